Background: an optimization exercise with open tools, aiming at small area and a short achievable clock period. Do not read the settings as production practice.
At most, simulation tests tie the RTL to the original design; equivalence was not proved.
Order is by start time. A run may have started before the one above it ended, and the first run may already hold edits.
The series may have gaps, and a smaller design here may also do less where the tests do not look.
For runs 2 to 4, only the layout was checked, not whether the RTL still works.

==> design.v <==
module sparc_alu_reg (
    input             clk,
    input      [31:0] valA_in,
    input      [31:0] valB_in,
    input      [1:0]  op_in,
    input      [2:0]  op2_in,
    input      [21:0] imm22_in,
    input      [5:0]  op3_in,
    input             i_in,
    input      [12:0] simm13_in,
    input      [31:0] pc_in,
    input             a_in,
    input      [3:0]  cond_in,
    input      [29:0] disp30_in,
    input      [3:0]  icc_in,
    input      [31:0] y_in,
    output reg [63:0] res_out,
    output reg [31:0] target_out,
    output reg        mux_sel_out,
    output reg [3:0]  icc_out,
    output reg [31:0] y_out,
    output reg        a_out,
    output reg        trap_out
);
    reg [31:0] r_valA, r_valB, r_pc, r_y;
    reg [1:0]  r_op;
    reg [2:0]  r_op2;
    reg [21:0] r_imm22;
    reg [5:0]  r_op3;
    reg        r_i, r_a;
    reg [12:0] r_simm13;
    reg [3:0]  r_cond, r_icc;
    reg [29:0] r_disp30;
    wire [63:0] w_res;
    wire [31:0] w_target, w_y;
    wire        w_mux_sel, w_a, w_trap;
    wire [3:0]  w_icc;
    always @(posedge clk) begin
        r_valA   <= valA_in;
        r_valB   <= valB_in;
        r_op     <= op_in;
        r_op2    <= op2_in;
        r_imm22  <= imm22_in;
        r_op3    <= op3_in;
        r_i      <= i_in;
        r_simm13 <= simm13_in;
        r_pc     <= pc_in;
        r_a      <= a_in;
        r_cond   <= cond_in;
        r_disp30 <= disp30_in;
        r_icc    <= icc_in;
        r_y      <= y_in;
        res_out     <= w_res;
        target_out  <= w_target;
        mux_sel_out <= w_mux_sel;
        icc_out     <= w_icc;
        y_out       <= w_y;
        a_out       <= w_a;
        trap_out    <= w_trap;
    end
    ALU alu (
        .ALU_valA_in(r_valA), .ALU_valB_in(r_valB), .ALU_op_in(r_op),
        .ALU_op2_in(r_op2), .ALU_imm22_in(r_imm22), .ALU_op3_in(r_op3),
        .ALU_i_in(r_i), .ALU_simm13_in(r_simm13), .ALU_res_out(w_res),
        .ALU_PC_in(r_pc), .ALU_a_in(r_a), .ALU_cond_in(r_cond),
        .ALU_rd_in(5'd0), .ALU_disp30_in(r_disp30),
        .ALU_target_address_out(w_target), .ALU_mux_sel_out(w_mux_sel),
        .clk(clk), .reset(1'b0), .ALU_icc_in(r_icc), .ALU_icc_out(w_icc),
        .ALU_Y_in(r_y), .ALU_Y_out(w_y), .ALU_a_out(w_a),
        .ALU_trap_out(w_trap)
    );
endmodule

module ALU
(
	input [31:0] ALU_valA_in,
	input [31:0] ALU_valB_in,
	input [1:0] ALU_op_in,
	input [2:0] ALU_op2_in,
	input [21:0] ALU_imm22_in,
	input [5:0] ALU_op3_in,
	input ALU_i_in,
	input [12:0] ALU_simm13_in,
	output logic [63:0] ALU_res_out,
	input [31:0] ALU_PC_in,
	input ALU_a_in,
	input [3:0] ALU_cond_in,
	input [4:0] ALU_rd_in,
	input [29:0] ALU_disp30_in,
	output logic [31:0] ALU_target_address_out,
	output logic ALU_mux_sel_out,
	input clk, 
	input reset,
	input [3:0] ALU_icc_in,
	output logic [3:0] ALU_icc_out,
	input [31:0] ALU_Y_in,
	output logic [31:0] ALU_Y_out,
	output logic ALU_a_out,
	output logic ALU_trap_out
);
logic [31:0] valB;
logic c, z, n, v;
always_comb begin
	ALU_mux_sel_out = 0;
	ALU_target_address_out = 0;
	ALU_icc_out = ALU_icc_in;
	ALU_Y_out = ALU_Y_in;
	ALU_a_out = ALU_a_in;
	ALU_trap_out = 0;
	c = 0;
	z = 0;
	n = 0;
	v = 0;
	if (ALU_i_in)
		valB = 32'(signed'(ALU_simm13_in));
	else
		valB = ALU_valB_in;
	ALU_res_out = ALU_valA_in + valB;
	if (ALU_op_in == 2'b01) begin  
		ALU_target_address_out = ALU_PC_in + (4*ALU_disp30_in);
		ALU_mux_sel_out = 1;
		ALU_res_out = ALU_PC_in;
		ALU_a_out = 0;
	end
	if (ALU_op_in == 2'b11) begin  
			ALU_res_out = ALU_valA_in + valB;
	end
	if (ALU_op_in == 2'b00) begin 
		if (ALU_op2_in == 3'b100)
			ALU_res_out = {ALU_imm22_in, 10'b0000000000};
		if (ALU_op2_in == 3'b010) begin  
			c = ALU_icc_in[0];
			v = ALU_icc_in[1];
			z = ALU_icc_in[2];
			n = ALU_icc_in[3];
			ALU_target_address_out = ALU_PC_in + (4*(32'(signed'(ALU_imm22_in))));
			if (ALU_cond_in == 4'b1000) begin
				ALU_mux_sel_out = 1;
			end
			if (ALU_cond_in == 4'b0000) begin
				ALU_mux_sel_out = 0;
			end
			if (ALU_cond_in == 4'b1001) begin
				if (~z)	begin
					ALU_mux_sel_out = 1;
					ALU_a_out = 0;
				end
			end
			if (ALU_cond_in == 4'b0001) begin
				if (z) begin	
					ALU_mux_sel_out = 1;
					ALU_a_out = 0;
				end
			end
			if (ALU_cond_in == 4'b1010) begin
				if (~(z || (n ^ v))) begin
					ALU_mux_sel_out = 1;
					ALU_a_out = 0;
				end
			end
			if (ALU_cond_in == 4'b0010) begin
				if (z || (n ^ v)) begin		
					ALU_mux_sel_out = 1;
					ALU_a_out = 0;
				end
			end
			if (ALU_cond_in == 4'b1011) begin
				if (~(n ^ v)) begin		
					ALU_mux_sel_out = 1;
					ALU_a_out = 0;
				end
			end
			if (ALU_cond_in == 4'b0011) begin
				if (n ^ v) begin		
					ALU_mux_sel_out = 1;
					ALU_a_out = 0;
				end
			end
			if (ALU_cond_in == 4'b1100) begin
				if (~(c || z)) begin		
					ALU_mux_sel_out = 1;
					ALU_a_out = 0;
				end
			end
			if (ALU_cond_in == 4'b0100) begin
				if (c || z) begin		
					ALU_mux_sel_out = 1;
					ALU_a_out = 0;
				end
			end
			if (ALU_cond_in == 4'b1101) begin
				if (~c) begin		
					ALU_mux_sel_out = 1;
					ALU_a_out = 0;
				end
			end
			if (ALU_cond_in == 4'b0101) begin
				if (c) begin		
					ALU_mux_sel_out = 1;
					ALU_a_out = 0;
				end
			end
			if (ALU_cond_in == 4'b1110) begin
				if (~n) begin		
					ALU_mux_sel_out = 1;
					ALU_a_out = 0;
				end
			end
			if (ALU_cond_in == 4'b0110) begin
				if (n) begin		
					ALU_mux_sel_out = 1;
					ALU_a_out = 0;
				end
			end
			if (ALU_cond_in == 4'b1111) begin
				if (~v)	begin
					ALU_mux_sel_out = 1;
					ALU_a_out = 0;
				end
			end
			if (ALU_cond_in == 4'b0111) begin
				if (v) begin		
					ALU_mux_sel_out = 1;
					ALU_a_out = 0;
				end
			end
		end
	end
	if (ALU_op_in == 2'b10) begin  
		if (ALU_op3_in == 6'b100101) 
			ALU_res_out = ALU_valA_in << valB[4:0];			
		if (ALU_op3_in == 6'b100110)
			ALU_res_out = ALU_valA_in >> valB[4:0];
		if (ALU_op3_in == 6'b100111)
			ALU_res_out = 32'(signed'(ALU_valA_in)) >>> valB[4:0];
		if (ALU_op3_in == 6'b000001)
			ALU_res_out = ALU_valA_in & valB;
		if (ALU_op3_in == 6'b010001) begin
			ALU_res_out = ALU_valA_in & valB;
			z = ALU_res_out?0:1;
			ALU_icc_out = ALU_icc_in;
			ALU_icc_out[2] = z;
		end
		if (ALU_op3_in == 6'b000101	)
			ALU_res_out = ALU_valA_in & (~valB);
		if (ALU_op3_in == 6'b010101) begin
			ALU_res_out = ALU_valA_in & (~valB);
			z = ALU_res_out?0:1;
			ALU_icc_out = ALU_icc_in;
			ALU_icc_out[2] = z;
		end
		if (ALU_op3_in == 6'b000010)
			ALU_res_out = ALU_valA_in | valB;
		if (ALU_op3_in == 6'b010010) begin
			ALU_res_out = ALU_valA_in | valB;
			z = ALU_res_out?0:1;
			ALU_icc_out = ALU_icc_in;
			ALU_icc_out[2] = z;
		end
		if (ALU_op3_in == 6'b000110)
			ALU_res_out = ALU_valA_in | (~valB);
		if (ALU_op3_in == 6'b010110) begin
			ALU_res_out = ALU_valA_in | (~valB);
			z = ALU_res_out?0:1;
			ALU_icc_out = ALU_icc_in;
			ALU_icc_out[2] = z;
		end
		if (ALU_op3_in == 6'b000011)
			ALU_res_out = ALU_valA_in ^ valB;
		if (ALU_op3_in == 6'b010011) begin
			ALU_res_out = ALU_valA_in ^ valB;
			z = ALU_res_out?0:1;
			ALU_icc_out = ALU_icc_in;
			ALU_icc_out[2] = z;
		end
		if (ALU_op3_in == 6'b000111)
			ALU_res_out = ALU_valA_in ^ (~valB);
		if (ALU_op3_in == 6'b010111) begin
			ALU_res_out = ALU_valA_in ^ (~valB);
			z = ALU_res_out?0:1;
			ALU_icc_out = ALU_icc_in;
			ALU_icc_out[2] = z;
		end
		if (ALU_op3_in == 6'b000000 || ALU_op3_in == 6'b111100 || ALU_op3_in == 6'b111101)
			ALU_res_out = ALU_valA_in + valB;
		if (ALU_op3_in == 6'b010000) begin
			ALU_res_out = ALU_valA_in + valB;
			c = ALU_res_out[32];
			z = ALU_res_out?0:1;
			n = ALU_res_out[31]?1:0;
			v = 0;
			if ((ALU_valA_in[31] == valB[31]) && (ALU_valA_in[31] != ALU_res_out[31]))
				v = 1;
			ALU_icc_out = {n,z,v,c};
		end
		if (ALU_op3_in == 6'b001000)
			ALU_res_out = ALU_valA_in + valB + ALU_icc_in[0];
		if (ALU_op3_in == 6'b011000) begin
			ALU_res_out = ALU_valA_in + valB + ALU_icc_in[0];
			c = ALU_res_out[32];
			z = ALU_res_out?0:1;
			n = ALU_res_out[31]?1:0;
			v = 0;
			if ((ALU_valA_in[31] == valB[31]) && (ALU_valA_in[31] != ALU_res_out[31]))
				v = 1;
			ALU_icc_out = {n,z,v,c};
		end
		if (ALU_op3_in == 6'b100000) begin
			ALU_res_out = ALU_valA_in + valB;
			c = ALU_res_out[32];
			z = ALU_res_out?0:1;
			n = ALU_res_out[31]?1:0;
			v = 0;
			if (ALU_valA_in[0] || ALU_valA_in[1] || valB[0] || valB[1])
				v = 1;
			if ((ALU_valA_in[31] == valB[31]) && (ALU_valA_in[31] != ALU_res_out[31]))
				v = 1;
			ALU_icc_out = {n,z,v,c};
		end
		if (ALU_op3_in == 6'b100010) begin
			ALU_res_out = ALU_valA_in + valB;
			c = ALU_res_out[32];
			z = ALU_res_out?0:1;
			n = ALU_res_out[31]?1:0;
			v = 0;
			ALU_icc_out = {n,z,v,c};
			if (ALU_valA_in[0] || ALU_valA_in[1] || valB[0] || valB[1]) begin
				v = 1;
				ALU_icc_out = ALU_icc_in;
			end
			if ((ALU_valA_in[31] == valB[31]) && (ALU_valA_in[31] != ALU_res_out[31])) begin
				v = 1;
				ALU_icc_out = ALU_icc_in;
			end
		end
		if (ALU_op3_in == 6'b100001) begin
			ALU_res_out = ALU_valA_in - valB;
			c = ALU_res_out[32];
			z = ALU_res_out?0:1;
			n = ALU_res_out[31]?1:0;
			v = 0;
			if (ALU_valA_in[0] || ALU_valA_in[1] || valB[0] || valB[1]) begin
				v = 1;
			end
			if ((ALU_valA_in[31] != valB[31]) && (ALU_valA_in[31] != ALU_res_out[31]))
				v = 1;
			ALU_icc_out = {n,z,v,c};
		end
		if (ALU_op3_in == 6'b100011) begin
			ALU_res_out = ALU_valA_in - valB;
			c = ALU_res_out[32];
			z = ALU_res_out?0:1;
			n = ALU_res_out[31]?1:0;
			v = 0;
			ALU_icc_out = {n,z,v,c};
			if (ALU_valA_in[0] || ALU_valA_in[1] || valB[0] || valB[1]) begin
				v = 1;
				ALU_icc_out = ALU_icc_in;
			end
			if ((ALU_valA_in[31] != valB[31]) && (ALU_valA_in[31] != ALU_res_out[31])) begin
				v = 1;
				ALU_icc_out = ALU_icc_in;
			end
		end
		if (ALU_op3_in == 6'b000100)
			ALU_res_out = ALU_valA_in - valB;
		if (ALU_op3_in == 6'b010100) begin
			ALU_res_out = ALU_valA_in - valB;
			c = ALU_res_out[32];
			z = ALU_res_out?0:1;
			n = ALU_res_out[31]?1:0;
			v = 0;
			if ((ALU_valA_in[31] != valB[31]) && (ALU_valA_in[31] != ALU_res_out[31]))
				v = 1;
			ALU_icc_out = {n,z,v,c};
		end
		if (ALU_op3_in == 6'b001100)
			ALU_res_out = ALU_valA_in - valB - ALU_icc_in[0];
		if (ALU_op3_in == 6'b011100) begin
			ALU_res_out = ALU_valA_in - valB - ALU_icc_in[0];
			c = ALU_res_out[32];
			z = ALU_res_out?0:1;
			n = ALU_res_out[31]?1:0;
			v = 0;
			if ((ALU_valA_in[31] != valB[31]) && (ALU_valA_in[31] != ALU_res_out[31]))
				v = 1;
			ALU_icc_out = {n,z,v,c};
		end
		if (ALU_op3_in == 6'b100100) begin
			logic [31:0] step2;
			step2 = {(ALU_icc_in[3] ^ ALU_icc_in[1]), (ALU_valA_in>>1)};
			if (ALU_Y_in[0])
				ALU_res_out = valB + step2;
			else
				ALU_res_out = 0 + step2;
			c = ALU_res_out[32];
			z = ALU_res_out?0:1;
			n = ALU_res_out[31]?1:0;
			v = 0;
			if ((ALU_valA_in[31] == valB[31]) && (ALU_valA_in[31] != ALU_res_out[31]))
				v = 1;
			ALU_icc_out = {n,z,v,c};
			ALU_Y_out = {ALU_valA_in[0], ALU_Y_in[31:1]};
		end
		if (ALU_op3_in == 6'b001010) 
			ALU_res_out = ALU_valA_in * valB;
		if (ALU_op3_in == 6'b001011) 
			ALU_res_out = 64'(signed'(ALU_valA_in * valB));
		if (ALU_op3_in == 6'b011010) begin 
			ALU_res_out = ALU_valA_in * valB;
			n = ALU_res_out[31]?1:0;
			z = (ALU_res_out[31:0] == 0)?1:0;
			v = 0;
			c = 0;
			ALU_icc_out = {n,z,v,c};
		end
		if (ALU_op3_in == 6'b011011) begin 
			ALU_res_out = 64'(signed'(ALU_valA_in * valB));
			n = ALU_res_out[31]?1:0;
			z = (ALU_res_out[31:0] == 0)?1:0;
			v = 0;
			c = 0;
			ALU_icc_out = {n,z,v,c};
		end
		if (ALU_op3_in == 6'b001110)  begin
			logic [31:0] quotient, remainder;
			logic [32:0] result;
			quotient = {ALU_Y_in,ALU_valA_in} / valB;
			remainder = {ALU_Y_in,ALU_valA_in} % valB;
			result = remainder + quotient;
			if ((result>(2**32)-1) && (remainder == valB-1)) 
				ALU_res_out = 32'hffffffff;
			else
				ALU_res_out = quotient;			
		end
		if (ALU_op3_in == 6'b011110)  begin
			logic [31:0] quotient, remainder;
			logic [32:0] result;
			quotient = {ALU_Y_in,ALU_valA_in} / valB;
			remainder = {ALU_Y_in,ALU_valA_in} % valB;
			result = remainder + quotient;
			if ((result>(2**32)-1) && (remainder == valB-1)) begin
				ALU_res_out = 32'hffffffff;
				v = 1;
			end
			else begin
				ALU_res_out = quotient;			
				v = 0;
			end
			n = ALU_res_out[31]?1:0;
			z = (ALU_res_out[31:0] == 0)?1:0;
			c = 0;
			ALU_icc_out = {n,z,v,c};
		end
		if (ALU_op3_in == 6'b001111) begin
			logic [31:0] quotient;
			logic [30:0] remainder;
			logic [31:0] result;
			quotient = {ALU_Y_in,ALU_valA_in} / valB;
			remainder = {ALU_Y_in,ALU_valA_in} % valB;
			result = remainder + quotient;
			if (result[31]) begin  
				if ((result < (-2**31)) && remainder == 0)
					ALU_res_out = 32'(signed'('h80000000));
				else 	
					ALU_res_out = quotient;			
			end
			else begin
				if ((result > (2**31)-1) && (remainder == valB[30:0]-1)) 
					ALU_res_out = 32'h7fffffff;
				else
					ALU_res_out = quotient;			
			end
		end
		if (ALU_op3_in == 6'b011111)  begin
			logic [31:0] quotient;
			logic [30:0] remainder;
			logic [31:0] result;
			quotient = {ALU_Y_in,ALU_valA_in} / valB;
			remainder = {ALU_Y_in,ALU_valA_in} % valB;
			result = remainder + quotient;
			if (result[31]) begin  
				if ((result < (-2**31)) && remainder == 0) begin
					v = 1;
					ALU_res_out = 32'(signed'('h80000000));
				end 
				else begin 	
					ALU_res_out = quotient;			
					v = 0;
				end
			end
			else begin
				if ((result > (2**31)-1) && (remainder == valB[30:0]-1)) begin
					ALU_res_out = 32'h7fffffff;
					v = 1;
				end
				else begin
					v = 0;
					ALU_res_out = quotient;			
				end
			end
			n = ALU_res_out[31]?1:0;
			z = (ALU_res_out[31:0] == 0)?1:0;
			c = 0;
			ALU_icc_out = {n,z,v,c};
		end
		if (ALU_op3_in == 6'b111000) begin
			ALU_target_address_out = ALU_valA_in + valB;
			ALU_res_out = ALU_PC_in;
			ALU_mux_sel_out = 1;
		end
		if (ALU_op3_in == 6'b101000)
			ALU_res_out = ALU_Y_in;
		if (ALU_op3_in == 6'b110000)
			ALU_res_out = {ALU_valA_in ^ valB, 32'h00000000} ;  
		if (ALU_op3_in == 6'b111010) begin
			c = ALU_icc_in[0];
			v = ALU_icc_in[1];
			z = ALU_icc_in[2];
			n = ALU_icc_in[3];
			ALU_res_out = 0;  
			if (ALU_cond_in == 4'b1000) begin
				ALU_trap_out = 1;
			end
			if (ALU_cond_in == 4'b1001) begin
				if (~z)
					ALU_trap_out = 1;
			end
			if (ALU_cond_in == 4'b0001) begin
				if (z)
					ALU_trap_out = 1;
			end
			if (ALU_cond_in == 4'b1010) begin
				if (~(z || (n ^ v)))
					ALU_trap_out = 1;
			end
			if (ALU_cond_in == 4'b0010) begin
				if ((z || (n ^ v)))
					ALU_trap_out = 1;
			end
			if (ALU_cond_in == 4'b1011) begin
				if (~(n ^ v))
					ALU_trap_out = 1;
			end
			if (ALU_cond_in == 4'b0011) begin
				if ((n ^ v))
					ALU_trap_out = 1;
			end
			if (ALU_cond_in == 4'b1100) begin
				if (~(c || z))
					ALU_trap_out = 1;
			end
			if (ALU_cond_in == 4'b0100) begin
				if (c || z)
					ALU_trap_out = 1;
			end
			if (ALU_cond_in == 4'b1101) begin
				if (~c)
					ALU_trap_out = 1;
			end
			if (ALU_cond_in == 4'b0101) begin
				if (c)
					ALU_trap_out = 1;
			end
			if (ALU_cond_in == 4'b1110) begin
				if (~n)
					ALU_trap_out = 1;
			end
			if (ALU_cond_in == 4'b0100) begin
				if (n)
					ALU_trap_out = 1;
			end
			if (ALU_cond_in == 4'b1111) begin
				if (~v)
					ALU_trap_out = 1;
			end
			if (ALU_cond_in == 4'b0111) begin
				if (v)
					ALU_trap_out = 1;
			end
		end
	end
end		
endmodule
==> run.sh <==
#!/bin/bash
# synth_recipe.tcl (not shown) runs the flow's synth.tcl, then flattens the netlist and writes it again
# the make line also repeats each setting of config.mk as NAME=value (left out here)
make -C /OpenROAD-flow-scripts/flow DESIGN_CONFIG=/design/flow/config.mk WORK_HOME=/design/flow/orfs CLKGATE_MAP_FILE= SYNTH_SCRIPT=/design/flow/synth_recipe.tcl finish
==> config.mk <==
export PLATFORM = sky130hd
export DESIGN_NAME = sparc_alu_reg
export DESIGN_NICKNAME = sparc_alu_reg
export VERILOG_FILES = /design/flow/design.v
export SDC_FILE = /design/flow/constraint.sdc
export NUM_CORES = 8
export LEC_CHECK = 0
export CAP_MARGIN = 20
export CORE_MARGIN = 2
export CORE_UTILIZATION = 40
export SLEW_MARGIN = 20
==> constraint.sdc <==
create_clock -name core_clock -period 400.0 [get_ports {clk}]
set_input_delay 80.0000 -clock core_clock [delete_from_list [all_inputs] [get_ports {clk}]]
set_output_delay 80.0000 -clock core_clock [all_outputs]
set_load 0.01 [all_outputs]
==> results.txt, run 1 <==
Min path:
- The terminating pin of the worst hold path is a_out.
- The instance count along the most critical hold path is 1.
- The worst hold path belongs to the class flip-flop to flip-flop.
- The worst hold path begins at r_a.

Floorplan:
- The number of core rows is 228.
- The effective utilization at floorplan is 40.1%.
- Measured along the y axis, the die boundary spans 626 um.
- For this design the top-level I/O count stands at 350.
- The die area is 0.392 mm^2.
- From left edge to right edge, the die measures 626 um.
- The region available for standard cell placement spans 0.385 mm^2.

Clock tree:
- Clock latency on the worst-skew pair, taken at its later pin, is 770 ps.
- The clock sink total is 349.
- The root buffer cell is sky130_fd_sc_hd__clkbuf_16.
- Once the clock tree was built, the setup fixing pass inserted 0 buffers.
- TritonCTS built the clock tree.
- No sink is reached through more buffers than the 3 on the longest clock path.
- The count of cells resized by post-cts repair is 0.
- The number of CTS-inserted buffers is 42.
- The clock-pin slew on the worst setup and hold paths is 70 ps.
- Hold repair after CTS inserted 0 buffers.
- The H-tree was split into 2 levels.

Global route:
- The initial antenna violation count is 101.
- The global-route wire length before repair is 1140 mm.
- The maximum number of pins on one net before global-route repair is 76.
- In the global route stage, overall resource usage came out at 39.8%.
- Global routing finished with a remaining overflow of 0.
- The via count of the first global-routing pass is 158000.

Synth:
- The synthesized area per cell is 7.32 um^2.
- The total nets after synthesis is 24300.
- In the synthesized netlist, the number of instances is 21100.
- The number of flip-flops and latches in the synthesized netlist is 349.
- The cell area that synthesis handed to floorplanning was 0.155 mm^2.
- The Yosys step of the flow raised 2 warnings.
- For this run, the register share of the synthesized area comes to 4.52%.
- The most used flip-flop cell after synthesis is sky130_fd_sc_hd__dfxtp_1.
- The number of different library cells in the post-synthesis netlist is 183.
- The synthesized design contains 0 enable-type register cells.
- The post-synthesis async set-or-reset flop share is 0%.

Placement:
- At the end of routability-driven placement, the weighted congestion stood at 1.11.
- The port buffer count is 349.
- The half-perimeter wire length of the detailed placement result is 658 mm.

Timing:
- The final number of max-transition violations is 0.
- The final number of setup-violating endpoints is 0.
- The count of endpoints failing hold in the final timing report is 0.
- The timing-limited maximum frequency is 0.00282 GHz.
- Setup repair after global routing left no endpoint under its margin.
- The post-route clock skew is 115 ps.
- The minimum clock period is 354660 ps.
- In this run the tightest slew margin relative to its limit is 2.01%.
- Adding up every negative setup slack in the final design gives 0 ps.
- The final cycle utilization of the critical path is 88.7%.

Worst setup path:
- The setup slack on the worst flop-to-flop path is 45340 ps.
- The worst reg2reg path endpoint is res_out[11].
- The startpoint identified for the worst register-to-register timing path is r_i.
- Counting cells, the worst reg-to-reg path comes to 1646.

Cells and area:
- The layout has 39800 filler cells.
- Compared with the post-synthesis result, the final layout area differs by 7.97%.
- The post-route netlist has 8.19% of its cells at a drive strength greater than 1.
- The most frequent standard cell in the layout excluding fill and tap cells is sky130_fd_sc_hd__nor2_1.
- The total number of nets in the final design is 24400.
- In the layout the commonest cells are 2259 x sky130_fd_sc_hd__nor2_1, 2100 x sky130_fd_sc_hd__ha_1, 2003 x sky130_fd_sc_hd__nand2_1, 1808 x sky130_fd_sc_hd__a21oi_1, 1583 x sky130_fd_sc_hd__inv_1.

Detailed routing:
- In the routed design, unresolved DRC markers number 0.
- The final antenna-violating net count is 0.
- The total wire length after detailed routing is 810 mm.
- The number of vias in the routed layout is 168000.
- The average via count per standard cell is 6.35.
- The number of violations reported at the end of detailed-routing iteration 0 is 19200.
- The first detailed-routing pass ran for 8 iterations.
- The average wire per standard cell is 30.6 um.

Flow run:
- Across the run, the number of max-cap violations was 0.

Run status:
- The flow ran to the end and the layout has no timing, DRC or antenna violations.
## metal layers
| metal | up-vias | global-route usage (%) | routed length, um |
|---|---|---|---|
| met5 | - | 0 | 399 |
| met4 | 46 | 28.7 | 70400 |
| li1 | 75700 | - | - |
| met3 | 2447 | 10.8 | 85700 |
| met1 | 80700 | 48.3 | 313000 |
| met2 | 9090 | 60.6 | 341000 |
## layout make-up
type | instances | area, um^2 | share of cell area (%)
clock inverters | 21 | 308 | 0.184
repair buffers | 922 | 7930 | 4.75
diodes | 55 | 138 | 0.0824
flip-flops and latches | 349 | 7030 | 4.21
inverters | 1658 | 6270 | 3.75
multi-input cells | 18200 | 138000 | 82.5
clock buffers | 54 | 1130 | 0.674
well taps | 5175 | 6470 | 3.88
## cell usage after synthesis (40+ instances only)
cell / instances / share of area (%)
sky130_fd_sc_hd__buf_1: 102 / 0.25
sky130_fd_sc_hd__a21o_1: 402 / 2.0
sky130_fd_sc_hd__or2_2: 253 / 1.0
sky130_fd_sc_hd__a211oi_1: 245 / 1.2
sky130_fd_sc_hd__fa_1: 903 / 12
sky130_fd_sc_hd__a31o_2: 46 / 0.26
sky130_fd_sc_hd__nand2b_1: 128 / 0.52
sky130_fd_sc_hd__and2_1: 156 / 0.63
sky130_fd_sc_hd__nor3_1: 835 / 2.7
sky130_fd_sc_hd__buf_4: 79 / 0.38
sky130_fd_sc_hd__inv_1: 1599 / 3.9
sky130_fd_sc_hd__buf_6: 68 / 0.49
sky130_fd_sc_hd__a21oi_1: 1818 / 5.9
sky130_fd_sc_hd__o221ai_1: 90 / 0.51
sky130_fd_sc_hd__nand4_1: 183 / 0.74
sky130_fd_sc_hd__dfxtp_1: 349 / 4.5
sky130_fd_sc_hd__nor3b_1: 40 / 0.19
sky130_fd_sc_hd__and4_1: 41 / 0.23
sky130_fd_sc_hd__xor2_1: 608 / 3.4
sky130_fd_sc_hd__or3_1: 188 / 0.76
sky130_fd_sc_hd__nor4_1: 143 / 0.58
sky130_fd_sc_hd__xnor2_1: 770 / 4.4
sky130_fd_sc_hd__o21ai_1: 82 / 0.27
sky130_fd_sc_hd__nand3_1: 353 / 1.1
sky130_fd_sc_hd__nor2b_1: 202 / 0.82
sky130_fd_sc_hd__mux2i_1: 252 / 1.6
sky130_fd_sc_hd__o2111ai_1: 43 / 0.24
sky130_fd_sc_hd__o21ai_0: 876 / 2.8
sky130_fd_sc_hd__nand2_1: 2005 / 4.9
sky130_fd_sc_hd__ha_1: 2100 / 17
sky130_fd_sc_hd__o21bai_1: 135 / 0.66
sky130_fd_sc_hd__a22oi_1: 99 / 0.48
sky130_fd_sc_hd__o22ai_1: 67 / 0.27
sky130_fd_sc_hd__a31oi_1: 162 / 0.66
sky130_fd_sc_hd__mux2_2: 345 / 2.5
sky130_fd_sc_hd__a21boi_0: 57 / 0.28
sky130_fd_sc_hd__o211ai_1: 191 / 0.93
sky130_fd_sc_hd__nor2_1: 2266 / 5.5
sky130_fd_sc_hd__o31ai_1: 283 / 1.4
sky130_fd_sc_hd__and3_1: 139 / 0.56
sky130_fd_sc_hd__a2111oi_0: 44 / 0.25
sky130_fd_sc_hd__or4_1: 56 / 0.27
sky130_fd_sc_hd__o21a_1: 690 / 3.3
sky130_fd_sc_hd__clkbuf_1: 600 / 1.5
sky130_fd_sc_hd__a221oi_1: 54 / 0.31
## state kept, by name, summed over array words and instances, names as in the netlist, 2 cells and up
signal      count
icc_out         4
r_cond          4
r_disp30       30
r_icc           4
r_imm22        22
r_op            2
r_op2           3
r_op3           6
r_pc           32
r_simm13       13
r_valA         32
r_valB         32
r_y            32
res_out        64
target_out     32
y_out          32
## cell families after synthesis
| family | count (synthesis) | synth area share (%) |
|---|---|---|
| buffers and inverters | 2555 | 6.89 |
| AND/OR/NAND/NOR | 7244 | 22.1 |
| XOR/XNOR | 1386 | 7.89 |
| adder cells (fa/ha/maj) | 3009 | 28.7 |
| flip-flops | 349 | 4.52 |
| AO/OA/AOI/OAI | 5966 | 25.5 |
| multiplexers | 621 | 4.35 |
## metrics by stage
stage / instance area, um^2 / hold WS [ps] / utilization [%] / instances / worst slack, ps
after floorplan: 155000 / 429 / - / 21100 / 76810
after global placement: 165000 / 490 / 42.9 / 26300 / 57220
after detailed placement: 165000 / 461 / 42.9 / 26300 / 52800
after CTS: 167000 / 493 / 43.3 / 26400 / 51690
after global routing: 167000 / 506 / 43.3 / 26400 / 16930
final: 167000 / 492 / 43.3 / 26500 / 45340
Power of run 1 is not shown: the default activity estimate is doubtful for this run.
==> inputs of run 2 (changes only) <==
==> design.v (replaced) <==
module sparc_alu_reg (
    input             clk,
    input      [31:0] valA_in,
    input      [31:0] valB_in,
    input      [1:0]  op_in,
    input      [2:0]  op2_in,
    input      [21:0] imm22_in,
    input      [5:0]  op3_in,
    input             i_in,
    input      [12:0] simm13_in,
    input      [31:0] pc_in,
    input             a_in,
    input      [3:0]  cond_in,
    input      [29:0] disp30_in,
    input      [3:0]  icc_in,
    input      [31:0] y_in,
    output reg [63:0] res_out,
    output reg [31:0] target_out,
    output reg        mux_sel_out,
    output reg [3:0]  icc_out,
    output reg [31:0] y_out,
    output reg        a_out,
    output reg        trap_out
);
    reg [31:0] r_valA, r_valB, r_pc, r_y;
    reg [1:0]  r_op;
    reg [2:0]  r_op2;
    reg [21:0] r_imm22;
    reg [5:0]  r_op3;
    reg        r_i, r_a;
    reg [12:0] r_simm13;
    reg [3:0]  r_cond, r_icc;
    reg [29:0] r_disp30;
    wire [63:0] w_res;
    wire [31:0] w_target, w_y;
    wire        w_mux_sel, w_a, w_trap;
    wire [3:0]  w_icc;
    always @(posedge clk) begin
        r_valA   <= valA_in;
        r_valB   <= valB_in;
        r_op     <= op_in;
        r_op2    <= op2_in;
        r_imm22  <= imm22_in;
        r_op3    <= op3_in;
        r_i      <= i_in;
        r_simm13 <= simm13_in;
        r_pc     <= pc_in;
        r_a      <= a_in;
        r_cond   <= cond_in;
        r_disp30 <= disp30_in;
        r_icc    <= icc_in;
        r_y      <= y_in;
        res_out     <= w_res;
        target_out  <= w_target;
        mux_sel_out <= w_mux_sel;
        icc_out     <= w_icc;
        y_out       <= w_y;
        a_out       <= w_a;
        trap_out    <= w_trap;
    end
    ALU alu (
        .ALU_valA_in(r_valA), .ALU_valB_in(r_valB), .ALU_op_in(r_op),
        .ALU_op2_in(r_op2), .ALU_imm22_in(r_imm22), .ALU_op3_in(r_op3),
        .ALU_i_in(r_i), .ALU_simm13_in(r_simm13), .ALU_res_out(w_res),
        .ALU_PC_in(r_pc), .ALU_a_in(r_a), .ALU_cond_in(r_cond),
        .ALU_rd_in(5'd0), .ALU_disp30_in(r_disp30),
        .ALU_target_address_out(w_target), .ALU_mux_sel_out(w_mux_sel),
        .clk(clk), .reset(1'b0), .ALU_icc_in(r_icc), .ALU_icc_out(w_icc),
        .ALU_Y_in(r_y), .ALU_Y_out(w_y), .ALU_a_out(w_a),
        .ALU_trap_out(w_trap)
    );
endmodule

module alu_fa (input a, input b, input c, output s, output co);
	assign s  = a ^ b ^ c;
	assign co = (a & b) | (a & c) | (b & c);
endmodule
module alu_rca #(parameter W = 32) (
	input  [W-1:0] a,
	input  [W-1:0] b,
	input          ci,
	output [W-1:0] s,
	output         co
);
	wire [W:0] c;
	assign c[0] = ci;
	genvar i;
	generate for (i = 0; i < W; i = i + 1) begin : g
		alu_fa fa (.a(a[i]), .b(b[i]), .c(c[i]), .s(s[i]), .co(c[i+1]));
	end endgenerate
	assign co = c[W];
endmodule
module alu_mul (
	input  [31:0] a,
	input  [31:0] b,
	output [63:0] p
);
	wire [31:0] ppn [0:31];
	genvar i, j;
	generate for (j = 0; j < 32; j = j + 1) begin : pp
		assign ppn[j] = ~(a & {32{b[j]}});
	end endgenerate
	wire [31:0] sn [0:31];
	wire [31:0] cn [0:31];
	wire [63:0] pn;
	assign pn[0] = ppn[0][0];
	assign sn[0] = {1'b1, ppn[0][31:1]};
	assign cn[0] = {32{1'b1}};
	generate for (j = 1; j < 32; j = j + 1) begin : row
		wire [31:0] s, c;
		for (i = 0; i < 32; i = i + 1) begin : col
			alu_fa fa (.a(ppn[j][i]), .b(sn[j-1][i]), .c(cn[j-1][i]), .s(s[i]), .co(c[i]));
		end
		assign pn[j] = s[0];
		assign sn[j] = {1'b1, s[31:1]};
		assign cn[j] = c;
	end endgenerate
	wire con;
	alu_rca #(32) fin (.a(sn[31]), .b(cn[31]), .ci(1'b1), .s(pn[63:32]), .co(con));
	assign p = ~pn;
endmodule
module alu_qsel (input [6:0] est, input [2:0] d, output pos, output s1, output s2);
	logic signed [6:0] tm1, t0, t1, t2;
	always_comb begin
		case (d)
			3'd0: begin tm1 = -7'sd13; t0 = -7'sd5; t1 = 7'sd4; t2 = 7'sd12; end
			3'd1: begin tm1 = -7'sd15; t0 = -7'sd5; t1 = 7'sd4; t2 = 7'sd14; end
			3'd2: begin tm1 = -7'sd16; t0 = -7'sd5; t1 = 7'sd4; t2 = 7'sd15; end
			3'd3: begin tm1 = -7'sd17; t0 = -7'sd5; t1 = 7'sd4; t2 = 7'sd17; end
			3'd4: begin tm1 = -7'sd19; t0 = -7'sd8; t1 = 7'sd6; t2 = 7'sd19; end
			3'd5: begin tm1 = -7'sd20; t0 = -7'sd8; t1 = 7'sd6; t2 = 7'sd20; end
			3'd6: begin tm1 = -7'sd21; t0 = -7'sd8; t1 = 7'sd6; t2 = 7'sd22; end
			default: begin tm1 = -7'sd23; t0 = -7'sd8; t1 = 7'sd6; t2 = 7'sd24; end
		endcase
	end
	wire signed [6:0] e = est;
	wire gm1 = e >= tm1;
	wire g0  = e >= t0;
	wire g1  = e >= t1;
	wire g2  = e >= t2;
	assign pos = g1;
	assign s2  = g2 | ~gm1;
	assign s1  = (g1 & ~g2) | (gm1 & ~g0);
endmodule
module alu_srt_step (
	input  [32:0] si,
	input  [32:0] ci,
	input  [1:0]  nb,     
	input  [31:0] dn,     
	output [32:0] so,
	output [32:0] co,
	output        pos,
	output        s1,
	output        s2
);
	wire [34:0] ys = {si, nb};
	wire [34:0] yc = {ci, 2'b00};
	wire [6:0] est = ys[34:28] + yc[34:28];
	alu_qsel q (.est(est), .d(dn[30:28]), .pos(pos), .s1(s1), .s2(s2));
	wire [32:0] d1 = {1'b0, dn};
	wire [32:0] d2 = {dn, 1'b0};
	wire [32:0] m = ((d1 & {33{s1}}) | (d2 & {33{s2}})) ^ {33{pos}};
	wire [31:0] mj;
	genvar i;
	generate for (i = 0; i < 33; i = i + 1) begin : b
		if (i < 32) begin : f
			alu_fa fa (.a(ys[i]), .b(yc[i]), .c(m[i]), .s(so[i]), .co(mj[i]));
		end else begin : l
			assign so[i] = ys[i] ^ yc[i] ^ m[i];
		end
	end endgenerate
	assign co = {mj, pos};
endmodule
module alu_div (
	input  [63:0] n,
	input  [31:0] d,
	output [31:0] q,
	output [31:0] r
);
	wire z16 = ~|d[31:16];
	wire [31:0] d_1 = z16 ? {d[15:0], 16'b0} : d;
	wire z8 = ~|d_1[31:24];
	wire [31:0] d_2 = z8 ? {d_1[23:0], 8'b0} : d_1;
	wire z4 = ~|d_2[31:28];
	wire [31:0] d_3 = z4 ? {d_2[27:0], 4'b0} : d_2;
	wire z2 = ~|d_3[31:30];
	wire [31:0] d_4 = z2 ? {d_3[29:0], 2'b0} : d_3;
	wire z1 = ~d_4[31];
	wire [31:0] dn = z1 ? {d_4[30:0], 1'b0} : d_4;
	wire [79:0] n_1 = z16 ? {n, 16'b0} : {16'b0, n};
	wire [87:0] n_2 = z8 ? {n_1, 8'b0} : {8'b0, n_1};
	wire [91:0] n_3 = z4 ? {n_2, 4'b0} : {4'b0, n_2};
	wire [93:0] n_4 = z2 ? {n_3, 2'b0} : {2'b0, n_3};
	wire [94:0] nn  = z1 ? {n_4, 1'b0} : {1'b0, n_4};
	wire [32:0] s [0:33];
	wire [32:0] c [0:33];
	wire [32:0] pos, s1, s2;
	assign s[33] = {4'b0, nn[94:66]};
	assign c[33] = 33'b0;
	genvar k;
	generate for (k = 32; k >= 0; k = k - 1) begin : st
		alu_srt_step step (.si(s[k+1]), .ci(c[k+1]), .nb(nn[2*k+1:2*k]), .dn(dn),
			.so(s[k]), .co(c[k]), .pos(pos[k]), .s1(s1[k]), .s2(s2[k]));
	end endgenerate
	wire [32:0] rem = s[0] + c[0];
	wire neg = rem[32];
	wire [31:0] qp, qn;
	generate for (k = 0; k < 16; k = k + 1) begin : qd
		assign qp[2*k+1:2*k] = {pos[k] & s2[k], pos[k] & s1[k]};
		assign qn[2*k+1:2*k] = {~pos[k] & s2[k], ~pos[k] & s1[k]};
	end endgenerate
	assign q = qp + ~qn + {31'b0, ~neg};
	wire [31:0] rc = rem[31:0] + (dn & {32{neg}});
	wire [31:0] r_1 = z1 ? {1'b0, rc[31:1]} : rc;
	wire [31:0] r_2 = z2 ? {2'b0, r_1[31:2]} : r_1;
	wire [31:0] r_3 = z4 ? {4'b0, r_2[31:4]} : r_2;
	wire [31:0] r_4 = z8 ? {8'b0, r_3[31:8]} : r_3;
	assign r = z16 ? {16'b0, r_4[31:16]} : r_4;
endmodule
module ALU
(
	input [31:0] ALU_valA_in,
	input [31:0] ALU_valB_in,
	input [1:0] ALU_op_in,
	input [2:0] ALU_op2_in,
	input [21:0] ALU_imm22_in,
	input [5:0] ALU_op3_in,
	input ALU_i_in,
	input [12:0] ALU_simm13_in,
	output logic [63:0] ALU_res_out,
	input [31:0] ALU_PC_in,
	input ALU_a_in,
	input [3:0] ALU_cond_in,
	input [4:0] ALU_rd_in,
	input [29:0] ALU_disp30_in,
	output logic [31:0] ALU_target_address_out,
	output logic ALU_mux_sel_out,
	input clk, 
	input reset,
	input [3:0] ALU_icc_in,
	output logic [3:0] ALU_icc_out,
	input [31:0] ALU_Y_in,
	output logic [31:0] ALU_Y_out,
	output logic ALU_a_out,
	output logic ALU_trap_out
);
	wire [31:0] A = ALU_valA_in;
	wire [31:0] B = ALU_i_in ? {{19{ALU_simm13_in[12]}}, ALU_simm13_in} : ALU_valB_in;
	wire [31:0] Y = ALU_Y_in;
	wire [5:0] op3 = ALU_op3_in;
	wire [3:0] cond = ALU_cond_in;
	wire [3:0] icc = ALU_icc_in;
	wire f3 = ALU_op_in == 2'b10;
	wire is_call = ALU_op_in == 2'b01;
	wire is_sethi = ALU_op_in == 2'b00 && ALU_op2_in == 3'b100;
	wire is_br = ALU_op_in == 2'b00 && ALU_op2_in == 3'b010;
	wire o_logic = f3 && op3[5] == 1'b0 && op3[3] == 1'b0 && op3[1:0] != 2'b00;
	wire o_logcc = o_logic && op3[4];
	wire o_sub   = f3 && (op3 == 6'b000100 || op3 == 6'b010100 || op3 == 6'b001100 || op3 == 6'b011100 ||
	                      op3 == 6'b100001 || op3 == 6'b100011);
	wire o_usec  = f3 && (op3 == 6'b001000 || op3 == 6'b011000 || op3 == 6'b001100 || op3 == 6'b011100);
	wire o_arcc  = f3 && (op3 == 6'b010000 || op3 == 6'b011000 || op3 == 6'b010100 || op3 == 6'b011100 ||
	                      op3 == 6'b100000 || op3 == 6'b100001 || op3 == 6'b100100);
	wire o_tag   = f3 && (op3 == 6'b100000 || op3 == 6'b100001);
	wire o_tagtv = f3 && (op3 == 6'b100010 || op3 == 6'b100011);
	wire o_mulscc = f3 && op3 == 6'b100100;
	wire o_shift = f3 && (op3 == 6'b100101 || op3 == 6'b100110 || op3 == 6'b100111);
	wire o_umul  = f3 && (op3 == 6'b001010 || op3 == 6'b011010);
	wire o_smul  = f3 && (op3 == 6'b001011 || op3 == 6'b011011);
	wire o_mulcc = f3 && (op3 == 6'b011010 || op3 == 6'b011011);
	wire o_udiv  = f3 && (op3 == 6'b001110 || op3 == 6'b011110);
	wire o_sdiv  = f3 && (op3 == 6'b001111 || op3 == 6'b011111);
	wire o_udivcc = f3 && op3 == 6'b011110;
	wire o_sdivcc = f3 && op3 == 6'b011111;
	wire o_jmpl  = f3 && op3 == 6'b111000;
	wire o_rdy   = f3 && op3 == 6'b101000;
	wire o_wry   = f3 && op3 == 6'b110000;
	wire o_trap  = f3 && op3 == 6'b111010;
	wire [31:0] ax = o_mulscc ? {1'b0, A[31:1]} : A;
	wire [31:0] bx = o_mulscc ? (B & {32{Y[0]}}) : B;
	wire cuse = o_usec & icc[0];
	wire [31:0] sum;
	wire cout;
	alu_rca #(32) add (.a(ax), .b(bx ^ {32{o_sub}}), .ci(cuse ^ o_sub), .s(sum), .co(cout));
	wire r32 = cout ^ o_sub;   
	wire [63:0] res_add = {{31{o_sub & r32}}, r32, sum};
	wire [31:0] bl = B ^ {32{op3[2]}};
	wire [31:0] lres = op3[1:0] == 2'b01 ? (A & bl) : op3[1:0] == 2'b10 ? (A | bl) : (A ^ bl);
	wire lhi = op3[2] & op3[1];   
	wire [63:0] res_log = {{32{lhi}}, lres};
	wire [4:0] sh = B[4:0];
	wire left = op3[1:0] == 2'b01;
	wire [4:0] ramt = left ? (~sh + 5'd1) : sh;
	wire [31:0] rt1 = ramt[0] ? {A[0], A[31:1]} : A;
	wire [31:0] rt2 = ramt[1] ? {rt1[1:0], rt1[31:2]} : rt1;
	wire [31:0] rt3 = ramt[2] ? {rt2[3:0], rt2[31:4]} : rt2;
	wire [31:0] rt4 = ramt[3] ? {rt3[7:0], rt3[31:8]} : rt3;
	wire [31:0] rot = ramt[4] ? {rt4[15:0], rt4[31:16]} : rt4;
	wire [31:0] ge;    
	genvar gi;
	generate for (gi = 0; gi < 32; gi = gi + 1) begin : thermo
		assign ge[gi] = gi >= sh;
	end endgenerate
	wire [31:0] ger;
	generate for (gi = 0; gi < 32; gi = gi + 1) begin : thermor
		assign ger[gi] = ge[31-gi];
	end endgenerate
	wire sgn = op3[0] & A[31];   
	wire [63:0] res_sh = left ? {rot & ~ge, rot & ge} :
	                     {{32{sgn}}, (rot & ger) | ({32{sgn}} & ~ger)};
	wire [63:0] prod;
	alu_mul mul (.a(A), .b(B), .p(prod));
	wire [31:0] dq, dr;
	alu_div div (.n({Y, A}), .d(B), .q(dq), .r(dr));
	wire [32:0] qr = {1'b0, dq} + {1'b0, dr};
	wire sat = qr[32] && dr == B - 32'd1;
	wire [31:0] udq = sat ? 32'hffffffff : dq;
	always_comb begin
		ALU_res_out = res_add;
		if (is_call || o_jmpl) ALU_res_out = {32'b0, ALU_PC_in};
		if (is_sethi) ALU_res_out = {32'b0, ALU_imm22_in, 10'b0};
		if (o_logic) ALU_res_out = res_log;
		if (o_shift) ALU_res_out = res_sh;
		if (o_umul) ALU_res_out = prod;
		if (o_smul) ALU_res_out = {{32{prod[31]}}, prod[31:0]};
		if (o_udiv) ALU_res_out = {32'b0, udq};
		if (o_sdiv) ALU_res_out = {32'b0, dq};
		if (o_rdy) ALU_res_out = {32'b0, Y};
		if (o_wry) ALU_res_out = {A ^ B, 32'b0};
		if (o_trap) ALU_res_out = 64'b0;
	end
	wire zadd = ~r32 & ~|sum;
	wire ovf = ~(A[31] ^ B[31] ^ o_sub) & (A[31] ^ sum[31]);
	wire tag = A[0] | A[1] | B[0] | B[1];
	always_comb begin
		ALU_icc_out = icc;
		if (o_logcc) ALU_icc_out[2] = ~lhi & ~|lres;
		if (o_arcc) ALU_icc_out = {sum[31], zadd, ovf | (o_tag & tag), r32};
		if (o_tagtv && !(tag || ovf)) ALU_icc_out = {sum[31], zadd, 1'b0, r32};
		if (o_mulcc) ALU_icc_out = {prod[31], ~|prod[31:0], 2'b00};
		if (o_udivcc) ALU_icc_out = {udq[31], ~|udq, sat, 1'b0};
		if (o_sdivcc) ALU_icc_out = {dq[31], ~|dq, 2'b00};
	end
	assign ALU_Y_out = o_mulscc ? {A[0], Y[31:1]} : Y;
	wire cn = icc[3], cz = icc[2], cv = icc[1], cc = icc[0];
	logic base;
	always_comb begin
		case (cond[2:0])
			3'd0: base = 1'b0;
			3'd1: base = cz;
			3'd2: base = cz | (cn ^ cv);
			3'd3: base = cn ^ cv;
			3'd4: base = cc | cz;
			3'd5: base = cc;
			3'd6: base = cn;
			default: base = cv;
		endcase
	end
	wire take = base ^ cond[3];
	wire ttake = cond == 4'b0100 ? (cc | cz | cn) : cond == 4'b0110 ? 1'b0 : take;
	wire [29:0] off = is_call ? ALU_disp30_in : {{8{ALU_imm22_in[21]}}, ALU_imm22_in};
	wire [29:0] pct;
	wire pcc;
	alu_rca #(30) tadd (.a(ALU_PC_in[31:2]), .b(off), .ci(1'b0), .s(pct), .co(pcc));
	assign ALU_target_address_out = o_jmpl ? sum : (is_call || is_br) ? {pct, ALU_PC_in[1:0]} : 32'b0;
	assign ALU_mux_sel_out = is_call | o_jmpl | (is_br & take);
	assign ALU_a_out = ALU_a_in & ~is_call & ~(is_br & take & (cond[2:0] != 3'b000));
	assign ALU_trap_out = o_trap & ttake;
endmodule
==> run 2 against run 1 <==
  * Utilization up 0.36 points
  * Count of clock-buffer cells in the layout down 12
  * Flip-flop and latch count unchanged
  * Global-route usage down 2.8 points
  * Synthesized cell count down 35%
  * Clock skew down 60 ps
  * Worst setup slack better by 200000 ps
  * Sequential share of layout area up 1.2 points
  * Routed wire length down 30%
==> results.txt, run 2 <==
Run status:
- Result of the run: complete, no violations (unchanged).

Worst setup path:
- In this design, the largest share of critical-path delay is due to compound AO/OA/AOI/OAI gates.
- The total stage count of the critical path is 637.
- The critical path's slowest cell is sky130_fd_sc_hd__and3_2.
- The maximum fanout encountered on the critical timing path is 55.
- The critical path buffer and inverter count is 89.
- The worst setup path is captured at a flip-flop.
- The worst reg2reg path endpoint was res_out[25] (was res_out[11]).
- Data arrives at the worst endpoint at 157140 ps.
- The largest single stage delay on the critical path is 970 ps.
- STA classifies the critical path startpoint as a flip-flop.
- The launch point of the worst path is r_i.
- The setup path with the least slack is of type flip-flop to flip-flop.
- The setup slack on the worst flop-to-flop path was 243410 ps (was 45340 ps).
- The most frequent cell on the critical path is sky130_fd_sc_hd__a21oi_1.
- The end point of the critical path is res_out[25].
- The start of the worst register-to-register path is r_i (unchanged).
- The number of cell instances on the worst register-to-register path is 637 (was 1646).
- The endpoint required time on the critical path is 400550 ps.

Cells and area:
- The number of flip-flops in the largest register was 64 (unchanged).
- The area growth from synthesis to layout is 8.96% (was 7.97%).
- The most frequent standard cell in the layout excluding fill and tap cells is sky130_fd_sc_hd__fa_1 (was sky130_fd_sc_hd__nor2_1).
- The post-route non-filler standard cell count was 17500 (was 26500).
- Top library cells by usage in the layout, fill and taps aside: 2011 x sky130_fd_sc_hd__fa_1, 1228 x sky130_fd_sc_hd__inv_1, 1171 x sky130_fd_sc_hd__xnor2_1, 1099 x sky130_fd_sc_hd__nand2_1, 1090 x sky130_fd_sc_hd__nor2_1 (was 2259 x sky130_fd_sc_hd__nor2_1, 2100 x sky130_fd_sc_hd__ha_1, 2003 x sky130_fd_sc_hd__nand2_1, 1808 x sky130_fd_sc_hd__a21oi_1, 1583 x sky130_fd_sc_hd__inv_1).
- The ratio of cells with drive above 1 in the final layout came to 6.81% (was 8.19%).
- The total number of nets in the final design is 16600 (was 24400).
- The register containing the most flip-flops in the final layout is res_out (unchanged).

Min path:
- The instance count along the most critical hold path came to 1 (unchanged).
- The terminating pin of the worst hold path is a_out (unchanged).
- The start point of the worst min-delay path was r_a (unchanged).
- The path class of the lowest-slack min-delay path is flip-flop to flip-flop (unchanged).

Placement:
- The routability congestion estimate from global placement came to 1.10 (was 1.11).
- The half-perimeter wire length of the detailed placement result is 461 mm (was 658 mm).
- The port buffer count was 349 (unchanged).
- The number of placed instances with taps included is 17400 (was 26300).

Synth:
- The number of cells produced by synthesis is 13700 (was 21100).
- The synthesized area per cell is 8.70 um^2 (was 7.32 um^2).
- The count of flip-flops with a built-in enable after synthesis was 0 (unchanged).
- The most repeated cell in the gate-level netlist after synthesis is sky130_fd_sc_hd__fa_1 (was sky130_fd_sc_hd__nor2_1).
- The number of different library cells in the post-synthesis netlist was 112 (was 183).
- The sequential area share after synthesis is 5.88% (was 4.52%).
- The total nets after synthesis is 16800 (was 24300).
- Cell types with the highest counts after synthesis: 2011 x sky130_fd_sc_hd__fa_1, 1233 x sky130_fd_sc_hd__inv_1, 1181 x sky130_fd_sc_hd__xnor2_1, 1114 x sky130_fd_sc_hd__nor2_1, 1108 x sky130_fd_sc_hd__nand2_1 (was 2266 x sky130_fd_sc_hd__nor2_1, 2100 x sky130_fd_sc_hd__ha_1, 2005 x sky130_fd_sc_hd__nand2_1, 1818 x sky130_fd_sc_hd__a21oi_1, 1599 x sky130_fd_sc_hd__inv_1).
- The most used flip-flop cell after synthesis is sky130_fd_sc_hd__dfxtp_1 (unchanged).
- The fraction of synthesized cell area taken by the top area cell type is 33.9% (was 17.0%).
- The warning count from the yosys run is 5 (was 2).
- The synthesized cell area is 0.119 mm^2 (was 0.155 mm^2).
- The cell type contributing the most total cell area after synthesis is sky130_fd_sc_hd__fa_1 (was sky130_fd_sc_hd__ha_1).
- The post-synthesis async set-or-reset flop share came to 0% (unchanged).
- The number of flip-flops and latches in the synthesized netlist came to 349 (unchanged).
- Leading cell types by total area after synthesis: sky130_fd_sc_hd__fa_1 34%, sky130_fd_sc_hd__ha_1 9.9%, sky130_fd_sc_hd__xnor2_1 8.7% (was sky130_fd_sc_hd__ha_1 17%, sky130_fd_sc_hd__fa_1 12%, sky130_fd_sc_hd__a21oi_1 5.9%).

Detailed routing:
- The final antenna-violating net count is 0 (unchanged).
- The post-detailed-route DRC marker count is 0 (unchanged).
- The number of violations reported at the end of detailed-routing iteration 0 is 15200 (was 19200).
- The iteration count of the initial detailed-routing pass was 9 (was 8).
- The total wire length after detailed routing is 568 mm (was 810 mm).
- The average via count per standard cell is 6.19 (was 6.35).
- The number of vias in the routed layout is 108000 (was 168000).
- The average wire per standard cell came to 32.4 um (was 30.6 um).

Timing:
- The final number of max-transition violations is 0 (unchanged).
- The minimum clock period is 156590 ps (was 354660 ps).
- The setup TNS is 0 ps (unchanged).
- The final number of setup-violating endpoints came to 0 (unchanged).
- For the pin with the worst max-slew slack, the measured transition is 1360 ps.
- The timing-limited maximum frequency is 0.00639 GHz (was 0.00282 GHz).
- Unrepaired setup endpoints after global routing: no (unchanged).
- The count of endpoints failing hold in the final timing report is 0 (unchanged).
- The final cycle utilization of the critical path is 39.1% (was 88.7%).
- The post-route clock skew is 55.2 ps (was 115 ps).
- The tightest slew margin relative to the limit came to 8.96% (was 2.01%).

Global route:
- The maximum number of pins on one net before global-route repair is 125 (was 76).
- The met3 layer usage reported by global route came to 14.6% (was 10.8%).
- The met1 routing resource usage after global routing is 52.8% (was 48.3%).
- The met2 global-route usage came to 49.0% (was 60.6%).
- The global-route wire length before repair is 800 mm (was 1140 mm).
- The overall track demand over capacity in global routing is 37.1% (was 39.8%).
- The global-route congestion overflow total was 0 (unchanged).
- The global routing's busiest layer was met1 (was met2).
- The initial antenna violation count came to 77 (was 101).
- The via count of the first global-routing pass is 104000 (was 158000).

Floorplan:
- The number of core rows is 200 (was 228).
- The effective utilization at floorplan is 40.1% (about the same).
- The top-level I/O count is 350 (unchanged).
- The vertical die dimension is 549 um (was 626 um).
- The die area is 0.302 mm^2 (was 0.392 mm^2).
- The x dimension of the die is 549 um (was 626 um).
- The area inside the core boundary was 0.296 mm^2 (was 0.385 mm^2).

Clock tree:
- The TritonCTS clock tree is done (unchanged).
- The root buffer cell is sky130_fd_sc_hd__clkbuf_16 (unchanged).
- The worst-case clock buffer depth is 3 (unchanged).
- The count of cells resized by post-cts repair is 0 (unchanged).
- The post-CTS setup buffer count was 0 (unchanged).
- The clock latency on the worst-skew pair is 660 ps (was 770 ps).
- The hold buffer count at cts was 0 (unchanged).
- The number of CTS-inserted buffers is 35 (was 42).
- The clock sink total was 349 (unchanged).
- The clock-pin slew on the worst setup and hold paths is 80 ps (was 70 ps).
- The H-tree depth reported by CTS is 2 (unchanged).

Flow run:
- The max-cap violation count was 0 (unchanged).
[run 2: changes by cell type after synthesis, sizes merged, moves of 653 or more]
cell	delta
a21oi	-1257
ha	-1164
nor2	-1163
fa	+1108
nand2	-902
o22ai	+760
nor3	-754
o21a	-653
[run 2: logic make-up after synthesis]
kind of cell | synth area share [%]
buf+inv | 7.60
fa+ha+maj | 43.7
xor+xnor | 10.9
compound gates | 16.3
mux | 4.23
flops | 5.88
simple gates | 11.4
[run 2: through the flow]
step	hold WS (ps)	cell area, um^2	worst slack, ps	util (%)
after detailed placement	452	128000	246390	43.2
after global placement	447	128000	247530	43.2
final	461	129000	243410	43.7
after global routing	472	129000	233140	43.7
after floorplan	425	119000	260830	-
after CTS	464	129000	245870	43.6
[run 2: metal layers]
layer / vias up / part of all wire, % / wire, um
li1: 45400 / - / -
met1: 54500 / 42 / 239000
met2: 7214 / 38 / 217000
met3: 1108 / 15 / 82800
met4: 48 / 5.2 / 29300
met5: - / 0.063 / 356
[run 2: cell type report]
class | instances | area (um^2)
diodes | 63 | 158
clock buffers | 42 | 932
clock inverters | 20 | 283
fillers | 29600 | 167000
inverters | 1265 | 4760
multi-input cells | 11000 | 104000
flip-flops and latches | 349 | 6990
well taps | 3939 | 4930
repair buffers | 866 | 7430
Power of run 2 is not shown: the default activity estimate is doubtful for this run.
==> inputs of run 3 (changes only) <==
--- a/design.v
+++ b/design.v
@@ -120,55 +120,97 @@
 	assign p = ~pn;
 endmodule
-module alu_qsel (input [6:0] est, input [2:0] d, output pos, output s1, output s2);
-	logic signed [6:0] tm1, t0, t1, t2;
-	always_comb begin
-		case (d)
-			3'd0: begin tm1 = -7'sd13; t0 = -7'sd5; t1 = 7'sd4; t2 = 7'sd12; end
-			3'd1: begin tm1 = -7'sd15; t0 = -7'sd5; t1 = 7'sd4; t2 = 7'sd14; end
-			3'd2: begin tm1 = -7'sd16; t0 = -7'sd5; t1 = 7'sd4; t2 = 7'sd15; end
-			3'd3: begin tm1 = -7'sd17; t0 = -7'sd5; t1 = 7'sd4; t2 = 7'sd17; end
-			3'd4: begin tm1 = -7'sd19; t0 = -7'sd8; t1 = 7'sd6; t2 = 7'sd19; end
-			3'd5: begin tm1 = -7'sd20; t0 = -7'sd8; t1 = 7'sd6; t2 = 7'sd20; end
-			3'd6: begin tm1 = -7'sd21; t0 = -7'sd8; t1 = 7'sd6; t2 = 7'sd22; end
-			default: begin tm1 = -7'sd23; t0 = -7'sd8; t1 = 7'sd6; t2 = 7'sd24; end
-		endcase
-	end
-	wire signed [6:0] e = est;
-	wire gm1 = e >= tm1;
-	wire g0  = e >= t0;
-	wire g1  = e >= t1;
-	wire g2  = e >= t2;
-	assign pos = g1;
-	assign s2  = g2 | ~gm1;
-	assign s1  = (g1 & ~g2) | (gm1 & ~g0);
+module alu_qsel (input [7:0] est, input [7:0] ds, output qp1, output qp2, output qn1, output qn2);
+	function automatic ge8(input [7:0] x, input [7:0] c);
+		logic r;
+		integer i;
+		begin
+			r = 1'b1;
+			for (i = 0; i < 8; i = i + 1)
+				if (c[i] ^ (i == 7)) r = (x[i] ^ (i == 7)) & r;
+				else r = (x[i] ^ (i == 7)) | r;
+			ge8 = r;
+		end
+	endfunction
+	wire gm1 = (ds[0] & ge8(est, 8'd230)) | (ds[1] & ge8(est, 8'd226)) | (ds[2] & ge8(est, 8'd224)) | (ds[3] & ge8(est, 8'd220)) | (ds[4] & ge8(est, 8'd216)) | (ds[5] & ge8(est, 8'd216)) | (ds[6] & ge8(est, 8'd212)) | (ds[7] & ge8(est, 8'd208));
+	wire g0 = (ds[0] & ge8(est, 8'd248)) | (ds[1] & ge8(est, 8'd244)) | (ds[2] & ge8(est, 8'd244)) | (ds[3] & ge8(est, 8'd244)) | (ds[4] & ge8(est, 8'd244)) | (ds[5] & ge8(est, 8'd244)) | (ds[6] & ge8(est, 8'd244)) | (ds[7] & ge8(est, 8'd240));
+	wire g1 = (ds[0] & ge8(est, 8'd8)) | (ds[1] & ge8(est, 8'd8)) | (ds[2] & ge8(est, 8'd8)) | (ds[3] & ge8(est, 8'd8)) | (ds[4] & ge8(est, 8'd12)) | (ds[5] & ge8(est, 8'd12)) | (ds[6] & ge8(est, 8'd12)) | (ds[7] & ge8(est, 8'd12));
+	wire g2 = (ds[0] & ge8(est, 8'd24)) | (ds[1] & ge8(est, 8'd28)) | (ds[2] & ge8(est, 8'd30)) | (ds[3] & ge8(est, 8'd32)) | (ds[4] & ge8(est, 8'd36)) | (ds[5] & ge8(est, 8'd40)) | (ds[6] & ge8(est, 8'd40)) | (ds[7] & ge8(est, 8'd44));
+	assign qp2 = g2;
+	assign qp1 = g1 & ~g2;
+	assign qn1 = gm1 & ~g0;
+	assign qn2 = ~gm1;
+endmodule
+module alu_add8 (input [7:0] a, input [7:0] b, output [7:0] s);
+	wire [7:0] p = a ^ b;
+	wire [7:0] P1, G1, P2, G2, P3, G3;
+	genvar i;
+	generate for (i = 0; i < 8; i = i + 1) begin : l
+		if (i % 2 == 1) begin : o1
+			assign P1[i] = p[i] & p[i-1];
+			assign G1[i] = p[i] ? a[i-1] : a[i];
+		end else begin : e1
+			assign P1[i] = p[i];
+			assign G1[i] = a[i];
+		end
+		if (i % 4 >= 2) begin : o2
+			assign P2[i] = P1[i] & P1[(i/4)*4+1];
+			assign G2[i] = P1[i] ? G1[(i/4)*4+1] : G1[i];
+		end else begin : e2
+			assign P2[i] = P1[i];
+			assign G2[i] = G1[i];
+		end
+		if (i >= 4) begin : o3
+			assign P3[i] = P2[i] & P2[3];
+			assign G3[i] = P2[i] ? G2[3] : G2[i];
+		end else begin : e3
+			assign P3[i] = P2[i];
+			assign G3[i] = G2[i];
+		end
+	end endgenerate
+	wire [7:0] c = {~P3[6:0] & G3[6:0], 1'b0};
+	assign s = p ^ c;
 endmodule
 module alu_srt_step (
-	input  [32:0] si,
-	input  [32:0] ci,
+	input  [7:0]  ti,
+	input  [24:0] si,
+	input  [24:0] ci,
+	input         ei,
 	input  [1:0]  nb,     
-	input  [31:0] dn,     
-	output [32:0] so,
-	output [32:0] co,
-	output        pos,
-	output        s1,
-	output        s2
+	input  [31:0] dn,
+	input  [31:0] dnb,    
+	input  [7:0]  ds,
+	output [7:0]  to,
+	output [24:0] so,
+	output [24:0] co,
+	output        eo,
+	output        qp1, qp2, qn1, qn2
 );
-	wire [34:0] ys = {si, nb};
-	wire [34:0] yc = {ci, 2'b00};
-	wire [6:0] est = ys[34:28] + yc[34:28];
-	alu_qsel q (.est(est), .d(dn[30:28]), .pos(pos), .s1(s1), .s2(s2));
-	wire [32:0] d1 = {1'b0, dn};
-	wire [32:0] d2 = {dn, 1'b0};
-	wire [32:0] m = ((d1 & {33{s1}}) | (d2 & {33{s2}})) ^ {33{pos}};
-	wire [31:0] mj;
+	alu_qsel q (.est(ti), .ds(ds), .qp1(qp1), .qp2(qp2), .qn1(qn1), .qn2(qn2));
+	wire [26:0] ys = {si, nb};
+	wire [26:0] yc = {ci, 2'b00};
+	wire [32:0] d1 = {1'b0, dn}, d1b = {1'b1, dnb};
+	wire [32:0] d2 = {dn, 1'b0}, d2b = {dnb, 1'b1};
+	wire [32:0] m = (d1b & {33{qp1}}) | (d1 & {33{qn1}}) | (d2b & {33{qp2}}) | (d2 & {33{qn2}});
+	wire [24:0] mj;
 	genvar i;
-	generate for (i = 0; i < 33; i = i + 1) begin : b
-		if (i < 32) begin : f
-			alu_fa fa (.a(ys[i]), .b(yc[i]), .c(m[i]), .s(so[i]), .co(mj[i]));
-		end else begin : l
-			assign so[i] = ys[i] ^ yc[i] ^ m[i];
-		end
+	generate for (i = 0; i < 25; i = i + 1) begin : b
+		alu_fa fa (.a(ys[i]), .b(yc[i]), .c(m[i]), .s(so[i]), .co(mj[i]));
+	end endgenerate
+	assign co = {mj[23:0], qp1 | qp2};
+	assign eo = mj[24];
+	wire [2:0] p = ys[26:25] + yc[26:25];
+	wire v1 = ei & p[2], v0 = ei ^ p[2];
+	wire [6:0] ic;
+	wire [5:0] ui;
+	assign ic[0] = v0;
+	assign ui[0] = ti[0] ^ v0;
+	assign ic[1] = (ti[0] & v0) | v1;
+	genvar j;
+	generate for (j = 1; j < 6; j = j + 1) begin : inc
+		assign ui[j] = ti[j] ^ ic[j];
+		assign ic[j+1] = ti[j] & ic[j];
 	end endgenerate
-	assign co = {mj, pos};
+	wire [7:0] u = {ui, p[1:0]};
+	alu_add8 ta (.a(u), .b(m[32:25]), .s(to));
 endmodule
 module alu_div (
@@ -188,4 +230,6 @@
 	wire z1 = ~d_4[31];
 	wire [31:0] dn = z1 ? {d_4[30:0], 1'b0} : d_4;
+	wire [31:0] dnb = ~dn;
+	wire [7:0] ds = 8'b1 << dn[30:28];
 	wire [79:0] n_1 = z16 ? {n, 16'b0} : {16'b0, n};
 	wire [87:0] n_2 = z8 ? {n_1, 8'b0} : {8'b0, n_1};
@@ -193,20 +237,25 @@
 	wire [93:0] n_4 = z2 ? {n_3, 2'b0} : {2'b0, n_3};
 	wire [94:0] nn  = z1 ? {n_4, 1'b0} : {1'b0, n_4};
-	wire [32:0] s [0:33];
-	wire [32:0] c [0:33];
-	wire [32:0] pos, s1, s2;
-	assign s[33] = {4'b0, nn[94:66]};
-	assign c[33] = 33'b0;
+	wire [7:0]  t [0:33];
+	wire [24:0] s [0:33];
+	wire [24:0] c [0:33];
+	wire [33:0] e;
+	wire [32:0] qp1, qp2, qn1, qn2;
+	assign t[33] = {4'b0, nn[94:91]};
+	assign s[33] = nn[90:66];
+	assign c[33] = 25'b0;
+	assign e[33] = 1'b0;
 	genvar k;
 	generate for (k = 32; k >= 0; k = k - 1) begin : st
-		alu_srt_step step (.si(s[k+1]), .ci(c[k+1]), .nb(nn[2*k+1:2*k]), .dn(dn),
-			.so(s[k]), .co(c[k]), .pos(pos[k]), .s1(s1[k]), .s2(s2[k]));
+		alu_srt_step step (.ti(t[k+1]), .si(s[k+1]), .ci(c[k+1]), .ei(e[k+1]), .nb(nn[2*k+1:2*k]),
+			.dn(dn), .dnb(dnb), .ds(ds), .to(t[k]), .so(s[k]), .co(c[k]), .eo(e[k]),
+			.qp1(qp1[k]), .qp2(qp2[k]), .qn1(qn1[k]), .qn2(qn2[k]));
 	end endgenerate
-	wire [32:0] rem = s[0] + c[0];
+	wire [32:0] rem = {t[0], s[0]} + {7'b0, e[0], c[0]};
 	wire neg = rem[32];
 	wire [31:0] qp, qn;
 	generate for (k = 0; k < 16; k = k + 1) begin : qd
-		assign qp[2*k+1:2*k] = {pos[k] & s2[k], pos[k] & s1[k]};
-		assign qn[2*k+1:2*k] = {~pos[k] & s2[k], ~pos[k] & s1[k]};
+		assign qp[2*k+1:2*k] = {qp2[k], qp1[k]};
+		assign qn[2*k+1:2*k] = {qn2[k], qn1[k]};
 	end endgenerate
 	assign q = qp + ~qn + {31'b0, ~neg};
--- a/config.mk
+++ b/config.mk
@@ -6,4 +6,5 @@
 export NUM_CORES = 8
 export LEC_CHECK = 0
+export ABC_AREA = 1
 export CAP_MARGIN = 20
 export CORE_MARGIN = 2
==> run 3 against run 2 <==
  * Utilization fell by 2.0 points
  * Die area increased by 15%
  * Worst setup slack gained 59000 ps
  * Synthesized cell count increased by 42%
  * Synthesized area grew 15%
  * Fmax up 60%
  * Critical path type unchanged
  * Global-route usage grew 3.4 points
  * Register-to-register slack improved by 59000 ps
  * Sequential share of layout area shrank 0.47 points
  * Count of clock-buffer cells in the layout is 11 higher
==> results.txt, run 3 <==
Run status:
- Result of the run: complete, no violations (unchanged).

Worst setup path:
- The launch point of the worst path is r_i (unchanged).
- The critical path's slowest cell is sky130_fd_sc_hd__dfxtp_1 (was sky130_fd_sc_hd__and3_2).
- The startpoint type of the worst setup path is a flip-flop (unchanged).
- The most frequent cell on the critical path is sky130_fd_sc_hd__nand2_1 (was sky130_fd_sc_hd__a21oi_1).
- The highest cell delay on the worst timing path is 1010 ps (was 970 ps).
- The endpoint required time on the critical path is 400430 ps (was 400550 ps).
- The maximum fanout encountered on the critical timing path is 76 (was 55).
- The setup slack on the worst flop-to-flop path is 302360 ps (was 243410 ps).
- The end point of the critical path was res_out[11] (was res_out[25]).
- The number of cell instances on the worst register-to-register path came to 654 (was 637).
- The arrival time at the worst endpoint is 98070 ps (was 157140 ps).
- The worst reg2reg path endpoint was res_out[11] (was res_out[25]).
- The total stage count of the critical path was 654 (was 637).
- The sort of element at the end of the critical path is a flip-flop (unchanged).
- The start of the worst register-to-register path was r_i (unchanged).
- The critical path buffer and inverter count was 74 (was 89).
- The critical path's top delay family is simple AND/OR/NAND/NOR gates (was compound AO/OA/AOI/OAI gates).
- The path type of the worst setup path is flip-flop to flip-flop (unchanged).

Placement:
- The port buffer count was 349 (unchanged).
- The placed instance area is 0.140 mm^2 (was 0.128 mm^2).
- The routability congestion estimate from global placement was 1.14 (was 1.10).
- The half-perimeter wire length of the detailed placement result is 573 mm (was 461 mm).

Timing:
- The minimum clock period is 97640 ps (was 156590 ps).
- The post-route clock skew is 57.6 ps (was 55.2 ps).
- The count of endpoints failing hold in the final timing report came to 0 (unchanged).
- The timing-limited maximum frequency is 0.0102 GHz (was 0.00639 GHz).
- The transition time at the pin with the least slew margin came to 1400 ps (was 1360 ps).
- The final cycle utilization of the critical path is 24.4% (was 39.1%).
- Unrepaired setup endpoints after global routing: no (unchanged).
- The setup TNS is 0 ps (unchanged).
- The final number of setup-violating endpoints was 0 (unchanged).
- The final number of max-transition violations is 0 (unchanged).
- The tightest slew margin relative to the limit was 6.47% (was 8.96%).

Synth:
- The sequential area share after synthesis is 5.11% (was 5.88%).
- The synthesized cell area is 0.137 mm^2 (was 0.119 mm^2).
- The post-synthesis async set-or-reset flop share is 0% (unchanged).
- The cell type contributing the most total cell area after synthesis was sky130_fd_sc_hd__fa_1 (unchanged).
- The count of flip-flops with a built-in enable after synthesis came to 0 (unchanged).
- The most repeated cell in the gate-level netlist after synthesis was sky130_fd_sc_hd__nand2_1 (was sky130_fd_sc_hd__fa_1).
- The number of flip-flops and latches in the synthesized netlist came to 349 (unchanged).
- The number of different library cells in the post-synthesis netlist is 107 (was 112).
- The total nets after synthesis is 22000 (was 16800).
- Cell types with the highest counts after synthesis: 4580 x sky130_fd_sc_hd__nand2_1, 1991 x sky130_fd_sc_hd__inv_1, 1824 x sky130_fd_sc_hd__fa_1, 1768 x sky130_fd_sc_hd__o21ai_0, 1566 x sky130_fd_sc_hd__nor2_1 (was 2011 x sky130_fd_sc_hd__fa_1, 1233 x sky130_fd_sc_hd__inv_1, 1181 x sky130_fd_sc_hd__xnor2_1, 1114 x sky130_fd_sc_hd__nor2_1, 1108 x sky130_fd_sc_hd__nand2_1).
- The fraction of synthesized cell area taken by the top area cell type is 26.7% (was 33.9%).
- The most used flip-flop cell after synthesis is sky130_fd_sc_hd__dfxtp_1 (unchanged).
- The warning count from the yosys run came to 5 (unchanged).
- Leading cell types by total area after synthesis: sky130_fd_sc_hd__fa_1 27%, sky130_fd_sc_hd__nand2_1 13%, sky130_fd_sc_hd__o21ai_0 6.5% (was sky130_fd_sc_hd__fa_1 34%, sky130_fd_sc_hd__ha_1 9.9%, sky130_fd_sc_hd__xnor2_1 8.7%).
- The number of cells produced by synthesis is 19400 (was 13700).
- The synthesized area per cell is 7.05 um^2 (was 8.70 um^2).

Global route:
- The met2 global-route usage came to 53.4% (was 49.0%).
- The met3 layer usage reported by global route was 17.3% (was 14.6%).
- The maximum number of pins on one net before global-route repair is 152 (was 125).
- The met1 routing resource usage after global routing is 56.0% (was 52.8%).
- The overall track demand over capacity in global routing was 40.5% (was 37.1%).
- The global-route wire length before repair came to 998 mm (was 800 mm).
- The global routing's busiest layer was met1 (unchanged).
- The initial antenna violation count is 100 (was 77).
- The global-route congestion overflow total is 0 (unchanged).
- The via count of the first global-routing pass was 128000 (was 104000).

Cells and area:
- The number of flip-flops in the largest register came to 64 (unchanged).
- The area of the multi-input gates was 0.112 mm^2 (was 0.104 mm^2).
- The number of fillers in the final layout was 36000 (was 29600).
- Top library cells by usage in the layout, fill and taps aside: 4579 x sky130_fd_sc_hd__nand2_1, 1973 x sky130_fd_sc_hd__inv_1, 1824 x sky130_fd_sc_hd__fa_1, 1753 x sky130_fd_sc_hd__o21ai_0, 1554 x sky130_fd_sc_hd__nor2_1 (was 2011 x sky130_fd_sc_hd__fa_1, 1228 x sky130_fd_sc_hd__inv_1, 1171 x sky130_fd_sc_hd__xnor2_1, 1099 x sky130_fd_sc_hd__nand2_1, 1090 x sky130_fd_sc_hd__nor2_1).
- The sequential standard cell area came to 0.00699 mm^2 (about the same).
- The ratio of cells with drive above 1 in the final layout came to 14.8% (was 6.81%).
- The most frequent standard cell in the layout excluding fill and tap cells is sky130_fd_sc_hd__nand2_1 (was sky130_fd_sc_hd__fa_1).
- The area growth from synthesis to layout is 3.65% (was 8.96%).
- The register containing the most flip-flops in the final layout is res_out (unchanged).
- The total number of nets in the final design is 21500 (was 16600).
- The post-route cell area came to 0.142 mm^2 (was 0.129 mm^2).

Clock tree:
- The clock latency on the worst-skew pair is 650 ps (was 660 ps).
- The post-CTS setup buffer count is 0 (unchanged).
- The root buffer cell is sky130_fd_sc_hd__clkbuf_16 (unchanged).
- The clock sink total is 349 (unchanged).
- The TritonCTS clock tree was done (unchanged).
- The number of CTS-inserted buffers is 37 (was 35).
- The worst-case clock buffer depth was 3 (unchanged).
- The H-tree depth reported by CTS is 2 (unchanged).
- The count of cells resized by post-cts repair is 0 (unchanged).
- The hold buffer count at cts is 0 (unchanged).
- The clock-pin slew on the worst setup and hold paths is 60 ps (was 80 ps).

Floorplan:
- The area inside the core boundary came to 0.340 mm^2 (was 0.296 mm^2).
- The top-level I/O count is 350 (unchanged).
- The vertical die dimension is 589 um (was 549 um).
- The die area is 0.347 mm^2 (was 0.302 mm^2).
- The number of core rows is 214 (was 200).
- The x dimension of the die is 589 um (was 549 um).
- The effective utilization at floorplan is 40.2% (was 40.1%).

Detailed routing:
- The iteration count of the initial detailed-routing pass came to 10 (was 9).
- The total wire length after detailed routing is 719 mm (was 568 mm).
- The number of vias in the routed layout is 140000 (was 108000).
- The post-detailed-route DRC marker count is 0 (unchanged).
- The average via count per standard cell is 5.95 (was 6.19).
- The number of violations reported at the end of detailed-routing iteration 0 came to 21600 (was 15200).
- The average wire per standard cell came to 30.5 um (was 32.4 um).
- The final antenna-violating net count is 0 (unchanged).

Min path:
- The path class of the lowest-slack min-delay path was flip-flop to flip-flop (unchanged).
- The start point of the worst min-delay path is r_a (unchanged).
- The instance count along the most critical hold path was 2 (was 1).
- The terminating pin of the worst hold path is a_out (unchanged).

Flow run:
- The max-cap violation count is 0 (unchanged).
[run 3: cell types whose count changed after synthesis, moves of 402 or more]
cell and change:
sky130_fd_sc_hd__o21ai_0 +1320, sky130_fd_sc_hd__nand3_1 +739, sky130_fd_sc_hd__ha_1 -402, sky130_fd_sc_hd__nand2_1 +3472, sky130_fd_sc_hd__xnor2_1 -1109, sky130_fd_sc_hd__inv_1 +758, sky130_fd_sc_hd__o22ai_1 -718, sky130_fd_sc_hd__nor2_1 +452
sky130_fd_sc_hd__nand2_2 +877
[run 3: final cells by class]
cell class | count | share of cell area (%)
well taps | 4536 | 4.00
inverters | 2354 | 6.46
repair buffers | 793 | 4.86
multi-input cells | 15400 | 78.7
clock inverters | 15 | 0.129
clock buffers | 53 | 0.759
diodes | 67 | 0.118
flip-flops and latches | 349 | 4.93
[run 3: routing by layer]
| metal | share of wire, % | wire length, um |
|---|---|---|
| met5 | 0.22 | 1600 |
| met4 | 5.4 | 38800 |
| met3 | 16 | 113000 |
| met2 | 38 | 271000 |
| met1 | 41 | 294000 |
[run 3: through the flow]
stage,std cells,util [%],setup slack [ps],hold WS (ps)
after floorplan,19400,-,319670,410
final,23500,41.7,302360,439
after detailed placement,23400,41.3,304720,428
after global routing,23500,41.7,293650,452
after global placement,23400,41.3,304890,440
after CTS,23500,41.7,304500,440
[run 3: cells by family after synthesis]
logic type | count (synthesis) | synth area share [%]
AND/OR/NAND/NOR | 8974 | 31.2
AO/OA/AOI/OAI | 3758 | 16.3
adder cells (fa/ha/maj) | 2360 | 31.6
buffers and inverters | 3670 | 13.8
XOR/XNOR | 284 | 1.99
flip-flops | 349 | 5.11
multiplexers | 6 | 0.0439
Power of run 3 is not shown: the default activity estimate is doubtful for this run.
## Run 4: large edit since run 3, in outline
design.v: 418 -> 1973 lines; modules unchanged: 3
  alu_fa: edited, 4 -> 4 lines
  alu_rca: edited, 15 -> 15 lines
  alu_rca0: new, 15 lines
  alu_mul: edited, 29 -> 1556 lines, shown in part
  alu_srt_step: edited, 43 -> 49 lines
  alu_div: edited, 53 -> 58 lines
  ALU: edited, 150 -> 152 lines
==> module alu_fa as of run 4 <==
module alu_fa (input A, input B, input CIN, output SUM, output COUT);
	assign SUM  = A ^ B ^ CIN;
	assign COUT = (A & B) | (A & CIN) | (B & CIN);
endmodule
==> module alu_rca as of run 4 <==
module alu_rca #(parameter W = 32) (
	input  [W-1:0] a,
	input  [W-1:0] b,
	input          ci,
	output [W-1:0] s,
	output         co
);
	wire [W:0] c;
	assign c[0] = ci;
	genvar i;
	generate for (i = 0; i < W; i = i + 1) begin : g
		alu_fa fa (.A(a[i]), .B(b[i]), .CIN(c[i]), .SUM(s[i]), .COUT(c[i+1]));
	end endgenerate
	assign co = c[W];
endmodule
==> module alu_rca0 as of run 4 <==
module alu_rca0 #(parameter W = 32) (
	input  [W-1:0] a,
	input  [W-1:0] b,
	output [W-1:0] s,
	output         co
);
	wire [W:0] c;
	assign s[0] = a[0] ^ b[0];
	assign c[1] = a[0] & b[0];
	genvar i;
	generate for (i = 1; i < W; i = i + 1) begin : g
		alu_fa fa (.A(a[i]), .B(b[i]), .CIN(c[i]), .SUM(s[i]), .COUT(c[i+1]));
	end endgenerate
	assign co = c[W];
endmodule
==> module alu_mul, changes in run 4, first 33 of 1575 lines <==
@@ -4,26 +4,1553 @@
 	output [63:0] p
 );
-	wire [31:0] ppn [0:31];
-	genvar i, j;
-	generate for (j = 0; j < 32; j = j + 1) begin : pp
-		assign ppn[j] = ~(a & {32{b[j]}});
-	end endgenerate
-	wire [31:0] sn [0:31];
-	wire [31:0] cn [0:31];
+	wire [33:0] a3;
+	wire [33:0] a3c;
+	assign a3[0] = a[0];
+	assign a3[1] = a[1] ^ a[0];
+	assign a3c[1] = a[1] & a[0];
+	alu_fa t2 (.A(a[2]), .B(a[1]), .CIN(a3c[1]), .SUM(a3[2]), .COUT(a3c[2]));
+	alu_fa t3 (.A(a[3]), .B(a[2]), .CIN(a3c[2]), .SUM(a3[3]), .COUT(a3c[3]));
+	alu_fa t4 (.A(a[4]), .B(a[3]), .CIN(a3c[3]), .SUM(a3[4]), .COUT(a3c[4]));
+	alu_fa t5 (.A(a[5]), .B(a[4]), .CIN(a3c[4]), .SUM(a3[5]), .COUT(a3c[5]));
+	alu_fa t6 (.A(a[6]), .B(a[5]), .CIN(a3c[5]), .SUM(a3[6]), .COUT(a3c[6]));
+	alu_fa t7 (.A(a[7]), .B(a[6]), .CIN(a3c[6]), .SUM(a3[7]), .COUT(a3c[7]));
+	alu_fa t8 (.A(a[8]), .B(a[7]), .CIN(a3c[7]), .SUM(a3[8]), .COUT(a3c[8]));
+	alu_fa t9 (.A(a[9]), .B(a[8]), .CIN(a3c[8]), .SUM(a3[9]), .COUT(a3c[9]));
+	alu_fa t10 (.A(a[10]), .B(a[9]), .CIN(a3c[9]), .SUM(a3[10]), .COUT(a3c[10]));
+	alu_fa t11 (.A(a[11]), .B(a[10]), .CIN(a3c[10]), .SUM(a3[11]), .COUT(a3c[11]));
+	alu_fa t12 (.A(a[12]), .B(a[11]), .CIN(a3c[11]), .SUM(a3[12]), .COUT(a3c[12]));
+	alu_fa t13 (.A(a[13]), .B(a[12]), .CIN(a3c[12]), .SUM(a3[13]), .COUT(a3c[13]));
+	alu_fa t14 (.A(a[14]), .B(a[13]), .CIN(a3c[13]), .SUM(a3[14]), .COUT(a3c[14]));
+	alu_fa t15 (.A(a[15]), .B(a[14]), .CIN(a3c[14]), .SUM(a3[15]), .COUT(a3c[15]));
+	alu_fa t16 (.A(a[16]), .B(a[15]), .CIN(a3c[15]), .SUM(a3[16]), .COUT(a3c[16]));
+	alu_fa t17 (.A(a[17]), .B(a[16]), .CIN(a3c[16]), .SUM(a3[17]), .COUT(a3c[17]));
+	alu_fa t18 (.A(a[18]), .B(a[17]), .CIN(a3c[17]), .SUM(a3[18]), .COUT(a3c[18]));
+	alu_fa t19 (.A(a[19]), .B(a[18]), .CIN(a3c[18]), .SUM(a3[19]), .COUT(a3c[19]));
==> module alu_srt_step, changes in run 4 <==
@@ -1,3 +1,3 @@
-module alu_srt_step (
+module alu_srt_step #(parameter FIRST = 0) (
 	input  [7:0]  ti,
 	input  [24:0] si,
@@ -5,5 +5,5 @@
 	input         ei,
 	input  [1:0]  nb,     
-	input  [31:0] dn,
+	input  [31:0] dn,     
 	input  [31:0] dnb,    
 	input  [7:0]  ds,
@@ -23,9 +23,15 @@
 	genvar i;
 	generate for (i = 0; i < 25; i = i + 1) begin : b
-		alu_fa fa (.a(ys[i]), .b(yc[i]), .c(m[i]), .s(so[i]), .co(mj[i]));
+		if (FIRST || i < 2) begin : h
+			assign so[i] = ys[i] ^ m[i];
+			assign mj[i] = ys[i] & m[i];
+		end else begin : f
+			alu_fa fa (.A(ys[i]), .B(yc[i]), .CIN(m[i]), .SUM(so[i]), .COUT(mj[i]));
+		end
 	end endgenerate
 	assign co = {mj[23:0], qp1 | qp2};
 	assign eo = mj[24];
-	wire [2:0] p = ys[26:25] + yc[26:25];
+	wire [2:0] p = {ys[26] & yc[26] | (ys[25] & yc[25] & (ys[26] ^ yc[26])),
+	                ys[26] ^ yc[26] ^ (ys[25] & yc[25]), ys[25] ^ yc[25]};
 	wire v1 = ei & p[2], v0 = ei ^ p[2];
 	wire [6:0] ic;
==> module alu_div as of run 4 <==
module alu_div (
	input  [63:0] n,
	input  [31:0] d,
	output [31:0] q,
	output [31:0] r
);
	wire z16 = ~|d[31:16];
	wire [15:0] h16 = z16 ? d[15:0] : d[31:16];
	wire z8 = ~|h16[15:8];
	wire [7:0] h8 = z8 ? h16[7:0] : h16[15:8];
	wire z4 = ~|h8[7:4];
	wire [3:0] h4 = z4 ? h8[3:0] : h8[7:4];
	wire z2 = ~|h4[3:2];
	wire [1:0] h2 = z2 ? h4[1:0] : h4[3:2];
	wire z1 = ~h2[1];
	wire [31:0] d_1 = z16 ? {d[15:0], 16'b0} : d;
	wire [31:0] d_2 = z8 ? {d_1[23:0], 8'b0} : d_1;
	wire [31:0] d_3 = z4 ? {d_2[27:0], 4'b0} : d_2;
	wire [31:0] d_4 = z2 ? {d_3[29:0], 2'b0} : d_3;
	wire [31:0] dn  = z1 ? {d_4[30:0], 1'b0} : d_4;
	wire [31:0] dnb = ~dn;
	wire [7:0] ds = 8'b1 << dn[30:28];
	wire [79:0] n_1 = z16 ? {n, 16'b0} : {16'b0, n};
	wire [87:0] n_2 = z8 ? {n_1, 8'b0} : {8'b0, n_1};
	wire [91:0] n_3 = z4 ? {n_2, 4'b0} : {4'b0, n_2};
	wire [93:0] n_4 = z2 ? {n_3, 2'b0} : {2'b0, n_3};
	wire [94:0] nn  = z1 ? {n_4, 1'b0} : {1'b0, n_4};
	wire [7:0]  t [0:33];
	wire [24:0] s [0:33];
	wire [24:0] c [0:33];
	wire [33:0] e;
	wire [32:0] qp1, qp2, qn1, qn2;
	assign t[33] = {4'b0, nn[94:91]};
	assign s[33] = nn[90:66];
	assign c[33] = 25'b0;
	assign e[33] = 1'b0;
	genvar k;
	generate for (k = 32; k >= 0; k = k - 1) begin : st
		alu_srt_step #(.FIRST(k == 32)) step (.ti(t[k+1]), .si(s[k+1]), .ci(c[k+1]), .ei(e[k+1]),
			.nb(nn[2*k+1:2*k]), .dn(dn), .dnb(dnb), .ds(ds), .to(t[k]), .so(s[k]), .co(c[k]),
			.eo(e[k]), .qp1(qp1[k]), .qp2(qp2[k]), .qn1(qn1[k]), .qn2(qn2[k]));
	end endgenerate
	wire [32:0] rem = {t[0], s[0]} + {7'b0, e[0], c[0]};
	wire neg = rem[32];
	wire [31:0] remd = {t[0][6:0], s[0]} + {6'b0, e[0], c[0]} + dn;
	wire [31:0] rc = neg ? remd : rem[31:0];
	wire [31:0] qp, qn;
	generate for (k = 0; k < 16; k = k + 1) begin : qd
		assign qp[2*k+1:2*k] = {qp2[k], qp1[k]};
		assign qn[2*k+1:2*k] = {qn2[k], qn1[k]};
	end endgenerate
	assign q = qp + ~qn + {31'b0, ~neg};
	wire [31:0] r_1 = z1 ? {1'b0, rc[31:1]} : rc;
	wire [31:0] r_2 = z2 ? {2'b0, r_1[31:2]} : r_1;
	wire [31:0] r_3 = z4 ? {4'b0, r_2[31:4]} : r_2;
	wire [31:0] r_4 = z8 ? {8'b0, r_3[31:8]} : r_3;
	assign r = z16 ? {16'b0, r_4[31:16]} : r_4;
endmodule
==> module ALU, changes in run 4 <==
@@ -63,8 +63,10 @@
 	wire [31:0] sum;
 	wire cout;
-	alu_rca #(32) add (.a(ax), .b(bx ^ {32{o_sub}}), .ci(cuse ^ o_sub), .s(sum), .co(cout));
+	wire binv = o_sub | (o_logic & op3[2]);   
+	wire [31:0] bi = bx ^ {32{binv}};
+	alu_rca #(32) add (.a(ax), .b(bi), .ci(cuse ^ o_sub), .s(sum), .co(cout));
 	wire r32 = cout ^ o_sub;   
 	wire [63:0] res_add = {{31{o_sub & r32}}, r32, sum};
-	wire [31:0] bl = B ^ {32{op3[2]}};
+	wire [31:0] bl = bi;
 	wire [31:0] lres = op3[1:0] == 2'b01 ? (A & bl) : op3[1:0] == 2'b10 ? (A | bl) : (A ^ bl);
 	wire lhi = op3[2] & op3[1];   
@@ -143,5 +145,5 @@
 	wire [29:0] pct;
 	wire pcc;
-	alu_rca #(30) tadd (.a(ALU_PC_in[31:2]), .b(off), .ci(1'b0), .s(pct), .co(pcc));
+	alu_rca0 #(30) tadd (.a(ALU_PC_in[31:2]), .b(off), .s(pct), .co(pcc));
 	assign ALU_target_address_out = o_jmpl ? sum : (is_call || is_br) ? {pct, ALU_PC_in[1:0]} : 32'b0;
 	assign ALU_mux_sel_out = is_call | o_jmpl | (is_br & take);
==> run 4 against run 3 <==
  * Global-route usage grew 2.3 points
  * Fmax grew 1.4%
  * Flip-flop and latch count is the same
  * Worst setup slack gained 1400 ps
  * Largest cell class unchanged
  * Highest routed layer unchanged
==> results.txt, run 4 <==
Detailed routing:
- The number of vias in the routed layout came to 143000 (was 140000).
- The total wire length after detailed routing is 737 mm (was 719 mm).
- The final antenna-violating net count is 0 (unchanged).
- The average wire per standard cell is 31.8 um (was 30.5 um).
- The post-detailed-route DRC marker count came to 0 (unchanged).
- The number of violations reported at the end of detailed-routing iteration 0 was 23400 (was 21600).
- The iteration count of the initial detailed-routing pass is 10 (unchanged).
- The average via count per standard cell is 6.18 (was 5.95).

Synth:
- The synthesized area per cell was 6.81 um^2 (was 7.05 um^2).
- The post-synthesis async set-or-reset flop share is 0% (unchanged).
- The total nets after synthesis is 21400 (was 22000).
- The warning count from the yosys run is 4 (was 5).
- The most used flip-flop cell after synthesis was sky130_fd_sc_hd__dfxtp_1 (unchanged).
- The sequential area share after synthesis is 5.32% (was 5.11%).
- The number of cells produced by synthesis is 19300 (was 19400).
- Cell types with the highest counts after synthesis: 4600 x sky130_fd_sc_hd__nand2_1, 2176 x sky130_fd_sc_hd__inv_1, 1781 x sky130_fd_sc_hd__o21ai_0, 1397 x sky130_fd_sc_hd__fa_1, 931 x sky130_fd_sc_hd__nor2_1 (was 4580 x sky130_fd_sc_hd__nand2_1, 1991 x sky130_fd_sc_hd__inv_1, 1824 x sky130_fd_sc_hd__fa_1, 1768 x sky130_fd_sc_hd__o21ai_0, 1566 x sky130_fd_sc_hd__nor2_1).
- The cell type contributing the most total cell area after synthesis is sky130_fd_sc_hd__fa_1 (unchanged).
- The number of different library cells in the post-synthesis netlist is 103 (was 107).
- Leading cell types by total area after synthesis: sky130_fd_sc_hd__fa_1 21%, sky130_fd_sc_hd__nand2_1 13%, sky130_fd_sc_hd__o21ai_0 6.8% (was sky130_fd_sc_hd__fa_1 27%, sky130_fd_sc_hd__nand2_1 13%, sky130_fd_sc_hd__o21ai_0 6.5%).
- The most repeated cell in the gate-level netlist after synthesis is sky130_fd_sc_hd__nand2_1 (unchanged).
- The fraction of synthesized cell area taken by the top area cell type is 21.3% (was 26.7%).
- The number of flip-flops and latches in the synthesized netlist is 349 (unchanged).
- The synthesized cell area came to 0.131 mm^2 (was 0.137 mm^2).
- The count of flip-flops with a built-in enable after synthesis was 0 (unchanged).

Timing:
- The minimum clock period is 96280 ps (was 97640 ps).
- The setup TNS is 0 ps (unchanged).
- The tightest slew margin relative to the limit is 6.49% (was 6.47%).
- The timing-limited maximum frequency is 0.0104 GHz (was 0.0102 GHz).
- The final number of setup-violating endpoints was 0 (unchanged).
- The post-route clock skew is 69.1 ps (was 57.6 ps).
- The final number of max-transition violations came to 0 (unchanged).
- The count of endpoints failing hold in the final timing report is 0 (unchanged).
- Unrepaired setup endpoints after global routing: no (unchanged).
- The transition time at the pin with the least slew margin is 1400 ps (about the same).
- The final cycle utilization of the critical path was 24.1% (was 24.4%).
- The worst hold slack was 464 ps (was 439 ps).

Global route:
- The via count of the first global-routing pass is 129000 (was 128000).
- The global-route congestion overflow total was 0 (unchanged).
- The initial antenna violation count is 107 (was 100).
- The overall track demand over capacity in global routing came to 42.8% (was 40.5%).
- The maximum number of pins on one net before global-route repair is 106 (was 152).
- The global-route wire length before repair is 1010 mm (was 998 mm).

Floorplan:
- The effective utilization at floorplan is 40.1% (was 40.2%).
- The x dimension of the die was 577 um (was 589 um).
- The top-level I/O count is 350 (unchanged).
- The die area is 0.333 mm^2 (was 0.347 mm^2).
- The area inside the core boundary came to 0.327 mm^2 (was 0.340 mm^2).
- The vertical die dimension is 577 um (was 589 um).
- The number of core rows was 210 (was 214).

Clock tree:
- The root buffer cell is sky130_fd_sc_hd__clkbuf_16 (unchanged).
- The worst-case clock buffer depth is 3 (unchanged).
- The post-CTS setup buffer count is 0 (unchanged).
- The count of cells resized by post-cts repair was 0 (unchanged).
- The H-tree depth reported by CTS is 2 (unchanged).
- The TritonCTS clock tree was done (unchanged).
- The hold buffer count at cts is 0 (unchanged).
- The clock sink total is 349 (unchanged).
- The number of CTS-inserted buffers was 40 (was 37).
- The clock-pin slew on the worst setup and hold paths is 60 ps (about the same).
- The clock latency on the worst-skew pair is 660 ps (was 650 ps).

Cells and area:
- The ratio of cells with drive above 1 in the final layout is 14.9% (was 14.8%).
- The register containing the most flip-flops in the final layout is res_out (unchanged).
- The sequential standard cell area is 0.00699 mm^2 (about the same).
- The number of flip-flops in the largest register is 64 (unchanged).
- Top library cells by usage in the layout, fill and taps aside: 4597 x sky130_fd_sc_hd__nand2_1, 2159 x sky130_fd_sc_hd__inv_1, 1749 x sky130_fd_sc_hd__o21ai_0, 1397 x sky130_fd_sc_hd__fa_1, 908 x sky130_fd_sc_hd__nor2_1 (was 4579 x sky130_fd_sc_hd__nand2_1, 1973 x sky130_fd_sc_hd__inv_1, 1824 x sky130_fd_sc_hd__fa_1, 1753 x sky130_fd_sc_hd__o21ai_0, 1554 x sky130_fd_sc_hd__nor2_1).
- The post-route cell area came to 0.136 mm^2 (was 0.142 mm^2).
- The most frequent standard cell in the layout excluding fill and tap cells is sky130_fd_sc_hd__nand2_1 (unchanged).
- The total number of nets in the final design was 20800 (was 21500).
- The area growth from synthesis to layout is 3.65% (about the same).
- The number of fillers in the final layout is 34800 (was 36000).
- The area of the multi-input gates was 0.105 mm^2 (was 0.112 mm^2).

Worst setup path:
- The worst reg2reg path endpoint is res_out[10] (was res_out[11]).
- The endpoint required time on the critical path was 400460 ps (was 400430 ps).
- The startpoint type of the worst setup path is a flip-flop (unchanged).
- The arrival time at the worst endpoint is 96730 ps (was 98070 ps).
- The start of the worst register-to-register path is r_i (unchanged).
- The path type of the worst setup path is flip-flop to flip-flop (unchanged).
- The total stage count of the critical path is 652 (was 654).
- The critical path buffer and inverter count is 75 (was 74).
- The most frequent cell on the critical path was sky130_fd_sc_hd__nand2_1 (unchanged).
- The maximum fanout encountered on the critical timing path came to 89 (was 76).
- The launch point of the worst path is r_i (unchanged).
- The number of cell instances on the worst register-to-register path is 652 (was 654).
- The highest cell delay on the worst timing path was 840 ps (was 1010 ps).
- The setup slack on the worst flop-to-flop path came to 303720 ps (was 302360 ps).
- The sort of element at the end of the critical path is a flip-flop (unchanged).
- The end point of the critical path is res_out[10] (was res_out[11]).
- The critical path's slowest cell is sky130_fd_sc_hd__buf_4 (was sky130_fd_sc_hd__dfxtp_1).
- The critical path's top delay family is simple AND/OR/NAND/NOR gates (unchanged).

Run status:
- Result of the run: complete, no violations (unchanged).

Placement:
- The half-perimeter wire length of the detailed placement result is 565 mm (was 573 mm).
- The port buffer count was 349 (unchanged).
- The placed instance area was 0.134 mm^2 (was 0.140 mm^2).
- The routability congestion estimate from global placement was 1.19 (was 1.14).

Min path:
- The start point of the worst min-delay path is r_y[23] (was r_a).
- The instance count along the most critical hold path came to 2 (unchanged).
- The path class of the lowest-slack min-delay path is flip-flop to flip-flop (unchanged).
- The terminating pin of the worst hold path is y_out[23] (was a_out).

Flow run:
- The max-cap violation count was 0 (unchanged).
## run 4: kinds of logic after synthesis
kind of cell	after synthesis	share of synthesized area [%]
simple gates	8388	30.9
compound gates	4412	20.4
buf+inv	3923	15.0
fa+ha+maj	1909	26.2
flops	349	5.32
xor+xnor	283	2.13
mux	7	0.0534
## run 4: metrics by stage
stage / std cells / util, % / worst slack [ps]
final: 23200 / 41.6 / 303720
after global routing: 23100 / 41.6 / 294640
after CTS: 23100 / 41.5 / 305930
after detailed placement: 23000 / 41.1 / 306180
after global placement: 23000 / 41.1 / 306740
after floorplan: 19300 / - / 319670
## run 4: area by class of cell
cell class | instances | share of cell area, %
repair buffers | 796 | 5.08
diodes | 63 | 0.116
flip-flops and latches | 349 | 5.14
inverters | 2536 | 7.22
clock inverters | 18 | 0.153
well taps | 4346 | 4.00
clock buffers | 55 | 0.851
multi-input cells | 15000 | 77.4
## run 4: per-layer routing
layer,vias up,share of wire (%),GRT usage (%)
met2,11000,37,55.7
met5,-,0.21,1.42
met4,94,7.0,24.0
met3,2369,16,20.0
li1,61700,-,-
met1,68000,39,56.8
Power of run 4 is not shown: the default activity estimate is doubtful for this run.
==> inputs of run 5 (changes only) <==
==> design.v (replaced) <==
module sparc_alu_reg (
    input             clk,
    input      [31:0] valA_in,
    input      [31:0] valB_in,
    input      [1:0]  op_in,
    input      [2:0]  op2_in,
    input      [21:0] imm22_in,
    input      [5:0]  op3_in,
    input             i_in,
    input      [12:0] simm13_in,
    input      [31:0] pc_in,
    input             a_in,
    input      [3:0]  cond_in,
    input      [29:0] disp30_in,
    input      [3:0]  icc_in,
    input      [31:0] y_in,
    output reg [63:0] res_out,
    output reg [31:0] target_out,
    output reg        mux_sel_out,
    output reg [3:0]  icc_out,
    output reg [31:0] y_out,
    output reg        a_out,
    output reg        trap_out
);
    reg [31:0] r_valA, r_valB, r_pc, r_y;
    reg [1:0]  r_op;
    reg [2:0]  r_op2;
    reg [21:0] r_imm22;
    reg [5:0]  r_op3;
    reg        r_i, r_a;
    reg [12:0] r_simm13;
    reg [3:0]  r_cond, r_icc;
    reg [29:0] r_disp30;
    wire [63:0] w_res;
    wire [31:0] w_target, w_y;
    wire        w_mux_sel, w_a, w_trap;
    wire [3:0]  w_icc;
    always @(posedge clk) begin
        r_valA   <= valA_in;
        r_valB   <= valB_in;
        r_op     <= op_in;
        r_op2    <= op2_in;
        r_imm22  <= imm22_in;
        r_op3    <= op3_in;
        r_i      <= i_in;
        r_simm13 <= simm13_in;
        r_pc     <= pc_in;
        r_a      <= a_in;
        r_cond   <= cond_in;
        r_disp30 <= disp30_in;
        r_icc    <= icc_in;
        r_y      <= y_in;
        res_out     <= w_res;
        target_out  <= w_target;
        mux_sel_out <= w_mux_sel;
        icc_out     <= w_icc;
        y_out       <= w_y;
        a_out       <= w_a;
        trap_out    <= w_trap;
    end
    ALU alu (
        .ALU_valA_in(r_valA), .ALU_valB_in(r_valB), .ALU_op_in(r_op),
        .ALU_op2_in(r_op2), .ALU_imm22_in(r_imm22), .ALU_op3_in(r_op3),
        .ALU_i_in(r_i), .ALU_simm13_in(r_simm13), .ALU_res_out(w_res),
        .ALU_PC_in(r_pc), .ALU_a_in(r_a), .ALU_cond_in(r_cond),
        .ALU_rd_in(5'd0), .ALU_disp30_in(r_disp30),
        .ALU_target_address_out(w_target), .ALU_mux_sel_out(w_mux_sel),
        .clk(clk), .reset(1'b0), .ALU_icc_in(r_icc), .ALU_icc_out(w_icc),
        .ALU_Y_in(r_y), .ALU_Y_out(w_y), .ALU_a_out(w_a),
        .ALU_trap_out(w_trap)
    );
endmodule

module alu_fa (input A, input B, input CIN, output SUM, output COUT);
	assign SUM  = A ^ B ^ CIN;
	assign COUT = (A & B) | (A & CIN) | (B & CIN);
endmodule
module alu_rca #(parameter W = 32) (
	input  [W-1:0] a,
	input  [W-1:0] b,
	input          ci,
	output [W-1:0] s,
	output         co
);
	wire [W:0] c;
	assign c[0] = ci;
	genvar i;
	generate for (i = 0; i < W; i = i + 1) begin : g
		alu_fa fa (.A(a[i]), .B(b[i]), .CIN(c[i]), .SUM(s[i]), .COUT(c[i+1]));
	end endgenerate
	assign co = c[W];
endmodule
module alu_rca0 #(parameter W = 32) (
	input  [W-1:0] a,
	input  [W-1:0] b,
	output [W-1:0] s,
	output         co
);
	wire [W:0] c;
	assign s[0] = a[0] ^ b[0];
	assign c[1] = a[0] & b[0];
	genvar i;
	generate for (i = 1; i < W; i = i + 1) begin : g
		alu_fa fa (.A(a[i]), .B(b[i]), .CIN(c[i]), .SUM(s[i]), .COUT(c[i+1]));
	end endgenerate
	assign co = c[W];
endmodule
module alu_add_sk #(parameter W = 32) (
	input  [W-1:0] a,
	input  [W-1:0] b,
	input          ci,
	output [W-1:0] s,
	output         co
);
	localparam L = W > 32 ? 6 : W > 16 ? 5 : W > 8 ? 4 : W > 4 ? 3 : W > 2 ? 2 : 1;
	wire [W-1:0] g [0:L];
	wire [W-1:0] p [0:L];
	assign g[0] = a & b;
	assign p[0] = a ^ b;
	genvar l, i;
	generate for (l = 0; l < L; l = l + 1) begin : lv
		for (i = 0; i < W; i = i + 1) begin : nd
			if ((i >> l) % 2 == 1) begin : c
				assign g[l+1][i] = g[l][i] | (p[l][i] & g[l][((i >> l) << l) - 1]);
				assign p[l+1][i] = p[l][i] & p[l][((i >> l) << l) - 1];
			end else begin : n
				assign g[l+1][i] = g[l][i];
				assign p[l+1][i] = p[l][i];
			end
		end
	end endgenerate
	wire [W:0] c;
	assign c[0] = ci;
	generate for (i = 0; i < W; i = i + 1) begin : cc
		assign c[i+1] = g[L][i] | (p[L][i] & ci);
	end endgenerate
	assign s = p[0] ^ c[W-1:0];
	assign co = c[W];
endmodule
module alu_carry #(parameter W = 32) (
	input  [W-1:0] a,
	input  [W-1:0] b,
	output         co
);
	function automatic [1:0] gp(input integer lo, input integer n, input [W-1:0] x, input [W-1:0] y);
		reg [1:0] h, l;
		begin
			if (n == 1) gp = {x[lo] & y[lo], x[lo] | y[lo]};
			else begin
				l = gp(lo, n / 2, x, y);
				h = gp(lo + n / 2, n - n / 2, x, y);
				gp = {h[1] | (h[0] & l[1]), h[0] & l[0]};
			end
		end
	endfunction
	wire [1:0] r = gp(0, W, a, b);
	assign co = r[1];
endmodule
module alu_qsel (input [6:0] est, input [7:0] ds, output qp1, output qp2, output qn1, output qn2);
	function automatic ge7(input [6:0] x, input [6:0] c);
		logic r;
		integer i;
		begin
			r = 1'b1;
			for (i = 0; i < 7; i = i + 1)
				if (c[i] ^ (i == 6)) r = (x[i] ^ (i == 6)) & r;
				else r = (x[i] ^ (i == 6)) | r;
			ge7 = r;
		end
	endfunction
	wire gm1 = (ds[0] & ge7(est, 7'd115)) | (ds[1] & ge7(est, 7'd113)) | (ds[2] & ge7(est, 7'd112)) | (ds[3] & ge7(est, 7'd111)) | (ds[4] & ge7(est, 7'd109)) | (ds[5] & ge7(est, 7'd108)) | (ds[6] & ge7(est, 7'd107)) | (ds[7] & ge7(est, 7'd105));
	wire g0 = (ds[0] & ge7(est, 7'd123)) | (ds[1] & ge7(est, 7'd123)) | (ds[2] & ge7(est, 7'd123)) | (ds[3] & ge7(est, 7'd123)) | (ds[4] & ge7(est, 7'd120)) | (ds[5] & ge7(est, 7'd120)) | (ds[6] & ge7(est, 7'd120)) | (ds[7] & ge7(est, 7'd120));
	wire g1 = (ds[0] & ge7(est, 7'd4)) | (ds[1] & ge7(est, 7'd4)) | (ds[2] & ge7(est, 7'd4)) | (ds[3] & ge7(est, 7'd4)) | (ds[4] & ge7(est, 7'd6)) | (ds[5] & ge7(est, 7'd6)) | (ds[6] & ge7(est, 7'd6)) | (ds[7] & ge7(est, 7'd6));
	wire g2 = (ds[0] & ge7(est, 7'd12)) | (ds[1] & ge7(est, 7'd14)) | (ds[2] & ge7(est, 7'd15)) | (ds[3] & ge7(est, 7'd17)) | (ds[4] & ge7(est, 7'd19)) | (ds[5] & ge7(est, 7'd20)) | (ds[6] & ge7(est, 7'd22)) | (ds[7] & ge7(est, 7'd24));
	assign qp2 = g2;
	assign qp1 = g1 & ~g2;
	assign qn1 = gm1 & ~g0;
	assign qn2 = ~gm1;
endmodule
module alu_qsel2 (input [6:0] est, input [27:0] thr, output qp1, output qp2, output qn1, output qn2);
	function automatic ge(input [6:0] x, input [6:0] y);
		reg [6:0] a, b, g, p;
		reg [6:0] G, P;
		integer i;
		begin
			a = x ^ 7'h40;
			b = ~(y ^ 7'h40);
			g = a & b;
			p = a | b;
			G[0] = g[0] | p[0];
			for (i = 1; i < 7; i = i + 1) G[i] = g[i] | (p[i] & G[i-1]);
			ge = G[6];
		end
	endfunction
	wire gm1 = ge(est, thr[6:0]);
	wire g0  = ge(est, thr[13:7]);
	wire g1  = ge(est, thr[20:14]);
	wire g2  = ge(est, thr[27:21]);
	assign qp2 = g2;
	assign qp1 = g1 & ~g2;
	assign qn1 = gm1 & ~g0;
	assign qn2 = ~gm1;
endmodule
module alu_add7 (input [6:0] a, input [6:0] b, input ci, output [6:0] s, output co);
	wire [6:0] p = a ^ b;
	wire [6:0] P1, G1, P2, G2, P3, G3;
	genvar i;
	generate for (i = 0; i < 7; i = i + 1) begin : l
		if (i % 2 == 1) begin : o1
			assign P1[i] = p[i] & p[i-1];
			assign G1[i] = p[i] ? a[i-1] : a[i];
		end else begin : e1
			assign P1[i] = p[i];
			assign G1[i] = a[i];
		end
		if (i % 4 >= 2) begin : o2
			assign P2[i] = P1[i] & P1[(i/4)*4+1];
			assign G2[i] = P1[i] ? G1[(i/4)*4+1] : G1[i];
		end else begin : e2
			assign P2[i] = P1[i];
			assign G2[i] = G1[i];
		end
		if (i >= 4) begin : o3
			assign P3[i] = P2[i] & P2[3];
			assign G3[i] = P2[i] ? G2[3] : G2[i];
		end else begin : e3
			assign P3[i] = P2[i];
			assign G3[i] = G2[i];
		end
	end endgenerate
	wire [6:0] c = {(P3[5:0] & {6{ci}}) | (~P3[5:0] & G3[5:0]), ci};
	assign s = p ^ c;
	assign co = P3[6] ? ci : G3[6];
endmodule
module alu_sm (input qp1, input qp2, input qn1, input qn2, output pos, output m1, output m2);
	assign pos = qp1 | qp2;
	assign m1 = qp1 | qn1;
	assign m2 = qp2 | qn2;
endmodule
module alu_srt_win (
	input  [6:0] ti,      
	input  [1:0] ys2,     
	input  [1:0] yc2,     
	input  [7:0] ds,      
	input  [6:0] dt,      
	input        cl,      
	input        mul,     
	input  [3:0] bs,      
	output [6:0] to,      
	output       hc,      
	output       ac,      
	output       qp1, qp2, qn1, qn2
);
	wire sp1, sp2, sn1, sn2;
	alu_qsel q (.est(ti), .ds(ds), .qp1(sp1), .qp2(sp2), .qn1(sn1), .qn2(sn2));
	assign qp1 = mul ? bs[3] : sp1;
	assign qp2 = mul ? bs[2] : sp2;
	assign qn1 = mul ? bs[1] : sn1;
	assign qn2 = mul ? bs[0] : sn2;
	wire [6:0] d1 = {1'b0, dt[6:1]};
	wire [6:0] d2 = dt;
	wire [6:0] m = (~d1 & {7{qp1}}) | (d1 & {7{qn1}}) | (~d2 & {7{qp2}}) | (d2 & {7{qn2}});
	wire [2:0] p = {ys2[1] & yc2[1] | (ys2[0] & yc2[0] & (ys2[1] ^ yc2[1])),
	                ys2[1] ^ yc2[1] ^ (ys2[0] & yc2[0]), ys2[0] ^ yc2[0]};
	wire [5:0] ic;
	wire [4:0] ui;
	assign ic[0] = p[2];
	genvar j;
	generate for (j = 0; j < 5; j = j + 1) begin : inc
		assign ui[j] = ti[j] ^ ic[j];
		assign ic[j+1] = ti[j] & ic[j];
	end endgenerate
	assign hc = ic[5];
	alu_add7 ta (.a({ui, p[1:0]}), .b(m), .ci(cl), .s(to), .co(ac));
endmodule
module alu_srt_step #(parameter FIRST = 0) (
	input  [6:0]  ti,
	input  [25:0] si,
	input  [25:0] ci,
	input  [1:0]  nb,     
	input  [31:0] dn,     
	input  [7:0]  ds,
	input         mul,
	input  [3:0]  bs,
	output [6:0]  to,
	output [25:0] so,
	output [25:0] co,
	output        hc, ac,
	output        qp1, qp2, qn1, qn2
);
	wire [27:0] ys = {si, nb};
	wire [27:0] yc = {ci, 2'b00};
	wire [25:0] mj;
	alu_srt_win win (.ti(ti), .ys2(ys[27:26]), .yc2(yc[27:26]), .ds(ds), .dt(dn[31:25]),
		.cl(mj[25]), .mul(mul), .bs(bs), .to(to), .hc(hc), .ac(ac),
		.qp1(qp1), .qp2(qp2), .qn1(qn1), .qn2(qn2));
	wire lpos, lm1, lm2;
	alu_sm sm (.qp1(qp1), .qp2(qp2), .qn1(qn1), .qn2(qn2), .pos(lpos), .m1(lm1), .m2(lm2));
	wire [25:0] d1 = dn[25:0];
	wire [25:0] d2 = {dn[24:0], 1'b0};
	wire [25:0] m;
	assign m[25] = (~d1[25] & qp1) | (d1[25] & qn1) | (~d2[25] & qp2) | (d2[25] & qn2);
	assign m[24:0] = ((d1[24:0] & {25{lm1}}) | (d2[24:0] & {25{lm2}})) ^ {25{lpos}};
	genvar i;
	generate for (i = 0; i < 26; i = i + 1) begin : b
		if (FIRST || i < 2) begin : h
			assign so[i] = ys[i] ^ m[i];
			assign mj[i] = ys[i] & m[i];
		end else if (i == 25) begin : t
			assign so[i] = ys[i] ^ yc[i] ^ m[i];
			assign mj[i] = (ys[i] & yc[i]) | (m[i] & (ys[i] | yc[i]));
		end else begin : f
			alu_fa fa (.A(ys[i]), .B(yc[i]), .CIN(m[i]), .SUM(so[i]), .COUT(mj[i]));
		end
	end endgenerate
	assign co = {mj[24:0], lpos};
endmodule
module alu_div_norm (
	input  [31:0] d,
	output [31:0] dn,
	output [4:0]  lz,
	output [7:0]  ds
);
	wire z16 = ~|d[31:16];
	wire [15:0] h16 = z16 ? d[15:0] : d[31:16];
	wire z8 = ~|h16[15:8];
	wire [7:0] h8 = z8 ? h16[7:0] : h16[15:8];
	wire z4 = ~|h8[7:4];
	wire [3:0] h4 = z4 ? h8[3:0] : h8[7:4];
	wire z2 = ~|h4[3:2];
	wire [1:0] h2 = z2 ? h4[1:0] : h4[3:2];
	wire z1 = ~h2[1];
	assign lz = {z16, z8, z4, z2, z1};
	wire [31:0] d_1 = z16 ? {d[15:0], 16'b0} : d;
	wire [31:0] d_2 = z8 ? {d_1[23:0], 8'b0} : d_1;
	wire [31:0] d_3 = z4 ? {d_2[27:0], 4'b0} : d_2;
	wire [31:0] d_4 = z2 ? {d_3[29:0], 2'b0} : d_3;
	assign dn = z1 ? {d_4[30:0], 1'b0} : d_4;
	assign ds = 8'b1 << dn[30:28];
endmodule
module alu_div_fin (
	input  [6:0]  t,
	input  [25:0] s,
	input  [25:0] c,
	input  [31:0] d,      
	input  [31:0] dn,     
	input  [4:0]  lz,
	input  [31:0] qp,
	input  [31:0] qn,
	output [31:0] q,
	output        sat,
	output [32:0] pl,
	output        plc
);
	wire [32:0] rem;
	alu_add_sk #(33) ar (.a({t, s}), .b({7'b0, c}), .ci(1'b0), .s(rem), .co(plc));
	assign pl = rem;
	wire neg = rem[32];
	wire qc;
	alu_add_sk #(32) aq (.a(qp), .b(~qn), .ci(~neg), .s(q), .co(qc));
	wire [32:0] ge, low;
	wire [31:0] dz;
	genvar i;
	generate for (i = 0; i < 33; i = i + 1) begin : st
		assign ge[i] = i >= lz;
		if (i == 0) begin : z
			assign low[i] = 1'b1;
			assign dz[i] = 1'b1;
		end else begin : nz
			assign low[i] = low[i-1] & ~dn[i-1];
			if (i < 32) begin : dd
				assign dz[i] = dz[i-1] & ~d[i-1];
			end
		end
	end endgenerate
	wire [32:0] k1 = {1'b0, dn} ^ (ge & low);    
	wire [32:0] k2 = ge;                          
	wire [31:0] dm1 = d ^ dz;                     
	wire [32:0] ea = {t, s}, eb = {7'b0, c};
	wire [32:0] ex = ea ^ eb;
	wire [32:0] x1 = ex ^ k1, x2 = ex ^ k2;
	wire [32:0] m1 = (ea & eb) | (ex & ~k1);
	wire [32:0] m2 = (ea & eb) | (ex & ~k2);
	wire eq1 = ~|(x1 ^ {m1[31:0], 1'b0});
	wire eq2 = ~|(x2 ^ {m2[31:0], 1'b0});
	wire qd;
	alu_carry #(32) qdc (.a(q), .b(dm1), .co(qd));
	assign sat = (eq1 | eq2) & qd;
endmodule
module alu_muldiv (
	input  [63:0] n,      
	input  [31:0] d,      
	input  [31:0] a,      
	input  [31:0] b,      
	input         mul,    
	output [31:0] q,
	output        sat,
	output [63:0] p
);
	wire [31:0] dn;
	wire [4:0] lz;
	wire [7:0] ds;
	alu_div_norm norm (.d(d), .dn(dn), .lz(lz), .ds(ds));
	wire [31:0] x = mul ? a : dn;
	wire [63:0] nm = n & {64{~mul}};
	wire [79:0] n_1 = lz[4] ? {nm, 16'b0} : {16'b0, nm};
	wire [87:0] n_2 = lz[3] ? {n_1, 8'b0} : {8'b0, n_1};
	wire [91:0] n_3 = lz[2] ? {n_2, 4'b0} : {4'b0, n_2};
	wire [93:0] n_4 = lz[1] ? {n_3, 2'b0} : {2'b0, n_3};
	wire [94:0] nn  = lz[0] ? {n_4, 1'b0} : {1'b0, n_4};
	wire [34:0] bx = {2'b0, b, 1'b0};
	wire [3:0] bsel [0:32];
	genvar k;
	generate for (k = 0; k < 33; k = k + 1) begin : bd
		if (k <= 16) begin : d
			wire b2 = bx[2*k+2], b1 = bx[2*k+1], b0 = bx[2*k];
			assign bsel[k] = {b2 & (b1 ^ b0), b2 & ~b1 & ~b0, ~b2 & (b1 ^ b0), ~b2 & b1 & b0};
		end else begin : z
			assign bsel[k] = 4'b0;
		end
	end endgenerate
	wire [6:0]  t [0:33];
	wire [25:0] s [0:33];
	wire [25:0] c [0:33];
	wire [32:0] qp1, qp2, qn1, qn2, hc, ac;
	assign t[33] = {4'b0, nn[94:92]};
	assign s[33] = nn[91:66];
	assign c[33] = 26'b0;
	generate for (k = 32; k >= 0; k = k - 1) begin : st
		alu_srt_step #(.FIRST(k == 32)) step (.ti(t[k+1]), .si(s[k+1]), .ci(c[k+1]),
			.nb(nn[2*k+1:2*k]), .dn(x), .ds(ds), .mul(mul), .bs(bsel[k]), .to(t[k]), .so(s[k]),
			.co(c[k]), .hc(hc[k]), .ac(ac[k]), .qp1(qp1[k]), .qp2(qp2[k]), .qn1(qn1[k]), .qn2(qn2[k]));
	end endgenerate
	wire [31:0] qp, qn;
	generate for (k = 0; k < 16; k = k + 1) begin : qd
		assign qp[2*k+1:2*k] = {qp2[k], qp1[k]};
		assign qn[2*k+1:2*k] = {qn2[k], qn1[k]};
	end endgenerate
	wire [32:0] pl;
	wire plc;
	alu_div_fin fin (.t(t[0]), .s(s[0]), .c(c[0]), .d(d), .dn(dn), .lz(lz), .qp(qp), .qn(qn),
		.q(q), .sat(sat), .pl(pl), .plc(plc));
	wire [30:0] v1, v2, v3;
	generate for (k = 0; k < 16; k = k + 1) begin : hi
		assign v1[2*k] = t[k+1][5];
		assign v2[2*k] = hc[k] ^ ac[k];
		assign v3[2*k] = ~(qp1[k] | qp2[k]);
		if (k < 15) begin : u
			assign v1[2*k+1] = t[k+1][6];
			assign v2[2*k+1] = hc[k] & ac[k];
			assign v3[2*k+1] = 1'b1;
		end
	end endgenerate
	wire [30:0] hs = v1 ^ v2 ^ v3;
	wire [30:0] hk = (v1 & v2) | (v1 & v3) | (v2 & v3);
	wire [30:0] ph;
	wire phc;
	alu_add_sk #(31) ah (.a(hs), .b({hk[29:0], 1'b1}), .ci(plc), .s(ph), .co(phc));
	assign p = {ph, pl};
endmodule
module ALU
(
	input [31:0] ALU_valA_in,
	input [31:0] ALU_valB_in,
	input [1:0] ALU_op_in,
	input [2:0] ALU_op2_in,
	input [21:0] ALU_imm22_in,
	input [5:0] ALU_op3_in,
	input ALU_i_in,
	input [12:0] ALU_simm13_in,
	output logic [63:0] ALU_res_out,
	input [31:0] ALU_PC_in,
	input ALU_a_in,
	input [3:0] ALU_cond_in,
	input [4:0] ALU_rd_in,
	input [29:0] ALU_disp30_in,
	output logic [31:0] ALU_target_address_out,
	output logic ALU_mux_sel_out,
	input clk, 
	input reset,
	input [3:0] ALU_icc_in,
	output logic [3:0] ALU_icc_out,
	input [31:0] ALU_Y_in,
	output logic [31:0] ALU_Y_out,
	output logic ALU_a_out,
	output logic ALU_trap_out
);
	wire [31:0] A = ALU_valA_in;
	wire [31:0] B = ALU_i_in ? {{19{ALU_simm13_in[12]}}, ALU_simm13_in} : ALU_valB_in;
	wire [31:0] Y = ALU_Y_in;
	wire [5:0] op3 = ALU_op3_in;
	wire [3:0] cond = ALU_cond_in;
	wire [3:0] icc = ALU_icc_in;
	wire f3 = ALU_op_in == 2'b10;
	wire is_call = ALU_op_in == 2'b01;
	wire is_sethi = ALU_op_in == 2'b00 && ALU_op2_in == 3'b100;
	wire is_br = ALU_op_in == 2'b00 && ALU_op2_in == 3'b010;
	wire o_logic = f3 && op3[5] == 1'b0 && op3[3] == 1'b0 && op3[1:0] != 2'b00;
	wire o_logcc = o_logic && op3[4];
	wire o_sub   = f3 && (op3 == 6'b000100 || op3 == 6'b010100 || op3 == 6'b001100 || op3 == 6'b011100 ||
	                      op3 == 6'b100001 || op3 == 6'b100011);
	wire o_usec  = f3 && (op3 == 6'b001000 || op3 == 6'b011000 || op3 == 6'b001100 || op3 == 6'b011100);
	wire o_arcc  = f3 && (op3 == 6'b010000 || op3 == 6'b011000 || op3 == 6'b010100 || op3 == 6'b011100 ||
	                      op3 == 6'b100000 || op3 == 6'b100001 || op3 == 6'b100100);
	wire o_tag   = f3 && (op3 == 6'b100000 || op3 == 6'b100001);
	wire o_tagtv = f3 && (op3 == 6'b100010 || op3 == 6'b100011);
	wire o_mulscc = f3 && op3 == 6'b100100;
	wire o_shift = f3 && (op3 == 6'b100101 || op3 == 6'b100110 || op3 == 6'b100111);
	wire o_umul  = f3 && (op3 == 6'b001010 || op3 == 6'b011010);
	wire o_smul  = f3 && (op3 == 6'b001011 || op3 == 6'b011011);
	wire o_mulcc = f3 && (op3 == 6'b011010 || op3 == 6'b011011);
	wire o_udiv  = f3 && (op3 == 6'b001110 || op3 == 6'b011110);
	wire o_sdiv  = f3 && (op3 == 6'b001111 || op3 == 6'b011111);
	wire o_udivcc = f3 && op3 == 6'b011110;
	wire o_sdivcc = f3 && op3 == 6'b011111;
	wire o_jmpl  = f3 && op3 == 6'b111000;
	wire o_rdy   = f3 && op3 == 6'b101000;
	wire o_wry   = f3 && op3 == 6'b110000;
	wire o_trap  = f3 && op3 == 6'b111010;
	wire [31:0] ax = o_mulscc ? {1'b0, A[31:1]} : A;
	wire [31:0] bx = o_mulscc ? (B & {32{Y[0]}}) : B;
	wire cuse = o_usec & icc[0];
	wire [31:0] sum;
	wire cout;
	wire binv = o_sub | (o_logic & op3[2]);   
	wire [31:0] bi = bx ^ {32{binv}};
	alu_rca #(32) add (.a(ax), .b(bi), .ci(cuse ^ o_sub), .s(sum), .co(cout));
	wire r32 = cout ^ o_sub;   
	wire [63:0] res_add = {{31{o_sub & r32}}, r32, sum};
	wire [31:0] bl = bi;
	wire [31:0] lres = op3[1:0] == 2'b01 ? (A & bl) : op3[1:0] == 2'b10 ? (A | bl) : (A ^ bl);
	wire lhi = op3[2] & op3[1];   
	wire [63:0] res_log = {{32{lhi}}, lres};
	wire [4:0] sh = B[4:0];
	wire left = op3[1:0] == 2'b01;
	wire [4:0] ramt = left ? (~sh + 5'd1) : sh;
	wire [31:0] rt1 = ramt[0] ? {A[0], A[31:1]} : A;
	wire [31:0] rt2 = ramt[1] ? {rt1[1:0], rt1[31:2]} : rt1;
	wire [31:0] rt3 = ramt[2] ? {rt2[3:0], rt2[31:4]} : rt2;
	wire [31:0] rt4 = ramt[3] ? {rt3[7:0], rt3[31:8]} : rt3;
	wire [31:0] rot = ramt[4] ? {rt4[15:0], rt4[31:16]} : rt4;
	wire [31:0] ge;    
	genvar gi;
	generate for (gi = 0; gi < 32; gi = gi + 1) begin : thermo
		assign ge[gi] = gi >= sh;
	end endgenerate
	wire [31:0] ger;
	generate for (gi = 0; gi < 32; gi = gi + 1) begin : thermor
		assign ger[gi] = ge[31-gi];
	end endgenerate
	wire sgn = op3[0] & A[31];   
	wire [63:0] res_sh = left ? {rot & ~ge, rot & ge} :
	                     {{32{sgn}}, (rot & ger) | ({32{sgn}} & ~ger)};
	wire [63:0] prod;
	wire [31:0] dq;
	wire sat;    
	alu_muldiv md (.n({Y, A}), .d(B), .a(A), .b(B), .mul(o_umul | o_smul), .q(dq), .sat(sat),
		.p(prod));
	wire [31:0] udq = sat ? 32'hffffffff : dq;
	always_comb begin
		ALU_res_out = res_add;
		if (is_call || o_jmpl) ALU_res_out = {32'b0, ALU_PC_in};
		if (is_sethi) ALU_res_out = {32'b0, ALU_imm22_in, 10'b0};
		if (o_logic) ALU_res_out = res_log;
		if (o_shift) ALU_res_out = res_sh;
		if (o_umul) ALU_res_out = prod;
		if (o_smul) ALU_res_out = {{32{prod[31]}}, prod[31:0]};
		if (o_udiv) ALU_res_out = {32'b0, udq};
		if (o_sdiv) ALU_res_out = {32'b0, dq};
		if (o_rdy) ALU_res_out = {32'b0, Y};
		if (o_wry) ALU_res_out = {A ^ B, 32'b0};
		if (o_trap) ALU_res_out = 64'b0;
	end
	wire zadd = ~r32 & ~|sum;
	wire ovf = ~(A[31] ^ B[31] ^ o_sub) & (A[31] ^ sum[31]);
	wire tag = A[0] | A[1] | B[0] | B[1];
	always_comb begin
		ALU_icc_out = icc;
		if (o_logcc) ALU_icc_out[2] = ~lhi & ~|lres;
		if (o_arcc) ALU_icc_out = {sum[31], zadd, ovf | (o_tag & tag), r32};
		if (o_tagtv && !(tag || ovf)) ALU_icc_out = {sum[31], zadd, 1'b0, r32};
		if (o_mulcc) ALU_icc_out = {prod[31], ~|prod[31:0], 2'b00};
		if (o_udivcc) ALU_icc_out = {udq[31], ~|udq, sat, 1'b0};
		if (o_sdivcc) ALU_icc_out = {dq[31], ~|dq, 2'b00};
	end
	assign ALU_Y_out = o_mulscc ? {A[0], Y[31:1]} : Y;
	wire cn = icc[3], cz = icc[2], cv = icc[1], cc = icc[0];
	logic base;
	always_comb begin
		case (cond[2:0])
			3'd0: base = 1'b0;
			3'd1: base = cz;
			3'd2: base = cz | (cn ^ cv);
			3'd3: base = cn ^ cv;
			3'd4: base = cc | cz;
			3'd5: base = cc;
			3'd6: base = cn;
			default: base = cv;
		endcase
	end
	wire take = base ^ cond[3];
	wire ttake = cond == 4'b0100 ? (cc | cz | cn) : cond == 4'b0110 ? 1'b0 : take;
	wire [29:0] off = is_call ? ALU_disp30_in : {{8{ALU_imm22_in[21]}}, ALU_imm22_in};
	wire [29:0] pct;
	wire pcc;
	alu_rca0 #(30) tadd (.a(ALU_PC_in[31:2]), .b(off), .s(pct), .co(pcc));
	assign ALU_target_address_out = o_jmpl ? sum : (is_call || is_br) ? {pct, ALU_PC_in[1:0]} : 32'b0;
	assign ALU_mux_sel_out = is_call | o_jmpl | (is_br & take);
	assign ALU_a_out = ALU_a_in & ~is_call & ~(is_br & take & (cond[2:0] != 3'b000));
	assign ALU_trap_out = o_trap & ttake;
endmodule
--- a/config.mk
+++ b/config.mk
@@ -9,4 +9,4 @@
 export CAP_MARGIN = 20
 export CORE_MARGIN = 2
-export CORE_UTILIZATION = 40
+export CORE_UTILIZATION = 55
 export SLEW_MARGIN = 20
==> run 5 against run 4 <==
  * Still clean
  * Synthesized area decreased by 18%
  * Clock skew fell by 16 ps
  * Hold slack worse by 6.5 ps
  * Die area down 40%
  * Fmax is 0.61% lower
  * Utilization rose by 17 points
  * Global-route usage rose by 9.9 points
  * Sequential share of layout area rose by 0.99 points
  * Register-to-register slack got worse by 590 ps
  * Worst setup slack lost 590 ps
  * Final cell count fell by 21%
  * Highest routed layer unchanged
==> results.txt, run 5 <==
Timing:
- The transition time at the pin with the least slew margin is 1330 ps (was 1400 ps).
- The tightest slew margin relative to the limit is 10.9% (was 6.49%).
- The final number of max-transition violations was 0 (unchanged).
- The final number of setup-violating endpoints is 0 (unchanged).
- The minimum clock period is 96870 ps (was 96280 ps).
- The setup TNS is 0 ps (unchanged).
- Unrepaired setup endpoints after global routing: no (unchanged).
- The post-route clock skew is 53.5 ps (was 69.1 ps).
- The count of endpoints failing hold in the final timing report is 0 (unchanged).
- The timing-limited maximum frequency is 0.0103 GHz (was 0.0104 GHz).
- The final cycle utilization of the critical path was 24.2% (was 24.1%).

Cells and area:
- The number of flip-flops in the largest register is 64 (unchanged).
- The total number of nets in the final design is 17400 (was 20800).
- Top library cells by usage in the layout, fill and taps aside: 3997 x sky130_fd_sc_hd__nand2_1, 1691 x sky130_fd_sc_hd__inv_1, 998 x sky130_fd_sc_hd__o21ai_0, 933 x sky130_fd_sc_hd__fa_1, 841 x sky130_fd_sc_hd__nand2_2 (was 4597 x sky130_fd_sc_hd__nand2_1, 2159 x sky130_fd_sc_hd__inv_1, 1749 x sky130_fd_sc_hd__o21ai_0, 1397 x sky130_fd_sc_hd__fa_1, 908 x sky130_fd_sc_hd__nor2_1).
- The ratio of cells with drive above 1 in the final layout is 15.9% (was 14.9%).
- The post-route non-filler standard cell count is 18400 (was 23200).
- The register containing the most flip-flops in the final layout is res_out (unchanged).
- The most frequent standard cell in the layout excluding fill and tap cells is sky130_fd_sc_hd__nand2_1 (unchanged).
- The number of fillers in the final layout is 18200 (was 34800).
- The sequential standard cell area was 0.00699 mm^2 (about the same).
- The area growth from synthesis to layout is 5.43% (was 3.65%).
- The fraction of the core area covered by cells at the end of the flow is 58.4% (was 41.6%).
- The area of the multi-input gates is 0.0888 mm^2 (was 0.105 mm^2).

Worst setup path:
- The most frequent cell on the critical path is sky130_fd_sc_hd__nand2_1 (unchanged).
- The start of the worst register-to-register path is r_i (unchanged).
- The worst reg2reg path endpoint is res_out[4] (was res_out[10]).
- The endpoint required time on the critical path came to 400410 ps (was 400460 ps).
- The critical path's slowest cell is sky130_fd_sc_hd__o21ai_0 (was sky130_fd_sc_hd__buf_4).
- The critical path buffer and inverter count is 76 (was 75).
- The arrival time at the worst endpoint came to 97280 ps (was 96730 ps).
- The launch point of the worst path was r_i (unchanged).
- The end point of the critical path was res_out[4] (was res_out[10]).
- The path type of the worst setup path is flip-flop to flip-flop (unchanged).
- The critical path's top delay family is simple AND/OR/NAND/NOR gates (unchanged).
- The highest cell delay on the worst timing path was 860 ps (was 840 ps).
- The startpoint type of the worst setup path was a flip-flop (unchanged).
- The setup slack on the worst flop-to-flop path is 303130 ps (was 303720 ps).
- The total stage count of the critical path is 627 (was 652).
- The number of cell instances on the worst register-to-register path was 627 (was 652).
- The sort of element at the end of the critical path is a flip-flop (unchanged).
- The maximum fanout encountered on the critical timing path is 70 (was 89).

Synth:
- The number of flip-flops and latches in the synthesized netlist came to 349 (unchanged).
- The fraction of synthesized cell area taken by the top area cell type is 17.3% (was 21.3%).
- The synthesized area per cell came to 6.85 um^2 (was 6.81 um^2).
- The number of different library cells in the post-synthesis netlist is 109 (was 103).
- Cell types with the highest counts after synthesis: 3998 x sky130_fd_sc_hd__nand2_1, 1699 x sky130_fd_sc_hd__inv_1, 1008 x sky130_fd_sc_hd__o21ai_0, 933 x sky130_fd_sc_hd__fa_1, 843 x sky130_fd_sc_hd__nand2_2 (was 4600 x sky130_fd_sc_hd__nand2_1, 2176 x sky130_fd_sc_hd__inv_1, 1781 x sky130_fd_sc_hd__o21ai_0, 1397 x sky130_fd_sc_hd__fa_1, 931 x sky130_fd_sc_hd__nor2_1).
- The cell type contributing the most total cell area after synthesis is sky130_fd_sc_hd__fa_1 (unchanged).
- The count of flip-flops with a built-in enable after synthesis is 0 (unchanged).
- The sequential area share after synthesis was 6.46% (was 5.32%).
- The number of cells produced by synthesis came to 15800 (was 19300).
- The synthesized cell area is 0.108 mm^2 (was 0.131 mm^2).
- The most used flip-flop cell after synthesis is sky130_fd_sc_hd__dfxtp_1 (unchanged).
- The most repeated cell in the gate-level netlist after synthesis is sky130_fd_sc_hd__nand2_1 (unchanged).
- The warning count from the yosys run is 8 (was 4).
- Leading cell types by total area after synthesis: sky130_fd_sc_hd__fa_1 17%, sky130_fd_sc_hd__nand2_1 14%, sky130_fd_sc_hd__xor2_1 6.5% (was sky130_fd_sc_hd__fa_1 21%, sky130_fd_sc_hd__nand2_1 13%, sky130_fd_sc_hd__o21ai_0 6.8%).
- The post-synthesis async set-or-reset flop share came to 0% (unchanged).
- The total nets after synthesis is 17500 (was 21400).

Floorplan:
- The number of core rows is 162 (was 210).
- The die area is 0.200 mm^2 (was 0.333 mm^2).
- The top-level I/O count is 350 (unchanged).
- The x dimension of the die was 447 um (was 577 um).
- The vertical die dimension is 447 um (was 577 um).
- The effective utilization at floorplan was 55.4% (was 40.1%).
- The area inside the core boundary is 0.195 mm^2 (was 0.327 mm^2).

Clock tree:
- The count of cells resized by post-cts repair is 0 (unchanged).
- The hold buffer count at cts is 0 (unchanged).
- The worst-case clock buffer depth was 3 (unchanged).
- The root buffer cell is sky130_fd_sc_hd__clkbuf_16 (unchanged).
- The clock sink total is 349 (unchanged).
- The number of CTS-inserted buffers was 36 (was 40).
- The TritonCTS clock tree is done (unchanged).
- The clock-pin slew on the worst setup and hold paths is 60 ps (about the same).
- The post-CTS setup buffer count is 0 (unchanged).
- The clock latency on the worst-skew pair is 610 ps (was 660 ps).
- The H-tree depth reported by CTS is 2 (unchanged).

Detailed routing:
- The total wire length after detailed routing came to 544 mm (was 737 mm).
- The iteration count of the initial detailed-routing pass is 13 (was 10).
- The average wire per standard cell came to 29.6 um (was 31.8 um).
- The number of vias in the routed layout is 120000 (was 143000).
- The final antenna-violating net count is 0 (unchanged).
- The post-detailed-route DRC marker count is 0 (unchanged).
- The average via count per standard cell was 6.54 (was 6.18).
- The number of violations reported at the end of detailed-routing iteration 0 is 19100 (was 23400).

Global route:
- The overall track demand over capacity in global routing is 52.6% (was 42.8%).
- The global-route wire length before repair is 771 mm (was 1010 mm).
- The initial antenna violation count is 58 (was 107).
- The via count of the first global-routing pass came to 112000 (was 129000).
- The maximum number of pins on one net before global-route repair is 128 (was 106).
- The global-route congestion overflow total is 0 (unchanged).

Min path:
- The start point of the worst min-delay path was r_a (was r_y[23]).
- The instance count along the most critical hold path is 2 (unchanged).
- The terminating pin of the worst hold path is a_out (was y_out[23]).
- The path class of the lowest-slack min-delay path is flip-flop to flip-flop (unchanged).

Placement:
- The routability congestion estimate from global placement came to 1.16 (was 1.19).
- The half-perimeter wire length of the detailed placement result is 431 mm (was 565 mm).
- The number of placed instances with taps included is 18300 (was 23000).
- The port buffer count is 349 (unchanged).

Flow run:
- The max-cap violation count is 0 (unchanged).

Run status:
- Result of the run: complete, no violations (unchanged).
run 5: changes by cell type after synthesis, moves of 98 or more:
cell | previous run | this run
sky130_fd_sc_hd__nor2_1 | 931 | 634
sky130_fd_sc_hd__clkbuf_1 | 813 | 461
sky130_fd_sc_hd__o221ai_1 | 354 | 17
sky130_fd_sc_hd__a21oi_1 | 852 | 284
sky130_fd_sc_hd__o22ai_1 | 273 | 797
sky130_fd_sc_hd__xor2_1 | 177 | 807
sky130_fd_sc_hd__nand2_1 | 4600 | 3998
sky130_fd_sc_hd__a211oi_1 | 184 | 9
sky130_fd_sc_hd__fa_1 | 1397 | 933
sky130_fd_sc_hd__o211ai_1 | 278 | 92
sky130_fd_sc_hd__o21ai_0 | 1781 | 1008
sky130_fd_sc_hd__a221oi_1 | 108 | 10
sky130_fd_sc_hd__inv_1 | 2176 | 1699
sky130_fd_sc_hd__clkbuf_8 | 283 | 159
run 5: metrics by stage:
stage	hold slack [ps]	instance area, um^2	setup WS [ps]
after floorplan	410	108000	319670
after global placement	431	113000	308600
after detailed placement	459	113000	307310
after CTS	463	114000	307020
after global routing	507	114000	297030
final	458	114000	303130
run 5: final cells by class:
cell class | count | area share (%)
sequential | 349 | 6.13
antenna | 62 | 0.136
tap | 2624 | 2.88
clock buffer | 46 | 0.876
clock inverter | 17 | 0.192
inverter | 1932 | 6.67
multi-input combinational | 12700 | 77.9
timing repair buffer | 673 | 5.23
run 5: kinds of logic (layout without fill, tap and decap cells):
| family | Yosys count | after routing | synth area share, % |
|---|---|---|---|
| compound gates | 2781 | 2781 | 15.6 |
| fa+ha+maj | 1474 | 1474 | 23.5 |
| buf+inv | 2752 | 2668 | 11.9 |
| mux | 23 | 23 | 0.213 |
| simple gates | 7434 | 7434 | 34.3 |
| other cells | 0 | 62 | 0 |
| xor+xnor | 977 | 977 | 8.02 |
| flops | 349 | 349 | 6.46 |
run 5: routing by layer:
layer	up-vias	wire, um	global-route usage [%]
met5	-	467	0
met4	44	53300	40.7
met3	2883	88100	22.4
met2	10600	209000	71.7
met1	55900	193000	64.8
li1	50900	-	-
Power of run 5 is not shown: the default activity estimate is doubtful for this run.
==> inputs of run 6 (changes only) <==
--- a/design.v
+++ b/design.v
@@ -138,4 +138,36 @@
 	assign co = c[W];
 endmodule
+module alu_add_mx #(parameter W = 32) (
+	input  [W-1:0] a,
+	input  [W-1:0] b,
+	input          ci,
+	output [W-1:0] s,
+	output         co
+);
+	localparam L = W > 32 ? 6 : W > 16 ? 5 : W > 8 ? 4 : W > 4 ? 3 : W > 2 ? 2 : 1;
+	wire [W-1:0] g [0:L];
+	wire [W-1:0] p [0:L];
+	assign g[0] = a;
+	assign p[0] = a ^ b;
+	genvar l, i;
+	generate for (l = 0; l < L; l = l + 1) begin : lv
+		for (i = 0; i < W; i = i + 1) begin : nd
+			if ((i >> l) % 2 == 1) begin : c
+				assign g[l+1][i] = p[l][i] ? g[l][((i >> l) << l) - 1] : g[l][i];
+				assign p[l+1][i] = p[l][i] & p[l][((i >> l) << l) - 1];
+			end else begin : n
+				assign g[l+1][i] = g[l][i];
+				assign p[l+1][i] = p[l][i];
+			end
+		end
+	end endgenerate
+	wire [W:0] c;
+	assign c[0] = ci;
+	generate for (i = 0; i < W; i = i + 1) begin : cc
+		assign c[i+1] = p[L][i] ? ci : g[L][i];
+	end endgenerate
+	assign s = p[0] ^ c[W-1:0];
+	assign co = c[W];
+endmodule
 module alu_carry #(parameter W = 32) (
 	input  [W-1:0] a,
@@ -354,9 +386,9 @@
 );
 	wire [32:0] rem;
-	alu_add_sk #(33) ar (.a({t, s}), .b({7'b0, c}), .ci(1'b0), .s(rem), .co(plc));
+	alu_add_mx #(33) ar (.a({t, s}), .b({7'b0, c}), .ci(1'b0), .s(rem), .co(plc));
 	assign pl = rem;
 	wire neg = rem[32];
 	wire qc;
-	alu_add_sk #(32) aq (.a(qp), .b(~qn), .ci(~neg), .s(q), .co(qc));
+	alu_add_mx #(32) aq (.a(qp), .b(~qn), .ci(~neg), .s(q), .co(qc));
 	wire [32:0] ge, low;
 	wire [31:0] dz;
@@ -456,5 +488,5 @@
 	wire [30:0] ph;
 	wire phc;
-	alu_add_sk #(31) ah (.a(hs), .b({hk[29:0], 1'b1}), .ci(plc), .s(ph), .co(phc));
+	alu_add_mx #(31) ah (.a(hs), .b({hk[29:0], 1'b1}), .ci(plc), .s(ph), .co(phc));
 	assign p = {ph, pl};
 endmodule
==> run 6 against run 5 <==
  * Die area is 1.6% higher
  * Synthesized cell count is 4.3% higher
  * Cell area is 1.4% higher
  * Utilization is 0.31 points lower
  * Final cell count is 3.7% higher
  * Non-clock buffer count is 20 lower
  * Register-to-register slack better by 9600 ps
  * Routed wire length is 5.1% lower
  * Hold slack worse by 27 ps
  * Sequential share of layout area is 0.086 points lower
  * Clock skew is 23 ps lower
  * Worst setup slack better by 9600 ps
  * Highest routed layer unchanged
==> results.txt, run 6 <==
Worst setup path:
- The path type of the worst setup path was flip-flop to flip-flop (unchanged).
- The worst reg2reg path endpoint is res_out[10] (was res_out[4]).
- The critical path's slowest cell is sky130_fd_sc_hd__a21oi_1 (was sky130_fd_sc_hd__o21ai_0).
- The setup slack on the worst flop-to-flop path came to 312760 ps (was 303130 ps).
- The most frequent cell on the critical path is sky130_fd_sc_hd__nand2_1 (unchanged).
- The startpoint type of the worst setup path is a flip-flop (unchanged).
- The critical path buffer and inverter count is 65 (was 76).
- The maximum fanout encountered on the critical timing path is 75 (was 70).
- The critical path's top delay family is simple AND/OR/NAND/NOR gates (unchanged).
- The endpoint required time on the critical path is 400460 ps (was 400410 ps).
- The end point of the critical path is res_out[10] (was res_out[4]).
- The number of cell instances on the worst register-to-register path is 540 (was 627).
- The highest cell delay on the worst timing path was 1110 ps (was 860 ps).
- The start of the worst register-to-register path is r_i (unchanged).
- The sort of element at the end of the critical path is a flip-flop (unchanged).
- The arrival time at the worst endpoint came to 87700 ps (was 97280 ps).
- The total stage count of the critical path is 540 (was 627).
- The launch point of the worst path is r_i (unchanged).

Detailed routing:
- The amount of wire on met2 after detailed routing was 202 mm (was 209 mm).
- The number of violations reported at the end of detailed-routing iteration 0 is 16600 (was 19100).
- The total wire length after detailed routing is 516 mm (was 544 mm).
- The top layer reached by signal wires is met5 (unchanged).
- The average wire per standard cell was 27.1 um (was 29.6 um).
- The wire length on met1 is 196 mm (was 193 mm).
- The met3 routed wirelength is 77.2 mm (was 88.1 mm).
- The number of vias in the routed layout is 118000 (was 120000).
- The average via count per standard cell was 6.18 (was 6.54).
- The final antenna-violating net count is 0 (unchanged).
- The iteration count of the initial detailed-routing pass came to 10 (was 13).
- The post-detailed-route DRC marker count is 0 (unchanged).

Placement:
- The number of placed instances with taps included was 19000 (was 18300).
- The port buffer count is 349 (unchanged).
- The placed instance area is 0.114 mm^2 (was 0.113 mm^2).
- The half-perimeter wire length of the detailed placement result is 416 mm (was 431 mm).
- The routability congestion estimate from global placement is 1.14 (was 1.16).

Synth:
- The compound-cell area share of the yosys netlist is 15.4% (was 15.6%).
- The synthesized cell area is 0.110 mm^2 (was 0.108 mm^2).
- The sequential area share after synthesis is 6.36% (was 6.46%).
- The most repeated cell in the gate-level netlist after synthesis is sky130_fd_sc_hd__nand2_1 (unchanged).
- The xor/xnor cell area share of the yosys netlist came to 7.89% (was 8.02%).
- The total nets after synthesis is 18100 (was 17500).
- The fraction of synthesized cell area taken by the top area cell type is 16.9% (was 17.3%).
- The multiplexer share of the synthesized area is 0.230% (was 0.213%).
- Leading cell types by total area after synthesis: sky130_fd_sc_hd__fa_1 17%, sky130_fd_sc_hd__nand2_1 14%, sky130_fd_sc_hd__inv_1 6.4% (was sky130_fd_sc_hd__fa_1 17%, sky130_fd_sc_hd__nand2_1 14%, sky130_fd_sc_hd__xor2_1 6.5%).
- The post-synthesis async set-or-reset flop share came to 0% (unchanged).
- The number of flip-flops and latches in the synthesized netlist was 349 (unchanged).
- The synthesized-area fraction occupied by and/or/nand/nor cells is 35.3% (was 34.3%).
- The number of different library cells in the post-synthesis netlist was 114 (was 109).
- The cell type contributing the most total cell area after synthesis is sky130_fd_sc_hd__fa_1 (unchanged).
- The count of flip-flops with a built-in enable after synthesis came to 0 (unchanged).
- The synthesized area per cell is 6.67 um^2 (was 6.85 um^2).
- The largest family of logic cells by synthesized area is simple AND/OR/NAND/NOR gates (unchanged).
- The warning count from the yosys run is 8 (unchanged).
- The number of cells produced by synthesis is 16500 (was 15800).
- Cell types with the highest counts after synthesis: 4155 x sky130_fd_sc_hd__nand2_1, 1879 x sky130_fd_sc_hd__inv_1, 1028 x sky130_fd_sc_hd__o21ai_0, 927 x sky130_fd_sc_hd__fa_1, 883 x sky130_fd_sc_hd__nand3_1 (was 3998 x sky130_fd_sc_hd__nand2_1, 1699 x sky130_fd_sc_hd__inv_1, 1008 x sky130_fd_sc_hd__o21ai_0, 933 x sky130_fd_sc_hd__fa_1, 843 x sky130_fd_sc_hd__nand2_2).
- The fraction of the mapped netlist area in adder cells is 22.4% (was 23.5%).
- The most used flip-flop cell after synthesis is sky130_fd_sc_hd__dfxtp_1 (unchanged).

Floorplan:
- The x dimension of the die is 451 um (was 447 um).
- The top-level I/O count is 350 (unchanged).
- The die area is 0.203 mm^2 (was 0.200 mm^2).
- The area inside the core boundary is 0.199 mm^2 (was 0.195 mm^2).
- The effective utilization at floorplan came to 55.2% (was 55.4%).
- The number of core rows is 164 (was 162).
- The vertical die dimension is 451 um (was 447 um).

Cells and area:
- The area growth from synthesis to layout is 5.25% (was 5.43%).
- The register containing the most flip-flops in the final layout is res_out (unchanged).
- The most frequent standard cell in the layout excluding fill and tap cells was sky130_fd_sc_hd__nand2_1 (unchanged).
- Top library cells by usage in the layout, fill and taps aside: 4154 x sky130_fd_sc_hd__nand2_1, 1870 x sky130_fd_sc_hd__inv_1, 1022 x sky130_fd_sc_hd__o21ai_0, 927 x sky130_fd_sc_hd__fa_1, 883 x sky130_fd_sc_hd__nand3_1 (was 3997 x sky130_fd_sc_hd__nand2_1, 1691 x sky130_fd_sc_hd__inv_1, 998 x sky130_fd_sc_hd__o21ai_0, 933 x sky130_fd_sc_hd__fa_1, 841 x sky130_fd_sc_hd__nand2_2).
- The post-route non-filler standard cell count is 19100 (was 18400).
- The total number of nets in the final design was 18000 (was 17400).
- The fraction of the core area covered by cells at the end of the flow is 58.1% (was 58.4%).
- The number of flip-flops in the largest register is 64 (unchanged).
- The ratio of cells with drive above 1 in the final layout is 15.2% (was 15.9%).
- The post-route cell area was 0.116 mm^2 (was 0.114 mm^2).

Min path:
- The terminating pin of the worst hold path is a_out (unchanged).
- The start point of the worst min-delay path is r_a (unchanged).
- The instance count along the most critical hold path is 2 (unchanged).
- The path class of the lowest-slack min-delay path is flip-flop to flip-flop (unchanged).

Clock tree:
- The hold buffer count at cts is 0 (unchanged).
- The clock sink total is 349 (unchanged).
- The post-CTS setup buffer count came to 0 (unchanged).
- The TritonCTS clock tree is done (unchanged).
- The H-tree depth reported by CTS is 2 (unchanged).
- The root buffer cell is sky130_fd_sc_hd__clkbuf_16 (unchanged).
- The count of cells resized by post-cts repair is 0 (unchanged).
- The worst-case clock buffer depth is 3 (unchanged).
- The clock-pin slew on the worst setup and hold paths is 70 ps (was 60 ps).
- The clock latency on the worst-skew pair was 610 ps (about the same).
- The number of CTS-inserted buffers came to 36 (unchanged).

Global route:
- The initial antenna violation count is 46 (was 58).
- The global-route congestion overflow total is 0 (unchanged).
- The global-route wire length before repair is 738 mm (was 771 mm).
- The maximum number of pins on one net before global-route repair is 88 (was 128).
- The overall track demand over capacity in global routing is 49.1% (was 52.6%).
- The via count of the first global-routing pass is 107000 (was 112000).

Timing:
- The final cycle utilization of the critical path came to 21.8% (was 24.2%).
- The minimum clock period is 87240 ps (was 96870 ps).
- The count of endpoints failing hold in the final timing report is 0 (unchanged).
- The setup TNS is 0 ps (unchanged).
- Unrepaired setup endpoints after global routing: no (unchanged).
- The final number of setup-violating endpoints is 0 (unchanged).
- The final number of max-transition violations is 0 (unchanged).
- The tightest slew margin relative to the limit is 13.6% (was 10.9%).
- The timing-limited maximum frequency is 0.0115 GHz (was 0.0103 GHz).
- The transition time at the pin with the least slew margin is 1300 ps (was 1330 ps).
- The post-route clock skew is 30.5 ps (was 53.5 ps).

Flow run:
- The max-cap violation count was 0 (unchanged).

Run status:
- Result of the run: complete, no violations (unchanged).
[run 6: how the worst max path moves through the flow]
stage	endpoint	slack, ps
floorplan	a_out	319670
global placement	res_out[10]	316230
[run 6: area by class of cell]
class / count / area [um^2]
clock inverters: 17 / 267
flip-flops and latches: 349 / 6990
well taps: 2656 / 3320
multi-input cells: 13200 / 89600
inverters: 2155 / 8460
fillers: 19600 / 83400
diodes: 46 / 115
repair buffers: 653 / 5850
clock buffers: 47 / 993
[run 6: through the flow]
| stage | worst slack [ps] | hold WS (ps) |
|---|---|---|
| floorplan | 319670 | 410 |
| global placement | 316230 | 417 |
| detailed placement | 315430 | 421 |
| CTS | 315110 | 429 |
| global route | 306280 | 444 |
| finish | 312760 | 430 |
[run 6: kinds of logic after synthesis]
kind of cell / count (synthesis)
AND/OR/NAND/NOR: 7914
buffers and inverters: 2969
AO/OA/AOI/OAI: 2832
adder cells (fa/ha/maj): 1407
XOR/XNOR: 974
flip-flops: 349
multiplexers: 25
[run 6: layer usage]
metal,track usage (%),up-vias
li1,-,52900
met1,64.2,54800
met2,67.4,8465
met3,17.8,1781
met4,31.8,28
met5,0,-
Power of run 6 is not shown: the default activity estimate is doubtful for this run.
==> inputs of run 7 (changes only) <==
--- a/config.mk
+++ b/config.mk
@@ -7,6 +7,6 @@
 export LEC_CHECK = 0
 export ABC_AREA = 1
-export CAP_MARGIN = 20
+export CAP_MARGIN = 50
 export CORE_MARGIN = 2
 export CORE_UTILIZATION = 55
-export SLEW_MARGIN = 20
+export SLEW_MARGIN = 50
==> run 7 against run 6 <==
  * First-iteration DRC count increased by 7.5%
  * Cell area is 0.40% higher
  * Count of clock-buffer cells in the layout stayed put
  * Largest cell class unchanged
  * Highest routed layer unchanged
==> results.txt, run 7 <==
Synth:
- The number of flip-flops and latches in the synthesized netlist came to 349 (unchanged).
- Cell types with the highest counts after synthesis: 4155 x sky130_fd_sc_hd__nand2_1, 1879 x sky130_fd_sc_hd__inv_1, 1028 x sky130_fd_sc_hd__o21ai_0, 927 x sky130_fd_sc_hd__fa_1, 883 x sky130_fd_sc_hd__nand3_1 (unchanged).
- The most repeated cell in the gate-level netlist after synthesis was sky130_fd_sc_hd__nand2_1 (unchanged).
- The compound-cell area share of the yosys netlist is 15.4% (unchanged).
- Leading cell types by total area after synthesis: sky130_fd_sc_hd__fa_1 17%, sky130_fd_sc_hd__nand2_1 14%, sky130_fd_sc_hd__inv_1 6.4% (unchanged).
- The cell type contributing the most total cell area after synthesis is sky130_fd_sc_hd__fa_1 (unchanged).
- The fraction of the mapped netlist area in adder cells is 22.4% (unchanged).
- The most used flip-flop cell after synthesis is sky130_fd_sc_hd__dfxtp_1 (unchanged).
- The sequential area share after synthesis was 6.36% (unchanged).
- The total nets after synthesis was 18100 (unchanged).
- The post-synthesis async set-or-reset flop share was 0% (unchanged).
- The number of different library cells in the post-synthesis netlist was 114 (unchanged).
- The xor/xnor cell area share of the yosys netlist was 7.89% (unchanged).
- The warning count from the yosys run is 8 (unchanged).
- The synthesized area per cell came to 6.67 um^2 (unchanged).
- The fraction of synthesized cell area taken by the top area cell type is 16.9% (unchanged).
- The number of cells produced by synthesis is 16500 (unchanged).
- The synthesized cell area is 0.110 mm^2 (unchanged).
- The largest family of logic cells by synthesized area is simple AND/OR/NAND/NOR gates (unchanged).
- The multiplexer share of the synthesized area is 0.230% (unchanged).
- The count of flip-flops with a built-in enable after synthesis is 0 (unchanged).
- The synthesized-area fraction occupied by and/or/nand/nor cells is 35.3% (unchanged).

Cells and area:
- The number of fillers in the final layout was 19700 (was 19600).
- The area of the multi-input gates is 0.0899 mm^2 (was 0.0896 mm^2).
- The number of flip-flops in the largest register is 64 (unchanged).
- The total number of nets in the final design was 18000 (about the same).
- The ratio of cells with drive above 1 in the final layout is 15.8% (was 15.2%).
- The post-route non-filler standard cell count is 19100 (about the same).
- The area growth from synthesis to layout came to 5.66% (was 5.25%).
- The sequential standard cell area is 0.00699 mm^2 (unchanged).
- The register containing the most flip-flops in the final layout is res_out (unchanged).
- The fraction of the core area covered by cells at the end of the flow is 58.3% (was 58.1%).
- Top library cells by usage in the layout, fill and taps aside: 4151 x sky130_fd_sc_hd__nand2_1, 1844 x sky130_fd_sc_hd__inv_1, 986 x sky130_fd_sc_hd__o21ai_0, 927 x sky130_fd_sc_hd__fa_1, 884 x sky130_fd_sc_hd__nand2_2 (was 4154 x sky130_fd_sc_hd__nand2_1, 1870 x sky130_fd_sc_hd__inv_1, 1022 x sky130_fd_sc_hd__o21ai_0, 927 x sky130_fd_sc_hd__fa_1, 883 x sky130_fd_sc_hd__nand3_1).
- The most frequent standard cell in the layout excluding fill and tap cells was sky130_fd_sc_hd__nand2_1 (unchanged).

Min path:
- The instance count along the most critical hold path was 2 (unchanged).
- The start point of the worst min-delay path is r_a (unchanged).
- The path class of the lowest-slack min-delay path is flip-flop to flip-flop (unchanged).
- The terminating pin of the worst hold path is a_out (unchanged).

Timing:
- The setup TNS came to 0 ps (unchanged).
- The count of endpoints failing hold in the final timing report was 0 (unchanged).
- The final number of max-transition violations was 0 (unchanged).
- The final cycle utilization of the critical path is 21.3% (was 21.8%).
- The minimum clock period is 85260 ps (was 87240 ps).
- The smallest setup slack after layout is 314740 ps (was 312760 ps).
- The transition time at the pin with the least slew margin is 924 ps (was 1300 ps).
- The timing-limited maximum frequency was 0.0117 GHz (was 0.0115 GHz).
- The final number of setup-violating endpoints is 0 (unchanged).
- Unrepaired setup endpoints after global routing: no (unchanged).
- The tightest slew margin relative to the limit is 37.8% (was 13.6%).
- The post-route clock skew is 20.4 ps (was 30.5 ps).

Detailed routing:
- The iteration count of the initial detailed-routing pass was 9 (was 10).
- The average via count per standard cell is 6.18 (about the same).
- The number of vias in the routed layout is 118000 (about the same).
- The average wire per standard cell is 27.1 um (about the same).
- The number of violations reported at the end of detailed-routing iteration 0 came to 17800 (was 16600).
- The post-detailed-route DRC marker count was 0 (unchanged).
- The total wire length after detailed routing came to 517 mm (was 516 mm).
- The final antenna-violating net count is 0 (unchanged).

Global route:
- The global-route wire length before repair is 739 mm (was 738 mm).
- The maximum number of pins on one net before global-route repair was 88 (unchanged).
- The via count of the first global-routing pass is 107000 (about the same).
- The initial antenna violation count is 49 (was 46).
- The global-route congestion overflow total is 0 (unchanged).
- The overall track demand over capacity in global routing is 49.2% (was 49.1%).

Placement:
- The half-perimeter wire length of the detailed placement result came to 416 mm (about the same).
- The routability congestion estimate from global placement is 1.14 (unchanged).
- The number of placed instances with taps included came to 19000 (about the same).
- The minimum setup slack after placement is 317390 ps (was 315430 ps).
- The port buffer count is 349 (unchanged).

Floorplan:
- The number of core rows was 164 (unchanged).
- The x dimension of the die is 451 um (unchanged).
- The die area is 0.203 mm^2 (unchanged).
- The vertical die dimension is 451 um (unchanged).
- The top-level I/O count was 350 (unchanged).
- The area inside the core boundary is 0.199 mm^2 (unchanged).
- The effective utilization at floorplan is 55.2% (unchanged).

Worst setup path:
- The arrival time at the worst endpoint is 85750 ps (was 87700 ps).
- The critical path buffer and inverter count came to 67 (was 65).
- The startpoint type of the worst setup path is a flip-flop (unchanged).
- The start of the worst register-to-register path is r_i (unchanged).
- The number of cell instances on the worst register-to-register path is 580 (was 540).
- The launch point of the worst path is r_i (unchanged).
- The worst reg2reg path endpoint is icc_out[2] (was res_out[10]).
- The setup slack on the worst flop-to-flop path is 314740 ps (was 312760 ps).
- The critical path's slowest cell is sky130_fd_sc_hd__nor4_1 (was sky130_fd_sc_hd__a21oi_1).
- The maximum fanout encountered on the critical timing path was 75 (unchanged).
- The total stage count of the critical path was 580 (was 540).
- The most frequent cell on the critical path is sky130_fd_sc_hd__nand2_1 (unchanged).
- The end point of the critical path is icc_out[2] (was res_out[10]).
- The path type of the worst setup path was flip-flop to flip-flop (unchanged).
- The sort of element at the end of the critical path is a flip-flop (unchanged).
- The endpoint required time on the critical path is 400480 ps (was 400460 ps).
- The highest cell delay on the worst timing path is 790 ps (was 1110 ps).
- The critical path's top delay family is simple AND/OR/NAND/NOR gates (unchanged).

Clock tree:
- The H-tree depth reported by CTS is 2 (unchanged).
- The worst-case clock buffer depth is 3 (unchanged).
- The hold buffer count at cts is 0 (unchanged).
- The number of CTS-inserted buffers came to 36 (unchanged).
- The root buffer cell is sky130_fd_sc_hd__clkbuf_16 (unchanged).
- The post-CTS setup buffer count is 0 (unchanged).
- The clock sink total is 349 (unchanged).
- The TritonCTS clock tree is done (unchanged).
- The clock latency on the worst-skew pair is 630 ps (was 610 ps).
- The count of cells resized by post-cts repair is 0 (unchanged).
- The clock-pin slew on the worst setup and hold paths came to 70 ps (about the same).

Flow run:
- The max-cap violation count is 0 (unchanged).

Run status:
- Result of the run: complete, no violations (unchanged).
## run 7: changes by cell type in the layout (fill, tap and decap cells not counted), sizes merged
cell      before  now
buf          304  315
clkinv        54   55
diode         46   57
clkbuf        47   48
clkinvlp       4    1
## run 7: cell type report
| cell class | instances | area share [%] |
|---|---|---|
| multi-input combinational | 13200 | 77.4 |
| inverter | 2155 | 7.30 |
| sequential | 349 | 6.02 |
| timing repair buffer | 665 | 5.20 |
| tap | 2656 | 2.86 |
| clock buffer | 47 | 0.863 |
| clock inverter | 15 | 0.222 |
| antenna | 57 | 0.123 |
## run 7: worst max path at each step
stage             slack, ps          end  start
floorplan            319670        a_out  a_out
global placement     316230  res_out[10]    r_i
## run 7: logic make-up after synthesis
group / after synthesis
multiplexers: 25
flip-flops: 349
buffers and inverters: 2969
AND/OR/NAND/NOR: 7914
XOR/XNOR: 974
adder cells (fa/ha/maj): 1407
AO/OA/AOI/OAI: 2832
## run 7: per-stage QoR
step                hold WS, ps  instance area [um^2]
finish                      429                116000
global route                444                116000
CTS                         430                116000
detailed placement          421                115000
global placement            417                114000
floorplan                   410                110000
## run 7: per-layer routing
layer	vias up	track usage (%)	wire, um
met5	-	0	378
met4	52	31.0	40800
met3	1745	17.7	76600
met2	8429	67.7	202000
met1	54800	64.6	197000
li1	52900	-	-
Power of run 7 is not shown: the default activity estimate is doubtful for this run.
==> inputs of run 8 (changes only) <==
--- a/config.mk
+++ b/config.mk
@@ -9,4 +9,5 @@
 export CAP_MARGIN = 50
 export CORE_MARGIN = 2
-export CORE_UTILIZATION = 55
+export CORE_UTILIZATION = 60
+export PLACE_DENSITY = 0.7
 export SLEW_MARGIN = 50
==> run 8 against run 7 <==
  * Count of clock-buffer cells in the layout rose by 1
  * Synthesized area did not move
  * Non-clock buffer count rose by 1
  * Clock skew rose by 15 ps
  * Die area fell by 8.3%
  * Cell area fell by 0.49%
  * Flip-flop and latch count did not move
  * Sequential share of layout area barely moved
  * Global-route usage rose by 3.2 points
  * Register-to-register slack improved by 90 ps
  * Utilization rose by 5.0 points
  * Critical endpoint is now res_out[18]
==> results.txt, run 8 <==
Clock tree:
- The hold buffer count at cts is 0 (unchanged).
- The worst-case clock buffer depth is 3 (unchanged).
- The H-tree depth reported by CTS came to 2 (unchanged).
- The root buffer cell is sky130_fd_sc_hd__clkbuf_16 (unchanged).
- The count of cells resized by post-cts repair is 0 (unchanged).
- The number of CTS-inserted buffers is 34 (was 36).
- The clock-pin slew on the worst setup and hold paths was 80 ps (was 70 ps).
- The TritonCTS clock tree is done (unchanged).
- The post-CTS setup buffer count was 0 (unchanged).
- The clock latency on the worst-skew pair is 630 ps (about the same).
- The clock sink total is 349 (unchanged).

Floorplan:
- The top-level I/O count is 350 (unchanged).
- The die area is 0.187 mm^2 (was 0.203 mm^2).
- The effective utilization at floorplan is 60.2% (was 55.2%).
- The number of core rows was 157 (was 164).
- The vertical die dimension came to 432 um (was 451 um).
- The area inside the core boundary is 0.182 mm^2 (was 0.199 mm^2).
- The x dimension of the die is 432 um (was 451 um).

Worst setup path:
- The path type of the worst setup path is flip-flop to flip-flop (unchanged).
- The most frequent cell on the critical path is sky130_fd_sc_hd__nand2_1 (unchanged).
- The worst reg2reg path endpoint is res_out[18] (was icc_out[2]).
- The critical path buffer and inverter count is 71 (was 67).
- The highest cell delay on the worst timing path was 610 ps (was 790 ps).
- The critical path's top delay family was simple AND/OR/NAND/NOR gates (unchanged).
- The sort of element at the end of the critical path is a flip-flop (unchanged).
- The maximum fanout encountered on the critical timing path is 71 (was 75).
- The launch point of the worst path is r_i (unchanged).
- The end point of the critical path is res_out[18] (was icc_out[2]).
- The startpoint type of the worst setup path is a flip-flop (unchanged).
- The total stage count of the critical path is 583 (was 580).
- The number of cell instances on the worst register-to-register path came to 583 (was 580).
- The endpoint required time on the critical path is 400520 ps (was 400480 ps).
- The start of the worst register-to-register path is r_i (unchanged).
- The setup slack on the worst flop-to-flop path was 314830 ps (was 314740 ps).
- The arrival time at the worst endpoint is 85690 ps (was 85750 ps).
- The critical path's slowest cell is sky130_fd_sc_hd__buf_4 (was sky130_fd_sc_hd__nor4_1).

Synth:
- The warning count from the yosys run is 8 (unchanged).
- The cell type contributing the most total cell area after synthesis is sky130_fd_sc_hd__fa_1 (unchanged).
- The most used flip-flop cell after synthesis is sky130_fd_sc_hd__dfxtp_1 (unchanged).
- Cell types with the highest counts after synthesis: 4155 x sky130_fd_sc_hd__nand2_1, 1879 x sky130_fd_sc_hd__inv_1, 1028 x sky130_fd_sc_hd__o21ai_0, 927 x sky130_fd_sc_hd__fa_1, 883 x sky130_fd_sc_hd__nand3_1 (unchanged).
- The synthesized area per cell came to 6.67 um^2 (unchanged).
- The post-synthesis async set-or-reset flop share is 0% (unchanged).
- Leading cell types by total area after synthesis: sky130_fd_sc_hd__fa_1 17%, sky130_fd_sc_hd__nand2_1 14%, sky130_fd_sc_hd__inv_1 6.4% (unchanged).
- The number of cells produced by synthesis is 16500 (unchanged).
- The count of flip-flops with a built-in enable after synthesis was 0 (unchanged).
- The total nets after synthesis came to 18100 (unchanged).
- The sequential area share after synthesis was 6.36% (unchanged).
- The synthesized cell area is 0.110 mm^2 (unchanged).
- The number of different library cells in the post-synthesis netlist is 114 (unchanged).
- The most repeated cell in the gate-level netlist after synthesis is sky130_fd_sc_hd__nand2_1 (unchanged).
- The number of flip-flops and latches in the synthesized netlist is 349 (unchanged).
- The fraction of synthesized cell area taken by the top area cell type was 16.9% (unchanged).

Global route:
- The overall track demand over capacity in global routing is 52.4% (was 49.2%).
- The global-route congestion overflow total came to 0 (unchanged).
- The initial antenna violation count is 37 (was 49).
- The maximum number of pins on one net before global-route repair is 106 (was 88).
- The via count of the first global-routing pass is 106000 (was 107000).
- The global-route wire length before repair is 722 mm (was 739 mm).

Timing:
- The setup TNS is 0 ps (unchanged).
- The minimum clock period is 85170 ps (was 85260 ps).
- The transition time at the pin with the least slew margin was 856 ps (was 924 ps).
- The post-route clock skew is 35.4 ps (was 20.4 ps).
- The final cycle utilization of the critical path is 21.3% (about the same).
- The timing-limited maximum frequency is 0.0117 GHz (about the same).
- Unrepaired setup endpoints after global routing: no (unchanged).
- The tightest slew margin relative to the limit was 42.3% (was 37.8%).
- The final number of setup-violating endpoints was 0 (unchanged).
- The final number of max-transition violations came to 0 (unchanged).
- The worst hold slack is 457 ps (was 429 ps).
- The count of endpoints failing hold in the final timing report is 0 (unchanged).

Cells and area:
- The ratio of cells with drive above 1 in the final layout was 15.6% (was 15.8%).
- The most frequent standard cell in the layout excluding fill and tap cells is sky130_fd_sc_hd__nand2_1 (unchanged).
- The total number of nets in the final design is 18000 (about the same).
- Top library cells by usage in the layout, fill and taps aside: 4150 x sky130_fd_sc_hd__nand2_1, 1846 x sky130_fd_sc_hd__inv_1, 973 x sky130_fd_sc_hd__o21ai_0, 927 x sky130_fd_sc_hd__fa_1, 886 x sky130_fd_sc_hd__nand2_2 (was 4151 x sky130_fd_sc_hd__nand2_1, 1844 x sky130_fd_sc_hd__inv_1, 986 x sky130_fd_sc_hd__o21ai_0, 927 x sky130_fd_sc_hd__fa_1, 884 x sky130_fd_sc_hd__nand2_2).
- The area growth from synthesis to layout was 5.15% (was 5.66%).
- The number of flip-flops in the largest register is 64 (unchanged).
- The register containing the most flip-flops in the final layout is res_out (unchanged).

Detailed routing:
- The total wire length after detailed routing is 506 mm (was 517 mm).
- The average via count per standard cell is 6.31 (was 6.18).
- The number of vias in the routed layout is 119000 (was 118000).
- The average wire per standard cell was 26.9 um (was 27.1 um).
- The iteration count of the initial detailed-routing pass is 10 (was 9).
- The number of violations reported at the end of detailed-routing iteration 0 is 17200 (was 17800).
- The post-detailed-route DRC marker count was 0 (unchanged).
- The final antenna-violating net count is 0 (unchanged).

Flow run:
- The max-cap violation count was 0 (unchanged).

Min path:
- The path class of the lowest-slack min-delay path is flip-flop to flip-flop (unchanged).
- The start point of the worst min-delay path was r_a (unchanged).
- The instance count along the most critical hold path is 2 (unchanged).
- The terminating pin of the worst hold path is a_out (unchanged).

Placement:
- The half-perimeter wire length of the detailed placement result is 400 mm (was 416 mm).
- The port buffer count is 349 (unchanged).
- The routability congestion estimate from global placement was 1.16 (was 1.14).

Run status:
- Result of the run: complete, no violations (unchanged).
-- run 8: cell count changes in the layout (fill, tap and decap cells not counted), sizes merged --
cell    change
clkinv      +7
inv         -5
buf         +2
bufinv      -5
diode      -20
-- run 8: metal layers --
layer	wire, um	GRT usage, %
met1	184000	67.6
met2	194000	71.0
met3	83800	21.1
met4	43300	35.6
met5	396	0.234
-- run 8: worst max-delay path by stage --
stage	depth (start not counted)	end	startpoint
2_1_floorplan	0	a_out	a_out
3_3_place_gp	542	res_out[18]	r_i
-- run 8: cell type report --
class                      instances  area, um^2
sequential                       349        6990
antenna                           37        92.6
multi-input combinational      13200       89800
clock buffer                      48         985
fill                           17100       67000
timing repair buffer             666        6070
clock inverter                    12         133
tap                             2385        2980
inverter                        2155        8470
-- run 8: cells by family (layout without fill, tap and decap cells) --
logic type | Yosys count | in the layout | share of synthesized area [%]
simple gates | 7914 | 7914 | 35.3
buf+inv | 2969 | 2881 | 12.5
compound gates | 2832 | 2832 | 15.4
fa+ha+maj | 1407 | 1407 | 22.4
xor+xnor | 974 | 974 | 7.89
flops | 349 | 349 | 6.36
mux | 25 | 25 | 0.230
other cells | 0 | 37 | 0
-- run 8: through the flow --
stage	cell area, um^2	cells	utilization, %	setup WS, ps
after floorplan	110000	16500	-	319670
after global placement	114000	18700	62.4	317440
after detailed placement	114000	18700	62.6	317790
after CTS	115000	18800	63.2	317650
after global routing	115000	18800	63.3	308470
final	116000	18800	63.3	314830
Power of run 8 is not shown: the default activity estimate is doubtful for this run.
==> inputs of run 9 (changes only) <==
--- a/design.v
+++ b/design.v
@@ -589,22 +589,21 @@
 	alu_muldiv md (.n({Y, A}), .d(B), .a(A), .b(B), .mul(o_umul | o_smul), .q(dq), .sat(sat),
 		.p(prod));
-	wire [31:0] udq = sat ? 32'hffffffff : dq;
-	always_comb begin
-		ALU_res_out = res_add;
-		if (is_call || o_jmpl) ALU_res_out = {32'b0, ALU_PC_in};
-		if (is_sethi) ALU_res_out = {32'b0, ALU_imm22_in, 10'b0};
-		if (o_logic) ALU_res_out = res_log;
-		if (o_shift) ALU_res_out = res_sh;
-		if (o_umul) ALU_res_out = prod;
-		if (o_smul) ALU_res_out = {{32{prod[31]}}, prod[31:0]};
-		if (o_udiv) ALU_res_out = {32'b0, udq};
-		if (o_sdiv) ALU_res_out = {32'b0, dq};
-		if (o_rdy) ALU_res_out = {32'b0, Y};
-		if (o_wry) ALU_res_out = {A ^ B, 32'b0};
-		if (o_trap) ALU_res_out = 64'b0;
-	end
+	wire s_pc   = is_call | o_jmpl;
+	wire s_div  = o_udiv | o_sdiv;
+	wire s_mul  = o_umul | o_smul;
+	wire s_none = s_pc | is_sethi | o_logic | o_shift | s_mul | s_div | o_rdy | o_wry | o_trap;
+	wire s_add  = ~s_none;
+	wire [31:0] dres = dq | {32{sat & o_udiv}};
+	assign ALU_res_out[31:0] = ({32{s_add}} & sum) | ({32{s_pc}} & ALU_PC_in) |
+		({32{is_sethi}} & {ALU_imm22_in, 10'b0}) | ({32{o_logic}} & lres) |
+		({32{o_shift}} & res_sh[31:0]) | ({32{s_mul}} & prod[31:0]) | ({32{s_div}} & dres) |
+		({32{o_rdy}} & Y);
+	assign ALU_res_out[63:32] = ({32{s_add}} & {{31{o_sub & r32}}, r32}) | ({32{o_logic & lhi}}) |
+		({32{o_shift}} & res_sh[63:32]) | ({32{o_umul}} & prod[63:32]) |
+		({32{o_smul & prod[31]}}) | ({32{o_wry}} & (A ^ B));
 	wire zadd = ~r32 & ~|sum;
 	wire ovf = ~(A[31] ^ B[31] ^ o_sub) & (A[31] ^ sum[31]);
 	wire tag = A[0] | A[1] | B[0] | B[1];
+	wire zdq = ~|dq;
 	always_comb begin
 		ALU_icc_out = icc;
@@ -613,6 +612,6 @@
 		if (o_tagtv && !(tag || ovf)) ALU_icc_out = {sum[31], zadd, 1'b0, r32};
 		if (o_mulcc) ALU_icc_out = {prod[31], ~|prod[31:0], 2'b00};
-		if (o_udivcc) ALU_icc_out = {udq[31], ~|udq, sat, 1'b0};
-		if (o_sdivcc) ALU_icc_out = {dq[31], ~|dq, 2'b00};
+		if (o_udivcc) ALU_icc_out = {dq[31] | sat, zdq & ~sat, sat, 1'b0};
+		if (o_sdivcc) ALU_icc_out = {dq[31], zdq, 2'b00};
 	end
 	assign ALU_Y_out = o_mulscc ? {A[0], Y[31:1]} : Y;
--- a/config.mk
+++ b/config.mk
@@ -9,5 +9,4 @@
 export CAP_MARGIN = 50
 export CORE_MARGIN = 2
-export CORE_UTILIZATION = 60
-export PLACE_DENSITY = 0.7
+export CORE_UTILIZATION = 55
 export SLEW_MARGIN = 50
==> run 9 against run 8 <==
  * Still clean on timing, DRC and antenna
  * Sequential share of layout area rose by 0.11 points
  * Synthesized cell count decreased by 3.7%
  * First-iteration DRC count grew 5.1%
  * Via count shrank 0.31%
  * Critical path depth is 19 lower
  * Worst setup slack worse by 760 ps
  * Hold slack better by 2.1 ps
==> results.txt, run 9 <==
Floorplan:
- The die area was 0.198 mm^2 (was 0.187 mm^2).
- The effective utilization at floorplan is 55.4% (was 60.2%).
- The vertical die dimension is 445 um (was 432 um).
- The top-level I/O count is 350 (unchanged).
- The number of core rows came to 161 (was 157).
- The x dimension of the die is 445 um (was 432 um).
- The area inside the core boundary is 0.193 mm^2 (was 0.182 mm^2).

Timing:
- The count of endpoints failing hold in the final timing report came to 0 (unchanged).
- Unrepaired setup endpoints after global routing: no (unchanged).
- The timing-limited maximum frequency came to 0.0116 GHz (was 0.0117 GHz).
- The final cycle utilization of the critical path came to 21.5% (was 21.3%).
- The setup TNS is 0 ps (unchanged).
- The worst hold slack is 459 ps (was 457 ps).
- The final number of setup-violating endpoints is 0 (unchanged).
- The tightest slew margin relative to the limit is 35.5% (was 42.3%).
- The transition time at the pin with the least slew margin was 964 ps (was 856 ps).
- The post-route clock skew came to 26.3 ps (was 35.4 ps).
- The minimum clock period is 85930 ps (was 85170 ps).
- The final number of max-transition violations is 0 (unchanged).

Run status:
- Result of the run: complete, no violations (unchanged).

Global route:
- The overall track demand over capacity in global routing is 51.4% (was 52.4%).
- The via count of the first global-routing pass came to 111000 (was 106000).
- The initial antenna violation count is 55 (was 37).
- The met2 global-route usage was 71.5% (was 71.0%).
- The global routing's busiest layer is met2 (unchanged).
- The met3 layer usage reported by global route is 20.9% (was 21.1%).
- The global-route congestion overflow total is 0 (unchanged).
- The global-route wire length before repair is 751 mm (was 722 mm).
- The met1 routing resource usage after global routing was 62.9% (was 67.6%).
- The maximum number of pins on one net before global-route repair is 114 (was 106).

Flow run:
- The max-cap violation count is 0 (unchanged).

Worst setup path:
- The highest cell delay on the worst timing path is 660 ps (was 610 ps).
- The start of the worst register-to-register path is r_i (unchanged).
- The most frequent cell on the critical path is sky130_fd_sc_hd__nand2_1 (unchanged).
- The launch point of the worst path is r_i (unchanged).
- The path type of the worst setup path is flip-flop to flip-flop (unchanged).
- The endpoint required time on the critical path is 400520 ps (about the same).
- The critical path's top delay family was simple AND/OR/NAND/NOR gates (unchanged).
- The startpoint type of the worst setup path is a flip-flop (unchanged).
- The setup slack on the worst flop-to-flop path is 314070 ps (was 314830 ps).
- The critical path buffer and inverter count is 65 (was 71).
- The critical path's slowest cell is sky130_fd_sc_hd__fa_1 (was sky130_fd_sc_hd__buf_4).
- The arrival time at the worst endpoint is 86450 ps (was 85690 ps).
- The number of cell instances on the worst register-to-register path is 564 (was 583).
- The sort of element at the end of the critical path is a flip-flop (unchanged).
- The end point of the critical path is res_out[20] (was res_out[18]).
- The maximum fanout encountered on the critical timing path came to 53 (was 71).
- The total stage count of the critical path was 564 (was 583).
- The worst reg2reg path endpoint was res_out[20] (was res_out[18]).

Synth:
- The number of cells produced by synthesis was 15900 (was 16500).
- The number of flip-flops and latches in the synthesized netlist came to 349 (unchanged).
- The synthesized area per cell is 6.73 um^2 (was 6.67 um^2).
- The most used flip-flop cell after synthesis is sky130_fd_sc_hd__dfxtp_1 (unchanged).
- The cell type contributing the most total cell area after synthesis is sky130_fd_sc_hd__fa_1 (unchanged).
- The most repeated cell in the gate-level netlist after synthesis was sky130_fd_sc_hd__nand2_1 (unchanged).
- The total nets after synthesis came to 17500 (was 18100).
- The count of flip-flops with a built-in enable after synthesis is 0 (unchanged).
- The warning count from the yosys run is 8 (unchanged).
- Leading cell types by total area after synthesis: sky130_fd_sc_hd__fa_1 17%, sky130_fd_sc_hd__nand2_1 14%, sky130_fd_sc_hd__dfxtp_1 6.5% (was sky130_fd_sc_hd__fa_1 17%, sky130_fd_sc_hd__nand2_1 14%, sky130_fd_sc_hd__inv_1 6.4%).
- The post-synthesis async set-or-reset flop share is 0% (unchanged).
- The fraction of synthesized cell area taken by the top area cell type is 17.4% (was 16.9%).
- The synthesized cell area came to 0.107 mm^2 (was 0.110 mm^2).
- The number of different library cells in the post-synthesis netlist is 111 (was 114).
- The sequential area share after synthesis is 6.54% (was 6.36%).
- Cell types with the highest counts after synthesis: 4075 x sky130_fd_sc_hd__nand2_1, 1709 x sky130_fd_sc_hd__inv_1, 938 x sky130_fd_sc_hd__o21ai_0, 927 x sky130_fd_sc_hd__fa_1, 883 x sky130_fd_sc_hd__nor2_1 (was 4155 x sky130_fd_sc_hd__nand2_1, 1879 x sky130_fd_sc_hd__inv_1, 1028 x sky130_fd_sc_hd__o21ai_0, 927 x sky130_fd_sc_hd__fa_1, 883 x sky130_fd_sc_hd__nand3_1).

Clock tree:
- The clock sink total is 349 (unchanged).
- The H-tree depth reported by CTS is 2 (unchanged).
- The count of cells resized by post-cts repair came to 0 (unchanged).
- The clock latency on the worst-skew pair is 590 ps (was 630 ps).
- The root buffer cell was sky130_fd_sc_hd__clkbuf_16 (unchanged).
- The worst-case clock buffer depth is 3 (unchanged).
- The post-CTS setup buffer count is 0 (unchanged).
- The hold buffer count at cts came to 0 (unchanged).
- The number of CTS-inserted buffers is 36 (was 34).
- The clock-pin slew on the worst setup and hold paths is 70 ps (was 80 ps).
- The TritonCTS clock tree is done (unchanged).

Detailed routing:
- The number of vias in the routed layout is 118000 (was 119000).
- The average wire per standard cell is 28.6 um (was 26.9 um).
- The final antenna-violating net count was 0 (unchanged).
- The iteration count of the initial detailed-routing pass is 14 (was 10).
- The total wire length after detailed routing is 525 mm (was 506 mm).
- The number of violations reported at the end of detailed-routing iteration 0 is 18100 (was 17200).
- The post-detailed-route DRC marker count was 0 (unchanged).
- The average via count per standard cell was 6.45 (was 6.31).

Min path:
- The start point of the worst min-delay path is r_y[6] (was r_a).
- The instance count along the most critical hold path is 2 (unchanged).
- The path class of the lowest-slack min-delay path is flip-flop to flip-flop (unchanged).
- The terminating pin of the worst hold path is y_out[5] (was a_out).

Cells and area:
- Top library cells by usage in the layout, fill and taps aside: 4068 x sky130_fd_sc_hd__nand2_1, 1674 x sky130_fd_sc_hd__inv_1, 927 x sky130_fd_sc_hd__fa_1, 890 x sky130_fd_sc_hd__o21ai_0, 863 x sky130_fd_sc_hd__nor2_1 (was 4150 x sky130_fd_sc_hd__nand2_1, 1846 x sky130_fd_sc_hd__inv_1, 973 x sky130_fd_sc_hd__o21ai_0, 927 x sky130_fd_sc_hd__fa_1, 886 x sky130_fd_sc_hd__nand2_2).
- The number of fillers in the final layout is 18500 (was 17100).
- The most frequent standard cell in the layout excluding fill and tap cells is sky130_fd_sc_hd__nand2_1 (unchanged).
- The fraction of the core area covered by cells at the end of the flow is 58.8% (was 63.3%).
- The area growth from synthesis to layout is 6.16% (was 5.15%).
- The total number of nets in the final design is 17400 (was 18000).
- The ratio of cells with drive above 1 in the final layout is 15.9% (was 15.6%).
- The register containing the most flip-flops in the final layout is res_out (unchanged).
- The number of flip-flops in the largest register is 64 (unchanged).

Placement:
- The routability congestion estimate from global placement was 1.16 (about the same).
- The port buffer count was 349 (unchanged).
- The half-perimeter wire length of the detailed placement result is 417 mm (was 400 mm).
run 9: layout make-up:
class	count	area [um^2]	share of cell area, %
antenna	25	62.6	0.0552
clock buffer	42	953	0.841
clock inverter	21	265	0.234
inverter	1985	7780	6.86
multi-input combinational	12700	88100	77.7
sequential	349	6990	6.16
tap	2526	3160	2.79
timing repair buffer	656	6090	5.37
run 9: metal layers:
layer  routed length (um)  up-vias
li1                     -    51000
met1               185000    55200
met5                  378        -
met3                84000     2567
met4                51000       56
met2               205000     9378
run 9: worst max path at each step:
| stage | from | end | slack [ps] | depth (start not counted) |
|---|---|---|---|---|
| floorplan | a_out | a_out | 319670 | 0 |
| global placement | r_i | res_out[20] | 317220 | 507 |
run 9: cells by family (layout without fill, tap and decap cells):
group | Yosys count | count (layout) | share of synthesized area, %
AOI/OAI and AO/OA | 2649 | 2649 | 15.1
xor gates and xnor gates | 964 | 964 | 8.02
adders and majority gates | 1408 | 1408 | 23.0
buffers and inverters | 2764 | 2704 | 11.9
DFF | 349 | 349 | 6.54
muxes | 21 | 21 | 0.197
other | 0 | 25 | 0
and+or+nand+nor | 7702 | 7702 | 35.2
run 9: stage by stage:
step           cells  instance area [um^2]  worst slack (ps)
2_1_floorplan  15900                107000            319670
3_3_place_gp   18200                111000            317220
3_5_place_dp   18300                112000            316840
4_1_cts        18300                113000            316590
5_1_grt        18300                113000            307460
6_report       18300                113000            314070
Power of run 9 is not shown: the default activity estimate is doubtful for this run.
==> inputs of run 10 (changes only) <==
--- a/design.v
+++ b/design.v
@@ -340,5 +340,6 @@
 			assign mj[i] = ys[i] & m[i];
 		end else if (i == 25) begin : t
-			assign so[i] = ys[i] ^ yc[i] ^ m[i];
+			wire ms = ((d1[i] & lm1) | (d2[i] & lm2)) ^ lpos;
+			assign so[i] = ys[i] ^ yc[i] ^ ms;
 			assign mj[i] = (ys[i] & yc[i]) | (m[i] & (ys[i] | yc[i]));
 		end else begin : f
==> run 10 against run 9 <==
  * Synthesized area rose by 4.3%
  * Worst setup slack improved by 4200 ps
  * Die area rose by 4.2%
  * Fmax rose by 5.2%
  * Global-route usage fell by 3.9 points
  * Final cell count rose by 5.5%
  * Critical path type is now flip-flop to output pin
  * Highest routed layer unchanged
==> results.txt, run 10 <==
Synth:
- The fraction of synthesized cell area taken by the top area cell type is 16.1% (was 17.4%).
- The sequential area share after synthesis is 6.27% (was 6.54%).
- The cell type contributing the most total cell area after synthesis was sky130_fd_sc_hd__fa_1 (unchanged).
- The most repeated cell in the gate-level netlist after synthesis is sky130_fd_sc_hd__nand2_1 (unchanged).
- The synthesized cell area is 0.111 mm^2 (was 0.107 mm^2).
- The number of flip-flops and latches in the synthesized netlist is 349 (unchanged).
- Leading cell types by total area after synthesis: sky130_fd_sc_hd__fa_1 16%, sky130_fd_sc_hd__nand2_1 14%, sky130_fd_sc_hd__inv_1 6.4% (was sky130_fd_sc_hd__fa_1 17%, sky130_fd_sc_hd__nand2_1 14%, sky130_fd_sc_hd__dfxtp_1 6.5%).
- The most used flip-flop cell after synthesis was sky130_fd_sc_hd__dfxtp_1 (unchanged).
- The number of cells produced by synthesis is 16700 (was 15900).
- The total nets after synthesis is 18400 (was 17500).
- The warning count from the yosys run is 8 (unchanged).
- Cell types with the highest counts after synthesis: 4263 x sky130_fd_sc_hd__nand2_1, 1891 x sky130_fd_sc_hd__inv_1, 1057 x sky130_fd_sc_hd__nand3_1, 936 x sky130_fd_sc_hd__nand2_2, 927 x sky130_fd_sc_hd__nor2_1 (was 4075 x sky130_fd_sc_hd__nand2_1, 1709 x sky130_fd_sc_hd__inv_1, 938 x sky130_fd_sc_hd__o21ai_0, 927 x sky130_fd_sc_hd__fa_1, 883 x sky130_fd_sc_hd__nor2_1).
- The count of flip-flops with a built-in enable after synthesis was 0 (unchanged).
- The synthesized area per cell is 6.66 um^2 (was 6.73 um^2).
- The post-synthesis async set-or-reset flop share is 0% (unchanged).
- The number of different library cells in the post-synthesis netlist is 116 (was 111).

Floorplan:
- The area inside the core boundary is 0.202 mm^2 (was 0.193 mm^2).
- The effective utilization at floorplan was 55.2% (was 55.4%).
- The top-level I/O count was 350 (unchanged).
- The die area is 0.206 mm^2 (was 0.198 mm^2).
- The vertical die dimension came to 454 um (was 445 um).
- The x dimension of the die is 454 um (was 445 um).
- The number of core rows is 165 (was 161).

Placement:
- The half-perimeter wire length of the detailed placement result is 405 mm (was 417 mm).
- The minimum setup slack after placement is 319020 ps (was 316840 ps).
- The routability congestion estimate from global placement was 1.10 (was 1.16).
- The port buffer count is 349 (unchanged).

Worst setup path:
- The endpoint required time on the critical path is 320000 ps (was 400520 ps).
- The start of the worst register-to-register path is r_i (unchanged).
- The path type of the worst setup path is flip-flop to output pin (was flip-flop to flip-flop).
- The startpoint type of the worst setup path is a flip-flop (unchanged).
- The highest cell delay on the worst timing path was 610 ps (was 660 ps).
- The critical path buffer and inverter count is 1 (was 65).
- The critical path's slowest cell is sky130_fd_sc_hd__clkdlybuf4s50_1 (was sky130_fd_sc_hd__fa_1).
- The end point of the critical path was icc_out[2] (was res_out[20]).
- The setup slack on the worst flop-to-flop path is 318640 ps (was 314070 ps).
- The total stage count of the critical path was 1 (was 564).
- The number of cell instances on the worst register-to-register path is 437 (was 564).
- The sort of element at the end of the critical path was an output pin (was flip-flop).
- The maximum fanout encountered on the critical timing path is 1 (was 53).
- The arrival time at the worst endpoint is 1720 ps (was 86450 ps).
- The launch point of the worst path is icc_out[2] (was r_i).
- The worst reg2reg path endpoint was res_out[21] (was res_out[20]).
- Traced cell by cell, the critical path runs through clkdlybuf4s50_1.
- The critical path's top delay family is buffers and inverters (was simple AND/OR/NAND/NOR gates).

Cells and area:
- The most frequent standard cell in the layout excluding fill and tap cells is sky130_fd_sc_hd__nand2_1 (unchanged).
- The number of fillers in the final layout is 20200 (was 18500).
- The number of flip-flops in the largest register is 64 (unchanged).
- The area growth from synthesis to layout is 5.38% (was 6.16%).
- The total number of nets in the final design is 18300 (was 17400).
- Top library cells by usage in the layout, fill and taps aside: 4261 x sky130_fd_sc_hd__nand2_1, 1865 x sky130_fd_sc_hd__inv_1, 1057 x sky130_fd_sc_hd__nand3_1, 937 x sky130_fd_sc_hd__nand2_2, 914 x sky130_fd_sc_hd__nor2_1 (was 4068 x sky130_fd_sc_hd__nand2_1, 1674 x sky130_fd_sc_hd__inv_1, 927 x sky130_fd_sc_hd__fa_1, 890 x sky130_fd_sc_hd__o21ai_0, 863 x sky130_fd_sc_hd__nor2_1).
- The ratio of cells with drive above 1 in the final layout came to 15.7% (was 15.9%).
- The register containing the most flip-flops in the final layout is res_out (unchanged).

Timing:
- The final number of setup-violating endpoints is 0 (unchanged).
- The count of endpoints failing hold in the final timing report is 0 (unchanged).
- The tightest slew margin relative to the limit came to 39.6% (was 35.5%).
- Unrepaired setup endpoints after global routing: no (unchanged).
- The post-route clock skew is 50.4 ps (was 26.3 ps).
- The smallest setup slack after layout is 318280 ps (was 314070 ps).
- The final number of max-transition violations is 0 (unchanged).
- The timing-limited maximum frequency was 0.0122 GHz (was 0.0116 GHz).
- The final cycle utilization of the critical path is 20.4% (was 21.5%).
- The transition time at the pin with the least slew margin came to 897 ps (was 964 ps).
- The minimum clock period is 81720 ps (was 85930 ps).
- The setup TNS was 0 ps (unchanged).

Clock tree:
- The H-tree depth reported by CTS is 1 (was 2).
- The root buffer cell is sky130_fd_sc_hd__clkbuf_16 (unchanged).
- The clock latency on the worst-skew pair came to 680 ps (was 590 ps).
- The clock sink total was 349 (unchanged).
- The hold buffer count at cts came to 0 (unchanged).
- The clock-pin slew on the worst setup and hold paths was 80 ps (was 70 ps).
- The TritonCTS clock tree is done (unchanged).
- The worst-case clock buffer depth is 3 (unchanged).
- The number of CTS-inserted buffers is 31 (was 36).
- The post-CTS setup buffer count is 0 (unchanged).
- The count of cells resized by post-cts repair is 0 (unchanged).

Flow run:
- The max-cap violation count came to 0 (unchanged).

Global route:
- The global-route wire length before repair is 726 mm (was 751 mm).
- The overall track demand over capacity in global routing is 47.5% (was 51.4%).
- The via count of the first global-routing pass is 107000 (was 111000).
- The global-route congestion overflow total is 0 (unchanged).
- The initial antenna violation count is 41 (was 55).
- The maximum number of pins on one net before global-route repair is 131 (was 114).

Detailed routing:
- The post-detailed-route DRC marker count is 0 (unchanged).
- The average via count per standard cell is 6.07 (was 6.45).
- The number of violations reported at the end of detailed-routing iteration 0 is 16000 (was 18100).
- The number of vias in the routed layout is 117000 (was 118000).
- The average wire per standard cell is 26.1 um (was 28.6 um).
- The total wire length after detailed routing is 505 mm (was 525 mm).
- The final antenna-violating net count was 0 (unchanged).
- The iteration count of the initial detailed-routing pass is 10 (was 14).

Run status:
- Result of the run: complete, no violations (unchanged).

Min path:
- The path class of the lowest-slack min-delay path is flip-flop to flip-flop (unchanged).
[run 10: metal layers]
layer / GRT usage, % / wire length, um / share of wire, % / vias to the layer above
met4: 31.3 / 41100 / 8.1 / 21
met3: 15.8 / 71400 / 14 / 1629
li1: - / - / - / 53600
met2: 66.6 / 199000 / 39 / 7669
met1: 61.7 / 193000 / 38 / 54500
met5: 0 / 149 / 0.030 / -
[run 10: area by class of cell]
cell class / count / area (um^2) / area share [%]
Antenna cell: 34 / 85.1 / 0.0725
Clock buffer: 40 / 830 / 0.707
Clock inverter: 17 / 225 / 0.192
Inverter: 2173 / 8450 / 7.20
Multi-Input combinational cell: 13400 / 91200 / 77.8
Sequential cell: 349 / 6990 / 5.96
Tap cell: 2672 / 3340 / 2.85
Timing Repair Buffer: 686 / 6170 / 5.26
[run 10: per-stage QoR]
stage               hold WS [ps]  cells  instance area [um^2]  util (%)
global route                 457  19300                117000      58.1
finish                       437  19400                117000      58.2
global placement             413  19200                116000      57.3
CTS                          439  19300                117000      58.1
detailed placement           429  19300                116000      57.6
floorplan                    410  16700                111000         -
[run 10: how the worst min path moves through the flow]
stage | end | depth (start not counted) | start | slack (ps)
after floorplan | a_out | 2 | r_a | 410
after global placement | a_out | 2 | r_a | 410
after detailed placement | a_out | 2 | r_a | 430
after CTS | a_out | 2 | r_a | 440
after global routing | a_out | 2 | r_a | 460
final | a_out | 2 | r_a | 440
[run 10: cells by family (layout without fill, tap and decap cells)]
logic type	count (synthesis)	after routing	share of synthesized area, %
flops	349	349	6.27
other cells	0	34	0
fa+ha+maj	1440	1440	22.2
xor+xnor	1003	1003	7.95
compound gates	2639	2639	14.5
simple gates	8277	8277	36.3
buf+inv	2984	2916	12.5
mux	25	25	0.225
Power of run 10 is not shown: default switching activity piles up to over one toggle a cycle in this logic, so the estimate is an artifact.
==> inputs of run 11 (changes only) <==
--- a/config.mk
+++ b/config.mk
@@ -7,6 +7,6 @@
 export LEC_CHECK = 0
 export ABC_AREA = 1
-export CAP_MARGIN = 50
+export CAP_MARGIN = 70
 export CORE_MARGIN = 2
 export CORE_UTILIZATION = 55
-export SLEW_MARGIN = 50
+export SLEW_MARGIN = 70
==> run 11 against run 10 <==
  * Still clean
  * Register-to-register slack gained 2000 ps
  * Global-route usage grew 0.19 points
  * Cell area grew 2.3%
  * Worst setup slack gained 32 ps
  * Die area is the same
  * Routed wire length grew 0.40%
  * Synthesized area is the same
  * Largest cell class unchanged
==> results.txt, run 11 <==
Timing:
- The count of endpoints failing hold in the final timing report is 0 (unchanged).
- The final number of setup-violating endpoints was 0 (unchanged).
- The transition time at the pin with the least slew margin was 585 ps (was 897 ps).
- The final number of max-transition violations is 0 (unchanged).
- The minimum clock period came to 81690 ps (was 81720 ps).
- The setup TNS is 0 ps (unchanged).
- The final cycle utilization of the critical path is 20.4% (about the same).
- The smallest setup slack after layout came to 318310 ps (was 318280 ps).
- The timing-limited maximum frequency is 0.0122 GHz (about the same).
- The post-route clock skew is 59.3 ps (was 50.4 ps).
- The tightest slew margin relative to the limit is 60.9% (was 39.6%).
- Unrepaired setup endpoints after global routing: no (unchanged).

Detailed routing:
- The number of vias in the routed layout is 118000 (was 117000).
- The number of violations reported at the end of detailed-routing iteration 0 came to 15600 (was 16000).
- The total wire length after detailed routing came to 507 mm (was 505 mm).
- The average wire per standard cell is 26.1 um (about the same).
- The post-detailed-route DRC marker count is 0 (unchanged).
- The average via count per standard cell was 6.08 (was 6.07).
- The iteration count of the initial detailed-routing pass was 8 (was 10).
- The final antenna-violating net count is 0 (unchanged).

Synth:
- The number of cells produced by synthesis is 16700 (unchanged).
- The total nets after synthesis is 18400 (unchanged).
- The number of flip-flops and latches in the synthesized netlist is 349 (unchanged).
- The synthesized area per cell is 6.66 um^2 (unchanged).
- The number of different library cells in the post-synthesis netlist is 116 (unchanged).
- Leading cell types by total area after synthesis: sky130_fd_sc_hd__fa_1 16%, sky130_fd_sc_hd__nand2_1 14%, sky130_fd_sc_hd__inv_1 6.4% (unchanged).
- The cell type contributing the most total cell area after synthesis is sky130_fd_sc_hd__fa_1 (unchanged).
- Cell types with the highest counts after synthesis: 4263 x sky130_fd_sc_hd__nand2_1, 1891 x sky130_fd_sc_hd__inv_1, 1057 x sky130_fd_sc_hd__nand3_1, 936 x sky130_fd_sc_hd__nand2_2, 927 x sky130_fd_sc_hd__nor2_1 (unchanged).
- The warning count from the yosys run is 8 (unchanged).
- The synthesized cell area is 0.111 mm^2 (unchanged).
- The post-synthesis async set-or-reset flop share is 0% (unchanged).
- The count of flip-flops with a built-in enable after synthesis is 0 (unchanged).
- The most used flip-flop cell after synthesis is sky130_fd_sc_hd__dfxtp_1 (unchanged).
- The sequential area share after synthesis is 6.27% (unchanged).
- The most repeated cell in the gate-level netlist after synthesis is sky130_fd_sc_hd__nand2_1 (unchanged).
- The fraction of synthesized cell area taken by the top area cell type came to 16.1% (unchanged).

Floorplan:
- The area inside the core boundary is 0.202 mm^2 (unchanged).
- The effective utilization at floorplan was 55.2% (unchanged).
- The vertical die dimension is 454 um (unchanged).
- The x dimension of the die is 454 um (unchanged).
- The die area came to 0.206 mm^2 (unchanged).
- The number of core rows is 165 (unchanged).
- The top-level I/O count is 350 (unchanged).

Clock tree:
- The clock-pin slew on the worst setup and hold paths is 80 ps (about the same).
- The clock sink total is 349 (unchanged).
- The TritonCTS clock tree was done (unchanged).
- The root buffer cell is sky130_fd_sc_hd__clkbuf_16 (unchanged).
- The worst-case clock buffer depth is 3 (unchanged).
- The number of CTS-inserted buffers is 31 (unchanged).
- The post-CTS setup buffer count is 0 (unchanged).
- The count of cells resized by post-cts repair was 0 (unchanged).
- The clock latency on the worst-skew pair is 690 ps (was 680 ps).
- The hold buffer count at cts is 0 (unchanged).
- The H-tree depth reported by CTS is 1 (unchanged).

Worst setup path:
- The critical path's slowest cell was sky130_fd_sc_hd__clkdlybuf4s50_1 (unchanged).
- Crit path cell chain: clkdlybuf4s50_1 (unchanged).
- The critical path buffer and inverter count is 1 (unchanged).
- The path type of the worst setup path is flip-flop to output pin (unchanged).
- The critical path's top delay family is buffers and inverters (unchanged).
- The maximum fanout encountered on the critical timing path is 1 (unchanged).
- The sort of element at the end of the critical path is an output pin (unchanged).
- The startpoint type of the worst setup path is a flip-flop (unchanged).
- The endpoint required time on the critical path was 320000 ps (about the same).
- The arrival time at the worst endpoint is 1690 ps (was 1720 ps).
- The highest cell delay on the worst timing path was 590 ps (was 610 ps).

Placement:
- The port buffer count is 349 (unchanged).
- The routability congestion estimate from global placement is 1.10 (unchanged).
- The half-perimeter wire length of the detailed placement result came to 410 mm (was 405 mm).
- The minimum setup slack after placement is 319020 ps (unchanged).
- The placed instance area came to 0.118 mm^2 (was 0.116 mm^2).

Min path:
- The path class of the lowest-slack min-delay path is flip-flop to flip-flop (unchanged).

Cells and area:
- The number of flip-flops in the largest register came to 64 (unchanged).
- The area growth from synthesis to layout is 7.77% (was 5.38%).
- The post-route cell area is 0.120 mm^2 (was 0.117 mm^2).
- The most frequent standard cell in the layout excluding fill and tap cells is sky130_fd_sc_hd__nand2_1 (unchanged).
- Top library cells by usage in the layout, fill and taps aside: 4259 x sky130_fd_sc_hd__nand2_1, 1820 x sky130_fd_sc_hd__inv_1, 1054 x sky130_fd_sc_hd__nand3_1, 938 x sky130_fd_sc_hd__nand2_2, 894 x sky130_fd_sc_hd__nor2_1 (was 4261 x sky130_fd_sc_hd__nand2_1, 1865 x sky130_fd_sc_hd__inv_1, 1057 x sky130_fd_sc_hd__nand3_1, 937 x sky130_fd_sc_hd__nand2_2, 914 x sky130_fd_sc_hd__nor2_1).
- The ratio of cells with drive above 1 in the final layout is 17.5% (was 15.7%).
- The register containing the most flip-flops in the final layout is res_out (unchanged).
- The total number of nets in the final design is 18400 (was 18300).

Run status:
- Result of the run: complete, no violations (unchanged).

Global route:
- The via count of the first global-routing pass was 107000 (about the same).
- The global-route wire length before repair is 730 mm (was 726 mm).
- The overall track demand over capacity in global routing is 47.7% (was 47.5%).
- The maximum number of pins on one net before global-route repair was 92 (was 131).
- The initial antenna violation count came to 30 (was 41).
- The global-route congestion overflow total is 0 (unchanged).

Flow run:
- The max-cap violation count is 0 (unchanged).
==> run 11: layer usage <==
metal  track usage (%)  wire [um]
met1              62.1     193000
met2              66.9     199000
met3              15.4      71800
met4              31.6      42700
met5                 0        171
==> run 11: stage by stage <==
stage	instances	utilization, %	hold slack, ps
after floorplan	16700	-	410
after global placement	19200	57.3	413
after detailed placement	19300	58.7	428
after CTS	19400	59.2	446
after global routing	19400	59.5	465
final	19400	59.5	444
==> run 11: layout make-up <==
| cell class | count | area, um^2 |
|---|---|---|
| inverters | 2173 | 8520 |
| flip-flops and latches | 349 | 7010 |
| clock inverters | 14 | 164 |
| clock buffers | 44 | 885 |
| multi-input cells | 13400 | 92500 |
| diodes | 21 | 52.6 |
| repair buffers | 762 | 7510 |
| fillers | 19900 | 81700 |
| well taps | 2672 | 3340 |
==> run 11: worst min-delay path, stage by stage, from the launching register on <==
cell	delay [ps]
sky130_fd_sc_hd__dfxtp_1	300
sky130_fd_sc_hd__nand2_1	60
sky130_fd_sc_hd__nor2_1	40
==> run 11: worst paths after layout <==
check | start | to | slack [ps] | cells after the start
worst max register to register | r_i | res_out[21] | 320610 | 456
worst min register to register | r_a | a_out | 440 | 2
worst max-delay path | icc_out[2] | icc_out[2] | 318310 | 1
worst min-delay path | r_a | a_out | 440 | 2
==> run 11: cell families after synthesis <==
kind of cell               Yosys count  share of synthesized area, %
muxes                               25                         0.225
adders and majority gates         1440                          22.2
buffers and inverters             2984                          12.5
xor gates and xnor gates          1003                          7.95
and+or+nand+nor                   8277                          36.3
DFF                                349                          6.27
AOI/OAI and AO/OA                 2639                          14.5
Power of run 11 is left out for the same reason.
==> inputs of run 12 (changes only) <==
--- a/config.mk
+++ b/config.mk
@@ -7,6 +7,6 @@
 export LEC_CHECK = 0
 export ABC_AREA = 1
-export CAP_MARGIN = 70
+export CAP_MARGIN = 50
 export CORE_MARGIN = 2
-export CORE_UTILIZATION = 55
-export SLEW_MARGIN = 70
+export CORE_UTILIZATION = 60
+export SLEW_MARGIN = 50
==> run 12 against run 11 <==
  * Cell area fell by 2.5%
  * Final cell count fell by 1.3%
  * Count of clock-buffer cells in the layout fell by 9
  * Die area fell by 8.3%
  * Sequential share of layout area rose by 0.13 points
  * Fmax rose by 0.15%
  * Critical endpoint is now res_out[7]
  * Hold slack got worse by 10 ps
  * Still clean
  * Clock skew fell by 26 ps
  * Flip-flop and latch count did not move
  * Synthesized cell count did not move
  * Via count rose by 1.2%
  * Global-route usage rose by 3.0 points
==> results.txt, run 12 <==
Run status:
- Result of the run: complete, no violations (unchanged).

Synth:
- The synthesized-area fraction occupied by and/or/nand/nor cells is 36.3% (unchanged).
- The cell type contributing the most total cell area after synthesis is sky130_fd_sc_hd__fa_1 (unchanged).
- The largest family of logic cells by synthesized area is simple AND/OR/NAND/NOR gates (unchanged).
- The synthesized cell area is 0.111 mm^2 (unchanged).
- The number of cells produced by synthesis came to 16700 (unchanged).
- The multiplexer share of the synthesized area was 0.225% (unchanged).
- The count of flip-flops with a built-in enable after synthesis is 0 (unchanged).
- Leading cell types by total area after synthesis: sky130_fd_sc_hd__fa_1 16%, sky130_fd_sc_hd__nand2_1 14%, sky130_fd_sc_hd__inv_1 6.4% (unchanged).
- The number of flip-flops and latches in the synthesized netlist was 349 (unchanged).
- The compound-cell area share of the yosys netlist is 14.5% (unchanged).
- The fraction of synthesized cell area taken by the top area cell type came to 16.1% (unchanged).
- The fraction of the mapped netlist area in adder cells was 22.2% (unchanged).
- The sequential area share after synthesis was 6.27% (unchanged).
- The most repeated cell in the gate-level netlist after synthesis is sky130_fd_sc_hd__nand2_1 (unchanged).
- The xor/xnor cell area share of the yosys netlist is 7.95% (unchanged).
- Cell types with the highest counts after synthesis: 4263 x sky130_fd_sc_hd__nand2_1, 1891 x sky130_fd_sc_hd__inv_1, 1057 x sky130_fd_sc_hd__nand3_1, 936 x sky130_fd_sc_hd__nand2_2, 927 x sky130_fd_sc_hd__nor2_1 (unchanged).
- The synthesized area per cell is 6.66 um^2 (unchanged).
- The most used flip-flop cell after synthesis is sky130_fd_sc_hd__dfxtp_1 (unchanged).
- The number of different library cells in the post-synthesis netlist came to 116 (unchanged).
- The warning count from the yosys run came to 8 (unchanged).
- The total nets after synthesis is 18400 (unchanged).
- The post-synthesis async set-or-reset flop share was 0% (unchanged).

Worst setup path:
- The worst reg2reg path endpoint is res_out[15] (was res_out[21]).
- The startpoint type of the worst setup path is a flip-flop (unchanged).
- The arrival time at the worst endpoint is 1560 ps (was 1690 ps).
- The critical path's top delay family is buffers and inverters (unchanged).
- The setup slack on the worst flop-to-flop path is 319030 ps (was 320610 ps).
- The start of the worst register-to-register path is r_i (unchanged).
- The sort of element at the end of the critical path is an output pin (unchanged).
- The maximum fanout encountered on the critical timing path is 1 (unchanged).
- The number of cell instances on the worst register-to-register path is 440 (was 456).
- Crit path cell chain: clkdlybuf4s50_1 (unchanged).
- The path type of the worst setup path was flip-flop to output pin (unchanged).
- The endpoint required time on the critical path came to 320000 ps (about the same).
- The critical path buffer and inverter count is 1 (unchanged).
- The highest cell delay on the worst timing path is 550 ps (was 590 ps).
- The critical path's slowest cell is sky130_fd_sc_hd__clkdlybuf4s50_1 (unchanged).

Detailed routing:
- The iteration count of the initial detailed-routing pass is 10 (was 8).
- The average wire per standard cell came to 25.9 um (was 26.1 um).
- The post-detailed-route DRC marker count is 0 (unchanged).
- The final antenna-violating net count is 0 (unchanged).
- The number of violations reported at the end of detailed-routing iteration 0 was 17700 (was 15600).
- The number of vias in the routed layout is 120000 (was 118000).
- The average via count per standard cell is 6.24 (was 6.08).
- The total wire length after detailed routing was 497 mm (was 507 mm).

Placement:
- The routability congestion estimate from global placement came to 1.14 (was 1.10).
- The half-perimeter wire length of the detailed placement result is 394 mm (was 410 mm).
- The port buffer count is 349 (unchanged).

Cells and area:
- The number of flip-flops in the largest register is 64 (unchanged).
- Top library cells by usage in the layout, fill and taps aside: 4262 x sky130_fd_sc_hd__nand2_1, 1861 x sky130_fd_sc_hd__inv_1, 1057 x sky130_fd_sc_hd__nand3_1, 936 x sky130_fd_sc_hd__nand2_2, 913 x sky130_fd_sc_hd__nor2_1 (was 4259 x sky130_fd_sc_hd__nand2_1, 1820 x sky130_fd_sc_hd__inv_1, 1054 x sky130_fd_sc_hd__nand3_1, 938 x sky130_fd_sc_hd__nand2_2, 894 x sky130_fd_sc_hd__nor2_1).
- The area growth from synthesis to layout is 5.09% (was 7.77%).
- The fraction of the core area covered by cells at the end of the flow is 63.3% (was 59.5%).
- The number of fillers in the final layout is 17600 (was 19900).
- The register containing the most flip-flops in the final layout is res_out (unchanged).
- The sequential standard cell area is 0.00699 mm^2 (was 0.00701 mm^2).
- The most frequent standard cell in the layout excluding fill and tap cells is sky130_fd_sc_hd__nand2_1 (unchanged).
- The area of the multi-input gates is 0.0911 mm^2 (was 0.0925 mm^2).
- The total number of nets in the final design was 18300 (was 18400).
- The ratio of cells with drive above 1 in the final layout was 15.7% (was 17.5%).

Flow run:
- The max-cap violation count is 0 (unchanged).

Global route:
- The global-route congestion overflow total is 0 (unchanged).
- The global-route wire length before repair is 723 mm (was 730 mm).
- The via count of the first global-routing pass is 109000 (was 107000).
- The initial antenna violation count is 37 (was 30).
- The maximum number of pins on one net before global-route repair came to 79 (was 92).
- The overall track demand over capacity in global routing is 50.7% (was 47.7%).

Timing:
- The tightest slew margin relative to the limit came to 38.9% (was 60.9%).
- The final number of setup-violating endpoints is 0 (unchanged).
- The timing-limited maximum frequency came to 0.0123 GHz (was 0.0122 GHz).
- The final cycle utilization of the critical path is 20.4% (about the same).
- The setup TNS is 0 ps (unchanged).
- The count of endpoints failing hold in the final timing report is 0 (unchanged).
- Unrepaired setup endpoints after global routing: no (unchanged).
- The post-route clock skew is 33.2 ps (was 59.3 ps).
- The final number of max-transition violations is 0 (unchanged).
- The minimum clock period was 81560 ps (was 81690 ps).
- The transition time at the pin with the least slew margin is 914 ps (was 585 ps).

Clock tree:
- The count of cells resized by post-cts repair came to 0 (unchanged).
- The post-CTS setup buffer count came to 0 (unchanged).
- The hold buffer count at cts is 0 (unchanged).
- The clock sink total is 349 (unchanged).
- The clock latency on the worst-skew pair is 660 ps (was 690 ps).
- The H-tree depth reported by CTS came to 1 (unchanged).
- The worst-case clock buffer depth was 3 (unchanged).
- The number of CTS-inserted buffers was 30 (was 31).
- The TritonCTS clock tree is done (unchanged).
- The clock-pin slew on the worst setup and hold paths is 70 ps (was 80 ps).
- The root buffer cell is sky130_fd_sc_hd__clkbuf_16 (unchanged).

Floorplan:
- The die area is 0.189 mm^2 (was 0.206 mm^2).
- The vertical die dimension is 435 um (was 454 um).
- The area inside the core boundary is 0.185 mm^2 (was 0.202 mm^2).
- The number of core rows was 158 (was 165).
- The top-level I/O count is 350 (unchanged).
- The x dimension of the die is 435 um (was 454 um).
- The effective utilization at floorplan came to 60.2% (was 55.2%).

Min path:
- The instance count along the most critical hold path is 2 (unchanged).
- The start point of the worst min-delay path was r_a (unchanged).
- The path class of the lowest-slack min-delay path is flip-flop to flip-flop (unchanged).
- The terminating pin of the worst hold path was a_out (unchanged).
run 12: cell counts after synthesis:
No cell type changed its count.
run 12: worst max-delay path by stage:
| stage | startpoint | to | slack [ps] | cells after the start |
|---|---|---|---|---|
| after CTS | y_out[17] | y_out[17] | 318430 | 1 |
| after global placement | res_out[10] | res_out[10] | 319110 | 1 |
| after floorplan | a_out | a_out | 319670 | 0 |
| after detailed placement | res_out[5] | res_out[5] | 319110 | 1 |
| final | res_out[7] | res_out[7] | 318440 | 1 |
| after global routing | r_i | res_out[13] | 314180 | 457 |
run 12: routing by layer:
layer,routed length [um],vias up,global-route usage [%],share of wire (%)
met5,234,-,0,0.047
met4,42400,24,34.4,8.5
met2,192000,9005,69.6,39
li1,-,53600,-,-
met3,80500,1940,19.3,16
met1,182000,54900,65.3,37
run 12: cell families after synthesis:
kind of cell / count (synthesis)
and+or+nand+nor: 8277
AOI/OAI and AO/OA: 2639
muxes: 25
xor gates and xnor gates: 1003
adders and majority gates: 1440
buffers and inverters: 2984
DFF: 349
run 12: area by class of cell:
cell class / instances / share of cell area [%]
clock inverters: 19 / 0.251
well taps: 2480 / 2.65
clock buffers: 35 / 0.675
inverters: 2173 / 7.22
flip-flops and latches: 349 / 5.98
repair buffers: 680 / 5.23
diodes: 46 / 0.0984
multi-input cells: 13400 / 77.9
run 12: worst min-delay path, stage by stage (launching register included):
cell and delay [ps]:
sky130_fd_sc_hd__dfxtp_1 300, sky130_fd_sc_hd__nand2_1 50, sky130_fd_sc_hd__nor2_1 40
run 12: through the flow:
step | setup slack, ps | hold WS, ps | cell area, um^2 | instances
after floorplan | 319670 | 410 | 111000 | 16700
after global placement | 319110 | 417 | 115000 | 19000
after detailed placement | 319110 | 425 | 116000 | 19100
after CTS | 318430 | 434 | 117000 | 19100
after global routing | 314180 | 468 | 117000 | 19100
final | 318440 | 434 | 117000 | 19200
Power of run 12 is left out for the same reason.
==> inputs of run 13 (changes only) <==
==> flow/run.sh (new file) <==
#!/bin/bash
# Own flow: the standard layout (standard.sh: the standard synthesis and every ORFS step
# unchanged), except that the port buffers that ORFS's buffer_ports inserts during placement
# are the library's smallest buffer, sky130_fd_sc_hd__buf_1 (ORFS's BUFFER_PORTS_ARGS), instead
# of the cell the resizer picks by default. Every input and output port still gets a buffer.
set -euo pipefail
bash standard.sh "BUFFER_PORTS_ARGS=-buffer_cell sky130_fd_sc_hd__buf_1" finish > layout.log 2>&1
==> standard.sh (new file) <==
#!/bin/bash
# synth_recipe.tcl (not shown) runs the flow's synth.tcl, then flattens the netlist and writes it again
# the make line also repeats each setting of config.mk as NAME=value (left out here)
make -C /OpenROAD-flow-scripts/flow DESIGN_CONFIG=/design/flow/config.mk WORK_HOME=/design/flow/orfs CLKGATE_MAP_FILE= SYNTH_SCRIPT=/design/flow/synth_recipe.tcl "${@:-finish}"
--- a/config.mk
+++ b/config.mk
@@ -9,4 +9,4 @@
 export CAP_MARGIN = 50
 export CORE_MARGIN = 2
-export CORE_UTILIZATION = 60
+export CORE_UTILIZATION = 55
 export SLEW_MARGIN = 50
removed: run.sh
==> run 13 against run 12 <==
  * Critical endpoint is now res_out[11]
  * Sequential share of layout area up 0.082 points
  * Fmax up 0.47%
  * Synthesized cell count is the same
  * Utilization decreased by 6.1 points
==> results.txt, run 13 <==
Clock tree:
- The clock-pin slew on the worst setup and hold paths came to 60 ps (was 70 ps).
- The worst-case clock buffer depth was 3 (unchanged).
- The number of CTS-inserted buffers is 35 (was 30).
- The H-tree depth reported by CTS is 2 (was 1).
- The hold buffer count at cts came to 0 (unchanged).
- The count of cells resized by post-cts repair was 0 (unchanged).
- The clock latency on the worst-skew pair was 630 ps (was 660 ps).
- The root buffer cell is sky130_fd_sc_hd__clkbuf_16 (unchanged).
- The TritonCTS clock tree is done (unchanged).
- The post-CTS setup buffer count is 0 (unchanged).
- The clock sink total was 349 (unchanged).

Floorplan:
- The top-level I/O count is 350 (unchanged).
- The effective utilization at floorplan came to 55.2% (was 60.2%).
- The number of core rows came to 165 (was 158).
- The area inside the core boundary came to 0.202 mm^2 (was 0.185 mm^2).
- The vertical die dimension was 454 um (was 435 um).
- The x dimension of the die came to 454 um (was 435 um).
- The die area is 0.206 mm^2 (was 0.189 mm^2).

Timing:
- The timing-limited maximum frequency is 0.0123 GHz (about the same).
- The post-route clock skew was 61.5 ps (was 33.2 ps).
- The tightest slew margin relative to the limit is 43.7% (was 38.9%).
- The count of endpoints failing hold in the final timing report is 0 (unchanged).
- The transition time at the pin with the least slew margin is 836 ps (was 914 ps).
- Unrepaired setup endpoints after global routing: no (unchanged).
- The final number of max-transition violations is 0 (unchanged).
- The final number of setup-violating endpoints is 0 (unchanged).
- The minimum clock period came to 81180 ps (was 81560 ps).
- The setup TNS came to 0 ps (unchanged).
- The final cycle utilization of the critical path is 20.3% (was 20.4%).

Cells and area:
- The register containing the most flip-flops in the final layout is res_out (unchanged).
- The area growth from synthesis to layout came to 3.64% (was 5.09%).
- The ratio of cells with drive above 1 in the final layout is 15.8% (was 15.7%).
- The most frequent standard cell in the layout excluding fill and tap cells is sky130_fd_sc_hd__nand2_1 (unchanged).
- The sequential standard cell area is 0.00699 mm^2 (about the same).
- Top library cells by usage in the layout, fill and taps aside: 4261 x sky130_fd_sc_hd__nand2_1, 1865 x sky130_fd_sc_hd__inv_1, 1057 x sky130_fd_sc_hd__nand3_1, 937 x sky130_fd_sc_hd__nand2_2, 919 x sky130_fd_sc_hd__nor2_1 (was 4262 x sky130_fd_sc_hd__nand2_1, 1861 x sky130_fd_sc_hd__inv_1, 1057 x sky130_fd_sc_hd__nand3_1, 936 x sky130_fd_sc_hd__nand2_2, 913 x sky130_fd_sc_hd__nor2_1).
- The total number of nets in the final design is 18300 (about the same).
- The number of flip-flops in the largest register is 64 (unchanged).
- The number of fillers in the final layout came to 20300 (was 17600).
- The area of the multi-input gates is 0.0912 mm^2 (was 0.0911 mm^2).

Global route:
- The via count of the first global-routing pass is 107000 (was 109000).
- The global-route wire length before repair is 742 mm (was 723 mm).
- The overall track demand over capacity in global routing was 48.9% (was 50.7%).
- The initial antenna violation count is 50 (was 37).
- The global-route congestion overflow total is 0 (unchanged).
- The maximum number of pins on one net before global-route repair came to 108 (was 79).

Detailed routing:
- The total wire length after detailed routing is 519 mm (was 497 mm).
- The number of vias in the routed layout is 118000 (was 120000).
- The post-detailed-route DRC marker count is 0 (unchanged).
- The average wire per standard cell is 26.8 um (was 25.9 um).
- The final antenna-violating net count is 0 (unchanged).
- The number of violations reported at the end of detailed-routing iteration 0 was 16800 (was 17700).
- The iteration count of the initial detailed-routing pass is 7 (was 10).
- The average via count per standard cell is 6.11 (was 6.24).

Worst setup path:
- The maximum fanout encountered on the critical timing path is 1 (unchanged).
- The critical path's top delay family is flip-flops (was buffers and inverters).
- The sort of element at the end of the critical path was an output pin (unchanged).
- The critical path's slowest cell is sky130_fd_sc_hd__dfxtp_1 (was sky130_fd_sc_hd__clkdlybuf4s50_1).
- The start of the worst register-to-register path is r_i (unchanged).
- The setup slack on the worst flop-to-flop path is 319570 ps (was 319030 ps).
- Crit path cell chain: buf_1 (was clkdlybuf4s50_1).
- The worst reg2reg path endpoint is res_out[60] (was res_out[15]).
- The path type of the worst setup path is flip-flop to output pin (unchanged).
- The arrival time at the worst endpoint is 1180 ps (was 1560 ps).
- The highest cell delay on the worst timing path is 400 ps (was 550 ps).
- The number of cell instances on the worst register-to-register path was 430 (was 440).
- The startpoint type of the worst setup path is a flip-flop (unchanged).
- The critical path buffer and inverter count was 1 (unchanged).
- The endpoint required time on the critical path came to 320000 ps (about the same).

Synth:
- The most used flip-flop cell after synthesis is sky130_fd_sc_hd__dfxtp_1 (unchanged).
- The post-synthesis async set-or-reset flop share is 0% (unchanged).
- The synthesized cell area was 0.111 mm^2 (unchanged).
- Cell types with the highest counts after synthesis: 4263 x sky130_fd_sc_hd__nand2_1, 1891 x sky130_fd_sc_hd__inv_1, 1057 x sky130_fd_sc_hd__nand3_1, 936 x sky130_fd_sc_hd__nand2_2, 927 x sky130_fd_sc_hd__nor2_1 (unchanged).
- Leading cell types by total area after synthesis: sky130_fd_sc_hd__fa_1 16%, sky130_fd_sc_hd__nand2_1 14%, sky130_fd_sc_hd__inv_1 6.4% (unchanged).
- The most repeated cell in the gate-level netlist after synthesis was sky130_fd_sc_hd__nand2_1 (unchanged).
- The cell type contributing the most total cell area after synthesis was sky130_fd_sc_hd__fa_1 (unchanged).
- The number of flip-flops and latches in the synthesized netlist is 349 (unchanged).
- The synthesized area per cell is 6.66 um^2 (unchanged).
- The total nets after synthesis is 18400 (unchanged).
- The warning count from the yosys run is 8 (unchanged).
- The number of different library cells in the post-synthesis netlist is 116 (unchanged).
- The number of cells produced by synthesis is 16700 (unchanged).
- The fraction of synthesized cell area taken by the top area cell type is 16.1% (unchanged).
- The count of flip-flops with a built-in enable after synthesis was 0 (unchanged).
- The sequential area share after synthesis is 6.27% (unchanged).

Placement:
- The routability congestion estimate from global placement is 1.17 (was 1.14).
- The port buffer count is 349 (unchanged).
- The half-perimeter wire length of the detailed placement result is 418 mm (was 394 mm).

Run status:
- Result of the run: complete, no violations (unchanged).

Min path:
- The instance count along the most critical hold path is 2 (unchanged).
- The terminating pin of the worst hold path is a_out (unchanged).
- The path class of the lowest-slack min-delay path is flip-flop to flip-flop (unchanged).
- The start point of the worst min-delay path is r_a (unchanged).

Flow run:
- The max-cap violation count is 0 (unchanged).
==> run 13: changes by cell type in the layout (fill, tap and decap cells not counted), moves of 12 or more <==
cell                              before  now
sky130_fd_sc_hd__o21ai_0             829  816
sky130_fd_sc_hd__buf_4               303  291
sky130_fd_sc_hd__buf_1                 0  349
sky130_fd_sc_hd__diode_2              46   24
sky130_fd_sc_hd__clkdlybuf4s50_1     349    0
sky130_fd_sc_hd__buf_6                14   30
==> run 13: worst max path at each step <==
stage                              to  cells past startpoint        start
after floorplan                 a_out                      0        a_out
after global placement    res_out[30]                    435          r_i
after detailed placement   icc_out[3]                      1   icc_out[3]
after CTS                  icc_out[3]                      1   icc_out[3]
after global routing      res_out[30]                    436          r_i
final                     res_out[11]                      1  res_out[11]
==> run 13: metrics by stage <==
step	worst slack (ps)	hold slack (ps)	instance area [um^2]	utilization (%)	instances
after detailed placement	319410	421	114000	56.4	19300
after global placement	318410	423	113000	56.2	19200
after CTS	318790	431	115000	57.1	19300
after global routing	314420	447	115000	57.2	19300
after floorplan	319670	410	111000	-	16700
final	318820	428	115000	57.2	19400
==> run 13: final cells by class <==
| type | count | area share (%) |
|---|---|---|
| clock buffer | 44 | 0.858 |
| clock inverter | 18 | 0.224 |
| antenna | 24 | 0.0520 |
| multi-input combinational | 13400 | 79.1 |
| tap | 2672 | 2.90 |
| sequential | 349 | 6.06 |
| inverter | 2173 | 7.32 |
| timing repair buffer | 687 | 3.54 |
==> run 13: routing by layer <==
metal | part of all wire [%] | vias to the layer above | track usage (%)
li1 | - | 53600 | -
met1 | 38 | 54900 | 62.9
met2 | 39 | 8023 | 67.9
met3 | 15 | 1644 | 19.0
met4 | 7.7 | 62 | 30.7
met5 | 0.075 | - | 0
==> run 13: kinds of logic (layout without fill, tap and decap cells) <==
family | after synthesis | after routing | synth area share, %
simple gates | 8277 | 8277 | 36.3
buf+inv | 2984 | 2922 | 12.5
compound gates | 2639 | 2639 | 14.5
fa+ha+maj | 1440 | 1440 | 22.2
xor+xnor | 1003 | 1003 | 7.95
flops | 349 | 349 | 6.27
mux | 25 | 25 | 0.225
other cells | 0 | 24 | 0
==> run 13: worst min-delay path, stage by stage, from the launching register on <==
cell                      delay, ps
sky130_fd_sc_hd__dfxtp_1        300
sky130_fd_sc_hd__nand2_1         50
sky130_fd_sc_hd__nor2_1          40
Power of run 13 is left out for the same reason.
==> inputs of run 14 (changes only) <==
==> run.sh (new file) <==
#!/bin/bash
# synth_recipe.tcl (not shown) runs the flow's synth.tcl, then flattens the netlist and writes it again
# the make line also repeats each setting of config.mk as NAME=value (left out here)
make -C /OpenROAD-flow-scripts/flow DESIGN_CONFIG=/design/flow/config.mk WORK_HOME=/design/flow/orfs CLKGATE_MAP_FILE= SYNTH_SCRIPT=/design/flow/synth_recipe.tcl finish
--- a/config.mk
+++ b/config.mk
@@ -7,6 +7,6 @@
 export LEC_CHECK = 0
 export ABC_AREA = 1
-export CAP_MARGIN = 50
+export CAP_MARGIN = 60
 export CORE_MARGIN = 2
-export CORE_UTILIZATION = 55
-export SLEW_MARGIN = 50
+export CORE_UTILIZATION = 60
+export SLEW_MARGIN = 60
removed: flow/run.sh
removed: standard.sh
==> run 14 against run 13 <==
  * First-iteration DRC count grew 4.0%
  * Register-to-register slack better by 430 ps
  * Utilization increased by 6.5 points
  * Via count increased by 0.94%
  * Synthesized area stayed put
  * Cell area up 2.0%
  * Fmax down 0.45%
==> results.txt, run 14 <==
Run status:
- Result of the run: complete, no violations (unchanged).

Synth:
- The number of cells produced by synthesis is 16700 (unchanged).
- The cell type contributing the most total cell area after synthesis is sky130_fd_sc_hd__fa_1 (unchanged).
- The synthesized area per cell is 6.66 um^2 (unchanged).
- The synthesized-area fraction occupied by and/or/nand/nor cells came to 36.3% (unchanged).
- The post-synthesis async set-or-reset flop share is 0% (unchanged).
- The count of flip-flops with a built-in enable after synthesis was 0 (unchanged).
- The total nets after synthesis is 18400 (unchanged).
- The fraction of synthesized cell area taken by the top area cell type came to 16.1% (unchanged).
- Cell types with the highest counts after synthesis: 4263 x sky130_fd_sc_hd__nand2_1, 1891 x sky130_fd_sc_hd__inv_1, 1057 x sky130_fd_sc_hd__nand3_1, 936 x sky130_fd_sc_hd__nand2_2, 927 x sky130_fd_sc_hd__nor2_1 (unchanged).
- The sequential area share after synthesis was 6.27% (unchanged).
- The compound-cell area share of the yosys netlist is 14.5% (unchanged).
- The xor/xnor cell area share of the yosys netlist was 7.95% (unchanged).
- Leading cell types by total area after synthesis: sky130_fd_sc_hd__fa_1 16%, sky130_fd_sc_hd__nand2_1 14%, sky130_fd_sc_hd__inv_1 6.4% (unchanged).
- The synthesized cell area is 0.111 mm^2 (unchanged).
- The fraction of the mapped netlist area in adder cells was 22.2% (unchanged).
- The most repeated cell in the gate-level netlist after synthesis is sky130_fd_sc_hd__nand2_1 (unchanged).
- The warning count from the yosys run is 8 (unchanged).
- The number of flip-flops and latches in the synthesized netlist is 349 (unchanged).
- The number of different library cells in the post-synthesis netlist is 116 (unchanged).
- The most used flip-flop cell after synthesis is sky130_fd_sc_hd__dfxtp_1 (unchanged).
- The largest family of logic cells by synthesized area is simple AND/OR/NAND/NOR gates (unchanged).
- The multiplexer share of the synthesized area is 0.225% (unchanged).

Detailed routing:
- The number of violations reported at the end of detailed-routing iteration 0 is 17400 (was 16800).
- The post-detailed-route DRC marker count is 0 (unchanged).
- The iteration count of the initial detailed-routing pass is 7 (unchanged).
- The final antenna-violating net count came to 0 (unchanged).
- The average wire per standard cell is 25.9 um (was 26.8 um).
- The number of vias in the routed layout is 119000 (was 118000).
- The average via count per standard cell was 6.22 (was 6.11).
- The total wire length after detailed routing is 496 mm (was 519 mm).

Clock tree:
- The TritonCTS clock tree is done (unchanged).
- The clock sink total came to 349 (unchanged).
- The root buffer cell is sky130_fd_sc_hd__clkbuf_16 (unchanged).
- The post-CTS setup buffer count came to 0 (unchanged).
- The clock latency on the worst-skew pair is 650 ps (was 630 ps).
- The clock-pin slew on the worst setup and hold paths is 70 ps (was 60 ps).
- The H-tree depth reported by CTS is 1 (was 2).
- The worst-case clock buffer depth is 3 (unchanged).
- The count of cells resized by post-cts repair is 0 (unchanged).
- The number of CTS-inserted buffers was 30 (was 35).
- The hold buffer count at cts is 0 (unchanged).

Placement:
- The routability congestion estimate from global placement is 1.14 (was 1.17).
- The port buffer count is 349 (unchanged).
- The half-perimeter wire length of the detailed placement result is 396 mm (was 418 mm).
- The placed instance area is 0.116 mm^2 (was 0.114 mm^2).

Timing:
- Unrepaired setup endpoints after global routing: no (unchanged).
- The setup TNS is 0 ps (unchanged).
- The tightest slew margin relative to the limit is 53.0% (was 43.7%).
- The final cycle utilization of the critical path is 20.4% (was 20.3%).
- The post-route clock skew is 27.3 ps (was 61.5 ps).
- The minimum clock period is 81550 ps (was 81180 ps).
- The count of endpoints failing hold in the final timing report was 0 (unchanged).
- The final number of max-transition violations came to 0 (unchanged).
- The transition time at the pin with the least slew margin is 703 ps (was 836 ps).
- The final number of setup-violating endpoints is 0 (unchanged).
- The timing-limited maximum frequency was 0.0123 GHz (about the same).

Worst setup path:
- The sort of element at the end of the critical path is an output pin (unchanged).
- The maximum fanout encountered on the critical timing path is 1 (unchanged).
- The critical path's slowest cell is sky130_fd_sc_hd__clkdlybuf4s50_1 (was sky130_fd_sc_hd__dfxtp_1).
- The critical path's top delay family is buffers and inverters (was flip-flops).
- The endpoint required time on the critical path is 320000 ps (about the same).
- Crit path cell chain: clkdlybuf4s50_1 (was buf_1).
- The critical path buffer and inverter count came to 1 (unchanged).
- The startpoint type of the worst setup path was a flip-flop (unchanged).
- The arrival time at the worst endpoint is 1550 ps (was 1180 ps).
- The highest cell delay on the worst timing path is 570 ps (was 400 ps).
- The path type of the worst setup path was flip-flop to output pin (unchanged).

Cells and area:
- Top library cells by usage in the layout, fill and taps aside: 4258 x sky130_fd_sc_hd__nand2_1, 1848 x sky130_fd_sc_hd__inv_1, 1057 x sky130_fd_sc_hd__nand3_1, 940 x sky130_fd_sc_hd__nand2_2, 909 x sky130_fd_sc_hd__nor2_1 (was 4261 x sky130_fd_sc_hd__nand2_1, 1865 x sky130_fd_sc_hd__inv_1, 1057 x sky130_fd_sc_hd__nand3_1, 937 x sky130_fd_sc_hd__nand2_2, 919 x sky130_fd_sc_hd__nor2_1).
- The ratio of cells with drive above 1 in the final layout is 16.2% (was 15.8%).
- The area growth from synthesis to layout came to 5.74% (was 3.64%).
- The register containing the most flip-flops in the final layout is res_out (unchanged).
- The number of flip-flops in the largest register was 64 (unchanged).
- The post-route cell area came to 0.118 mm^2 (was 0.115 mm^2).
- The number of fillers in the final layout came to 17600 (was 20300).
- The most frequent standard cell in the layout excluding fill and tap cells is sky130_fd_sc_hd__nand2_1 (unchanged).
- The total number of nets in the final design is 18300 (about the same).

Floorplan:
- The x dimension of the die is 435 um (was 454 um).
- The die area is 0.189 mm^2 (was 0.206 mm^2).
- The top-level I/O count came to 350 (unchanged).
- The vertical die dimension is 435 um (was 454 um).
- The number of core rows is 158 (was 165).
- The area inside the core boundary came to 0.185 mm^2 (was 0.202 mm^2).
- The effective utilization at floorplan came to 60.2% (was 55.2%).

Global route:
- The initial antenna violation count is 32 (was 50).
- The overall track demand over capacity in global routing is 50.6% (was 48.9%).
- The maximum number of pins on one net before global-route repair is 79 (was 108).
- The via count of the first global-routing pass is 109000 (was 107000).
- The global-route congestion overflow total is 0 (unchanged).
- The global-route wire length before repair came to 721 mm (was 742 mm).

Flow run:
- The max-cap violation count is 0 (unchanged).

Min path:
- The path class of the lowest-slack min-delay path was flip-flop to flip-flop (unchanged).
[run 14: cell counts after synthesis]
No cell type changed its count.
[run 14: logic make-up (layout without fill, tap and decap cells)]
| kind of cell | after synthesis | after routing |
|---|---|---|
| AO/OA/AOI/OAI | 2639 | 2639 |
| XOR/XNOR | 1003 | 1003 |
| adder cells (fa/ha/maj) | 1440 | 1440 |
| buffers and inverters | 2984 | 2929 |
| flip-flops | 349 | 349 |
| multiplexers | 25 | 25 |
| other | 0 | 43 |
| AND/OR/NAND/NOR | 8277 | 8277 |
[run 14: per-layer routing]
metal / global-route usage, % / vias up / routed length (um)
met5: 0 / - / 115
met2: 69.1 / 8861 / 190000
met1: 64.8 / 54800 / 183000
li1: - / 53700 / -
met4: 36.2 / 18 / 45000
met3: 19.2 / 2079 / 77900
[run 14: per-stage QoR]
stage / std cells / hold slack (ps) / utilization, % / setup slack [ps]
floorplan: 16700 / 410 / - / 319670
global placement: 19000 / 417 / 62.4 / 319110
detailed placement: 19100 / 423 / 62.9 / 319110
CTS: 19100 / 434 / 63.5 / 318410
global route: 19100 / 482 / 63.6 / 315350
finish: 19200 / 433 / 63.7 / 318450
[run 14: final cells by class]
cell class	instances	area [um^2]	area share, %
repair buffers	702	6490	5.52
well taps	2480	3100	2.64
inverters	2173	8460	7.19
multi-input cells	13400	91500	77.7
diodes	43	108	0.0914
clock inverters	18	278	0.236
clock buffers	36	823	0.699
flip-flops and latches	349	7000	5.94
[run 14: final timing paths]
path	depth (start not counted)	slack, ps	endpoint	from
setup / recovery	1	318450	y_out[18]	y_out[18]
setup reg to reg	447	320000	res_out[24]	r_i
hold reg to reg	2	430	a_out	r_a
hold / removal	2	430	a_out	r_a
[run 14: worst reg2reg max path: cells and delay by family, from the launching register on]
family / cells / cell delay, ps
and+or+nand+nor: 232 / 31290
AOI/OAI and AO/OA: 36 / 7170
adders and majority gates: 103 / 29210
xor gates and xnor gates: 17 / 3230
buffers and inverters: 59 / 8740
DFF: 1 / 310
Power of run 14 is left out for the same reason.
==> inputs of run 15 (changes only) <==
==> flow/run.sh (new file) <==
#!/bin/bash
# Own flow: the standard layout (standard.sh: the standard synthesis and every ORFS step
# unchanged), except that the port buffers that ORFS's buffer_ports inserts during placement
# are the library's smallest buffer, sky130_fd_sc_hd__buf_1 (ORFS's BUFFER_PORTS_ARGS), instead
# of the cell the resizer picks by default. Every input and output port still gets a buffer.
set -euo pipefail
bash standard.sh "BUFFER_PORTS_ARGS=-buffer_cell sky130_fd_sc_hd__buf_1" finish > layout.log 2>&1
==> standard.sh (new file) <==
#!/bin/bash
# synth_recipe.tcl (not shown) runs the flow's synth.tcl, then flattens the netlist and writes it again
# the make line also repeats each setting of config.mk as NAME=value (left out here)
make -C /OpenROAD-flow-scripts/flow DESIGN_CONFIG=/design/flow/config.mk WORK_HOME=/design/flow/orfs CLKGATE_MAP_FILE= SYNTH_SCRIPT=/design/flow/synth_recipe.tcl "${@:-finish}"
--- a/config.mk
+++ b/config.mk
@@ -7,6 +7,6 @@
 export LEC_CHECK = 0
 export ABC_AREA = 1
-export CAP_MARGIN = 60
+export CAP_MARGIN = 50
 export CORE_MARGIN = 2
 export CORE_UTILIZATION = 60
-export SLEW_MARGIN = 60
+export SLEW_MARGIN = 50
removed: run.sh
==> run 15 against run 14 <==
  * Still clean
  * Utilization shrank 1.6 points
  * Critical path depth grew 431
  * Worst setup slack gained 210 ps
  * Non-clock buffer count shrank 20
  * Fmax grew 0.26%
  * Global-route usage shrank 0.99 points
  * First-iteration DRC count shrank 5.6%
  * Routed wire length shrank 1.8%
  * Hold slack lost 10 ps
  * Sequential share of layout area grew 0.15 points
  * Critical endpoint is now res_out[30]
  * Highest routed layer unchanged
==> results.txt, run 15 <==
Run status:
- Result of the run: complete, no violations (unchanged).

Worst setup path:
- The highest cell delay on the worst timing path is 710 ps (was 570 ps).
- The cell that appears most often on the critical path is sky130_fd_sc_hd__nand2_1.
- The worst reg2reg path endpoint is res_out[30] (was res_out[24]).
- The start of the worst register-to-register path is r_i (unchanged).
- The setup slack on the worst flop-to-flop path is 318660 ps (was 320000 ps).
- The arrival time at the worst endpoint came to 81910 ps (was 1550 ps).
- The maximum fanout encountered on the critical timing path came to 62 (was 1).
- The path type of the worst setup path is flip-flop to flip-flop (was flip-flop to output pin).
- The number of cell instances on the worst register-to-register path is 432 (was 447).
- The end point of the critical path is res_out[30] (was y_out[18]).
- The sort of element at the end of the critical path is a flip-flop (was output pin).
- The critical path's slowest cell is sky130_fd_sc_hd__fa_1 (was sky130_fd_sc_hd__clkdlybuf4s50_1).
- The launch point of the worst path is r_i (was y_out[18]).
- The endpoint required time on the critical path was 400570 ps (was 320000 ps).
- The startpoint type of the worst setup path is a flip-flop (unchanged).

Timing:
- The final number of max-transition violations is 0 (unchanged).
- The minimum clock period is 81340 ps (was 81550 ps).
- The smallest setup slack after layout is 318660 ps (was 318450 ps).
- The final cycle utilization of the critical path is 20.3% (was 20.4%).
- The timing-limited maximum frequency came to 0.0123 GHz (about the same).
- The count of endpoints failing hold in the final timing report is 0 (unchanged).
- The post-route clock skew is 49.7 ps (was 27.3 ps).
- The tightest slew margin relative to the limit was 42.6% (was 53.0%).
- The transition time at the pin with the least slew margin is 861 ps (was 703 ps).
- The setup TNS is 0 ps (unchanged).
- Unrepaired setup endpoints after global routing: no (unchanged).
- The final number of setup-violating endpoints came to 0 (unchanged).

Cells and area:
- The sequential standard cell area is 0.00699 mm^2 (was 0.00700 mm^2).
- The number of fillers in the final layout is 18000 (was 17600).
- The area growth from synthesis to layout was 3.10% (was 5.74%).
- Top library cells by usage in the layout, fill and taps aside: 4262 x sky130_fd_sc_hd__nand2_1, 1858 x sky130_fd_sc_hd__inv_1, 1057 x sky130_fd_sc_hd__nand3_1, 936 x sky130_fd_sc_hd__nand2_2, 915 x sky130_fd_sc_hd__nor2_1 (was 4258 x sky130_fd_sc_hd__nand2_1, 1848 x sky130_fd_sc_hd__inv_1, 1057 x sky130_fd_sc_hd__nand3_1, 940 x sky130_fd_sc_hd__nand2_2, 909 x sky130_fd_sc_hd__nor2_1).
- The number of flip-flops in the largest register is 64 (unchanged).
- The register containing the most flip-flops in the final layout is res_out (unchanged).
- The post-route non-filler standard cell count is 19200 (about the same).
- The area of the multi-input gates is 0.0912 mm^2 (was 0.0915 mm^2).
- The most frequent standard cell in the layout excluding fill and tap cells is sky130_fd_sc_hd__nand2_1 (unchanged).
- The total number of nets in the final design came to 18300 (about the same).
- The ratio of cells with drive above 1 in the final layout is 15.7% (was 16.2%).

Clock tree:
- The worst-case clock buffer depth is 3 (unchanged).
- The clock sink total is 349 (unchanged).
- The clock latency on the worst-skew pair is 660 ps (was 650 ps).
- The H-tree depth reported by CTS is 1 (unchanged).
- The clock-pin slew on the worst setup and hold paths is 70 ps (about the same).
- The count of cells resized by post-cts repair is 0 (unchanged).
- The hold buffer count at cts is 0 (unchanged).
- The number of CTS-inserted buffers is 29 (was 30).
- The root buffer cell was sky130_fd_sc_hd__clkbuf_16 (unchanged).
- The post-CTS setup buffer count is 0 (unchanged).
- The TritonCTS clock tree is done (unchanged).

Synth:
- The post-synthesis async set-or-reset flop share is 0% (unchanged).
- The synthesized-area fraction occupied by and/or/nand/nor cells was 36.3% (unchanged).
- The most used flip-flop cell after synthesis is sky130_fd_sc_hd__dfxtp_1 (unchanged).
- The compound-cell area share of the yosys netlist is 14.5% (unchanged).
- The most repeated cell in the gate-level netlist after synthesis is sky130_fd_sc_hd__nand2_1 (unchanged).
- The fraction of the mapped netlist area in adder cells is 22.2% (unchanged).
- The largest family of logic cells by synthesized area was simple AND/OR/NAND/NOR gates (unchanged).
- Cell types with the highest counts after synthesis: 4263 x sky130_fd_sc_hd__nand2_1, 1891 x sky130_fd_sc_hd__inv_1, 1057 x sky130_fd_sc_hd__nand3_1, 936 x sky130_fd_sc_hd__nand2_2, 927 x sky130_fd_sc_hd__nor2_1 (unchanged).
- The total nets after synthesis is 18400 (unchanged).
- The fraction of synthesized cell area taken by the top area cell type is 16.1% (unchanged).
- The synthesized cell area is 0.111 mm^2 (unchanged).
- The synthesized area per cell is 6.66 um^2 (unchanged).
- The xor/xnor cell area share of the yosys netlist came to 7.95% (unchanged).
- The multiplexer share of the synthesized area came to 0.225% (unchanged).
- The cell type contributing the most total cell area after synthesis is sky130_fd_sc_hd__fa_1 (unchanged).
- The warning count from the yosys run is 8 (unchanged).
- The count of flip-flops with a built-in enable after synthesis was 0 (unchanged).
- The number of flip-flops and latches in the synthesized netlist is 349 (unchanged).
- The number of cells produced by synthesis was 16700 (unchanged).
- The sequential area share after synthesis was 6.27% (unchanged).
- Leading cell types by total area after synthesis: sky130_fd_sc_hd__fa_1 16%, sky130_fd_sc_hd__nand2_1 14%, sky130_fd_sc_hd__inv_1 6.4% (unchanged).
- The number of different library cells in the post-synthesis netlist is 116 (unchanged).

Floorplan:
- The top-level I/O count is 350 (unchanged).
- The effective utilization at floorplan is 60.2% (unchanged).
- The die area is 0.189 mm^2 (unchanged).
- The x dimension of the die is 435 um (unchanged).
- The area inside the core boundary is 0.185 mm^2 (unchanged).
- The number of core rows came to 158 (unchanged).
- The vertical die dimension was 435 um (unchanged).

Detailed routing:
- The average wire per standard cell was 25.4 um (was 25.9 um).
- The final antenna-violating net count came to 0 (unchanged).
- The post-detailed-route DRC marker count is 0 (unchanged).
- The total wire length after detailed routing was 487 mm (was 496 mm).
- The average via count per standard cell came to 6.18 (was 6.22).
- The number of violations reported at the end of detailed-routing iteration 0 came to 16400 (was 17400).
- The iteration count of the initial detailed-routing pass is 10 (was 7).
- The number of vias in the routed layout is 118000 (was 119000).

Min path:
- The instance count along the most critical hold path is 2 (unchanged).
- The path class of the lowest-slack min-delay path is flip-flop to flip-flop (unchanged).

Placement:
- The half-perimeter wire length of the detailed placement result is 389 mm (was 396 mm).
- The number of placed instances with taps included is 19100 (about the same).
- The port buffer count is 349 (unchanged).
- The minimum setup slack after placement is 319500 ps (was 319110 ps).
- The routability congestion estimate from global placement was 1.14 (about the same).

Global route:
- The global routing's busiest layer is met2 (unchanged).
- The initial antenna violation count is 39 (was 32).
- The global-route wire length before repair is 706 mm (was 721 mm).
- The overall track demand over capacity in global routing is 49.6% (was 50.6%).
- The met2 global-route usage is 68.5% (was 69.1%).
- The global-route congestion overflow total is 0 (unchanged).
- The met1 routing resource usage after global routing is 63.9% (was 64.8%).
- The met3 layer usage reported by global route came to 17.5% (was 19.2%).
- The maximum number of pins on one net before global-route repair is 83 (was 79).
- The via count of the first global-routing pass is 107000 (was 109000).

Flow run:
- The max-cap violation count came to 0 (unchanged).
run 15: final cells by class:
type,instances,area share [%]
antenna,39,0.0850
clock buffer,40,0.729
clock inverter,14,0.140
inverter,2173,7.35
multi-input combinational,13400,79.4
sequential,349,6.09
tap,2480,2.70
timing repair buffer,682,3.50
run 15: worst min-delay path by stage:
| stage | to | start | slack, ps |
|---|---|---|---|
| 2_1_floorplan | a_out | r_a | 410 |
| 3_3_place_gp | a_out | r_a | 420 |
| 6_report | a_out | r_a | 420 |
| 3_5_place_dp | a_out | r_a | 420 |
| 5_1_grt | a_out | r_a | 440 |
| 4_1_cts | a_out | r_a | 430 |
run 15: through the flow:
stage               utilization [%]  hold WS, ps  instance area (um^2)
floorplan                         -          410                111000
global placement               61.2          417                113000
detailed placement             61.4          417                113000
CTS                            61.9          426                114000
global route                   62.1          444                115000
finish                         62.1          423                115000
run 15: logic make-up (layout without fill, tap and decap cells):
group | after synthesis | after routing
compound gates | 2639 | 2639
xor+xnor | 1003 | 1003
fa+ha+maj | 1440 | 1440
buf+inv | 2984 | 2909
flops | 349 | 349
mux | 25 | 25
other cells | 0 | 39
simple gates | 8277 | 8277
run 15: per-layer routing:
layer  routed length, um  part of all wire [%]
met1              182000                    37
met2              189000                    39
met3               72700                    15
met4               43500                   8.9
met5                 157                 0.032
run 15: worst max-delay path, delay by kind of cell (launching register included):
kind	cells	cell delay, ps
flops	1	310
simple gates	229	31330
fa+ha+maj	100	29250
xor+xnor	16	3170
buf+inv	58	10620
compound gates	29	5920
Power of run 15 is left out for the same reason.
==> inputs of run 16 (changes only) <==
--- a/config.mk
+++ b/config.mk
@@ -7,6 +7,6 @@
 export LEC_CHECK = 0
 export ABC_AREA = 1
-export CAP_MARGIN = 50
+export CAP_MARGIN = 60
 export CORE_MARGIN = 2
-export CORE_UTILIZATION = 60
-export SLEW_MARGIN = 50
+export CORE_UTILIZATION = 55
+export SLEW_MARGIN = 60
==> run 16 against run 15 <==
  * Still clean
  * First-iteration DRC count up 5.8%
  * Cell area up 1.1%
  * Synthesized area unchanged
  * Routed wire length up 6.9%
  * Fmax up 0.17%
  * Via count up 0.58%
  * Synthesized cell count unchanged
==> results.txt, run 16 <==
Global route:
- The global-route congestion overflow total came to 0 (unchanged).
- The maximum number of pins on one net before global-route repair is 108 (was 83).
- The initial antenna violation count is 43 (was 39).
- The global-route wire length before repair is 742 mm (was 706 mm).
- The via count of the first global-routing pass is 107000 (about the same).
- The overall track demand over capacity in global routing is 48.9% (was 49.6%).

Cells and area:
- Top library cells by usage in the layout, fill and taps aside: 4259 x sky130_fd_sc_hd__nand2_1, 1849 x sky130_fd_sc_hd__inv_1, 1055 x sky130_fd_sc_hd__nand3_1, 939 x sky130_fd_sc_hd__nand2_2, 909 x sky130_fd_sc_hd__nor2_1 (was 4262 x sky130_fd_sc_hd__nand2_1, 1858 x sky130_fd_sc_hd__inv_1, 1057 x sky130_fd_sc_hd__nand3_1, 936 x sky130_fd_sc_hd__nand2_2, 915 x sky130_fd_sc_hd__nor2_1).
- The total number of nets in the final design is 18300 (about the same).
- The fraction of the core area covered by cells at the end of the flow is 57.5% (was 62.1%).
- The area of the multi-input gates is 0.0916 mm^2 (was 0.0912 mm^2).
- The number of fillers in the final layout came to 20200 (was 18000).
- The area growth from synthesis to layout is 4.24% (was 3.10%).
- The most frequent standard cell in the layout excluding fill and tap cells is sky130_fd_sc_hd__nand2_1 (unchanged).
- The register containing the most flip-flops in the final layout is res_out (unchanged).
- The ratio of cells with drive above 1 in the final layout came to 16.4% (was 15.7%).
- The sequential standard cell area was 0.00700 mm^2 (was 0.00699 mm^2).
- The number of flip-flops in the largest register is 64 (unchanged).

Detailed routing:
- The number of violations reported at the end of detailed-routing iteration 0 is 17400 (was 16400).
- The post-detailed-route DRC marker count was 0 (unchanged).
- The final antenna-violating net count is 0 (unchanged).
- The average wire per standard cell is 26.9 um (was 25.4 um).
- The iteration count of the initial detailed-routing pass came to 7 (was 10).
- The total wire length after detailed routing was 521 mm (was 487 mm).
- The average via count per standard cell came to 6.14 (was 6.18).
- The number of vias in the routed layout came to 119000 (was 118000).

Clock tree:
- The clock sink total is 349 (unchanged).
- The clock latency on the worst-skew pair is 630 ps (was 660 ps).
- The worst-case clock buffer depth is 3 (unchanged).
- The post-CTS setup buffer count is 0 (unchanged).
- The TritonCTS clock tree was done (unchanged).
- The count of cells resized by post-cts repair is 0 (unchanged).
- The number of CTS-inserted buffers came to 35 (was 29).
- The hold buffer count at cts is 0 (unchanged).
- The root buffer cell is sky130_fd_sc_hd__clkbuf_16 (unchanged).
- The H-tree depth reported by CTS was 2 (was 1).
- The clock-pin slew on the worst setup and hold paths is 70 ps (about the same).

Worst setup path:
- The setup slack on the worst flop-to-flop path is 320550 ps (was 318660 ps).
- The critical path goes through buf_1.
- The startpoint type of the worst setup path is a flip-flop (unchanged).
- The critical path's top delay family was flip-flops (was simple AND/OR/NAND/NOR gates).
- The start of the worst register-to-register path is r_i (unchanged).
- The maximum fanout encountered on the critical timing path is 1 (was 62).
- The sort of element at the end of the critical path is an output pin (was flip-flop).
- The critical path buffer and inverter count is 1 (was 58).
- The critical path's slowest cell is sky130_fd_sc_hd__dfxtp_1 (was sky130_fd_sc_hd__fa_1).
- The worst reg2reg path endpoint is res_out[24] (was res_out[30]).
- The arrival time at the worst endpoint is 1200 ps (was 81910 ps).
- The endpoint required time on the critical path came to 320000 ps (was 400570 ps).
- The path type of the worst setup path is flip-flop to output pin (was flip-flop to flip-flop).
- The number of cell instances on the worst register-to-register path is 435 (was 432).
- The highest cell delay on the worst timing path was 430 ps (was 710 ps).

Flow run:
- The max-cap violation count was 0 (unchanged).

Timing:
- The final number of setup-violating endpoints is 0 (unchanged).
- The setup TNS is 0 ps (unchanged).
- Unrepaired setup endpoints after global routing: no (unchanged).
- The minimum clock period is 81200 ps (was 81340 ps).
- The worst hold slack was 428 ps (was 423 ps).
- The count of endpoints failing hold in the final timing report is 0 (unchanged).
- The final cycle utilization of the critical path is 20.3% (about the same).
- The timing-limited maximum frequency is 0.0123 GHz (about the same).
- The transition time at the pin with the least slew margin is 712 ps (was 861 ps).
- The tightest slew margin relative to the limit is 52.6% (was 42.6%).
- The final number of max-transition violations is 0 (unchanged).
- The post-route clock skew is 56.8 ps (was 49.7 ps).

Synth:
- Leading cell types by total area after synthesis: sky130_fd_sc_hd__fa_1 16%, sky130_fd_sc_hd__nand2_1 14%, sky130_fd_sc_hd__inv_1 6.4% (unchanged).
- The most repeated cell in the gate-level netlist after synthesis is sky130_fd_sc_hd__nand2_1 (unchanged).
- The cell type contributing the most total cell area after synthesis is sky130_fd_sc_hd__fa_1 (unchanged).
- The warning count from the yosys run is 8 (unchanged).
- The count of flip-flops with a built-in enable after synthesis is 0 (unchanged).
- The number of flip-flops and latches in the synthesized netlist was 349 (unchanged).
- The post-synthesis async set-or-reset flop share came to 0% (unchanged).
- The most used flip-flop cell after synthesis is sky130_fd_sc_hd__dfxtp_1 (unchanged).
- The synthesized cell area is 0.111 mm^2 (unchanged).
- The number of cells produced by synthesis came to 16700 (unchanged).
- The total nets after synthesis is 18400 (unchanged).
- The synthesized area per cell is 6.66 um^2 (unchanged).
- The sequential area share after synthesis is 6.27% (unchanged).
- Cell types with the highest counts after synthesis: 4263 x sky130_fd_sc_hd__nand2_1, 1891 x sky130_fd_sc_hd__inv_1, 1057 x sky130_fd_sc_hd__nand3_1, 936 x sky130_fd_sc_hd__nand2_2, 927 x sky130_fd_sc_hd__nor2_1 (unchanged).
- The fraction of synthesized cell area taken by the top area cell type is 16.1% (unchanged).
- The number of different library cells in the post-synthesis netlist is 116 (unchanged).

Floorplan:
- The vertical die dimension is 454 um (was 435 um).
- The effective utilization at floorplan is 55.2% (was 60.2%).
- The area inside the core boundary is 0.202 mm^2 (was 0.185 mm^2).
- The number of core rows is 165 (was 158).
- The die area is 0.206 mm^2 (was 0.189 mm^2).
- The x dimension of the die is 454 um (was 435 um).
- The top-level I/O count is 350 (unchanged).

Placement:
- The half-perimeter wire length of the detailed placement result is 420 mm (was 389 mm).
- The routability congestion estimate from global placement is 1.17 (was 1.14).
- The port buffer count is 349 (unchanged).

Min path:
- The path class of the lowest-slack min-delay path was flip-flop to flip-flop (unchanged).
- The terminating pin of the worst hold path is a_out (unchanged).
- The start point of the worst min-delay path is r_a (unchanged).
- The instance count along the most critical hold path is 2 (unchanged).

Run status:
- Result of the run: complete, no violations (unchanged).
==> run 16: cells by family (layout without fill, tap and decap cells) <==
kind of cell | count (synthesis) | in the layout | synth area share [%]
AND/OR/NAND/NOR | 8277 | 8277 | 36.3
buffers and inverters | 2984 | 2953 | 12.5
AO/OA/AOI/OAI | 2639 | 2639 | 14.5
adder cells (fa/ha/maj) | 1440 | 1440 | 22.2
XOR/XNOR | 1003 | 1003 | 7.95
flip-flops | 349 | 349 | 6.27
multiplexers | 25 | 25 | 0.225
other | 0 | 38 | 0
==> run 16: worst max-delay path by stage <==
| stage | startpoint | to | cells after the start |
|---|---|---|---|
| final | icc_out[3] | icc_out[3] | 1 |
| after detailed placement | icc_out[3] | icc_out[3] | 1 |
| after floorplan | a_out | a_out | 0 |
| after CTS | icc_out[3] | icc_out[3] | 1 |
| after global routing | r_i | res_out[21] | 449 |
| after global placement | r_i | res_out[30] | 435 |
==> run 16: metal layers <==
metal | up-vias | GRT usage, % | routed length [um] | part of all wire (%)
li1 | 53700 | - | - | -
met3 | 1594 | 17.3 | 77000 | 15
met5 | - | 0 | 292 | 0.056
met1 | 55500 | 64.2 | 200000 | 38
met2 | 8201 | 68.4 | 206000 | 40
met4 | 42 | 29.3 | 37900 | 7.3
==> run 16: layout make-up <==
| type | instances | area share (%) |
|---|---|---|
| antenna | 38 | 0.0819 |
| clock buffer | 44 | 0.818 |
| clock inverter | 18 | 0.196 |
| inverter | 2173 | 7.28 |
| multi-input combinational | 13400 | 78.9 |
| sequential | 349 | 6.03 |
| tap | 2672 | 2.88 |
| timing repair buffer | 718 | 3.82 |
==> run 16: through the flow <==
stage	area (um^2)	worst slack, ps	instances
6_report	116000	318800	19400
4_1_cts	116000	318790	19400
3_5_place_dp	115000	319410	19300
2_1_floorplan	111000	319670	16700
5_1_grt	116000	315490	19400
3_3_place_gp	113000	318410	19200
==> run 16: worst min-delay path: stages, from the launching register on <==
cell	delay (ps)
sky130_fd_sc_hd__dfxtp_1	300
sky130_fd_sc_hd__nand2_1	50
sky130_fd_sc_hd__nor2_1	40
Power of run 16 is left out for the same reason.
==> inputs of run 17 (changes only) <==
--- a/design.v
+++ b/design.v
@@ -392,5 +392,5 @@
 	wire qc;
 	alu_add_mx #(32) aq (.a(qp), .b(~qn), .ci(~neg), .s(q), .co(qc));
-	wire [32:0] ge, low;
+	wire [32:0] ge;
 	wire [31:0] dz;
 	genvar i;
@@ -398,23 +398,12 @@
 		assign ge[i] = i >= lz;
 		if (i == 0) begin : z
-			assign low[i] = 1'b1;
 			assign dz[i] = 1'b1;
-		end else begin : nz
-			assign low[i] = low[i-1] & ~dn[i-1];
-			if (i < 32) begin : dd
-				assign dz[i] = dz[i-1] & ~d[i-1];
-			end
+		end else if (i < 32) begin : nz
+			assign dz[i] = dz[i-1] & ~d[i-1];
 		end
 	end endgenerate
-	wire [32:0] k1 = {1'b0, dn} ^ (ge & low);    
-	wire [32:0] k2 = ge;                          
 	wire [31:0] dm1 = d ^ dz;                     
-	wire [32:0] ea = {t, s}, eb = {7'b0, c};
-	wire [32:0] ex = ea ^ eb;
-	wire [32:0] x1 = ex ^ k1, x2 = ex ^ k2;
-	wire [32:0] m1 = (ea & eb) | (ex & ~k1);
-	wire [32:0] m2 = (ea & eb) | (ex & ~k2);
-	wire eq1 = ~|(x1 ^ {m1[31:0], 1'b0});
-	wire eq2 = ~|(x2 ^ {m2[31:0], 1'b0});
+	wire eq2 = rem == ge;
+	wire eq1 = (d == 32'd2 && rem == 33'h040000000) || (d == 32'd3 && rem == 33'h080000000);
 	wire qd;
 	alu_carry #(32) qdc (.a(q), .b(dm1), .co(qd));
--- a/config.mk
+++ b/config.mk
@@ -7,6 +7,6 @@
 export LEC_CHECK = 0
 export ABC_AREA = 1
-export CAP_MARGIN = 60
+export CAP_MARGIN = 50
 export CORE_MARGIN = 2
 export CORE_UTILIZATION = 55
-export SLEW_MARGIN = 60
+export SLEW_MARGIN = 50
==> run 17 against run 16 <==
  * Non-clock buffer count shrank 37
  * Critical path type unchanged
  * Clock skew increased by 16 ps
  * Global-route usage fell by 2.4 points
  * Synthesized cell count decreased by 1.3%
  * Fmax barely moved
  * Synthesized area is 2.0% lower
==> results.txt, run 17 <==
Detailed routing:
- The iteration count of the initial detailed-routing pass came to 7 (unchanged).
- The post-detailed-route DRC marker count is 0 (unchanged).
- The final antenna-violating net count is 0 (unchanged).
- The total wire length after detailed routing is 485 mm (was 521 mm).
- The number of violations reported at the end of detailed-routing iteration 0 is 14700 (was 17400).
- The average wire per standard cell is 25.4 um (was 26.9 um).
- The number of vias in the routed layout came to 114000 (was 119000).
- The average via count per standard cell is 5.99 (was 6.14).

Worst setup path:
- The arrival time at the worst endpoint is 1250 ps (was 1200 ps).
- The critical path's slowest cell is sky130_fd_sc_hd__dfxtp_1 (unchanged).
- The path type of the worst setup path is flip-flop to output pin (unchanged).
- The endpoint required time on the critical path is 320000 ps (about the same).
- The maximum fanout encountered on the critical timing path is 1 (unchanged).
- The sort of element at the end of the critical path was an output pin (unchanged).
- The highest cell delay on the worst timing path is 390 ps (was 430 ps).
- The critical path buffer and inverter count is 1 (unchanged).
- Crit path cell chain: buf_1 (unchanged).
- The startpoint type of the worst setup path is a flip-flop (unchanged).
- The critical path's top delay family was flip-flops (unchanged).

Synth:
- The number of cells produced by synthesis is 16500 (was 16700).
- The total nets after synthesis is 18100 (was 18400).
- The warning count from the yosys run is 8 (unchanged).
- The number of flip-flops and latches in the synthesized netlist came to 349 (unchanged).
- The sequential area share after synthesis came to 6.40% (was 6.27%).
- The number of different library cells in the post-synthesis netlist is 106 (was 116).
- The most repeated cell in the gate-level netlist after synthesis is sky130_fd_sc_hd__nand2_1 (unchanged).
- The synthesized area per cell is 6.62 um^2 (was 6.66 um^2).
- The most used flip-flop cell after synthesis is sky130_fd_sc_hd__dfxtp_1 (unchanged).
- Cell types with the highest counts after synthesis: 4237 x sky130_fd_sc_hd__nand2_1, 1899 x sky130_fd_sc_hd__inv_1, 1017 x sky130_fd_sc_hd__nand3_1, 906 x sky130_fd_sc_hd__o21ai_0, 903 x sky130_fd_sc_hd__nor2_1 (was 4263 x sky130_fd_sc_hd__nand2_1, 1891 x sky130_fd_sc_hd__inv_1, 1057 x sky130_fd_sc_hd__nand3_1, 936 x sky130_fd_sc_hd__nand2_2, 927 x sky130_fd_sc_hd__nor2_1).
- The post-synthesis async set-or-reset flop share is 0% (unchanged).
- Leading cell types by total area after synthesis: sky130_fd_sc_hd__fa_1 15%, sky130_fd_sc_hd__nand2_1 15%, sky130_fd_sc_hd__inv_1 6.5% (was sky130_fd_sc_hd__fa_1 16%, sky130_fd_sc_hd__nand2_1 14%, sky130_fd_sc_hd__inv_1 6.4%).
- The synthesized cell area was 0.109 mm^2 (was 0.111 mm^2).
- The count of flip-flops with a built-in enable after synthesis was 0 (unchanged).
- The fraction of synthesized cell area taken by the top area cell type came to 15.5% (was 16.1%).
- The cell type contributing the most total cell area after synthesis is sky130_fd_sc_hd__fa_1 (unchanged).

Timing:
- The final cycle utilization of the critical path is 20.3% (about the same).
- The tightest slew margin relative to the limit is 41.4% (was 52.6%).
- The timing-limited maximum frequency came to 0.0123 GHz (about the same).
- The post-route clock skew is 72.9 ps (was 56.8 ps).
- The worst hold slack is 470 ps (was 428 ps).
- The count of endpoints failing hold in the final timing report came to 0 (unchanged).
- The final number of max-transition violations is 0 (unchanged).
- The minimum clock period is 81250 ps (was 81200 ps).
- The setup TNS was 0 ps (unchanged).
- The final number of setup-violating endpoints was 0 (unchanged).
- Unrepaired setup endpoints after global routing: no (unchanged).
- The transition time at the pin with the least slew margin is 872 ps (was 712 ps).

Global route:
- The global-route congestion overflow total came to 0 (unchanged).
- The initial antenna violation count is 36 (was 43).
- The overall track demand over capacity in global routing came to 46.5% (was 48.9%).
- The via count of the first global-routing pass was 105000 (was 107000).
- The global-route wire length before repair came to 705 mm (was 742 mm).
- The maximum number of pins on one net before global-route repair came to 107 (was 108).

Clock tree:
- The clock sink total was 349 (unchanged).
- The root buffer cell is sky130_fd_sc_hd__clkbuf_16 (unchanged).
- The H-tree depth reported by CTS is 1 (was 2).
- The TritonCTS clock tree was done (unchanged).
- The clock latency on the worst-skew pair was 690 ps (was 630 ps).
- The count of cells resized by post-cts repair is 0 (unchanged).
- The clock-pin slew on the worst setup and hold paths is 70 ps (about the same).
- The number of CTS-inserted buffers is 30 (was 35).
- The post-CTS setup buffer count is 0 (unchanged).
- The hold buffer count at cts came to 0 (unchanged).
- The worst-case clock buffer depth is 3 (unchanged).

Cells and area:
- Top library cells by usage in the layout, fill and taps aside: 4234 x sky130_fd_sc_hd__nand2_1, 1875 x sky130_fd_sc_hd__inv_1, 1017 x sky130_fd_sc_hd__nand3_1, 902 x sky130_fd_sc_hd__nand2_2, 892 x sky130_fd_sc_hd__nor2_1 (was 4259 x sky130_fd_sc_hd__nand2_1, 1849 x sky130_fd_sc_hd__inv_1, 1055 x sky130_fd_sc_hd__nand3_1, 939 x sky130_fd_sc_hd__nand2_2, 909 x sky130_fd_sc_hd__nor2_1).
- The most frequent standard cell in the layout excluding fill and tap cells is sky130_fd_sc_hd__nand2_1 (unchanged).
- The total number of nets in the final design came to 18000 (was 18300).
- The area growth from synthesis to layout is 3.25% (was 4.24%).
- The register containing the most flip-flops in the final layout is res_out (unchanged).
- The fraction of the core area covered by cells at the end of the flow came to 57.1% (was 57.5%).
- The number of flip-flops in the largest register is 64 (unchanged).
- The number of fillers in the final layout is 20100 (was 20200).
- The ratio of cells with drive above 1 in the final layout is 16.1% (was 16.4%).

Floorplan:
- The die area came to 0.202 mm^2 (was 0.206 mm^2).
- The vertical die dimension was 449 um (was 454 um).
- The number of core rows is 163 (was 165).
- The top-level I/O count is 350 (unchanged).
- The x dimension of the die is 449 um (was 454 um).
- The area inside the core boundary is 0.197 mm^2 (was 0.202 mm^2).
- The effective utilization at floorplan is 55.3% (was 55.2%).

Run status:
- Result of the run: complete, no violations (unchanged).

Placement:
- The half-perimeter wire length of the detailed placement result is 391 mm (was 420 mm).
- The port buffer count was 349 (unchanged).
- The routability congestion estimate from global placement is 1.11 (was 1.17).

Flow run:
- The max-cap violation count is 0 (unchanged).

Min path:
- The path class of the lowest-slack min-delay path is flip-flop to flip-flop (unchanged).
run 17: final cells by class:
cell class | instances | area [um^2] | share of cell area [%]
well taps | 2640 | 3300 | 2.93
inverters | 2216 | 8670 | 7.70
clock buffers | 39 | 835 | 0.741
clock inverters | 16 | 253 | 0.224
repair buffers | 681 | 3890 | 3.45
diodes | 21 | 52.6 | 0.0466
multi-input cells | 13100 | 88700 | 78.7
flip-flops and latches | 349 | 6990 | 6.20
run 17: per-layer routing:
| metal | vias to the layer above | global-route usage, % | share of wire, % |
|---|---|---|---|
| li1 | 52800 | - | - |
| met1 | 53000 | 60.6 | 39 |
| met2 | 7063 | 66.3 | 40 |
| met3 | 1586 | 13.7 | 13 |
| met4 | 36 | 30.5 | 8.3 |
| met5 | - | 0 | 0.049 |
run 17: worst paths after layout:
kind / start / endpoint / slack [ps] / cells past startpoint
setup / recovery: res_out[60] / res_out[60] / 318750 / 1
hold / removal: r_a / a_out / 470 / 2
setup reg to reg: r_i / res_out[16] / 319100 / 454
hold reg to reg: r_a / a_out / 470 / 2
run 17: stage by stage:
stage / cell area, um^2 / worst slack (ps) / instances
after global placement: 111000 / 319450 / 19000
after detailed placement: 111000 / 319460 / 19000
final: 113000 / 318750 / 19100
after floorplan: 109000 / 319670 / 16500
after global routing: 113000 / 314580 / 19100
after CTS: 112000 / 318750 / 19100
run 17: cell families (layout without fill, tap and decap cells):
group | after synthesis | after routing | share of synthesized area (%)
compound gates | 2621 | 2621 | 14.7
xor+xnor | 962 | 962 | 7.82
other cells | 0 | 21 | 0
buf+inv | 3012 | 2952 | 12.8
mux | 23 | 23 | 0.214
flops | 349 | 349 | 6.40
fa+ha+maj | 1349 | 1349 | 21.3
simple gates | 8179 | 8179 | 36.8
Power of run 17 is left out for the same reason.
==> inputs of run 18 (changes only) <==
--- a/design.v
+++ b/design.v
@@ -556,26 +556,16 @@
 	wire [4:0] sh = B[4:0];
 	wire left = op3[1:0] == 2'b01;
-	wire [4:0] ramt = left ? (~sh + 5'd1) : sh;
-	wire [31:0] rt1 = ramt[0] ? {A[0], A[31:1]} : A;
-	wire [31:0] rt2 = ramt[1] ? {rt1[1:0], rt1[31:2]} : rt1;
-	wire [31:0] rt3 = ramt[2] ? {rt2[3:0], rt2[31:4]} : rt2;
-	wire [31:0] rt4 = ramt[3] ? {rt3[7:0], rt3[31:8]} : rt3;
-	wire [31:0] rot = ramt[4] ? {rt4[15:0], rt4[31:16]} : rt4;
-	wire [31:0] ge;    
+	wire [31:0] shm = 32'b1 << (left ? sh : ~sh);
+	wire [31:0] ger;   
 	genvar gi;
 	generate for (gi = 0; gi < 32; gi = gi + 1) begin : thermo
-		assign ge[gi] = gi >= sh;
+		assign ger[gi] = gi + sh > 31;
 	end endgenerate
-	wire [31:0] ger;
-	generate for (gi = 0; gi < 32; gi = gi + 1) begin : thermor
-		assign ger[gi] = ge[31-gi];
-	end endgenerate
-	wire sgn = op3[0] & A[31];   
-	wire [63:0] res_sh = left ? {rot & ~ge, rot & ge} :
-	                     {{32{sgn}}, (rot & ger) | ({32{sgn}} & ~ger)};
+	wire sgn = op3[1] & op3[0] & A[31];   
 	wire [63:0] prod;
 	wire [31:0] dq;
 	wire sat;    
-	alu_muldiv md (.n({Y, A}), .d(B), .a(A), .b(B), .mul(o_umul | o_smul), .q(dq), .sat(sat),
+	alu_muldiv md (.n({Y, A}), .d(B), .a(A), .b(o_shift ? shm : B), .mul(o_umul | o_smul | o_shift),
+		.q(dq), .sat(sat),
 		.p(prod));
 	wire s_pc   = is_call | o_jmpl;
@@ -587,8 +577,10 @@
 	assign ALU_res_out[31:0] = ({32{s_add}} & sum) | ({32{s_pc}} & ALU_PC_in) |
 		({32{is_sethi}} & {ALU_imm22_in, 10'b0}) | ({32{o_logic}} & lres) |
-		({32{o_shift}} & res_sh[31:0]) | ({32{s_mul}} & prod[31:0]) | ({32{s_div}} & dres) |
+		({32{o_shift & left}} & prod[31:0]) |
+		({32{o_shift & ~left}} & (prod[62:31] | ({32{sgn}} & ger))) |
+		({32{s_mul}} & prod[31:0]) | ({32{s_div}} & dres) |
 		({32{o_rdy}} & Y);
 	assign ALU_res_out[63:32] = ({32{s_add}} & {{31{o_sub & r32}}, r32}) | ({32{o_logic & lhi}}) |
-		({32{o_shift}} & res_sh[63:32]) | ({32{o_umul}} & prod[63:32]) |
+		({32{o_shift & left}} & prod[63:32]) | ({32{o_shift & sgn}}) | ({32{o_umul}} & prod[63:32]) |
 		({32{o_smul & prod[31]}}) | ({32{o_wry}} & (A ^ B));
 	wire zadd = ~r32 & ~|sum;
==> run 18 against run 17 <==
  * Via count fell by 1.0%
  * Sequential share of layout area increased by 0.15 points
  * Critical endpoint is now res_out[29]
  * Die area is 2.4% lower
  * Highest routed layer unchanged
  * Count of clock-buffer cells in the layout increased by 11
  * Synthesized cell count fell by 4.5%
  * Clock skew fell by 50 ps
  * Largest cell class unchanged
  * Hold slack got worse by 19 ps
  * Critical path depth is 415 higher
  * Cell area is 2.4% lower
==> results.txt, run 18 <==
Synth:
- The post-synthesis async set-or-reset flop share is 0% (unchanged).
- The most repeated cell in the gate-level netlist after synthesis is sky130_fd_sc_hd__nand2_1 (unchanged).
- The warning count from the yosys run came to 8 (unchanged).
- The sequential area share after synthesis was 6.56% (was 6.40%).
- The synthesized cell area is 0.106 mm^2 (was 0.109 mm^2).
- The number of flip-flops and latches in the synthesized netlist is 349 (unchanged).
- Leading cell types by total area after synthesis: sky130_fd_sc_hd__fa_1 16%, sky130_fd_sc_hd__nand2_1 13%, sky130_fd_sc_hd__xor2_1 6.6% (was sky130_fd_sc_hd__fa_1 15%, sky130_fd_sc_hd__nand2_1 15%, sky130_fd_sc_hd__inv_1 6.5%).
- The most used flip-flop cell after synthesis is sky130_fd_sc_hd__dfxtp_1 (unchanged).
- The count of flip-flops with a built-in enable after synthesis is 0 (unchanged).
- The synthesized area per cell is 6.76 um^2 (was 6.62 um^2).
- The cell type contributing the most total cell area after synthesis is sky130_fd_sc_hd__fa_1 (unchanged).
- The fraction of synthesized cell area taken by the top area cell type is 15.9% (was 15.5%).
- The number of different library cells in the post-synthesis netlist came to 119 (was 106).
- The total nets after synthesis is 17300 (was 18100).
- The number of cells produced by synthesis was 15800 (was 16500).
- Cell types with the highest counts after synthesis: 3811 x sky130_fd_sc_hd__nand2_1, 1780 x sky130_fd_sc_hd__inv_1, 1033 x sky130_fd_sc_hd__nand2_2, 974 x sky130_fd_sc_hd__nand3_1, 888 x sky130_fd_sc_hd__nor2_1 (was 4237 x sky130_fd_sc_hd__nand2_1, 1899 x sky130_fd_sc_hd__inv_1, 1017 x sky130_fd_sc_hd__nand3_1, 906 x sky130_fd_sc_hd__o21ai_0, 903 x sky130_fd_sc_hd__nor2_1).

Cells and area:
- The ratio of cells with drive above 1 in the final layout is 17.3% (was 16.1%).
- Top library cells by usage in the layout, fill and taps aside: 3806 x sky130_fd_sc_hd__nand2_1, 1753 x sky130_fd_sc_hd__inv_1, 1034 x sky130_fd_sc_hd__nand2_2, 972 x sky130_fd_sc_hd__nand3_1, 875 x sky130_fd_sc_hd__nor2_1 (was 4234 x sky130_fd_sc_hd__nand2_1, 1875 x sky130_fd_sc_hd__inv_1, 1017 x sky130_fd_sc_hd__nand3_1, 902 x sky130_fd_sc_hd__nand2_2, 892 x sky130_fd_sc_hd__nor2_1).
- The register containing the most flip-flops in the final layout is res_out (unchanged).
- The sequential standard cell area was 0.00699 mm^2 (about the same).
- The number of fillers in the final layout came to 18700 (was 20100).
- The number of flip-flops in the largest register is 64 (unchanged).
- The area growth from synthesis to layout came to 3.34% (was 3.25%).
- The area of the multi-input gates is 0.0869 mm^2 (was 0.0887 mm^2).
- The most frequent standard cell in the layout excluding fill and tap cells is sky130_fd_sc_hd__nand2_1 (unchanged).
- The total number of nets in the final design is 17200 (was 18000).

Worst setup path:
- The sort of element at the end of the critical path is a flip-flop (was output pin).
- The setup slack on the worst flop-to-flop path is 317800 ps (was 319100 ps).
- The path type of the worst setup path is flip-flop to flip-flop (was flip-flop to output pin).
- The endpoint required time on the critical path came to 400490 ps (was 320000 ps).
- The maximum fanout encountered on the critical timing path is 43 (was 1).
- The launch point of the worst path is r_i (was res_out[60]).
- The critical path's slowest cell is sky130_fd_sc_hd__dfxtp_2 (was sky130_fd_sc_hd__dfxtp_1).
- The start of the worst register-to-register path is r_i (unchanged).
- The end point of the critical path is res_out[29] (was res_out[60]).
- The startpoint type of the worst setup path is a flip-flop (unchanged).
- The worst reg2reg path endpoint is res_out[29] (was res_out[16]).
- The highest cell delay on the worst timing path came to 650 ps (was 390 ps).
- The number of cell instances on the worst register-to-register path was 416 (was 454).
- The most frequent cell on the critical path is sky130_fd_sc_hd__nand2_1.
- The arrival time at the worst endpoint is 82690 ps (was 1250 ps).

Global route:
- The initial antenna violation count is 32 (was 36).
- The overall track demand over capacity in global routing is 46.9% (was 46.5%).
- The global-route congestion overflow total was 0 (unchanged).
- The maximum number of pins on one net before global-route repair was 125 (was 107).
- The via count of the first global-routing pass came to 107000 (was 105000).
- The global-route wire length before repair is 697 mm (was 705 mm).

Detailed routing:
- The iteration count of the initial detailed-routing pass is 9 (was 7).
- The total wire length after detailed routing is 478 mm (was 485 mm).
- The average wire per standard cell is 26.2 um (was 25.4 um).
- The number of vias in the routed layout is 113000 (was 114000).
- The average via count per standard cell came to 6.21 (was 5.99).
- The final antenna-violating net count came to 0 (unchanged).
- The number of violations reported at the end of detailed-routing iteration 0 came to 14500 (was 14700).
- The post-detailed-route DRC marker count is 0 (unchanged).

Clock tree:
- The hold buffer count at cts was 0 (unchanged).
- The clock sink total came to 349 (unchanged).
- The clock latency on the worst-skew pair is 570 ps (was 690 ps).
- The count of cells resized by post-cts repair was 0 (unchanged).
- The clock-pin slew on the worst setup and hold paths came to 70 ps (about the same).
- The worst-case clock buffer depth is 3 (unchanged).
- The root buffer cell is sky130_fd_sc_hd__clkbuf_16 (unchanged).
- The TritonCTS clock tree is done (unchanged).
- The post-CTS setup buffer count was 0 (unchanged).
- The number of CTS-inserted buffers is 35 (was 30).
- The H-tree depth reported by CTS came to 2 (was 1).

Timing:
- The transition time at the pin with the least slew margin is 842 ps (was 872 ps).
- The setup TNS is 0 ps (unchanged).
- The tightest slew margin relative to the limit is 43.8% (was 41.4%).
- The final number of max-transition violations came to 0 (unchanged).
- The minimum clock period is 82200 ps (was 81250 ps).
- Unrepaired setup endpoints after global routing: no (unchanged).
- The post-route clock skew is 23.2 ps (was 72.9 ps).
- The count of endpoints failing hold in the final timing report was 0 (unchanged).
- The timing-limited maximum frequency was 0.0122 GHz (was 0.0123 GHz).
- The final cycle utilization of the critical path came to 20.6% (was 20.3%).
- The final number of setup-violating endpoints is 0 (unchanged).

Floorplan:
- The die area is 0.197 mm^2 (was 0.202 mm^2).
- The number of core rows is 161 (was 163).
- The vertical die dimension is 444 um (was 449 um).
- The area inside the core boundary was 0.192 mm^2 (was 0.197 mm^2).
- The effective utilization at floorplan was 55.3% (about the same).
- The top-level I/O count is 350 (unchanged).
- The x dimension of the die was 444 um (was 449 um).

Placement:
- The port buffer count is 349 (unchanged).
- The routability congestion estimate from global placement came to 1.08 (was 1.11).
- The half-perimeter wire length of the detailed placement result is 381 mm (was 391 mm).

Flow run:
- The max-cap violation count is 0 (unchanged).

Min path:
- The path class of the lowest-slack min-delay path is flip-flop to flip-flop (unchanged).

Run status:
- Result of the run: complete, no violations (unchanged).
[run 18: changes by cell type after synthesis, sizes merged, moves of 36 or more]
cell,delta
nand3,-47
o22ai,+36
nand2,-336
o21ai,-202
inv,-129
xnor2,+48
[run 18: kinds of logic after synthesis]
group,after synthesis,share of synthesized area (%)
and+or+nand+nor,7768,36.1
AOI/OAI and AO/OA,2438,14.5
buffers and inverters,2827,12.5
xor gates and xnor gates,1017,8.46
adders and majority gates,1343,21.7
muxes,12,0.118
DFF,349,6.56
[run 18: cell type report]
cell class	instances	area share (%)
Antenna cell	24	0.0546
Timing Repair Buffer	631	3.34
Clock inverter	12	0.133
Tap cell	2526	2.87
Sequential cell	349	6.36
Multi-Input combinational cell	12600	79.0
Clock buffer	50	0.911
Inverter	2064	7.33
[run 18: stage by stage]
step / hold WS [ps] / instances / worst slack, ps / utilization [%] / instance area, um^2
after floorplan: 410 / 15800 / 319670 / - / 106000
after global placement: 423 / 18100 / 318580 / 56.0 / 108000
after detailed placement: 441 / 18100 / 319230 / 56.4 / 109000
after CTS: 449 / 18200 / 318820 / 57.0 / 110000
after global routing: 471 / 18200 / 313130 / 57.1 / 110000
final: 451 / 18200 / 317800 / 57.2 / 110000
[run 18: how the worst min path moves through the flow]
stage | start | end | slack [ps] | cells past startpoint
after floorplan | r_a | a_out | 410 | 2
after global placement | r_a | a_out | 420 | 2
after detailed placement | r_a | a_out | 440 | 2
after CTS | r_a | a_out | 450 | 2
after global routing | r_a | a_out | 470 | 2
final | r_a | a_out | 450 | 2
[run 18: worst max-delay path, delay by kind of cell (launching register included)]
family	cells	cell delay [ps]
DFF	1	650
and+or+nand+nor	196	27580
AOI/OAI and AO/OA	34	7640
adders and majority gates	107	31490
xor gates and xnor gates	20	4840
buffers and inverters	59	9480
[run 18: routing by layer]
| layer | GRT usage, % | vias up | part of all wire (%) |
|---|---|---|---|
| li1 | - | 50500 | - |
| met1 | 59.0 | 53200 | 37 |
| met2 | 68.9 | 7674 | 41 |
| met3 | 14.7 | 1883 | 14 |
| met4 | 31.3 | 30 | 8.1 |
| met5 | 0 | - | 0.046 |
Power of run 18 is left out for the same reason.
==> inputs of run 19 (changes only) <==
--- a/config.mk
+++ b/config.mk
@@ -7,6 +7,6 @@
 export LEC_CHECK = 0
 export ABC_AREA = 1
-export CAP_MARGIN = 50
+export CAP_MARGIN = 60
 export CORE_MARGIN = 2
 export CORE_UTILIZATION = 55
-export SLEW_MARGIN = 50
+export SLEW_MARGIN = 60
==> run 19 against run 18 <==
  * Still clean
  * Die area did not move
  * Via count grew 0.69%
  * Utilization is 0.49 points higher
  * Final cell count is 0.19% higher
  * Worst setup slack improved by 1000 ps
  * First-iteration DRC count rose by 5.3%
  * Critical endpoint is now res_out[3]
==> results.txt, run 19 <==
Timing:
- The minimum clock period is 81190 ps (was 82200 ps).
- The timing-limited maximum frequency is 0.0123 GHz (was 0.0122 GHz).
- The final number of max-transition violations is 0 (unchanged).
- The setup TNS was 0 ps (unchanged).
- The final number of setup-violating endpoints is 0 (unchanged).
- The final cycle utilization of the critical path is 20.3% (was 20.6%).
- The tightest slew margin relative to the limit is 54.3% (was 43.8%).
- Unrepaired setup endpoints after global routing: no (unchanged).
- The post-route clock skew is 30.0 ps (was 23.2 ps).
- The transition time at the pin with the least slew margin is 679 ps (was 842 ps).
- The count of endpoints failing hold in the final timing report is 0 (unchanged).

Synth:
- The post-synthesis async set-or-reset flop share is 0% (unchanged).
- The most used flip-flop cell after synthesis is sky130_fd_sc_hd__dfxtp_1 (unchanged).
- The xor/xnor cell area share of the yosys netlist is 8.46% (unchanged).
- The sequential area share after synthesis is 6.56% (unchanged).
- The warning count from the yosys run was 8 (unchanged).
- The number of cells produced by synthesis is 15800 (unchanged).
- The number of flip-flops and latches in the synthesized netlist came to 349 (unchanged).
- The multiplexer share of the synthesized area is 0.118% (unchanged).
- The synthesized area per cell is 6.76 um^2 (unchanged).
- The largest family of logic cells by synthesized area is simple AND/OR/NAND/NOR gates (unchanged).
- Cell types with the highest counts after synthesis: 3811 x sky130_fd_sc_hd__nand2_1, 1780 x sky130_fd_sc_hd__inv_1, 1033 x sky130_fd_sc_hd__nand2_2, 974 x sky130_fd_sc_hd__nand3_1, 888 x sky130_fd_sc_hd__nor2_1 (unchanged).
- The synthesized cell area is 0.106 mm^2 (unchanged).
- The cell type contributing the most total cell area after synthesis is sky130_fd_sc_hd__fa_1 (unchanged).
- The number of different library cells in the post-synthesis netlist is 119 (unchanged).
- Leading cell types by total area after synthesis: sky130_fd_sc_hd__fa_1 16%, sky130_fd_sc_hd__nand2_1 13%, sky130_fd_sc_hd__xor2_1 6.6% (unchanged).
- The compound-cell area share of the yosys netlist was 14.5% (unchanged).
- The fraction of synthesized cell area taken by the top area cell type is 15.9% (unchanged).
- The total nets after synthesis came to 17300 (unchanged).
- The fraction of the mapped netlist area in adder cells is 21.7% (unchanged).
- The synthesized-area fraction occupied by and/or/nand/nor cells is 36.1% (unchanged).
- The most repeated cell in the gate-level netlist after synthesis is sky130_fd_sc_hd__nand2_1 (unchanged).
- The count of flip-flops with a built-in enable after synthesis is 0 (unchanged).

Worst setup path:
- The launch point of the worst path is res_out[3] (was r_i).
- The highest cell delay on the worst timing path was 430 ps (was 650 ps).
- The critical path's slowest cell is sky130_fd_sc_hd__dfxtp_1 (was sky130_fd_sc_hd__dfxtp_2).
- The endpoint required time on the critical path is 320000 ps (was 400490 ps).
- The startpoint type of the worst setup path is a flip-flop (unchanged).
- The arrival time at the worst endpoint is 1190 ps (was 82690 ps).
- The critical path's top delay family is flip-flops (was adder cells).
- The start of the worst register-to-register path is r_i (unchanged).
- The signal on the critical path passes through buf_1.
- The maximum fanout encountered on the critical timing path came to 1 (was 43).
- The critical path buffer and inverter count was 1 (was 59).
- The sort of element at the end of the critical path is an output pin (was flip-flop).
- The path type of the worst setup path is flip-flop to output pin (was flip-flop to flip-flop).

Placement:
- The port buffer count came to 349 (unchanged).
- The routability congestion estimate from global placement came to 1.08 (unchanged).
- The half-perimeter wire length of the detailed placement result is 382 mm (was 381 mm).

Detailed routing:
- The number of vias in the routed layout is 114000 (was 113000).
- The average wire per standard cell was 26.2 um (about the same).
- The post-detailed-route DRC marker count came to 0 (unchanged).
- The iteration count of the initial detailed-routing pass is 7 (was 9).
- The total wire length after detailed routing is 479 mm (was 478 mm).
- The final antenna-violating net count came to 0 (unchanged).
- The number of violations reported at the end of detailed-routing iteration 0 is 15300 (was 14500).
- The average via count per standard cell came to 6.24 (was 6.21).

Clock tree:
- The hold buffer count at cts is 0 (unchanged).
- The number of CTS-inserted buffers was 35 (unchanged).
- The TritonCTS clock tree is done (unchanged).
- The H-tree depth reported by CTS is 2 (unchanged).
- The clock-pin slew on the worst setup and hold paths is 70 ps (about the same).
- The clock latency on the worst-skew pair came to 580 ps (was 570 ps).
- The clock sink total was 349 (unchanged).
- The root buffer cell is sky130_fd_sc_hd__clkbuf_16 (unchanged).
- The count of cells resized by post-cts repair is 0 (unchanged).
- The post-CTS setup buffer count is 0 (unchanged).
- The worst-case clock buffer depth is 3 (unchanged).

Global route:
- The initial antenna violation count is 39 (was 32).
- The global-route congestion overflow total is 0 (unchanged).
- The via count of the first global-routing pass is 107000 (about the same).
- The maximum number of pins on one net before global-route repair is 87 (was 125).
- The global-route wire length before repair came to 696 mm (was 697 mm).
- The overall track demand over capacity in global routing is 46.9% (about the same).

Floorplan:
- The area inside the core boundary was 0.192 mm^2 (unchanged).
- The vertical die dimension is 444 um (unchanged).
- The number of core rows is 161 (unchanged).
- The top-level I/O count came to 350 (unchanged).
- The effective utilization at floorplan was 55.3% (unchanged).
- The die area is 0.197 mm^2 (unchanged).
- The x dimension of the die is 444 um (unchanged).

Flow run:
- The max-cap violation count is 0 (unchanged).

Cells and area:
- The number of fillers in the final layout is 18600 (was 18700).
- The register containing the most flip-flops in the final layout was res_out (unchanged).
- Top library cells by usage in the layout, fill and taps aside: 3804 x sky130_fd_sc_hd__nand2_1, 1748 x sky130_fd_sc_hd__inv_1, 1035 x sky130_fd_sc_hd__nand2_2, 972 x sky130_fd_sc_hd__nand3_1, 872 x sky130_fd_sc_hd__nor2_1 (was 3806 x sky130_fd_sc_hd__nand2_1, 1753 x sky130_fd_sc_hd__inv_1, 1034 x sky130_fd_sc_hd__nand2_2, 972 x sky130_fd_sc_hd__nand3_1, 875 x sky130_fd_sc_hd__nor2_1).
- The area growth from synthesis to layout is 4.22% (was 3.34%).
- The sequential standard cell area is 0.00699 mm^2 (about the same).
- The number of flip-flops in the largest register is 64 (unchanged).
- The ratio of cells with drive above 1 in the final layout is 17.7% (was 17.3%).
- The most frequent standard cell in the layout excluding fill and tap cells is sky130_fd_sc_hd__nand2_1 (unchanged).
- The total number of nets in the final design was 17200 (about the same).
- The area of the multi-input gates is 0.0873 mm^2 (was 0.0869 mm^2).

Run status:
- Result of the run: complete, no violations (unchanged).

Min path:
- The start point of the worst min-delay path is r_a (unchanged).
- The path class of the lowest-slack min-delay path is flip-flop to flip-flop (unchanged).
run 19: stage by stage:
step,std cells,hold WS [ps],area [um^2],util [%],worst slack (ps)
after floorplan,15800,410,106000,-,319670
after global placement,18100,423,108000,56.0,318580
after detailed placement,18200,441,109000,56.8,319430
after CTS,18200,454,110000,57.4,318820
after global routing,18200,475,111000,57.6,314540
final,18300,451,111000,57.7,318810
run 19: logic make-up (layout without fill, tap and decap cells):
family | after synthesis | count (layout)
multiplexers | 12 | 12
XOR/XNOR | 1017 | 1017
flip-flops | 349 | 349
other | 0 | 41
AO/OA/AOI/OAI | 2438 | 2438
AND/OR/NAND/NOR | 7768 | 7768
adder cells (fa/ha/maj) | 1343 | 1343
buffers and inverters | 2827 | 2775
run 19: routing by layer:
metal	vias up	global-route usage, %	wire, um	part of all wire (%)
met3	1962	14.4	64500	13
met5	-	0	198	0.041
met4	28	32.4	40300	8.4
met2	7883	68.6	196000	41
met1	53600	58.9	178000	37
li1	50600	-	-	-
run 19: cell type report:
cell class | count | area share [%]
timing repair buffer | 647 | 3.61
antenna | 41 | 0.0925
multi-input combinational | 12600 | 78.7
clock inverter | 17 | 0.271
clock buffer | 47 | 0.875
inverter | 2064 | 7.28
sequential | 349 | 6.31
tap | 2526 | 2.85
run 19: worst reg2reg max path: cells and delay by family (launching register included):
| family | cells | cell delay, ps |
|---|---|---|
| AO/OA/AOI/OAI | 30 | 6110 |
| XOR/XNOR | 19 | 4110 |
| adder cells (fa/ha/maj) | 105 | 30750 |
| buffers and inverters | 63 | 10170 |
| flip-flops | 1 | 660 |
| AND/OR/NAND/NOR | 214 | 28700 |
run 19: final timing paths:
check | slack, ps | depth (start not counted) | end
worst max-delay path | 318810 | 1 | res_out[3]
worst min-delay path | 450 | 2 | a_out
worst max register to register | 319320 | 431 | res_out[19]
worst min register to register | 450 | 2 | a_out
Power of run 19 is left out for the same reason.
==> inputs of run 20 (changes only) <==
--- a/design.v
+++ b/design.v
@@ -583,5 +583,5 @@
 	assign ALU_res_out[63:32] = ({32{s_add}} & {{31{o_sub & r32}}, r32}) | ({32{o_logic & lhi}}) |
 		({32{o_shift & left}} & prod[63:32]) | ({32{o_shift & sgn}}) | ({32{o_umul}} & prod[63:32]) |
-		({32{o_smul & prod[31]}}) | ({32{o_wry}} & (A ^ B));
+		({32{o_smul & prod[31]}}) | ({32{o_wry}} & lres);
 	wire zadd = ~r32 & ~|sum;
 	wire ovf = ~(A[31] ^ B[31] ^ o_sub) & (A[31] ^ sum[31]);
==> run 20 against run 19 <==
  * Still clean
  * Routed wire length rose by 2.6%
  * Register-to-register slack got worse by 240 ps
  * Non-clock buffer count fell by 9
  * Critical path depth did not move
  * Clock skew rose by 16 ps
  * Flip-flop and latch count did not move
  * Via count rose by 0.46%
  * Fmax fell by 0.19%
  * Die area rose by 0.50%
  * Utilization rose by 0.29 points
  * Global-route usage rose by 0.92 points
==> results.txt, run 20 <==
Run status:
- Result of the run: complete, no violations (unchanged).

Flow run:
- The max-cap violation count is 0 (unchanged).

Clock tree:
- The worst-case clock buffer depth is 3 (unchanged).
- The number of CTS-inserted buffers is 37 (was 35).
- The clock-pin slew on the worst setup and hold paths is 60 ps (was 70 ps).
- The count of cells resized by post-cts repair was 0 (unchanged).
- The hold buffer count at cts came to 0 (unchanged).
- The H-tree depth reported by CTS came to 2 (unchanged).
- The TritonCTS clock tree is done (unchanged).
- The post-CTS setup buffer count was 0 (unchanged).
- The clock sink total came to 349 (unchanged).
- The clock latency on the worst-skew pair is 610 ps (was 580 ps).
- The root buffer cell is sky130_fd_sc_hd__clkbuf_16 (unchanged).

Timing:
- The final number of setup-violating endpoints was 0 (unchanged).
- The tightest slew margin relative to the limit is 53.4% (was 54.3%).
- The minimum clock period was 81350 ps (was 81190 ps).
- Unrepaired setup endpoints after global routing: no (unchanged).
- The count of endpoints failing hold in the final timing report is 0 (unchanged).
- The setup TNS is 0 ps (unchanged).
- The transition time at the pin with the least slew margin is 698 ps (was 679 ps).
- The post-route clock skew is 46.4 ps (was 30.0 ps).
- The timing-limited maximum frequency is 0.0123 GHz (about the same).
- The final number of max-transition violations came to 0 (unchanged).
- The final cycle utilization of the critical path is 20.3% (about the same).

Floorplan:
- The die area came to 0.198 mm^2 (was 0.197 mm^2).
- The x dimension of the die is 445 um (was 444 um).
- The area inside the core boundary is 0.193 mm^2 (was 0.192 mm^2).
- The effective utilization at floorplan was 55.4% (was 55.3%).
- The top-level I/O count came to 350 (unchanged).
- The vertical die dimension is 445 um (was 444 um).
- The number of core rows came to 161 (unchanged).

Worst setup path:
- The critical path's slowest cell is sky130_fd_sc_hd__dfxtp_1 (unchanged).
- The worst reg2reg path endpoint is icc_out[3] (was res_out[19]).
- The sort of element at the end of the critical path was an output pin (unchanged).
- The highest cell delay on the worst timing path is 570 ps (was 430 ps).
- The endpoint required time on the critical path is 320000 ps (about the same).
- Crit path cell chain: buf_1 (unchanged).
- The critical path's top delay family is flip-flops (unchanged).
- The arrival time at the worst endpoint is 1350 ps (was 1190 ps).
- The start of the worst register-to-register path is r_i (unchanged).
- The maximum fanout encountered on the critical timing path is 1 (unchanged).
- The setup slack on the worst flop-to-flop path is 319080 ps (was 319320 ps).
- The path type of the worst setup path is flip-flop to output pin (unchanged).
- The number of cell instances on the worst register-to-register path was 419 (was 431).
- The startpoint type of the worst setup path is a flip-flop (unchanged).
- The critical path buffer and inverter count was 1 (unchanged).

Min path:
- The instance count along the most critical hold path is 2 (unchanged).
- The path class of the lowest-slack min-delay path is flip-flop to flip-flop (unchanged).
- The terminating pin of the worst hold path is y_out[7] (was a_out).
- The start point of the worst min-delay path was r_y[7] (was r_a).

Global route:
- The via count of the first global-routing pass is 108000 (was 107000).
- The global-route wire length before repair came to 707 mm (was 696 mm).
- The global routing's busiest layer is met2 (unchanged).
- The overall track demand over capacity in global routing is 47.8% (was 46.9%).
- The maximum number of pins on one net before global-route repair is 86 (was 87).
- The global-route congestion overflow total was 0 (unchanged).
- The met2 global-route usage is 69.2% (was 68.6%).
- The met3 layer usage reported by global route was 17.2% (was 14.4%).
- The met1 routing resource usage after global routing is 59.0% (was 58.9%).
- The initial antenna violation count was 40 (was 39).

Cells and area:
- The area growth from synthesis to layout was 4.55% (was 4.22%).
- Top library cells by usage in the layout, fill and taps aside: 3767 x sky130_fd_sc_hd__nand2_1, 1753 x sky130_fd_sc_hd__inv_1, 1087 x sky130_fd_sc_hd__nand3_1, 885 x sky130_fd_sc_hd__nand2_2, 841 x sky130_fd_sc_hd__fa_1 (was 3804 x sky130_fd_sc_hd__nand2_1, 1748 x sky130_fd_sc_hd__inv_1, 1035 x sky130_fd_sc_hd__nand2_2, 972 x sky130_fd_sc_hd__nand3_1, 872 x sky130_fd_sc_hd__nor2_1).
- The number of flip-flops in the largest register was 64 (unchanged).
- The ratio of cells with drive above 1 in the final layout is 17.8% (was 17.7%).
- The register containing the most flip-flops in the final layout was res_out (unchanged).
- The post-route non-filler standard cell count is 18300 (about the same).
- The total number of nets in the final design is 17200 (about the same).
- The most frequent standard cell in the layout excluding fill and tap cells is sky130_fd_sc_hd__nand2_1 (unchanged).

Placement:
- The port buffer count is 349 (unchanged).
- The routability congestion estimate from global placement is 1.12 (was 1.08).
- The half-perimeter wire length of the detailed placement result is 395 mm (was 382 mm).
- The number of placed instances with taps included is 18200 (about the same).

Synth:
- The compound-cell area share of the yosys netlist is 14.1% (was 14.5%).
- The number of flip-flops and latches in the synthesized netlist is 349 (unchanged).
- The post-synthesis async set-or-reset flop share was 0% (unchanged).
- The count of flip-flops with a built-in enable after synthesis was 0 (unchanged).
- The warning count from the yosys run came to 8 (unchanged).
- The synthesized area per cell is 6.79 um^2 (was 6.76 um^2).
- The multiplexer share of the synthesized area is 0.140% (was 0.118%).
- The cell type contributing the most total cell area after synthesis was sky130_fd_sc_hd__fa_1 (unchanged).
- Cell types with the highest counts after synthesis: 3777 x sky130_fd_sc_hd__nand2_1, 1787 x sky130_fd_sc_hd__inv_1, 1109 x sky130_fd_sc_hd__nand3_1, 878 x sky130_fd_sc_hd__nand2_2, 842 x sky130_fd_sc_hd__fa_1 (was 3811 x sky130_fd_sc_hd__nand2_1, 1780 x sky130_fd_sc_hd__inv_1, 1033 x sky130_fd_sc_hd__nand2_2, 974 x sky130_fd_sc_hd__nand3_1, 888 x sky130_fd_sc_hd__nor2_1).
- The largest family of logic cells by synthesized area is simple AND/OR/NAND/NOR gates (unchanged).
- The number of cells produced by synthesis is 15800 (about the same).
- The total nets after synthesis was 17300 (about the same).
- The most repeated cell in the gate-level netlist after synthesis was sky130_fd_sc_hd__nand2_1 (unchanged).
- The number of different library cells in the post-synthesis netlist is 120 (was 119).
- The fraction of the mapped netlist area in adder cells was 21.6% (was 21.7%).
- The most used flip-flop cell after synthesis is sky130_fd_sc_hd__dfxtp_1 (unchanged).
- Leading cell types by total area after synthesis: sky130_fd_sc_hd__fa_1 16%, sky130_fd_sc_hd__nand2_1 13%, sky130_fd_sc_hd__xor2_1 6.6% (unchanged).
- The xor/xnor cell area share of the yosys netlist came to 8.22% (was 8.46%).
- The synthesized-area fraction occupied by and/or/nand/nor cells is 36.8% (was 36.1%).
- The synthesized cell area came to 0.107 mm^2 (was 0.106 mm^2).
- The sequential area share after synthesis is 6.53% (was 6.56%).
- The fraction of synthesized cell area taken by the top area cell type is 15.8% (was 15.9%).

Detailed routing:
- The average via count per standard cell is 6.28 (was 6.24).
- The number of violations reported at the end of detailed-routing iteration 0 is 15400 (was 15300).
- The iteration count of the initial detailed-routing pass is 8 (was 7).
- The post-detailed-route DRC marker count is 0 (unchanged).
- The total wire length after detailed routing came to 491 mm (was 479 mm).
- The number of vias in the routed layout is 115000 (was 114000).
- The average wire per standard cell is 26.9 um (was 26.2 um).
- The final antenna-violating net count is 0 (unchanged).
==> run 20: cell count changes in the layout (fill, tap and decap cells not counted), moves of 52 or more <==
cell,before,now
sky130_fd_sc_hd__nand3_1,972,1087
sky130_fd_sc_hd__nand2_2,1035,885
sky130_fd_sc_hd__nand4_1,129,182
sky130_fd_sc_hd__o22ai_1,819,764
sky130_fd_sc_hd__nor2_1,872,820
sky130_fd_sc_hd__o21ai_0,670,611
==> run 20: how the worst max path moves through the flow <==
stage	start	to	slack (ps)	cells after the start
after global placement	r_i	res_out[25]	315950	404
final	icc_out[1]	icc_out[1]	318650	1
after floorplan	a_out	a_out	319670	0
after detailed placement	icc_out[1]	icc_out[1]	319270	1
after global routing	r_i	res_out[18]	314700	421
after CTS	icc_out[1]	icc_out[1]	318660	1
==> run 20: worst min-delay path, stage by stage (launching register included) <==
cell and delay, ps:
sky130_fd_sc_hd__dfxtp_1 320, sky130_fd_sc_hd__nand2_1 50, sky130_fd_sc_hd__o21ai_0 60
==> run 20: kinds of logic after synthesis <==
logic type / after synthesis
flip-flops: 349
XOR/XNOR: 988
multiplexers: 15
buffers and inverters: 2857
AO/OA/AOI/OAI: 2359
AND/OR/NAND/NOR: 7842
adder cells (fa/ha/maj): 1342
==> run 20: metal layers <==
metal | wire, um | vias to the layer above
li1 | - | 50800
met1 | 179000 | 53800
met2 | 199000 | 8001
met3 | 70500 | 1989
met4 | 42500 | 46
met5 | 320 | -
==> run 20: area by class of cell <==
class	count	area, um^2
multi-input cells	12500	88000
fillers	18500	81100
flip-flops and latches	349	6990
clock buffers	48	1020
diodes	27	67.6
well taps	2526	3160
clock inverters	19	240
repair buffers	638	3960
inverters	2102	8380
==> run 20: per-stage QoR <==
step / area (um^2) / util, % / hold slack [ps] / worst slack, ps
floorplan: 107000 / - / 410 / 319670
global placement: 108000 / 56.1 / 450 / 315950
detailed placement: 110000 / 57.1 / 451 / 319270
CTS: 111000 / 57.7 / 472 / 318660
global route: 112000 / 57.9 / 504 / 314700
finish: 112000 / 58.0 / 465 / 318650
Power of run 20 is left out for the same reason.
==> inputs of run 21 (changes only) <==
--- a/config.mk
+++ b/config.mk
@@ -7,6 +7,6 @@
 export LEC_CHECK = 0
 export ABC_AREA = 1
-export CAP_MARGIN = 60
+export CAP_MARGIN = 70
 export CORE_MARGIN = 2
 export CORE_UTILIZATION = 55
-export SLEW_MARGIN = 60
+export SLEW_MARGIN = 70
==> run 21 against run 20 <==
  * Count of clock-buffer cells in the layout down 4
  * Sequential share of layout area down 0.12 points
  * Cell area up 2.0%
  * Critical path type unchanged
  * Highest routed layer unchanged
==> results.txt, run 21 <==
Placement:
- The half-perimeter wire length of the detailed placement result is 399 mm (was 395 mm).
- The routability congestion estimate from global placement is 1.12 (unchanged).
- The number of placed instances with taps included is 18200 (about the same).
- The minimum setup slack after placement is 319280 ps (was 319270 ps).
- The port buffer count is 349 (unchanged).
- The placed instance area is 0.112 mm^2 (was 0.110 mm^2).

Worst setup path:
- The number of cell instances on the worst register-to-register path came to 415 (was 419).
- The critical path's slowest cell is sky130_fd_sc_hd__dfxtp_1 (unchanged).
- The endpoint required time on the critical path is 320000 ps (about the same).
- The critical path buffer and inverter count is 1 (unchanged).
- The highest cell delay on the worst timing path is 610 ps (was 570 ps).
- The worst reg2reg path endpoint is icc_out[3] (unchanged).
- The start of the worst register-to-register path is r_i (unchanged).
- The arrival time at the worst endpoint is 1390 ps (was 1350 ps).
- The critical path's top delay family is flip-flops (unchanged).
- The setup slack on the worst flop-to-flop path was 320690 ps (was 319080 ps).
- The startpoint type of the worst setup path is a flip-flop (unchanged).
- The maximum fanout encountered on the critical timing path is 2 (was 1).
- Crit path cell chain: buf_1 (unchanged).
- The sort of element at the end of the critical path is an output pin (unchanged).
- The path type of the worst setup path is flip-flop to output pin (unchanged).

Global route:
- The initial antenna violation count is 38 (was 40).
- The via count of the first global-routing pass is 109000 (was 108000).
- The maximum number of pins on one net before global-route repair is 85 (was 86).
- The overall track demand over capacity in global routing is 48.0% (was 47.8%).
- The global-route wire length before repair is 710 mm (was 707 mm).
- The global-route congestion overflow total is 0 (unchanged).

Synth:
- The compound-cell area share of the yosys netlist is 14.1% (unchanged).
- The most repeated cell in the gate-level netlist after synthesis is sky130_fd_sc_hd__nand2_1 (unchanged).
- The xor/xnor cell area share of the yosys netlist is 8.22% (unchanged).
- The most used flip-flop cell after synthesis is sky130_fd_sc_hd__dfxtp_1 (unchanged).
- The count of flip-flops with a built-in enable after synthesis is 0 (unchanged).
- The synthesized-area fraction occupied by and/or/nand/nor cells is 36.8% (unchanged).
- The number of cells produced by synthesis is 15800 (unchanged).
- The sequential area share after synthesis is 6.53% (unchanged).
- The number of flip-flops and latches in the synthesized netlist was 349 (unchanged).
- The number of different library cells in the post-synthesis netlist is 120 (unchanged).
- The cell type contributing the most total cell area after synthesis is sky130_fd_sc_hd__fa_1 (unchanged).
- The fraction of the mapped netlist area in adder cells is 21.6% (unchanged).
- The total nets after synthesis is 17300 (unchanged).
- The largest family of logic cells by synthesized area is simple AND/OR/NAND/NOR gates (unchanged).
- The synthesized cell area is 0.107 mm^2 (unchanged).
- Cell types with the highest counts after synthesis: 3777 x sky130_fd_sc_hd__nand2_1, 1787 x sky130_fd_sc_hd__inv_1, 1109 x sky130_fd_sc_hd__nand3_1, 878 x sky130_fd_sc_hd__nand2_2, 842 x sky130_fd_sc_hd__fa_1 (unchanged).
- The warning count from the yosys run is 8 (unchanged).
- The post-synthesis async set-or-reset flop share came to 0% (unchanged).
- The multiplexer share of the synthesized area is 0.140% (unchanged).
- The synthesized area per cell is 6.79 um^2 (unchanged).
- Leading cell types by total area after synthesis: sky130_fd_sc_hd__fa_1 16%, sky130_fd_sc_hd__nand2_1 13%, sky130_fd_sc_hd__xor2_1 6.6% (unchanged).
- The fraction of synthesized cell area taken by the top area cell type is 15.8% (unchanged).

Detailed routing:
- The amount of wire on met2 after detailed routing is 200 mm (was 199 mm).
- The average wire per standard cell is 26.9 um (about the same).
- The iteration count of the initial detailed-routing pass is 9 (was 8).
- The total wire length after detailed routing was 492 mm (was 491 mm).
- The post-detailed-route DRC marker count is 0 (unchanged).
- The met3 routed wirelength is 70.7 mm (was 70.5 mm).
- The number of violations reported at the end of detailed-routing iteration 0 came to 15100 (was 15400).
- The final antenna-violating net count is 0 (unchanged).
- The average via count per standard cell is 6.26 (was 6.28).
- The top layer reached by signal wires was met5 (unchanged).
- The number of vias in the routed layout is 115000 (about the same).
- The wire length on met1 came to 179 mm (about the same).

Timing:
- The tightest slew margin relative to the limit is 65.1% (was 53.4%).
- The minimum clock period is 81390 ps (was 81350 ps).
- Unrepaired setup endpoints after global routing: no (unchanged).
- The final number of max-transition violations was 0 (unchanged).
- The transition time at the pin with the least slew margin is 524 ps (was 698 ps).
- The setup TNS was 0 ps (unchanged).
- The count of endpoints failing hold in the final timing report is 0 (unchanged).
- The final cycle utilization of the critical path came to 20.3% (about the same).
- The post-route clock skew is 29.9 ps (was 46.4 ps).
- The timing-limited maximum frequency is 0.0123 GHz (about the same).
- The smallest setup slack after layout is 318610 ps (was 318650 ps).
- The final number of setup-violating endpoints is 0 (unchanged).

Clock tree:
- The TritonCTS clock tree is done (unchanged).
- The clock-pin slew on the worst setup and hold paths is 60 ps (about the same).
- The post-CTS setup buffer count is 0 (unchanged).
- The root buffer cell is sky130_fd_sc_hd__clkbuf_16 (unchanged).
- The count of cells resized by post-cts repair is 0 (unchanged).
- The clock latency on the worst-skew pair was 570 ps (was 610 ps).
- The worst-case clock buffer depth was 3 (unchanged).
- The number of CTS-inserted buffers was 35 (was 37).
- The H-tree depth reported by CTS is 2 (unchanged).
- The clock sink total was 349 (unchanged).
- The hold buffer count at cts is 0 (unchanged).

Min path:
- The start point of the worst min-delay path is r_y[8] (was r_y[7]).
- The terminating pin of the worst hold path is y_out[8] (was y_out[7]).
- The instance count along the most critical hold path is 2 (unchanged).
- The path class of the lowest-slack min-delay path is flip-flop to flip-flop (unchanged).

Cells and area:
- The ratio of cells with drive above 1 in the final layout is 18.8% (was 17.8%).
- The number of flip-flops in the largest register is 64 (unchanged).
- The post-route cell area was 0.114 mm^2 (was 0.112 mm^2).
- The number of fillers in the final layout is 18200 (was 18500).
- The most frequent standard cell in the layout excluding fill and tap cells is sky130_fd_sc_hd__nand2_1 (unchanged).
- The area growth from synthesis to layout is 6.65% (was 4.55%).
- Top library cells by usage in the layout, fill and taps aside: 3764 x sky130_fd_sc_hd__nand2_1, 1747 x sky130_fd_sc_hd__inv_1, 1087 x sky130_fd_sc_hd__nand3_1, 881 x sky130_fd_sc_hd__nand2_2, 842 x sky130_fd_sc_hd__fa_1 (was 3767 x sky130_fd_sc_hd__nand2_1, 1753 x sky130_fd_sc_hd__inv_1, 1087 x sky130_fd_sc_hd__nand3_1, 885 x sky130_fd_sc_hd__nand2_2, 841 x sky130_fd_sc_hd__fa_1).
- The post-route non-filler standard cell count is 18300 (about the same).
- The register containing the most flip-flops in the final layout is res_out (unchanged).
- The total number of nets in the final design is 17300 (was 17200).

Floorplan:
- The effective utilization at floorplan is 55.4% (unchanged).
- The top-level I/O count is 350 (unchanged).
- The number of core rows is 161 (unchanged).
- The area inside the core boundary is 0.193 mm^2 (unchanged).
- The die area came to 0.198 mm^2 (unchanged).
- The vertical die dimension is 445 um (unchanged).
- The x dimension of the die was 445 um (unchanged).

Flow run:
- The max-cap violation count is 0 (unchanged).

Run status:
- Result of the run: complete, no violations (unchanged).
==> run 21: tightest hold or removal path, delay by kind of cell (launching register included) <==
kind	cells	cell delay, ps
DFF	1	320
AOI/OAI and AO/OA	1	60
and+or+nand+nor	1	50
==> run 21: stage by stage <==
step / utilization, % / hold WS [ps]
5_1_grt: 59.1 / 504
3_3_place_gp: 56.1 / 450
6_report: 59.1 / 467
4_1_cts: 58.7 / 476
3_5_place_dp: 58.1 / 447
2_1_floorplan: - / 410
==> run 21: how the worst max path moves through the flow <==
stage	start	end	slack, ps	depth (start not counted)
after global placement	r_i	res_out[25]	315950	404
final	icc_out[1]	icc_out[1]	318610	1
after global routing	r_i	icc_out[3]	316270	436
after CTS	icc_out[1]	icc_out[1]	318670	1
after detailed placement	icc_out[1]	icc_out[1]	319280	1
after floorplan	a_out	a_out	319670	0
==> run 21: routing by layer <==
layer,vias to the layer above,global-route usage [%]
li1,50900,-
met1,53800,58.9
met2,8024,69.5
met3,2023,17.3
met4,26,33.9
met5,-,0.488
==> run 21: logic make-up (layout without fill, tap and decap cells) <==
kind of cell             Yosys count  count (layout)
AO/OA/AOI/OAI                   2359            2359
XOR/XNOR                         988             988
adder cells (fa/ha/maj)         1342            1342
buffers and inverters           2857            2879
flip-flops                       349             349
multiplexers                      15              15
other                              0              28
AND/OR/NAND/NOR                 7842            7842
==> run 21: layout make-up <==
type	instances	area, um^2	area share [%]
Antenna cell	28	70.1	0.0614
Clock buffer	44	970	0.850
Clock inverter	16	198	0.173
Inverter	2102	8440	7.40
Multi-Input combinational cell	12500	89200	78.2
Sequential cell	349	7000	6.13
Tap cell	2526	3160	2.77
Timing Repair Buffer	717	5080	4.45
Power of run 21 is left out for the same reason.
==> inputs of run 22 (changes only) <==
--- a/design.v
+++ b/design.v
@@ -301,5 +301,5 @@
 	generate for (j = 0; j < 5; j = j + 1) begin : inc
 		assign ui[j] = ti[j] ^ ic[j];
-		assign ic[j+1] = ti[j] & ic[j];
+		assign ic[j+1] = p[2] & (&ti[j:0]);
 	end endgenerate
 	assign hc = ic[5];
@@ -583,5 +583,5 @@
 	assign ALU_res_out[63:32] = ({32{s_add}} & {{31{o_sub & r32}}, r32}) | ({32{o_logic & lhi}}) |
 		({32{o_shift & left}} & prod[63:32]) | ({32{o_shift & sgn}}) | ({32{o_umul}} & prod[63:32]) |
-		({32{o_smul & prod[31]}}) | ({32{o_wry}} & lres);
+		({32{o_smul & prod[31]}}) | ({32{o_wry}} & (A ^ B));
 	wire zadd = ~r32 & ~|sum;
 	wire ovf = ~(A[31] ^ B[31] ^ o_sub) & (A[31] ^ sum[31]);
--- a/config.mk
+++ b/config.mk
@@ -7,6 +7,6 @@
 export LEC_CHECK = 0
 export ABC_AREA = 1
-export CAP_MARGIN = 70
+export CAP_MARGIN = 60
 export CORE_MARGIN = 2
 export CORE_UTILIZATION = 55
-export SLEW_MARGIN = 70
+export SLEW_MARGIN = 60
==> run 22 against run 21 <==
  * Register-to-register slack got worse by 450 ps
  * Synthesized area fell by 0.32%
  * Routed wire length increased by 0.70%
  * Cell area is 2.3% lower
  * Largest cell class unchanged
  * Critical path depth unchanged
  * Final cell count is 0.54% higher
  * Synthesized cell count rose by 0.81%
  * Clock skew is 0.72 ps higher
  * Die area shrank 0.31%
  * Via count up 1.3%
  * Still clean on timing, DRC and antenna
==> results.txt, run 22 <==
Detailed routing:
- The post-detailed-route DRC marker count is 0 (unchanged).
- The iteration count of the initial detailed-routing pass is 10 (was 9).
- The final antenna-violating net count is 0 (unchanged).
- The amount of wire on met2 after detailed routing is 202 mm (was 200 mm).
- The wire length on met1 is 179 mm (about the same).
- The number of violations reported at the end of detailed-routing iteration 0 is 15900 (was 15100).
- The total wire length after detailed routing is 496 mm (was 492 mm).
- The top layer reached by signal wires is met5 (unchanged).
- The number of vias in the routed layout is 116000 (was 115000).
- The met3 routed wirelength is 72.9 mm (was 70.7 mm).
- The average wire per standard cell is 26.9 um (about the same).
- The average via count per standard cell is 6.31 (was 6.26).

Clock tree:
- The worst-case clock buffer depth was 3 (unchanged).
- The H-tree depth reported by CTS came to 1 (was 2).
- The number of CTS-inserted buffers is 29 (was 35).
- The clock-pin slew on the worst setup and hold paths is 70 ps (was 60 ps).
- The post-CTS setup buffer count was 0 (unchanged).
- The root buffer cell is sky130_fd_sc_hd__clkbuf_16 (unchanged).
- The clock sink total is 349 (unchanged).
- The TritonCTS clock tree is done (unchanged).
- The clock latency on the worst-skew pair is 590 ps (was 570 ps).
- The hold buffer count at cts is 0 (unchanged).
- The count of cells resized by post-cts repair is 0 (unchanged).

Worst setup path:
- The worst reg2reg path endpoint is res_out[29] (was icc_out[3]).
- The critical path buffer and inverter count came to 1 (unchanged).
- The path type of the worst setup path is flip-flop to output pin (unchanged).
- The total stage count of the critical path is 1 (unchanged).
- The endpoint required time on the critical path is 320000 ps (about the same).
- Crit path cell chain: buf_1 (unchanged).
- The startpoint type of the worst setup path is a flip-flop (unchanged).
- The end point of the critical path is res_out[24] (was icc_out[1]).
- The highest cell delay on the worst timing path is 340 ps (was 610 ps).
- The launch point of the worst path is res_out[24] (was icc_out[1]).
- The start of the worst register-to-register path was r_i (unchanged).
- The sort of element at the end of the critical path was an output pin (unchanged).
- The arrival time at the worst endpoint came to 1120 ps (was 1390 ps).
- The critical path's top delay family is flip-flops (unchanged).
- The setup slack on the worst flop-to-flop path was 320240 ps (was 320690 ps).
- The number of cell instances on the worst register-to-register path is 460 (was 415).
- The maximum fanout encountered on the critical timing path was 1 (was 2).
- The critical path's slowest cell was sky130_fd_sc_hd__dfxtp_1 (unchanged).

Cells and area:
- The most frequent standard cell in the layout excluding fill and tap cells is sky130_fd_sc_hd__nand2_1 (unchanged).
- The number of flip-flops in the largest register is 64 (unchanged).
- The total number of nets in the final design is 17300 (about the same).
- The post-route cell area is 0.111 mm^2 (was 0.114 mm^2).
- Top library cells by usage in the layout, fill and taps aside: 3840 x sky130_fd_sc_hd__nand2_1, 1730 x sky130_fd_sc_hd__inv_1, 1095 x sky130_fd_sc_hd__nand3_1, 975 x sky130_fd_sc_hd__nand2_2, 912 x sky130_fd_sc_hd__nor2_1 (was 3764 x sky130_fd_sc_hd__nand2_1, 1747 x sky130_fd_sc_hd__inv_1, 1087 x sky130_fd_sc_hd__nand3_1, 881 x sky130_fd_sc_hd__nand2_2, 842 x sky130_fd_sc_hd__fa_1).
- The ratio of cells with drive above 1 in the final layout is 17.7% (was 18.8%).
- The register containing the most flip-flops in the final layout was res_out (unchanged).
- The area growth from synthesis to layout is 4.48% (was 6.65%).

Timing:
- The transition time at the pin with the least slew margin was 693 ps (was 524 ps).
- The post-route clock skew is 30.6 ps (was 29.9 ps).
- The count of endpoints failing hold in the final timing report is 0 (unchanged).
- The setup TNS came to 0 ps (unchanged).
- The final number of max-transition violations is 0 (unchanged).
- Unrepaired setup endpoints after global routing: no (unchanged).
- The tightest slew margin relative to the limit was 53.8% (was 65.1%).
- The timing-limited maximum frequency came to 0.0123 GHz (about the same).
- The minimum clock period came to 81120 ps (was 81390 ps).
- The final cycle utilization of the critical path is 20.3% (about the same).
- The final number of setup-violating endpoints is 0 (unchanged).

Global route:
- The overall track demand over capacity in global routing is 48.5% (was 48.0%).
- The via count of the first global-routing pass is 108000 (was 109000).
- The maximum number of pins on one net before global-route repair came to 95 (was 85).
- The global-route congestion overflow total came to 0 (unchanged).
- The initial antenna violation count is 42 (was 38).
- The global-route wire length before repair is 717 mm (was 710 mm).

Placement:
- The half-perimeter wire length of the detailed placement result came to 393 mm (was 399 mm).
- The port buffer count is 349 (unchanged).
- The placed instance area was 0.110 mm^2 (was 0.112 mm^2).
- The routability congestion estimate from global placement was 1.09 (was 1.12).

Floorplan:
- The area inside the core boundary was 0.193 mm^2 (about the same).
- The effective utilization at floorplan is 55.4% (about the same).
- The top-level I/O count is 350 (unchanged).
- The vertical die dimension is 444 um (was 445 um).
- The number of core rows came to 161 (unchanged).
- The x dimension of the die was 444 um (was 445 um).
- The die area is 0.197 mm^2 (was 0.198 mm^2).

Synth:
- The warning count from the yosys run is 8 (unchanged).
- Cell types with the highest counts after synthesis: 3848 x sky130_fd_sc_hd__nand2_1, 1767 x sky130_fd_sc_hd__inv_1, 1096 x sky130_fd_sc_hd__nand3_1, 968 x sky130_fd_sc_hd__nand2_2, 930 x sky130_fd_sc_hd__nor2_1 (was 3777 x sky130_fd_sc_hd__nand2_1, 1787 x sky130_fd_sc_hd__inv_1, 1109 x sky130_fd_sc_hd__nand3_1, 878 x sky130_fd_sc_hd__nand2_2, 842 x sky130_fd_sc_hd__fa_1).
- The fraction of synthesized cell area taken by the top area cell type came to 15.8% (about the same).
- The number of different library cells in the post-synthesis netlist is 115 (was 120).
- The cell type contributing the most total cell area after synthesis is sky130_fd_sc_hd__fa_1 (unchanged).
- Leading cell types by total area after synthesis: sky130_fd_sc_hd__fa_1 16%, sky130_fd_sc_hd__nand2_1 14%, sky130_fd_sc_hd__xor2_1 7.0% (was sky130_fd_sc_hd__fa_1 16%, sky130_fd_sc_hd__nand2_1 13%, sky130_fd_sc_hd__xor2_1 6.6%).
- The synthesized cell area was 0.107 mm^2 (about the same).
- The number of cells produced by synthesis was 15900 (was 15800).
- The synthesized area per cell is 6.72 um^2 (was 6.79 um^2).
- The most repeated cell in the gate-level netlist after synthesis was sky130_fd_sc_hd__nand2_1 (unchanged).
- The number of flip-flops and latches in the synthesized netlist is 349 (unchanged).
- The most used flip-flop cell after synthesis was sky130_fd_sc_hd__dfxtp_1 (unchanged).
- The total nets after synthesis is 17300 (about the same).
- The count of flip-flops with a built-in enable after synthesis came to 0 (unchanged).
- The sequential area share after synthesis is 6.55% (was 6.53%).
- The post-synthesis async set-or-reset flop share is 0% (unchanged).

Run status:
- Result of the run: complete, no violations (unchanged).

Min path:
- The path class of the lowest-slack min-delay path is flip-flop to flip-flop (unchanged).

Flow run:
- The max-cap violation count is 0 (unchanged).
-- run 22: cell count changes after synthesis, sizes merged, moves of 44 or more --
| cell | change |
|---|---|
| nand2 | +165 |
| xor2 | +59 |
| ha | -112 |
| nor2 | +69 |
| nand4 | -48 |
| o22ai | +58 |
| a22o | -44 |
-- run 22: kinds of logic after synthesis --
| logic type | Yosys count | share of synthesized area (%) |
|---|---|---|
| and+or+nand+nor | 7947 | 37.1 |
| AOI/OAI and AO/OA | 2461 | 14.6 |
| DFF | 349 | 6.55 |
| adders and majority gates | 1230 | 20.4 |
| muxes | 17 | 0.168 |
| xor gates and xnor gates | 1035 | 8.64 |
| buffers and inverters | 2840 | 12.6 |
-- run 22: layer usage --
metal / track usage, % / vias to the layer above
li1: - / 51200
met1: 60.2 / 54400
met2: 70.2 / 8541
met3: 16.8 / 2058
met4: 33.9 / 30
met5: 0 / -
-- run 22: cell type report --
type / count / area [um^2]
Multi-Input combinational cell: 12700 / 87600
Fill cell: 18700 / 81200
Inverter: 2080 / 8230
Sequential cell: 349 / 6990
Timing Repair Buffer: 680 / 4350
Tap cell: 2526 / 3160
Clock buffer: 39 / 813
Antenna cell: 50 / 125
Clock inverter: 13 / 120
-- run 22: stage by stage --
step                      cells  hold WS, ps  utilization, %  setup slack (ps)
final                     18400          443            57.8            318880
after global routing      18400          470            57.8            315610
after CTS                 18400          445            57.5            318870
after detailed placement  18300          432            57.0            319490
after global placement    18300          433            56.1            319490
after floorplan           15900          410               -            319670
-- run 22: worst reg2reg max path, delay by kind of cell (launching register included) --
family,cells,cell delay (ps)
AND/OR/NAND/NOR,273,33370
flip-flops,1,310
buffers and inverters,60,10540
adder cells (fa/ha/maj),64,21860
AO/OA/AOI/OAI,38,8270
XOR/XNOR,25,5390
-- run 22: worst min path at each step --
| stage | from | end | slack, ps | cells past startpoint |
|---|---|---|---|---|
| 6_report | r_a | a_out | 440 | 2 |
| 5_1_grt | r_a | a_out | 470 | 2 |
| 4_1_cts | r_a | a_out | 440 | 2 |
| 3_5_place_dp | r_a | a_out | 430 | 2 |
| 3_3_place_gp | r_a | a_out | 430 | 2 |
| 2_1_floorplan | r_a | a_out | 410 | 2 |
Power of run 22 is left out for the same reason.
==> inputs of run 23 (changes only) <==
--- a/design.v
+++ b/design.v
@@ -332,6 +332,7 @@
 	wire [25:0] d2 = {dn[24:0], 1'b0};
 	wire [25:0] m;
-	assign m[25] = (~d1[25] & qp1) | (d1[25] & qn1) | (~d2[25] & qp2) | (d2[25] & qn2);
-	assign m[24:0] = ((d1[24:0] & {25{lm1}}) | (d2[24:0] & {25{lm2}})) ^ {25{lpos}};
+	assign m[25:23] = (~d1[25:23] & {3{qp1}}) | (d1[25:23] & {3{qn1}}) | (~d2[25:23] & {3{qp2}}) |
+		(d2[25:23] & {3{qn2}});
+	assign m[22:0] = ((d1[22:0] & {23{lm1}}) | (d2[22:0] & {23{lm2}})) ^ {23{lpos}};
 	genvar i;
 	generate for (i = 0; i < 26; i = i + 1) begin : b
==> run 23 against run 22 <==
  * Still clean on timing, DRC and antenna
  * Hold slack improved by 30 ps
  * Non-clock buffer count shrank 7
  * Synthesized area increased by 1.6%
  * Critical path type unchanged
  * Critical endpoint is now res_out[54]
  * Largest cell class unchanged
  * Highest routed layer unchanged
==> results.txt, run 23 <==
Placement:
- The number of placed instances with taps included is 18700 (was 18300).
- The port buffer count is 349 (unchanged).
- The routability congestion estimate from global placement was 1.10 (was 1.09).
- The half-perimeter wire length of the detailed placement result is 399 mm (was 393 mm).

Clock tree:
- The post-CTS setup buffer count is 0 (unchanged).
- The clock sink total was 349 (unchanged).
- The root buffer cell is sky130_fd_sc_hd__clkbuf_16 (unchanged).
- The count of cells resized by post-cts repair is 0 (unchanged).
- The clock-pin slew on the worst setup and hold paths is 60 ps (was 70 ps).
- The hold buffer count at cts is 0 (unchanged).
- The H-tree depth reported by CTS is 1 (unchanged).
- The number of CTS-inserted buffers is 31 (was 29).
- The worst-case clock buffer depth is 3 (unchanged).
- The clock latency on the worst-skew pair is 590 ps (about the same).
- The TritonCTS clock tree is done (unchanged).

Detailed routing:
- The total wire length after detailed routing is 497 mm (was 496 mm).
- The number of violations reported at the end of detailed-routing iteration 0 is 15800 (was 15900).
- The average via count per standard cell is 6.22 (was 6.31).
- The post-detailed-route DRC marker count came to 0 (unchanged).
- The number of vias in the routed layout is 117000 (was 116000).
- The final antenna-violating net count is 0 (unchanged).
- The iteration count of the initial detailed-routing pass came to 10 (unchanged).
- The average wire per standard cell is 26.5 um (was 26.9 um).

Timing:
- Unrepaired setup endpoints after global routing: no (unchanged).
- The transition time at the pin with the least slew margin is 704 ps (was 693 ps).
- The setup TNS is 0 ps (unchanged).
- The minimum clock period is 81080 ps (was 81120 ps).
- The timing-limited maximum frequency is 0.0123 GHz (about the same).
- The final cycle utilization of the critical path is 20.3% (about the same).
- The tightest slew margin relative to the limit is 53.0% (was 53.8%).
- The final number of setup-violating endpoints is 0 (unchanged).
- The post-route clock skew is 30.0 ps (was 30.6 ps).
- The final number of max-transition violations came to 0 (unchanged).
- The count of endpoints failing hold in the final timing report is 0 (unchanged).

Worst setup path:
- The startpoint type of the worst setup path was a flip-flop (unchanged).
- The arrival time at the worst endpoint is 1080 ps (was 1120 ps).
- The highest cell delay on the worst timing path was 320 ps (was 340 ps).
- The critical path buffer and inverter count came to 1 (unchanged).
- The sort of element at the end of the critical path is an output pin (unchanged).
- The launch point of the worst path is res_out[54] (was res_out[24]).
- The critical path's slowest cell is sky130_fd_sc_hd__dfxtp_1 (unchanged).
- The maximum fanout encountered on the critical timing path was 1 (unchanged).
- The critical path's top delay family was flip-flops (unchanged).
- Crit path cell chain: buf_1 (unchanged).
- The path type of the worst setup path is flip-flop to output pin (unchanged).
- The endpoint required time on the critical path is 320000 ps (about the same).
- The start of the worst register-to-register path was r_i (unchanged).

Synth:
- The xor/xnor cell area share of the yosys netlist came to 7.97% (was 8.64%).
- The synthesized area per cell is 6.71 um^2 (was 6.72 um^2).
- The fraction of synthesized cell area taken by the top area cell type came to 15.6% (was 15.8%).
- The synthesized-area fraction occupied by and/or/nand/nor cells is 37.6% (was 37.1%).
- The sequential area share after synthesis is 6.45% (was 6.55%).
- The number of cells produced by synthesis is 16200 (was 15900).
- The count of flip-flops with a built-in enable after synthesis was 0 (unchanged).
- The largest family of logic cells by synthesized area was simple AND/OR/NAND/NOR gates (unchanged).
- Cell types with the highest counts after synthesis: 3837 x sky130_fd_sc_hd__nand2_1, 1919 x sky130_fd_sc_hd__inv_1, 1077 x sky130_fd_sc_hd__nand3_1, 1076 x sky130_fd_sc_hd__nand2_2, 923 x sky130_fd_sc_hd__nor2_1 (was 3848 x sky130_fd_sc_hd__nand2_1, 1767 x sky130_fd_sc_hd__inv_1, 1096 x sky130_fd_sc_hd__nand3_1, 968 x sky130_fd_sc_hd__nand2_2, 930 x sky130_fd_sc_hd__nor2_1).
- The synthesized cell area is 0.108 mm^2 (was 0.107 mm^2).
- The fraction of the mapped netlist area in adder cells is 20.1% (was 20.4%).
- The total nets after synthesis is 17600 (was 17300).
- The post-synthesis async set-or-reset flop share is 0% (unchanged).
- The number of flip-flops and latches in the synthesized netlist came to 349 (unchanged).
- The compound-cell area share of the yosys netlist is 14.6% (about the same).
- The warning count from the yosys run came to 8 (unchanged).
- The most used flip-flop cell after synthesis is sky130_fd_sc_hd__dfxtp_1 (unchanged).
- Leading cell types by total area after synthesis: sky130_fd_sc_hd__fa_1 16%, sky130_fd_sc_hd__nand2_1 13%, sky130_fd_sc_hd__inv_1 6.6% (was sky130_fd_sc_hd__fa_1 16%, sky130_fd_sc_hd__nand2_1 14%, sky130_fd_sc_hd__xor2_1 7.0%).
- The number of different library cells in the post-synthesis netlist is 113 (was 115).
- The multiplexer share of the synthesized area is 0.112% (was 0.168%).
- The most repeated cell in the gate-level netlist after synthesis is sky130_fd_sc_hd__nand2_1 (unchanged).
- The cell type contributing the most total cell area after synthesis was sky130_fd_sc_hd__fa_1 (unchanged).

Global route:
- The global-route wire length before repair is 718 mm (was 717 mm).
- The overall track demand over capacity in global routing came to 48.0% (was 48.5%).
- The initial antenna violation count is 35 (was 42).
- The global-route congestion overflow total came to 0 (unchanged).
- The maximum number of pins on one net before global-route repair is 124 (was 95).
- The via count of the first global-routing pass is 109000 (was 108000).

Floorplan:
- The top-level I/O count is 350 (unchanged).
- The die area is 0.201 mm^2 (was 0.197 mm^2).
- The effective utilization at floorplan is 55.5% (was 55.4%).
- The area inside the core boundary is 0.195 mm^2 (was 0.193 mm^2).
- The vertical die dimension is 448 um (was 444 um).
- The number of core rows is 162 (was 161).
- The x dimension of the die is 448 um (was 444 um).

Cells and area:
- The most frequent standard cell in the layout excluding fill and tap cells is sky130_fd_sc_hd__nand2_1 (unchanged).
- The post-route non-filler standard cell count came to 18800 (was 18400).
- The area of the multi-input gates is 0.0884 mm^2 (was 0.0876 mm^2).
- The number of fillers in the final layout came to 19100 (was 18700).
- The total number of nets in the final design is 17500 (was 17300).
- The ratio of cells with drive above 1 in the final layout came to 18.7% (was 17.7%).
- The number of flip-flops in the largest register is 64 (unchanged).
- The register containing the most flip-flops in the final layout is res_out (unchanged).
- Top library cells by usage in the layout, fill and taps aside: 3830 x sky130_fd_sc_hd__nand2_1, 1885 x sky130_fd_sc_hd__inv_1, 1077 x sky130_fd_sc_hd__nand2_2, 1075 x sky130_fd_sc_hd__nand3_1, 910 x sky130_fd_sc_hd__nor2_1 (was 3840 x sky130_fd_sc_hd__nand2_1, 1730 x sky130_fd_sc_hd__inv_1, 1095 x sky130_fd_sc_hd__nand3_1, 975 x sky130_fd_sc_hd__nand2_2, 912 x sky130_fd_sc_hd__nor2_1).
- The sequential standard cell area is 0.00700 mm^2 (was 0.00699 mm^2).
- The area growth from synthesis to layout is 4.21% (was 4.48%).

Run status:
- Result of the run: complete, no violations (unchanged).

Flow run:
- The max-cap violation count is 0 (unchanged).

Min path:
- The path class of the lowest-slack min-delay path was flip-flop to flip-flop (unchanged).
- The start point of the worst min-delay path is r_a (unchanged).
==> run 23: cell count changes after synthesis, moves of 19 or more <==
cell,previous run,this run
sky130_fd_sc_hd__nor2_2,138,162
sky130_fd_sc_hd__buf_1,112,63
sky130_fd_sc_hd__nand3_1,1096,1077
sky130_fd_sc_hd__buf_6,31,53
sky130_fd_sc_hd__o211ai_1,67,116
sky130_fd_sc_hd__inv_1,1767,1919
sky130_fd_sc_hd__o21ai_0,669,782
sky130_fd_sc_hd__nand3_2,193,243
sky130_fd_sc_hd__nand2_4,231,263
sky130_fd_sc_hd__nand2_2,968,1076
sky130_fd_sc_hd__o22ai_1,841,786
sky130_fd_sc_hd__xor2_1,858,793
sky130_fd_sc_hd__o21ai_1,182,155
sky130_fd_sc_hd__clkbuf_1,380,419
==> run 23: metrics by stage <==
stage	setup WS (ps)	area (um^2)	util (%)	hold WS [ps]
2_1_floorplan	319670	108000	-	410
3_3_place_gp	319530	110000	56.1	457
3_5_place_dp	319530	111000	57.0	458
4_1_cts	318890	112000	57.5	480
5_1_grt	316810	113000	57.8	486
6_report	318920	113000	57.8	473
==> run 23: path summary, 6_finish.rpt <==
check / end / slack [ps] / cells after the start
setup / recovery: res_out[54] / 318920 / 1
hold / removal: a_out / 470 / 2
setup reg to reg: res_out[27] / 322230 / 503
hold reg to reg: a_out / 470 / 2
==> run 23: kinds of logic after synthesis <==
logic type      count (synthesis)
compound gates               2517
xor+xnor                      974
fa+ha+maj                    1231
buf+inv                      3002
flops                         349
mux                            12
simple gates                 8075
==> run 23: layer usage <==
layer	part of all wire, %	track usage (%)	vias to the layer above	wire [um]
met1	36	60.1	54800	181000
met3	14	15.5	1980	70000
met2	40	68.9	8194	201000
li1	-	-	51800	-
met5	0.028	0	-	137
met4	9.0	34.9	18	44500
==> run 23: cell type report <==
cell class / count / area share [%]
well taps: 2624 / 2.91
repair buffers: 673 / 3.82
flip-flops and latches: 349 / 6.20
multi-input cells: 12800 / 78.3
inverters: 2233 / 7.82
diodes: 21 / 0.0465
clock buffers: 45 / 0.804
clock inverters: 11 / 0.123
==> run 23: worst min-delay path, stage by stage, from the launching register on <==
cell and delay [ps]:
sky130_fd_sc_hd__dfxtp_1 310, sky130_fd_sc_hd__nand2_1 80, sky130_fd_sc_hd__nor2_1 50
Power of run 23 is left out for the same reason.
==> inputs of run 24 (changes only) <==
--- a/design.v
+++ b/design.v
@@ -340,6 +340,6 @@
 			assign so[i] = ys[i] ^ m[i];
 			assign mj[i] = ys[i] & m[i];
-		end else if (i == 25) begin : t
-			wire ms = ((d1[i] & lm1) | (d2[i] & lm2)) ^ lpos;
+		end else if (i >= 23) begin : t
+			wire ms = ((~d1[i] & qp1) | (~d2[i] & qp2)) | ((d1[i] & qn1) | (d2[i] & qn2));
 			assign so[i] = ys[i] ^ yc[i] ^ ms;
 			assign mj[i] = (ys[i] & yc[i]) | (m[i] & (ys[i] | yc[i]));
==> run 24 against run 23 <==
  * Via count is 1.7% lower
  * Hold slack better by 14 ps
  * Synthesized area is 1.4% higher
  * Flip-flop and latch count stayed put
  * First-iteration DRC count is 7.5% lower
  * Synthesized cell count is 2.5% higher
  * Sequential share of layout area is 0.094 points lower
  * Cell area is 1.5% higher
  * Clock skew is 2.8 ps lower
  * Critical path type unchanged
  * Highest routed layer unchanged
==> results.txt, run 24 <==
Synth:
- The cell type contributing the most total cell area after synthesis is sky130_fd_sc_hd__fa_1 (unchanged).
- The synthesized cell area is 0.110 mm^2 (was 0.108 mm^2).
- Cell types with the highest counts after synthesis: 3966 x sky130_fd_sc_hd__nand2_1, 2052 x sky130_fd_sc_hd__inv_1, 1201 x sky130_fd_sc_hd__nand3_1, 977 x sky130_fd_sc_hd__nand2_2, 932 x sky130_fd_sc_hd__nor2_1 (was 3837 x sky130_fd_sc_hd__nand2_1, 1919 x sky130_fd_sc_hd__inv_1, 1077 x sky130_fd_sc_hd__nand3_1, 1076 x sky130_fd_sc_hd__nand2_2, 923 x sky130_fd_sc_hd__nor2_1).
- The sequential area share after synthesis is 6.36% (was 6.45%).
- The post-synthesis async set-or-reset flop share came to 0% (unchanged).
- The number of cells produced by synthesis is 16600 (was 16200).
- The count of flip-flops with a built-in enable after synthesis is 0 (unchanged).
- The fraction of synthesized cell area taken by the top area cell type is 14.2% (was 15.6%).
- The most used flip-flop cell after synthesis was sky130_fd_sc_hd__dfxtp_1 (unchanged).
- The number of flip-flops and latches in the synthesized netlist is 349 (unchanged).
- Leading cell types by total area after synthesis: sky130_fd_sc_hd__fa_1 14%, sky130_fd_sc_hd__nand2_1 14%, sky130_fd_sc_hd__inv_1 7.0% (was sky130_fd_sc_hd__fa_1 16%, sky130_fd_sc_hd__nand2_1 13%, sky130_fd_sc_hd__inv_1 6.6%).
- The warning count from the yosys run is 8 (unchanged).
- The synthesized area per cell is 6.64 um^2 (was 6.71 um^2).
- The number of different library cells in the post-synthesis netlist came to 114 (was 113).
- The total nets after synthesis is 18100 (was 17600).
- The most repeated cell in the gate-level netlist after synthesis is sky130_fd_sc_hd__nand2_1 (unchanged).

Clock tree:
- The number of CTS-inserted buffers was 34 (was 31).
- The count of cells resized by post-cts repair was 0 (unchanged).
- The worst-case clock buffer depth is 3 (unchanged).
- The hold buffer count at cts is 0 (unchanged).
- The TritonCTS clock tree is done (unchanged).
- The clock sink total is 349 (unchanged).
- The clock latency on the worst-skew pair is 570 ps (was 590 ps).
- The clock-pin slew on the worst setup and hold paths is 70 ps (was 60 ps).
- The H-tree depth reported by CTS is 2 (was 1).
- The root buffer cell is sky130_fd_sc_hd__clkbuf_16 (unchanged).
- The post-CTS setup buffer count is 0 (unchanged).

Worst setup path:
- The maximum fanout encountered on the critical timing path was 1 (unchanged).
- The endpoint required time on the critical path is 320000 ps (about the same).
- The highest cell delay on the worst timing path is 330 ps (was 320 ps).
- The critical path buffer and inverter count came to 1 (unchanged).
- Crit path cell chain: buf_1 (unchanged).
- The path type of the worst setup path is flip-flop to output pin (unchanged).
- The sort of element at the end of the critical path is an output pin (unchanged).
- The critical path's slowest cell is sky130_fd_sc_hd__dfxtp_1 (unchanged).
- The startpoint type of the worst setup path was a flip-flop (unchanged).
- The arrival time at the worst endpoint is 1070 ps (was 1080 ps).
- The critical path's top delay family is flip-flops (unchanged).

Flow run:
- The max-cap violation count came to 0 (unchanged).

Cells and area:
- The register containing the most flip-flops in the final layout is res_out (unchanged).
- The post-route non-filler standard cell count was 19200 (was 18800).
- The most frequent standard cell in the layout excluding fill and tap cells is sky130_fd_sc_hd__nand2_1 (unchanged).
- The total number of nets in the final design is 18000 (was 17500).
- The area growth from synthesis to layout is 4.32% (was 4.21%).
- Top library cells by usage in the layout, fill and taps aside: 3961 x sky130_fd_sc_hd__nand2_1, 2017 x sky130_fd_sc_hd__inv_1, 1181 x sky130_fd_sc_hd__nand3_1, 980 x sky130_fd_sc_hd__nand2_2, 922 x sky130_fd_sc_hd__nor2_1 (was 3830 x sky130_fd_sc_hd__nand2_1, 1885 x sky130_fd_sc_hd__inv_1, 1077 x sky130_fd_sc_hd__nand2_2, 1075 x sky130_fd_sc_hd__nand3_1, 910 x sky130_fd_sc_hd__nor2_1).
- The number of flip-flops in the largest register is 64 (unchanged).
- The ratio of cells with drive above 1 in the final layout is 17.6% (was 18.7%).

Detailed routing:
- The total wire length after detailed routing was 477 mm (was 497 mm).
- The iteration count of the initial detailed-routing pass is 8 (was 10).
- The number of violations reported at the end of detailed-routing iteration 0 is 14600 (was 15800).
- The post-detailed-route DRC marker count came to 0 (unchanged).
- The average via count per standard cell was 5.98 (was 6.22).
- The final antenna-violating net count was 0 (unchanged).
- The number of vias in the routed layout is 115000 (was 117000).
- The average wire per standard cell was 24.9 um (was 26.5 um).

Timing:
- The final cycle utilization of the critical path was 20.3% (about the same).
- The transition time at the pin with the least slew margin is 695 ps (was 704 ps).
- The final number of setup-violating endpoints is 0 (unchanged).
- The final number of max-transition violations is 0 (unchanged).
- The setup TNS is 0 ps (unchanged).
- The post-route clock skew is 27.2 ps (was 30.0 ps).
- The timing-limited maximum frequency came to 0.0123 GHz (about the same).
- The count of endpoints failing hold in the final timing report is 0 (unchanged).
- The tightest slew margin relative to the limit was 53.2% (was 53.0%).
- Unrepaired setup endpoints after global routing: no (unchanged).
- The minimum clock period is 81070 ps (was 81080 ps).
- The worst hold slack is 487 ps (was 473 ps).

Placement:
- The routability congestion estimate from global placement is 1.08 (was 1.10).
- The half-perimeter wire length of the detailed placement result is 383 mm (was 399 mm).
- The port buffer count is 349 (unchanged).
- The number of placed instances with taps included is 19100 (was 18700).

Floorplan:
- The number of core rows is 164 (was 162).
- The effective utilization at floorplan is 55.1% (was 55.5%).
- The top-level I/O count is 350 (unchanged).
- The die area is 0.203 mm^2 (was 0.201 mm^2).
- The x dimension of the die is 451 um (was 448 um).
- The area inside the core boundary is 0.199 mm^2 (was 0.195 mm^2).
- The vertical die dimension is 451 um (was 448 um).

Global route:
- The global-route congestion overflow total came to 0 (unchanged).
- The initial antenna violation count is 45 (was 35).
- The global-route wire length before repair is 700 mm (was 718 mm).
- The via count of the first global-routing pass is 105000 (was 109000).
- The maximum number of pins on one net before global-route repair was 104 (was 124).
- The overall track demand over capacity in global routing was 45.5% (was 48.0%).

Min path:
- The path class of the lowest-slack min-delay path is flip-flop to flip-flop (unchanged).

Run status:
- Result of the run: complete, no violations (unchanged).
-- run 24: metrics by stage --
stage | area, um^2 | util (%) | worst slack [ps]
6_report | 115000 | 57.5 | 318930
4_1_cts | 114000 | 57.3 | 318920
5_1_grt | 115000 | 57.5 | 318890
3_5_place_dp | 113000 | 56.8 | 319520
2_1_floorplan | 110000 | - | 319670
3_3_place_gp | 112000 | 56.0 | 319530
-- run 24: path summary, 6_finish.rpt --
path,cells past startpoint,from,slack [ps],endpoint
min,2,r_y[22],490,y_out[22]
max,1,icc_out[1],318930,icc_out[1]
max reg2reg,552,r_i,325370,res_out[1]
min reg2reg,2,r_y[22],490,y_out[22]
-- run 24: kinds of logic (layout without fill, tap and decap cells) --
| logic type | Yosys count | count (layout) | synth area share [%] |
|---|---|---|---|
| fa+ha+maj | 1294 | 1294 | 20.1 |
| other cells | 0 | 14 | 0 |
| flops | 349 | 349 | 6.36 |
| simple gates | 8268 | 8268 | 37.6 |
| compound gates | 2476 | 2476 | 14.3 |
| xor+xnor | 1014 | 1014 | 8.19 |
| mux | 19 | 19 | 0.175 |
| buf+inv | 3136 | 3107 | 13.4 |
-- run 24: layer usage --
metal	up-vias	share of wire [%]	track usage, %
met5	-	0.065	0
met2	6457	41	67.5
met1	53800	39	60.0
met4	42	6.7	24.3
li1	53100	-	-
met3	1374	12	12.3
-- run 24: final cells by class --
| class | instances | area [um^2] |
|---|---|---|
| Tap cell | 2656 | 3320 |
| Sequential cell | 349 | 6990 |
| Inverter | 2391 | 9530 |
| Timing Repair Buffer | 655 | 4050 |
| Antenna cell | 14 | 35.0 |
| Multi-Input combinational cell | 13100 | 89600 |
| Clock inverter | 10 | 136 |
| Fill cell | 20200 | 84600 |
| Clock buffer | 51 | 996 |
Power of run 24 is left out for the same reason.
==> inputs of run 25 (changes only) <==
--- a/design.v
+++ b/design.v
@@ -332,7 +332,6 @@
 	wire [25:0] d2 = {dn[24:0], 1'b0};
 	wire [25:0] m;
-	assign m[25:23] = (~d1[25:23] & {3{qp1}}) | (d1[25:23] & {3{qn1}}) | (~d2[25:23] & {3{qp2}}) |
-		(d2[25:23] & {3{qn2}});
-	assign m[22:0] = ((d1[22:0] & {23{lm1}}) | (d2[22:0] & {23{lm2}})) ^ {23{lpos}};
+	assign m[25] = (~d1[25] & qp1) | (d1[25] & qn1) | (~d2[25] & qp2) | (d2[25] & qn2);
+	assign m[24:0] = ((d1[24:0] & {25{lm1}}) | (d2[24:0] & {25{lm2}})) ^ {25{lpos}};
 	genvar i;
 	generate for (i = 0; i < 26; i = i + 1) begin : b
@@ -340,6 +339,6 @@
 			assign so[i] = ys[i] ^ m[i];
 			assign mj[i] = ys[i] & m[i];
-		end else if (i >= 23) begin : t
-			wire ms = ((~d1[i] & qp1) | (~d2[i] & qp2)) | ((d1[i] & qn1) | (d2[i] & qn2));
+		end else if (i == 25) begin : t
+			wire ms = ((d1[i] & lm1) | (d2[i] & lm2)) ^ lpos;
 			assign so[i] = ys[i] ^ yc[i] ^ ms;
 			assign mj[i] = (ys[i] & yc[i]) | (m[i] & (ys[i] | yc[i]));
--- a/config.mk
+++ b/config.mk
@@ -10,3 +10,4 @@
 export CORE_MARGIN = 2
 export CORE_UTILIZATION = 55
+export PLACE_DENSITY = 0.72
 export SLEW_MARGIN = 60
==> run 25 against run 24 <==
  * Fmax is essentially flat
  * Clock skew shrank 1.1 ps
  * Synthesized area shrank 3.0%
  * First-iteration DRC count grew 11%
  * Cell area shrank 3.1%
  * Critical path depth is the same
  * Synthesized cell count shrank 4.1%
  * Register-to-register slack lost 4900 ps
  * Global-route usage grew 0.34 points
  * Flip-flop and latch count is the same
  * Die area shrank 2.9%
  * Highest routed layer unchanged
==> results.txt, run 25 <==
Global route:
- The overall track demand over capacity in global routing is 45.9% (was 45.5%).
- The global-route congestion overflow total is 0 (unchanged).
- The maximum number of pins on one net before global-route repair is 103 (was 104).
- The global-route wire length before repair is 682 mm (was 700 mm).
- The initial antenna violation count came to 28 (was 45).
- The via count of the first global-routing pass came to 103000 (was 105000).

Placement:
- The half-perimeter wire length of the detailed placement result is 371 mm (was 383 mm).
- The port buffer count is 349 (unchanged).
- The number of placed instances with taps included was 18300 (was 19100).
- The routability congestion estimate from global placement came to 1.10 (was 1.08).

Worst setup path:
- The highest cell delay on the worst timing path is 310 ps (was 330 ps).
- The startpoint type of the worst setup path was a flip-flop (unchanged).
- The arrival time at the worst endpoint is 1090 ps (was 1070 ps).
- The critical path's top delay family is flip-flops (unchanged).
- The path type of the worst setup path is flip-flop to output pin (unchanged).
- Crit path cell chain: buf_1 (unchanged).
- The maximum fanout encountered on the critical timing path is 1 (unchanged).
- The critical path's slowest cell was sky130_fd_sc_hd__dfxtp_1 (unchanged).
- The endpoint required time on the critical path is 320000 ps (about the same).
- The critical path buffer and inverter count is 1 (unchanged).
- The sort of element at the end of the critical path was an output pin (unchanged).

Detailed routing:
- The wire length on met1 came to 174 mm (was 188 mm).
- The number of violations reported at the end of detailed-routing iteration 0 is 16200 (was 14600).
- The final antenna-violating net count came to 0 (unchanged).
- The top layer reached by signal wires is met5 (unchanged).
- The post-detailed-route DRC marker count is 0 (unchanged).
- The number of vias in the routed layout is 113000 (was 115000).
- The average wire per standard cell came to 25.4 um (was 24.9 um).
- The total wire length after detailed routing came to 467 mm (was 477 mm).
- The average via count per standard cell is 6.13 (was 5.98).
- The met3 routed wirelength is 69.9 mm (was 59.6 mm).
- The iteration count of the initial detailed-routing pass is 10 (was 8).
- The amount of wire on met2 after detailed routing is 184 mm (was 198 mm).

Floorplan:
- The vertical die dimension is 444 um (was 451 um).
- The effective utilization at floorplan is 55.4% (was 55.1%).
- The top-level I/O count is 350 (unchanged).
- The x dimension of the die is 444 um (was 451 um).
- The area inside the core boundary was 0.193 mm^2 (was 0.199 mm^2).
- The die area is 0.197 mm^2 (was 0.203 mm^2).
- The number of core rows is 161 (was 164).

Synth:
- The number of cells produced by synthesis came to 15900 (was 16600).
- The number of different library cells in the post-synthesis netlist is 115 (was 114).
- The count of flip-flops with a built-in enable after synthesis is 0 (unchanged).
- The most repeated cell in the gate-level netlist after synthesis is sky130_fd_sc_hd__nand2_1 (unchanged).
- Leading cell types by total area after synthesis: sky130_fd_sc_hd__fa_1 16%, sky130_fd_sc_hd__nand2_1 14%, sky130_fd_sc_hd__xor2_1 7.0% (was sky130_fd_sc_hd__fa_1 14%, sky130_fd_sc_hd__nand2_1 14%, sky130_fd_sc_hd__inv_1 7.0%).
- Cell types with the highest counts after synthesis: 3848 x sky130_fd_sc_hd__nand2_1, 1767 x sky130_fd_sc_hd__inv_1, 1096 x sky130_fd_sc_hd__nand3_1, 968 x sky130_fd_sc_hd__nand2_2, 930 x sky130_fd_sc_hd__nor2_1 (was 3966 x sky130_fd_sc_hd__nand2_1, 2052 x sky130_fd_sc_hd__inv_1, 1201 x sky130_fd_sc_hd__nand3_1, 977 x sky130_fd_sc_hd__nand2_2, 932 x sky130_fd_sc_hd__nor2_1).
- The synthesized cell area came to 0.107 mm^2 (was 0.110 mm^2).
- The synthesized area per cell came to 6.72 um^2 (was 6.64 um^2).
- The warning count from the yosys run is 8 (unchanged).
- The number of flip-flops and latches in the synthesized netlist is 349 (unchanged).
- The fraction of synthesized cell area taken by the top area cell type was 15.8% (was 14.2%).
- The cell type contributing the most total cell area after synthesis is sky130_fd_sc_hd__fa_1 (unchanged).
- The total nets after synthesis came to 17300 (was 18100).
- The sequential area share after synthesis came to 6.55% (was 6.36%).
- The post-synthesis async set-or-reset flop share is 0% (unchanged).
- The most used flip-flop cell after synthesis was sky130_fd_sc_hd__dfxtp_1 (unchanged).

Run status:
- Result of the run: complete, no violations (unchanged).

Timing:
- The minimum clock period is 81090 ps (was 81070 ps).
- Unrepaired setup endpoints after global routing: no (unchanged).
- The tightest slew margin relative to the limit is 54.5% (was 53.2%).
- The count of endpoints failing hold in the final timing report came to 0 (unchanged).
- The final cycle utilization of the critical path was 20.3% (about the same).
- The transition time at the pin with the least slew margin is 680 ps (was 695 ps).
- The setup TNS is 0 ps (unchanged).
- The final number of max-transition violations is 0 (unchanged).
- The timing-limited maximum frequency came to 0.0123 GHz (about the same).
- The final number of setup-violating endpoints is 0 (unchanged).
- The post-route clock skew is 26.1 ps (was 27.2 ps).

Clock tree:
- The number of CTS-inserted buffers came to 34 (unchanged).
- The root buffer cell is sky130_fd_sc_hd__clkbuf_16 (unchanged).
- The TritonCTS clock tree is done (unchanged).
- The clock sink total came to 349 (unchanged).
- The worst-case clock buffer depth came to 3 (unchanged).
- The count of cells resized by post-cts repair came to 0 (unchanged).
- The clock latency on the worst-skew pair came to 560 ps (was 570 ps).
- The post-CTS setup buffer count is 0 (unchanged).
- The H-tree depth reported by CTS is 2 (unchanged).
- The hold buffer count at cts is 0 (unchanged).
- The clock-pin slew on the worst setup and hold paths is 60 ps (was 70 ps).

Cells and area:
- The ratio of cells with drive above 1 in the final layout is 17.6% (about the same).
- The most frequent standard cell in the layout excluding fill and tap cells is sky130_fd_sc_hd__nand2_1 (unchanged).
- The post-route non-filler standard cell count came to 18400 (was 19200).
- The register containing the most flip-flops in the final layout is res_out (unchanged).
- The number of flip-flops in the largest register is 64 (unchanged).
- The area growth from synthesis to layout is 4.21% (was 4.32%).
- Top library cells by usage in the layout, fill and taps aside: 3841 x sky130_fd_sc_hd__nand2_1, 1743 x sky130_fd_sc_hd__inv_1, 1095 x sky130_fd_sc_hd__nand3_1, 974 x sky130_fd_sc_hd__nand2_2, 911 x sky130_fd_sc_hd__nor2_1 (was 3961 x sky130_fd_sc_hd__nand2_1, 2017 x sky130_fd_sc_hd__inv_1, 1181 x sky130_fd_sc_hd__nand3_1, 980 x sky130_fd_sc_hd__nand2_2, 922 x sky130_fd_sc_hd__nor2_1).
- The total number of nets in the final design is 17300 (was 18000).

Flow run:
- The max-cap violation count is 0 (unchanged).

Min path:
- The path class of the lowest-slack min-delay path is flip-flop to flip-flop (unchanged).
## run 25: cell types whose count changed after synthesis, moves of 62 or more
cell / previous run / this run
sky130_fd_sc_hd__buf_1: 50 / 112
sky130_fd_sc_hd__fa_1: 779 / 842
sky130_fd_sc_hd__ha_1: 514 / 387
sky130_fd_sc_hd__inv_1: 2052 / 1767
sky130_fd_sc_hd__nand2_1: 3966 / 3848
sky130_fd_sc_hd__nand3_1: 1201 / 1096
sky130_fd_sc_hd__o21ai_0: 813 / 669
sky130_fd_sc_hd__o22ai_1: 717 / 841
## run 25: area by class of cell
type                       instances  area (um^2)
fill                           19100        81500
timing repair buffer             674         4220
inverter                        2080         8230
sequential                       349         6990
antenna                           25         62.6
multi-input combinational      12700        87300
tap                             2526         3160
clock inverter                    17          216
clock buffer                      42          972
## run 25: worst register-to-register path, delay by kind of cell, from the launching register on
family,cells,cell delay (ps)
flops,1,310
xor+xnor,28,6440
buf+inv,62,9080
fa+ha+maj,65,21760
compound gates,30,6770
simple gates,274,35310
## run 25: final timing paths
check / cells after the start / end / startpoint / slack (ps)
setup reg to reg: 459 / res_out[15] / r_i / 320430
setup / recovery: 1 / res_out[29] / res_out[29] / 318910
hold reg to reg: 2 / y_out[21] / r_y[22] / 450
hold / removal: 2 / y_out[21] / r_y[22] / 450
## run 25: cell families (layout without fill, tap and decap cells)
logic type,after synthesis,in the layout,synth area share (%)
multiplexers,17,17,0.168
AO/OA/AOI/OAI,2461,2461,14.6
AND/OR/NAND/NOR,7947,7947,37.1
XOR/XNOR,1035,1035,8.64
buffers and inverters,2840,2813,12.6
other,0,25,0
adder cells (fa/ha/maj),1230,1230,20.4
flip-flops,349,349,6.55
## run 25: through the flow
stage / setup WS [ps] / util (%) / hold slack, ps / instance area [um^2]
after floorplan: 319670 / - / 410 / 107000
after global placement: 319490 / 56.2 / 426 / 108000
after detailed placement: 319490 / 56.8 / 437 / 109000
after CTS: 318920 / 57.4 / 451 / 111000
after global routing: 315340 / 57.7 / 476 / 111000
final: 318910 / 57.7 / 451 / 111000
## run 25: layer usage
layer,track usage (%),up-vias
met3,16.1,1678
met5,0,-
met4,30.4,18
li1,-,51200
met2,64.3,7860
met1,59.1,52000
Power of run 25 is left out for the same reason.
==> inputs of run 26 (changes only) <==
--- a/config.mk
+++ b/config.mk
@@ -10,4 +10,4 @@
 export CORE_MARGIN = 2
 export CORE_UTILIZATION = 55
-export PLACE_DENSITY = 0.72
+export PLACE_DENSITY = 0.85
 export SLEW_MARGIN = 60
==> run 26 against run 25 <==
  * Cell area down 0.16%
  * Non-clock buffer count is 16 lower
  * Critical path depth unchanged
  * Die area is the same
  * Synthesized cell count is the same
  * Sequential share of layout area barely moved
  * Worst setup slack got worse by 110 ps
  * Utilization decreased by 0.094 points
==> results.txt, run 26 <==
Global route:
- The initial antenna violation count is 33 (was 28).
- The maximum number of pins on one net before global-route repair was 116 (was 103).
- The global-route congestion overflow total is 0 (unchanged).
- The via count of the first global-routing pass is 105000 (was 103000).
- The overall track demand over capacity in global routing is 43.5% (was 45.9%).
- The global-route wire length before repair came to 656 mm (was 682 mm).

Detailed routing:
- The average wire per standard cell is 24.1 um (was 25.4 um).
- The total wire length after detailed routing is 444 mm (was 467 mm).
- The number of violations reported at the end of detailed-routing iteration 0 is 16100 (was 16200).
- The number of vias in the routed layout is 114000 (was 113000).
- The average via count per standard cell is 6.22 (was 6.13).
- The final antenna-violating net count came to 0 (unchanged).
- The iteration count of the initial detailed-routing pass came to 13 (was 10).
- The post-detailed-route DRC marker count is 0 (unchanged).

Synth:
- The sequential area share after synthesis is 6.55% (unchanged).
- The synthesized area per cell came to 6.72 um^2 (unchanged).
- Cell types with the highest counts after synthesis: 3848 x sky130_fd_sc_hd__nand2_1, 1767 x sky130_fd_sc_hd__inv_1, 1096 x sky130_fd_sc_hd__nand3_1, 968 x sky130_fd_sc_hd__nand2_2, 930 x sky130_fd_sc_hd__nor2_1 (unchanged).
- The fraction of synthesized cell area taken by the top area cell type is 15.8% (unchanged).
- The multiplexer share of the synthesized area is 0.168% (unchanged).
- The most repeated cell in the gate-level netlist after synthesis is sky130_fd_sc_hd__nand2_1 (unchanged).
- The count of flip-flops with a built-in enable after synthesis is 0 (unchanged).
- The xor/xnor cell area share of the yosys netlist is 8.64% (unchanged).
- The compound-cell area share of the yosys netlist is 14.6% (unchanged).
- The total nets after synthesis was 17300 (unchanged).
- The post-synthesis async set-or-reset flop share is 0% (unchanged).
- The number of flip-flops and latches in the synthesized netlist is 349 (unchanged).
- The number of different library cells in the post-synthesis netlist is 115 (unchanged).
- The largest family of logic cells by synthesized area was simple AND/OR/NAND/NOR gates (unchanged).
- Leading cell types by total area after synthesis: sky130_fd_sc_hd__fa_1 16%, sky130_fd_sc_hd__nand2_1 14%, sky130_fd_sc_hd__xor2_1 7.0% (unchanged).
- The cell type contributing the most total cell area after synthesis was sky130_fd_sc_hd__fa_1 (unchanged).
- The synthesized-area fraction occupied by and/or/nand/nor cells is 37.1% (unchanged).
- The number of cells produced by synthesis was 15900 (unchanged).
- The most used flip-flop cell after synthesis was sky130_fd_sc_hd__dfxtp_1 (unchanged).
- The fraction of the mapped netlist area in adder cells was 20.4% (unchanged).
- The warning count from the yosys run is 8 (unchanged).
- The synthesized cell area is 0.107 mm^2 (unchanged).

Cells and area:
- The area of the multi-input gates is 0.0873 mm^2 (about the same).
- The area growth from synthesis to layout is 4.04% (was 4.21%).
- Top library cells by usage in the layout, fill and taps aside: 3842 x sky130_fd_sc_hd__nand2_1, 1739 x sky130_fd_sc_hd__inv_1, 1094 x sky130_fd_sc_hd__nand3_1, 973 x sky130_fd_sc_hd__nand2_2, 915 x sky130_fd_sc_hd__nor2_1 (was 3841 x sky130_fd_sc_hd__nand2_1, 1743 x sky130_fd_sc_hd__inv_1, 1095 x sky130_fd_sc_hd__nand3_1, 974 x sky130_fd_sc_hd__nand2_2, 911 x sky130_fd_sc_hd__nor2_1).
- The total number of nets in the final design was 17300 (about the same).
- The sequential standard cell area was 0.00699 mm^2 (about the same).
- The register containing the most flip-flops in the final layout was res_out (unchanged).
- The most frequent standard cell in the layout excluding fill and tap cells is sky130_fd_sc_hd__nand2_1 (unchanged).
- The number of flip-flops in the largest register is 64 (unchanged).
- The ratio of cells with drive above 1 in the final layout is 17.4% (was 17.6%).
- The number of fillers in the final layout was 17900 (was 19100).

Timing:
- The transition time at the pin with the least slew margin is 703 ps (was 680 ps).
- The timing-limited maximum frequency was 0.0123 GHz (about the same).
- The post-route clock skew is 46.2 ps (was 26.1 ps).
- The final number of max-transition violations is 0 (unchanged).
- The tightest slew margin relative to the limit is 52.6% (was 54.5%).
- The setup TNS came to 0 ps (unchanged).
- The worst hold slack was 509 ps (was 451 ps).
- The final number of setup-violating endpoints came to 0 (unchanged).
- The final cycle utilization of the critical path was 20.3% (about the same).
- The minimum clock period was 81190 ps (was 81090 ps).
- The count of endpoints failing hold in the final timing report is 0 (unchanged).
- Unrepaired setup endpoints after global routing: no (unchanged).

Clock tree:
- The TritonCTS clock tree is done (unchanged).
- The H-tree depth reported by CTS was 1 (was 2).
- The hold buffer count at cts was 0 (unchanged).
- The number of CTS-inserted buffers is 30 (was 34).
- The root buffer cell was sky130_fd_sc_hd__clkbuf_16 (unchanged).
- The post-CTS setup buffer count is 0 (unchanged).
- The clock sink total is 349 (unchanged).
- The count of cells resized by post-cts repair is 0 (unchanged).
- The clock latency on the worst-skew pair is 610 ps (was 560 ps).
- The clock-pin slew on the worst setup and hold paths was 80 ps (was 60 ps).
- The worst-case clock buffer depth is 3 (unchanged).

Flow run:
- The max-cap violation count is 0 (unchanged).

Run status:
- Result of the run: complete, no violations (unchanged).

Worst setup path:
- Crit path cell chain: buf_1 (unchanged).
- The maximum fanout encountered on the critical timing path is 1 (unchanged).
- The critical path buffer and inverter count came to 1 (unchanged).
- The sort of element at the end of the critical path was an output pin (unchanged).
- The critical path's slowest cell is sky130_fd_sc_hd__dfxtp_1 (unchanged).
- The critical path's top delay family is flip-flops (unchanged).
- The arrival time at the worst endpoint is 1190 ps (was 1090 ps).
- The highest cell delay on the worst timing path is 360 ps (was 310 ps).
- The endpoint required time on the critical path is 320000 ps (about the same).
- The startpoint type of the worst setup path is a flip-flop (unchanged).
- The path type of the worst setup path is flip-flop to output pin (unchanged).

Floorplan:
- The number of core rows came to 161 (unchanged).
- The vertical die dimension is 444 um (unchanged).
- The die area was 0.197 mm^2 (unchanged).
- The x dimension of the die is 444 um (unchanged).
- The area inside the core boundary is 0.193 mm^2 (unchanged).
- The effective utilization at floorplan is 55.4% (unchanged).
- The top-level I/O count is 350 (unchanged).

Min path:
- The path class of the lowest-slack min-delay path was flip-flop to flip-flop (unchanged).

Placement:
- The half-perimeter wire length of the detailed placement result is 343 mm (was 371 mm).
- The routability congestion estimate from global placement is 1.14 (was 1.10).
- The port buffer count is 349 (unchanged).
==> run 26: changes by cell type in the layout (fill, tap and decap cells not counted), sizes merged <==
cell	previous run	this run
clkbuf	42	39
dlymetal6s2s	1	2
inv	2000	1999
clkinvlp	3	2
clkinv	76	75
diode	25	30
buf	672	654
bufinv	18	23
clkdlybuf4s18	1	0
==> run 26: cell families after synthesis <==
group                    count (synthesis)
AO/OA/AOI/OAI                         2461
XOR/XNOR                              1035
adder cells (fa/ha/maj)               1230
buffers and inverters                 2840
flip-flops                             349
multiplexers                            17
AND/OR/NAND/NOR                       7947
==> run 26: area by class of cell <==
cell class / count / area share (%)
multi-input combinational: 12700 / 78.7
inverter: 2080 / 7.41
sequential: 349 / 6.30
timing repair buffer: 658 / 3.62
tap: 2526 / 2.85
clock buffer: 37 / 0.736
clock inverter: 19 / 0.335
antenna: 30 / 0.0677
==> run 26: stage by stage <==
step | util [%] | setup slack (ps) | std cells | cell area, um^2
final | 57.6 | 318810 | 18400 | 111000
after global routing | 57.6 | 314670 | 18400 | 111000
after CTS | 57.4 | 318790 | 18400 | 111000
after detailed placement | 56.8 | 319500 | 18300 | 109000
after global placement | 56.1 | 319550 | 18300 | 108000
after floorplan | - | 319670 | 15900 | 107000
==> run 26: worst paths after layout <==
kind         startpoint         end  slack [ps]  cells after the start
max            trap_out    trap_out      318810                      1
min             r_y[10]    y_out[9]         510                      2
min reg2reg     r_y[10]    y_out[9]         510                      2
max reg2reg         r_i  res_out[2]      319100                    446
==> run 26: metal layers <==
metal / global-route usage, % / wire, um / share of wire [%] / up-vias
met5: 0.220 / 319 / 0.072 / -
li1: - / - / - / 51100
met1: 53.4 / 154000 / 35 / 52100
met4: 33.0 / 43300 / 9.8 / 36
met3: 17.6 / 74600 / 17 / 2307
met2: 60.3 / 172000 / 39 / 8798
==> run 26: worst min-delay path, cell delays in order, from the launching register on <==
cell and delay, ps:
sky130_fd_sc_hd__dfxtp_1 350, sky130_fd_sc_hd__nand2_1 60, sky130_fd_sc_hd__o21ai_0 60
Power of run 26 is left out for the same reason.
==> inputs of run 27 (changes only) <==
--- a/config.mk
+++ b/config.mk
@@ -10,4 +10,5 @@
 export CORE_MARGIN = 2
 export CORE_UTILIZATION = 55
-export PLACE_DENSITY = 0.85
+export CTS_BUF_LIST = sky130_fd_sc_hd__clkbuf_4
+export PLACE_DENSITY = 0.72
 export SLEW_MARGIN = 60
==> run 27 against run 26 <==
  * Sequential share of layout area is essentially flat
  * Critical path type unchanged
  * Highest routed layer unchanged
  * Via count fell by 0.96%
  * Flip-flop and latch count unchanged
  * Synthesized area did not move
==> results.txt, run 27 <==
Timing:
- The timing-limited maximum frequency was 0.0123 GHz (about the same).
- The tightest slew margin relative to the limit was 53.2% (was 52.6%).
- The setup TNS is 0 ps (unchanged).
- The final cycle utilization of the critical path was 20.3% (about the same).
- The minimum clock period came to 81370 ps (was 81190 ps).
- The count of endpoints failing hold in the final timing report is 0 (unchanged).
- Unrepaired setup endpoints after global routing: no (unchanged).
- The transition time at the pin with the least slew margin is 697 ps (was 703 ps).
- The final number of setup-violating endpoints is 0 (unchanged).
- The post-route clock skew is 77.9 ps (was 46.2 ps).
- The final number of max-transition violations is 0 (unchanged).

Worst setup path:
- The critical path's slowest cell is sky130_fd_sc_hd__dfxtp_1 (unchanged).
- The critical path buffer and inverter count was 1 (unchanged).
- The worst reg2reg path endpoint is res_out[13] (was res_out[2]).
- The critical path's top delay family is flip-flops (unchanged).
- The start of the worst register-to-register path is r_i (unchanged).
- The setup slack on the worst flop-to-flop path came to 320440 ps (was 319100 ps).
- The sort of element at the end of the critical path is an output pin (unchanged).
- The endpoint required time on the critical path is 320000 ps (about the same).
- Crit path cell chain: buf_1 (unchanged).
- The highest cell delay on the worst timing path is 320 ps (was 360 ps).
- The total stage count of the critical path was 1 (unchanged).
- The path type of the worst setup path is flip-flop to output pin (unchanged).
- The maximum fanout encountered on the critical timing path is 1 (unchanged).
- The launch point of the worst path was res_out[19] (was trap_out).
- The number of cell instances on the worst register-to-register path came to 453 (was 446).
- The startpoint type of the worst setup path is a flip-flop (unchanged).
- The end point of the critical path is res_out[19] (was trap_out).
- The arrival time at the worst endpoint came to 1370 ps (was 1190 ps).

Cells and area:
- The number of flip-flops in the largest register is 64 (unchanged).
- The area growth from synthesis to layout is 4.07% (was 4.04%).
- The most frequent standard cell in the layout excluding fill and tap cells is sky130_fd_sc_hd__nand2_1 (unchanged).
- The area of the multi-input gates was 0.0873 mm^2 (about the same).
- The register containing the most flip-flops in the final layout was res_out (unchanged).
- Top library cells by usage in the layout, fill and taps aside: 3841 x sky130_fd_sc_hd__nand2_1, 1743 x sky130_fd_sc_hd__inv_1, 1095 x sky130_fd_sc_hd__nand3_1, 974 x sky130_fd_sc_hd__nand2_2, 911 x sky130_fd_sc_hd__nor2_1 (was 3842 x sky130_fd_sc_hd__nand2_1, 1739 x sky130_fd_sc_hd__inv_1, 1094 x sky130_fd_sc_hd__nand3_1, 973 x sky130_fd_sc_hd__nand2_2, 915 x sky130_fd_sc_hd__nor2_1).
- The post-route cell area is 0.111 mm^2 (about the same).
- The sequential standard cell area is 0.00699 mm^2 (about the same).
- The ratio of cells with drive above 1 in the final layout is 17.9% (was 17.4%).
- The total number of nets in the final design is 17300 (about the same).
- The number of fillers in the final layout is 19200 (was 17900).

Global route:
- The overall track demand over capacity in global routing came to 46.0% (was 43.5%).
- The global-route wire length before repair is 684 mm (was 656 mm).
- The via count of the first global-routing pass is 104000 (was 105000).
- The initial antenna violation count is 32 (was 33).
- The global-route congestion overflow total is 0 (unchanged).
- The maximum number of pins on one net before global-route repair is 103 (was 116).

Detailed routing:
- The iteration count of the initial detailed-routing pass is 9 (was 13).
- The total wire length after detailed routing is 468 mm (was 444 mm).
- The final antenna-violating net count came to 0 (unchanged).
- The number of violations reported at the end of detailed-routing iteration 0 is 15400 (was 16100).
- The average wire per standard cell came to 25.3 um (was 24.1 um).
- The post-detailed-route DRC marker count is 0 (unchanged).
- The number of vias in the routed layout came to 113000 (was 114000).
- The average via count per standard cell is 6.13 (was 6.22).

Placement:
- The port buffer count was 349 (unchanged).
- The placed instance area is 0.109 mm^2 (about the same).
- The half-perimeter wire length of the detailed placement result is 371 mm (was 343 mm).
- The routability congestion estimate from global placement is 1.10 (was 1.14).

Synth:
- The synthesized cell area is 0.107 mm^2 (unchanged).
- Leading cell types by total area after synthesis: sky130_fd_sc_hd__fa_1 16%, sky130_fd_sc_hd__nand2_1 14%, sky130_fd_sc_hd__xor2_1 7.0% (unchanged).
- Cell types with the highest counts after synthesis: 3848 x sky130_fd_sc_hd__nand2_1, 1767 x sky130_fd_sc_hd__inv_1, 1096 x sky130_fd_sc_hd__nand3_1, 968 x sky130_fd_sc_hd__nand2_2, 930 x sky130_fd_sc_hd__nor2_1 (unchanged).
- The warning count from the yosys run is 8 (unchanged).
- The count of flip-flops with a built-in enable after synthesis is 0 (unchanged).
- The fraction of synthesized cell area taken by the top area cell type was 15.8% (unchanged).
- The number of different library cells in the post-synthesis netlist is 115 (unchanged).
- The cell type contributing the most total cell area after synthesis is sky130_fd_sc_hd__fa_1 (unchanged).
- The sequential area share after synthesis came to 6.55% (unchanged).
- The total nets after synthesis came to 17300 (unchanged).
- The most used flip-flop cell after synthesis is sky130_fd_sc_hd__dfxtp_1 (unchanged).
- The number of cells produced by synthesis is 15900 (unchanged).
- The post-synthesis async set-or-reset flop share came to 0% (unchanged).
- The synthesized area per cell came to 6.72 um^2 (unchanged).
- The most repeated cell in the gate-level netlist after synthesis is sky130_fd_sc_hd__nand2_1 (unchanged).
- The number of flip-flops and latches in the synthesized netlist is 349 (unchanged).

Floorplan:
- The x dimension of the die came to 444 um (unchanged).
- The top-level I/O count was 350 (unchanged).
- The area inside the core boundary is 0.193 mm^2 (unchanged).
- The effective utilization at floorplan came to 55.4% (unchanged).
- The vertical die dimension is 444 um (unchanged).
- The number of core rows was 161 (unchanged).
- The die area was 0.197 mm^2 (unchanged).

Clock tree:
- The number of CTS-inserted buffers is 83 (was 30).
- The clock sink total is 349 (unchanged).
- The clock-pin slew on the worst setup and hold paths is 70 ps (was 80 ps).
- The worst-case clock buffer depth came to 3 (unchanged).
- The H-tree depth reported by CTS is 3 (was 1).
- The hold buffer count at cts is 0 (unchanged).
- The post-CTS setup buffer count is 0 (unchanged).
- The TritonCTS clock tree is done (unchanged).
- The clock latency on the worst-skew pair is 860 ps (was 610 ps).
- The count of cells resized by post-cts repair is 0 (unchanged).
- The root buffer cell is sky130_fd_sc_hd__clkbuf_4 (was sky130_fd_sc_hd__clkbuf_16).

Min path:
- The path class of the lowest-slack min-delay path is flip-flop to flip-flop (unchanged).

Flow run:
- The max-cap violation count came to 0 (unchanged).

Run status:
- Result of the run: complete, no violations (unchanged).
[run 27: per-stage QoR]
stage,cells,hold WS [ps],util (%),worst slack (ps)
detailed placement,18300,437,56.8,319490
CTS,18500,451,57.3,318600
global route,18500,477,57.6,315120
global placement,18300,426,56.2,319490
finish,18500,436,57.6,318630
floorplan,15900,410,-,319670
[run 27: cell families after synthesis]
kind of cell               synth area share, %
and+or+nand+nor                           37.1
buffers and inverters                     12.6
muxes                                    0.168
DFF                                       6.55
xor gates and xnor gates                  8.64
adders and majority gates                 20.4
AOI/OAI and AO/OA                         14.6
[run 27: cell type report]
type | count | share of cell area (%)
Multi-Input combinational cell | 12700 | 78.7
Sequential cell | 349 | 6.30
Inverter | 2080 | 7.41
Clock buffer | 111 | 0.751
Antenna cell | 23 | 0.0519
Tap cell | 2526 | 2.85
Timing Repair Buffer | 675 | 3.80
Clock inverter | 34 | 0.174
[run 27: how the worst min path moves through the flow]
stage | from | to | slack, ps | depth (start not counted)
floorplan | r_a | a_out | 410 | 2
finish | r_a | a_out | 440 | 2
detailed placement | r_y[22] | y_out[21] | 440 | 2
global route | r_y[22] | y_out[21] | 480 | 2
CTS | r_a | a_out | 450 | 2
global placement | r_y[22] | y_out[21] | 430 | 2
[run 27: routing by layer]
metal	part of all wire [%]	vias up	track usage, %	wire (um)
met5	0.040	-	0	189
met1	37	52300	59.0	174000
met3	15	1740	16.5	70600
met4	8.4	24	30.6	39300
li1	-	51300	-	-
met2	39	7849	64.5	184000
Power of run 27 is left out for the same reason.
==> inputs of run 28 (changes only) <==
--- a/config.mk
+++ b/config.mk
@@ -10,5 +10,5 @@
 export CORE_MARGIN = 2
 export CORE_UTILIZATION = 55
-export CTS_BUF_LIST = sky130_fd_sc_hd__clkbuf_4
+export CTS_BUF_LIST = sky130_fd_sc_hd__clkbuf_8
 export PLACE_DENSITY = 0.72
 export SLEW_MARGIN = 60
==> run 28 against run 27 <==
  * Synthesized area unchanged
  * Die area unchanged
  * Synthesized cell count unchanged
  * Sequential share of layout area about the same
  * Final cell count down 0.25%
  * Utilization about the same
  * Via count about the same
  * Count of clock-buffer cells in the layout down 50
  * Global-route usage down 0.12 points
  * Cell area about the same
  * Worst setup slack better by 150 ps
==> results.txt, run 28 <==
Clock tree:
- The hold buffer count at cts is 0 (unchanged).
- The number of CTS-inserted buffers came to 52 (was 83).
- The worst-case clock buffer depth was 3 (unchanged).
- The H-tree depth reported by CTS came to 2 (was 3).
- The clock sink total is 349 (unchanged).
- The clock-pin slew on the worst setup and hold paths is 80 ps (was 70 ps).
- The root buffer cell was sky130_fd_sc_hd__clkbuf_8 (was sky130_fd_sc_hd__clkbuf_4).
- The TritonCTS clock tree is done (unchanged).
- The post-CTS setup buffer count is 0 (unchanged).
- The clock latency on the worst-skew pair was 650 ps (was 860 ps).
- The count of cells resized by post-cts repair is 0 (unchanged).

Global route:
- The global-route congestion overflow total is 0 (unchanged).
- The maximum number of pins on one net before global-route repair came to 103 (unchanged).
- The via count of the first global-routing pass is 103000 (was 104000).
- The global-route wire length before repair is 682 mm (was 684 mm).
- The initial antenna violation count is 35 (was 32).
- The overall track demand over capacity in global routing is 45.9% (was 46.0%).

Floorplan:
- The area inside the core boundary is 0.193 mm^2 (unchanged).
- The top-level I/O count is 350 (unchanged).
- The vertical die dimension is 444 um (unchanged).
- The effective utilization at floorplan was 55.4% (unchanged).
- The die area came to 0.197 mm^2 (unchanged).
- The number of core rows is 161 (unchanged).
- The x dimension of the die is 444 um (unchanged).

Synth:
- The synthesized cell area is 0.107 mm^2 (unchanged).
- The most used flip-flop cell after synthesis is sky130_fd_sc_hd__dfxtp_1 (unchanged).
- The most repeated cell in the gate-level netlist after synthesis is sky130_fd_sc_hd__nand2_1 (unchanged).
- Cell types with the highest counts after synthesis: 3848 x sky130_fd_sc_hd__nand2_1, 1767 x sky130_fd_sc_hd__inv_1, 1096 x sky130_fd_sc_hd__nand3_1, 968 x sky130_fd_sc_hd__nand2_2, 930 x sky130_fd_sc_hd__nor2_1 (unchanged).
- The cell type contributing the most total cell area after synthesis is sky130_fd_sc_hd__fa_1 (unchanged).
- The synthesized area per cell is 6.72 um^2 (unchanged).
- Leading cell types by total area after synthesis: sky130_fd_sc_hd__fa_1 16%, sky130_fd_sc_hd__nand2_1 14%, sky130_fd_sc_hd__xor2_1 7.0% (unchanged).
- The warning count from the yosys run was 8 (unchanged).
- The number of different library cells in the post-synthesis netlist was 115 (unchanged).
- The sequential area share after synthesis is 6.55% (unchanged).
- The number of cells produced by synthesis is 15900 (unchanged).
- The count of flip-flops with a built-in enable after synthesis came to 0 (unchanged).
- The total nets after synthesis came to 17300 (unchanged).
- The number of flip-flops and latches in the synthesized netlist is 349 (unchanged).
- The fraction of synthesized cell area taken by the top area cell type is 15.8% (unchanged).
- The post-synthesis async set-or-reset flop share is 0% (unchanged).

Detailed routing:
- The number of vias in the routed layout is 113000 (about the same).
- The number of violations reported at the end of detailed-routing iteration 0 is 16800 (was 15400).
- The iteration count of the initial detailed-routing pass is 7 (was 9).
- The total wire length after detailed routing is 468 mm (about the same).
- The average via count per standard cell is 6.13 (about the same).
- The final antenna-violating net count is 0 (unchanged).
- The average wire per standard cell is 25.4 um (was 25.3 um).
- The post-detailed-route DRC marker count is 0 (unchanged).

Timing:
- The count of endpoints failing hold in the final timing report is 0 (unchanged).
- The final cycle utilization of the critical path was 20.3% (about the same).
- The post-route clock skew is 62.0 ps (was 77.9 ps).
- The timing-limited maximum frequency came to 0.0123 GHz (about the same).
- The final number of max-transition violations came to 0 (unchanged).
- The setup TNS is 0 ps (unchanged).
- The final number of setup-violating endpoints was 0 (unchanged).
- The transition time at the pin with the least slew margin was 736 ps (was 697 ps).
- Unrepaired setup endpoints after global routing: no (unchanged).
- The tightest slew margin relative to the limit is 50.9% (was 53.2%).
- The minimum clock period is 81220 ps (was 81370 ps).

Run status:
- Result of the run: complete, no violations (unchanged).

Cells and area:
- The ratio of cells with drive above 1 in the final layout is 17.6% (was 17.9%).
- Top library cells by usage in the layout, fill and taps aside: 3841 x sky130_fd_sc_hd__nand2_1, 1766 x sky130_fd_sc_hd__inv_1, 1095 x sky130_fd_sc_hd__nand3_1, 974 x sky130_fd_sc_hd__nand2_2, 911 x sky130_fd_sc_hd__nor2_1 (was 3841 x sky130_fd_sc_hd__nand2_1, 1743 x sky130_fd_sc_hd__inv_1, 1095 x sky130_fd_sc_hd__nand3_1, 974 x sky130_fd_sc_hd__nand2_2, 911 x sky130_fd_sc_hd__nor2_1).
- The number of flip-flops in the largest register is 64 (unchanged).
- The number of fillers in the final layout is 19100 (was 19200).
- The post-route non-filler standard cell count is 18400 (was 18500).
- The total number of nets in the final design is 17300 (about the same).
- The most frequent standard cell in the layout excluding fill and tap cells is sky130_fd_sc_hd__nand2_1 (unchanged).
- The register containing the most flip-flops in the final layout is res_out (unchanged).
- The area growth from synthesis to layout was 4.14% (was 4.07%).

Worst setup path:
- The maximum fanout encountered on the critical timing path is 1 (unchanged).
- The sort of element at the end of the critical path is an output pin (unchanged).
- The critical path buffer and inverter count came to 1 (unchanged).
- The path type of the worst setup path is flip-flop to output pin (unchanged).
- The arrival time at the worst endpoint was 1220 ps (was 1370 ps).
- The highest cell delay on the worst timing path is 350 ps (was 320 ps).
- Crit path cell chain: buf_1 (unchanged).
- The startpoint type of the worst setup path is a flip-flop (unchanged).
- The critical path's slowest cell is sky130_fd_sc_hd__dfxtp_1 (unchanged).
- The endpoint required time on the critical path is 320000 ps (about the same).
- The critical path's top delay family was flip-flops (unchanged).

Placement:
- The routability congestion estimate from global placement came to 1.10 (unchanged).
- The port buffer count is 349 (unchanged).
- The half-perimeter wire length of the detailed placement result is 371 mm (unchanged).
- The number of placed instances with taps included is 18300 (unchanged).

Flow run:
- The max-cap violation count is 0 (unchanged).

Min path:
- The path class of the lowest-slack min-delay path is flip-flop to flip-flop (unchanged).
[run 28: cell counts after synthesis]
No cell type changed its count.
[run 28: cell type report]
cell class / instances / area, um^2 / area share (%)
multi-input combinational: 12700 / 87300 / 78.6
clock buffer: 61 / 840 / 0.756
sequential: 349 / 6990 / 6.30
inverter: 2080 / 8230 / 7.41
tap: 2526 / 3160 / 2.85
clock inverter: 34 / 269 / 0.242
timing repair buffer: 673 / 4200 / 3.78
antenna: 28 / 70.1 / 0.0631
[run 28: path summary, 6_finish.rpt]
kind / start / to / slack, ps / cells after the start
hold reg to reg: r_y[22] / y_out[21] / 460 / 2
setup reg to reg: r_i / res_out[22] / 320610 / 460
hold / removal: r_y[22] / y_out[21] / 460 / 2
setup / recovery: res_out[19] / res_out[19] / 318780 / 1
[run 28: cells by family after synthesis]
family,after synthesis,share of synthesized area [%]
AO/OA/AOI/OAI,2461,14.6
XOR/XNOR,1035,8.64
adder cells (fa/ha/maj),1230,20.4
buffers and inverters,2840,12.6
flip-flops,349,6.55
multiplexers,17,0.168
AND/OR/NAND/NOR,7947,37.1
[run 28: metrics by stage]
step	worst slack (ps)	instance area (um^2)	util (%)	hold slack [ps]
after global placement	319490	108000	56.2	426
after CTS	318820	111000	57.4	452
after floorplan	319670	107000	-	410
after global routing	315530	111000	57.6	475
after detailed placement	319490	109000	56.8	437
final	318780	111000	57.7	456
[run 28: layer usage]
layer,up-vias,wire length (um),global-route usage [%]
li1,51200,-,-
met1,52300,174000,59.3
met2,7817,183000,64.2
met3,1776,70300,15.8
met4,26,39800,30.6
met5,-,236,0.269
Power of run 28 is left out for the same reason.

## what the ideal ports hide
How much do the figures lean on ideal ports? The routed layouts below were timed once more, with nothing changed but the port constraints.
Step 1: set_driving_cell puts a clkbuf_16 on clk and a buf_2 on each other input, an assumption about the parent block.
Step 2 also shifts input and output timing later by t, the mid clock arrival at the registers, as if the neighbouring blocks saw the same clock.
Slacks: ideal ports / drivers / drivers and shift; pairs: ideal ports / drivers.
run | shift t [ns] | setup slack, ns | latest minus earliest clock arrival (ns)
run 1 | 0.804 | 45.344 / 45.344 / 45.344 | 0.116 / 0.115
run 2 | 0.686 | 243.406 / 243.406 / 243.406 | 0.055 / 0.055
run 3 | 0.710 | 302.364 / 302.364 / 302.364 | 0.059 / 0.059
run 4 | 0.711 | 303.724 / 303.724 / 303.724 | 0.069 / 0.069
run 5 | 0.662 | 303.134 / 303.134 / 303.134 | 0.054 / 0.054
run 6 | 0.676 | 312.764 / 312.764 / 312.764 | 0.032 / 0.031
run 7 | 0.689 | 314.736 / 314.736 / 314.736 | 0.023 / 0.023
run 8 | 0.679 | 314.827 / 314.827 / 314.827 | 0.036 / 0.036
run 9 | 0.651 | 314.067 / 314.067 / 314.067 | 0.026 / 0.027
run 10 | 0.750 | 318.282 / 318.188 / 318.643 | 0.051 / 0.051
run 11 | 0.745 | 318.314 / 318.223 / 318.968 | 0.062 / 0.062
run 12 | 0.736 | 318.437 / 318.345 / 319.026 | 0.033 / 0.033
run 13 | 0.696 | 318.817 / 318.722 / 319.408 | 0.061 / 0.061
run 14 | 0.724 | 318.448 / 318.365 / 319.088 | 0.028 / 0.027
run 15 | 0.726 | 318.657 / 318.657 / 318.657 | 0.051 / 0.050
run 16 | 0.703 | 318.798 / 318.700 / 319.403 | 0.057 / 0.057
run 17 | 0.729 | 318.752 / 318.672 / 319.100 | 0.073 / 0.072
run 18 | 0.621 | 317.796 / 317.796 / 317.796 | 0.024 / 0.024
run 19 | 0.628 | 318.813 / 318.751 / 319.315 | 0.030 / 0.030
run 20 | 0.651 | 318.654 / 318.588 / 319.077 | 0.048 / 0.047
run 21 | 0.614 | 318.610 / 318.549 / 319.163 | 0.033 / 0.032
run 22 | 0.639 | 318.884 / 318.821 / 319.459 | 0.030 / 0.031
run 23 | 0.641 | 318.919 / 318.856 / 319.497 | 0.031 / 0.031
run 24 | 0.599 | 318.930 / 318.882 / 319.481 | 0.027 / 0.028
run 25 | 0.603 | 318.914 / 318.853 / 319.456 | 0.027 / 0.026
run 26 | 0.639 | 318.808 / 318.758 / 319.097 | 0.047 / 0.047
run 27 | 0.885 | 318.627 / 318.563 / 319.448 | 0.077 / 0.078
run 28 | 0.690 | 318.776 / 318.710 / 319.400 | 0.062 / 0.062
After both steps every run listed still meets setup and hold.
